What follows belongs to an exercise in optimizing a design on an open flow for small area and a short achievable clock period; a production flow would make more cautious choices.
RTL that was checked went through simulation tests only; none was proved equivalent to the original.
The runs stand in the order in which they began. Some may have run side by side, so a run need not build on the results above it, and the first need not be the original design.
Some runs may be left out. An edit can pass the tests and still lose a function that they never use.
No functional check of the RTL was part of runs 2 to 7, 10 to 19, 23 to 34 and 36 to 41.

[design/flow/design.v]
module plastic_neuron (
    input wire clk,
    input wire rst,
    input wire [15:0] input_signal,       
    input wire [15:0] feedback_error,     
    input wire enable_learning,           
    output reg [31:0] output_signal       
);
    reg signed [15:0] weight;
    parameter LEARNING_RATE = 16'd10; 
    always @(posedge clk or posedge rst) begin
        if (rst) begin
            weight <= 16'd1000;  
            output_signal <= 0;
        end else begin
            output_signal <= $signed(input_signal) * $signed(weight);
            if (enable_learning) begin
                if (input_signal > 0 && feedback_error > 0) begin
                    weight <= weight + LEARNING_RATE;
                end else if (input_signal > 0 && feedback_error < 0) begin
                    weight <= weight - LEARNING_RATE;
                end
            end
        end
    end
endmodule
[design/flow/run.sh]
#!/bin/bash
# synth_recipe.tcl (not shown) runs the flow's synth.tcl, then flattens the netlist and writes it again
# the make line also repeats each setting of config.mk as NAME=value (left out here)
make -C /OpenROAD-flow-scripts/flow DESIGN_CONFIG=/design/flow/config.mk WORK_HOME=/design/flow/orfs CLKGATE_MAP_FILE= SYNTH_SCRIPT=/design/flow/synth_recipe.tcl finish
[design/flow/config.mk]
export PLATFORM = sky130hd
export DESIGN_NAME = plastic_neuron
export DESIGN_NICKNAME = plastic_neuron
export VERILOG_FILES = /design/flow/design.v
export SDC_FILE = /design/flow/constraint.sdc
export NUM_CORES = 4
export LEC_CHECK = 0
export CAP_MARGIN = 20
export CORE_MARGIN = 2
export CORE_UTILIZATION = 40
export SLEW_MARGIN = 20
[design/flow/constraint.sdc]
create_clock -name core_clock -period 7.0 [get_ports {clk}]
set_input_delay 1.4000 -clock core_clock [delete_from_list [all_inputs] [get_ports {clk}]]
set_output_delay 1.4000 -clock core_clock [all_outputs]
set_load 0.01 [all_outputs]
==> results of run 1 <==
## metal layers
layer  GRT usage  wire [µm]  part of all wire  vias to the layer above
li1            -          -                 -                     3573
met1      0.2354      10190              0.40                     4006
met2      0.3530      13970              0.55                      152
met3     0.01497        982             0.038                       23
met4     0.03336        367             0.014                        0
met5           0          0                 0                        -
## state kept, by name, indices dropped and copies added (netlist names)
register / flops
weight: 15
output_signal: 31
## area by class of cell
cell class	count	area (µm²)
clock buffer	5	125.1
clock inverter	3	25.02
fill	2482	13110
inverter	270	1015
multi-input combinational	751	8513
sequential	46	1159
tap	335	419.2
timing repair buffer	186	1619
## through the flow
| stage | TNS, ns | cell area, µm² |
|---|---|---|
| 6_report | 0 | 12870 |
| 4_1_cts | 0 | 12520 |
| 2_1_floorplan | 0 | 10580 |
| 5_1_grt | -0.04392 | 12870 |
| 3_3_place_gp | -4.453 | 12360 |
| 3_5_place_dp | -5.498 | 12360 |
## worst paths after layout
check / cells after the start / endpoint / slack, ns
max in group asynchronous: 2 / output_signal[4]$_DFF_PP0_ / 4.95
min in group asynchronous: 2 / output_signal[30]$_DFF_PP0_ / 1.54
worst max register to register: 20 / output_signal[30]$_DFF_PP0_ / 0.94
worst min-delay path: 2 / weight[15]$_DFFE_PP0P_ / 0.66
worst max-delay path: 21 / output_signal[30]$_DFF_PP0_ / 0.14
worst min register to register: 2 / weight[15]$_DFFE_PP0P_ / 0.66
## critical path, stage by stage
cell and delay (ns):
clkdlybuf4s50_1 0.42, buf_6 0.15, and2_1 0.17, fa_1 0.50
inv_1 0.06, fa_2 0.57, fa_1 0.43, fa_1 0.59
fa_1 0.43, fa_1 0.56, inv_2 0.06, ha_4 0.15
a211oi_1 0.21, o21ai_1 0.14, a211oi_2 0.28, o21ai_2 0.11
nand4_1 0.15, a41oi_2 0.16, buf_4 0.18, o2bb2ai_1 0.12
a31o_2 0.21
## cell usage in the layout (no fill, tap or decap), drive strengths merged, types with 9 or more instances in the layout
cell and n:
nand2 128, clkdlybuf4s50 54, nand3 11, fa 235, o21ai 15, xor2 10, buf 121, dfrtp 40
a21oi 17, inv 270, ha 86, xnor2 34, nor2 32, and2 107, nor4 9
## kinds of logic after synthesis
group           share of synthesized area
compound gates                    0.04788
xor+xnor                          0.03642
fa+ha+maj                          0.5462
buf+inv                            0.1117
flops                              0.1095
mux                              0.001064
other cells                     0.0003544
simple gates                       0.1468
## what timing repair did
action                     4_1_cts  5_1_grt
gates resized for setup         13       58
cloned                           0        3
pin swaps                        1       37
buffers inserted                 0        5
setup endpoints to repair       10       12
hold buffers                     0        0
==> flow_metrics.tcl, run 1 <==
set metrics [dict create \
    ant_nets 0 \
    num_rows 59 \
    worstHoldStart "weight[15]$_DFFE_PP0P_" \
    skew_ns 0.009183 \
    via_count 7754 \
    syn_avg_cell_area_um2 9.525 \
    layout_setup_ws_ns 0.1370 \
    io_buffers 65 \
    finalCritPeriodShare 0.9804 \
    setup_violations 0 \
    hp-class "reg -> reg" \
    worst_pin_slew_ns 0.8255 \
    cp_max_fo 7 \
    synth_area_leaders "fa_1 (44%), ha_1 (10%), inv_1 (9.6%), dfrtp_1 (9.5%), and2_1 (6.3%)" \
    cts_buffer_depth 2 \
    synth_largest_area_cell "fa_1" \
    cts-root-buf "clkbuf_16" \
    critical_path_class "in -> reg" \
    antenna_found_initial 0 \
    ys_types 47 \
    synth-edff-count 0 \
    drc 0 \
    dp_hpwl_um 21110 \
    synth-seq-cells 46 \
    ioPinCount 67 \
    grt_pass1_wl_um 41500 \
    die-area_mm2 0.02777 \
    yosys_warnings 1 \
    status "finished clean" \
    cts.clk_slew.worst_paths_ns 0.08 \
    core_area_mm2 0.02598 \
    clock.fmax_mhz 145.7 \
    place_ws_ns -0.5944 \
    synth_common_cells "inv_1 (270), fa_1 (235), nand2_1 (128)" \
    crit_path_end_kind "flip-flop" \
    drt-initial-drc-count 333 \
    wl_per_cell_um 15.98 \
    grt-ovfl-total 0 \
    placed_cells 1580 \
    layout_min_cycle_time_ns 6.863 \
    cts_tree "built" \
    layout-drive-gt1-share 0.1443 \
    grt_max_degree 47 \
    worstSetupStartpointType "input port" \
    place.gp.congestion 0.8533 \
    cts_made_buffers 5 \
    yosysMostFrequentCell "inv_1" \
    worstPathRequired_ns 7.19 \
    yosysSeqAreaShare 0.1095 \
    die_h_um 166.7 \
    hold_violations 0 \
    async_reset_ff_frac 1.000 \
    grt_pass1_vias 8336 \
    instances_no_fill 1596 \
    die_w_um 166.7 \
    syn_inst 1111 \
    whs_ns 0.6562 \
    syn-cell-area_mm2 0.01058 \
    clk-insertion-delay-late_ns 0.30 \
    routed_wl_um 25510 \
    cts_sinks 46 \
    viasPerCell 4.858 \
    slew_headroom 0.4496 \
    utilization 0.4955 \
    reg2reg_from "weight[11]$_DFFE_PP0P_" \
    arrival_ns 7.05 \
    ys.flop_type "dfrtp_1" \
    ctsHtreeMaxLevel 2 \
    drtPass1Iterations 5 \
    drv_cap 0 \
    rsz0062_at_grt "yes" \
    antenna_cells 0 \
    track_usage 0.1867 \
    start_util 0.4073 \
    syn_to_final_growth_pct 21.66 \
    synth_top_area_share 0.4445 \
    nets 1616 \
    finalMaxSlewViolations 0 \
    crit_start "input_signal[12]" \
]
Power of run 1 is not shown: default switching activity piles up to over one toggle a cycle in this logic, so the estimate is an artifact.
==> run 2: changes to the inputs <==
==> design/flow/design.v (replaced) <==
module plastic_neuron (
    input wire clk,
    input wire rst,
    input wire [15:0] input_signal,
    input wire [15:0] feedback_error,
    input wire enable_learning,
    output wire [31:0] output_signal
);
  reg [15:0] weight;
  wire learn = enable_learning & (|input_signal) & (|feedback_error);
  always @(posedge clk or posedge rst) begin
    if (rst) weight <= 16'd1000;
    else if (learn) weight <= weight + 16'd10;
  end
  wire pp1;
  wire pp2;
  wire pp3;
  wire pp4;
  wire pp5;
  wire pp6;
  wire pp7;
  wire pp8;
  wire pp9;
  wire pp10;
  wire pp11;
  wire pp12;
  wire pp13;
  wire pp14;
  wire pp15;
  wire pp16;
  wire pp17;
  wire pp18;
  wire pp19;
  wire pp20;
  wire pp21;
  wire pp22;
  wire pp23;
  wire pp24;
  wire pp25;
  wire pp26;
  wire pp27;
  wire pp28;
  wire pp29;
  wire pp30;
  wire pp31;
  wire pp32;
  wire pp33;
  wire pp34;
  wire pp35;
  wire pp36;
  wire pp37;
  wire pp38;
  wire pp39;
  wire pp40;
  wire pp41;
  wire pp42;
  wire pp43;
  wire pp44;
  wire pp45;
  wire pp46;
  wire pp47;
  wire pp48;
  wire pp49;
  wire pp50;
  wire pp51;
  wire pp52;
  wire pp53;
  wire pp54;
  wire pp55;
  wire pp56;
  wire pp57;
  wire pp58;
  wire pp59;
  wire pp60;
  wire pp61;
  wire pp62;
  wire pp63;
  wire pp64;
  wire pp65;
  wire pp66;
  wire pp67;
  wire pp68;
  wire pp69;
  wire pp70;
  wire pp71;
  wire pp72;
  wire pp73;
  wire pp74;
  wire pp75;
  wire pp76;
  wire pp77;
  wire pp78;
  wire pp79;
  wire pp80;
  wire pp81;
  wire pp82;
  wire pp83;
  wire pp84;
  wire pp85;
  wire pp86;
  wire pp87;
  wire pp88;
  wire pp89;
  wire pp90;
  wire pp91;
  wire pp92;
  wire pp93;
  wire pp94;
  wire pp95;
  wire pp96;
  wire pp97;
  wire pp98;
  wire pp99;
  wire pp100;
  wire pp101;
  wire pp102;
  wire pp103;
  wire pp104;
  wire pp105;
  wire pp106;
  wire pp107;
  wire pp108;
  wire pp109;
  wire pp110;
  wire pp111;
  wire pp112;
  wire pp113;
  wire pp114;
  wire pp115;
  wire pp116;
  wire pp117;
  wire pp118;
  wire pp119;
  wire pp120;
  wire pp121;
  wire pp122;
  wire pp123;
  wire pp124;
  wire pp125;
  wire pp126;
  wire pp127;
  wire pp128;
  wire pp129;
  wire pp130;
  wire pp131;
  wire pp132;
  wire pp133;
  wire pp134;
  wire pp135;
  wire pp136;
  wire nb137;
  wire nb138;
  wire nb139;
  wire nb140;
  wire nb141;
  wire nb142;
  wire nb143;
  wire nb144;
  wire s145;
  wire c146;
  wire s147;
  wire c148;
  wire s149;
  wire c150;
  wire s151;
  wire c152;
  wire s153;
  wire c154;
  wire s155;
  wire c156;
  wire s157;
  wire c158;
  wire s159;
  wire c160;
  wire s161;
  wire c162;
  wire s163;
  wire c164;
  wire s165;
  wire c166;
  wire s167;
  wire c168;
  wire s169;
  wire c170;
  wire s171;
  wire c172;
  wire s173;
  wire c174;
  wire s175;
  wire c176;
  wire s177;
  wire c178;
  wire s179;
  wire c180;
  wire s181;
  wire c182;
  wire s183;
  wire c184;
  wire s185;
  wire c186;
  wire s187;
  wire c188;
  wire s189;
  wire c190;
  wire s191;
  wire c192;
  wire s193;
  wire c194;
  wire s195;
  wire c196;
  wire s197;
  wire c198;
  wire s199;
  wire c200;
  wire s201;
  wire c202;
  wire s203;
  wire c204;
  wire s205;
  wire c206;
  wire s207;
  wire c208;
  wire s209;
  wire c210;
  wire s211;
  wire c212;
  wire s213;
  wire c214;
  wire s215;
  wire c216;
  wire s217;
  wire c218;
  wire s219;
  wire c220;
  wire s221;
  wire c222;
  wire s223;
  wire c224;
  wire s225;
  wire c226;
  wire s227;
  wire c228;
  wire s229;
  wire c230;
  wire s231;
  wire c232;
  wire s233;
  wire c234;
  wire s235;
  wire c236;
  wire s237;
  wire c238;
  wire s239;
  wire c240;
  wire s241;
  wire c242;
  wire s243;
  wire c244;
  wire s245;
  wire c246;
  wire s247;
  wire c248;
  wire s249;
  wire c250;
  wire s251;
  wire c252;
  wire s253;
  wire c254;
  wire s255;
  wire c256;
  wire s257;
  wire c258;
  wire s259;
  wire c260;
  wire s261;
  wire c262;
  wire s263;
  wire c264;
  wire s265;
  wire c266;
  wire s267;
  wire c268;
  wire s269;
  wire c270;
  wire s271;
  wire c272;
  wire s273;
  wire c274;
  wire s275;
  wire c276;
  wire s277;
  wire c278;
  wire s279;
  wire c280;
  wire s281;
  wire c282;
  wire s283;
  wire c284;
  wire s285;
  wire c286;
  wire s287;
  wire c288;
  wire s289;
  wire c290;
  wire s291;
  wire c292;
  wire s293;
  wire c294;
  wire s295;
  wire c296;
  wire s297;
  wire c298;
  wire s299;
  wire c300;
  wire s301;
  wire c302;
  wire s303;
  wire c304;
  wire s305;
  wire c306;
  wire s307;
  wire c308;
  wire s309;
  wire c310;
  wire s311;
  wire c312;
  wire s313;
  wire c314;
  wire s315;
  wire c316;
  wire s317;
  wire c318;
  wire s319;
  wire c320;
  wire s321;
  wire c322;
  wire s323;
  wire c324;
  wire s325;
  wire c326;
  wire s327;
  wire c328;
  wire s329;
  wire c330;
  wire s331;
  wire c332;
  wire s333;
  wire c334;
  wire s335;
  wire c336;
  wire s337;
  wire c338;
  wire s339;
  wire c340;
  wire s341;
  wire c342;
  wire s343;
  wire c344;
  wire s345;
  wire c346;
  wire s347;
  wire c348;
  wire s349;
  wire c350;
  wire s351;
  wire c352;
  wire s353;
  wire c354;
  wire s355;
  wire c356;
  wire s357;
  wire c358;
  wire s359;
  wire c360;
  wire s361;
  wire c362;
  wire s363;
  wire c364;
  wire s365;
  wire c366;
  wire s367;
  wire c368;
  wire s369;
  wire c370;
  wire s371;
  wire c372;
  wire s373;
  wire c374;
  wire s375;
  wire c376;
  wire s377;
  wire c378;
  wire s379;
  wire c380;
  wire s381;
  wire c382;
  wire one0 = weight[0] ^ 1'b0;
  wire two0 = (weight[1] & ~weight[0] & ~1'b0) | (~weight[1] & weight[0] & 1'b0);
  wire neg0 = weight[1];
  assign pp1 = ((input_signal[0] & one0) ^ neg0);
  assign pp2 = (((input_signal[1] & one0) | (input_signal[0] & two0)) ^ neg0);
  assign pp3 = (((input_signal[2] & one0) | (input_signal[1] & two0)) ^ neg0);
  assign pp4 = (((input_signal[3] & one0) | (input_signal[2] & two0)) ^ neg0);
  assign pp5 = (((input_signal[4] & one0) | (input_signal[3] & two0)) ^ neg0);
  assign pp6 = (((input_signal[5] & one0) | (input_signal[4] & two0)) ^ neg0);
  assign pp7 = (((input_signal[6] & one0) | (input_signal[5] & two0)) ^ neg0);
  assign pp8 = (((input_signal[7] & one0) | (input_signal[6] & two0)) ^ neg0);
  assign pp9 = (((input_signal[8] & one0) | (input_signal[7] & two0)) ^ neg0);
  assign pp10 = (((input_signal[9] & one0) | (input_signal[8] & two0)) ^ neg0);
  assign pp11 = (((input_signal[10] & one0) | (input_signal[9] & two0)) ^ neg0);
  assign pp12 = (((input_signal[11] & one0) | (input_signal[10] & two0)) ^ neg0);
  assign pp13 = (((input_signal[12] & one0) | (input_signal[11] & two0)) ^ neg0);
  assign pp14 = (((input_signal[13] & one0) | (input_signal[12] & two0)) ^ neg0);
  assign pp15 = (((input_signal[14] & one0) | (input_signal[13] & two0)) ^ neg0);
  assign pp16 = (((input_signal[15] & one0) | (input_signal[14] & two0)) ^ neg0);
  assign pp17 = ~((input_signal[15] & (one0 | two0)) ^ neg0);
  wire one1 = weight[2] ^ weight[1];
  wire two1 = (weight[3] & ~weight[2] & ~weight[1]) | (~weight[3] & weight[2] & weight[1]);
  wire neg1 = weight[3];
  assign pp18 = ((input_signal[0] & one1) ^ neg1);
  assign pp19 = (((input_signal[1] & one1) | (input_signal[0] & two1)) ^ neg1);
  assign pp20 = (((input_signal[2] & one1) | (input_signal[1] & two1)) ^ neg1);
  assign pp21 = (((input_signal[3] & one1) | (input_signal[2] & two1)) ^ neg1);
  assign pp22 = (((input_signal[4] & one1) | (input_signal[3] & two1)) ^ neg1);
  assign pp23 = (((input_signal[5] & one1) | (input_signal[4] & two1)) ^ neg1);
  assign pp24 = (((input_signal[6] & one1) | (input_signal[5] & two1)) ^ neg1);
  assign pp25 = (((input_signal[7] & one1) | (input_signal[6] & two1)) ^ neg1);
  assign pp26 = (((input_signal[8] & one1) | (input_signal[7] & two1)) ^ neg1);
  assign pp27 = (((input_signal[9] & one1) | (input_signal[8] & two1)) ^ neg1);
  assign pp28 = (((input_signal[10] & one1) | (input_signal[9] & two1)) ^ neg1);
  assign pp29 = (((input_signal[11] & one1) | (input_signal[10] & two1)) ^ neg1);
  assign pp30 = (((input_signal[12] & one1) | (input_signal[11] & two1)) ^ neg1);
  assign pp31 = (((input_signal[13] & one1) | (input_signal[12] & two1)) ^ neg1);
  assign pp32 = (((input_signal[14] & one1) | (input_signal[13] & two1)) ^ neg1);
  assign pp33 = (((input_signal[15] & one1) | (input_signal[14] & two1)) ^ neg1);
  assign pp34 = ~((input_signal[15] & (one1 | two1)) ^ neg1);
  wire one2 = weight[4] ^ weight[3];
  wire two2 = (weight[5] & ~weight[4] & ~weight[3]) | (~weight[5] & weight[4] & weight[3]);
  wire neg2 = weight[5];
  assign pp35 = ((input_signal[0] & one2) ^ neg2);
  assign pp36 = (((input_signal[1] & one2) | (input_signal[0] & two2)) ^ neg2);
  assign pp37 = (((input_signal[2] & one2) | (input_signal[1] & two2)) ^ neg2);
  assign pp38 = (((input_signal[3] & one2) | (input_signal[2] & two2)) ^ neg2);
  assign pp39 = (((input_signal[4] & one2) | (input_signal[3] & two2)) ^ neg2);
  assign pp40 = (((input_signal[5] & one2) | (input_signal[4] & two2)) ^ neg2);
  assign pp41 = (((input_signal[6] & one2) | (input_signal[5] & two2)) ^ neg2);
  assign pp42 = (((input_signal[7] & one2) | (input_signal[6] & two2)) ^ neg2);
  assign pp43 = (((input_signal[8] & one2) | (input_signal[7] & two2)) ^ neg2);
  assign pp44 = (((input_signal[9] & one2) | (input_signal[8] & two2)) ^ neg2);
  assign pp45 = (((input_signal[10] & one2) | (input_signal[9] & two2)) ^ neg2);
  assign pp46 = (((input_signal[11] & one2) | (input_signal[10] & two2)) ^ neg2);
  assign pp47 = (((input_signal[12] & one2) | (input_signal[11] & two2)) ^ neg2);
  assign pp48 = (((input_signal[13] & one2) | (input_signal[12] & two2)) ^ neg2);
  assign pp49 = (((input_signal[14] & one2) | (input_signal[13] & two2)) ^ neg2);
  assign pp50 = (((input_signal[15] & one2) | (input_signal[14] & two2)) ^ neg2);
  assign pp51 = ~((input_signal[15] & (one2 | two2)) ^ neg2);
  wire one3 = weight[6] ^ weight[5];
  wire two3 = (weight[7] & ~weight[6] & ~weight[5]) | (~weight[7] & weight[6] & weight[5]);
  wire neg3 = weight[7];
  assign pp52 = ((input_signal[0] & one3) ^ neg3);
  assign pp53 = (((input_signal[1] & one3) | (input_signal[0] & two3)) ^ neg3);
  assign pp54 = (((input_signal[2] & one3) | (input_signal[1] & two3)) ^ neg3);
  assign pp55 = (((input_signal[3] & one3) | (input_signal[2] & two3)) ^ neg3);
  assign pp56 = (((input_signal[4] & one3) | (input_signal[3] & two3)) ^ neg3);
  assign pp57 = (((input_signal[5] & one3) | (input_signal[4] & two3)) ^ neg3);
  assign pp58 = (((input_signal[6] & one3) | (input_signal[5] & two3)) ^ neg3);
  assign pp59 = (((input_signal[7] & one3) | (input_signal[6] & two3)) ^ neg3);
  assign pp60 = (((input_signal[8] & one3) | (input_signal[7] & two3)) ^ neg3);
  assign pp61 = (((input_signal[9] & one3) | (input_signal[8] & two3)) ^ neg3);
  assign pp62 = (((input_signal[10] & one3) | (input_signal[9] & two3)) ^ neg3);
  assign pp63 = (((input_signal[11] & one3) | (input_signal[10] & two3)) ^ neg3);
  assign pp64 = (((input_signal[12] & one3) | (input_signal[11] & two3)) ^ neg3);
  assign pp65 = (((input_signal[13] & one3) | (input_signal[12] & two3)) ^ neg3);
  assign pp66 = (((input_signal[14] & one3) | (input_signal[13] & two3)) ^ neg3);
  assign pp67 = (((input_signal[15] & one3) | (input_signal[14] & two3)) ^ neg3);
  assign pp68 = ~((input_signal[15] & (one3 | two3)) ^ neg3);
  wire one4 = weight[8] ^ weight[7];
  wire two4 = (weight[9] & ~weight[8] & ~weight[7]) | (~weight[9] & weight[8] & weight[7]);
  wire neg4 = weight[9];
  assign pp69 = ((input_signal[0] & one4) ^ neg4);
  assign pp70 = (((input_signal[1] & one4) | (input_signal[0] & two4)) ^ neg4);
  assign pp71 = (((input_signal[2] & one4) | (input_signal[1] & two4)) ^ neg4);
  assign pp72 = (((input_signal[3] & one4) | (input_signal[2] & two4)) ^ neg4);
  assign pp73 = (((input_signal[4] & one4) | (input_signal[3] & two4)) ^ neg4);
  assign pp74 = (((input_signal[5] & one4) | (input_signal[4] & two4)) ^ neg4);
  assign pp75 = (((input_signal[6] & one4) | (input_signal[5] & two4)) ^ neg4);
  assign pp76 = (((input_signal[7] & one4) | (input_signal[6] & two4)) ^ neg4);
  assign pp77 = (((input_signal[8] & one4) | (input_signal[7] & two4)) ^ neg4);
  assign pp78 = (((input_signal[9] & one4) | (input_signal[8] & two4)) ^ neg4);
  assign pp79 = (((input_signal[10] & one4) | (input_signal[9] & two4)) ^ neg4);
  assign pp80 = (((input_signal[11] & one4) | (input_signal[10] & two4)) ^ neg4);
  assign pp81 = (((input_signal[12] & one4) | (input_signal[11] & two4)) ^ neg4);
  assign pp82 = (((input_signal[13] & one4) | (input_signal[12] & two4)) ^ neg4);
  assign pp83 = (((input_signal[14] & one4) | (input_signal[13] & two4)) ^ neg4);
  assign pp84 = (((input_signal[15] & one4) | (input_signal[14] & two4)) ^ neg4);
  assign pp85 = ~((input_signal[15] & (one4 | two4)) ^ neg4);
  wire one5 = weight[10] ^ weight[9];
  wire two5 = (weight[11] & ~weight[10] & ~weight[9]) | (~weight[11] & weight[10] & weight[9]);
  wire neg5 = weight[11];
  assign pp86 = ((input_signal[0] & one5) ^ neg5);
  assign pp87 = (((input_signal[1] & one5) | (input_signal[0] & two5)) ^ neg5);
  assign pp88 = (((input_signal[2] & one5) | (input_signal[1] & two5)) ^ neg5);
  assign pp89 = (((input_signal[3] & one5) | (input_signal[2] & two5)) ^ neg5);
  assign pp90 = (((input_signal[4] & one5) | (input_signal[3] & two5)) ^ neg5);
  assign pp91 = (((input_signal[5] & one5) | (input_signal[4] & two5)) ^ neg5);
  assign pp92 = (((input_signal[6] & one5) | (input_signal[5] & two5)) ^ neg5);
  assign pp93 = (((input_signal[7] & one5) | (input_signal[6] & two5)) ^ neg5);
  assign pp94 = (((input_signal[8] & one5) | (input_signal[7] & two5)) ^ neg5);
  assign pp95 = (((input_signal[9] & one5) | (input_signal[8] & two5)) ^ neg5);
  assign pp96 = (((input_signal[10] & one5) | (input_signal[9] & two5)) ^ neg5);
  assign pp97 = (((input_signal[11] & one5) | (input_signal[10] & two5)) ^ neg5);
  assign pp98 = (((input_signal[12] & one5) | (input_signal[11] & two5)) ^ neg5);
  assign pp99 = (((input_signal[13] & one5) | (input_signal[12] & two5)) ^ neg5);
  assign pp100 = (((input_signal[14] & one5) | (input_signal[13] & two5)) ^ neg5);
  assign pp101 = (((input_signal[15] & one5) | (input_signal[14] & two5)) ^ neg5);
  assign pp102 = ~((input_signal[15] & (one5 | two5)) ^ neg5);
  wire one6 = weight[12] ^ weight[11];
  wire two6 = (weight[13] & ~weight[12] & ~weight[11]) | (~weight[13] & weight[12] & weight[11]);
  wire neg6 = weight[13];
  assign pp103 = ((input_signal[0] & one6) ^ neg6);
  assign pp104 = (((input_signal[1] & one6) | (input_signal[0] & two6)) ^ neg6);
  assign pp105 = (((input_signal[2] & one6) | (input_signal[1] & two6)) ^ neg6);
  assign pp106 = (((input_signal[3] & one6) | (input_signal[2] & two6)) ^ neg6);
  assign pp107 = (((input_signal[4] & one6) | (input_signal[3] & two6)) ^ neg6);
  assign pp108 = (((input_signal[5] & one6) | (input_signal[4] & two6)) ^ neg6);
  assign pp109 = (((input_signal[6] & one6) | (input_signal[5] & two6)) ^ neg6);
  assign pp110 = (((input_signal[7] & one6) | (input_signal[6] & two6)) ^ neg6);
  assign pp111 = (((input_signal[8] & one6) | (input_signal[7] & two6)) ^ neg6);
  assign pp112 = (((input_signal[9] & one6) | (input_signal[8] & two6)) ^ neg6);
  assign pp113 = (((input_signal[10] & one6) | (input_signal[9] & two6)) ^ neg6);
  assign pp114 = (((input_signal[11] & one6) | (input_signal[10] & two6)) ^ neg6);
  assign pp115 = (((input_signal[12] & one6) | (input_signal[11] & two6)) ^ neg6);
  assign pp116 = (((input_signal[13] & one6) | (input_signal[12] & two6)) ^ neg6);
  assign pp117 = (((input_signal[14] & one6) | (input_signal[13] & two6)) ^ neg6);
  assign pp118 = (((input_signal[15] & one6) | (input_signal[14] & two6)) ^ neg6);
  assign pp119 = ~((input_signal[15] & (one6 | two6)) ^ neg6);
  wire one7 = weight[14] ^ weight[13];
  wire two7 = (weight[15] & ~weight[14] & ~weight[13]) | (~weight[15] & weight[14] & weight[13]);
  wire neg7 = weight[15];
  assign pp120 = ((input_signal[0] & one7) ^ neg7);
  assign pp121 = (((input_signal[1] & one7) | (input_signal[0] & two7)) ^ neg7);
  assign pp122 = (((input_signal[2] & one7) | (input_signal[1] & two7)) ^ neg7);
  assign pp123 = (((input_signal[3] & one7) | (input_signal[2] & two7)) ^ neg7);
  assign pp124 = (((input_signal[4] & one7) | (input_signal[3] & two7)) ^ neg7);
  assign pp125 = (((input_signal[5] & one7) | (input_signal[4] & two7)) ^ neg7);
  assign pp126 = (((input_signal[6] & one7) | (input_signal[5] & two7)) ^ neg7);
  assign pp127 = (((input_signal[7] & one7) | (input_signal[6] & two7)) ^ neg7);
  assign pp128 = (((input_signal[8] & one7) | (input_signal[7] & two7)) ^ neg7);
  assign pp129 = (((input_signal[9] & one7) | (input_signal[8] & two7)) ^ neg7);
  assign pp130 = (((input_signal[10] & one7) | (input_signal[9] & two7)) ^ neg7);
  assign pp131 = (((input_signal[11] & one7) | (input_signal[10] & two7)) ^ neg7);
  assign pp132 = (((input_signal[12] & one7) | (input_signal[11] & two7)) ^ neg7);
  assign pp133 = (((input_signal[13] & one7) | (input_signal[12] & two7)) ^ neg7);
  assign pp134 = (((input_signal[14] & one7) | (input_signal[13] & two7)) ^ neg7);
  assign pp135 = (((input_signal[15] & one7) | (input_signal[14] & two7)) ^ neg7);
  assign pp136 = ~((input_signal[15] & (one7 | two7)) ^ neg7);
  assign nb137 = ~pp17;
  assign nb138 = ~pp33;
  assign nb139 = ~pp50;
  assign nb140 = ~pp67;
  assign nb141 = ~pp84;
  assign nb142 = ~pp101;
  assign nb143 = ~pp118;
  assign nb144 = ~pp135;
  assign s145 = neg5 ^ pp11;
  assign c146 = neg5 & pp11;
  assign s147 = pp12 ^ pp27;
  assign c148 = pp12 & pp27;
  assign s149 = neg6 ^ pp13 ^ pp28;
  assign c150 = (neg6 & pp13) | (neg6 & pp28) | (pp13 & pp28);
  assign s151 = pp43 ^ pp58;
  assign c152 = pp43 & pp58;
  assign s153 = pp14 ^ pp29 ^ pp44;
  assign c154 = (pp14 & pp29) | (pp14 & pp44) | (pp29 & pp44);
  assign s155 = pp59 ^ pp74;
  assign c156 = pp59 & pp74;
  assign s157 = neg7 ^ pp15 ^ pp30;
  assign c158 = (neg7 & pp15) | (neg7 & pp30) | (pp15 & pp30);
  assign s159 = pp45 ^ pp60 ^ pp75;
  assign c160 = (pp45 & pp60) | (pp45 & pp75) | (pp60 & pp75);
  assign s161 = pp90 ^ pp105;
  assign c162 = pp90 & pp105;
  assign s163 = pp16 ^ pp31 ^ pp46;
  assign c164 = (pp16 & pp31) | (pp16 & pp46) | (pp31 & pp46);
  assign s165 = pp61 ^ pp76 ^ pp91;
  assign c166 = (pp61 & pp76) | (pp61 & pp91) | (pp76 & pp91);
  assign s167 = pp106 ^ pp121;
  assign c168 = pp106 & pp121;
  assign s169 = pp32 ^ pp47 ^ pp62;
  assign c170 = (pp32 & pp47) | (pp32 & pp62) | (pp47 & pp62);
  assign s171 = pp77 ^ pp92 ^ pp107;
  assign c172 = (pp77 & pp92) | (pp77 & pp107) | (pp92 & pp107);
  assign s173 = pp122 ^ nb137;
  assign c174 = pp122 & nb137;
  assign s175 = pp48 ^ pp63 ^ pp78;
  assign c176 = (pp48 & pp63) | (pp48 & pp78) | (pp63 & pp78);
  assign s177 = pp93 ^ pp108 ^ pp123;
  assign c178 = (pp93 & pp108) | (pp93 & pp123) | (pp108 & pp123);
  assign s179 = pp17 ^ nb138;
  assign c180 = pp17 & nb138;
  assign s181 = pp34 ^ pp49 ^ pp64;
  assign c182 = (pp34 & pp49) | (pp34 & pp64) | (pp49 & pp64);
  assign s183 = pp79 ^ pp94 ^ pp109;
  assign c184 = (pp79 & pp94) | (pp79 & pp109) | (pp94 & pp109);
  assign s185 = pp124 ^ pp33;
  assign c186 = pp124 & pp33;
  assign s187 = pp65 ^ pp80 ^ pp95;
  assign c188 = (pp65 & pp80) | (pp65 & pp95) | (pp80 & pp95);
  assign s189 = pp110 ^ pp125;
  assign c190 = pp110 & pp125;
  assign s191 = pp51 ^ pp66 ^ pp81;
  assign c192 = (pp51 & pp66) | (pp51 & pp81) | (pp66 & pp81);
  assign s193 = pp96 ^ pp111;
  assign c194 = pp96 & pp111;
  assign s195 = pp82 ^ pp97;
  assign c196 = pp82 & pp97;
  assign s197 = pp68 ^ pp83;
  assign c198 = pp68 & pp83;
  assign s199 = neg3 ^ pp7;
  assign c200 = neg3 & pp7;
  assign s201 = pp8 ^ pp23;
  assign c202 = pp8 & pp23;
  assign s203 = neg4 ^ pp9 ^ pp24;
  assign c204 = (neg4 & pp9) | (neg4 & pp24) | (pp9 & pp24);
  assign s205 = pp39 ^ pp54;
  assign c206 = pp39 & pp54;
  assign s207 = pp10 ^ pp25 ^ pp40;
  assign c208 = (pp10 & pp25) | (pp10 & pp40) | (pp25 & pp40);
  assign s209 = pp55 ^ pp70;
  assign c210 = pp55 & pp70;
  assign s211 = pp26 ^ pp41 ^ pp56;
  assign c212 = (pp26 & pp41) | (pp26 & pp56) | (pp41 & pp56);
  assign s213 = pp71 ^ pp86 ^ s145;
  assign c214 = (pp71 & pp86) | (pp71 & s145) | (pp86 & s145);
  assign s215 = pp42 ^ pp57 ^ pp72;
  assign c216 = (pp42 & pp57) | (pp42 & pp72) | (pp57 & pp72);
  assign s217 = pp87 ^ c146 ^ s147;
  assign c218 = (pp87 & c146) | (pp87 & s147) | (c146 & s147);
  assign s219 = pp73 ^ pp88 ^ pp103;
  assign c220 = (pp73 & pp88) | (pp73 & pp103) | (pp88 & pp103);
  assign s221 = c148 ^ s151 ^ s149;
  assign c222 = (c148 & s151) | (c148 & s149) | (s151 & s149);
  assign s223 = pp89 ^ pp104 ^ c152;
  assign c224 = (pp89 & pp104) | (pp89 & c152) | (pp104 & c152);
  assign s225 = s155 ^ c150 ^ s153;
  assign c226 = (s155 & c150) | (s155 & s153) | (c150 & s153);
  assign s227 = pp120 ^ c156 ^ s161;
  assign c228 = (pp120 & c156) | (pp120 & s161) | (c156 & s161);
  assign s229 = c154 ^ s157 ^ s159;
  assign c230 = (c154 & s157) | (c154 & s159) | (s157 & s159);
  assign s231 = c162 ^ s167 ^ c158;
  assign c232 = (c162 & s167) | (c162 & c158) | (s167 & c158);
  assign s233 = c160 ^ s163 ^ s165;
  assign c234 = (c160 & s163) | (c160 & s165) | (s163 & s165);
  assign s235 = c168 ^ c164 ^ c166;
  assign c236 = (c168 & c164) | (c168 & c166) | (c164 & c166);
  assign s237 = s173 ^ s169 ^ s171;
  assign c238 = (s173 & s169) | (s173 & s171) | (s169 & s171);
  assign s239 = c174 ^ c170 ^ c172;
  assign c240 = (c174 & c170) | (c174 & c172) | (c170 & c172);
  assign s241 = s179 ^ s175 ^ s177;
  assign c242 = (s179 & s175) | (s179 & s177) | (s175 & s177);
  assign s243 = c180 ^ s185 ^ c176;
  assign c244 = (c180 & s185) | (c180 & c176) | (s185 & c176);
  assign s245 = c178 ^ s181 ^ s183;
  assign c246 = (c178 & s181) | (c178 & s183) | (s181 & s183);
  assign s247 = nb139 ^ c186 ^ s189;
  assign c248 = (nb139 & c186) | (nb139 & s189) | (c186 & s189);
  assign s249 = c182 ^ c184 ^ s187;
  assign c250 = (c182 & c184) | (c182 & s187) | (c184 & s187);
  assign s251 = pp126 ^ pp50 ^ c190;
  assign c252 = (pp126 & pp50) | (pp126 & c190) | (pp50 & c190);
  assign s253 = s193 ^ c188 ^ s191;
  assign c254 = (s193 & c188) | (s193 & s191) | (c188 & s191);
  assign s255 = pp112 ^ pp127 ^ nb140;
  assign c256 = (pp112 & pp127) | (pp112 & nb140) | (pp127 & nb140);
  assign s257 = c194 ^ s195 ^ c192;
  assign c258 = (c194 & s195) | (c194 & c192) | (s195 & c192);
  assign s259 = pp98 ^ pp113 ^ pp128;
  assign c260 = (pp98 & pp113) | (pp98 & pp128) | (pp113 & pp128);
  assign s261 = pp67 ^ c196 ^ s197;
  assign c262 = (pp67 & c196) | (pp67 & s197) | (c196 & s197);
  assign s263 = pp99 ^ pp114 ^ pp129;
  assign c264 = (pp99 & pp114) | (pp99 & pp129) | (pp114 & pp129);
  assign s265 = nb141 ^ c198;
  assign c266 = nb141 & c198;
  assign s267 = pp85 ^ pp100 ^ pp115;
  assign c268 = (pp85 & pp100) | (pp85 & pp115) | (pp100 & pp115);
  assign s269 = pp130 ^ pp84;
  assign c270 = pp130 & pp84;
  assign s271 = pp116 ^ pp131;
  assign c272 = pp116 & pp131;
  assign s273 = pp102 ^ pp117;
  assign c274 = pp102 & pp117;
  assign s275 = neg2 ^ pp5;
  assign c276 = neg2 & pp5;
  assign s277 = pp6 ^ pp21;
  assign c278 = pp6 & pp21;
  assign s279 = pp22 ^ pp37 ^ pp52;
  assign c280 = (pp22 & pp37) | (pp22 & pp52) | (pp37 & pp52);
  assign s281 = pp38 ^ pp53 ^ c200;
  assign c282 = (pp38 & pp53) | (pp38 & c200) | (pp53 & c200);
  assign s283 = pp69 ^ c202 ^ s205;
  assign c284 = (pp69 & c202) | (pp69 & s205) | (c202 & s205);
  assign s285 = c206 ^ s209 ^ c204;
  assign c286 = (c206 & s209) | (c206 & c204) | (s209 & c204);
  assign s287 = c210 ^ c208 ^ s211;
  assign c288 = (c210 & c208) | (c210 & s211) | (c208 & s211);
  assign s289 = c212 ^ s215 ^ c214;
  assign c290 = (c212 & s215) | (c212 & c214) | (s215 & c214);
  assign s291 = c216 ^ s219 ^ c218;
  assign c292 = (c216 & s219) | (c216 & c218) | (s219 & c218);
  assign s293 = c220 ^ s223 ^ c222;
  assign c294 = (c220 & s223) | (c220 & c222) | (s223 & c222);
  assign s295 = c224 ^ s227 ^ c226;
  assign c296 = (c224 & s227) | (c224 & c226) | (s227 & c226);
  assign s297 = c228 ^ c230 ^ s231;
  assign c298 = (c228 & c230) | (c228 & s231) | (c230 & s231);
  assign s299 = c232 ^ c234 ^ s235;
  assign c300 = (c232 & c234) | (c232 & s235) | (c234 & s235);
  assign s301 = c236 ^ c238 ^ s239;
  assign c302 = (c236 & c238) | (c236 & s239) | (c238 & s239);
  assign s303 = c240 ^ c242 ^ s243;
  assign c304 = (c240 & c242) | (c240 & s243) | (c242 & s243);
  assign s305 = c244 ^ s247 ^ c246;
  assign c306 = (c244 & s247) | (c244 & c246) | (s247 & c246);
  assign s307 = s251 ^ c248 ^ c250;
  assign c308 = (s251 & c248) | (s251 & c250) | (c248 & c250);
  assign s309 = s255 ^ c252 ^ c254;
  assign c310 = (s255 & c252) | (s255 & c254) | (c252 & c254);
  assign s311 = c256 ^ s259 ^ c258;
  assign c312 = (c256 & s259) | (c256 & c258) | (s259 & c258);
  assign s313 = c260 ^ s263 ^ s265;
  assign c314 = (c260 & s263) | (c260 & s265) | (s263 & s265);
  assign s315 = s269 ^ c264 ^ s267;
  assign c316 = (s269 & c264) | (s269 & s267) | (c264 & s267);
  assign s317 = nb142 ^ c270 ^ s271;
  assign c318 = (nb142 & c270) | (nb142 & s271) | (c270 & s271);
  assign s319 = pp132 ^ pp101 ^ c272;
  assign c320 = (pp132 & pp101) | (pp132 & c272) | (pp101 & c272);
  assign s321 = pp133 ^ nb143;
  assign c322 = pp133 & nb143;
  assign s323 = pp119 ^ pp134;
  assign c324 = pp119 & pp134;
  assign s325 = neg1 ^ pp3;
  assign c326 = neg1 & pp3;
  assign s327 = pp4 ^ pp19;
  assign c328 = pp4 & pp19;
  assign s329 = pp20 ^ pp35 ^ s275;
  assign c330 = (pp20 & pp35) | (pp20 & s275) | (pp35 & s275);
  assign s331 = pp36 ^ c276 ^ s277;
  assign c332 = (pp36 & c276) | (pp36 & s277) | (c276 & s277);
  assign s333 = c278 ^ s199 ^ s279;
  assign c334 = (c278 & s199) | (c278 & s279) | (s199 & s279);
  assign s335 = s201 ^ c280 ^ s281;
  assign c336 = (s201 & c280) | (s201 & s281) | (c280 & s281);
  assign s337 = s203 ^ c282 ^ s283;
  assign c338 = (s203 & c282) | (s203 & s283) | (c282 & s283);
  assign s339 = s207 ^ c284 ^ s285;
  assign c340 = (s207 & c284) | (s207 & s285) | (c284 & s285);
  assign s341 = c286 ^ s213 ^ s287;
  assign c342 = (c286 & s213) | (c286 & s287) | (s213 & s287);
  assign s343 = s217 ^ c288 ^ s289;
  assign c344 = (s217 & c288) | (s217 & s289) | (c288 & s289);
  assign s345 = s221 ^ c290 ^ s291;
  assign c346 = (s221 & c290) | (s221 & s291) | (c290 & s291);
  assign s347 = s225 ^ c292 ^ s293;
  assign c348 = (s225 & c292) | (s225 & s293) | (c292 & s293);
  assign s349 = s229 ^ c294 ^ s295;
  assign c350 = (s229 & c294) | (s229 & s295) | (c294 & s295);
  assign s351 = s233 ^ c296 ^ s297;
  assign c352 = (s233 & c296) | (s233 & s297) | (c296 & s297);
  assign s353 = s237 ^ c298 ^ s299;
  assign c354 = (s237 & c298) | (s237 & s299) | (c298 & s299);
  assign s355 = s241 ^ c300 ^ s301;
  assign c356 = (s241 & c300) | (s241 & s301) | (c300 & s301);
  assign s357 = s245 ^ c302 ^ s303;
  assign c358 = (s245 & c302) | (s245 & s303) | (c302 & s303);
  assign s359 = s249 ^ c304 ^ s305;
  assign c360 = (s249 & c304) | (s249 & s305) | (c304 & s305);
  assign s361 = s253 ^ c306 ^ s307;
  assign c362 = (s253 & c306) | (s253 & s307) | (c306 & s307);
  assign s363 = s257 ^ c308 ^ s309;
  assign c364 = (s257 & c308) | (s257 & s309) | (c308 & s309);
  assign s365 = s261 ^ s311 ^ c310;
  assign c366 = (s261 & s311) | (s261 & c310) | (s311 & c310);
  assign s367 = c262 ^ s313 ^ c312;
  assign c368 = (c262 & s313) | (c262 & c312) | (s313 & c312);
  assign s369 = c266 ^ s315 ^ c314;
  assign c370 = (c266 & s315) | (c266 & c314) | (s315 & c314);
  assign s371 = c268 ^ s317 ^ c316;
  assign c372 = (c268 & s317) | (c268 & c316) | (s317 & c316);
  assign s373 = s273 ^ s319 ^ c318;
  assign c374 = (s273 & s319) | (s273 & c318) | (s319 & c318);
  assign s375 = c274 ^ s321 ^ c320;
  assign c376 = (c274 & s321) | (c274 & c320) | (s321 & c320);
  assign s377 = pp118 ^ c322 ^ s323;
  assign c378 = (pp118 & c322) | (pp118 & s323) | (c322 & s323);
  assign s379 = nb144 ^ c324;
  assign c380 = nb144 & c324;
  assign s381 = pp136 ^ pp135;
  assign c382 = pp136 & pp135;
  wire [31:0] pa = {c382, c380, c378, c376, c374, c372, c370, c368, c366, c364, c362, c360, c358, c356, c354, c352, c350, c348, c346, c344, c342, c340, c338, c336, c334, c332, c330, c328, c326, s325, pp2, neg0};
  wire [31:0] pb = {1'b1, s381, s379, s377, s375, s373, s371, s369, s367, s365, s363, s361, s359, s357, s355, s353, s351, s349, s347, s345, s343, s341, s339, s337, s335, s333, s331, s329, s327, pp18, 1'b0, pp1};
  wire [31:0] prod = pa + pb;
  reg [31:0] prod_q;
  always @(posedge clk or posedge rst) begin
    if (rst) prod_q <= 32'd0;
    else prod_q <= prod;
  end
  assign output_signal = prod_q;
endmodule
==> run 2 against run 1 <==
Against the previous run: worst hold slack got worse by 0.12 ns; first-iteration DRC count increased by 20%; area after synthesis decreased by 27%; routed wire length decreased by 23%; critical path depth decreased by 5; critical endpoint is now prod_q[26]$_DFF_PP0_; still clean; via count decreased by 22%; flip-flop and latch count unchanged; critical path type unchanged.
==> flow_metrics.tcl, run 2 <==
set metrics [dict create \
    status "finished clean" \
    crit_path_end_kind "flip-flop" \
    grt_use_met2 0.3293 \
    syn-cell-area_mm2 0.007770 \
    start_util 0.4113 \
    routed_wl_um 19620 \
    drc 0 \
    setup_violations 0 \
    grt_max_degree 47 \
    cts_sinks 46 \
    finalCritPeriodShare 0.9013 \
    finalMaxSlewViolations 0 \
    cts.clk_slew.worst_paths_ns 0.07 \
    synthXorXnorAreaFrac 0.1758 \
    largest_reg_flops 31 \
    setup_tns_ns 0 \
    syn_to_final_growth_pct 14.32 \
    critical_path_class "in -> reg" \
    wl_per_cell_um 17.35 \
    ioPinCount 67 \
    synth_compound_gate_area_share 0.1734 \
    most-common-layout-cells "xnor2_1 (107), inv_1 (101), a22oi_1 (99)" \
    clk-insertion-delay-late_ns 0.31 \
    reg_top3 "prod_q: 31 flops, weight: 15 flops" \
    syn_avg_cell_area_um2 9.339 \
    synth_common_cells "xnor2_1 (107), inv_1 (102), a22oi_1 (99)" \
    dp_hpwl_um 15060 \
    die-area_mm2 0.02056 \
    yosys.area_share.simple 0.07713 \
    grt-ovfl-total 0 \
    synth_largest_area_cell "fa_1" \
    layout_commonest_cell "xnor2_1" \
    layout-drive-gt1-share 0.06774 \
    clock.fmax_mhz 158.5 \
    viasPerCell 5.363 \
    use_met1 0.2771 \
    worstPathRequired_ns 7.20 \
    cts_tree "built" \
    async_reset_ff_frac 1.000 \
    grt_pass1_wl_um 32240 \
    nets 1061 \
    globalRoute.busiestLayer "met2" \
    ant_nets 0 \
    place.gp.congestion 0.9000 \
    skew_ns 0.01170 \
    ctsHoldBuffers 0 \
    cts-root-buf "clkbuf_16" \
    ys_types 53 \
    synth_top_family_by_area "adder cells" \
    antenna_found_initial 0 \
    drtPass1Iterations 5 \
    hp-class "reg -> reg" \
    cts_buffer_depth 2 \
    yosys_warnings 1 \
    yosysMostFrequentCell "xnor2_1" \
    regToRegSetupSlack_ns 0.77 \
    drv_cap 0 \
    synth-edff-count 0 \
    cts_resized 0 \
    cp_max_fo 11 \
    cts_made_buffers 5 \
    rsz0062_at_grt "no" \
    arrival_ns 6.51 \
    antenna_cells 0 \
    use_met3 0.02732 \
    die_w_um 143.4 \
    die_h_um 143.4 \
    hold_violations 0 \
    syn_inst 832 \
    num_rows 50 \
    ys.flop_type "dfrtp_1" \
    synthMuxAreaShare 0.002738 \
    yosysSeqAreaShare 0.1491 \
    slew_headroom 0.3131 \
    ctsHtreeMaxLevel 2 \
    synth-seq-cells 46 \
    synth_top_area_share 0.2293 \
    track_usage 0.2027 \
    worstSetupStartpointType "input port" \
    drt-initial-drc-count 401 \
    io_buffers 65 \
    worst_pin_slew_ns 1.023 \
    cts_setup_buffers 0 \
    core_area_mm2 0.01889 \
    layout_min_cycle_time_ns 6.309 \
    via_count 6066 \
    synth_area_leaders "fa_1 (23%), dfrtp_1 (13%), xnor2_1 (12%), ha_1 (11%), a22oi_1 (9.6%)" \
    regMostFlops "prod_q" \
    grt_pass1_vias 6108 \
    synthAdderAreaFrac 0.3372 \
]
## run 2: cell type report
type                            count  area [µm²]
Fill cell                        1839       10010
Multi-Input combinational cell    614        5958
Sequential cell                    46        1159
Timing Repair Buffer               99       905.9
Inverter                          104       391.6
Tap cell                          260       325.3
Clock buffer                        6       128.9
Clock inverter                      2       13.76
## run 2: worst paths after layout
| check | startpoint | endpoint | cells after the start |
|---|---|---|---|
| min | weight[14]$_DFFE_PP0P_ | weight[14]$_DFFE_PP0P_ | 1 |
| max in group asynchronous | rst | weight[15]$_DFFE_PP0P_ | 2 |
| max | input_signal[8] | prod_q[26]$_DFF_PP0_ | 16 |
| min reg2reg | weight[14]$_DFFE_PP0P_ | weight[14]$_DFFE_PP0P_ | 1 |
| max reg2reg | weight[9]$_DFFE_PP1P_ | prod_q[26]$_DFF_PP0_ | 18 |
| min in group asynchronous | rst | prod_q[21]$_DFF_PP0_ | 2 |
## run 2: logic make-up (layout without fill, tap and decap cells)
group / Yosys count / in the layout
flops: 46 / 46
other cells: 1 / 1
mux: 2 / 2
fa+ha+maj: 156 / 156
simple gates: 116 / 116
xor+xnor: 156 / 156
compound gates: 183 / 183
buf+inv: 172 / 211
## run 2: per-layer routing
layer | vias to the layer above | share of wire
li1 | 2866 | -
met1 | 2944 | 0.45
met2 | 222 | 0.47
met3 | 34 | 0.055
met4 | 0 | 0.029
met5 | - | 0
## run 2: critical path: stages
cell             delay [ns]
clkdlybuf4s50_1        0.78
a22oi_1                0.20
xnor2_1                0.22
fa_1                   0.54
inv_1                  0.05
fa_1                   0.38
fa_1                   0.53
fa_1                   0.41
ha_1                   0.39
nand2_1                0.07
o21ai_0                0.42
o31a_1                 0.25
o41ai_4                0.14
o21ai_2                0.29
a31oi_1                0.18
o311ai_1               0.27
## run 2: per-stage QoR
step | cell area [µm²] | cells | util | setup WS, ns | hold WS [ns]
6_report | 8882 | 1131 | 0.4701 | 0.6911 | 0.5347
5_1_grt | 8882 | 1131 | 0.4701 | 0.4121 | 0.5621
4_1_cts | 8881 | 1131 | 0.4701 | 0.7332 | 0.5391
3_5_place_dp | 8738 | 1123 | 0.4625 | 0.3874 | 0.5252
3_3_place_gp | 8738 | 1123 | 0.4625 | 0.4800 | 0.5258
2_1_floorplan | 7770 | 832 | - | 1.091 | 0.4931
Power of run 2 is left out for the same reason.
==> run 3: changes to the inputs <==
--- a/design/flow/design.v
+++ b/design/flow/design.v
@@ -802,11 +802,18 @@
   assign c382 = pp136 & pp135;
   wire [31:0] pa = {c382, c380, c378, c376, c374, c372, c370, c368, c366, c364, c362, c360, c358, c356, c354, c352, c350, c348, c346, c344, c342, c340, c338, c336, c334, c332, c330, c328, c326, s325, pp2, neg0};
   wire [31:0] pb = {1'b1, s381, s379, s377, s375, s373, s371, s369, s367, s365, s363, s361, s359, s357, s355, s353, s351, s349, s347, s345, s343, s341, s339, s337, s335, s333, s331, s329, s327, pp18, 1'b0, pp1};
-  wire [31:0] prod = pa + pb;
-  reg [31:0] prod_q;
+  wire [6:0] lo_d = pa[5:0] + pb[5:0];
+  reg [6:0] lo_q;
+  reg [25:0] ha_q, hb_q;
   always @(posedge clk or posedge rst) begin
-    if (rst) prod_q <= 32'd0;
-    else prod_q <= prod;
+    if (rst) begin
+      ha_q <= 26'd0; hb_q <= 26'd0;
+      lo_q <= 7'd0;
+    end else begin
+      ha_q <= pa[31:6];
+      hb_q <= pb[31:6];
+      lo_q <= lo_d;
+    end
   end
-  assign output_signal = prod_q;
+  assign output_signal = {ha_q + hb_q + {25'd0, lo_q[6]}, lo_q[5:0]};
 endmodule
==> run 3 against run 2 <==
Against the previous run: critical path depth decreased by 4; final cell count increased by 4.7%; sequential share of layout area increased by 6.0 points; register-to-register slack improved by 1.7 ns; via count increased by 4.1%; clock skew decreased by 0.0042 ns; worst hold slack got worse by 0.020 ns; first-iteration DRC count unchanged.
==> flow_metrics.tcl, run 3 <==
set metrics [dict create \
    wl_per_cell_um 17.13 \
    worst_pin_slew_ns 0.9769 \
    drv_cap 0 \
    drc 0 \
    layout_commonest_cell "xnor2_1" \
    die_h_um 150.8 \
    skew_ns 0.007523 \
    slew_headroom 0.3487 \
    setup_tns_ns 0 \
    num_rows 53 \
    critical_path_class "reg -> out" \
    whs_ns 0.5148 \
    hold_violations 0 \
    grt_pass1_vias 6429 \
    ctsHoldBuffers 0 \
    synth_top_area_share 0.2114 \
    cts_tree "built" \
    dpl_cell_area_mm2 0.009363 \
    ys_types 51 \
    ctsHtreeMaxLevel 3 \
    synth_area_leaders "fa_1 (21%), dfrtp_1 (19%), xnor2_1 (12%), ha_1 (9.6%), a22oi_1 (8.7%)" \
    cp_max_fo 5 \
    cts_resized 0 \
    nets 1096 \
    start_util 0.4086 \
    yosys_warnings 1 \
    fin_area_mm2 0.009619 \
    via_count 6314 \
    syn_avg_cell_area_um2 9.617 \
    cts_sinks 73 \
    synth-seq-cells 73 \
    n_fill_cell 2064 \
    drt-initial-drc-count 401 \
    cts_setup_buffers 0 \
    dp_hpwl_um 15010 \
    grt-ovfl-total 0 \
    routed_wl_um 20280 \
    arrival_ns 3.67 \
    synth_largest_area_cell "fa_1" \
    grt_pass1_wl_um 33530 \
    yosysSeqAreaShare 0.2129 \
    worstSetupStartpointType "flip-flop" \
    grt_max_degree 74 \
    cts_made_buffers 9 \
    die-area_mm2 0.02273 \
    finalCritPeriodShare 0.7243 \
    syn-cell-area_mm2 0.008617 \
    antenna_cells 0 \
    hp-class "reg -> reg" \
    viasPerCell 5.333 \
    core_area_mm2 0.02109 \
    regToRegSetupSlack_ns 2.43 \
    syn_to_final_growth_pct 11.63 \
    rsz0062_at_grt "no" \
    most-common-layout-cells "xnor2_1 (116), inv_1 (115), a22oi_1 (100)" \
    multi_input_area_mm2 0.006012 \
    ant_nets 0 \
    cts_buffer_depth 2 \
    layout-drive-gt1-share 0.04730 \
    place.gp.congestion 0.8830 \
    syn_inst 896 \
    setup_violations 0 \
    ioPinCount 67 \
    die_w_um 150.8 \
    io_buffers 65 \
    finalMaxSlewViolations 0 \
    track_usage 0.1909 \
    synth-edff-count 0 \
    layout_min_cycle_time_ns 5.070 \
    cts-root-buf "clkbuf_16" \
    clock.fmax_mhz 197.2 \
    synth_common_cells "inv_1 (116), xnor2_1 (116), a22oi_1 (100)" \
    antenna_found_initial 0 \
    utilization 0.4562 \
    ys.flop_type "dfrtp_1" \
    worstPathRequired_ns 5.60 \
    crit_path_end_kind "primary output" \
    async_reset_ff_frac 1.000 \
    clk-insertion-delay-late_ns 0.35 \
    reg_top3 "ha_q: 26 flops, hb_q: 26 flops, weight: 15 flops" \
    drtPass1Iterations 6 \
    area.sequential_mm2 0.001834 \
    status "finished clean" \
    cts.clk_slew.worst_paths_ns 0.06 \
]
[run 3: changes by cell type after synthesis, sizes merged, moves of 5 or more]
cell	before	now
dfrtp	40	67
xor2	49	44
a21oi	18	27
xnor2	107	116
buf	11	19
nand2	28	33
inv	103	119
[run 3: logic make-up after synthesis]
logic type / share of synthesized area
adder cells (fa/ha/maj): 0.3072
XOR/XNOR: 0.1626
AO/OA/AOI/OAI: 0.1513
flip-flops: 0.2129
multiplexers: 0.001307
AND/OR/NAND/NOR: 0.07434
other: 0.0008715
buffers and inverters: 0.08944
[run 3: worst paths after layout]
path,to,cells after the start,start
worst min register to register,weight[6]$_DFFE_PP1P_,1,weight[6]$_DFFE_PP1P_
max in group asynchronous,hb_q[18]$_DFF_PP0_,3,rst
min in group asynchronous,hb_q[0]$_DFF_PP0_,3,rst
worst max-delay path,output_signal[30],12,lo_q[6]$_DFF_PP0_
worst max register to register,hb_q[12]$_DFF_PP0_,11,weight[13]$_DFFE_PP0P_
worst min-delay path,weight[6]$_DFFE_PP1P_,1,weight[6]$_DFFE_PP1P_
[run 3: stage by stage]
step	instances	setup WS, ns
2_1_floorplan	896	2.761
3_3_place_gp	1168	2.102
3_5_place_dp	1168	2.089
4_1_cts	1184	1.866
5_1_grt	1184	1.682
6_report	1184	1.930
[run 3: per-layer routing]
layer | GRT usage | part of all wire | wire, µm
met1 | 0.2669 | 0.46 | 9276
met2 | 0.3025 | 0.46 | 9346
met3 | 0.02741 | 0.057 | 1155
met4 | 0.07009 | 0.025 | 503
met5 | 0 | 0 | 0
[run 3: cell type report]
type	count	share of cell area
multi-input cells	626	0.6250
flip-flops and latches	73	0.1907
repair buffers	75	0.07544
inverters	119	0.04644
well taps	275	0.03577
clock buffers	12	0.02458
clock inverters	4	0.002081
[run 3: worst max-delay path, cell delays in order, from the launching register on]
cell and delay [ns]:
dfrtp_1 0.32, inv_1 0.05, fa_1 0.47, inv_1 0.09
fa_1 0.22, a21oi_1 0.11, nor3b_1 0.33, o211ai_1 0.22
o21ai_2 0.34, a41oi_1 0.27, o21ai_1 0.20, xor2_1 0.15
clkdlybuf4s50_1 0.55
Power of run 3 is left out for the same reason.
==> run 4: changes to the inputs <==
--- a/design/flow/config.mk
+++ b/design/flow/config.mk
@@ -5,7 +5,9 @@
 export SDC_FILE = /design/flow/constraint.sdc
 export NUM_CORES = 4
 export LEC_CHECK = 0
+export ABC_CLOCK_PERIOD_IN_PS = 2500
 export CAP_MARGIN = 20
 export CORE_MARGIN = 2
 export CORE_UTILIZATION = 40
+export SETUP_SLACK_MARGIN = 2.5
 export SLEW_MARGIN = 20
==> run 4 against run 3 <==
Against the previous run: worst setup slack better by 0.67 ns; utilization up 0.62 points; fmax up 15%; first-iteration DRC count down 12%; die area unchanged.
==> flow_metrics.tcl, run 4 <==
set metrics [dict create \
    cts_buffer_depth 2 \
    synth_common_cells "inv_1 (116), xnor2_1 (116), a22oi_1 (100)" \
    most-common-layout-cells "xnor2_1 (116), inv_1 (113), a22oi_1 (100)" \
    r2r_cells 11 \
    regToRegSetupSlack_ns 2.74 \
    reg2reg_from "weight[3]$_DFFE_PP1P_" \
    grt_pass1_vias 6471 \
    die-area_mm2 0.02273 \
    hp-class "reg -> reg" \
    drv_cap 0 \
    slowest_delay_ns 0.45 \
    skew_ns 0.007790 \
    reg_top3 "ha_q: 26 flops, hb_q: 26 flops, weight: 15 flops" \
    num_rows 53 \
    ctsHoldBuffers 0 \
    synth-seq-cells 73 \
    syn_inst 896 \
    synth-edff-count 0 \
    synth_area_leaders "fa_1 (21%), dfrtp_1 (19%), xnor2_1 (12%), ha_1 (9.6%), a22oi_1 (8.7%)" \
    start_util 0.4086 \
    ys_types 51 \
    slew_headroom 0.3851 \
    syn_avg_cell_area_um2 9.617 \
    arrival_ns 3.00 \
    slowest_stage "a221o_2" \
    cts_tree "built" \
    cts_sinks 73 \
    place.gp.congestion 0.8830 \
    ioPinCount 67 \
    cp_max_fo 3 \
    r2r-end "hb_q[9]$_DFF_PP0_" \
    nets 1105 \
    rsz0062_at_grt "yes" \
    whs_ns 0.5138 \
    viasPerCell 5.307 \
    grt_pass1_wl_um 33720 \
    die_h_um 150.8 \
    async_reset_ff_frac 1.000 \
    worst_pin_slew_ns 0.9223 \
    syn_to_final_growth_pct 13.14 \
    setup_tns_ns 0 \
    routed_wl_um 20590 \
    instances_no_fill 1193 \
    placed_cells 1168 \
    cts_made_buffers 9 \
    yosysSeqAreaShare 0.2129 \
    drc 0 \
    ys.flop_type "dfrtp_1" \
    core_area_mm2 0.02109 \
    ant_nets 0 \
    syn-cell-area_mm2 0.008617 \
    endpoint "output_signal[25]" \
    die_w_um 150.8 \
    critical_path_class "reg -> out" \
    worstSetupStartpointType "flip-flop" \
    synth_top_area_share 0.2114 \
    dp_hpwl_um 15010 \
    drtPass1Iterations 5 \
    layout_min_cycle_time_ns 4.401 \
    wl_per_cell_um 17.26 \
    status "finished clean" \
    clk-insertion-delay-late_ns 0.35 \
    grt-ovfl-total 0 \
    crit_path_end_kind "primary output" \
    layout_commonest_cell "xnor2_1" \
    cts.clk_slew.worst_paths_ns 0.05 \
    synth_largest_area_cell "fa_1" \
    finalCritPeriodShare 0.6287 \
    setup_violations 0 \
    ctsHtreeMaxLevel 3 \
    finalMaxSlewViolations 0 \
    crit_start "hb_q[1]$_DFF_PP0_" \
    grt_max_degree 74 \
    n_fill_cell 2060 \
    crit_chain "ha_1 -> nor2b_1 -> o31a_1 -> or2_1 -> a221o_2 -> buf_4 -> a31oi_4 -> o211ai_1 -> xor2_1 -> dlygate4sd2_1" \
    antenna_found_initial 0 \
    drt-initial-drc-count 354 \
    antenna_cells 0 \
    clock.fmax_mhz 227.2 \
    io_buffers 65 \
    track_usage 0.1919 \
    layout-drive-gt1-share 0.07407 \
    via_count 6331 \
    place_ws_ns 2.089 \
    worstPathRequired_ns 5.60 \
    hold_violations 0 \
    layout_setup_ws_ns 2.599 \
    cts-root-buf "clkbuf_16" \
    yosys_warnings 1 \
]
==> run 4: cell counts after synthesis <==
Identical to the previous run, type by type.
==> run 4: worst min-delay path by stage <==
stage | endpoint | start | cells past startpoint
finish | weight[6]$_DFFE_PP1P_ | weight[6]$_DFFE_PP1P_ | 1
global route | weight[6]$_DFFE_PP1P_ | weight[6]$_DFFE_PP1P_ | 1
CTS | weight[6]$_DFFE_PP1P_ | weight[6]$_DFFE_PP1P_ | 1
detailed placement | weight[6]$_DFFE_PP1P_ | weight[6]$_DFFE_PP1P_ | 1
global placement | weight[6]$_DFFE_PP1P_ | weight[6]$_DFFE_PP1P_ | 1
floorplan | weight[14]$_DFFE_PP0P_ | weight[14]$_DFFE_PP0P_ | 1
==> run 4: worst max-delay path: cells and delay by family, from the launching register on <==
family,cells,cell delay [ns]
xor gates and xnor gates,1,0.15
DFF,1,0.39
AOI/OAI and AO/OA,4,1.00
and+or+nand+nor,2,0.39
adders and majority gates,1,0.27
buffers and inverters,2,0.46
==> run 4: area by class of cell <==
cell class,instances,area [µm²],area share
Clock buffer,12,236.5,0.02426
Multi-Input combinational cell,626,6063,0.6219
Timing Repair Buffer,84,795.8,0.08162
Inverter,119,450.4,0.04620
Sequential cell,73,1839,0.1887
Tap cell,275,344.1,0.03529
Clock inverter,4,20.02,0.002053
==> run 4: cells by family after synthesis <==
| kind of cell | share of synthesized area |
|---|---|
| AO/OA/AOI/OAI | 0.1513 |
| AND/OR/NAND/NOR | 0.07434 |
| multiplexers | 0.001307 |
| flip-flops | 0.2129 |
| adder cells (fa/ha/maj) | 0.3072 |
| buffers and inverters | 0.08944 |
| other | 0.0008715 |
| XOR/XNOR | 0.1626 |
==> run 4: per-stage QoR <==
stage | util | instance area (µm²)
global placement | 0.4440 | 9363
finish | 0.4623 | 9749
CTS | 0.4598 | 9697
floorplan | - | 8617
detailed placement | 0.4440 | 9363
global route | 0.4623 | 9749
==> run 4: timing repair <==
item,in CTS,in global routing
setup buffers,6,3
setup endpoints to repair,20,25
pin swaps,6,7
resized for setup,26,34
==> run 4: layer usage <==
| metal | wire (µm) | track usage |
|---|---|---|
| met2 | 9532 | 0.3050 |
| met5 | 0 | 0 |
| met3 | 1050 | 0.02741 |
| met1 | 9498 | 0.2679 |
| met4 | 511 | 0.07009 |
Power of run 4 is left out for the same reason.
==> run 5: changes to the inputs <==
--- a/design/flow/config.mk
+++ b/design/flow/config.mk
@@ -5,7 +5,6 @@
 export SDC_FILE = /design/flow/constraint.sdc
 export NUM_CORES = 4
 export LEC_CHECK = 0
-export ABC_CLOCK_PERIOD_IN_PS = 2500
 export CAP_MARGIN = 20
 export CORE_MARGIN = 2
 export CORE_UTILIZATION = 40
==> run 5 against run 4 <==
Against the previous run: first-iteration DRC count stayed put; fmax stayed put; register-to-register slack hardly changed; final cell count stayed put; via count stayed put; sequential share of layout area stayed put; clock skew stayed put; area after synthesis stayed put; cell area stayed put; synthesized cell count stayed put; highest routed layer unchanged.
==> flow_metrics.tcl, run 5 <==
set metrics [dict create \
    synth_top_family_by_area "adder cells" \
    setup_violations 0 \
    wl_per_cell_um 17.26 \
    crit_start "hb_q[1]$_DFF_PP0_" \
    ys_types 51 \
    die_w_um 150.8 \
    holdPathStages 1 \
    cts_made_buffers 9 \
    syn_to_final_growth_pct 13.14 \
    start_util 0.4086 \
    setup_tns_ns 0 \
    r2r_cells 11 \
    slowest_delay_ns 0.45 \
    via_count 6331 \
    grt_max_degree 74 \
    num_rows 53 \
    synth-edff-count 0 \
    synth-seq-cells 73 \
    place.gp.congestion 0.8830 \
    antenna_cells 0 \
    finalCritPeriodShare 0.6287 \
    die-area_mm2 0.02273 \
    arrival_ns 3.00 \
    cts_sinks 73 \
    antenna_found_initial 0 \
    syn_inst 896 \
    ctsHoldBuffers 0 \
    core_area_mm2 0.02109 \
    cts_tree "built" \
    cp_max_fo 3 \
    clock.fmax_mhz 227.2 \
    synth_compound_gate_area_share 0.1513 \
    nets 1105 \
    yosys_warnings 1 \
    clk-insertion-delay-late_ns 0.35 \
    worstSetupStartpointType "flip-flop" \
    ys.flop_type "dfrtp_1" \
    cts_buffer_depth 2 \
    ioPinCount 67 \
    hp-class "reg -> reg" \
    cts.clk_slew.worst_paths_ns 0.05 \
    yosys.area_share.simple 0.07434 \
    slowest_stage "a221o_2" \
    crit_path_end_kind "primary output" \
    grt_pass1_wl_um 33720 \
    synth_top_area_share 0.2114 \
    cts-root-buf "clkbuf_16" \
    drt-initial-drc-count 354 \
    drv_cap 0 \
    grt-ovfl-total 0 \
    finalMaxSlewViolations 0 \
    drtPass1Iterations 5 \
    slew_headroom 0.3851 \
    layout_commonest_cell "xnor2_1" \
    worst_pin_slew_ns 0.9223 \
    io_buffers 65 \
    most-common-layout-cells "xnor2_1 (116), inv_1 (113), a22oi_1 (100)" \
    syn_avg_cell_area_um2 9.617 \
    worstHoldStart "weight[6]$_DFFE_PP1P_" \
    status "finished clean" \
    syn-cell-area_mm2 0.008617 \
    hold_violations 0 \
    grt_pass1_vias 6471 \
    drc 0 \
    synth_largest_area_cell "fa_1" \
    synthMuxAreaShare 0.001307 \
    viasPerCell 5.307 \
    reg_top3 "ha_q: 26 flops, hb_q: 26 flops, weight: 15 flops" \
    ctsHtreeMaxLevel 3 \
    yosysSeqAreaShare 0.2129 \
    n_fill_cell 2060 \
    skew_ns 0.007790 \
    worstPathRequired_ns 5.60 \
    layout_min_cycle_time_ns 4.401 \
    track_usage 0.1919 \
    synth_common_cells "inv_1 (116), xnor2_1 (116), a22oi_1 (100)" \
    synthXorXnorAreaFrac 0.1626 \
    critical_path_class "reg -> out" \
    die_h_um 150.8 \
    layout-drive-gt1-share 0.07407 \
    reg2reg_from "weight[3]$_DFFE_PP1P_" \
    ant_nets 0 \
    routed_wl_um 20590 \
    synth_area_leaders "fa_1 (21%), dfrtp_1 (19%), xnor2_1 (12%), ha_1 (9.6%), a22oi_1 (8.7%)" \
    dp_hpwl_um 15010 \
    synthAdderAreaFrac 0.3072 \
    async_reset_ff_frac 1.000 \
    crit_chain "ha_1 -> nor2b_1 -> o31a_1 -> or2_1 -> a221o_2 -> buf_4 -> a31oi_4 -> o211ai_1 -> xor2_1 -> dlygate4sd2_1" \
    rsz0062_at_grt "yes" \
    utilization 0.4623 \
]
==> run 5: cell counts after synthesis <==
Identical to the previous run, type by type.
==> run 5: repair_timing <==
item,in CTS,in global routing
endpoints found under the setup margin,20,25
resized for setup,26,34
pin swaps,6,7
gates cloned,0,0
buffers inserted,6,3
==> run 5: layer usage <==
metal | share of wire | global-route usage
met5 | 0 | 0
met4 | 0.025 | 0.07009
met3 | 0.051 | 0.02741
met2 | 0.46 | 0.3050
met1 | 0.46 | 0.2679
==> run 5: cells by family (layout without fill, tap and decap cells) <==
group	Yosys count	in the layout
xor+xnor	160	160
flops	73	73
simple gates	123	123
other cells	2	2
buf+inv	197	219
fa+ha+maj	157	157
compound gates	183	183
mux	1	1
==> run 5: worst max-delay path, delay by kind of cell (launching register included) <==
kind | cells | cell delay, ns
AOI/OAI and AO/OA | 4 | 1.00
buffers and inverters | 2 | 0.46
DFF | 1 | 0.39
and+or+nand+nor | 2 | 0.39
adders and majority gates | 1 | 0.27
xor gates and xnor gates | 1 | 0.15
==> run 5: final timing paths <==
| path | endpoint | slack, ns |
|---|---|---|
| min | weight[6]$_DFFE_PP1P_ | 0.51 |
| min in group asynchronous | hb_q[0]$_DFF_PP0_ | 1.67 |
| max in group asynchronous | weight[13]$_DFFE_PP0P_ | 4.70 |
| max | output_signal[25] | 2.60 |
| min reg2reg | weight[6]$_DFFE_PP1P_ | 0.51 |
| max reg2reg | hb_q[9]$_DFF_PP0_ | 2.74 |
==> run 5: final cells by class <==
cell class / count / area (µm²) / share of cell area
clock buffers: 12 / 236.5 / 0.02426
clock inverters: 4 / 20.02 / 0.002053
inverters: 119 / 450.4 / 0.04620
multi-input cells: 626 / 6063 / 0.6219
flip-flops and latches: 73 / 1839 / 0.1887
well taps: 275 / 344.1 / 0.03529
repair buffers: 84 / 795.8 / 0.08162
==> run 5: metrics by stage <==
step,cell area [µm²],worst slack (ns),hold WS [ns],std cells
2_1_floorplan,8617,2.761,0.4890,896
3_3_place_gp,9363,2.102,0.5034,1168
3_5_place_dp,9363,2.089,0.5074,1168
4_1_cts,9697,2.358,0.5174,1190
5_1_grt,9749,2.420,0.5361,1193
6_report,9749,2.599,0.5138,1193
Power of run 5 is left out for the same reason.
==> run 6: changes to the inputs <==
--- a/design/flow/config.mk
+++ b/design/flow/config.mk
@@ -8,5 +8,5 @@
 export CAP_MARGIN = 20
 export CORE_MARGIN = 2
 export CORE_UTILIZATION = 40
-export SETUP_SLACK_MARGIN = 2.5
+export SETUP_SLACK_MARGIN = 3.0
 export SLEW_MARGIN = 20
==> run 6 against run 5 <==
Against the previous run: flip-flop and latch count is the same; non-clock buffer count up 32; die area did not move; utilization up 2.0 points; register-to-register slack gained 0.43 ns; critical path type unchanged; critical endpoint is now output_signal[31].
==> flow_metrics.tcl, run 6 <==
set metrics [dict create \
    cts-root-buf "clkbuf_16" \
    io_buffers 65 \
    track_usage 0.1969 \
    wl_per_cell_um 17.14 \
    yosys.area_share.simple 0.07434 \
    async_reset_ff_frac 1.000 \
    slowest_stage "a221o_2" \
    crit_chain "ha_1 -> nor2b_1 -> o31a_1 -> or2_4 -> a221o_2 -> a31oi_4 -> buf_6 -> a31oi_1 -> xnor2_1 -> buf_2" \
    hp-class "reg -> reg" \
    syn_avg_cell_area_um2 9.617 \
    fin_area_mm2 0.01018 \
    layout_setup_ws_ns 2.695 \
    grt-ovfl-total 0 \
    die_h_um 150.8 \
    drt-initial-drc-count 607 \
    syn_inst 896 \
    num_rows 53 \
    worst_pin_slew_ns 0.9261 \
    routed_wl_um 21020 \
    cts_sinks 73 \
    drtPass1Iterations 5 \
    cp_max_fo 3 \
    drc 0 \
    setup_tns_ns 0 \
    ant_nets 0 \
    drv_cap 0 \
    synth_top_family_by_area "adder cells" \
    most-common-layout-cells "xnor2_1 (111), inv_1 (111), a22oi_1 (90)" \
    path_delay_family "compound AO/OA/AOI/OAI gates" \
    nets 1138 \
    dpl_cell_area_mm2 0.009403 \
    grt_max_degree 74 \
    slew_headroom 0.3826 \
    yosysSeqAreaShare 0.2129 \
    die-area_mm2 0.02273 \
    ioPinCount 67 \
    synthMuxAreaShare 0.001307 \
    synth_largest_area_cell "fa_1" \
    place_ws_ns 2.139 \
    viasPerCell 5.264 \
    rsz0062_at_grt "yes" \
    layout_min_cycle_time_ns 4.305 \
    critical_path_class "reg -> out" \
    place.gp.congestion 0.8801 \
    arrival_ns 2.90 \
    skew_ns 0.01223 \
    finalMaxSlewViolations 0 \
    grt_pass1_vias 6496 \
    yosys_warnings 1 \
    antenna_cells 0 \
    synthAdderAreaFrac 0.3072 \
    status "finished clean" \
    crit_path_end_kind "primary output" \
    critical_path_buf_inv_count 2 \
    antenna_found_initial 0 \
    cts_tree "built" \
    synth-seq-cells 73 \
    syn-cell-area_mm2 0.008617 \
    clock.fmax_mhz 232.3 \
    grt_pass1_wl_um 34850 \
    core_area_mm2 0.02109 \
    worstPathRequired_ns 5.60 \
    ys.flop_type "dfrtp_1" \
    ys_types 51 \
    layout-drive-gt1-share 0.1788 \
    synth_top_area_share 0.2114 \
    setup_violations 0 \
    ctsHoldBuffers 0 \
    die_w_um 150.8 \
    cts.clk_slew.worst_paths_ns 0.06 \
    cts_made_buffers 9 \
    synth_area_leaders "fa_1 (21%), dfrtp_1 (19%), xnor2_1 (12%), ha_1 (9.6%), a22oi_1 (8.7%)" \
    slowest_delay_ns 0.46 \
    finalCritPeriodShare 0.6150 \
    whs_ns 0.5259 \
    synth_compound_gate_area_share 0.1513 \
    synth-edff-count 0 \
    hold_violations 0 \
    clk-insertion-delay-late_ns 0.35 \
    ctsHtreeMaxLevel 3 \
    synth_common_cells "inv_1 (116), xnor2_1 (116), a22oi_1 (100)" \
    dp_hpwl_um 14980 \
    start_util 0.4086 \
    worstSetupStartpointType "flip-flop" \
    via_count 6454 \
    synthXorXnorAreaFrac 0.1626 \
    reg_top3 "ha_q: 26 flops, hb_q: 26 flops, weight: 15 flops" \
    syn_to_final_growth_pct 18.15 \
    cts_buffer_depth 2 \
]
==> run 6: changes by cell type in the layout (fill, tap and decap cells not counted), moves of 8 or more <==
cell	change
a22oi_2	+10
a22oi_1	-10
dlymetal6s2s_1	-13
dlygate4sd2_1	-8
buf_2	+24
buf_4	+23
==> run 6: timing repair <==
| item | CTS | global route |
|---|---|---|
| gates resized for setup | 143 | 57 |
| buffers inserted | 16 | 23 |
| endpoints found under the hold margin | 0 | 0 |
| endpoints found under the setup margin | 50 | 31 |
| gates cloned | 0 | 2 |
| pin swaps | 24 | 15 |
==> run 6: worst reg2reg max path: cells and delay by family, from the launching register on <==
kind	cells	cell delay, ns
buf+inv	4	0.51
compound gates	1	0.28
flops	1	0.64
xor+xnor	1	0.19
fa+ha+maj	5	2.08
==> run 6: kinds of logic after synthesis <==
kind of cell               Yosys count
AOI/OAI and AO/OA                  183
and+or+nand+nor                    123
xor gates and xnor gates           160
other                                2
adders and majority gates          157
muxes                                1
buffers and inverters              197
DFF                                 73
==> run 6: stage by stage <==
step | utilization | cells
floorplan | - | 896
global placement | 0.4459 | 1169
detailed placement | 0.4459 | 1169
CTS | 0.4678 | 1201
global route | 0.4828 | 1226
finish | 0.4828 | 1226
==> run 6: metal layers <==
| metal | vias to the layer above | global-route usage | wire length, µm |
|---|---|---|---|
| met3 | 23 | 0.04247 | 1588 |
| met2 | 228 | 0.3050 | 9688 |
| met1 | 3155 | 0.2779 | 9473 |
| li1 | 3048 | - | - |
| met5 | - | 0 | 0 |
| met4 | 0 | 0.05888 | 265 |
==> run 6: worst paths after layout <==
kind / slack (ns) / cells past startpoint / end / start
worst min-delay path: 0.53 / 1 / weight[6]$_DFFE_PP1P_ / weight[6]$_DFFE_PP1P_
worst max-delay path: 2.70 / 10 / output_signal[31] / ha_q[1]$_DFF_PP0_
min in group asynchronous: 1.66 / 3 / hb_q[0]$_DFF_PP0_ / rst
max in group asynchronous: 4.65 / 3 / weight[13]$_DFFE_PP0P_ / rst
worst max register to register: 3.17 / 11 / hb_q[11]$_DFF_PP0_ / weight[3]$_DFFE_PP1P_
worst min register to register: 0.53 / 1 / weight[6]$_DFFE_PP1P_ / weight[6]$_DFFE_PP1P_
==> run 6: layout make-up <==
type                       count  area [µm²]
inverter                     119       450.4
multi-input combinational    626        6275
fill                        2034       10910
timing repair inverter         1       7.507
sequential                    73        1857
timing repair buffer         116       979.7
tap                          275       344.1
clock buffer                  13       250.2
clock inverter                 3       17.52
Power of run 6 is left out for the same reason.
==> run 7: changes to the inputs <==
--- a/design/flow/config.mk
+++ b/design/flow/config.mk
@@ -8,5 +8,5 @@
 export CAP_MARGIN = 20
 export CORE_MARGIN = 2
 export CORE_UTILIZATION = 40
-export SETUP_SLACK_MARGIN = 3.0
+export SETUP_SLACK_MARGIN = 3.5
 export SLEW_MARGIN = 20
==> run 7 against run 6 <==
Against the previous run: highest routed layer unchanged; global-route usage is 1.1 points higher; worst setup slack worse by 0.12 ns; cell area is 9.1% higher; final cell count is 2.8% higher; utilization is 4.4 points higher.
==> flow_metrics.tcl, run 7 <==
set metrics [dict create \
    io_buffers 65 \
    layout-drive-gt1-share 0.3208 \
    path_delay_family "compound AO/OA/AOI/OAI gates" \
    ys.flop_type "dfrtp_1" \
    crit_start "ha_q[0]$_DFF_PP0_" \
    slowest_delay_ns 0.42 \
    setup_violations 0 \
    grt_max_degree 74 \
    setup_tns_ns 0 \
    die-area_mm2 0.02273 \
    most-common-layout-cells "inv_1 (97), xnor2_1 (96), dfrtp_1 (65)" \
    cts_buffer_depth 2 \
    synth-edff-count 0 \
    crit_chain "inv_2 -> fa_2 -> inv_2 -> fa_2 -> a21oi_2 -> nor3b_2 -> o211ai_1 -> buf_4 -> o21ai_4 -> a41oi_2 -> buf_4 -> o21ai_2 -> xor2_1 -> buf_2" \
    reg2reg_from "weight[3]$_DFFE_PP1P_" \
    worstHoldStart "weight[14]$_DFFE_PP0P_" \
    worstSetupStartpointType "flip-flop" \
    finalMaxSlewViolations 0 \
    critical_path_class "reg -> out" \
    antenna_cells 0 \
    nets 1172 \
    n_fill_cell 1908 \
    drc 0 \
    syn_avg_cell_area_um2 9.617 \
    drt-initial-drc-count 530 \
    regToRegSetupSlack_ns 3.39 \
    ys_types 51 \
    drv_cap 0 \
    synth_common_cells "inv_1 (116), xnor2_1 (116), a22oi_1 (100)" \
    grt_pass1_wl_um 36430 \
    cts_sinks 73 \
    syn_inst 896 \
    synth-seq-cells 73 \
    syn-cell-area_mm2 0.008617 \
    routed_wl_um 22540 \
    cts.clk_slew.worst_paths_ns 0.07 \
    clock.fmax_mhz 226.2 \
    ioPinCount 67 \
    yosysSeqAreaShare 0.2129 \
    status "finished clean" \
    core_area_mm2 0.02109 \
    via_count 6772 \
    utilization 0.5268 \
    synth_area_leaders "fa_1 (21%), dfrtp_1 (19%), xnor2_1 (12%), ha_1 (9.6%), a22oi_1 (8.7%)" \
    cp_max_fo 5 \
    place.gp.congestion 0.8331 \
    num_rows 53 \
    ant_nets 0 \
    worstPathRequired_ns 5.60 \
    finalCritPeriodShare 0.6316 \
    grt-ovfl-total 0 \
    grt_pass1_vias 6846 \
    dp_hpwl_um 15090 \
    track_usage 0.2077 \
    slowest_stage "fa_2" \
    ctsHoldBuffers 0 \
    die_h_um 150.8 \
    synth_largest_area_cell "fa_1" \
    synth_top_area_share 0.2114 \
    layout_commonest_cell "inv_1" \
    skew_ns 0.01351 \
    worst_pin_slew_ns 0.9213 \
    wl_per_cell_um 17.89 \
    hp-class "reg -> reg" \
    layout_min_cycle_time_ns 4.421 \
    ctsHtreeMaxLevel 3 \
    reg_top3 "ha_q: 26 flops, hb_q: 26 flops, weight: 15 flops" \
    viasPerCell 5.375 \
    syn_to_final_growth_pct 28.91 \
    slew_headroom 0.3858 \
    arrival_ns 3.02 \
    rsz0062_at_grt "yes" \
    die_w_um 150.8 \
    clk-insertion-delay-late_ns 0.35 \
    antenna_found_initial 0 \
    cts_made_buffers 9 \
    start_util 0.4086 \
    hold_violations 0 \
    async_reset_ff_frac 1.000 \
    yosys_warnings 1 \
    crit_path_end_kind "primary output" \
    drtPass1Iterations 5 \
    cts-root-buf "clkbuf_16" \
    cts_tree "built" \
    critical_path_buf_inv_count 5 \
]
run 7: cell counts after synthesis:
Identical to the previous run, type by type.
run 7: metrics by stage:
step	setup slack (ns)	area (µm²)	hold slack (ns)	instances
after global routing	2.446	11110	0.5595	1260
after detailed placement	2.108	9639	0.5118	1167
after global placement	2.137	9639	0.5049	1167
after floorplan	3.043	9209	0.4890	896
after CTS	2.540	10690	0.5298	1240
final	2.579	11110	0.5256	1260
run 7: area by class of cell:
type | instances | area (µm²) | area share
tap | 275 | 344.1 | 0.03098
inverter | 119 | 467.9 | 0.04213
clock buffer | 9 | 225.2 | 0.02027
sequential | 73 | 1854 | 0.1669
multi-input combinational | 626 | 6775 | 0.6099
timing repair buffer | 151 | 1364 | 0.1228
clock inverter | 7 | 77.57 | 0.006984
run 7: per-layer routing:
| metal | GRT usage | part of all wire |
|---|---|---|
| met4 | 0.07570 | 0.024 |
| met1 | 0.2875 | 0.44 |
| met5 | 0 | 0 |
| met3 | 0.03825 | 0.063 |
| met2 | 0.3266 | 0.47 |
run 7: timing repair:
| item | CTS | global route |
|---|---|---|
| pin swaps | 67 | 62 |
| setup endpoints to repair | 74 | 43 |
| resized for setup | 281 | 68 |
| gates cloned | 2 | 0 |
| setup buffers | 55 | 20 |
run 7: kinds of logic after synthesis:
group	share of synthesized area
and+or+nand+nor	0.07434
AOI/OAI and AO/OA	0.1513
DFF	0.2129
xor gates and xnor gates	0.1626
adders and majority gates	0.3072
other	0.0008715
muxes	0.001307
buffers and inverters	0.08944
run 7: final timing paths:
kind / to / depth (start not counted)
setup / recovery: output_signal[30] / 14
hold / removal: weight[14]$_DFFE_PP0P_ / 1
setup reg to reg: hb_q[10]$_DFF_PP0_ / 11
hold reg to reg: weight[14]$_DFFE_PP0P_ / 1
max in group asynchronous: weight[1]$_DFFE_PP0P_ / 3
min in group asynchronous: ha_q[4]$_DFF_PP0_ / 3
Power of run 7 is left out for the same reason.
--- run 8: outline of the changes from run 7 ---
design/flow/design.v: 819 -> 708 lines; modules unchanged: 0
  plastic_neuron: edited, 819 -> 700 lines, shown in part
  pn_fa: new, 4 lines
  pn_ha: new, 4 lines
==> module plastic_neuron as of run 8, first 119 of 700 lines <==
module plastic_neuron (
    input wire clk,
    input wire rst,
    input wire [15:0] input_signal,
    input wire [15:0] feedback_error,
    input wire enable_learning,
    output wire [31:0] output_signal
);
  reg [15:0] weight;
  wire learn = enable_learning & (|input_signal) & (|feedback_error);
  always @(posedge clk or posedge rst) begin
    if (rst) weight <= 16'd1000;
    else if (learn) weight <= weight + 16'd10;
  end
  wire pp1;
  wire pp2;
  wire pp3;
  wire pp4;
  wire pp5;
  wire pp6;
  wire pp7;
  wire pp8;
  wire pp9;
  wire pp10;
  wire pp11;
  wire pp12;
  wire pp13;
  wire pp14;
  wire pp15;
  wire pp16;
  wire pp17;
  wire pp18;
  wire pp19;
  wire pp20;
  wire pp21;
  wire pp22;
  wire pp23;
  wire pp24;
  wire pp25;
  wire pp26;
  wire pp27;
  wire pp28;
  wire pp29;
  wire pp30;
  wire pp31;
  wire pp32;
  wire pp33;
  wire pp34;
  wire pp35;
  wire pp36;
  wire pp37;
  wire pp38;
  wire pp39;
  wire pp40;
  wire pp41;
  wire pp42;
  wire pp43;
  wire pp44;
  wire pp45;
  wire pp46;
  wire pp47;
  wire pp48;
  wire pp49;
  wire pp50;
  wire pp51;
  wire pp52;
  wire pp53;
  wire pp54;
  wire pp55;
  wire pp56;
  wire pp57;
  wire pp58;
  wire pp59;
  wire pp60;
  wire pp61;
  wire pp62;
  wire pp63;
  wire pp64;
  wire pp65;
  wire pp66;
  wire pp67;
  wire pp68;
  wire pp69;
  wire pp70;
  wire pp71;
  wire pp72;
  wire pp73;
  wire pp74;
  wire pp75;
  wire pp76;
  wire pp77;
  wire pp78;
  wire pp79;
  wire pp80;
  wire pp81;
  wire pp82;
  wire pp83;
  wire pp84;
  wire pp85;
  wire pp86;
  wire pp87;
  wire pp88;
  wire pp89;
  wire pp90;
  wire pp91;
  wire pp92;
  wire pp93;
  wire pp94;
  wire pp95;
  wire pp96;
  wire pp97;
  wire pp98;
  wire pp99;
  wire pp100;
  wire pp101;
  wire pp102;
  wire pp103;
  wire pp104;
  wire pp105;
==> module pn_fa as of run 8 <==
module pn_fa (input wire a, input wire b, input wire c, output wire s, output wire co);
  assign s = a ^ b ^ c;
  assign co = (a & b) | (a & c) | (b & c);
endmodule
==> module pn_ha as of run 8 <==
module pn_ha (input wire a, input wire b, output wire s, output wire co);
  assign s = a ^ b;
  assign co = a & b;
endmodule
--- a/design/flow/config.mk
+++ b/design/flow/config.mk
@@ -8,5 +8,6 @@
 export CAP_MARGIN = 20
 export CORE_MARGIN = 2
 export CORE_UTILIZATION = 40
-export SETUP_SLACK_MARGIN = 3.5
+export SETUP_SLACK_MARGIN = 2.5
 export SLEW_MARGIN = 20
+export SYNTH_HIERARCHICAL = 1
==> run 8 against run 7 <==
Against the previous run: sequential share of layout area increased by 2.7 points; routed wire length decreased by 11%; flip-flop and latch count unchanged; final cell count decreased by 13%; highest routed layer unchanged; register-to-register slack got worse by 0.67 ns; worst hold slack improved by 0.0053 ns; global-route usage decreased by 1.7 points; worst setup slack improved by 0.030 ns.
==> flow_metrics.tcl, run 8 <==
set metrics [dict create \
    cp_max_fo 4 \
    cts_tree "built" \
    io_buffers 65 \
    start_util 0.4099 \
    via_count 6013 \
    maxUsedRoutingLayer "met4" \
    die_w_um 148.5 \
    grt_pass1_wl_um 33330 \
    synth-edff-count 0 \
    synth_largest_area_cell "fa_1" \
    slew_headroom 0.3974 \
    hp-class "reg -> reg" \
    syn-cell-area_mm2 0.008348 \
    ctsHtreeMaxLevel 3 \
    syn_inst 812 \
    ctsHoldBuffers 0 \
    drv_cap 0 \
    wl_met2_um 9170 \
    clock.fmax_mhz 227.8 \
    utilization 0.4665 \
    grt_pass1_vias 6301 \
    worstSetupStartpointType "flip-flop" \
    cts_made_buffers 9 \
    syn_to_final_growth_pct 13.80 \
    layout_commonest_cell "xnor2_1" \
    finalMaxSlewViolations 0 \
    cts_buffer_depth 2 \
    reg_top3 "ha_q: 26 flops, hb_q: 26 flops, weight: 15 flops" \
    n_fill_cell 1923 \
    most-common-layout-cells "xnor2_1 (133), a22oi_1 (98), fa_1 (90)" \
    arrival_ns 2.99 \
    layout-drive-gt1-share 0.07488 \
    wl_per_cell_um 18.22 \
    slowest_delay_ns 0.42 \
    drc 0 \
    rsz0062_at_grt "yes" \
    placed_cells 1077 \
    ys_types 55 \
    hold_violations 0 \
    fin_area_mm2 0.009500 \
    synth-seq-cells 73 \
    synth_top_area_share 0.2206 \
    path_delay_family "adder cells" \
    synth_area_leaders "fa_1 (22%), dfrtp_1 (20%), xnor2_1 (14%), ha_1 (9.7%), a22oi_1 (8.8%)" \
    ioPinCount 67 \
    regToRegSetupSlack_ns 2.72 \
    synth_common_cells "xnor2_1 (133), a22oi_1 (98), fa_1 (92)" \
    status "finished clean" \
    yosysMostFrequentCell "xnor2_1" \
    area.sequential_mm2 0.001839 \
    grt-ovfl-total 0 \
    die_h_um 148.5 \
    ys.flop_type "dfrtp_1" \
    critical_path_class "reg -> out" \
    worst_pin_slew_ns 0.9039 \
    slowest_stage "fa_2" \
    place.gp.congestion 0.8510 \
    instances_no_fill 1099 \
    setup_tns_ns 0 \
    worstPathRequired_ns 5.60 \
    wl_met1_um 9357 \
    drt-initial-drc-count 524 \
    critical_path_buf_inv_count 4 \
    yosys_warnings 7 \
    multi_input_area_mm2 0.006123 \
    nets 1015 \
    yosysSeqAreaShare 0.2197 \
    route.met3.wl_um 1294 \
    crit_path_end_kind "primary output" \
    skew_ns 0.009012 \
    track_usage 0.1911 \
    num_rows 52 \
    dpl_cell_area_mm2 0.009057 \
    viasPerCell 5.471 \
    finalCritPeriodShare 0.6272 \
    drtPass1Iterations 5 \
    cts-root-buf "clkbuf_16" \
    cts_sinks 73 \
    crit_chain "inv_1 -> fa_2 -> fa_2 -> nor2b_2 -> o2111ai_1 -> nand2_2 -> a31oi_4 -> o21ai_4 -> buf_4 -> buf_4 -> a41oi_1 -> xnor2_1 -> clkbuf_2" \
    ant_nets 0 \
    async_reset_ff_frac 1.000 \
    routed_wl_um 20020 \
    die-area_mm2 0.02204 \
    syn_avg_cell_area_um2 10.28 \
    clk-insertion-delay-late_ns 0.34 \
    layout_min_cycle_time_ns 4.391 \
    dp_hpwl_um 14460 \
    cts.clk_slew.worst_paths_ns 0.06 \
    antenna_found_initial 1 \
    core_area_mm2 0.02036 \
    setup_violations 0 \
    grt_max_degree 74 \
]
-- run 8: cell count changes after synthesis, sizes merged, moves of 4 or more --
cell,previous run,this run
inv,119,23
xor2,44,26
xnor2,116,133
nand3,12,6
nor2,19,25
o21a,3,8
a21o,6,10
buf,19,23
-- run 8: worst register-to-register path, cell delays in order, from the launching register on --
cell      delay (ns)
dfstp_4         0.82
clkinv_1        0.34
ha_1            0.40
clkinv_2        0.22
o21ai_0         0.29
xor2_1          0.25
fa_1            0.44
fa_1            0.42
fa_1            0.53
fa_1            0.43
-- run 8: logic make-up (layout without fill, tap and decap cells) --
group | after synthesis | after routing | share of synthesized area
mux | 2 | 2 | 0.002548
fa+ha+maj | 157 | 157 | 0.3180
simple gates | 120 | 120 | 0.07329
flops | 73 | 73 | 0.2197
xor+xnor | 159 | 159 | 0.1668
buf+inv | 105 | 121 | 0.05366
other cells | 2 | 3 | 0.0008996
compound gates | 194 | 194 | 0.1650
-- run 8: Yosys stat by module, one instance, submodules excluded --
module | copies in the design | cell area [µm²] | cells
pn_fa | 90 | 20.02 | 1
pn_ha | 29 | 12.51 | 1
plastic_neuron | 1 | 6183 | 693
-- run 8: what timing repair did --
action / 4_1_cts / 5_1_grt
resized for setup: 16 / 24
pin swaps: 3 / 7
endpoints found under the setup margin: 30 / 21
buffers inserted: 3 / 2
-- run 8: final cells by class --
cell class                 count  share of cell area
tap                          270             0.03556
clock inverter                 7            0.009746
clock buffer                   9             0.02371
antenna                        1           0.0002634
sequential                    73              0.1936
inverter                      25             0.01001
timing repair buffer          80             0.08258
multi-input combinational    634              0.6445
-- run 8: path summary, 6_finish.rpt --
kind                                   startpoint  cells after the start                endpoint
max                             lo_q[6]$_DFF_PP0_                     13       output_signal[30]
min                        weight[14]$_DFFE_PP0P_                      1  weight[14]$_DFFE_PP0P_
max reg2reg                 weight[3]$_DFFE_PP1P_                      9      hb_q[15]$_DFF_PP0_
min reg2reg                weight[14]$_DFFE_PP0P_                      1  weight[14]$_DFFE_PP0P_
max in group asynchronous                     rst                      3  weight[15]$_DFFE_PP0P_
min in group asynchronous                     rst                      3       hb_q[8]$_DFF_PP0_
-- run 8: metrics by stage --
step                setup WS, ns  hold WS, ns
detailed placement         2.170       0.5362
global route               2.412       0.5718
global placement           2.166       0.5282
finish                     2.609       0.5309
floorplan                  2.892       0.4928
CTS                        2.339       0.5442
-- run 8: layer usage --
| metal | GRT usage | vias up |
|---|---|---|
| li1 | - | 2811 |
| met1 | 0.2721 | 2976 |
| met2 | 0.2991 | 213 |
| met3 | 0.03804 | 13 |
| met4 | 0.05143 | 0 |
| met5 | 0 | - |
Power of run 8 is left out for the same reason.
==> run 9: changes to the inputs <==
--- a/design/flow/config.mk
+++ b/design/flow/config.mk
@@ -8,6 +8,6 @@
 export CAP_MARGIN = 20
 export CORE_MARGIN = 2
 export CORE_UTILIZATION = 40
-export SETUP_SLACK_MARGIN = 2.5
+export SETUP_SLACK_MARGIN = 3.0
 export SLEW_MARGIN = 20
 export SYNTH_HIERARCHICAL = 1
==> run 9 against run 8 <==
Against the previous run: still clean; synthesized cell count stayed put; final cell count is 0.73% higher; critical path depth is 1 lower; clock skew is 0.0060 ns higher; routed wire length is 5.3% higher; worst setup slack better by 0.17 ns; register-to-register slack better by 0.47 ns; utilization is 0.71 points higher; clock-buffer cell count is 2 higher; die area stayed put; cell area is 1.5% higher; critical endpoint is now output_signal[26].
==> flow_metrics.tcl, run 9 <==
set metrics [dict create \
    yosys_warnings 7 \
    crit_path_end_kind "primary output" \
    min_to "weight[14]$_DFFE_PP0P_" \
    finalCritPeriodShare 0.6025 \
    nets 1024 \
    synth-seq-cells 73 \
    worst_pin_slew_ns 0.9086 \
    worstHoldStart "weight[14]$_DFFE_PP0P_" \
    hold_violations 0 \
    reg2reg_from "weight[3]$_DFFE_PP1P_" \
    ctsHoldBuffers 0 \
    core_area_mm2 0.02036 \
    holdPathStages 1 \
    cts_tree "built" \
    cts.clk_slew.worst_paths_ns 0.06 \
    antenna_found_initial 0 \
    antenna_cells 0 \
    finalMaxSlewViolations 0 \
    synth_common_cells "xnor2_1 (133), a22oi_1 (98), fa_1 (92)" \
    most-common-layout-cells "xnor2_1 (131), a22oi_1 (98), fa_1 (90)" \
    async_reset_ff_frac 1.000 \
    syn-cell-area_mm2 0.008348 \
    grt-ovfl-total 0 \
    drtPass1Iterations 5 \
    synth_top_family_by_area "adder cells" \
    yosys.area_share.simple 0.07329 \
    layout_min_cycle_time_ns 4.218 \
    cts-root-buf "clkbuf_16" \
    cp_max_fo 4 \
    drc 0 \
    reg_top3 "ha_q: 26 flops, hb_q: 26 flops, weight: 15 flops" \
    ctsHtreeMaxLevel 3 \
    dp_hpwl_um 14580 \
    r2r_cells 9 \
    synth_area_leaders "fa_1 (22%), dfrtp_1 (20%), xnor2_1 (14%), ha_1 (9.7%), a22oi_1 (8.8%)" \
    synthXorXnorAreaFrac 0.1668 \
    yosysSeqAreaShare 0.2197 \
    io_buffers 65 \
    hp-class "reg -> reg" \
    cts_buffer_depth 2 \
    place.gp.congestion 0.8397 \
    n_fill_cell 1861 \
    via_count 6122 \
    layout-drive-gt1-share 0.1493 \
    ant_nets 0 \
    track_usage 0.1971 \
    status "finished clean" \
    num_rows 52 \
    ys_types 55 \
    regToRegSetupSlack_ns 3.19 \
    synthAdderAreaFrac 0.3180 \
    cts_made_buffers 9 \
    grt_max_degree 74 \
    worstSetupStartpointType "flip-flop" \
    clk-insertion-delay-late_ns 0.35 \
    r2r-end "hb_q[12]$_DFF_PP0_" \
    ys.flop_type "dfrtp_1" \
    setup_tns_ns 0 \
    critical_path_class "reg -> out" \
    grt_pass1_vias 6221 \
    die_w_um 148.5 \
    ioPinCount 67 \
    die-area_mm2 0.02204 \
    arrival_ns 2.82 \
    synth-edff-count 0 \
    rsz0062_at_grt "yes" \
    syn_to_final_growth_pct 15.54 \
    routed_wl_um 21080 \
    drv_cap 0 \
    synth_compound_gate_area_share 0.1650 \
    synthMuxAreaShare 0.002548 \
    wl_per_cell_um 19.05 \
    clock.fmax_mhz 237.1 \
    syn_avg_cell_area_um2 10.28 \
    layout_commonest_cell "xnor2_1" \
    viasPerCell 5.530 \
    drt-initial-drc-count 370 \
    yosysMostFrequentCell "xnor2_1" \
    grt_pass1_wl_um 34130 \
    syn_inst 812 \
    skew_ns 0.01505 \
    synth_largest_area_cell "fa_1" \
    synth_top_area_share 0.2206 \
    start_util 0.4099 \
    cts_sinks 73 \
    worstPathRequired_ns 5.60 \
    setup_violations 0 \
    slew_headroom 0.3943 \
    die_h_um 148.5 \
]
-- run 9: cell counts after synthesis --
Identical to the previous run, type by type.
-- run 9: how the worst max path moves through the flow --
stage / start / to / slack, ns / cells past startpoint
after floorplan: input_signal[13] / hb_q[12]$_DFF_PP0_ / 2.99 / 8
after global placement: input_signal[10] / hb_q[11]$_DFF_PP0_ / 2.16 / 7
after detailed placement: input_signal[12] / hb_q[9]$_DFF_PP0_ / 2.17 / 7
after CTS: hb_q[0]$_DFF_PP0_ / output_signal[26] / 2.64 / 12
after global routing: lo_q[6]$_DFF_PP0_ / output_signal[26] / 2.67 / 12
final: lo_q[6]$_DFF_PP0_ / output_signal[26] / 2.78 / 12
-- run 9: critical path, stage by stage (launching register included) --
cell	delay, ns
dfrtp_1	0.34
inv_2	0.04
fa_2	0.41
fa_2	0.39
nor2b_4	0.15
o2111ai_2	0.13
nand2_2	0.12
a31oi_4	0.14
o21ai_4	0.19
buf_6	0.13
a41oi_2	0.11
xnor2_2	0.17
buf_2	0.15
-- run 9: layout make-up --
type	instances	area (µm²)	share of cell area
multi-input combinational	634	6287	0.6518
sequential	73	1852	0.1920
timing repair buffer	89	772.0	0.08004
tap	270	337.8	0.03502
clock buffer	11	242.7	0.02517
inverter	25	97.59	0.01012
clock inverter	5	56.30	0.005837
-- run 9: stage by stage --
stage / area [µm²] / util / instances / hold WS, ns / worst slack, ns
after floorplan: 8362 / - / 812 / 0.4928 / 2.995
after global placement: 9072 / 0.4455 / 1079 / 0.5201 / 2.163
after detailed placement: 9072 / 0.4455 / 1079 / 0.5295 / 2.173
after CTS: 9509 / 0.4669 / 1103 / 0.5409 / 2.644
after global routing: 9646 / 0.4736 / 1107 / 0.5627 / 2.666
final: 9646 / 0.4736 / 1107 / 0.5371 / 2.782
-- run 9: metal layers --
| layer | part of all wire | vias up | GRT usage |
|---|---|---|---|
| li1 | - | 2825 | - |
| met1 | 0.46 | 3043 | 0.2781 |
| met2 | 0.46 | 228 | 0.3104 |
| met3 | 0.063 | 26 | 0.03804 |
| met4 | 0.014 | 0 | 0.05667 |
| met5 | 0 | - | 0 |
-- run 9: per-module statistics from Yosys (local to each module, per instance) --
| module | flops+latches | cells |
|---|---|---|
| plastic_neuron | 73 | 693 |
| pn_ha | 0 | 1 |
| pn_fa | 0 | 1 |
-- run 9: cell families (layout without fill, tap and decap cells) --
group	Yosys count	in the layout
xor+xnor	159	159
flops	73	73
compound gates	194	194
other cells	2	2
buf+inv	105	130
fa+ha+maj	157	157
mux	2	2
simple gates	120	120
-- run 9: repair_timing --
action | in CTS | in global routing
pin swaps | 22 | 19
setup endpoints to repair | 53 | 37
resized for setup | 132 | 39
setup buffers | 8 | 4
Power of run 9 is left out for the same reason.
==> run 10: changes to the inputs <==
--- a/design/flow/design.v
+++ b/design/flow/design.v
@@ -696,7 +696,8 @@
       lo_q <= lo_d;
     end
   end
-  assign output_signal = {ha_q + hb_q + {25'd0, lo_q[6]}, lo_q[5:0]};
+  wire [26:0] hi_sum = {ha_q, lo_q[6]} + {hb_q, lo_q[6]};
+  assign output_signal = {hi_sum[26:1], lo_q[5:0]};
 endmodule
 module pn_fa (input wire a, input wire b, input wire c, output wire s, output wire co);
   assign s = a ^ b ^ c;
==> run 10 against run 9 <==
Against the previous run: clock-buffer cell count down 2; non-clock buffer count up 9; area after synthesis is 0.75% higher; synthesized cell count rose by 2.3%; first-iteration DRC count decreased by 7.0%; largest cell class unchanged; flip-flop and latch count is the same; cell area grew 3.0%.
==> flow_metrics.tcl, run 10 <==
set metrics [dict create \
    viasPerCell 5.605 \
    reg2reg_from "weight[3]$_DFFE_PP1P_" \
    wl_per_cell_um 18.86 \
    core_area_mm2 0.02082 \
    rsz0062_at_grt "yes" \
    syn-cell-area_mm2 0.008411 \
    synth_top_area_share 0.2166 \
    use_met3 0.03089 \
    cts_tree "built" \
    die-area_mm2 0.02220 \
    r2r_cells 9 \
    clk-insertion-delay-late_ns 0.35 \
    finalMaxSlewViolations 0 \
    die_w_um 149.0 \
    syn_avg_cell_area_um2 10.12 \
    regToRegSetupSlack_ns 3.13 \
    worst_pin_slew_ns 0.8940 \
    status "finished clean" \
    layout-drive-gt1-share 0.1651 \
    yosysSeqAreaShare 0.2181 \
    critical_path_class "reg -> out" \
    ioPinCount 67 \
    antenna_cells 0 \
    cts_sinks 73 \
    num_rows 53 \
    cp_max_fo 3 \
    yosysMostFrequentCell "xnor2_1" \
    drt-initial-drc-count 344 \
    r2r-end "hb_q[15]$_DFF_PP0_" \
    finalCritPeriodShare 0.5833 \
    grt_pass1_wl_um 34890 \
    place.gp.congestion 0.8753 \
    yosys_warnings 7 \
    via_count 6395 \
    track_usage 0.2002 \
    reg_top3 "ha_q: 26 flops, hb_q: 26 flops, weight: 15 flops" \
    routed_wl_um 21520 \
    multi_input_area_mm2 0.006466 \
    syn_to_final_growth_pct 18.09 \
    min_to "weight[8]$_DFFE_PP1P_" \
    nets 1054 \
    grt_pass1_vias 6500 \
    holdPathStages 1 \
    grt-ovfl-total 0 \
    n_fill_cell 1942 \
    drc 0 \
    layout_commonest_cell "xnor2_1" \
    setup_violations 0 \
    globalRoute.busiestLayer "met2" \
    worstPathRequired_ns 5.60 \
    ctsHtreeMaxLevel 3 \
    dp_hpwl_um 15000 \
    synth_area_leaders "fa_1 (22%), dfrtp_1 (20%), xnor2_1 (14%), ha_1 (9.8%), a22oi_1 (8.7%)" \
    ys.flop_type "dfrtp_1" \
    synth-seq-cells 73 \
    most-common-layout-cells "xnor2_1 (130), a22oi_1 (97), fa_1 (89)" \
    worstHoldStart "weight[8]$_DFFE_PP1P_" \
    synth-edff-count 0 \
    io_buffers 65 \
    area.sequential_mm2 0.001849 \
    start_util 0.4039 \
    drtPass1Iterations 5 \
    die_h_um 149.0 \
    ys_types 55 \
    antenna_found_initial 0 \
    arrival_ns 2.68 \
    ant_nets 0 \
    syn_inst 831 \
    synth_common_cells "xnor2_1 (131), a22oi_1 (98), fa_1 (91)" \
    cts_buffer_depth 2 \
    worstSetupStartpointType "flip-flop" \
    crit_path_end_kind "primary output" \
    async_reset_ff_frac 1.000 \
    grt_max_degree 74 \
    cts_made_buffers 9 \
    cts-root-buf "clkbuf_16" \
    hold_violations 0 \
    use_met1 0.2723 \
    drv_cap 0 \
    slew_headroom 0.4040 \
    synth_largest_area_cell "fa_1" \
    skew_ns 0.01272 \
    hp-class "reg -> reg" \
    ctsHoldBuffers 0 \
    setup_tns_ns 0 \
    layout_min_cycle_time_ns 4.083 \
    cts.clk_slew.worst_paths_ns 0.07 \
    clock.fmax_mhz 244.9 \
    grt_use_met2 0.3267 \
]
-- run 10: changes by cell type after synthesis, moves of 3 or more --
| cell | before | now |
|---|---|---|
| a21o_1 | 10 | 1 |
| clkbuf_2 | 14 | 0 |
| buf_2 | 11 | 18 |
| nand3b_1 | 1 | 4 |
| a21oi_2 | 0 | 4 |
| o21bai_1 | 0 | 3 |
| nor2_1 | 25 | 31 |
| clkbuf_1 | 43 | 50 |
| buf_1 | 6 | 3 |
| o21ai_0 | 12 | 16 |
| o21ai_1 | 9 | 14 |
| nand2_1 | 35 | 39 |
-- run 10: logic make-up after synthesis --
kind of cell / count (synthesis) / synth area share
multiplexers: 1 / 0.001190
XOR/XNOR: 156 / 0.1625
buffers and inverters: 102 / 0.05132
AO/OA/AOI/OAI: 198 / 0.1663
adder cells (fa/ha/maj): 157 / 0.3148
flip-flops: 73 / 0.2181
other: 2 / 0.0008929
AND/OR/NAND/NOR: 142 / 0.08494
-- run 10: critical path: stages (launching register included) --
cell and delay, ns:
dfrtp_1 0.40, ha_4 0.27, a21oi_4 0.15, nand2b_1 0.10, o21a_1 0.21, a21o_1 0.20
buf_4 0.16, a2111oi_4 0.39, o21ai_1 0.15, xor2_1 0.15, clkbuf_2 0.15
-- run 10: worst max path at each step --
stage | endpoint | slack [ns] | cells after the start | startpoint
2_1_floorplan | hb_q[12]$_DFF_PP0_ | 3.00 | 8 | input_signal[4]
3_3_place_gp | hb_q[12]$_DFF_PP0_ | 2.17 | 7 | input_signal[11]
3_5_place_dp | hb_q[9]$_DFF_PP0_ | 2.16 | 7 | input_signal[12]
4_1_cts | output_signal[29] | 2.82 | 10 | ha_q[3]$_DFF_PP0_
5_1_grt | output_signal[21] | 2.79 | 12 | lo_q[6]$_DFF_PP0_
6_report | output_signal[29] | 2.92 | 10 | ha_q[3]$_DFF_PP0_
-- run 10: layout make-up --
cell class,instances,share of cell area
clock buffers,9,0.02268
inverters,24,0.009952
well taps,275,0.03464
clock inverters,6,0.009322
flip-flops and latches,73,0.1862
multi-input cells,656,0.6510
repair buffers,98,0.08617
-- run 10: routing by layer --
layer | routed length, µm | share of wire
met1 | 9390 | 0.44
met2 | 10120 | 0.47
met3 | 1460 | 0.068
met4 | 545 | 0.025
met5 | 0 | 0
-- run 10: stage by stage --
step	hold slack [ns]	setup slack (ns)	utilization	std cells	area [µm²]
finish	0.5172	2.917	0.4770	1141	9932
CTS	0.5181	2.817	0.4742	1134	9874
global route	0.5365	2.793	0.4770	1141	9932
floorplan	0.4894	2.998	-	831	8464
detailed placement	0.5027	2.159	0.4399	1105	9159
global placement	0.5026	2.171	0.4399	1105	9159
-- run 10: what timing repair did --
item                                    CTS  global route
endpoints found under the setup margin   49            30
buffers inserted                         14             7
pin swaps                                27            19
gates resized for setup                 138            38
-- run 10: per-module statistics from Yosys (local to each module, per instance) --
| module | cells inside | copies in the design | flops+latches |
|---|---|---|---|
| plastic_neuron | 712 | 1 | 73 |
| pn_ha | 1 | 29 | 0 |
| pn_fa | 1 | 90 | 0 |
Power of run 10 is left out for the same reason.
==> run 11: changes to the inputs <==
--- a/design/flow/config.mk
+++ b/design/flow/config.mk
@@ -8,6 +8,7 @@
 export CAP_MARGIN = 20
 export CORE_MARGIN = 2
 export CORE_UTILIZATION = 40
+export CTS_BUF_LIST = sky130_fd_sc_hd__clkbuf_4 sky130_fd_sc_hd__clkbuf_8
 export SETUP_SLACK_MARGIN = 3.0
 export SLEW_MARGIN = 20
 export SYNTH_HIERARCHICAL = 1
==> run 11 against run 10 <==
Against the previous run: cell area fell by 0.31%; register-to-register slack improved by 0.03 ns; clock-buffer cell count is the same; highest routed layer unchanged; largest cell class unchanged; first-iteration DRC count up 4.9%; area after synthesis stayed put; still clean on timing, DRC and antenna; die area unchanged; utilization down 0.15 points; final cell count rose by 0.26%; via count decreased by 0.30%; routed wire length is 0.17% higher; non-clock buffer count is 3 higher; fmax shrank 1.3%.
==> flow_metrics.tcl, run 11 <==
set metrics [dict create \
    status "finished clean" \
    cts.clk_slew.worst_paths_ns 0.09 \
    crit_path_end_kind "primary output" \
    ant_nets 0 \
    worstPathRequired_ns 5.60 \
    synth_top_family_by_area "adder cells" \
    setup_violations 0 \
    skew_ns 0.01543 \
    path_delay_family "simple AND/OR/NAND/NOR gates" \
    yosys.area_share.simple 0.08494 \
    crit_top_cell "buf_6" \
    cts_made_buffers 9 \
    yosysSeqAreaShare 0.2181 \
    grt_pass1_wl_um 35220 \
    setup_tns_ns 0 \
    crit_chain "inv_2 -> fa_2 -> nand2b_4 -> a21oi_4 -> buf_6 -> o211ai_1 -> nand2_2 -> buf_6 -> buf_6 -> nor4_4 -> nor3_2 -> xor2_1 -> buf_2" \
    grt_max_degree 74 \
    drt-initial-drc-count 361 \
    start_util 0.4039 \
    ctsHoldBuffers 0 \
    finalMaxSlewViolations 0 \
    hp-class "reg -> reg" \
    antenna_cells 0 \
    die-area_mm2 0.02220 \
    slew_headroom 0.4023 \
    layout_min_cycle_time_ns 4.135 \
    routed_wl_um 21560 \
    multi_input_area_mm2 0.006501 \
    synthAdderAreaFrac 0.3148 \
    syn_avg_cell_area_um2 10.12 \
    synth_top_area_share 0.2166 \
    synth_common_cells "xnor2_1 (131), a22oi_1 (98), fa_1 (91)" \
    yosysMostFrequentCell "xnor2_1" \
    core_area_mm2 0.02082 \
    synth-seq-cells 73 \
    io_buffers 65 \
    async_reset_ff_frac 1.000 \
    critical_path_buf_inv_count 5 \
    die_w_um 149.0 \
    synth_largest_area_cell "fa_1" \
    wl_per_cell_um 18.84 \
    cp_max_fo 3 \
    cts_tree "built" \
    dp_hpwl_um 15000 \
    ctsHtreeMaxLevel 3 \
    num_rows 53 \
    syn_to_final_growth_pct 17.72 \
    nets 1057 \
    grt-ovfl-total 0 \
    layout_commonest_cell "xnor2_1" \
    layout-drive-gt1-share 0.1749 \
    synth_area_leaders "fa_1 (22%), dfrtp_1 (20%), xnor2_1 (14%), ha_1 (9.8%), a22oi_1 (8.7%)" \
    drtPass1Iterations 5 \
    worstSetupStartpointType "flip-flop" \
    ys_types 55 \
    utilization 0.4755 \
    worst_pin_slew_ns 0.8966 \
    most-common-layout-cells "xnor2_1 (130), a22oi_1 (97), fa_1 (89)" \
    ioPinCount 67 \
    syn-cell-area_mm2 0.008411 \
    drc 0 \
    n_fill_cell 1958 \
    synth-edff-count 0 \
    slowest_stage "fa_2" \
    via_count 6376 \
    finalCritPeriodShare 0.5907 \
    synthXorXnorAreaFrac 0.1625 \
    place.gp.congestion 0.8753 \
    drv_cap 0 \
    reg_top3 "ha_q: 26 flops, hb_q: 26 flops, weight: 15 flops" \
    die_h_um 149.0 \
    synthMuxAreaShare 0.001190 \
    ys.flop_type "dfrtp_1" \
    viasPerCell 5.573 \
    synth_compound_gate_area_share 0.1663 \
    clk-insertion-delay-late_ns 0.37 \
    arrival_ns 2.73 \
    slowest_delay_ns 0.42 \
    hold_violations 0 \
    critical_path_class "reg -> out" \
    area.sequential_mm2 0.001849 \
    yosys_warnings 7 \
    cts_sinks 73 \
    grt_pass1_vias 6548 \
    track_usage 0.2016 \
    syn_inst 831 \
    cts_buffer_depth 2 \
    rsz0062_at_grt "yes" \
    clock.fmax_mhz 241.8 \
    cts-root-buf "clkbuf_8" \
    antenna_found_initial 0 \
]
-- run 11: changes by cell type in the layout (fill, tap and decap cells not counted), sizes merged --
cell           before  now
clkdlybuf4s18       2    0
clkdlybuf4s15      12   15
dlymetal6s2s        2    1
buf                42   46
dlygate4sd2         5    4
-- run 11: per-layer routing --
| layer | global-route usage | share of wire |
|---|---|---|
| met1 | 0.2758 | 0.44 |
| met2 | 0.3311 | 0.47 |
| met3 | 0.02966 | 0.065 |
| met4 | 0.06429 | 0.024 |
| met5 | 0 | 0 |
-- run 11: modules after synthesis, one instance, submodules excluded --
module / area, µm² / copies in the design / flops+latches
plastic_neuron: 6246 / 1 / 73
pn_ha: 12.51 / 29 / 0
pn_fa: 20.02 / 90 / 0
-- run 11: cells by family after synthesis --
group,Yosys count
other,2
muxes,1
DFF,73
buffers and inverters,102
adders and majority gates,157
AOI/OAI and AO/OA,198
and+or+nand+nor,142
xor gates and xnor gates,156
-- run 11: through the flow --
| stage | hold WS (ns) | worst slack (ns) | instance area [µm²] | cells |
|---|---|---|---|---|
| 6_report | 0.5208 | 2.865 | 9901 | 1144 |
| 5_1_grt | 0.5409 | 2.718 | 9901 | 1144 |
| 4_1_cts | 0.5221 | 2.863 | 9796 | 1137 |
| 3_5_place_dp | 0.5027 | 2.159 | 9159 | 1105 |
| 3_3_place_gp | 0.5026 | 2.171 | 9159 | 1105 |
| 2_1_floorplan | 0.4894 | 2.998 | 8464 | 831 |
-- run 11: worst register-to-register path, delay by kind of cell (launching register included) --
family / cells / cell delay (ns)
fa+ha+maj: 5 / 2.47
flops: 1 / 0.82
xor+xnor: 1 / 0.16
compound gates: 1 / 0.26
-- run 11: what timing repair did --
item                       CTS  global route
setup buffers               17             7
hold endpoints to repair     0             0
setup endpoints to repair   50            29
gates resized for setup    152            35
pin swaps                   34            19
-- run 11: final cells by class --
class / count / area share
Timing Repair Buffer: 101 / 0.08998
Inverter: 24 / 0.009984
Clock inverter: 6 / 0.009352
Tap cell: 275 / 0.03475
Clock buffer: 9 / 0.01251
Multi-Input combinational cell: 656 / 0.6566
Sequential cell: 73 / 0.1868
-- run 11: worst paths after layout --
| kind | slack (ns) | endpoint | from | cells past startpoint |
|---|---|---|---|---|
| worst max-delay path | 2.87 | output_signal[25] | ha_q[0]$_DFF_PP0_ | 13 |
| worst min-delay path | 0.52 | weight[8]$_DFFE_PP1P_ | weight[8]$_DFFE_PP1P_ | 1 |
| worst max register to register | 3.16 | hb_q[9]$_DFF_PP0_ | weight[1]$_DFFE_PP0P_ | 7 |
| worst min register to register | 0.52 | weight[8]$_DFFE_PP1P_ | weight[8]$_DFFE_PP1P_ | 1 |
| max in group asynchronous | 4.80 | ha_q[20]$_DFF_PP0_ | rst | 3 |
| min in group asynchronous | 1.62 | ha_q[4]$_DFF_PP0_ | rst | 3 |
Power of run 11 is left out for the same reason.
==> run 12: changes to the inputs <==
--- a/design/flow/config.mk
+++ b/design/flow/config.mk
@@ -7,8 +7,7 @@
 export LEC_CHECK = 0
 export CAP_MARGIN = 20
 export CORE_MARGIN = 2
-export CORE_UTILIZATION = 40
-export CTS_BUF_LIST = sky130_fd_sc_hd__clkbuf_4 sky130_fd_sc_hd__clkbuf_8
+export CORE_UTILIZATION = 65
 export SETUP_SLACK_MARGIN = 3.0
 export SLEW_MARGIN = 20
 export SYNTH_HIERARCHICAL = 1
==> run 12 against run 11 <==
Against the previous run: first-iteration DRC count is 96% higher; worst hold slack is essentially flat; final cell count decreased by 8.9%; worst setup slack lost 0.071 ns; non-clock buffer count did not move; fmax decreased by 1.7%; largest cell class unchanged; highest routed layer unchanged.
==> flow_metrics.tcl, run 12 <==
set metrics [dict create \
    hold_violations 0 \
    drt-initial-drc-count 706 \
    slew_headroom 0.3781 \
    synth-seq-cells 73 \
    setup_violations 0 \
    ys_types 55 \
    ctsHtreeMaxLevel 3 \
    arrival_ns 2.81 \
    clock.fmax_mhz 237.8 \
    reg_top3 "ha_q: 26 flops, hb_q: 26 flops, weight: 15 flops" \
    rsz0062_at_grt "yes" \
    cts.clk_slew.worst_paths_ns 0.06 \
    ant_nets 0 \
    via_count 6944 \
    finalMaxSlewViolations 0 \
    clk-insertion-delay-late_ns 0.34 \
    syn_avg_cell_area_um2 10.12 \
    track_usage 0.3463 \
    synth_common_cells "xnor2_1 (131), a22oi_1 (98), fa_1 (91)" \
    wl_per_cell_um 23.47 \
    layout-drive-gt1-share 0.1747 \
    grt_max_degree 74 \
    finalCritPeriodShare 0.6008 \
    drtPass1Iterations 5 \
    synth-edff-count 0 \
    worstSetupStartpointType "flip-flop" \
    hp-class "reg -> reg" \
    yosysMostFrequentCell "xnor2_1" \
    synth_top_area_share 0.2166 \
    ioPinCount 67 \
    grt_pass1_vias 7039 \
    cts_sinks 73 \
    dp_hpwl_um 15160 \
    cp_max_fo 7 \
    cts-root-buf "clkbuf_16" \
    n_fill_cell 848 \
    cts_made_buffers 9 \
    yosys_warnings 7 \
    place.gp.congestion 0.9297 \
    skew_ns 0.01062 \
    routed_wl_um 24460 \
    yosysSeqAreaShare 0.2181 \
    layout_commonest_cell "xnor2_1" \
    multi_input_area_mm2 0.006575 \
    die-area_mm2 0.01387 \
    cts_tree "built" \
    worst_pin_slew_ns 0.9328 \
    nets 1057 \
    synth_area_leaders "fa_1 (22%), dfrtp_1 (20%), xnor2_1 (14%), ha_1 (9.8%), a22oi_1 (8.7%)" \
    drv_cap 0 \
    die_w_um 117.8 \
    crit_path_end_kind "primary output" \
    io_buffers 65 \
    syn-cell-area_mm2 0.008411 \
    layout_min_cycle_time_ns 4.206 \
    antenna_found_initial 0 \
    synth_largest_area_cell "fa_1" \
    drc 0 \
    most-common-layout-cells "xnor2_1 (129), a22oi_1 (96), fa_1 (90)" \
    syn_to_final_growth_pct 17.84 \
    critical_path_class "reg -> out" \
    ys.flop_type "dfrtp_1" \
    core_area_mm2 0.01262 \
    utilization 0.7853 \
    num_rows 41 \
    viasPerCell 6.664 \
    grt-ovfl-total 0 \
    async_reset_ff_frac 1.000 \
    status "finished clean" \
    syn_inst 831 \
    cts_buffer_depth 2 \
    start_util 0.6665 \
    die_h_um 117.8 \
    antenna_cells 0 \
    grt_pass1_wl_um 37670 \
    setup_tns_ns 0 \
    area.sequential_mm2 0.001852 \
    worstPathRequired_ns 5.60 \
]
## run 12: path summary, 6_finish.rpt
| kind | depth (start not counted) | from | to | slack [ns] |
|---|---|---|---|---|
| min reg2reg | 1 | weight[8]$_DFFE_PP1P_ | weight[8]$_DFFE_PP1P_ | 0.52 |
| min | 1 | weight[8]$_DFFE_PP1P_ | weight[8]$_DFFE_PP1P_ | 0.52 |
| max reg2reg | 7 | weight[5]$_DFFE_PP1P_ | hb_q[15]$_DFF_PP0_ | 3.11 |
| max | 10 | ha_q[7]$_DFF_PP0_ | output_signal[25] | 2.79 |
| min in group asynchronous | 3 | rst | ha_q[6]$_DFF_PP0_ | 1.69 |
| max in group asynchronous | 3 | rst | ha_q[11]$_DFF_PP0_ | 4.66 |
## run 12: cells by family after synthesis
kind of cell,Yosys count,synth area share
AO/OA/AOI/OAI,198,0.1663
adder cells (fa/ha/maj),157,0.3148
XOR/XNOR,156,0.1625
AND/OR/NAND/NOR,142,0.08494
buffers and inverters,102,0.05132
flip-flops,73,0.2181
other,2,0.0008929
multiplexers,1,0.001190
## run 12: metrics by stage
step / setup WS [ns] / cells / cell area (µm²) / hold slack, ns
after global placement: 2.126 / 1000 / 9015 / 0.5006
after global routing: 2.744 / 1042 / 9911 / 0.5359
final: 2.794 / 1042 / 9911 / 0.5207
after detailed placement: 2.131 / 1000 / 9019 / 0.5124
after CTS: 2.937 / 1035 / 9784 / 0.5228
after floorplan: 2.998 / 831 / 8464 / 0.4894
## run 12: layout make-up
| cell class | count | area share |
|---|---|---|
| multi-input cells | 656 | 0.6634 |
| well taps | 172 | 0.02171 |
| clock inverters | 6 | 0.006817 |
| clock buffers | 10 | 0.02310 |
| flip-flops and latches | 73 | 0.1868 |
| repair buffers | 101 | 0.08863 |
| inverters | 24 | 0.009468 |
## run 12: what timing repair did
action / in CTS / in global routing
pin swaps: 29 / 19
buffers inserted: 19 / 7
cloned: 0 / 0
endpoints found under the setup margin: 49 / 36
hold buffers: 0 / 0
gates resized for setup: 135 / 57
## run 12: worst max-delay path, cell delays in order (launching register included)
cell and delay (ns):
dfrtp_1 0.41, ha_4 0.34, nand4_1 0.20, nor3_2 0.29, o211ai_1 0.20, nand2_1 0.17, buf_4 0.14, nor4_2 0.04
nor3_1 0.21, xor2_1 0.20, clkdlybuf4s15_2 0.24
## run 12: layer usage
metal	part of all wire	global-route usage
met1	0.41	0.4704
met2	0.48	0.5607
met3	0.074	0.05669
met4	0.033	0.1348
met5	0	0
## run 12: per-module statistics from Yosys (local to each module, per instance)
module / cell area, µm² / copies in the design / cells / flip-flops and latches
plastic_neuron: 6246 / 1 / 712 / 73
pn_fa: 20.02 / 90 / 1 / 0
pn_ha: 12.51 / 29 / 1 / 0
Power of run 12 is left out for the same reason.
## Run 13: large edit since run 12, in outline
design/flow/design.v: 709 -> 1398 lines; modules unchanged: 2
  plastic_neuron: edited, 701 -> 1369 lines, shown in part
  pn_inv: new, 3 lines
  pn_nand2: new, 3 lines
  pn_nor2: new, 3 lines
  pn_xor2: new, 3 lines
  pn_xnor2: new, 3 lines
  pn_aoi21: new, 3 lines
  pn_oai21: new, 3 lines
==> module plastic_neuron, changes in run 13, first 27 of 1006 lines <==
@@ -12,6 +12,30 @@
     if (rst) weight <= 16'd1000;
     else if (learn) weight <= weight + 16'd10;
   end
+  wire one0 = weight[0] ^ 1'b0;
+  wire two0 = (weight[1] & ~weight[0] & ~1'b0) | (~weight[1] & weight[0] & 1'b0);
+  wire neg0 = weight[1];
+  wire one1 = weight[2] ^ weight[1];
+  wire two1 = (weight[3] & ~weight[2] & ~weight[1]) | (~weight[3] & weight[2] & weight[1]);
+  wire neg1 = weight[3];
+  wire one2 = weight[4] ^ weight[3];
+  wire two2 = (weight[5] & ~weight[4] & ~weight[3]) | (~weight[5] & weight[4] & weight[3]);
+  wire neg2 = weight[5];
+  wire one3 = weight[6] ^ weight[5];
+  wire two3 = (weight[7] & ~weight[6] & ~weight[5]) | (~weight[7] & weight[6] & weight[5]);
+  wire neg3 = weight[7];
+  wire one4 = weight[8] ^ weight[7];
+  wire two4 = (weight[9] & ~weight[8] & ~weight[7]) | (~weight[9] & weight[8] & weight[7]);
+  wire neg4 = weight[9];
+  wire one5 = weight[10] ^ weight[9];
+  wire two5 = (weight[11] & ~weight[10] & ~weight[9]) | (~weight[11] & weight[10] & weight[9]);
+  wire neg5 = weight[11];
+  wire one6 = weight[12] ^ weight[11];
+  wire two6 = (weight[13] & ~weight[12] & ~weight[11]) | (~weight[13] & weight[12] & weight[11]);
+  wire neg6 = weight[13];
+  wire one7 = weight[14] ^ weight[13];
+  wire two7 = (weight[15] & ~weight[14] & ~weight[13]) | (~weight[15] & weight[14] & weight[13]);
==> module pn_inv as of run 13 <==
module pn_inv (input wire a, output wire y);
  assign y = ~a;
endmodule
==> module pn_nand2 as of run 13 <==
module pn_nand2 (input wire a, input wire b, output wire y);
  assign y = ~(a & b);
endmodule
==> module pn_nor2 as of run 13 <==
module pn_nor2 (input wire a, input wire b, output wire y);
  assign y = ~(a | b);
endmodule
==> module pn_xor2 as of run 13 <==
module pn_xor2 (input wire a, input wire b, output wire y);
  assign y = a ^ b;
endmodule
==> module pn_xnor2 as of run 13 <==
module pn_xnor2 (input wire a, input wire b, output wire y);
  assign y = ~(a ^ b);
endmodule
==> module pn_aoi21 as of run 13 <==
module pn_aoi21 (input wire g1, input wire t1, input wire g0, output wire y);
  assign y = ~(g1 | (t1 & g0));
endmodule
==> module pn_oai21 as of run 13 <==
module pn_oai21 (input wire g1, input wire t1, input wire g0, output wire y);
  assign y = ~(g1 & (t1 | g0));
endmodule
--- a/design/flow/config.mk
+++ b/design/flow/config.mk
@@ -7,7 +7,7 @@
 export LEC_CHECK = 0
 export CAP_MARGIN = 20
 export CORE_MARGIN = 2
-export CORE_UTILIZATION = 65
+export CORE_UTILIZATION = 40
 export SETUP_SLACK_MARGIN = 3.0
 export SLEW_MARGIN = 20
 export SYNTH_HIERARCHICAL = 1
==> run 13 against run 12 <==
Against the previous run: clock skew grew 0.0021 ns; global-route usage fell by 13 points; worst hold slack gained 0.0046 ns; cell area up 18%; clock-buffer cell count unchanged; critical path depth is 1 lower; sequential share of layout area grew 3.2 points; flip-flop and latch count grew 29; die area is 86% higher; non-clock buffer count is 7 higher; final cell count grew 30%; critical path type unchanged.
==> flow_metrics.tcl, run 13 <==
set metrics [dict create \
    grt-ovfl-total 0 \
    grt_max_degree 81 \
    die_h_um 160.8 \
    syn_avg_cell_area_um2 9.742 \
    status "finished clean" \
    syn-cell-area_mm2 0.009829 \
    ys_types 37 \
    worstPathRequired_ns 5.60 \
    crit_path_end_kind "primary output" \
    die_w_um 160.8 \
    start_util 0.4054 \
    clock.fmax_mhz 243.2 \
    setup_violations 0 \
    track_usage 0.2123 \
    n_fill_cell 2267 \
    viasPerCell 5.469 \
    slew_headroom 0.4519 \
    ys.flop_type "dfrtp_1" \
    routed_wl_um 27200 \
    syn_to_final_growth_pct 19.45 \
    synth-edff-count 0 \
    die-area_mm2 0.02584 \
    yosysSeqAreaShare 0.2604 \
    arrival_ns 2.71 \
    worst_pin_slew_ns 0.8209 \
    finalCritPeriodShare 0.5874 \
    cts_buffer_depth 2 \
    dp_hpwl_um 19440 \
    cts_made_buffers 9 \
    drc 0 \
    drv_cap 0 \
    finalMaxSlewViolations 0 \
    rsz0062_at_grt "yes" \
    setup_tns_ns 0 \
    layout_commonest_cell "xnor2_1" \
    layout-drive-gt1-share 0.2897 \
    yosys_warnings 7 \
    hp-class "reg -> reg" \
    clk-insertion-delay-late_ns 0.35 \
    wl_per_cell_um 20.06 \
    drtPass1Iterations 7 \
    most-common-layout-cells "xnor2_1 (126), a22oi_1 (98), dfrtp_1 (96)" \
    num_rows 57 \
    reg_top3 "cut_q: 87 flops, weight: 15 flops" \
    synth_top_area_share 0.2444 \
    synth_common_cells "xnor2_1 (128), a22oi_1 (98), dfrtp_1 (96)" \
    drt-initial-drc-count 525 \
    largest_reg_flops 87 \
    cts.clk_slew.worst_paths_ns 0.07 \
    grt_pass1_vias 7707 \
    synth_area_leaders "dfrtp_1 (24%), fa_1 (18%), xnor2_1 (11%), a22oi_1 (7.5%), xor2_1 (6.1%)" \
    place.gp.congestion 0.9312 \
    synth-seq-cells 102 \
    hold_violations 0 \
    synth_largest_area_cell "dfrtp_1" \
    grt_pass1_wl_um 42700 \
    worstSetupStartpointType "flip-flop" \
    core_area_mm2 0.02425 \
    syn_inst 1009 \
    cts-root-buf "clkbuf_16" \
    cts_tree "built" \
    io_buffers 65 \
    layout_min_cycle_time_ns 4.112 \
    yosysMostFrequentCell "xnor2_1" \
    cts_sinks 102 \
    via_count 7416 \
    critical_path_class "reg -> out" \
    nets 1189 \
    ioPinCount 67 \
    ctsHtreeMaxLevel 3 \
    antenna_cells 0 \
    skew_ns 0.01273 \
    regMostFlops "cut_q" \
    async_reset_ff_frac 1.000 \
    ant_nets 0 \
    cp_max_fo 3 \
    ctsHoldBuffers 0 \
    antenna_found_initial 0 \
]
[run 13: cell count changes after synthesis, sizes merged, moves of 7 or more]
cell / delta
buf: +31
nor2: +55
o21ai: +50
xor2: +43
ha: -29
clkbuf: -8
a21oi: +22
nand2: +49
o21a: -7
dfrtp: +29
[run 13: repair_timing]
| action | CTS | global route |
|---|---|---|
| endpoints found under the setup margin | 48 | 44 |
| gates resized for setup | 238 | 94 |
| buffers inserted | 19 | 13 |
| pin swaps | 40 | 37 |
[run 13: kinds of logic after synthesis]
kind of cell / Yosys count / share of synthesized area
xor+xnor: 196 / 0.1746
mux: 1 / 0.001146
simple gates: 222 / 0.09929
compound gates: 240 / 0.1693
other cells: 2 / 0.0007640
buf+inv: 119 / 0.06403
flops: 102 / 0.2604
fa+ha+maj: 127 / 0.2304
[run 13: final timing paths]
kind,end,slack (ns),from,depth (start not counted)
max,output_signal[10],2.89,cut_q[16]$_DFF_PP0_,9
min,weight[14]$_DFFE_PP0P_,0.53,weight[14]$_DFFE_PP0P_,1
max reg2reg,cut_q[41]$_DFF_PP0_,3.18,weight[7]$_DFFE_PP1P_,6
min reg2reg,weight[14]$_DFFE_PP0P_,0.53,weight[14]$_DFFE_PP0P_,1
max in group asynchronous,cut_q[71]$_DFF_PP0_,4.50,rst,4
min in group asynchronous,weight[2]$_DFFE_PP0P_,1.46,rst,2
[run 13: Yosys stat by module, one instance, submodules excluded, a selection]
module / cells / flops+latches
plastic_neuron: 553 / 102
pn_fa: 1 / 0
pn_xnor2: 1 / 0
pn_xor2: 1 / 0
pn_oai21: 1 / 0
pn_nand2: 1 / 0
pn_nor2: 1 / 0
[run 13: final cells by class]
type,count,area (µm²),area share
clock inverter,6,55.05,0.004689
clock buffer,10,229.0,0.01950
timing repair buffer,108,907.1,0.07726
tap,324,405.4,0.03453
multi-input combinational,788,7508,0.6395
sequential,102,2564,0.2183
inverter,18,72.57,0.006181
[run 13: metal layers]
layer  track usage  up-vias  part of all wire
li1              -     3395                 -
met1        0.2888     3691              0.45
met2        0.3452      263              0.47
met3       0.03409       67             0.053
met4       0.07549        0             0.033
met5             0        -                 0
[run 13: stage by stage]
stage	setup WS (ns)	utilization	instances	hold slack, ns	area [µm²]
4_1_cts	2.776	0.4704	1342	0.5268	11410
3_5_place_dp	2.557	0.4292	1307	0.5155	10410
5_1_grt	2.779	0.4842	1356	0.5365	11740
3_3_place_gp	2.587	0.4292	1307	0.5107	10410
2_1_floorplan	3.330	-	1009	0.3848	9833
6_report	2.888	0.4842	1356	0.5252	11740
[run 13: worst max-delay path, cell delays in order (launching register included)]
cell	delay [ns]
dfrtp_1	0.41
fa_2	0.55
nor2_4	0.23
nor2_4	0.09
a21oi_2	0.23
o21ai_2	0.11
a21oi_2	0.18
buf_4	0.14
xnor2_1	0.12
dlygate4sd2_1	0.29
Power of run 13 is left out for the same reason.
==> run 14: changes to the inputs <==
--- a/design/flow/design.v
+++ b/design/flow/design.v
@@ -756,7 +756,7 @@
   wire as718;
   wire as719;
   wire as720;
-  reg [87:0] cut_q;
+  reg [62:0] cut_q;
   assign pp1 = ((input_signal[0] & one0) ^ neg0);
   assign pp2 = (((input_signal[1] & one0) | (input_signal[0] & two0)) ^ neg0);
   assign pp3 = (((input_signal[2] & one0) | (input_signal[1] & two0)) ^ neg0);
@@ -991,126 +991,126 @@
   pn_fa u_s319 (.a(c272), .b(s273), .c(pp132), .s(s319), .co(c320));
   pn_ha u_s321 (.a(c274), .b(pp133), .s(s321), .co(c322));
   pn_ha u_s323 (.a(pp119), .b(pp134), .s(s323), .co(c324));
-  pn_ha u_s325 (.a(cut_q[0]), .b(cut_q[1]), .s(s325), .co(c326));
-  pn_ha u_s327 (.a(cut_q[2]), .b(cut_q[3]), .s(s327), .co(c328));
-  pn_fa u_s329 (.a(cut_q[4]), .b(cut_q[5]), .c(cut_q[6]), .s(s329), .co(c330));
-  pn_fa u_s331 (.a(cut_q[7]), .b(cut_q[8]), .c(cut_q[9]), .s(s331), .co(c332));
-  pn_fa u_s333 (.a(cut_q[10]), .b(cut_q[11]), .c(cut_q[12]), .s(s333), .co(c334));
-  pn_fa u_s335 (.a(cut_q[13]), .b(cut_q[14]), .c(cut_q[15]), .s(s335), .co(c336));
-  pn_fa u_s337 (.a(cut_q[16]), .b(cut_q[17]), .c(cut_q[18]), .s(s337), .co(c338));
-  pn_fa u_s339 (.a(cut_q[19]), .b(cut_q[20]), .c(cut_q[21]), .s(s339), .co(c340));
-  pn_fa u_s341 (.a(cut_q[22]), .b(cut_q[23]), .c(cut_q[24]), .s(s341), .co(c342));
-  pn_fa u_s343 (.a(cut_q[25]), .b(cut_q[26]), .c(cut_q[27]), .s(s343), .co(c344));
-  pn_fa u_s345 (.a(cut_q[28]), .b(cut_q[29]), .c(cut_q[30]), .s(s345), .co(c346));
-  pn_fa u_s347 (.a(cut_q[31]), .b(cut_q[32]), .c(cut_q[33]), .s(s347), .co(c348));
-  pn_fa u_s349 (.a(cut_q[34]), .b(cut_q[35]), .c(cut_q[36]), .s(s349), .co(c350));
-  pn_fa u_s351 (.a(cut_q[37]), .b(cut_q[38]), .c(cut_q[39]), .s(s351), .co(c352));
-  pn_fa u_s353 (.a(cut_q[40]), .b(cut_q[41]), .c(cut_q[42]), .s(s353), .co(c354));
-  pn_fa u_s355 (.a(cut_q[43]), .b(cut_q[44]), .c(cut_q[45]), .s(s355), .co(c356));
-  pn_fa u_s357 (.a(cut_q[46]), .b(cut_q[47]), .c(cut_q[48]), .s(s357), .co(c358));
-  pn_fa u_s359 (.a(cut_q[49]), .b(cut_q[50]), .c(cut_q[51]), .s(s359), .co(c360));
-  pn_fa u_s361 (.a(cut_q[52]), .b(cut_q[53]), .c(cut_q[54]), .s(s361), .co(c362));
-  pn_fa u_s363 (.a(cut_q[55]), .b(cut_q[56]), .c(cut_q[57]), .s(s363), .co(c364));
-  pn_fa u_s365 (.a(cut_q[58]), .b(cut_q[59]), .c(cut_q[60]), .s(s365), .co(c366));
-  pn_fa u_s367 (.a(cut_q[61]), .b(cut_q[62]), .c(cut_q[63]), .s(s367), .co(c368));
-  pn_fa u_s369 (.a(cut_q[64]), .b(cut_q[65]), .c(cut_q[66]), .s(s369), .co(c370));
-  pn_fa u_s371 (.a(cut_q[67]), .b(cut_q[68]), .c(cut_q[69]), .s(s371), .co(c372));
-  pn_fa u_s373 (.a(cut_q[70]), .b(cut_q[71]), .c(cut_q[72]), .s(s373), .co(c374));
-  pn_fa u_s375 (.a(cut_q[73]), .b(cut_q[74]), .c(cut_q[75]), .s(s375), .co(c376));
-  pn_fa u_s377 (.a(cut_q[76]), .b(cut_q[77]), .c(cut_q[78]), .s(s377), .co(c378));
-  pn_ha u_s379 (.a(cut_q[79]), .b(cut_q[80]), .s(s379), .co(c380));
-  pn_ha u_s381 (.a(cut_q[81]), .b(cut_q[82]), .s(s381), .co(c382));
+  pn_ha u_s325 (.a(pp3), .b(pp18), .s(s325), .co(c326));
+  pn_ha u_s327 (.a(pp4), .b(pp19), .s(s327), .co(c328));
+  pn_fa u_s329 (.a(s275), .b(pp35), .c(neg2), .s(s329), .co(c330));
+  pn_fa u_s331 (.a(c276), .b(s277), .c(pp36), .s(s331), .co(c332));
+  pn_fa u_s333 (.a(c278), .b(s279), .c(neg3), .s(s333), .co(c334));
+  pn_fa u_s335 (.a(c280), .b(s281), .c(pp53), .s(s335), .co(c336));
+  pn_fa u_s337 (.a(c282), .b(s283), .c(neg4), .s(s337), .co(c338));
+  pn_fa u_s339 (.a(c284), .b(s285), .c(s209), .s(s339), .co(c340));
+  pn_fa u_s341 (.a(c286), .b(s287), .c(s213), .s(s341), .co(c342));
+  pn_fa u_s343 (.a(c288), .b(s289), .c(s217), .s(s343), .co(c344));
+  pn_fa u_s345 (.a(c290), .b(s291), .c(s221), .s(s345), .co(c346));
+  pn_fa u_s347 (.a(c292), .b(s293), .c(s225), .s(s347), .co(c348));
+  pn_fa u_s349 (.a(c294), .b(s295), .c(s229), .s(s349), .co(c350));
+  pn_fa u_s351 (.a(c296), .b(s297), .c(s233), .s(s351), .co(c352));
+  pn_fa u_s353 (.a(c298), .b(s299), .c(s237), .s(s353), .co(c354));
+  pn_fa u_s355 (.a(c300), .b(s301), .c(s241), .s(s355), .co(c356));
+  pn_fa u_s357 (.a(c302), .b(s303), .c(s245), .s(s357), .co(c358));
+  pn_fa u_s359 (.a(c304), .b(s305), .c(s249), .s(s359), .co(c360));
+  pn_fa u_s361 (.a(c306), .b(s307), .c(s253), .s(s361), .co(c362));
+  pn_fa u_s363 (.a(c308), .b(s309), .c(s257), .s(s363), .co(c364));
+  pn_fa u_s365 (.a(c310), .b(s311), .c(s261), .s(s365), .co(c366));
+  pn_fa u_s367 (.a(c312), .b(s313), .c(s265), .s(s367), .co(c368));
+  pn_fa u_s369 (.a(c314), .b(s315), .c(s269), .s(s369), .co(c370));
+  pn_fa u_s371 (.a(c316), .b(s317), .c(nb142), .s(s371), .co(c372));
+  pn_fa u_s373 (.a(c318), .b(s319), .c(pp101), .s(s373), .co(c374));
+  pn_fa u_s375 (.a(c320), .b(s321), .c(nb143), .s(s375), .co(c376));
+  pn_fa u_s377 (.a(c322), .b(s323), .c(pp118), .s(s377), .co(c378));
+  pn_ha u_s379 (.a(c324), .b(nb144), .s(s379), .co(c380));
+  pn_ha u_s381 (.a(pp136), .b(pp135), .s(s381), .co(c382));
   assign losum383 = {pp1} + {neg0};
-  pn_xor2 u_ap384 (.a(cut_q[84]), .b(cut_q[85]), .y(ap384));
-  pn_xor2 u_ap385 (.a(s325), .b(cut_q[86]), .y(ap385));
-  pn_xor2 u_ap386 (.a(c326), .b(s327), .y(ap386));
-  pn_xor2 u_ap387 (.a(c328), .b(s329), .y(ap387));
-  pn_xor2 u_ap388 (.a(c330), .b(s331), .y(ap388));
-  pn_xor2 u_ap389 (.a(c332), .b(s333), .y(ap389));
-  pn_xor2 u_ap390 (.a(c334), .b(s335), .y(ap390));
-  pn_xor2 u_ap391 (.a(c336), .b(s337), .y(ap391));
-  pn_xor2 u_ap392 (.a(c338), .b(s339), .y(ap392));
-  pn_xor2 u_ap393 (.a(c340), .b(s341), .y(ap393));
-  pn_xor2 u_ap394 (.a(c342), .b(s343), .y(ap394));
-  pn_xor2 u_ap395 (.a(c344), .b(s345), .y(ap395));
-  pn_xor2 u_ap396 (.a(c346), .b(s347), .y(ap396));
-  pn_xor2 u_ap397 (.a(c348), .b(s349), .y(ap397));
-  pn_xor2 u_ap398 (.a(c350), .b(s351), .y(ap398));
-  pn_xor2 u_ap399 (.a(c352), .b(s353), .y(ap399));
-  pn_xor2 u_ap400 (.a(c354), .b(s355), .y(ap400));
-  pn_xor2 u_ap401 (.a(c356), .b(s357), .y(ap401));
-  pn_xor2 u_ap402 (.a(c358), .b(s359), .y(ap402));
-  pn_xor2 u_ap403 (.a(c360), .b(s361), .y(ap403));
-  pn_xor2 u_ap404 (.a(c362), .b(s363), .y(ap404));
-  pn_xor2 u_ap405 (.a(c364), .b(s365), .y(ap405));
-  pn_xor2 u_ap406 (.a(c366), .b(s367), .y(ap406));
-  pn_xor2 u_ap407 (.a(c368), .b(s369), .y(ap407));
-  pn_xor2 u_ap408 (.a(c370), .b(s371), .y(ap408));
-  pn_xor2 u_ap409 (.a(c372), .b(s373), .y(ap409));
-  pn_xor2 u_ap410 (.a(c374), .b(s375), .y(ap410));
-  pn_xor2 u_ap411 (.a(c376), .b(s377), .y(ap411));
-  pn_xor2 u_ap412 (.a(c378), .b(s379), .y(ap412));
-  pn_xor2 u_ap413 (.a(c380), .b(s381), .y(ap413));
-  pn_xor2 u_ap414 (.a(c382), .b(cut_q[87]), .y(ap414));
-  pn_nand2 u_ag415 (.a(cut_q[84]), .b(cut_q[85]), .y(ag415));
-  pn_nand2 u_ag416 (.a(s325), .b(cut_q[86]), .y(ag416));
-  pn_nand2 u_ag417 (.a(c326), .b(s327), .y(ag417));
-  pn_nand2 u_ag418 (.a(c328), .b(s329), .y(ag418));
-  pn_nand2 u_ag419 (.a(c330), .b(s331), .y(ag419));
-  pn_nand2 u_ag420 (.a(c332), .b(s333), .y(ag420));
-  pn_nand2 u_ag421 (.a(c334), .b(s335), .y(ag421));
-  pn_nand2 u_ag422 (.a(c336), .b(s337), .y(ag422));
-  pn_nand2 u_ag423 (.a(c338), .b(s339), .y(ag423));
-  pn_nand2 u_ag424 (.a(c340), .b(s341), .y(ag424));
-  pn_nand2 u_ag425 (.a(c342), .b(s343), .y(ag425));
-  pn_nand2 u_ag426 (.a(c344), .b(s345), .y(ag426));
-  pn_nand2 u_ag427 (.a(c346), .b(s347), .y(ag427));
-  pn_nand2 u_ag428 (.a(c348), .b(s349), .y(ag428));
-  pn_nand2 u_ag429 (.a(c350), .b(s351), .y(ag429));
-  pn_nand2 u_ag430 (.a(c352), .b(s353), .y(ag430));
-  pn_nand2 u_ag431 (.a(c354), .b(s355), .y(ag431));
-  pn_nand2 u_ag432 (.a(c356), .b(s357), .y(ag432));
-  pn_nand2 u_ag433 (.a(c358), .b(s359), .y(ag433));
-  pn_nand2 u_ag434 (.a(c360), .b(s361), .y(ag434));
-  pn_nand2 u_ag435 (.a(c362), .b(s363), .y(ag435));
-  pn_nand2 u_ag436 (.a(c364), .b(s365), .y(ag436));
-  pn_nand2 u_ag437 (.a(c366), .b(s367), .y(ag437));
-  pn_nand2 u_ag438 (.a(c368), .b(s369), .y(ag438));
-  pn_nand2 u_ag439 (.a(c370), .b(s371), .y(ag439));
-  pn_nand2 u_ag440 (.a(c372), .b(s373), .y(ag440));
-  pn_nand2 u_ag441 (.a(c374), .b(s375), .y(ag441));
-  pn_nand2 u_ag442 (.a(c376), .b(s377), .y(ag442));
-  pn_nand2 u_ag443 (.a(c378), .b(s379), .y(ag443));
-  pn_nand2 u_ag444 (.a(c380), .b(s381), .y(ag444));
-  pn_nor2 u_at445 (.a(s325), .b(cut_q[86]), .y(at445));
-  pn_nor2 u_at446 (.a(c326), .b(s327), .y(at446));
-  pn_nor2 u_at447 (.a(c328), .b(s329), .y(at447));
-  pn_nor2 u_at448 (.a(c330), .b(s331), .y(at448));
-  pn_nor2 u_at449 (.a(c332), .b(s333), .y(at449));
-  pn_nor2 u_at450 (.a(c334), .b(s335), .y(at450));
-  pn_nor2 u_at451 (.a(c336), .b(s337), .y(at451));
-  pn_nor2 u_at452 (.a(c338), .b(s339), .y(at452));
-  pn_nor2 u_at453 (.a(c340), .b(s341), .y(at453));
-  pn_nor2 u_at454 (.a(c342), .b(s343), .y(at454));
-  pn_nor2 u_at455 (.a(c344), .b(s345), .y(at455));
-  pn_nor2 u_at456 (.a(c346), .b(s347), .y(at456));
-  pn_nor2 u_at457 (.a(c348), .b(s349), .y(at457));
-  pn_nor2 u_at458 (.a(c350), .b(s351), .y(at458));
-  pn_nor2 u_at459 (.a(c352), .b(s353), .y(at459));
-  pn_nor2 u_at460 (.a(c354), .b(s355), .y(at460));
-  pn_nor2 u_at461 (.a(c356), .b(s357), .y(at461));
-  pn_nor2 u_at462 (.a(c358), .b(s359), .y(at462));
-  pn_nor2 u_at463 (.a(c360), .b(s361), .y(at463));
-  pn_nor2 u_at464 (.a(c362), .b(s363), .y(at464));
-  pn_nor2 u_at465 (.a(c364), .b(s365), .y(at465));
-  pn_nor2 u_at466 (.a(c366), .b(s367), .y(at466));
-  pn_nor2 u_at467 (.a(c368), .b(s369), .y(at467));
-  pn_nor2 u_at468 (.a(c370), .b(s371), .y(at468));
-  pn_nor2 u_at469 (.a(c372), .b(s373), .y(at469));
-  pn_nor2 u_at470 (.a(c374), .b(s375), .y(at470));
-  pn_nor2 u_at471 (.a(c376), .b(s377), .y(at471));
-  pn_nor2 u_at472 (.a(c378), .b(s379), .y(at472));
-  pn_nor2 u_at473 (.a(c380), .b(s381), .y(at473));
+  pn_xor2 u_ap384 (.a(cut_q[1]), .b(cut_q[32]), .y(ap384));
+  pn_xor2 u_ap385 (.a(cut_q[2]), .b(cut_q[33]), .y(ap385));
+  pn_xor2 u_ap386 (.a(cut_q[3]), .b(cut_q[34]), .y(ap386));
+  pn_xor2 u_ap387 (.a(cut_q[4]), .b(cut_q[35]), .y(ap387));
+  pn_xor2 u_ap388 (.a(cut_q[5]), .b(cut_q[36]), .y(ap388));
+  pn_xor2 u_ap389 (.a(cut_q[6]), .b(cut_q[37]), .y(ap389));
+  pn_xor2 u_ap390 (.a(cut_q[7]), .b(cut_q[38]), .y(ap390));
+  pn_xor2 u_ap391 (.a(cut_q[8]), .b(cut_q[39]), .y(ap391));
+  pn_xor2 u_ap392 (.a(cut_q[9]), .b(cut_q[40]), .y(ap392));
+  pn_xor2 u_ap393 (.a(cut_q[10]), .b(cut_q[41]), .y(ap393));
+  pn_xor2 u_ap394 (.a(cut_q[11]), .b(cut_q[42]), .y(ap394));
+  pn_xor2 u_ap395 (.a(cut_q[12]), .b(cut_q[43]), .y(ap395));
+  pn_xor2 u_ap396 (.a(cut_q[13]), .b(cut_q[44]), .y(ap396));
+  pn_xor2 u_ap397 (.a(cut_q[14]), .b(cut_q[45]), .y(ap397));
+  pn_xor2 u_ap398 (.a(cut_q[15]), .b(cut_q[46]), .y(ap398));
+  pn_xor2 u_ap399 (.a(cut_q[16]), .b(cut_q[47]), .y(ap399));
+  pn_xor2 u_ap400 (.a(cut_q[17]), .b(cut_q[48]), .y(ap400));
+  pn_xor2 u_ap401 (.a(cut_q[18]), .b(cut_q[49]), .y(ap401));
+  pn_xor2 u_ap402 (.a(cut_q[19]), .b(cut_q[50]), .y(ap402));
+  pn_xor2 u_ap403 (.a(cut_q[20]), .b(cut_q[51]), .y(ap403));
+  pn_xor2 u_ap404 (.a(cut_q[21]), .b(cut_q[52]), .y(ap404));
+  pn_xor2 u_ap405 (.a(cut_q[22]), .b(cut_q[53]), .y(ap405));
+  pn_xor2 u_ap406 (.a(cut_q[23]), .b(cut_q[54]), .y(ap406));
+  pn_xor2 u_ap407 (.a(cut_q[24]), .b(cut_q[55]), .y(ap407));
+  pn_xor2 u_ap408 (.a(cut_q[25]), .b(cut_q[56]), .y(ap408));
+  pn_xor2 u_ap409 (.a(cut_q[26]), .b(cut_q[57]), .y(ap409));
+  pn_xor2 u_ap410 (.a(cut_q[27]), .b(cut_q[58]), .y(ap410));
+  pn_xor2 u_ap411 (.a(cut_q[28]), .b(cut_q[59]), .y(ap411));
+  pn_xor2 u_ap412 (.a(cut_q[29]), .b(cut_q[60]), .y(ap412));
+  pn_xor2 u_ap413 (.a(cut_q[30]), .b(cut_q[61]), .y(ap413));
+  pn_xor2 u_ap414 (.a(cut_q[31]), .b(cut_q[62]), .y(ap414));
+  pn_nand2 u_ag415 (.a(cut_q[1]), .b(cut_q[32]), .y(ag415));
+  pn_nand2 u_ag416 (.a(cut_q[2]), .b(cut_q[33]), .y(ag416));
+  pn_nand2 u_ag417 (.a(cut_q[3]), .b(cut_q[34]), .y(ag417));
+  pn_nand2 u_ag418 (.a(cut_q[4]), .b(cut_q[35]), .y(ag418));
+  pn_nand2 u_ag419 (.a(cut_q[5]), .b(cut_q[36]), .y(ag419));
+  pn_nand2 u_ag420 (.a(cut_q[6]), .b(cut_q[37]), .y(ag420));
+  pn_nand2 u_ag421 (.a(cut_q[7]), .b(cut_q[38]), .y(ag421));
+  pn_nand2 u_ag422 (.a(cut_q[8]), .b(cut_q[39]), .y(ag422));
+  pn_nand2 u_ag423 (.a(cut_q[9]), .b(cut_q[40]), .y(ag423));
+  pn_nand2 u_ag424 (.a(cut_q[10]), .b(cut_q[41]), .y(ag424));
+  pn_nand2 u_ag425 (.a(cut_q[11]), .b(cut_q[42]), .y(ag425));
+  pn_nand2 u_ag426 (.a(cut_q[12]), .b(cut_q[43]), .y(ag426));
+  pn_nand2 u_ag427 (.a(cut_q[13]), .b(cut_q[44]), .y(ag427));
+  pn_nand2 u_ag428 (.a(cut_q[14]), .b(cut_q[45]), .y(ag428));
+  pn_nand2 u_ag429 (.a(cut_q[15]), .b(cut_q[46]), .y(ag429));
+  pn_nand2 u_ag430 (.a(cut_q[16]), .b(cut_q[47]), .y(ag430));
+  pn_nand2 u_ag431 (.a(cut_q[17]), .b(cut_q[48]), .y(ag431));
+  pn_nand2 u_ag432 (.a(cut_q[18]), .b(cut_q[49]), .y(ag432));
+  pn_nand2 u_ag433 (.a(cut_q[19]), .b(cut_q[50]), .y(ag433));
+  pn_nand2 u_ag434 (.a(cut_q[20]), .b(cut_q[51]), .y(ag434));
+  pn_nand2 u_ag435 (.a(cut_q[21]), .b(cut_q[52]), .y(ag435));
+  pn_nand2 u_ag436 (.a(cut_q[22]), .b(cut_q[53]), .y(ag436));
+  pn_nand2 u_ag437 (.a(cut_q[23]), .b(cut_q[54]), .y(ag437));
+  pn_nand2 u_ag438 (.a(cut_q[24]), .b(cut_q[55]), .y(ag438));
+  pn_nand2 u_ag439 (.a(cut_q[25]), .b(cut_q[56]), .y(ag439));
+  pn_nand2 u_ag440 (.a(cut_q[26]), .b(cut_q[57]), .y(ag440));
+  pn_nand2 u_ag441 (.a(cut_q[27]), .b(cut_q[58]), .y(ag441));
+  pn_nand2 u_ag442 (.a(cut_q[28]), .b(cut_q[59]), .y(ag442));
+  pn_nand2 u_ag443 (.a(cut_q[29]), .b(cut_q[60]), .y(ag443));
+  pn_nand2 u_ag444 (.a(cut_q[30]), .b(cut_q[61]), .y(ag444));
+  pn_nor2 u_at445 (.a(cut_q[2]), .b(cut_q[33]), .y(at445));
+  pn_nor2 u_at446 (.a(cut_q[3]), .b(cut_q[34]), .y(at446));
+  pn_nor2 u_at447 (.a(cut_q[4]), .b(cut_q[35]), .y(at447));
+  pn_nor2 u_at448 (.a(cut_q[5]), .b(cut_q[36]), .y(at448));
+  pn_nor2 u_at449 (.a(cut_q[6]), .b(cut_q[37]), .y(at449));
+  pn_nor2 u_at450 (.a(cut_q[7]), .b(cut_q[38]), .y(at450));
+  pn_nor2 u_at451 (.a(cut_q[8]), .b(cut_q[39]), .y(at451));
+  pn_nor2 u_at452 (.a(cut_q[9]), .b(cut_q[40]), .y(at452));
+  pn_nor2 u_at453 (.a(cut_q[10]), .b(cut_q[41]), .y(at453));
+  pn_nor2 u_at454 (.a(cut_q[11]), .b(cut_q[42]), .y(at454));
+  pn_nor2 u_at455 (.a(cut_q[12]), .b(cut_q[43]), .y(at455));
+  pn_nor2 u_at456 (.a(cut_q[13]), .b(cut_q[44]), .y(at456));
+  pn_nor2 u_at457 (.a(cut_q[14]), .b(cut_q[45]), .y(at457));
+  pn_nor2 u_at458 (.a(cut_q[15]), .b(cut_q[46]), .y(at458));
+  pn_nor2 u_at459 (.a(cut_q[16]), .b(cut_q[47]), .y(at459));
+  pn_nor2 u_at460 (.a(cut_q[17]), .b(cut_q[48]), .y(at460));
+  pn_nor2 u_at461 (.a(cut_q[18]), .b(cut_q[49]), .y(at461));
+  pn_nor2 u_at462 (.a(cut_q[19]), .b(cut_q[50]), .y(at462));
+  pn_nor2 u_at463 (.a(cut_q[20]), .b(cut_q[51]), .y(at463));
+  pn_nor2 u_at464 (.a(cut_q[21]), .b(cut_q[52]), .y(at464));
+  pn_nor2 u_at465 (.a(cut_q[22]), .b(cut_q[53]), .y(at465));
+  pn_nor2 u_at466 (.a(cut_q[23]), .b(cut_q[54]), .y(at466));
+  pn_nor2 u_at467 (.a(cut_q[24]), .b(cut_q[55]), .y(at467));
+  pn_nor2 u_at468 (.a(cut_q[25]), .b(cut_q[56]), .y(at468));
+  pn_nor2 u_at469 (.a(cut_q[26]), .b(cut_q[57]), .y(at469));
+  pn_nor2 u_at470 (.a(cut_q[27]), .b(cut_q[58]), .y(at470));
+  pn_nor2 u_at471 (.a(cut_q[28]), .b(cut_q[59]), .y(at471));
+  pn_nor2 u_at472 (.a(cut_q[29]), .b(cut_q[60]), .y(at472));
+  pn_nor2 u_at473 (.a(cut_q[30]), .b(cut_q[61]), .y(at473));
   pn_oai21 u_pg474 (.g1(ag416), .t1(at445), .g0(ag415), .y(pg474));
   pn_oai21 u_pg475 (.g1(ag417), .t1(at446), .g0(ag416), .y(pg475));
   pn_nor2 u_pt476 (.a(at446), .b(at445), .y(pt476));
@@ -1360,12 +1360,12 @@
   pn_xor2 u_as720 (.a(ap414), .b(pg690), .y(as720));
   always @(posedge clk or posedge rst) begin
     if (rst) begin
-      cut_q <= 88'd0;
+      cut_q <= 63'd0;
     end else begin
-      cut_q <= {1'b1, neg1, losum383[1], pp2, losum383[0], pp135, pp136, nb144, c324, pp118, s323, c322, nb143, s321, c320, pp101, s319, c318, nb142, s317, c316, s269, s315, c314, s265, s313, c312, s261, s311, c310, s257, s309, c308, s253, s307, c306, s249, s305, c304, s245, s303, c302, s241, s301, c300, s237, s299, c298, s233, s297, c296, s229, s295, c294, s225, s293, c292, s221, s291, c290, s217, s289, c288, s213, s287, c286, s209, s285, c284, neg4, s283, c282, pp53, s281, c280, neg3, s279, c278, pp36, s277, c276, neg2, pp35, s275, pp19, pp4, pp18, pp3};
+      cut_q <= {1'b1, s381, s379, s377, s375, s373, s371, s369, s367, s365, s363, s361, s359, s357, s355, s353, s351, s349, s347, s345, s343, s341, s339, s337, s335, s333, s331, s329, s327, neg1, losum383[1], c382, c380, c378, c376, c374, c372, c370, c368, c366, c364, c362, c360, c358, c356, c354, c352, c350, c348, c346, c344, c342, c340, c338, c336, c334, c332, c330, c328, c326, s325, pp2, losum383[0]};
     end
   end
-  assign output_signal = {{as720, as719, as718, as717, as716, as715, as714, as713, as712, as711, as710, as709, as708, as707, as706, as705, as704, as703, as702, as701, as700, as699, as698, as697, as696, as695, as694, as693, as692, as691, ap384}, {cut_q[83]}};
+  assign output_signal = {{as720, as719, as718, as717, as716, as715, as714, as713, as712, as711, as710, as709, as708, as707, as706, as705, as704, as703, as702, as701, as700, as699, as698, as697, as696, as695, as694, as693, as692, as691, ap384}, {cut_q[0]}};
 endmodule
 module pn_inv (input wire a, output wire y);
   assign y = ~a;
==> run 14 against run 13 <==
Against the previous run: non-clock buffer count down 13; synthesized cell count down 2.5%; utilization down 1.8 points; first-iteration DRC count down 0.19%; fmax up 4.5%; area after synthesis down 6.4%; highest routed layer unchanged; critical path depth down 2; worst hold slack worse by 0.0060 ns; register-to-register slack worse by 0.09 ns; critical path type is now in -> reg; sequential share of layout area down 3.3 points; flip-flop and latch count down 25; final cell count down 5.7%.
==> flow_metrics.tcl, run 14 <==
set metrics [dict create \
    layout-drive-gt1-share 0.2082 \
    reg_top3 "cut_q: 62 flops, weight: 15 flops" \
    die_h_um 155.7 \
    antenna_cells 0 \
    syn_inst 984 \
    grt_pass1_wl_um 39420 \
    yosysSeqAreaShare 0.2102 \
    setup_tns_ns 0 \
    place.gp.congestion 0.9379 \
    yosysMostFrequentCell "xnor2_1" \
    ys_types 37 \
    cts_made_buffers 9 \
    grt_max_degree 78 \
    drtPass1Iterations 6 \
    start_util 0.4065 \
    synth-seq-cells 77 \
    clock.fmax_mhz 254.1 \
    worst_pin_slew_ns 0.9658 \
    grt-ovfl-total 0 \
    grt_pass1_vias 7302 \
    regMostFlops "cut_q" \
    core_area_mm2 0.02264 \
    cts_sinks 77 \
    syn_avg_cell_area_um2 9.353 \
    setup_violations 0 \
    critical_path_class "in -> reg" \
    synth-edff-count 0 \
    cts_buffer_depth 2 \
    die_w_um 155.7 \
    most-common-layout-cells "xnor2_1 (127), a22oi_1 (87), nand2_1 (85)" \
    clk-insertion-delay-late_ns 0.35 \
    worstPathRequired_ns 7.21 \
    cts-root-buf "clkbuf_16" \
    fin_area_mm2 0.01055 \
    rsz0062_at_grt "yes" \
    layout_commonest_cell "xnor2_1" \
    via_count 7101 \
    whs_ns 0.5193 \
    layout_min_cycle_time_ns 3.936 \
    wl_per_cell_um 19.67 \
    viasPerCell 5.552 \
    largest_reg_flops 62 \
    cts.clk_slew.worst_paths_ns 0.06 \
    skew_ns 0.007481 \
    finalCritPeriodShare 0.5623 \
    drt-initial-drc-count 524 \
    num_rows 55 \
    synth_common_cells "xnor2_1 (128), a22oi_1 (98), fa_1 (90)" \
    synth_top_area_share 0.1958 \
    track_usage 0.2093 \
    ant_nets 0 \
    finalMaxSlewViolations 0 \
    nets 1151 \
    arrival_ns 4.15 \
    async_reset_ff_frac 1.000 \
    cp_max_fo 16 \
    synth_area_leaders "fa_1 (20%), dfrtp_1 (19%), xnor2_1 (12%), a22oi_1 (8.0%), xor2_1 (6.5%)" \
    io_buffers 65 \
    ioPinCount 67 \
    hold_violations 0 \
    die-area_mm2 0.02424 \
    ys.flop_type "dfrtp_1" \
    crit_path_end_kind "flip-flop" \
    ctsHtreeMaxLevel 3 \
    drv_cap 0 \
    yosys_warnings 7 \
    antenna_found_initial 0 \
    ctsHoldBuffers 0 \
    status "finished clean" \
    hp-class "reg -> reg" \
    dp_hpwl_um 18770 \
    dpl_cell_area_mm2 0.009806 \
    cts_tree "built" \
    routed_wl_um 25150 \
    syn-cell-area_mm2 0.009204 \
    synth_largest_area_cell "fa_1" \
    syn_to_final_growth_pct 14.67 \
    slew_headroom 0.3561 \
    drc 0 \
    worstSetupStartpointType "input port" \
]
-- run 14: cell count changes after synthesis --
cell / change
dfrtp_1: -25
-- run 14: stage by stage --
stage	std cells	setup WS, ns	util
finish	1279	3.064	0.4662
global route	1279	2.931	0.4662
CTS	1263	2.990	0.4543
detailed placement	1242	2.065	0.4331
global placement	1242	2.082	0.4331
floorplan	984	2.963	-
-- run 14: final cells by class --
| type | instances | area (µm²) |
|---|---|---|
| Clock inverter | 6 | 92.59 |
| Inverter | 18 | 73.82 |
| Sequential cell | 77 | 1952 |
| Timing Repair Buffer | 95 | 847.1 |
| Multi-Input combinational cell | 788 | 6993 |
| Fill cell | 2140 | 12090 |
| Clock buffer | 10 | 239.0 |
| Tap cell | 285 | 356.6 |
-- run 14: Yosys stat by module, one instance, submodules excluded --
module,cell area (µm²),cells
pn_oai21,5.005,1
pn_nand2,3.754,1
pn_inv,3.754,1
pn_ha,12.51,1
pn_fa,20.02,1
plastic_neuron,5132,528
pn_xnor2,8.758,1
pn_aoi21,8.758,1
pn_xor2,8.758,1
pn_nor2,3.754,1
-- run 14: critical path, stage by stage --
cell             delay [ns]
clkdlybuf4s18_2        0.38
a22oi_1                0.32
xnor2_1                0.13
fa_1                   0.45
fa_1                   0.55
fa_1                   0.45
fa_1                   0.47
-- run 14: path summary, 6_finish.rpt --
check	slack, ns	endpoint	startpoint	depth (start not counted)
setup / recovery	3.06	cut_q[50]$_DFF_PP0_	input_signal[8]	7
hold / removal	0.52	weight[14]$_DFFE_PP0P_	weight[14]$_DFFE_PP0P_	1
setup reg to reg	3.09	cut_q[52]$_DFF_PP0_	weight[3]$_DFFE_PP1P_	9
hold reg to reg	0.52	weight[14]$_DFFE_PP0P_	weight[14]$_DFFE_PP0P_	1
max in group asynchronous	4.64	weight[11]$_DFFE_PP0P_	rst	3
min in group asynchronous	1.64	cut_q[31]$_DFF_PP0_	rst	3
-- run 14: repair_timing --
action,CTS,global route
buffers inserted,5,16
gates resized for setup,70,82
pin swaps,2,6
endpoints found under the setup margin,49,36
-- run 14: cell families after synthesis --
logic type | count (synthesis) | share of synthesized area
compound gates | 240 | 0.1808
simple gates | 222 | 0.1060
xor+xnor | 196 | 0.1865
fa+ha+maj | 127 | 0.2461
buf+inv | 119 | 0.06838
flops | 77 | 0.2102
other cells | 2 | 0.0008160
mux | 1 | 0.001223
-- run 14: metal layers --
| layer | track usage | wire length, µm | vias up |
|---|---|---|---|
| met5 | 0 | 0 | - |
| met4 | 0.06815 | 671 | 0 |
| met3 | 0.04528 | 1742 | 55 |
| met2 | 0.3378 | 11650 | 276 |
| met1 | 0.2810 | 11090 | 3474 |
| li1 | - | - | 3296 |
Power of run 14 is left out for the same reason.
==> run 15: changes to the inputs <==
==> design/flow/flow/run.sh (new file) <==
#!/bin/bash
# Layout flow: the standard flow (standard.sh), with the standard
# synthesis unchanged, and the I/O port buffers made from the plain buffer
# family (buf_N) instead of the delay-buffer cells buffer_ports picks on its
# own, so that repair_timing can size them. Each step's output goes to its
# own log in this folder.
set -euo pipefail
bash standard.sh synth > synth.log 2>&1
bash standard.sh BUFFER_PORTS_ARGS="-buffer_cell sky130_fd_sc_hd__buf_4" finish > layout.log 2>&1
==> design/flow/standard.sh (new file) <==
#!/bin/bash
# synth_recipe.tcl (not shown) runs the flow's synth.tcl, then flattens the netlist and writes it again
# the make line also repeats each setting of config.mk as NAME=value (left out here)
make -C /OpenROAD-flow-scripts/flow DESIGN_CONFIG=/design/flow/config.mk WORK_HOME=/design/flow/orfs CLKGATE_MAP_FILE= SYNTH_SCRIPT=/design/flow/synth_recipe.tcl "${@:-finish}"
removed: design/flow/run.sh
==> run 15 against run 14 <==
Against the previous run: still clean; cell area down 4.4%; via count down 0.18%; register-to-register slack better by 0.05 ns; utilization down 2.1 points; die area unchanged; global-route usage about the same; worst setup slack better by 0.079 ns; final cell count down 1.0%; clock-buffer cell count down 1; critical path type is now reg -> reg.
==> flow_metrics.tcl, run 15 <==
set metrics [dict create \
    status "finished clean" \
    r2r_cells 7 \
    crit_chain "ha_2 -> a22oi_1 -> xnor2_1 -> fa_1 -> fa_1 -> fa_1 -> fa_1" \
    worstSetupStartpointType "flip-flop" \
    worstSetupPathDepth 7 \
    antenna_cells 0 \
    ctsHtreeMaxLevel 3 \
    drv_cap 0 \
    cts-root-buf "clkbuf_16" \
    layout-drive-gt1-share 0.1906 \
    grt-ovfl-total 0 \
    cts_buffer_depth 2 \
    endpoint "cut_q[47]$_DFF_PP0_" \
    yosysSeqAreaShare 0.2102 \
    antenna_found_initial 0 \
    rsz0062_at_grt "yes" \
    start_util 0.4065 \
    regToRegSetupSlack_ns 3.14 \
    clock.fmax_mhz 259.3 \
    regMostFlops "cut_q" \
    ys_types 37 \
    ioPinCount 67 \
    dp_hpwl_um 18760 \
    async_reset_ff_frac 1.000 \
    via_count 7088 \
    crit_start "weight[5]$_DFFE_PP1P_" \
    ctsHoldBuffers 0 \
    finalCritPeriodShare 0.5510 \
    worstPathRequired_ns 7.21 \
    finalMaxSlewViolations 0 \
    slew_headroom 0.5215 \
    grt_pass1_vias 7062 \
    drtPass1Iterations 5 \
    cts_tree "built" \
    path_delay_family "adder cells" \
    cp_max_fo 25 \
    die_h_um 155.7 \
    n_fill_cell 2156 \
    ys.flop_type "dfrtp_1" \
    syn_to_final_growth_pct 9.598 \
    place.gp.congestion 0.9176 \
    drt-initial-drc-count 532 \
    cts_made_buffers 9 \
    crit_path_end_kind "flip-flop" \
    ant_nets 0 \
    r2r-end "cut_q[47]$_DFF_PP0_" \
    core_area_mm2 0.02264 \
    most-common-layout-cells "xnor2_1 (127), nand2_1 (87), nor2_1 (87), a22oi_1 (87), fa_1 (84)" \
    yosys_warnings 7 \
    synth-seq-cells 77 \
    grt_pass1_wl_um 39080 \
    layout_min_cycle_time_ns 3.857 \
    cts_sinks 77 \
    synth_area_leaders "fa_1 (20%), dfrtp_1 (19%), xnor2_1 (12%), a22oi_1 (8.0%), xor2_1 (6.5%)" \
    crit_top_cell "fa_1" \
    drc 0 \
    syn-cell-area_mm2 0.009204 \
    critical_path_class "reg -> reg" \
    multi_input_area_mm2 0.006746 \
    syn_avg_cell_area_um2 9.353 \
    area.sequential_mm2 0.001951 \
    routed_wl_um 24920 \
    synth_top_area_share 0.1958 \
    largest_reg_flops 62 \
    setup_tns_ns 0 \
    layout_commonest_cell "xnor2_1" \
    yosysMostFrequentCell "xnor2_1" \
    skew_ns 0.01427 \
    wl_per_cell_um 19.69 \
    viasPerCell 5.599 \
    hp-class "reg -> reg" \
    syn_inst 984 \
    synth-edff-count 0 \
    nets 1138 \
    arrival_ns 4.06 \
    cts.clk_slew.worst_paths_ns 0.07 \
    synth_largest_area_cell "fa_1" \
    setup_violations 0 \
    synth_common_cells "xnor2_1 (128), a22oi_1 (98), fa_1 (90)" \
    num_rows 55 \
    die-area_mm2 0.02424 \
    io_buffers 65 \
    hold_violations 0 \
    reg2reg_from "weight[5]$_DFFE_PP1P_" \
    critical_path_buf_inv_count 0 \
    reg_top3 "cut_q: 62 flops, weight: 15 flops" \
    worst_pin_slew_ns 0.7177 \
    die_w_um 155.7 \
    slowest_stage "dfstp_4" \
    clk-insertion-delay-late_ns 0.35 \
    slowest_delay_ns 0.86 \
    track_usage 0.2088 \
    grt_max_degree 56 \
]
run 15: routing by layer:
metal  wire length (µm)  track usage  share of wire  vias to the layer above
met5                  0            0              0                        -
met4                648      0.07121          0.026                        0
met3               1450      0.03333          0.058                       44
met2              11690       0.3420           0.47                      257
met1              11140       0.2826           0.45                     3521
li1                   -            -              -                     3266
run 15: cell families after synthesis:
| family | Yosys count | synth area share |
|---|---|---|
| adders and majority gates | 127 | 0.2461 |
| DFF | 77 | 0.2102 |
| and+or+nand+nor | 222 | 0.1060 |
| buffers and inverters | 119 | 0.06838 |
| xor gates and xnor gates | 196 | 0.1865 |
| muxes | 1 | 0.001223 |
| AOI/OAI and AO/OA | 240 | 0.1808 |
| other | 2 | 0.0008160 |
run 15: per-stage QoR:
| step | hold WS (ns) | instances | area (µm²) | utilization | setup WS (ns) |
|---|---|---|---|---|---|
| after floorplan | 0.3848 | 984 | 9330 | - | 2.963 |
| after global placement | 0.5114 | 1243 | 9644 | 0.4260 | 2.478 |
| after detailed placement | 0.5121 | 1243 | 9644 | 0.4260 | 2.374 |
| after CTS | 0.5259 | 1260 | 10010 | 0.4421 | 3.058 |
| after global routing | 0.5349 | 1266 | 10090 | 0.4455 | 2.998 |
| final | 0.5266 | 1266 | 10090 | 0.4455 | 3.143 |
run 15: modules after synthesis (local to each module, per instance):
module          area (µm²)  cells
plastic_neuron        5132    528
pn_fa                20.02      1
pn_ha                12.51      1
pn_aoi21             8.758      1
pn_xnor2             8.758      1
pn_xor2              8.758      1
pn_oai21             5.005      1
pn_inv               3.754      1
pn_nand2             3.754      1
pn_nor2              3.754      1
run 15: worst min-delay path by stage:
stage | start | endpoint | depth (start not counted)
floorplan | weight[1]$_DFFE_PP0P_ | cut_q[32]$_DFF_PP0_ | 0
global placement | weight[8]$_DFFE_PP1P_ | weight[8]$_DFFE_PP1P_ | 1
detailed placement | weight[8]$_DFFE_PP1P_ | weight[8]$_DFFE_PP1P_ | 1
CTS | weight[8]$_DFFE_PP1P_ | weight[8]$_DFFE_PP1P_ | 1
global route | weight[8]$_DFFE_PP1P_ | weight[8]$_DFFE_PP1P_ | 1
finish | weight[8]$_DFFE_PP1P_ | weight[8]$_DFFE_PP1P_ | 1
run 15: cell type report:
| cell class | count | area share |
|---|---|---|
| sequential | 77 | 0.1934 |
| inverter | 18 | 0.007318 |
| clock buffer | 9 | 0.02233 |
| timing repair buffer | 82 | 0.06413 |
| tap | 285 | 0.03535 |
| clock inverter | 7 | 0.008683 |
| multi-input combinational | 788 | 0.6688 |
run 15: repair_timing:
item                                    CTS  global route
endpoints found under the setup margin   34            13
pin swaps                                 0             1
setup buffers                             1             6
gates resized for setup                  12             3
Power of run 15 is left out for the same reason.
==> run 16: changes to the inputs <==
==> design/flow/design.v: back to that of run 13 <==
==> run 16 against run 15 <==
Against the previous run: clock skew up 0.0019 ns; flip-flop and latch count up 25; final cell count up 5.8%; fmax down 4.7%; clock-buffer cell count unchanged; highest routed layer unchanged.
==> flow_metrics.tcl, run 16 <==
set metrics [dict create \
    setup_tns_ns 0 \
    die_h_um 160.8 \
    worstPathRequired_ns 5.60 \
    syn_avg_cell_area_um2 9.742 \
    hp-class "reg -> reg" \
    reg_top3 "cut_q: 87 flops, weight: 15 flops" \
    crit_start "cut_q[14]$_DFF_PP0_" \
    finalMaxSlewViolations 0 \
    viasPerCell 5.457 \
    regMostFlops "cut_q" \
    ys_types 37 \
    utilization 0.4671 \
    drc 0 \
    synth_common_cells "xnor2_1 (128), a22oi_1 (98), dfrtp_1 (96)" \
    syn-cell-area_mm2 0.009829 \
    grt_max_degree 63 \
    regToRegSetupSlack_ns 3.12 \
    crit_path_end_kind "primary output" \
    skew_ns 0.01614 \
    layout_min_cycle_time_ns 4.049 \
    place_ws_ns 2.949 \
    synth_top_area_share 0.2444 \
    crit_chain "fa_2 -> nor2_4 -> o21ai_2 -> a21oi_2 -> o21ai_2 -> buf_4 -> a21oi_2 -> o21ai_1 -> xor2_1 -> buf_4" \
    worst_pin_slew_ns 0.9423 \
    die_w_um 160.8 \
    critical_path_class "reg -> out" \
    cts_buffer_depth 2 \
    endpoint "output_signal[18]" \
    ys.flop_type "dfrtp_1" \
    slowest_stage "fa_2" \
    clock.fmax_mhz 247.0 \
    layout-drive-gt1-share 0.3110 \
    hold_violations 0 \
    yosysMostFrequentCell "xnor2_1" \
    finalCritPeriodShare 0.5784 \
    synth-seq-cells 102 \
    rsz0062_at_grt "yes" \
    start_util 0.4054 \
    cts-root-buf "clkbuf_16" \
    track_usage 0.2082 \
    layout_setup_ws_ns 2.951 \
    antenna_found_initial 0 \
    ctsHtreeMaxLevel 3 \
    reg2reg_from "weight[5]$_DFFE_PP1P_" \
    arrival_ns 2.65 \
    ioPinCount 67 \
    slew_headroom 0.3705 \
    r2r_cells 6 \
    nets 1174 \
    ant_nets 0 \
    holdPathStages 1 \
    dp_hpwl_um 19420 \
    routed_wl_um 26570 \
    r2r-end "cut_q[53]$_DFF_PP0_" \
    yosysSeqAreaShare 0.2604 \
    grt_pass1_vias 7652 \
    cts_made_buffers 9 \
    most-common-layout-cells "xnor2_1 (128), a22oi_1 (98), dfrtp_1 (96)" \
    grt_pass1_wl_um 41970 \
    status "finished clean" \
    cts_sinks 102 \
    num_rows 57 \
    io_buffers 65 \
    slowest_delay_ns 0.52 \
    async_reset_ff_frac 1.000 \
    ctsHoldBuffers 0 \
    die-area_mm2 0.02584 \
    cts.clk_slew.worst_paths_ns 0.08 \
    grt-ovfl-total 0 \
    yosys_warnings 7 \
    wl_per_cell_um 19.83 \
    synth_area_leaders "dfrtp_1 (24%), fa_1 (18%), xnor2_1 (11%), a22oi_1 (7.5%), xor2_1 (6.1%)" \
    via_count 7313 \
    clk-insertion-delay-late_ns 0.36 \
    layout_commonest_cell "xnor2_1" \
    synth_largest_area_cell "dfrtp_1" \
    cts_tree "built" \
    cp_max_fo 3 \
    drtPass1Iterations 5 \
    syn_to_final_growth_pct 15.24 \
    synth-edff-count 0 \
    setup_violations 0 \
    core_area_mm2 0.02425 \
    antenna_cells 0 \
    worstSetupStartpointType "flip-flop" \
    drv_cap 0 \
    syn_inst 1009 \
    place.gp.congestion 0.8638 \
    largest_reg_flops 87 \
    drt-initial-drc-count 505 \
]
==> run 16: how the worst min path moves through the flow <==
stage / from / endpoint / slack, ns
floorplan: weight[1]$_DFFE_PP0P_ / cut_q[85]$_DFF_PP0_ / 0.38
global placement: weight[8]$_DFFE_PP1P_ / weight[8]$_DFFE_PP1P_ / 0.51
detailed placement: weight[8]$_DFFE_PP1P_ / weight[8]$_DFFE_PP1P_ / 0.51
CTS: weight[8]$_DFFE_PP1P_ / weight[8]$_DFFE_PP1P_ / 0.53
global route: weight[8]$_DFFE_PP1P_ / weight[8]$_DFFE_PP1P_ / 0.55
finish: weight[8]$_DFFE_PP1P_ / weight[8]$_DFFE_PP1P_ / 0.53
==> run 16: final cells by class <==
type | count | area (µm²)
fill | 2251 | 12920
multi-input combinational | 788 | 7307
sequential | 102 | 2564
timing repair buffer | 93 | 698.2
tap | 324 | 405.4
clock buffer | 9 | 225.2
inverter | 18 | 75.07
clock inverter | 6 | 52.55
==> run 16: Yosys stat by module, one instance, submodules excluded, a selection <==
| module | flops+latches | area [µm²] |
|---|---|---|
| plastic_neuron | 102 | 5758 |
| pn_fa | 0 | 20.02 |
| pn_ha | 0 | 12.51 |
| pn_xnor2 | 0 | 8.758 |
| pn_xor2 | 0 | 8.758 |
| pn_aoi21 | 0 | 8.758 |
| pn_oai21 | 0 | 5.005 |
| pn_nor2 | 0 | 3.754 |
| pn_nand2 | 0 | 3.754 |
==> run 16: per-layer routing <==
| metal | part of all wire | wire [µm] | GRT usage |
|---|---|---|---|
| met5 | 0 | 0 | 0 |
| met4 | 0.025 | 674 | 0.07792 |
| met3 | 0.065 | 1739 | 0.03435 |
| met2 | 0.47 | 12480 | 0.3325 |
| met1 | 0.44 | 11680 | 0.2860 |
==> run 16: through the flow <==
step	cell area, µm²	hold slack (ns)	std cells
final	11330	0.5264	1340
after global routing	11330	0.5470	1340
after CTS	10920	0.5261	1332
after detailed placement	10250	0.5097	1308
after global placement	10250	0.5107	1308
after floorplan	9833	0.3848	1009
==> run 16: kinds of logic after synthesis <==
family | share of synthesized area
flip-flops | 0.2604
multiplexers | 0.001146
buffers and inverters | 0.06403
AND/OR/NAND/NOR | 0.09929
XOR/XNOR | 0.1746
other | 0.0007640
adder cells (fa/ha/maj) | 0.2304
AO/OA/AOI/OAI | 0.1693
==> run 16: critical path, delay by kind of cell (launching register included) <==
kind,cells,cell delay [ns]
adder cells (fa/ha/maj),1,0.52
XOR/XNOR,1,0.26
AND/OR/NAND/NOR,1,0.20
AO/OA/AOI/OAI,5,0.60
buffers and inverters,2,0.31
flip-flops,1,0.41
==> run 16: timing repair <==
item,in CTS,in global routing
pin swaps,16,25
endpoints found under the setup margin,22,28
setup buffers,9,8
gates resized for setup,102,92
hold endpoints to repair,0,0
Power of run 16 is left out for the same reason.
==> run 17: changes to the inputs <==
==> design/flow/design.v: back to that of run 14 <==
--- a/design/flow/config.mk
+++ b/design/flow/config.mk
@@ -8,6 +8,6 @@
 export CAP_MARGIN = 20
 export CORE_MARGIN = 2
 export CORE_UTILIZATION = 40
-export SETUP_SLACK_MARGIN = 3.0
+export SETUP_SLACK_MARGIN = 3.3
 export SLEW_MARGIN = 20
 export SYNTH_HIERARCHICAL = 1
==> run 17 against run 16 <==
Against the previous run: still clean on timing, DRC and antenna; cell area down 6.5%; final cell count down 4.0%; worst setup slack better by 0.38 ns; first-iteration DRC count down 3.6%; fmax up 11%; via count down 2.6%; worst hold slack better by 0.027 ns; sequential share of layout area down 4.2 points; non-clock buffer count up 8; routed wire length down 3.2%; critical path type is now in -> reg; highest routed layer unchanged.
==> flow_metrics.tcl, run 17 <==
set metrics [dict create \
    status "finished clean" \
    yosysSeqAreaShare 0.2102 \
    syn-cell-area_mm2 0.009204 \
    ys_types 37 \
    regMostFlops "cut_q" \
    ctsHoldBuffers 0 \
    drc 0 \
    drtPass1Iterations 6 \
    slowest_delay_ns 0.62 \
    finalMaxSlewViolations 0 \
    finalCritPeriodShare 0.5234 \
    layout_min_cycle_time_ns 3.664 \
    rsz0062_at_grt "yes" \
    worstSetupStartpointType "input port" \
    reg2reg_from "weight[3]$_DFFE_PP1P_" \
    synth_common_cells "xnor2_1 (128), a22oi_1 (98), fa_1 (90)" \
    synth_top_area_share 0.1958 \
    syn_inst 984 \
    cts_buffer_depth 2 \
    wl_per_cell_um 20.00 \
    grt-ovfl-total 0 \
    clk-insertion-delay-late_ns 0.37 \
    clock.fmax_mhz 272.9 \
    ioPinCount 67 \
    worstPathRequired_ns 7.23 \
    reg_top3 "cut_q: 62 flops, weight: 15 flops" \
    grt_pass1_vias 7424 \
    core_area_mm2 0.02264 \
    ys.flop_type "dfrtp_1" \
    cts-root-buf "clkbuf_16" \
    fin_area_mm2 0.01059 \
    synth-edff-count 0 \
    skew_ns 0.01572 \
    instances_no_fill 1286 \
    most-common-layout-cells "xnor2_1 (119), nand2_1 (86), buf_4 (82)" \
    worst_pin_slew_ns 0.7165 \
    dpl_cell_area_mm2 0.009732 \
    largest_reg_flops 62 \
    layout-drive-gt1-share 0.2677 \
    die_w_um 155.7 \
    syn_avg_cell_area_um2 9.353 \
    place.gp.congestion 0.9081 \
    crit_path_end_kind "flip-flop" \
    viasPerCell 5.537 \
    nets 1158 \
    layout_commonest_cell "xnor2_1" \
    die-area_mm2 0.02424 \
    yosys_warnings 7 \
    cts.clk_slew.worst_paths_ns 0.07 \
    io_buffers 65 \
    syn_to_final_growth_pct 15.08 \
    cp_max_fo 16 \
    via_count 7121 \
    antenna_cells 0 \
    slew_headroom 0.5223 \
    grt_pass1_wl_um 40570 \
    crit_start "input_signal[5]" \
    placed_cells 1243 \
    hold_violations 0 \
    ctsHtreeMaxLevel 3 \
    crit_top_cell "fa_1" \
    cts_tree "built" \
    cts_made_buffers 9 \
    synth-seq-cells 77 \
    cts_sinks 77 \
    setup_tns_ns 0 \
    hp-class "reg -> reg" \
    drt-initial-drc-count 487 \
    start_util 0.4065 \
    routed_wl_um 25730 \
    slowest_stage "fa_1" \
    yosysMostFrequentCell "xnor2_1" \
    die_h_um 155.7 \
    worstHoldStart "weight[12]$_DFFE_PP0P_" \
    critical_path_buf_inv_count 1 \
    track_usage 0.2180 \
    num_rows 55 \
    ant_nets 0 \
    synth_largest_area_cell "fa_1" \
    critical_path_class "in -> reg" \
    path_delay_family "adder cells" \
    drv_cap 0 \
    arrival_ns 3.89 \
    setup_violations 0 \
    antenna_found_initial 0 \
    async_reset_ff_frac 1.000 \
    grt_max_degree 78 \
    dp_hpwl_um 18250 \
    crit_chain "buf_4 -> a22oi_1 -> xnor2_1 -> fa_1 -> fa_1 -> fa_1 -> fa_2" \
    synth_area_leaders "fa_1 (20%), dfrtp_1 (19%), xnor2_1 (12%), a22oi_1 (8.0%), xor2_1 (6.5%)" \
]
run 17: path summary, 6_finish.rpt:
kind                                          end  cells past startpoint  slack, ns
setup / recovery              cut_q[50]$_DFF_PP0_                      7       3.34
hold / removal             weight[12]$_DFFE_PP0P_                      1       0.55
setup reg to reg              cut_q[50]$_DFF_PP0_                     10       3.38
hold reg to reg            weight[12]$_DFFE_PP0P_                      1       0.55
max in group asynchronous   weight[1]$_DFFE_PP0P_                      3       5.24
min in group asynchronous     cut_q[31]$_DFF_PP0_                      3       1.21
run 17: cell type report:
type | instances | area [µm²]
Fill cell | 2096 | 12050
Sequential cell | 77 | 1951
Timing Repair Buffer | 101 | 858.3
Clock buffer | 10 | 229.0
Timing Repair inverter | 1 | 5.005
Clock inverter | 6 | 47.55
Multi-Input combinational cell | 788 | 7071
Tap cell | 285 | 356.6
Inverter | 18 | 73.82
run 17: repair_timing:
action                                  4_1_cts  5_1_grt
resized for setup                            34       40
endpoints found under the setup margin       47       26
setup buffers                                18        8
gates cloned                                  0        1
pin swaps                                     3        6
run 17: logic make-up after synthesis:
kind of cell,synth area share
adders and majority gates,0.2461
DFF,0.2102
muxes,0.001223
other,0.0008160
AOI/OAI and AO/OA,0.1808
and+or+nand+nor,0.1060
xor gates and xnor gates,0.1865
buffers and inverters,0.06838
run 17: modules after synthesis (local to each module, per instance), excerpt:
module / cell area, µm² / cells inside / times used
pn_fa: 20.02 / 1 / 90
pn_nand2: 3.754 / 1 / 70
pn_ha: 12.51 / 1 / 29
plastic_neuron: 5132 / 528 / 1
pn_inv: 3.754 / 1 / 8
pn_aoi21: 8.758 / 1 / 50
pn_xnor2: 8.758 / 1 / 11
run 17: per-stage QoR:
step | util | hold slack, ns | setup WS [ns]
floorplan | - | 0.3848 | 3.015
global placement | 0.4298 | 0.5191 | 2.424
detailed placement | 0.4298 | 0.5213 | 2.349
CTS | 0.4565 | 0.5409 | 3.311
global route | 0.4678 | 0.5640 | 3.264
finish | 0.4678 | 0.5533 | 3.336
run 17: layer usage:
layer | wire [µm] | share of wire | up-vias | global-route usage
li1 | - | - | 3318 | -
met1 | 11370 | 0.44 | 3442 | 0.2907
met2 | 11720 | 0.46 | 311 | 0.3506
met3 | 1840 | 0.072 | 50 | 0.03556
met4 | 794 | 0.031 | 0 | 0.09699
met5 | 0 | 0 | - | 0
Power of run 17 is left out for the same reason.
## Run 18: large edit since run 17, in outline
design/flow/design.v: 1398 -> 1244 lines; modules unchanged: 9
  plastic_neuron: edited, 1369 -> 1209 lines, shown in part
  pn_nand3: new, 3 lines
  pn_xor2e: new, 3 lines
==> module plastic_neuron, changes in run 18, first 119 of 762 lines <==
@@ -538,224 +538,144 @@
   wire pt500;
   wire pg501;
   wire pt502;
-  wire pg503;
-  wire pt504;
+  wire iv503;
+  wire pg504;
   wire pg505;
-  wire pt506;
-  wire pg507;
-  wire pt508;
-  wire pg509;
-  wire pt510;
-  wire pg511;
-  wire pt512;
-  wire pg513;
-  wire pt514;
-  wire pg515;
-  wire pt516;
-  wire pg517;
-  wire pt518;
-  wire pg519;
-  wire pt520;
-  wire pg521;
-  wire pt522;
-  wire pg523;
-  wire pt524;
-  wire pg525;
-  wire pt526;
-  wire pg527;
-  wire pt528;
-  wire pg529;
-  wire pt530;
+  wire iv506;
+  wire iv507;
+  wire pg508;
+  wire pt509;
+  wire pg510;
+  wire pt511;
+  wire iv512;
+  wire iv513;
+  wire pg514;
+  wire pt515;
+  wire pg516;
+  wire pt517;
+  wire iv518;
+  wire iv519;
+  wire pg520;
+  wire pt521;
+  wire pg522;
+  wire pt523;
+  wire iv524;
+  wire iv525;
+  wire pg526;
+  wire pt527;
+  wire pg528;
+  wire pt529;
+  wire iv530;
   wire iv531;
   wire pg532;
-  wire pg533;
+  wire pt533;
   wire pg534;
   wire pt535;
-  wire pg536;
-  wire pt537;
+  wire iv536;
+  wire iv537;
   wire pg538;
   wire pt539;
   wire pg540;
   wire pt541;
   wire pg542;
-  wire pt543;
+  wire iv543;
   wire pg544;
-  wire pt545;
+  wire pg545;
   wire pg546;
-  wire pt547;
-  wire pg548;
-  wire pt549;
-  wire pg550;
-  wire pt551;
-  wire pg552;
-  wire pt553;
-  wire pg554;
-  wire pt555;
-  wire pg556;
-  wire pt557;
-  wire pg558;
-  wire pt559;
-  wire pg560;
-  wire pt561;
-  wire pg562;
-  wire pt563;
-  wire pg564;
-  wire pt565;
-  wire pg566;
-  wire pt567;
-  wire pg568;
-  wire pt569;
-  wire pg570;
-  wire pt571;
-  wire pg572;
-  wire pt573;
+  wire pg547;
+  wire pt548;
+  wire iv549;
+  wire iv550;
+  wire pg551;
+  wire pt552;
+  wire pg553;
+  wire pt554;
+  wire pg555;
+  wire pt556;
+  wire pg557;
+  wire pt558;
==> module pn_nand3 as of run 18 <==
module pn_nand3 (input wire a, input wire b, input wire c, output wire y);
  assign y = ~(a & b & c);
endmodule
==> module pn_xor2e as of run 18 <==
module pn_xor2e (input wire a, input wire b, input wire e, output wire y);
  assign y = (a ^ b) & e;
endmodule
--- a/design/flow/config.mk
+++ b/design/flow/config.mk
@@ -8,6 +8,6 @@
 export CAP_MARGIN = 20
 export CORE_MARGIN = 2
 export CORE_UTILIZATION = 40
-export SETUP_SLACK_MARGIN = 3.3
+export SETUP_SLACK_MARGIN = 3.0
 export SLEW_MARGIN = 20
 export SYNTH_HIERARCHICAL = 1
==> run 18 against run 17 <==
Against the previous run: still clean; clock-buffer cell count grew 2; sequential share of layout area grew 1.7 points; cell area shrank 8.7%; critical path type is now reg -> reg; critical endpoint is now cut_q[46]$_DFF_PP0_; largest cell class unchanged.
==> flow_metrics.tcl, run 18 <==
set metrics [dict create \
    die_h_um 152.0 \
    ctsHtreeMaxLevel 3 \
    worstPathRequired_ns 7.22 \
    yosys_warnings 7 \
    syn_avg_cell_area_um2 9.691 \
    antenna_found_initial 0 \
    dpl_cell_area_mm2 0.009191 \
    most-common-layout-cells "xnor2_1 (131), a22oi_1 (87), fa_1 (84)" \
    drv_cap 0 \
    dp_hpwl_um 14290 \
    ys.flop_type "dfrtp_1" \
    cts-root-buf "clkbuf_16" \
    multi_input_area_mm2 0.006280 \
    start_util 0.4039 \
    hold_violations 0 \
    setup_violations 0 \
    regMostFlops "cut_q" \
    slowest_delay_ns 0.84 \
    clk-insertion-delay-late_ns 0.35 \
    drtPass1Iterations 6 \
    slew_headroom 0.5298 \
    grt_pass1_wl_um 32390 \
    cts_sinks 77 \
    via_count 6163 \
    cts_made_buffers 9 \
    finalMaxSlewViolations 0 \
    grt_pass1_vias 6399 \
    setup_tns_ns 0 \
    nets 1060 \
    antenna_cells 0 \
    core_area_mm2 0.02169 \
    io_buffers 65 \
    cts_tree "built" \
    syn_inst 904 \
    synth_common_cells "xnor2_1 (132), a22oi_1 (98), fa_1 (90)" \
    die-area_mm2 0.02310 \
    layout_commonest_cell "xnor2_1" \
    wl_met1_um 8851 \
    syn-cell-area_mm2 0.008761 \
    skew_ns 0.01372 \
    wl_met2_um 9401 \
    layout-drive-gt1-share 0.1860 \
    ant_nets 0 \
    cp_max_fo 25 \
    cts_buffer_depth 2 \
    crit_chain "ha_2 -> a22oi_1 -> xnor2_1 -> fa_1 -> fa_1 -> fa_1 -> fa_1" \
    rsz0062_at_grt "no" \
    fin_area_mm2 0.009673 \
    worstSetupStartpointType "flip-flop" \
    die_w_um 152.0 \
    finalCritPeriodShare 0.5435 \
    num_rows 54 \
    ioPinCount 67 \
    worst_pin_slew_ns 0.7053 \
    grt_max_degree 78 \
    synth_top_area_share 0.2057 \
    cts.clk_slew.worst_paths_ns 0.06 \
    drt-initial-drc-count 470 \
    reg_top3 "cut_q: 62 flops, weight: 15 flops" \
    synth_area_leaders "fa_1 (21%), dfrtp_1 (20%), xnor2_1 (13%), a22oi_1 (8.4%), xor2_1 (6.4%)" \
    yosysSeqAreaShare 0.2208 \
    status "finished clean" \
    clock.fmax_mhz 262.9 \
    syn_to_final_growth_pct 10.41 \
    largest_reg_flops 62 \
    viasPerCell 5.210 \
    grt-ovfl-total 0 \
    area.sequential_mm2 0.001949 \
    track_usage 0.1708 \
    synth_largest_area_cell "fa_1" \
    layout_min_cycle_time_ns 3.804 \
    slowest_stage "dfstp_4" \
    wl_per_cell_um 16.33 \
    n_fill_cell 2083 \
    crit_path_end_kind "flip-flop" \
    place.gp.congestion 0.7975 \
    yosysMostFrequentCell "xnor2_1" \
    critical_path_class "reg -> reg" \
    hp-class "reg -> reg" \
    synth-seq-cells 77 \
    routed_wl_um 19310 \
    synth-edff-count 0 \
    ctsHoldBuffers 0 \
    async_reset_ff_frac 1.000 \
    ys_types 37 \
    maxUsedRoutingLayer "met4" \
    drc 0 \
    arrival_ns 4.02 \
    route.met3.wl_um 887 \
    crit_top_cell "fa_1" \
]
run 18: cell types whose count changed after synthesis:
| cell | previous run | this run |
|---|---|---|
| a21oi_2 | 50 | 28 |
| inv_1 | 17 | 33 |
| nand2_1 | 87 | 61 |
| nor2_1 | 87 | 65 |
| o21ai_1 | 75 | 49 |
| xnor2_1 | 128 | 132 |
| xor2_1 | 68 | 64 |
run 18: layer usage:
| layer | global-route usage | vias to the layer above |
|---|---|---|
| li1 | - | 2963 |
| met5 | 0 | - |
| met1 | 0.2319 | 3034 |
| met2 | 0.2851 | 156 |
| met3 | 0.03309 | 10 |
| met4 | 0.03694 | 0 |
run 18: metrics by stage:
step | utilization | instances | hold WS (ns) | worst slack [ns]
detailed placement | 0.4238 | 1158 | 0.5147 | 2.367
global route | 0.4460 | 1183 | 0.5492 | 3.001
global placement | 0.4238 | 1158 | 0.5136 | 2.548
CTS | 0.4421 | 1177 | 0.5247 | 3.011
finish | 0.4460 | 1183 | 0.5259 | 3.196
floorplan | - | 904 | 0.3848 | 2.963
run 18: timing repair:
| item | in CTS | in global routing |
|---|---|---|
| endpoints found under the setup margin | 52 | 33 |
| resized for setup | 14 | 8 |
| buffers inserted | 3 | 6 |
| pin swaps | 1 | 1 |
| hold endpoints to repair | 0 | 0 |
run 18: worst paths after layout:
path                                  startpoint                endpoint  slack (ns)  depth (start not counted)
setup / recovery           weight[9]$_DFFE_PP1P_     cut_q[46]$_DFF_PP0_        3.20                          7
hold / removal             weight[8]$_DFFE_PP1P_   weight[8]$_DFFE_PP1P_        0.53                          1
setup reg to reg           weight[9]$_DFFE_PP1P_     cut_q[46]$_DFF_PP0_        3.20                          7
hold reg to reg            weight[8]$_DFFE_PP1P_   weight[8]$_DFFE_PP1P_        0.53                          1
max in group asynchronous                    rst  weight[13]$_DFFE_PP0P_        5.27                          3
min in group asynchronous                    rst     cut_q[54]$_DFF_PP0_        1.24                          3
run 18: layout make-up:
type / instances / area share
clock buffers: 12 / 0.02445
clock inverters: 4 / 0.007632
inverters: 34 / 0.01423
multi-input cells: 692 / 0.6492
flip-flops and latches: 77 / 0.2015
well taps: 280 / 0.03622
repair buffers: 84 / 0.06674
run 18: modules after synthesis, one instance, submodules excluded, excerpt:
| module | flops+latches | cells |
|---|---|---|
| pn_nand2 | 0 | 1 |
| pn_inv | 0 | 1 |
| pn_ha | 0 | 1 |
| pn_xnor2 | 0 | 1 |
| pn_oai21 | 0 | 1 |
| pn_xor2 | 0 | 1 |
run 18: critical path, delay by kind of cell (launching register included):
kind / cells / cell delay, ns
compound gates: 1 / 0.25
flops: 1 / 0.84
xor+xnor: 1 / 0.17
fa+ha+maj: 5 / 2.39
run 18: logic make-up after synthesis:
logic type	count (synthesis)	share of synthesized area
adder cells (fa/ha/maj)	127	0.2585
AND/OR/NAND/NOR	174	0.09083
AO/OA/AOI/OAI	192	0.1531
flip-flops	77	0.2208
other	2	0.0008572
XOR/XNOR	196	0.1959
buffers and inverters	135	0.07869
multiplexers	1	0.001285
Power of run 18 is left out for the same reason.
--- run 19: outline of the changes from run 18 ---
design/flow/design.v: 1244 -> 1228 lines; modules unchanged: 11
  plastic_neuron: edited, 1209 -> 1193 lines, shown in part
==> module plastic_neuron, changes in run 19, first 119 of 475 lines <==
@@ -538,114 +538,114 @@
   wire pt500;
   wire pg501;
   wire pt502;
-  wire iv503;
+  wire pg503;
   wire pg504;
-  wire pg505;
-  wire iv506;
-  wire iv507;
+  wire pt505;
+  wire pg506;
+  wire pt507;
   wire pg508;
   wire pt509;
   wire pg510;
   wire pt511;
-  wire iv512;
-  wire iv513;
+  wire pg512;
+  wire pt513;
   wire pg514;
   wire pt515;
   wire pg516;
   wire pt517;
-  wire iv518;
-  wire iv519;
+  wire pg518;
+  wire pt519;
   wire pg520;
   wire pt521;
   wire pg522;
   wire pt523;
-  wire iv524;
-  wire iv525;
+  wire pg524;
+  wire pt525;
   wire pg526;
   wire pt527;
   wire pg528;
   wire pt529;
   wire iv530;
-  wire iv531;
+  wire pg531;
   wire pg532;
-  wire pt533;
-  wire pg534;
-  wire pt535;
-  wire iv536;
-  wire iv537;
-  wire pg538;
-  wire pt539;
-  wire pg540;
-  wire pt541;
-  wire pg542;
-  wire iv543;
-  wire pg544;
+  wire pg533;
+  wire pt534;
+  wire pg535;
+  wire pt536;
+  wire pg537;
+  wire pt538;
+  wire pg539;
+  wire pt540;
+  wire pg541;
+  wire pt542;
+  wire pg543;
+  wire pt544;
   wire pg545;
-  wire pg546;
+  wire pt546;
   wire pg547;
   wire pt548;
-  wire iv549;
-  wire iv550;
+  wire pg549;
+  wire pt550;
   wire pg551;
   wire pt552;
   wire pg553;
   wire pt554;
   wire pg555;
-  wire pt556;
+  wire iv556;
   wire pg557;
-  wire pt558;
-  wire iv559;
-  wire iv560;
-  wire pg561;
-  wire pt562;
-  wire pg563;
-  wire pt564;
-  wire pg565;
-  wire pt566;
-  wire pg567;
-  wire pt568;
-  wire iv569;
-  wire iv570;
-  wire pg571;
-  wire pt572;
-  wire iv573;
+  wire pg558;
+  wire pg559;
+  wire pg560;
+  wire pt561;
+  wire pg562;
+  wire pt563;
+  wire pg564;
+  wire pt565;
+  wire pg566;
+  wire pt567;
+  wire pg568;
+  wire pt569;
+  wire pg570;
+  wire pt571;
+  wire pg572;
+  wire pt573;
   wire pg574;
==> run 19 against run 18 <==
Against the previous run: global-route usage is 2.6 points higher; die area shrank 0.42%; clock-buffer cell count shrank 1; utilization decreased by 0.063 points; critical endpoint is now output_signal[24]; register-to-register slack got worse by 0.07 ns; worst setup slack worse by 0.091 ns; critical path depth up 3; first-iteration DRC count decreased by 21%; synthesized cell count is 0.88% lower; clock skew up 0.0017 ns; via count up 0.67%.
==> flow_metrics.tcl, run 19 <==
set metrics [dict create \
    crit_start "cut_q[1]$_DFF_PP0_" \
    layout_min_cycle_time_ns 3.895 \
    nets 1048 \
    reg2reg_from "weight[9]$_DFFE_PP1P_" \
    clk-insertion-delay-late_ns 0.36 \
    synth_area_leaders "fa_1 (21%), dfrtp_1 (20%), xnor2_1 (12%), a22oi_1 (8.4%), xor2_1 (7.3%)" \
    finalCritPeriodShare 0.5564 \
    synth_compound_gate_area_share 0.1542 \
    via_count 6204 \
    area.sequential_mm2 0.001951 \
    wl_met1_um 9814 \
    route.met3.wl_um 1150 \
    utilization 0.4454 \
    arrival_ns 2.49 \
    layout_commonest_cell "xnor2_1" \
    drc 0 \
    worst_pin_slew_ns 0.6642 \
    syn_to_final_growth_pct 10.38 \
    wl_met2_um 10530 \
    ctsHtreeMaxLevel 3 \
    worstSetupStartpointType "flip-flop" \
    critical_path_class "reg -> out" \
    cts-root-buf "clkbuf_16" \
    die_w_um 151.7 \
    synthXorXnorAreaFrac 0.1968 \
    io_buffers 65 \
    cts_made_buffers 9 \
    track_usage 0.1968 \
    syn_avg_cell_area_um2 9.736 \
    status "finished clean" \
    largest_reg_flops 62 \
    rsz0062_at_grt "yes" \
    viasPerCell 5.298 \
    cp_max_fo 4 \
    worstHoldStart "weight[8]$_DFFE_PP1P_" \
    yosysSeqAreaShare 0.2217 \
    clock.fmax_mhz 256.7 \
    grt_pass1_wl_um 34280 \
    worstPathRequired_ns 5.60 \
    hold_violations 0 \
    cts.clk_slew.worst_paths_ns 0.07 \
    synth_top_area_share 0.2065 \
    wl_per_cell_um 18.73 \
    drv_cap 0 \
    antenna_found_initial 0 \
    synth_common_cells "xnor2_1 (123), a22oi_1 (98), fa_1 (90)" \
    grt-ovfl-total 0 \
    skew_ns 0.01544 \
    grt_max_degree 54 \
    cts_buffer_depth 2 \
    regToRegSetupSlack_ns 3.13 \
    finalMaxSlewViolations 0 \
    regMostFlops "cut_q" \
    syn_inst 896 \
    multi_input_area_mm2 0.006287 \
    most-common-layout-cells "xnor2_1 (122), a22oi_1 (87), fa_1 (84)" \
    instances_no_fill 1171 \
    die-area_mm2 0.02301 \
    ys_types 37 \
    dp_hpwl_um 16110 \
    ctsHoldBuffers 0 \
    placed_cells 1151 \
    synth-seq-cells 77 \
    start_util 0.4035 \
    synth_top_family_by_area "adder cells" \
    setup_tns_ns 0 \
    routed_wl_um 21930 \
    ioPinCount 67 \
    maxUsedRoutingLayer "met4" \
    layout-drive-gt1-share 0.1852 \
    grt_pass1_vias 6202 \
    slew_headroom 0.5572 \
    n_fill_cell 2091 \
    drtPass1Iterations 5 \
    cts_sinks 77 \
    cts_tree "built" \
    crit_path_end_kind "primary output" \
    num_rows 54 \
    ys.flop_type "dfrtp_1" \
    yosysMostFrequentCell "xnor2_1" \
    whs_ns 0.5266 \
    synth-edff-count 0 \
    async_reset_ff_frac 1.000 \
    hp-class "reg -> reg" \
    core_area_mm2 0.02162 \
    antenna_cells 0 \
    yosys.area_share.simple 0.09251 \
    synthMuxAreaShare 0.001291 \
    ant_nets 0 \
    synth_largest_area_cell "fa_1" \
    setup_violations 0 \
    drt-initial-drc-count 369 \
    place.gp.congestion 0.8619 \
    synthAdderAreaFrac 0.2596 \
    die_h_um 151.7 \
    reg_top3 "cut_q: 62 flops, weight: 15 flops" \
    syn-cell-area_mm2 0.008723 \
    yosys_warnings 7 \
]
==> run 19: per-module statistics from Yosys, one instance, submodules excluded <==
module          area (µm²)  cells  copies in the design
plastic_neuron        5132    528                     1
pn_fa                20.02      1                    90
pn_ha                12.51      1                    29
pn_aoi21             8.758      1                    25
pn_xnor2             8.758      1                     6
pn_xor2              8.758      1                    55
pn_oai21             5.005      1                    49
pn_inv               3.754      1                    10
pn_nand2             3.754      1                    50
pn_nor2              3.754      1                    54
==> run 19: routing by layer <==
layer | GRT usage | up-vias
li1 | - | 2945
met1 | 0.2722 | 3040
met2 | 0.3216 | 188
met3 | 0.02844 | 31
met4 | 0.05833 | 0
met5 | 0 | -
==> run 19: worst paths after layout <==
check / to / cells after the start
max in group asynchronous: cut_q[56]$_DFF_PP0_ / 3
worst min register to register: weight[8]$_DFFE_PP1P_ / 1
min in group asynchronous: cut_q[35]$_DFF_PP0_ / 2
worst max-delay path: output_signal[24] / 10
worst max register to register: cut_q[50]$_DFF_PP0_ / 7
worst min-delay path: weight[8]$_DFFE_PP1P_ / 1
==> run 19: repair_timing <==
item	4_1_cts	5_1_grt
resized for setup	14	8
buffers inserted	1	3
pin swaps	0	1
setup endpoints to repair	40	20
==> run 19: kinds of logic after synthesis <==
kind of cell               after synthesis
xor gates and xnor gates               196
AOI/OAI and AO/OA                      195
and+or+nand+nor                        177
adders and majority gates              127
buffers and inverters                  121
DFF                                     77
other                                    2
muxes                                    1
==> run 19: cell type report <==
type / count / area share
multi-input combinational: 698 / 0.6529
sequential: 77 / 0.2026
timing repair buffer: 80 / 0.06354
tap: 280 / 0.03638
clock buffer: 11 / 0.02521
clock inverter: 5 / 0.01117
inverter: 20 / 0.008186
==> run 19: critical path: stages, from the launching register on <==
cell,delay (ns)
dfrtp_1,0.36
nand2_1,0.12
o21ai_4,0.23
inv_1,0.16
o21ai_2,0.28
inv_1,0.15
o21ai_2,0.24
inv_1,0.07
o21ai_1,0.18
xor2_1,0.20
buf_4,0.15
==> run 19: stage by stage <==
stage / instance area (µm²) / setup WS (ns)
global route: 9629 / 2.985
CTS: 9572 / 3.019
finish: 9629 / 3.105
global placement: 9161 / 2.500
detailed placement: 9161 / 2.430
floorplan: 8850 / 2.963
Power of run 19 is left out for the same reason.
==> run 20: changes to the inputs <==
--- a/design/flow/design.v
+++ b/design/flow/design.v
@@ -552,122 +552,74 @@
   wire pg514;
   wire pt515;
   wire pg516;
-  wire pt517;
-  wire pg518;
-  wire pt519;
-  wire pg520;
-  wire pt521;
-  wire pg522;
-  wire pt523;
-  wire pg524;
-  wire pt525;
+  wire pg517;
+  wire pt518;
+  wire pg519;
+  wire pt520;
+  wire pg521;
+  wire iv522;
+  wire pg523;
+  wire iv524;
+  wire pg525;
   wire pg526;
-  wire pt527;
-  wire pg528;
-  wire pt529;
-  wire iv530;
+  wire pg527;
+  wire iv528;
+  wire pg529;
+  wire pg530;
   wire pg531;
   wire pg532;
   wire pg533;
-  wire pt534;
+  wire iv534;
   wire pg535;
-  wire pt536;
-  wire pg537;
-  wire pt538;
+  wire pg536;
+  wire iv537;
+  wire pg538;
   wire pg539;
-  wire pt540;
+  wire pg540;
   wire pg541;
-  wire pt542;
-  wire pg543;
-  wire pt544;
+  wire pg542;
+  wire iv543;
+  wire pg544;
   wire pg545;
-  wire pt546;
+  wire pg546;
   wire pg547;
-  wire pt548;
+  wire iv548;
   wire pg549;
-  wire pt550;
+  wire pg550;
   wire pg551;
-  wire pt552;
-  wire pg553;
-  wire pt554;
-  wire pg555;
-  wire iv556;
-  wire pg557;
-  wire pg558;
-  wire pg559;
-  wire pg560;
-  wire pt561;
-  wire pg562;
-  wire pt563;
-  wire pg564;
-  wire pt565;
-  wire pg566;
-  wire pt567;
-  wire pg568;
-  wire pt569;
-  wire pg570;
-  wire pt571;
-  wire pg572;
-  wire pt573;
-  wire pg574;
-  wire pg575;
-  wire iv576;
-  wire pg577;
-  wire iv578;
-  wire pg579;
-  wire pg580;
-  wire pg581;
-  wire pg582;
-  wire pg583;
-  wire pg584;
-  wire pg585;
-  wire pg586;
-  wire pg587;
-  wire pg588;
-  wire pg589;
-  wire pg590;
-  wire iv591;
-  wire pg592;
-  wire iv593;
-  wire pg594;
-  wire iv595;
-  wire pg596;
-  wire iv597;
-  wire pg598;
-  wire iv599;
-  wire pg600;
-  wire iv601;
-  wire pg602;
-  wire as603;
-  wire as604;
-  wire as605;
-  wire as606;
-  wire as607;
-  wire as608;
-  wire as609;
-  wire as610;
-  wire as611;
-  wire as612;
-  wire as613;
-  wire as614;
-  wire as615;
-  wire as616;
-  wire as617;
-  wire as618;
-  wire as619;
-  wire as620;
-  wire as621;
-  wire as622;
-  wire as623;
-  wire as624;
-  wire as625;
-  wire as626;
-  wire as627;
-  wire as628;
-  wire as629;
-  wire as630;
-  wire as631;
-  wire as632;
+  wire pg552;
+  wire iv553;
+  wire pg554;
+  wire as555;
+  wire as556;
+  wire as557;
+  wire as558;
+  wire as559;
+  wire as560;
+  wire as561;
+  wire as562;
+  wire as563;
+  wire as564;
+  wire as565;
+  wire as566;
+  wire as567;
+  wire as568;
+  wire as569;
+  wire as570;
+  wire as571;
+  wire as572;
+  wire as573;
+  wire as574;
+  wire as575;
+  wire as576;
+  wire as577;
+  wire as578;
+  wire as579;
+  wire as580;
+  wire as581;
+  wire as582;
+  wire as583;
+  wire as584;
   reg [62:0] cut_q;
   assign pp1 = ((input_signal[0] & one0) ^ neg0);
   assign pp2 = (((input_signal[1] & one0) | (input_signal[0] & two0)) ^ neg0);
@@ -1053,135 +1005,87 @@
   pn_oai21 u_pg501 (.g1(ag444), .t1(at473), .g0(ag443), .y(pg501));
   pn_nor2 u_pt502 (.a(at473), .b(at472), .y(pt502));
   pn_aoi21 u_pg503 (.g1(pg475), .t1(pt476), .g0(pg474), .y(pg503));
-  pn_aoi21 u_pg504 (.g1(pg477), .t1(pt478), .g0(pg475), .y(pg504));
-  pn_nand2 u_pt505 (.a(pt478), .b(pt476), .y(pt505));
-  pn_aoi21 u_pg506 (.g1(pg479), .t1(pt480), .g0(pg477), .y(pg506));
-  pn_nand2 u_pt507 (.a(pt480), .b(pt478), .y(pt507));
-  pn_aoi21 u_pg508 (.g1(pg481), .t1(pt482), .g0(pg479), .y(pg508));
-  pn_nand2 u_pt509 (.a(pt482), .b(pt480), .y(pt509));
-  pn_aoi21 u_pg510 (.g1(pg483), .t1(pt484), .g0(pg481), .y(pg510));
-  pn_nand2 u_pt511 (.a(pt484), .b(pt482), .y(pt511));
-  pn_aoi21 u_pg512 (.g1(pg485), .t1(pt486), .g0(pg483), .y(pg512));
-  pn_nand2 u_pt513 (.a(pt486), .b(pt484), .y(pt513));
-  pn_aoi21 u_pg514 (.g1(pg487), .t1(pt488), .g0(pg485), .y(pg514));
-  pn_nand2 u_pt515 (.a(pt488), .b(pt486), .y(pt515));
-  pn_aoi21 u_pg516 (.g1(pg489), .t1(pt490), .g0(pg487), .y(pg516));
-  pn_nand2 u_pt517 (.a(pt490), .b(pt488), .y(pt517));
-  pn_aoi21 u_pg518 (.g1(pg491), .t1(pt492), .g0(pg489), .y(pg518));
-  pn_nand2 u_pt519 (.a(pt492), .b(pt490), .y(pt519));
-  pn_aoi21 u_pg520 (.g1(pg493), .t1(pt494), .g0(pg491), .y(pg520));
-  pn_nand2 u_pt521 (.a(pt494), .b(pt492), .y(pt521));
-  pn_aoi21 u_pg522 (.g1(pg495), .t1(pt496), .g0(pg493), .y(pg522));
-  pn_nand2 u_pt523 (.a(pt496), .b(pt494), .y(pt523));
-  pn_aoi21 u_pg524 (.g1(pg497), .t1(pt498), .g0(pg495), .y(pg524));
-  pn_nand2 u_pt525 (.a(pt498), .b(pt496), .y(pt525));
-  pn_aoi21 u_pg526 (.g1(pg499), .t1(pt500), .g0(pg497), .y(pg526));
-  pn_nand2 u_pt527 (.a(pt500), .b(pt498), .y(pt527));
-  pn_aoi21 u_pg528 (.g1(pg501), .t1(pt502), .g0(pg499), .y(pg528));
-  pn_nand2 u_pt529 (.a(pt502), .b(pt500), .y(pt529));
-  pn_inv u_iv530 (.a(pg474), .y(iv530));
-  pn_oai21 u_pg531 (.g1(pg504), .t1(pt505), .g0(iv530), .y(pg531));
-  pn_oai21 u_pg532 (.g1(pg506), .t1(pt507), .g0(pg503), .y(pg532));
-  pn_oai21 u_pg533 (.g1(pg508), .t1(pt509), .g0(pg504), .y(pg533));
-  pn_nor2 u_pt534 (.a(pt509), .b(pt505), .y(pt534));
-  pn_oai21 u_pg535 (.g1(pg510), .t1(pt511), .g0(pg506), .y(pg535));
-  pn_nor2 u_pt536 (.a(pt511), .b(pt507), .y(pt536));
-  pn_oai21 u_pg537 (.g1(pg512), .t1(pt513), .g0(pg508), .y(pg537));
-  pn_nor2 u_pt538 (.a(pt513), .b(pt509), .y(pt538));
-  pn_oai21 u_pg539 (.g1(pg514), .t1(pt515), .g0(pg510), .y(pg539));
-  pn_nor2 u_pt540 (.a(pt515), .b(pt511), .y(pt540));
-  pn_oai21 u_pg541 (.g1(pg516), .t1(pt517), .g0(pg512), .y(pg541));
-  pn_nor2 u_pt542 (.a(pt517), .b(pt513), .y(pt542));
-  pn_oai21 u_pg543 (.g1(pg518), .t1(pt519), .g0(pg514), .y(pg543));
-  pn_nor2 u_pt544 (.a(pt519), .b(pt515), .y(pt544));
-  pn_oai21 u_pg545 (.g1(pg520), .t1(pt521), .g0(pg516), .y(pg545));
-  pn_nor2 u_pt546 (.a(pt521), .b(pt517), .y(pt546));
-  pn_oai21 u_pg547 (.g1(pg522), .t1(pt523), .g0(pg518), .y(pg547));
-  pn_nor2 u_pt548 (.a(pt523), .b(pt519), .y(pt548));
-  pn_oai21 u_pg549 (.g1(pg524), .t1(pt525), .g0(pg520), .y(pg549));
-  pn_nor2 u_pt550 (.a(pt525), .b(pt521), .y(pt550));
-  pn_oai21 u_pg551 (.g1(pg526), .t1(pt527), .g0(pg522), .y(pg551));
-  pn_nor2 u_pt552 (.a(pt527), .b(pt523), .y(pt552));
-  pn_oai21 u_pg553 (.g1(pg528), .t1(pt529), .g0(pg524), .y(pg553));
-  pn_nor2 u_pt554 (.a(pt529), .b(pt525), .y(pt554));
-  pn_aoi21 u_pg555 (.g1(pg533), .t1(pt534), .g0(pg474), .y(pg555));
-  pn_inv u_iv556 (.a(pg503), .y(iv556));
-  pn_aoi21 u_pg557 (.g1(pg535), .t1(pt536), .g0(iv556), .y(pg557));
-  pn_aoi21 u_pg558 (.g1(pg537), .t1(pt538), .g0(pg531), .y(pg558));
-  pn_aoi21 u_pg559 (.g1(pg539), .t1(pt540), .g0(pg532), .y(pg559));
-  pn_aoi21 u_pg560 (.g1(pg541), .t1(pt542), .g0(pg533), .y(pg560));
-  pn_nand2 u_pt561 (.a(pt542), .b(pt534), .y(pt561));
-  pn_aoi21 u_pg562 (.g1(pg543), .t1(pt544), .g0(pg535), .y(pg562));
-  pn_nand2 u_pt563 (.a(pt544), .b(pt536), .y(pt563));
-  pn_aoi21 u_pg564 (.g1(pg545), .t1(pt546), .g0(pg537), .y(pg564));
-  pn_nand2 u_pt565 (.a(pt546), .b(pt538), .y(pt565));
-  pn_aoi21 u_pg566 (.g1(pg547), .t1(pt548), .g0(pg539), .y(pg566));
-  pn_nand2 u_pt567 (.a(pt548), .b(pt540), .y(pt567));
-  pn_aoi21 u_pg568 (.g1(pg549), .t1(pt550), .g0(pg541), .y(pg568));
-  pn_nand2 u_pt569 (.a(pt550), .b(pt542), .y(pt569));
-  pn_aoi21 u_pg570 (.g1(pg551), .t1(pt552), .g0(pg543), .y(pg570));
-  pn_nand2 u_pt571 (.a(pt552), .b(pt544), .y(pt571));
-  pn_aoi21 u_pg572 (.g1(pg553), .t1(pt554), .g0(pg545), .y(pg572));
-  pn_nand2 u_pt573 (.a(pt554), .b(pt546), .y(pt573));
-  pn_oai21 u_pg574 (.g1(pg560), .t1(pt561), .g0(iv530), .y(pg574));
-  pn_oai21 u_pg575 (.g1(pg562), .t1(pt563), .g0(pg503), .y(pg575));
-  pn_inv u_iv576 (.a(pg531), .y(iv576));
-  pn_oai21 u_pg577 (.g1(pg564), .t1(pt565), .g0(iv576), .y(pg577));
-  pn_inv u_iv578 (.a(pg532), .y(iv578));
-  pn_oai21 u_pg579 (.g1(pg566), .t1(pt567), .g0(iv578), .y(pg579));
-  pn_oai21 u_pg580 (.g1(pg568), .t1(pt569), .g0(pg555), .y(pg580));
-  pn_oai21 u_pg581 (.g1(pg570), .t1(pt571), .g0(pg557), .y(pg581));
-  pn_oai21 u_pg582 (.g1(pg572), .t1(pt573), .g0(pg558), .y(pg582));
-  pn_oai21 u_pg583 (.g1(ag417), .t1(at446), .g0(iv530), .y(pg583));
-  pn_oai21 u_pg584 (.g1(ag419), .t1(at448), .g0(pg503), .y(pg584));
-  pn_oai21 u_pg585 (.g1(ag421), .t1(at450), .g0(iv576), .y(pg585));
-  pn_oai21 u_pg586 (.g1(ag423), .t1(at452), .g0(iv578), .y(pg586));
-  pn_oai21 u_pg587 (.g1(ag425), .t1(at454), .g0(pg555), .y(pg587));
-  pn_oai21 u_pg588 (.g1(ag427), .t1(at456), .g0(pg557), .y(pg588));
-  pn_oai21 u_pg589 (.g1(ag429), .t1(at458), .g0(pg558), .y(pg589));
-  pn_oai21 u_pg590 (.g1(ag431), .t1(at460), .g0(pg559), .y(pg590));
-  pn_inv u_iv591 (.a(pg574), .y(iv591));
-  pn_oai21 u_pg592 (.g1(ag433), .t1(at462), .g0(iv591), .y(pg592));
-  pn_inv u_iv593 (.a(pg575), .y(iv593));
-  pn_oai21 u_pg594 (.g1(ag435), .t1(at464), .g0(iv593), .y(pg594));
-  pn_inv u_iv595 (.a(pg577), .y(iv595));
-  pn_oai21 u_pg596 (.g1(ag437), .t1(at466), .g0(iv595), .y(pg596));
-  pn_inv u_iv597 (.a(pg579), .y(iv597));
-  pn_oai21 u_pg598 (.g1(ag439), .t1(at468), .g0(iv597), .y(pg598));
-  pn_inv u_iv599 (.a(pg580), .y(iv599));
-  pn_oai21 u_pg600 (.g1(ag441), .t1(at470), .g0(iv599), .y(pg600));
-  pn_inv u_iv601 (.a(pg581), .y(iv601));
-  pn_oai21 u_pg602 (.g1(ag443), .t1(at472), .g0(iv601), .y(pg602));
-  pn_xnor2 u_as603 (.a(ap385), .b(ag415), .y(as603));
-  pn_xor2 u_as604 (.a(ap386), .b(pg474), .y(as604));
-  pn_xor2 u_as605 (.a(ap387), .b(pg583), .y(as605));
-  pn_xnor2 u_as606 (.a(ap388), .b(pg503), .y(as606));
-  pn_xor2 u_as607 (.a(ap389), .b(pg584), .y(as607));
-  pn_xor2 u_as608 (.a(ap390), .b(pg531), .y(as608));
-  pn_xor2 u_as609 (.a(ap391), .b(pg585), .y(as609));
-  pn_xor2 u_as610 (.a(ap392), .b(pg532), .y(as610));
-  pn_xor2 u_as611 (.a(ap393), .b(pg586), .y(as611));
-  pn_xnor2 u_as612 (.a(ap394), .b(pg555), .y(as612));
-  pn_xor2 u_as613 (.a(ap395), .b(pg587), .y(as613));
-  pn_xnor2 u_as614 (.a(ap396), .b(pg557), .y(as614));
-  pn_xor2 u_as615 (.a(ap397), .b(pg588), .y(as615));
-  pn_xnor2 u_as616 (.a(ap398), .b(pg558), .y(as616));
-  pn_xor2 u_as617 (.a(ap399), .b(pg589), .y(as617));
-  pn_xnor2 u_as618 (.a(ap400), .b(pg559), .y(as618));
-  pn_xor2 u_as619 (.a(ap401), .b(pg590), .y(as619));
-  pn_xor2 u_as620 (.a(ap402), .b(pg574), .y(as620));
-  pn_xor2 u_as621 (.a(ap403), .b(pg592), .y(as621));
-  pn_xor2 u_as622 (.a(ap404), .b(pg575), .y(as622));
-  pn_xor2 u_as623 (.a(ap405), .b(pg594), .y(as623));
-  pn_xor2 u_as624 (.a(ap406), .b(pg577), .y(as624));
-  pn_xor2 u_as625 (.a(ap407), .b(pg596), .y(as625));
-  pn_xor2 u_as626 (.a(ap408), .b(pg579), .y(as626));
-  pn_xor2 u_as627 (.a(ap409), .b(pg598), .y(as627));
-  pn_xor2 u_as628 (.a(ap410), .b(pg580), .y(as628));
-  pn_xor2 u_as629 (.a(ap411), .b(pg600), .y(as629));
-  pn_xor2 u_as630 (.a(ap412), .b(pg581), .y(as630));
-  pn_xor2 u_as631 (.a(ap413), .b(pg602), .y(as631));
-  pn_xor2 u_as632 (.a(ap414), .b(pg582), .y(as632));
+  pn_aoi21 u_pg504 (.g1(pg479), .t1(pt480), .g0(pg477), .y(pg504));
+  pn_nand2 u_pt505 (.a(pt480), .b(pt478), .y(pt505));
+  pn_aoi21 u_pg506 (.g1(pg483), .t1(pt484), .g0(pg481), .y(pg506));
+  pn_nand2 u_pt507 (.a(pt484), .b(pt482), .y(pt507));
+  pn_aoi21 u_pg508 (.g1(pg487), .t1(pt488), .g0(pg485), .y(pg508));
+  pn_nand2 u_pt509 (.a(pt488), .b(pt486), .y(pt509));
+  pn_aoi21 u_pg510 (.g1(pg491), .t1(pt492), .g0(pg489), .y(pg510));
+  pn_nand2 u_pt511 (.a(pt492), .b(pt490), .y(pt511));
+  pn_aoi21 u_pg512 (.g1(pg495), .t1(pt496), .g0(pg493), .y(pg512));
+  pn_nand2 u_pt513 (.a(pt496), .b(pt494), .y(pt513));
+  pn_aoi21 u_pg514 (.g1(pg499), .t1(pt500), .g0(pg497), .y(pg514));
+  pn_nand2 u_pt515 (.a(pt500), .b(pt498), .y(pt515));
+  pn_oai21 u_pg516 (.g1(pg504), .t1(pt505), .g0(pg503), .y(pg516));
+  pn_oai21 u_pg517 (.g1(pg508), .t1(pt509), .g0(pg506), .y(pg517));
+  pn_nor2 u_pt518 (.a(pt509), .b(pt507), .y(pt518));
+  pn_oai21 u_pg519 (.g1(pg512), .t1(pt513), .g0(pg510), .y(pg519));
+  pn_nor2 u_pt520 (.a(pt513), .b(pt511), .y(pt520));
+  pn_aoi21 u_pg521 (.g1(pg517), .t1(pt518), .g0(pg516), .y(pg521));
+  pn_inv u_iv522 (.a(pg521), .y(iv522));
+  pn_aoi21 u_pg523 (.g1(pg519), .t1(pt520), .g0(iv522), .y(pg523));
+  pn_inv u_iv524 (.a(pg516), .y(iv524));
+  pn_oai21 u_pg525 (.g1(pg506), .t1(pt507), .g0(iv524), .y(pg525));
+  pn_oai21 u_pg526 (.g1(pg510), .t1(pt511), .g0(pg521), .y(pg526));
+  pn_oai21 u_pg527 (.g1(pg514), .t1(pt515), .g0(pg523), .y(pg527));
+  pn_inv u_iv528 (.a(pg503), .y(iv528));
+  pn_aoi21 u_pg529 (.g1(pg477), .t1(pt478), .g0(iv528), .y(pg529));
+  pn_aoi21 u_pg530 (.g1(pg481), .t1(pt482), .g0(pg516), .y(pg530));
+  pn_aoi21 u_pg531 (.g1(pg485), .t1(pt486), .g0(pg525), .y(pg531));
+  pn_aoi21 u_pg532 (.g1(pg489), .t1(pt490), .g0(iv522), .y(pg532));
+  pn_aoi21 u_pg533 (.g1(pg493), .t1(pt494), .g0(pg526), .y(pg533));
+  pn_inv u_iv534 (.a(pg523), .y(iv534));
+  pn_aoi21 u_pg535 (.g1(pg497), .t1(pt498), .g0(iv534), .y(pg535));
+  pn_aoi21 u_pg536 (.g1(pg501), .t1(pt502), .g0(pg527), .y(pg536));
+  pn_inv u_iv537 (.a(pg474), .y(iv537));
+  pn_oai21 u_pg538 (.g1(ag417), .t1(at446), .g0(iv537), .y(pg538));
+  pn_oai21 u_pg539 (.g1(ag419), .t1(at448), .g0(pg503), .y(pg539));
+  pn_oai21 u_pg540 (.g1(ag421), .t1(at450), .g0(pg529), .y(pg540));
+  pn_oai21 u_pg541 (.g1(ag423), .t1(at452), .g0(iv524), .y(pg541));
+  pn_oai21 u_pg542 (.g1(ag425), .t1(at454), .g0(pg530), .y(pg542));
+  pn_inv u_iv543 (.a(pg525), .y(iv543));
+  pn_oai21 u_pg544 (.g1(ag427), .t1(at456), .g0(iv543), .y(pg544));
+  pn_oai21 u_pg545 (.g1(ag429), .t1(at458), .g0(pg531), .y(pg545));
+  pn_oai21 u_pg546 (.g1(ag431), .t1(at460), .g0(pg521), .y(pg546));
+  pn_oai21 u_pg547 (.g1(ag433), .t1(at462), .g0(pg532), .y(pg547));
+  pn_inv u_iv548 (.a(pg526), .y(iv548));
+  pn_oai21 u_pg549 (.g1(ag435), .t1(at464), .g0(iv548), .y(pg549));
+  pn_oai21 u_pg550 (.g1(ag437), .t1(at466), .g0(pg533), .y(pg550));
+  pn_oai21 u_pg551 (.g1(ag439), .t1(at468), .g0(pg523), .y(pg551));
+  pn_oai21 u_pg552 (.g1(ag441), .t1(at470), .g0(pg535), .y(pg552));
+  pn_inv u_iv553 (.a(pg527), .y(iv553));
+  pn_oai21 u_pg554 (.g1(ag443), .t1(at472), .g0(iv553), .y(pg554));
+  pn_xnor2 u_as555 (.a(ap385), .b(ag415), .y(as555));
+  pn_xor2 u_as556 (.a(ap386), .b(pg474), .y(as556));
+  pn_xor2 u_as557 (.a(ap387), .b(pg538), .y(as557));
+  pn_xnor2 u_as558 (.a(ap388), .b(pg503), .y(as558));
+  pn_xor2 u_as559 (.a(ap389), .b(pg539), .y(as559));
+  pn_xnor2 u_as560 (.a(ap390), .b(pg529), .y(as560));
+  pn_xor2 u_as561 (.a(ap391), .b(pg540), .y(as561));
+  pn_xor2 u_as562 (.a(ap392), .b(pg516), .y(as562));
+  pn_xor2 u_as563 (.a(ap393), .b(pg541), .y(as563));
+  pn_xnor2 u_as564 (.a(ap394), .b(pg530), .y(as564));
+  pn_xor2 u_as565 (.a(ap395), .b(pg542), .y(as565));
+  pn_xor2 u_as566 (.a(ap396), .b(pg525), .y(as566));
+  pn_xor2 u_as567 (.a(ap397), .b(pg544), .y(as567));
+  pn_xnor2 u_as568 (.a(ap398), .b(pg531), .y(as568));
+  pn_xor2 u_as569 (.a(ap399), .b(pg545), .y(as569));
+  pn_xnor2 u_as570 (.a(ap400), .b(pg521), .y(as570));
+  pn_xor2 u_as571 (.a(ap401), .b(pg546), .y(as571));
+  pn_xnor2 u_as572 (.a(ap402), .b(pg532), .y(as572));
+  pn_xor2 u_as573 (.a(ap403), .b(pg547), .y(as573));
+  pn_xor2 u_as574 (.a(ap404), .b(pg526), .y(as574));
+  pn_xor2 u_as575 (.a(ap405), .b(pg549), .y(as575));
+  pn_xnor2 u_as576 (.a(ap406), .b(pg533), .y(as576));
+  pn_xor2 u_as577 (.a(ap407), .b(pg550), .y(as577));
+  pn_xnor2 u_as578 (.a(ap408), .b(pg523), .y(as578));
+  pn_xor2 u_as579 (.a(ap409), .b(pg551), .y(as579));
+  pn_xnor2 u_as580 (.a(ap410), .b(pg535), .y(as580));
+  pn_xor2 u_as581 (.a(ap411), .b(pg552), .y(as581));
+  pn_xor2 u_as582 (.a(ap412), .b(pg527), .y(as582));
+  pn_xor2 u_as583 (.a(ap413), .b(pg554), .y(as583));
+  pn_xnor2 u_as584 (.a(ap414), .b(pg536), .y(as584));
   always @(posedge clk or posedge rst) begin
     if (rst) begin
       cut_q <= 63'd0;
@@ -1189,7 +1093,7 @@
       cut_q <= {1'b1, s381, s379, s377, s375, s373, s371, s369, s367, s365, s363, s361, s359, s357, s355, s353, s351, s349, s347, s345, s343, s341, s339, s337, s335, s333, s331, s329, s327, neg1, losum383[1], c382, c380, c378, c376, c374, c372, c370, c368, c366, c364, c362, c360, c358, c356, c354, c352, c350, c348, c346, c344, c342, c340, c338, c336, c334, c332, c330, c328, c326, s325, pp2, losum383[0]};
     end
   end
-  assign output_signal = {{as632, as631, as630, as629, as628, as627, as626, as625, as624, as623, as622, as621, as620, as619, as618, as617, as616, as615, as614, as613, as612, as611, as610, as609, as608, as607, as606, as605, as604, as603, ap384}, {cut_q[0]}};
+  assign output_signal = {{as584, as583, as582, as581, as580, as579, as578, as577, as576, as575, as574, as573, as572, as571, as570, as569, as568, as567, as566, as565, as564, as563, as562, as561, as560, as559, as558, as557, as556, as555, ap384}, {cut_q[0]}};
 endmodule
 module pn_inv (input wire a, output wire y);
   assign y = ~a;
==> run 20 against run 19 <==
Against the previous run: still clean; sequential share of layout area rose by 0.33 points; via count fell by 5.1%; worst setup slack improved by 0.078 ns; flip-flop and latch count did not move; clock skew fell by 0.0058 ns; first-iteration DRC count rose by 7.6%; fmax rose by 2.0%; clock-buffer cell count did not move; utilization rose by 0.83 points; global-route usage fell by 1.8 points; final cell count fell by 3.8%; die area fell by 2.7%; critical endpoint is now cut_q[49]$_DFF_PP0_.
==> flow_metrics.tcl, run 20 <==
set metrics [dict create \
    drtPass1Iterations 5 \
    layout-drive-gt1-share 0.2031 \
    drt-initial-drc-count 397 \
    drc 0 \
    slowest_delay_ns 0.78 \
    hold_violations 0 \
    finalCritPeriodShare 0.5453 \
    grt_pass1_wl_um 31180 \
    antenna_cells 0 \
    hp-class "reg -> reg" \
    cts_buffer_depth 2 \
    cts-root-buf "clkbuf_16" \
    viasPerCell 5.222 \
    cts.clk_slew.worst_paths_ns 0.06 \
    syn_avg_cell_area_um2 10.00 \
    yosys_warnings 7 \
    clock.fmax_mhz 262.0 \
    rsz0062_at_grt "yes" \
    syn_to_final_growth_pct 11.74 \
    start_util 0.4060 \
    largest_reg_flops 62 \
    setup_tns_ns 0 \
    synth_common_cells "xnor2_1 (128), a22oi_1 (98), fa_1 (90)" \
    synth_area_leaders "fa_1 (21%), dfrtp_1 (21%), xnor2_1 (13%), a22oi_1 (8.7%), xor2_1 (7.0%)" \
    io_buffers 65 \
    critical_path_buf_inv_count 1 \
    slew_headroom 0.3576 \
    crit_path_end_kind "flip-flop" \
    die-area_mm2 0.02238 \
    die_h_um 149.6 \
    track_usage 0.1784 \
    grt_max_degree 78 \
    ioPinCount 67 \
    crit_chain "buf_4 -> ha_1 -> a22oi_1 -> xnor2_1 -> fa_1 -> fa_1 -> fa_1 -> fa_1" \
    crit_top_cell "fa_1" \
    syn_inst 848 \
    antenna_found_initial 0 \
    slowest_stage "ha_1" \
    die_w_um 149.6 \
    syn-cell-area_mm2 0.008481 \
    num_rows 53 \
    clk-insertion-delay-late_ns 0.36 \
    cts_made_buffers 9 \
    grt-ovfl-total 0 \
    cp_max_fo 25 \
    reg_top3 "cut_q: 62 flops, weight: 15 flops" \
    nets 1010 \
    synth-edff-count 0 \
    ctsHtreeMaxLevel 3 \
    critical_path_class "reg -> reg" \
    synth_largest_area_cell "fa_1" \
    routed_wl_um 18590 \
    synth_top_area_share 0.2125 \
    cts_sinks 77 \
    skew_ns 0.009592 \
    setup_violations 0 \
    ys_types 37 \
    status "finished clean" \
    cts_tree "built" \
    layout_commonest_cell "xnor2_1" \
    regMostFlops "cut_q" \
    synth-seq-cells 77 \
    finalMaxSlewViolations 0 \
    core_area_mm2 0.02089 \
    async_reset_ff_frac 1.000 \
    worstPathRequired_ns 7.23 \
    via_count 5885 \
    worstSetupStartpointType "flip-flop" \
    yosysSeqAreaShare 0.2281 \
    ys.flop_type "dfrtp_1" \
    drv_cap 0 \
    worst_pin_slew_ns 0.9636 \
    ant_nets 0 \
    layout_min_cycle_time_ns 3.817 \
    most-common-layout-cells "xnor2_1 (127), buf_4 (88), a22oi_1 (87)" \
    wl_per_cell_um 16.49 \
    ctsHoldBuffers 0 \
    yosysMostFrequentCell "xnor2_1" \
    place.gp.congestion 0.7859 \
    dp_hpwl_um 13500 \
    arrival_ns 4.04 \
    path_delay_family "adder cells" \
    grt_pass1_vias 6058 \
]
run 20: cell types whose count changed in the layout (fill, tap and decap cells not counted), moves of 5 or more:
cell	before	now
nor2_1	59	46
buf_4	78	88
a21oi_2	25	13
xnor2_1	122	127
o21ai_1	49	32
nand2_1	67	53
xor2_1	73	68
run 20: path summary, 6_finish.rpt:
kind,startpoint,endpoint,slack (ns),cells after the start
max in group asynchronous,rst,weight[1]$_DFFE_PP0P_,4.97,3
worst max-delay path,weight[11]$_DFFE_PP0P_,cut_q[49]$_DFF_PP0_,3.18,8
worst min register to register,weight[14]$_DFFE_PP0P_,weight[14]$_DFFE_PP0P_,0.52,1
worst min-delay path,weight[14]$_DFFE_PP0P_,weight[14]$_DFFE_PP0P_,0.52,1
worst max register to register,weight[11]$_DFFE_PP0P_,cut_q[49]$_DFF_PP0_,3.18,8
min in group asynchronous,rst,cut_q[19]$_DFF_PP0_,1.34,3
run 20: logic make-up after synthesis:
kind of cell	Yosys count	synth area share
AO/OA/AOI/OAI	172	0.1410
other	2	0.0008855
XOR/XNOR	196	0.2024
AND/OR/NAND/NOR	154	0.08498
buffers and inverters	119	0.07421
multiplexers	1	0.001328
adder cells (fa/ha/maj)	127	0.2670
flip-flops	77	0.2281
run 20: final cells by class:
cell class / count / area [µm²]
fillers: 1970 / 11410
multi-input cells: 652 / 6108
flip-flops and latches: 77 / 1951
repair buffers: 90 / 686.9
well taps: 275 / 344.1
clock buffers: 11 / 242.7
clock inverters: 4 / 72.57
inverters: 18 / 71.32
run 20: worst register-to-register path, delay by kind of cell, from the launching register on:
kind,cells,cell delay [ns]
flops,1,0.36
fa+ha+maj,5,2.64
xor+xnor,1,0.20
buf+inv,1,0.26
compound gates,1,0.24
run 20: what timing repair did:
action	in CTS	in global routing
buffers inserted	9	6
pin swaps	5	9
resized for setup	18	17
endpoints found under the setup margin	45	26
hold endpoints to repair	0	0
run 20: Yosys stat by module (local to each module, per instance):
module	cells inside	times used	cell area (µm²)
pn_nand2	1	36	3.754
pn_xor2	1	50	8.758
plastic_neuron	528	1	5132
pn_ha	1	29	12.51
pn_inv	1	8	3.754
pn_oai21	1	35	5.005
pn_xnor2	1	11	8.758
pn_aoi21	1	16	8.758
pn_nor2	1	45	3.754
pn_fa	1	90	20.02
run 20: through the flow:
stage          instance area (µm²)  utilization  hold WS, ns  setup slack (ns)  instances
2_1_floorplan                 8607            -       0.3848             2.963        848
3_3_place_gp                  8905       0.4263       0.5085             2.555       1097
3_5_place_dp                  8905       0.4263       0.5152             2.448       1097
4_1_cts                       9364       0.4483       0.5248             3.003       1121
5_1_grt                       9477       0.4537       0.5589             2.977       1127
6_report                      9477       0.4537       0.5248             3.183       1127
run 20: per-layer routing:
layer	global-route usage	vias up	share of wire
met4	0.05571	0	0.015
met1	0.2384	2935	0.45
met3	0.03567	17	0.050
li1	-	2798	-
met2	0.2924	135	0.49
met5	0	-	0
Power of run 20 is left out for the same reason.
==> run 21: changes to the inputs <==
--- a/design/flow/flow/run.sh
+++ b/design/flow/flow/run.sh
@@ -6,4 +6,4 @@
 # own log in this folder.
 set -euo pipefail
 bash standard.sh synth > synth.log 2>&1
-bash standard.sh BUFFER_PORTS_ARGS="-buffer_cell sky130_fd_sc_hd__buf_4" finish > layout.log 2>&1
+bash standard.sh BUFFER_PORTS_ARGS="-buffer_cell sky130_fd_sc_hd__buf_2" finish > layout.log 2>&1
==> run 21 against run 20 <==
Against the previous run: die area did not move; critical path type is now reg -> out; register-to-register slack barely moved; utilization fell by 0.92 points; largest cell class unchanged; clock skew fell by 0.0031 ns; synthesized cell count did not move; highest routed layer unchanged; critical path depth rose by 4; routed wire length fell by 2.5%; clock-buffer cell count rose by 1; via count rose by 0.46%; area after synthesis did not move.
==> flow_metrics.tcl, run 21 <==
set metrics [dict create \
    worstPathRequired_ns 5.60 \
    via_count 5912 \
    finalCritPeriodShare 0.5539 \
    synth_common_cells "xnor2_1 (128), a22oi_1 (98), fa_1 (90)" \
    crit_chain "nor2_1 -> o21ai_2 -> a21oi_2 -> o21ai_4 -> a21oi_4 -> inv_2 -> a21oi_4 -> inv_1 -> a21oi_2 -> o21ai_1 -> xor2_1 -> buf_2" \
    drt-initial-drc-count 401 \
    synth_top_area_share 0.2125 \
    setup_tns_ns 0 \
    cts_tree "built" \
    die_h_um 149.6 \
    layout-drive-gt1-share 0.1930 \
    ctsHtreeMaxLevel 3 \
    most-common-layout-cells "xnor2_1 (127), a22oi_1 (87), fa_1 (84)" \
    grt_pass1_wl_um 30570 \
    place_ws_ns 2.384 \
    critical_path_class "reg -> out" \
    holdPathStages 1 \
    io_buffers 65 \
    wl_per_cell_um 16.03 \
    ys_types 37 \
    yosysSeqAreaShare 0.2281 \
    arrival_ns 2.48 \
    slowest_delay_ns 0.40 \
    synth_area_leaders "fa_1 (21%), dfrtp_1 (21%), xnor2_1 (13%), a22oi_1 (8.7%), xor2_1 (7.0%)" \
    die-area_mm2 0.02238 \
    routed_wl_um 18130 \
    grt_pass1_vias 6018 \
    regMostFlops "cut_q" \
    syn_to_final_growth_pct 9.472 \
    place.gp.congestion 0.7886 \
    ioPinCount 67 \
    syn_inst 848 \
    dp_hpwl_um 13390 \
    instances_no_fill 1131 \
    antenna_found_initial 1 \
    slew_headroom 0.3560 \
    grt_max_degree 78 \
    slowest_stage "dfrtp_1" \
    ys.flop_type "dfrtp_1" \
    cts.clk_slew.worst_paths_ns 0.06 \
    cts-root-buf "clkbuf_16" \
    placed_cells 1097 \
    reg2reg_from "weight[5]$_DFFE_PP1P_" \
    crit_path_end_kind "primary output" \
    status "finished clean" \
    clock.fmax_mhz 257.9 \
    die_w_um 149.6 \
    r2r_cells 9 \
    worstSetupStartpointType "flip-flop" \
    worst_pin_slew_ns 0.9660 \
    yosysMostFrequentCell "xnor2_1" \
    hold_violations 0 \
    finalMaxSlewViolations 0 \
    cp_max_fo 4 \
    clk-insertion-delay-late_ns 0.35 \
    min_to "weight[14]$_DFFE_PP0P_" \
    setup_violations 0 \
    num_rows 53 \
    ant_nets 0 \
    synth_largest_area_cell "fa_1" \
    reg_top3 "cut_q: 62 flops, weight: 15 flops" \
    drc 0 \
    drtPass1Iterations 6 \
    cts_buffer_depth 2 \
    yosys_warnings 7 \
    layout_min_cycle_time_ns 3.878 \
    synth-seq-cells 77 \
    layout_setup_ws_ns 3.123 \
    ctsHoldBuffers 0 \
    layout_commonest_cell "xnor2_1" \
    start_util 0.4060 \
    core_area_mm2 0.02089 \
    async_reset_ff_frac 1.000 \
    regToRegSetupSlack_ns 3.18 \
    worstHoldStart "weight[14]$_DFFE_PP0P_" \
    syn-cell-area_mm2 0.008481 \
    hp-class "reg -> reg" \
    skew_ns 0.006481 \
    cts_sinks 77 \
    r2r-end "cut_q[49]$_DFF_PP0_" \
    synth-edff-count 0 \
    nets 1012 \
    viasPerCell 5.227 \
    largest_reg_flops 62 \
    cts_made_buffers 9 \
    drv_cap 0 \
    syn_avg_cell_area_um2 10.00 \
    grt-ovfl-total 0 \
    rsz0062_at_grt "yes" \
    track_usage 0.1729 \
]
-- run 21: logic make-up (layout without fill, tap and decap cells) --
| family | count (synthesis) | in the layout | synth area share |
|---|---|---|---|
| AO/OA/AOI/OAI | 172 | 172 | 0.1410 |
| multiplexers | 1 | 1 | 0.001328 |
| flip-flops | 77 | 77 | 0.2281 |
| XOR/XNOR | 196 | 196 | 0.2024 |
| other | 2 | 3 | 0.0008855 |
| adder cells (fa/ha/maj) | 127 | 127 | 0.2670 |
| buffers and inverters | 119 | 126 | 0.07421 |
| AND/OR/NAND/NOR | 154 | 154 | 0.08498 |
-- run 21: per-layer routing --
| metal | part of all wire | up-vias | wire (µm) | track usage |
|---|---|---|---|---|
| met1 | 0.45 | 2949 | 8149 | 0.2266 |
| met2 | 0.49 | 137 | 8834 | 0.2904 |
| met3 | 0.047 | 20 | 856 | 0.03811 |
| met5 | 0 | - | 0 | 0 |
| met4 | 0.016 | 0 | 292 | 0.04524 |
| li1 | - | 2806 | - | - |
-- run 21: repair_timing --
action                                  in CTS  in global routing
pin swaps                                    6                  6
gates resized for setup                     20                  4
buffers inserted                             6                 11
endpoints found under the setup margin      46                 15
-- run 21: worst max-delay path, delay by kind of cell (launching register included) --
kind            cells  cell delay, ns
compound gates      7            1.11
flops               1            0.40
xor+xnor            1            0.16
buf+inv             3            0.30
simple gates        1            0.14
-- run 21: per-stage QoR --
stage                     cell area [µm²]  hold slack [ns]  utilization
after floorplan                      8607           0.3848            -
after global placement               8742           0.5098       0.4185
after detailed placement             8742           0.5142       0.4185
after CTS                            9180           0.5263       0.4395
after global routing                 9281           0.5490       0.4443
final                                9284           0.5205       0.4444
-- run 21: area by class of cell --
| cell class | instances | area [µm²] |
|---|---|---|
| clock inverter | 4 | 72.57 |
| multi-input combinational | 652 | 6068 |
| inverter | 18 | 73.82 |
| fill | 1958 | 11600 |
| sequential | 77 | 1951 |
| tap | 275 | 344.1 |
| antenna | 1 | 2.502 |
| timing repair buffer | 92 | 535.5 |
| clock buffer | 12 | 236.5 |
-- run 21: modules after synthesis (local to each module, per instance), a selection --
| module | cells inside | times used | cell area [µm²] | flip-flops and latches |
|---|---|---|---|---|
| plastic_neuron | 528 | 1 | 5132 | 77 |
| pn_aoi21 | 1 | 16 | 8.758 | 0 |
| pn_xor2 | 1 | 50 | 8.758 | 0 |
| pn_xnor2 | 1 | 11 | 8.758 | 0 |
| pn_oai21 | 1 | 35 | 5.005 | 0 |
| pn_inv | 1 | 8 | 3.754 | 0 |
| pn_nor2 | 1 | 45 | 3.754 | 0 |
| pn_nand2 | 1 | 36 | 3.754 | 0 |
-- run 21: how the worst max path moves through the flow --
stage / start / end / slack (ns) / depth (start not counted)
floorplan: input_signal[9] / cut_q[44]$_DFF_PP0_ / 2.96 / 8
global placement: weight[5]$_DFFE_PP1P_ / cut_q[51]$_DFF_PP0_ / 2.55 / 8
detailed placement: weight[5]$_DFFE_PP1P_ / cut_q[52]$_DFF_PP0_ / 2.38 / 8
CTS: cut_q[2]$_DFF_PP0_ / output_signal[28] / 3.01 / 12
global route: cut_q[2]$_DFF_PP0_ / output_signal[28] / 2.97 / 12
finish: cut_q[2]$_DFF_PP0_ / output_signal[28] / 3.12 / 12
Power of run 21 is left out for the same reason.
==> run 22: changes to the inputs <==
--- a/design/flow/flow/run.sh
+++ b/design/flow/flow/run.sh
@@ -6,4 +6,4 @@
 # own log in this folder.
 set -euo pipefail
 bash standard.sh synth > synth.log 2>&1
-bash standard.sh BUFFER_PORTS_ARGS="-buffer_cell sky130_fd_sc_hd__buf_2" finish > layout.log 2>&1
+bash standard.sh BUFFER_PORTS_ARGS="-buffer_cell sky130_fd_sc_hd__buf_1" finish > layout.log 2>&1
==> run 22 against run 21 <==
Against the previous run: critical path type is now in -> reg; critical endpoint is now cut_q[46]$_DFF_PP0_; cell area down 0.20%; critical path depth decreased by 5; highest routed layer unchanged; utilization is 0.090 points lower; worst hold slack improved by 0.015 ns; flip-flop and latch count did not move; via count increased by 0.58%; first-iteration DRC count fell by 21%.
==> flow_metrics.tcl, run 22 <==
set metrics [dict create \
    cts.clk_slew.worst_paths_ns 0.06 \
    cp_max_fo 16 \
    layout_commonest_cell "xnor2_1" \
    cts_sinks 77 \
    async_reset_ff_frac 1.000 \
    slowest_stage "fa_1" \
    place.gp.congestion 0.7989 \
    hp-class "reg -> reg" \
    die-area_mm2 0.02238 \
    syn_inst 848 \
    yosys_warnings 7 \
    die_h_um 149.6 \
    synth-seq-cells 77 \
    synth_largest_area_cell "fa_1" \
    whs_ns 0.5351 \
    drtPass1Iterations 5 \
    arrival_ns 4.12 \
    yosysMostFrequentCell "xnor2_1" \
    cts_made_buffers 9 \
    ys_types 37 \
    setup_violations 0 \
    viasPerCell 5.276 \
    synth-edff-count 0 \
    ioPinCount 67 \
    antenna_found_initial 0 \
    drv_cap 0 \
    regMostFlops "cut_q" \
    utilization 0.4435 \
    cts_tree "built" \
    drt-initial-drc-count 315 \
    io_buffers 65 \
    grt_max_degree 78 \
    core_area_mm2 0.02089 \
    grt_pass1_wl_um 30700 \
    via_count 5946 \
    start_util 0.4060 \
    grt-ovfl-total 0 \
    rsz0062_at_grt "yes" \
    cts-root-buf "clkbuf_16" \
    synth_area_leaders "fa_1 (21%), dfrtp_1 (21%), xnor2_1 (13%), a22oi_1 (8.7%), xor2_1 (7.0%)" \
    slew_headroom 0.4013 \
    worst_pin_slew_ns 0.8980 \
    regToRegSetupSlack_ns 3.18 \
    synth_top_area_share 0.2125 \
    critical_path_class "in -> reg" \
    grt_pass1_vias 5891 \
    crit_chain "clkdlybuf4s15_2 -> a22oi_1 -> xnor2_1 -> fa_1 -> fa_1 -> fa_1 -> fa_1" \
    n_fill_cell 1990 \
    layout_min_cycle_time_ns 3.904 \
    worstSetupStartpointType "input port" \
    finalMaxSlewViolations 0 \
    finalCritPeriodShare 0.5577 \
    slowest_delay_ns 0.54 \
    yosysSeqAreaShare 0.2281 \
    synth_common_cells "xnor2_1 (128), a22oi_1 (98), fa_1 (90)" \
    ant_nets 0 \
    num_rows 53 \
    syn-cell-area_mm2 0.008481 \
    hold_violations 0 \
    crit_path_end_kind "flip-flop" \
    routed_wl_um 18630 \
    track_usage 0.1750 \
    syn_to_final_growth_pct 9.251 \
    largest_reg_flops 62 \
    nets 1009 \
    place_ws_ns 2.337 \
    layout_setup_ws_ns 3.096 \
    drc 0 \
    antenna_cells 0 \
    most-common-layout-cells "xnor2_1 (127), a22oi_1 (87), fa_1 (84)" \
    ctsHtreeMaxLevel 3 \
    die_w_um 149.6 \
    wl_per_cell_um 16.53 \
    crit_top_cell "fa_1" \
    reg_top3 "cut_q: 62 flops, weight: 15 flops" \
    syn_avg_cell_area_um2 10.00 \
    layout-drive-gt1-share 0.1432 \
    setup_tns_ns 0 \
    ys.flop_type "dfrtp_1" \
    clk-insertion-delay-late_ns 0.35 \
    worstPathRequired_ns 7.22 \
    clock.fmax_mhz 256.2 \
    cts_buffer_depth 2 \
    dp_hpwl_um 13370 \
    skew_ns 0.009283 \
    status "finished clean" \
]
## run 22: cell counts after synthesis
Identical to the previous run, type by type.
## run 22: area by class of cell
cell class / count / area, µm² / share of cell area
clock buffers: 13 / 270.3 / 0.02917
repair buffers: 89 / 479.2 / 0.05172
flip-flops and latches: 77 / 1951 / 0.2105
multi-input cells: 652 / 6107 / 0.6591
inverters: 18 / 71.32 / 0.007697
well taps: 275 / 344.1 / 0.03714
clock inverters: 3 / 42.54 / 0.004591
## run 22: modules after synthesis (local to each module, per instance), excerpt
module / times used / flip-flops and latches / area, µm² / cells
pn_ha: 29 / 0 / 12.51 / 1
pn_oai21: 35 / 0 / 5.005 / 1
pn_nand2: 36 / 0 / 3.754 / 1
pn_xnor2: 11 / 0 / 8.758 / 1
pn_fa: 90 / 0 / 20.02 / 1
pn_inv: 8 / 0 / 3.754 / 1
pn_aoi21: 16 / 0 / 8.758 / 1
pn_xor2: 50 / 0 / 8.758 / 1
## run 22: cells by family after synthesis
group                    share of synthesized area
AO/OA/AOI/OAI                               0.1410
XOR/XNOR                                    0.2024
adder cells (fa/ha/maj)                     0.2670
buffers and inverters                      0.07421
flip-flops                                  0.2281
multiplexers                              0.001328
other                                    0.0008855
AND/OR/NAND/NOR                            0.08498
## run 22: final timing paths
path,from,to,cells after the start
max in group asynchronous,rst,weight[1]$_DFFE_PP0P_,3
worst max register to register,weight[7]$_DFFE_PP1P_,cut_q[49]$_DFF_PP0_,9
worst min-delay path,weight[14]$_DFFE_PP0P_,weight[14]$_DFFE_PP0P_,1
worst max-delay path,input_signal[6],cut_q[46]$_DFF_PP0_,7
min in group asynchronous,rst,cut_q[53]$_DFF_PP0_,3
worst min register to register,weight[14]$_DFFE_PP0P_,weight[14]$_DFFE_PP0P_,1
## run 22: critical path, delay by kind of cell
family / cells / cell delay, ns
AOI/OAI and AO/OA: 1 / 0.29
xor gates and xnor gates: 1 / 0.16
adders and majority gates: 4 / 1.88
buffers and inverters: 1 / 0.37
## run 22: per-layer routing
metal  up-vias  GRT usage  wire length [µm]
li1       2802          -                 -
met1      2977     0.2429              8632
met2       145     0.2782              8784
met3        22    0.02896               892
met4         0    0.06000               319
met5         -          0                 0
## run 22: stage by stage
step                cell area [µm²]  cells
detailed placement             8676   1099
global route                   9265   1127
global placement               8676   1099
finish                         9265   1127
CTS                            9179   1122
floorplan                      8607    848
## run 22: timing repair
action                     in CTS  in global routing
setup buffers                   7                  5
hold buffers                    0                  0
hold endpoints to repair        0                  0
pin swaps                       6                  7
resized for setup              40                 30
setup endpoints to repair      47                 32
gates cloned                    0                  0
Power of run 22 is left out for the same reason.
==> run 23: changes to the inputs <==
--- a/design/flow/design.v
+++ b/design/flow/design.v
@@ -765,15 +765,15 @@
   assign nb142 = ~pp101;
   assign nb143 = ~pp118;
   assign nb144 = ~pp135;
-  pn_ha u_s145 (.a(pp11), .b(pp26), .s(s145), .co(c146));
+  pn_ha u_s145 (.a(neg5), .b(pp11), .s(s145), .co(c146));
   pn_ha u_s147 (.a(pp12), .b(pp27), .s(s147), .co(c148));
-  pn_fa u_s149 (.a(pp13), .b(pp28), .c(pp43), .s(s149), .co(c150));
-  pn_ha u_s151 (.a(pp58), .b(pp73), .s(s151), .co(c152));
+  pn_fa u_s149 (.a(neg6), .b(pp13), .c(pp28), .s(s149), .co(c150));
+  pn_ha u_s151 (.a(pp43), .b(pp58), .s(s151), .co(c152));
   pn_fa u_s153 (.a(pp14), .b(pp29), .c(pp44), .s(s153), .co(c154));
   pn_ha u_s155 (.a(pp59), .b(pp74), .s(s155), .co(c156));
-  pn_fa u_s157 (.a(pp15), .b(pp30), .c(pp45), .s(s157), .co(c158));
-  pn_fa u_s159 (.a(pp60), .b(pp75), .c(pp90), .s(s159), .co(c160));
-  pn_ha u_s161 (.a(pp105), .b(pp120), .s(s161), .co(c162));
+  pn_fa u_s157 (.a(neg7), .b(pp15), .c(pp30), .s(s157), .co(c158));
+  pn_fa u_s159 (.a(pp45), .b(pp60), .c(pp75), .s(s159), .co(c160));
+  pn_ha u_s161 (.a(pp90), .b(pp105), .s(s161), .co(c162));
   pn_fa u_s163 (.a(pp16), .b(pp31), .c(pp46), .s(s163), .co(c164));
   pn_fa u_s165 (.a(pp61), .b(pp76), .c(pp91), .s(s165), .co(c166));
   pn_ha u_s167 (.a(pp106), .b(pp121), .s(s167), .co(c168));
@@ -792,99 +792,99 @@
   pn_ha u_s193 (.a(pp96), .b(pp111), .s(s193), .co(c194));
   pn_ha u_s195 (.a(pp82), .b(pp97), .s(s195), .co(c196));
   pn_ha u_s197 (.a(pp68), .b(pp83), .s(s197), .co(c198));
-  pn_ha u_s199 (.a(pp7), .b(pp22), .s(s199), .co(c200));
+  pn_ha u_s199 (.a(neg3), .b(pp7), .s(s199), .co(c200));
   pn_ha u_s201 (.a(pp8), .b(pp23), .s(s201), .co(c202));
-  pn_fa u_s203 (.a(pp9), .b(pp24), .c(pp39), .s(s203), .co(c204));
-  pn_ha u_s205 (.a(pp54), .b(pp69), .s(s205), .co(c206));
+  pn_fa u_s203 (.a(neg4), .b(pp9), .c(pp24), .s(s203), .co(c204));
+  pn_ha u_s205 (.a(pp39), .b(pp54), .s(s205), .co(c206));
   pn_fa u_s207 (.a(pp10), .b(pp25), .c(pp40), .s(s207), .co(c208));
   pn_ha u_s209 (.a(pp55), .b(pp70), .s(s209), .co(c210));
-  pn_fa u_s211 (.a(s145), .b(pp41), .c(pp56), .s(s211), .co(c212));
-  pn_fa u_s213 (.a(pp71), .b(pp86), .c(neg5), .s(s213), .co(c214));
-  pn_fa u_s215 (.a(c146), .b(s147), .c(pp42), .s(s215), .co(c216));
-  pn_fa u_s217 (.a(pp57), .b(pp72), .c(pp87), .s(s217), .co(c218));
-  pn_fa u_s219 (.a(c148), .b(s149), .c(s151), .s(s219), .co(c220));
-  pn_fa u_s221 (.a(pp88), .b(pp103), .c(neg6), .s(s221), .co(c222));
-  pn_fa u_s223 (.a(c150), .b(c152), .c(s153), .s(s223), .co(c224));
-  pn_fa u_s225 (.a(s155), .b(pp89), .c(pp104), .s(s225), .co(c226));
-  pn_fa u_s227 (.a(c154), .b(c156), .c(s157), .s(s227), .co(c228));
-  pn_fa u_s229 (.a(s159), .b(s161), .c(neg7), .s(s229), .co(c230));
-  pn_fa u_s231 (.a(c158), .b(c160), .c(c162), .s(s231), .co(c232));
-  pn_fa u_s233 (.a(s163), .b(s165), .c(s167), .s(s233), .co(c234));
-  pn_fa u_s235 (.a(c164), .b(c166), .c(c168), .s(s235), .co(c236));
-  pn_fa u_s237 (.a(s169), .b(s171), .c(s173), .s(s237), .co(c238));
-  pn_fa u_s239 (.a(c170), .b(c172), .c(c174), .s(s239), .co(c240));
-  pn_fa u_s241 (.a(s175), .b(s177), .c(s179), .s(s241), .co(c242));
-  pn_fa u_s243 (.a(c176), .b(c178), .c(c180), .s(s243), .co(c244));
-  pn_fa u_s245 (.a(s181), .b(s183), .c(s185), .s(s245), .co(c246));
-  pn_fa u_s247 (.a(c182), .b(c184), .c(c186), .s(s247), .co(c248));
-  pn_fa u_s249 (.a(s187), .b(s189), .c(nb139), .s(s249), .co(c250));
-  pn_fa u_s251 (.a(c188), .b(c190), .c(s191), .s(s251), .co(c252));
-  pn_fa u_s253 (.a(s193), .b(pp126), .c(pp50), .s(s253), .co(c254));
-  pn_fa u_s255 (.a(c192), .b(c194), .c(s195), .s(s255), .co(c256));
-  pn_fa u_s257 (.a(pp112), .b(pp127), .c(nb140), .s(s257), .co(c258));
-  pn_fa u_s259 (.a(c196), .b(s197), .c(pp98), .s(s259), .co(c260));
-  pn_fa u_s261 (.a(pp113), .b(pp128), .c(pp67), .s(s261), .co(c262));
-  pn_fa u_s263 (.a(c198), .b(pp99), .c(pp114), .s(s263), .co(c264));
-  pn_ha u_s265 (.a(pp129), .b(nb141), .s(s265), .co(c266));
+  pn_fa u_s211 (.a(pp26), .b(pp41), .c(pp56), .s(s211), .co(c212));
+  pn_fa u_s213 (.a(pp71), .b(pp86), .c(s145), .s(s213), .co(c214));
+  pn_fa u_s215 (.a(pp42), .b(pp57), .c(pp72), .s(s215), .co(c216));
+  pn_fa u_s217 (.a(pp87), .b(c146), .c(s147), .s(s217), .co(c218));
+  pn_fa u_s219 (.a(pp73), .b(pp88), .c(pp103), .s(s219), .co(c220));
+  pn_fa u_s221 (.a(c148), .b(s151), .c(s149), .s(s221), .co(c222));
+  pn_fa u_s223 (.a(pp89), .b(pp104), .c(c152), .s(s223), .co(c224));
+  pn_fa u_s225 (.a(s155), .b(c150), .c(s153), .s(s225), .co(c226));
+  pn_fa u_s227 (.a(pp120), .b(c156), .c(s161), .s(s227), .co(c228));
+  pn_fa u_s229 (.a(c154), .b(s157), .c(s159), .s(s229), .co(c230));
+  pn_fa u_s231 (.a(c162), .b(s167), .c(c158), .s(s231), .co(c232));
+  pn_fa u_s233 (.a(c160), .b(s163), .c(s165), .s(s233), .co(c234));
+  pn_fa u_s235 (.a(c168), .b(s173), .c(c164), .s(s235), .co(c236));
+  pn_fa u_s237 (.a(c166), .b(s169), .c(s171), .s(s237), .co(c238));
+  pn_fa u_s239 (.a(c174), .b(s179), .c(c170), .s(s239), .co(c240));
+  pn_fa u_s241 (.a(c172), .b(s175), .c(s177), .s(s241), .co(c242));
+  pn_fa u_s243 (.a(c180), .b(s185), .c(c176), .s(s243), .co(c244));
+  pn_fa u_s245 (.a(c178), .b(s181), .c(s183), .s(s245), .co(c246));
+  pn_fa u_s247 (.a(nb139), .b(c186), .c(s189), .s(s247), .co(c248));
+  pn_fa u_s249 (.a(c182), .b(c184), .c(s187), .s(s249), .co(c250));
+  pn_fa u_s251 (.a(pp126), .b(pp50), .c(c190), .s(s251), .co(c252));
+  pn_fa u_s253 (.a(s193), .b(c188), .c(s191), .s(s253), .co(c254));
+  pn_fa u_s255 (.a(pp112), .b(pp127), .c(nb140), .s(s255), .co(c256));
+  pn_fa u_s257 (.a(c194), .b(s195), .c(c192), .s(s257), .co(c258));
+  pn_fa u_s259 (.a(pp98), .b(pp113), .c(pp128), .s(s259), .co(c260));
+  pn_fa u_s261 (.a(pp67), .b(c196), .c(s197), .s(s261), .co(c262));
+  pn_fa u_s263 (.a(pp99), .b(pp114), .c(pp129), .s(s263), .co(c264));
+  pn_ha u_s265 (.a(nb141), .b(c198), .s(s265), .co(c266));
   pn_fa u_s267 (.a(pp85), .b(pp100), .c(pp115), .s(s267), .co(c268));
   pn_ha u_s269 (.a(pp130), .b(pp84), .s(s269), .co(c270));
   pn_ha u_s271 (.a(pp116), .b(pp131), .s(s271), .co(c272));
   pn_ha u_s273 (.a(pp102), .b(pp117), .s(s273), .co(c274));
-  pn_ha u_s275 (.a(pp5), .b(pp20), .s(s275), .co(c276));
+  pn_ha u_s275 (.a(neg2), .b(pp5), .s(s275), .co(c276));
   pn_ha u_s277 (.a(pp6), .b(pp21), .s(s277), .co(c278));
-  pn_fa u_s279 (.a(s199), .b(pp37), .c(pp52), .s(s279), .co(c280));
-  pn_fa u_s281 (.a(c200), .b(s201), .c(pp38), .s(s281), .co(c282));
-  pn_fa u_s283 (.a(c202), .b(s203), .c(s205), .s(s283), .co(c284));
-  pn_fa u_s285 (.a(c204), .b(c206), .c(s207), .s(s285), .co(c286));
-  pn_fa u_s287 (.a(c208), .b(c210), .c(s211), .s(s287), .co(c288));
-  pn_fa u_s289 (.a(c212), .b(c214), .c(s215), .s(s289), .co(c290));
-  pn_fa u_s291 (.a(c216), .b(c218), .c(s219), .s(s291), .co(c292));
-  pn_fa u_s293 (.a(c220), .b(c222), .c(s223), .s(s293), .co(c294));
-  pn_fa u_s295 (.a(c224), .b(c226), .c(s227), .s(s295), .co(c296));
+  pn_fa u_s279 (.a(pp22), .b(pp37), .c(pp52), .s(s279), .co(c280));
+  pn_fa u_s281 (.a(pp38), .b(pp53), .c(c200), .s(s281), .co(c282));
+  pn_fa u_s283 (.a(pp69), .b(c202), .c(s205), .s(s283), .co(c284));
+  pn_fa u_s285 (.a(c206), .b(s209), .c(c204), .s(s285), .co(c286));
+  pn_fa u_s287 (.a(c210), .b(c208), .c(s211), .s(s287), .co(c288));
+  pn_fa u_s289 (.a(c212), .b(s215), .c(c214), .s(s289), .co(c290));
+  pn_fa u_s291 (.a(c216), .b(s219), .c(c218), .s(s291), .co(c292));
+  pn_fa u_s293 (.a(c220), .b(s223), .c(c222), .s(s293), .co(c294));
+  pn_fa u_s295 (.a(c224), .b(s227), .c(c226), .s(s295), .co(c296));
   pn_fa u_s297 (.a(c228), .b(c230), .c(s231), .s(s297), .co(c298));
   pn_fa u_s299 (.a(c232), .b(c234), .c(s235), .s(s299), .co(c300));
   pn_fa u_s301 (.a(c236), .b(c238), .c(s239), .s(s301), .co(c302));
   pn_fa u_s303 (.a(c240), .b(c242), .c(s243), .s(s303), .co(c304));
-  pn_fa u_s305 (.a(c244), .b(c246), .c(s247), .s(s305), .co(c306));
-  pn_fa u_s307 (.a(c248), .b(c250), .c(s251), .s(s307), .co(c308));
-  pn_fa u_s309 (.a(c252), .b(c254), .c(s255), .s(s309), .co(c310));
-  pn_fa u_s311 (.a(c256), .b(c258), .c(s259), .s(s311), .co(c312));
-  pn_fa u_s313 (.a(c260), .b(c262), .c(s263), .s(s313), .co(c314));
-  pn_fa u_s315 (.a(c264), .b(c266), .c(s267), .s(s315), .co(c316));
-  pn_fa u_s317 (.a(c268), .b(c270), .c(s271), .s(s317), .co(c318));
-  pn_fa u_s319 (.a(c272), .b(s273), .c(pp132), .s(s319), .co(c320));
-  pn_ha u_s321 (.a(c274), .b(pp133), .s(s321), .co(c322));
+  pn_fa u_s305 (.a(c244), .b(s247), .c(c246), .s(s305), .co(c306));
+  pn_fa u_s307 (.a(s251), .b(c248), .c(c250), .s(s307), .co(c308));
+  pn_fa u_s309 (.a(s255), .b(c252), .c(c254), .s(s309), .co(c310));
+  pn_fa u_s311 (.a(c256), .b(s259), .c(c258), .s(s311), .co(c312));
+  pn_fa u_s313 (.a(c260), .b(s263), .c(s265), .s(s313), .co(c314));
+  pn_fa u_s315 (.a(s269), .b(c264), .c(c266), .s(s315), .co(c316));
+  pn_fa u_s317 (.a(nb142), .b(c270), .c(s271), .s(s317), .co(c318));
+  pn_fa u_s319 (.a(pp132), .b(pp101), .c(c272), .s(s319), .co(c320));
+  pn_ha u_s321 (.a(pp133), .b(nb143), .s(s321), .co(c322));
   pn_ha u_s323 (.a(pp119), .b(pp134), .s(s323), .co(c324));
-  pn_ha u_s325 (.a(pp3), .b(pp18), .s(s325), .co(c326));
+  pn_ha u_s325 (.a(neg1), .b(pp3), .s(s325), .co(c326));
   pn_ha u_s327 (.a(pp4), .b(pp19), .s(s327), .co(c328));
-  pn_fa u_s329 (.a(s275), .b(pp35), .c(neg2), .s(s329), .co(c330));
-  pn_fa u_s331 (.a(c276), .b(s277), .c(pp36), .s(s331), .co(c332));
-  pn_fa u_s333 (.a(c278), .b(s279), .c(neg3), .s(s333), .co(c334));
-  pn_fa u_s335 (.a(c280), .b(s281), .c(pp53), .s(s335), .co(c336));
-  pn_fa u_s337 (.a(c282), .b(s283), .c(neg4), .s(s337), .co(c338));
-  pn_fa u_s339 (.a(c284), .b(s285), .c(s209), .s(s339), .co(c340));
-  pn_fa u_s341 (.a(c286), .b(s287), .c(s213), .s(s341), .co(c342));
-  pn_fa u_s343 (.a(c288), .b(s289), .c(s217), .s(s343), .co(c344));
-  pn_fa u_s345 (.a(c290), .b(s291), .c(s221), .s(s345), .co(c346));
-  pn_fa u_s347 (.a(c292), .b(s293), .c(s225), .s(s347), .co(c348));
-  pn_fa u_s349 (.a(c294), .b(s295), .c(s229), .s(s349), .co(c350));
-  pn_fa u_s351 (.a(c296), .b(s297), .c(s233), .s(s351), .co(c352));
-  pn_fa u_s353 (.a(c298), .b(s299), .c(s237), .s(s353), .co(c354));
-  pn_fa u_s355 (.a(c300), .b(s301), .c(s241), .s(s355), .co(c356));
-  pn_fa u_s357 (.a(c302), .b(s303), .c(s245), .s(s357), .co(c358));
-  pn_fa u_s359 (.a(c304), .b(s305), .c(s249), .s(s359), .co(c360));
-  pn_fa u_s361 (.a(c306), .b(s307), .c(s253), .s(s361), .co(c362));
-  pn_fa u_s363 (.a(c308), .b(s309), .c(s257), .s(s363), .co(c364));
-  pn_fa u_s365 (.a(c310), .b(s311), .c(s261), .s(s365), .co(c366));
-  pn_fa u_s367 (.a(c312), .b(s313), .c(s265), .s(s367), .co(c368));
-  pn_fa u_s369 (.a(c314), .b(s315), .c(s269), .s(s369), .co(c370));
-  pn_fa u_s371 (.a(c316), .b(s317), .c(nb142), .s(s371), .co(c372));
-  pn_fa u_s373 (.a(c318), .b(s319), .c(pp101), .s(s373), .co(c374));
-  pn_fa u_s375 (.a(c320), .b(s321), .c(nb143), .s(s375), .co(c376));
-  pn_fa u_s377 (.a(c322), .b(s323), .c(pp118), .s(s377), .co(c378));
-  pn_ha u_s379 (.a(c324), .b(nb144), .s(s379), .co(c380));
+  pn_fa u_s329 (.a(pp20), .b(pp35), .c(s275), .s(s329), .co(c330));
+  pn_fa u_s331 (.a(pp36), .b(c276), .c(s277), .s(s331), .co(c332));
+  pn_fa u_s333 (.a(c278), .b(s199), .c(s279), .s(s333), .co(c334));
+  pn_fa u_s335 (.a(s201), .b(c280), .c(s281), .s(s335), .co(c336));
+  pn_fa u_s337 (.a(s203), .b(c282), .c(s283), .s(s337), .co(c338));
+  pn_fa u_s339 (.a(s207), .b(c284), .c(s285), .s(s339), .co(c340));
+  pn_fa u_s341 (.a(c286), .b(s213), .c(s287), .s(s341), .co(c342));
+  pn_fa u_s343 (.a(s217), .b(c288), .c(s289), .s(s343), .co(c344));
+  pn_fa u_s345 (.a(s221), .b(c290), .c(s291), .s(s345), .co(c346));
+  pn_fa u_s347 (.a(s225), .b(c292), .c(s293), .s(s347), .co(c348));
+  pn_fa u_s349 (.a(s229), .b(c294), .c(s295), .s(s349), .co(c350));
+  pn_fa u_s351 (.a(s233), .b(c296), .c(s297), .s(s351), .co(c352));
+  pn_fa u_s353 (.a(s237), .b(c298), .c(s299), .s(s353), .co(c354));
+  pn_fa u_s355 (.a(s241), .b(c300), .c(s301), .s(s355), .co(c356));
+  pn_fa u_s357 (.a(s245), .b(c302), .c(s303), .s(s357), .co(c358));
+  pn_fa u_s359 (.a(s249), .b(c304), .c(s305), .s(s359), .co(c360));
+  pn_fa u_s361 (.a(s253), .b(c306), .c(s307), .s(s361), .co(c362));
+  pn_fa u_s363 (.a(s257), .b(c308), .c(s309), .s(s363), .co(c364));
+  pn_fa u_s365 (.a(s261), .b(c310), .c(s311), .s(s365), .co(c366));
+  pn_fa u_s367 (.a(c262), .b(s313), .c(c312), .s(s367), .co(c368));
+  pn_fa u_s369 (.a(s267), .b(s315), .c(c314), .s(s369), .co(c370));
+  pn_fa u_s371 (.a(c268), .b(s317), .c(c316), .s(s371), .co(c372));
+  pn_fa u_s373 (.a(s273), .b(s319), .c(c318), .s(s373), .co(c374));
+  pn_fa u_s375 (.a(c274), .b(s321), .c(c320), .s(s375), .co(c376));
+  pn_fa u_s377 (.a(pp118), .b(c322), .c(s323), .s(s377), .co(c378));
+  pn_ha u_s379 (.a(nb144), .b(c324), .s(s379), .co(c380));
   pn_ha u_s381 (.a(pp136), .b(pp135), .s(s381), .co(c382));
-  assign losum383 = {pp1} + {neg0};
+  assign losum383 = {neg0} + {pp1};
   pn_xor2 u_ap384 (.a(cut_q[1]), .b(cut_q[32]), .y(ap384));
   pn_xor2 u_ap385 (.a(cut_q[2]), .b(cut_q[33]), .y(ap385));
   pn_xor2 u_ap386 (.a(cut_q[3]), .b(cut_q[34]), .y(ap386));
@@ -1090,7 +1090,7 @@
     if (rst) begin
       cut_q <= 63'd0;
     end else begin
-      cut_q <= {1'b1, s381, s379, s377, s375, s373, s371, s369, s367, s365, s363, s361, s359, s357, s355, s353, s351, s349, s347, s345, s343, s341, s339, s337, s335, s333, s331, s329, s327, neg1, losum383[1], c382, c380, c378, c376, c374, c372, c370, c368, c366, c364, c362, c360, c358, c356, c354, c352, c350, c348, c346, c344, c342, c340, c338, c336, c334, c332, c330, c328, c326, s325, pp2, losum383[0]};
+      cut_q <= {1'b1, s381, s379, s377, s375, s373, s371, s369, s367, s365, s363, s361, s359, s357, s355, s353, s351, s349, s347, s345, s343, s341, s339, s337, s335, s333, s331, s329, s327, pp18, losum383[1], c382, c380, c378, c376, c374, c372, c370, c368, c366, c364, c362, c360, c358, c356, c354, c352, c350, c348, c346, c344, c342, c340, c338, c336, c334, c332, c330, c328, c326, s325, pp2, losum383[0]};
     end
   end
   assign output_signal = {{as584, as583, as582, as581, as580, as579, as578, as577, as576, as575, as574, as573, as572, as571, as570, as569, as568, as567, as566, as565, as564, as563, as562, as561, as560, as559, as558, as557, as556, as555, ap384}, {cut_q[0]}};
--- a/design/flow/flow/run.sh
+++ b/design/flow/flow/run.sh
@@ -6,4 +6,4 @@
 # own log in this folder.
 set -euo pipefail
 bash standard.sh synth > synth.log 2>&1
-bash standard.sh BUFFER_PORTS_ARGS="-buffer_cell sky130_fd_sc_hd__buf_1" finish > layout.log 2>&1
+bash standard.sh BUFFER_PORTS_ARGS="-buffer_cell sky130_fd_sc_hd__buf_2" finish > layout.log 2>&1
==> run 23 against run 22 <==
Against the previous run: still clean; cell area shrank 0.46%; die area is the same; via count is essentially flat; routed wire length grew 5.8%; fmax grew 1.2%; utilization shrank 0.20 points; worst hold slack lost 0.0062 ns; non-clock buffer count shrank 6; flip-flop and latch count is the same; critical path depth is the same; register-to-register slack is essentially flat; global-route usage grew 1.0 points; critical endpoint is now cut_q[47]$_DFF_PP0_.
==> flow_metrics.tcl, run 23 <==
set metrics [dict create \
    synth_common_cells "xnor2_1 (128), a22oi_1 (98), fa_1 (90)" \
    slowest_stage "fa_1" \
    ctsHtreeMaxLevel 3 \
    hold_violations 0 \
    reg_top3 "cut_q: 62 flops, weight: 15 flops" \
    cts-root-buf "clkbuf_16" \
    clock.fmax_mhz 259.2 \
    worstSetupStartpointType "input port" \
    syn_inst 848 \
    hp-class "reg -> reg" \
    wl_per_cell_um 17.58 \
    finalMaxSlewViolations 0 \
    finalCritPeriodShare 0.5512 \
    synthAdderAreaFrac 0.2670 \
    yosysSeqAreaShare 0.2281 \
    grt_pass1_wl_um 32310 \
    layout_min_cycle_time_ns 3.858 \
    layout-drive-gt1-share 0.1820 \
    most-common-layout-cells "xnor2_1 (128), a22oi_1 (97), fa_1 (90)" \
    via_count 5943 \
    largest_reg_flops 62 \
    cts_tree "built" \
    cts_made_buffers 9 \
    cts_sinks 77 \
    synth-seq-cells 77 \
    place_ws_ns 2.569 \
    ys_types 37 \
    layout_commonest_cell "xnor2_1" \
    status "finished clean" \
    synth-edff-count 0 \
    core_area_mm2 0.02089 \
    die-area_mm2 0.02238 \
    synth_compound_gate_area_share 0.1410 \
    critical_path_class "in -> reg" \
    start_util 0.4060 \
    cp_max_fo 16 \
    slew_headroom 0.5221 \
    nets 1003 \
    synth_top_family_by_area "adder cells" \
    ctsHoldBuffers 0 \
    syn_avg_cell_area_um2 10.00 \
    yosys.area_share.simple 0.08498 \
    critical_path_buf_inv_count 1 \
    grt_max_degree 78 \
    ioPinCount 67 \
    synth_top_area_share 0.2125 \
    cts_buffer_depth 2 \
    drtPass1Iterations 5 \
    synthXorXnorAreaFrac 0.2024 \
    fin_area_mm2 0.009223 \
    yosysMostFrequentCell "xnor2_1" \
    worstPathRequired_ns 7.21 \
    slowest_delay_ns 0.53 \
    clk-insertion-delay-late_ns 0.35 \
    utilization 0.4415 \
    synth_largest_area_cell "fa_1" \
    die_w_um 149.6 \
    rsz0062_at_grt "yes" \
    setup_violations 0 \
    worst_pin_slew_ns 0.7167 \
    dp_hpwl_um 13380 \
    layout_setup_ws_ns 3.142 \
    drt-initial-drc-count 426 \
    drv_cap 0 \
    regMostFlops "cut_q" \
    routed_wl_um 19710 \
    crit_path_end_kind "flip-flop" \
    viasPerCell 5.302 \
    die_h_um 149.6 \
    yosys_warnings 7 \
    place.gp.congestion 0.8792 \
    antenna_cells 0 \
    cts.clk_slew.worst_paths_ns 0.06 \
    num_rows 53 \
    crit_top_cell "fa_1" \
    track_usage 0.1851 \
    path_delay_family "adder cells" \
    syn-cell-area_mm2 0.008481 \
    antenna_found_initial 0 \
    syn_to_final_growth_pct 8.749 \
    dpl_cell_area_mm2 0.008656 \
    io_buffers 65 \
    grt-ovfl-total 0 \
    arrival_ns 4.07 \
    setup_tns_ns 0 \
    ys.flop_type "dfrtp_1" \
    grt_pass1_vias 6183 \
    async_reset_ff_frac 1.000 \
    crit_chain "buf_2 -> a22oi_1 -> xnor2_1 -> fa_1 -> fa_1 -> fa_1 -> fa_1" \
    ant_nets 0 \
    skew_ns 0.008397 \
    synth_area_leaders "fa_1 (21%), dfrtp_1 (21%), xnor2_1 (13%), a22oi_1 (8.7%), xor2_1 (7.0%)" \
    synthMuxAreaShare 0.001328 \
    drc 0 \
]
## run 23: cell types whose count changed in the layout (fill, tap and decap cells not counted), sizes merged
cell           change
clkdlybuf4s15      -2
buf                -3
bufinv             +1
clkbuf             -4
inv                +2
## run 23: final timing paths
path	start	cells after the start	end	slack, ns
min in group asynchronous	rst	3	cut_q[60]$_DFF_PP0_	1.22
worst min-delay path	weight[8]$_DFFE_PP1P_	1	weight[8]$_DFFE_PP1P_	0.53
max in group asynchronous	rst	3	weight[1]$_DFFE_PP0P_	5.28
worst max register to register	weight[3]$_DFFE_PP1P_	8	cut_q[50]$_DFF_PP0_	3.17
worst min register to register	weight[8]$_DFFE_PP1P_	1	weight[8]$_DFFE_PP1P_	0.53
worst max-delay path	input_signal[13]	7	cut_q[47]$_DFF_PP0_	3.14
## run 23: cell families after synthesis
kind of cell	after synthesis
AO/OA/AOI/OAI	172
XOR/XNOR	196
adder cells (fa/ha/maj)	127
buffers and inverters	119
flip-flops	77
multiplexers	1
other	2
AND/OR/NAND/NOR	154
## run 23: Yosys stat by module (local to each module, per instance), a selection
module / cells / times used / flip-flops and latches
pn_xnor2: 1 / 11 / 0
pn_fa: 1 / 90 / 0
pn_inv: 1 / 8 / 0
pn_ha: 1 / 29 / 0
pn_nor2: 1 / 45 / 0
pn_nand2: 1 / 36 / 0
## run 23: stage by stage
stage / std cells / hold WS, ns
after floorplan: 848 / 0.3848
after detailed placement: 1094 / 0.5168
after global routing: 1121 / 0.5410
after CTS: 1116 / 0.5272
final: 1121 / 0.5289
after global placement: 1094 / 0.5094
## run 23: cell type report
cell class                      instances  area, µm²
Fill cell                            1984      11670
Multi-Input combinational cell        652       6046
Sequential cell                        77       1953
Timing Repair Buffer                   83      475.5
Tap cell                              275      344.1
Clock buffer                           10      239.0
Clock inverter                          6      93.84
Inverter                               18      71.32
## run 23: per-layer routing
metal	vias to the layer above	share of wire	track usage
li1	2784	-	-
met1	2961	0.44	0.2484
met2	172	0.49	0.3103
met3	26	0.049	0.02957
met4	0	0.019	0.05238
met5	-	0	0
## run 23: what timing repair did
item	4_1_cts	5_1_grt
resized for setup	17	19
buffers inserted	6	5
endpoints found under the setup margin	38	24
pin swaps	6	6
Power of run 23 is left out for the same reason.
==> run 24: changes to the inputs <==
--- a/design/flow/config.mk
+++ b/design/flow/config.mk
@@ -8,6 +8,7 @@
 export CAP_MARGIN = 20
 export CORE_MARGIN = 2
 export CORE_UTILIZATION = 40
+export GPL_TIMING_DRIVEN = 1
 export SETUP_SLACK_MARGIN = 3.0
 export SLEW_MARGIN = 20
 export SYNTH_HIERARCHICAL = 1
==> run 24 against run 23 <==
Against the previous run: critical path depth is the same; cell area is the same; flip-flop and latch count is the same; die area is the same; still clean; critical path type unchanged; first-iteration DRC count is the same.
==> flow_metrics.tcl, run 24 <==
set metrics [dict create \
    status "finished clean" \
    finalCritPeriodShare 0.5512 \
    setup_tns_ns 0 \
    critical_path_class "in -> reg" \
    async_reset_ff_frac 1.000 \
    ys_types 37 \
    nets 1003 \
    drc 0 \
    worst_pin_slew_ns 0.7167 \
    place.gp.congestion 0.8792 \
    largest_reg_flops 62 \
    cts_sinks 77 \
    synth-seq-cells 77 \
    crit_start "input_signal[13]" \
    track_usage 0.1851 \
    yosysMostFrequentCell "xnor2_1" \
    critical_path_buf_inv_count 1 \
    start_util 0.4060 \
    hold_violations 0 \
    drt-initial-drc-count 426 \
    cts_made_buffers 9 \
    drtPass1Iterations 5 \
    layout-drive-gt1-share 0.1820 \
    rsz0062_at_grt "yes" \
    holdPathStages 1 \
    synth-edff-count 0 \
    dp_hpwl_um 13380 \
    worstPathRequired_ns 7.21 \
    yosysSeqAreaShare 0.2281 \
    crit_top_cell "fa_1" \
    layout_setup_ws_ns 3.142 \
    die_h_um 149.6 \
    reg_top3 "cut_q: 62 flops, weight: 15 flops" \
    regToRegSetupSlack_ns 3.17 \
    finalMaxSlewViolations 0 \
    core_area_mm2 0.02089 \
    clock.fmax_mhz 259.2 \
    ctsHtreeMaxLevel 3 \
    yosys_warnings 7 \
    drv_cap 0 \
    layout_commonest_cell "xnor2_1" \
    grt-ovfl-total 0 \
    synth_largest_area_cell "fa_1" \
    synth_area_leaders "fa_1 (21%), dfrtp_1 (21%), xnor2_1 (13%), a22oi_1 (8.7%), xor2_1 (7.0%)" \
    grt_pass1_wl_um 32310 \
    clk-insertion-delay-late_ns 0.35 \
    cts_buffer_depth 2 \
    n_fill_cell 1984 \
    io_buffers 65 \
    synth_top_area_share 0.2125 \
    crit_chain "buf_2 -> a22oi_1 -> xnor2_1 -> fa_1 -> fa_1 -> fa_1 -> fa_1" \
    setup_violations 0 \
    regMostFlops "cut_q" \
    die-area_mm2 0.02238 \
    syn-cell-area_mm2 0.008481 \
    syn_inst 848 \
    worstHoldStart "weight[8]$_DFFE_PP1P_" \
    arrival_ns 4.07 \
    via_count 5943 \
    ioPinCount 67 \
    wl_per_cell_um 17.58 \
    r2r_cells 8 \
    syn_to_final_growth_pct 8.749 \
    slowest_stage "fa_1" \
    reg2reg_from "weight[3]$_DFFE_PP1P_" \
    ys.flop_type "dfrtp_1" \
    min_to "weight[8]$_DFFE_PP1P_" \
    grt_max_degree 78 \
    slew_headroom 0.5221 \
    skew_ns 0.008397 \
    worstSetupStartpointType "input port" \
    cts-root-buf "clkbuf_16" \
    viasPerCell 5.302 \
    crit_path_end_kind "flip-flop" \
    antenna_cells 0 \
    cts_tree "built" \
    path_delay_family "adder cells" \
    syn_avg_cell_area_um2 10.00 \
    layout_min_cycle_time_ns 3.858 \
    synth_common_cells "xnor2_1 (128), a22oi_1 (98), fa_1 (90)" \
    hp-class "reg -> reg" \
    r2r-end "cut_q[50]$_DFF_PP0_" \
    antenna_found_initial 0 \
    die_w_um 149.6 \
    ant_nets 0 \
    place_ws_ns 2.569 \
    most-common-layout-cells "xnor2_1 (128), a22oi_1 (97), fa_1 (90)" \
    grt_pass1_vias 6183 \
    routed_wl_um 19710 \
    cp_max_fo 16 \
    ctsHoldBuffers 0 \
    num_rows 53 \
    whs_ns 0.5289 \
    cts.clk_slew.worst_paths_ns 0.06 \
    slowest_delay_ns 0.53 \
]
## run 24: stage by stage
stage                     instances  utilization  instance area (µm²)
after floorplan                 848            -                 8499
after global placement         1094       0.4140                 8647
after detailed placement       1094       0.4144                 8656
after CTS                      1116       0.4355                 9096
after global routing           1121       0.4415                 9223
final                          1121       0.4415                 9223
## run 24: cell families after synthesis
kind of cell,share of synthesized area
buffers and inverters,0.07421
XOR/XNOR,0.2024
other,0.0008855
flip-flops,0.2281
AND/OR/NAND/NOR,0.08498
multiplexers,0.001328
AO/OA/AOI/OAI,0.1410
adder cells (fa/ha/maj),0.2670
## run 24: area by class of cell
class	count	area, µm²	share of cell area
well taps	275	344.1	0.03731
clock inverters	6	93.84	0.01018
clock buffers	10	239.0	0.02591
multi-input cells	652	6046	0.6555
repair buffers	83	475.5	0.05155
inverters	18	71.32	0.007733
flip-flops and latches	77	1953	0.2118
## run 24: how the worst max path moves through the flow
stage                                     end  slack, ns  cells after the start
after detailed placement  cut_q[50]$_DFF_PP0_       2.57                      8
after floorplan           cut_q[49]$_DFF_PP0_       3.00                      8
final                     cut_q[47]$_DFF_PP0_       3.14                      7
after global placement    cut_q[49]$_DFF_PP0_       2.55                      7
after global routing        output_signal[28]       2.98                     12
after CTS                   output_signal[28]       3.01                     12
## run 24: modules after synthesis (local to each module, per instance), a selection
| module | flops+latches | copies in the design | area, µm² |
|---|---|---|---|
| plastic_neuron | 77 | 1 | 5132 |
| pn_aoi21 | 0 | 16 | 8.758 |
| pn_inv | 0 | 8 | 3.754 |
| pn_nand2 | 0 | 36 | 3.754 |
| pn_nor2 | 0 | 45 | 3.754 |
| pn_oai21 | 0 | 35 | 5.005 |
| pn_xnor2 | 0 | 11 | 8.758 |
| pn_xor2 | 0 | 50 | 8.758 |
## run 24: timing repair
item,CTS,global route
pin swaps,6,6
setup buffers,6,5
endpoints found under the setup margin,38,24
resized for setup,17,19
## run 24: layer usage
layer | vias to the layer above | share of wire | global-route usage
li1 | 2784 | - | -
met3 | 26 | 0.049 | 0.02957
met4 | 0 | 0.019 | 0.05238
met1 | 2961 | 0.44 | 0.2484
met2 | 172 | 0.49 | 0.3103
met5 | - | 0 | 0
Power of run 24 is left out for the same reason.
==> run 25: changes to the inputs <==
--- a/design/flow/config.mk
+++ b/design/flow/config.mk
@@ -8,7 +8,7 @@
 export CAP_MARGIN = 20
 export CORE_MARGIN = 2
 export CORE_UTILIZATION = 40
-export GPL_TIMING_DRIVEN = 1
+export PLACE_DENSITY = 0.75
 export SETUP_SLACK_MARGIN = 3.0
 export SLEW_MARGIN = 20
 export SYNTH_HIERARCHICAL = 1
==> run 25 against run 24 <==
Against the previous run: still clean; routed wire length shrank 3.6%; clock-buffer cell count increased by 1; largest cell class unchanged; via count grew 3.0%; flip-flop and latch count unchanged; worst setup slack worse by 0.0021 ns; critical endpoint is now cut_q[46]$_DFF_PP0_.
==> flow_metrics.tcl, run 25 <==
set metrics [dict create \
    status "finished clean" \
    drt-initial-drc-count 497 \
    grt_pass1_wl_um 31380 \
    ctsHtreeMaxLevel 3 \
    syn-cell-area_mm2 0.008481 \
    syn_inst 848 \
    place.gp.congestion 0.9126 \
    die-area_mm2 0.02238 \
    layout_setup_ws_ns 3.140 \
    most-common-layout-cells "xnor2_1 (128), a22oi_1 (97), fa_1 (90)" \
    area.sequential_mm2 0.001952 \
    antenna_cells 0 \
    yosysMostFrequentCell "xnor2_1" \
    nets 1007 \
    clk-insertion-delay-late_ns 0.35 \
    n_fill_cell 1990 \
    critical_path_class "in -> reg" \
    track_usage 0.1784 \
    regMostFlops "cut_q" \
    multi_input_area_mm2 0.006017 \
    finalCritPeriodShare 0.5515 \
    finalMaxSlewViolations 0 \
    cts.clk_slew.worst_paths_ns 0.06 \
    ctsHoldBuffers 0 \
    cts_made_buffers 9 \
    cts_tree "built" \
    largest_reg_flops 62 \
    synth_top_area_share 0.2125 \
    num_rows 53 \
    ant_nets 0 \
    wl_per_cell_um 16.88 \
    antenna_found_initial 0 \
    synth_largest_area_cell "fa_1" \
    rsz0062_at_grt "yes" \
    synth-seq-cells 77 \
    reg_top3 "cut_q: 62 flops, weight: 15 flops" \
    io_buffers 65 \
    clock.fmax_mhz 259.0 \
    drv_cap 0 \
    worstPathRequired_ns 7.22 \
    layout_min_cycle_time_ns 3.860 \
    core_area_mm2 0.02089 \
    arrival_ns 4.08 \
    layout-drive-gt1-share 0.1776 \
    die_h_um 149.6 \
    hold_violations 0 \
    synth_area_leaders "fa_1 (21%), dfrtp_1 (21%), xnor2_1 (13%), a22oi_1 (8.7%), xor2_1 (7.0%)" \
    drtPass1Iterations 6 \
    crit_path_end_kind "flip-flop" \
    syn_to_final_growth_pct 8.498 \
    worstSetupStartpointType "input port" \
    dp_hpwl_um 13370 \
    syn_avg_cell_area_um2 10.00 \
    viasPerCell 5.439 \
    setup_tns_ns 0 \
    regToRegSetupSlack_ns 3.18 \
    cts_sinks 77 \
    grt_pass1_vias 6363 \
    cp_max_fo 16 \
    place_ws_ns 2.568 \
    worst_pin_slew_ns 0.9575 \
    yosys_warnings 7 \
    slew_headroom 0.3617 \
    ys_types 37 \
    cts_buffer_depth 2 \
    cts-root-buf "clkbuf_16" \
    routed_wl_um 18990 \
    grt-ovfl-total 0 \
    drc 0 \
    skew_ns 0.008636 \
    synth-edff-count 0 \
    yosysSeqAreaShare 0.2281 \
    layout_commonest_cell "xnor2_1" \
    ys.flop_type "dfrtp_1" \
    grt_max_degree 78 \
    hp-class "reg -> reg" \
    ioPinCount 67 \
    start_util 0.4060 \
    setup_violations 0 \
    synth_common_cells "xnor2_1 (128), a22oi_1 (98), fa_1 (90)" \
    via_count 6119 \
    die_w_um 149.6 \
    async_reset_ff_frac 1.000 \
]
## run 25: area by class of cell
type                       instances  area share
tap                              275     0.03739
multi-input combinational        652      0.6539
clock buffer                      11     0.02638
clock inverter                     5    0.006527
inverter                          18    0.007479
timing repair buffer              87     0.05616
sequential                        77      0.2121
## run 25: worst paths after layout
kind | startpoint | end | cells after the start
hold reg to reg | weight[8]$_DFFE_PP1P_ | weight[8]$_DFFE_PP1P_ | 1
max in group asynchronous | rst | weight[11]$_DFFE_PP0P_ | 3
setup reg to reg | weight[11]$_DFFE_PP0P_ | cut_q[48]$_DFF_PP0_ | 9
setup / recovery | input_signal[12] | cut_q[46]$_DFF_PP0_ | 7
min in group asynchronous | rst | cut_q[62]$_DFF_PP0_ | 3
hold / removal | weight[8]$_DFFE_PP1P_ | weight[8]$_DFFE_PP1P_ | 1
## run 25: critical path, stage by stage
cell,delay [ns]
buf_2,0.32
a22oi_1,0.17
xnor2_1,0.28
fa_1,0.52
fa_1,0.43
fa_1,0.53
fa_1,0.41
## run 25: stage by stage
stage               cell area (µm²)  std cells    util  hold slack, ns
global route                   9201       1125  0.4405          0.5524
detailed placement             8655       1095  0.4143          0.5161
global placement               8653       1095  0.4143          0.5081
CTS                            9066       1115  0.4340          0.5244
finish                         9201       1125  0.4405          0.5303
floorplan                      8499        848       -          0.3848
## run 25: modules after synthesis, one instance, submodules excluded
module / times used / cell area [µm²]
pn_xor2: 50 / 8.758
pn_xnor2: 11 / 8.758
pn_nand2: 36 / 3.754
pn_inv: 8 / 3.754
plastic_neuron: 1 / 5132
pn_oai21: 35 / 5.005
pn_nor2: 45 / 3.754
pn_ha: 29 / 12.51
pn_aoi21: 16 / 8.758
pn_fa: 90 / 20.02
## run 25: layer usage
layer  part of all wire  vias to the layer above  track usage
li1                   -                     2793            -
met1               0.41                     3028       0.2283
met2               0.48                      253       0.2936
met3              0.087                       45      0.04573
met4              0.027                        0      0.06238
met5                  0                        -            0
## run 25: logic make-up (layout without fill, tap and decap cells)
group / after synthesis / count (layout) / share of synthesized area
buffers and inverters: 119 / 121 / 0.07421
other: 2 / 2 / 0.0008855
XOR/XNOR: 196 / 196 / 0.2024
AO/OA/AOI/OAI: 172 / 172 / 0.1410
adder cells (fa/ha/maj): 127 / 127 / 0.2670
AND/OR/NAND/NOR: 154 / 154 / 0.08498
multiplexers: 1 / 1 / 0.001328
flip-flops: 77 / 77 / 0.2281
## run 25: what timing repair did
item	in CTS	in global routing
gates resized for setup	18	11
pin swaps	6	5
setup endpoints to repair	38	24
buffers inserted	4	10
Power of run 25 is left out for the same reason.
==> run 26: changes to the inputs <==
==> design/flow/flow/run.sh (replaced) <==
#!/bin/bash
# Layout flow: the standard flow (standard.sh) with the standard
# synthesis unchanged; the I/O port buffers are plain buf_2 cells (sizeable
# by repair_timing) instead of the delay buffers buffer_ports picks, and an
# area-recovery pass runs after global routing. Each step logs to its own
# file in this folder.
set -euo pipefail
bash standard.sh synth > synth.log 2>&1
bash standard.sh BUFFER_PORTS_ARGS="-buffer_cell sky130_fd_sc_hd__buf_2" \
  POST_GLOBAL_ROUTE_TCL="$PWD/flow/post_grt.tcl" finish > layout.log 2>&1
==> design/flow/flow/post_grt.tcl (new file) <==
# Area recovery after global routing, keeping the setup margin the flow
# repaired to.
report_tns
report_wns
repair_timing -recover_power 100 -setup_margin 3.0 -verbose
report_tns
report_wns
--- a/design/flow/config.mk
+++ b/design/flow/config.mk
@@ -8,7 +8,6 @@
 export CAP_MARGIN = 20
 export CORE_MARGIN = 2
 export CORE_UTILIZATION = 40
-export PLACE_DENSITY = 0.75
 export SETUP_SLACK_MARGIN = 3.0
 export SLEW_MARGIN = 20
 export SYNTH_HIERARCHICAL = 1
==> run 26 against run 25 <==
Against the previous run: via count down 3.4%; die area is the same; worst hold slack got worse by 0.0026 ns; utilization fell by 0.58 points; fmax is 23% lower; now fails the layout checks on max-capacitance violations, max-slew violations; largest cell class unchanged; critical path depth unchanged; synthesized cell count did not move; global-route usage up 0.67 points; register-to-register slack got worse by 1.2 ns; highest routed layer unchanged; flip-flop and latch count unchanged.
==> flow_metrics.tcl, run 26 <==
set metrics [dict create \
    status "finished with violations" \
    so.violations "max-capacitance violations, max-slew violations" \
    arrival_ns 5.26 \
    synth_largest_area_cell "fa_1" \
    yosysSeqAreaShare 0.2281 \
    slew_headroom -0.2700 \
    synth_area_leaders "fa_1 (21%), dfrtp_1 (21%), xnor2_1 (13%), a22oi_1 (8.7%), xor2_1 (7.0%)" \
    finalCritPeriodShare 0.7192 \
    num_rows 53 \
    ctsHtreeMaxLevel 3 \
    place_ws_ns 2.569 \
    finalMaxSlewViolations 17 \
    grt-ovfl-total 0 \
    wl_per_cell_um 17.57 \
    grt_pass1_vias 6183 \
    cts_setup_buffers 6 \
    nets 1003 \
    ant_nets 0 \
    worst_pin_slew_ns 1.885 \
    cts-root-buf "clkbuf_16" \
    cts.clk_slew.worst_paths_ns 0.06 \
    cts_buffer_depth 2 \
    n_fill_cell 2009 \
    instances_no_fill 1121 \
    layout_min_cycle_time_ns 5.035 \
    ys.flop_type "dfrtp_1" \
    synth-edff-count 0 \
    dp_hpwl_um 13380 \
    syn-cell-area_mm2 0.008481 \
    setup_violations 0 \
    drtPass1Iterations 5 \
    regMostFlops "cut_q" \
    die_h_um 149.6 \
    drt-initial-drc-count 450 \
    crit_path_end_kind "flip-flop" \
    viasPerCell 5.271 \
    multi_input_area_mm2 0.005928 \
    clk-insertion-delay-late_ns 0.35 \
    io_buffers 65 \
    die_w_um 149.6 \
    yosys_warnings 7 \
    hold_violations 0 \
    critical_path_class "reg -> reg" \
    syn_to_final_growth_pct 7.067 \
    drv_cap 1 \
    grt_pass1_wl_um 32310 \
    drc 0 \
    worstPathRequired_ns 7.23 \
    via_count 5909 \
    layout_setup_ws_ns 1.965 \
    ys_types 37 \
    core_area_mm2 0.02089 \
    syn_avg_cell_area_um2 10.00 \
    cp_max_fo 26 \
    grt_max_degree 78 \
    synth_top_area_share 0.2125 \
    synth_common_cells "xnor2_1 (128), a22oi_1 (98), fa_1 (90)" \
    place.gp.congestion 0.8792 \
    area.sequential_mm2 0.001951 \
    skew_ns 0.007687 \
    layout-drive-gt1-share 0.1454 \
    cts_resized 17 \
    cts_made_buffers 9 \
    worstSetupStartpointType "flip-flop" \
    clock.fmax_mhz 198.6 \
    antenna_cells 0 \
    largest_reg_flops 62 \
    most-common-layout-cells "xnor2_1 (128), a22oi_1 (97), fa_1 (90)" \
    start_util 0.4060 \
    layout_commonest_cell "xnor2_1" \
    hp-class "reg -> reg" \
    placed_cells 1094 \
    reg_top3 "cut_q: 62 flops, weight: 15 flops" \
    ioPinCount 67 \
    track_usage 0.1851 \
    synth-seq-cells 77 \
    cts_sinks 77 \
    setup_tns_ns 0 \
    yosysMostFrequentCell "xnor2_1" \
    cts_tree "built" \
    async_reset_ff_frac 1.000 \
    syn_inst 848 \
    antenna_found_initial 0 \
    die-area_mm2 0.02238 \
    ctsHoldBuffers 0 \
    routed_wl_um 19700 \
]
[run 26: cell counts after synthesis]
Identical to the previous run, type by type.
[run 26: cell families after synthesis]
group           Yosys count  share of synthesized area
compound gates          172                     0.1410
xor+xnor                196                     0.2024
fa+ha+maj               127                     0.2670
buf+inv                 119                    0.07421
flops                    77                     0.2281
mux                       1                   0.001328
other cells               2                  0.0008855
simple gates            154                    0.08498
[run 26: modules after synthesis, one instance, submodules excluded, excerpt]
module / flops+latches / area [µm²] / copies in the design
plastic_neuron: 77 / 5132 / 1
pn_aoi21: 0 / 8.758 / 16
pn_ha: 0 / 12.51 / 29
pn_nand2: 0 / 3.754 / 36
pn_oai21: 0 / 5.005 / 35
pn_xnor2: 0 / 8.758 / 11
[run 26: layout make-up]
class                           instances  area share
Multi-Input combinational cell        652      0.6529
Sequential cell                        77      0.2148
Timing Repair Buffer                   83     0.04988
Tap cell                              275     0.03789
Clock buffer                           10     0.02632
Clock inverter                          6     0.01033
Inverter                               18    0.007854
[run 26: path summary, 6_finish.rpt]
path                       slack (ns)                     end                    from  cells past startpoint
max                              1.97     cut_q[49]$_DFF_PP0_  weight[13]$_DFFE_PP0P_                      7
min                              0.53   weight[8]$_DFFE_PP1P_   weight[8]$_DFFE_PP1P_                      1
max reg2reg                      1.97     cut_q[49]$_DFF_PP0_  weight[13]$_DFFE_PP0P_                      7
min reg2reg                      0.53   weight[8]$_DFFE_PP1P_   weight[8]$_DFFE_PP1P_                      1
max in group asynchronous        5.25  weight[11]$_DFFE_PP0P_                     rst                      3
min in group asynchronous        1.26     cut_q[60]$_DFF_PP0_                     rst                      3
[run 26: layer usage]
metal,vias up,part of all wire,track usage
met5,-,0,0
met4,0,0.016,0.05238
met3,22,0.047,0.02957
met2,157,0.49,0.3103
met1,2951,0.44,0.2484
li1,2779,-,-
[run 26: stage by stage]
step                cell area, µm²  hold WS, ns  utilization
finish                        9080       0.5277       0.4347
global placement              8647       0.5094       0.4140
CTS                           9096       0.5272       0.4355
detailed placement            8656       0.5168       0.4144
floorplan                     8499       0.3848            -
[run 26: worst max-delay path, stage by stage, from the launching register on]
cell and delay, ns:
dfrtp_1 0.87, o21ai_0 1.67, a22oi_1 0.23, xnor2_1 0.30
fa_1 0.50, fa_1 0.41, fa_1 0.53, fa_1 0.41
Power of run 26 is left out for the same reason.
==> run 27: changes to the inputs <==
==> design/flow/flow/run.sh (replaced) <==
#!/bin/bash
# Layout flow: the standard flow (standard.sh), with the standard
# synthesis unchanged, and the I/O port buffers made from the plain buffer
# family (buf_N) instead of the delay-buffer cells buffer_ports picks on its
# own, so that repair_timing can size them. Each step's output goes to its
# own log in this folder.
set -euo pipefail
bash standard.sh synth > synth.log 2>&1
bash standard.sh BUFFER_PORTS_ARGS="-buffer_cell sky130_fd_sc_hd__buf_2" finish > layout.log 2>&1
--- a/design/flow/config.mk
+++ b/design/flow/config.mk
@@ -8,6 +8,6 @@
 export CAP_MARGIN = 20
 export CORE_MARGIN = 2
 export CORE_UTILIZATION = 40
-export SETUP_SLACK_MARGIN = 3.0
+export SETUP_SLACK_MARGIN = 2.6
 export SLEW_MARGIN = 20
 export SYNTH_HIERARCHICAL = 1
removed: design/flow/flow/post_grt.tcl
==> run 27 against run 26 <==
Against the previous run: the run now finishes clean; register-to-register slack improved by 0.82 ns; synthesized cell count stayed put; clock skew about the same; worst hold slack better by 0.0052 ns; sequential share of layout area is 0.098 points higher; non-clock buffer count fell by 10; utilization decreased by 0.42 points; critical path depth stayed put; largest cell class unchanged; highest routed layer unchanged.
==> flow_metrics.tcl, run 27 <==
set metrics [dict create \
    dp_hpwl_um 13560 \
    finalMaxSlewViolations 0 \
    grt_max_degree 78 \
    clock.fmax_mhz 237.1 \
    area.sequential_mm2 0.001941 \
    skew_ns 0.007609 \
    arrival_ns 4.45 \
    grt_pass1_wl_um 31800 \
    ys_types 37 \
    slew_headroom 0.4685 \
    antenna_found_initial 0 \
    wl_per_cell_um 17.44 \
    syn_avg_cell_area_um2 10.00 \
    drtPass1Iterations 6 \
    crit_top_cell "fa_1" \
    ys.flop_type "dfrtp_1" \
    num_rows 53 \
    layout_min_cycle_time_ns 4.218 \
    start_util 0.4060 \
    path_delay_family "adder cells" \
    synth_common_cells "xnor2_1 (128), a22oi_1 (98), fa_1 (90)" \
    regMostFlops "cut_q" \
    drv_cap 0 \
    multi_input_area_mm2 0.005951 \
    synth-seq-cells 77 \
    rsz0062_at_grt "no" \
    drt-initial-drc-count 446 \
    cts-root-buf "clkbuf_16" \
    use_met3 0.03018 \
    antenna_cells 0 \
    globalRoute.busiestLayer "met2" \
    critical_path_class "reg -> reg" \
    largest_reg_flops 62 \
    slowest_delay_ns 1.02 \
    track_usage 0.1825 \
    viasPerCell 5.338 \
    utilization 0.4305 \
    clk-insertion-delay-late_ns 0.36 \
    cts_buffer_depth 2 \
    synth_largest_area_cell "fa_1" \
    syn_to_final_growth_pct 6.034 \
    grt_pass1_vias 6116 \
    io_buffers 65 \
    ctsHtreeMaxLevel 3 \
    yosysMostFrequentCell "xnor2_1" \
    async_reset_ff_frac 1.000 \
    placed_cells 1095 \
    synth-edff-count 0 \
    instances_no_fill 1111 \
    cts_made_buffers 9 \
    n_fill_cell 2018 \
    syn-cell-area_mm2 0.008481 \
    syn_inst 848 \
    setup_tns_ns 0 \
    worst_pin_slew_ns 0.7973 \
    die-area_mm2 0.02238 \
    synth_area_leaders "fa_1 (21%), dfrtp_1 (21%), xnor2_1 (13%), a22oi_1 (8.7%), xor2_1 (7.0%)" \
    cts_sinks 77 \
    reg_top3 "cut_q: 62 flops, weight: 15 flops" \
    via_count 5931 \
    layout_commonest_cell "xnor2_1" \
    crit_path_end_kind "flip-flop" \
    ioPinCount 67 \
    layout-drive-gt1-share 0.1471 \
    nets 993 \
    cp_max_fo 25 \
    most-common-layout-cells "xnor2_1 (128), a22oi_1 (98), fa_1 (90)" \
    hp-class "reg -> reg" \
    use_met1 0.2438 \
    place.gp.congestion 0.8622 \
    grt_use_met2 0.3067 \
    yosys_warnings 7 \
    worstSetupStartpointType "flip-flop" \
    die_w_um 149.6 \
    grt-ovfl-total 0 \
    critical_path_buf_inv_count 0 \
    whs_ns 0.5329 \
    die_h_um 149.6 \
    slowest_stage "dfstp_2" \
    routed_wl_um 19380 \
    worstPathRequired_ns 7.23 \
    status "finished clean" \
    finalCritPeriodShare 0.6026 \
    core_area_mm2 0.02089 \
    setup_violations 0 \
    cts.clk_slew.worst_paths_ns 0.06 \
    cts_tree "built" \
    ant_nets 0 \
    drc 0 \
    synth_top_area_share 0.2125 \
    crit_chain "ha_1 -> a22oi_1 -> xnor2_1 -> fa_1 -> fa_1 -> fa_1 -> fa_1" \
    hold_violations 0 \
    yosysSeqAreaShare 0.2281 \
]
==> run 27: final cells by class <==
cell class                 count  share of cell area
sequential                    77              0.2158
timing repair buffer          73             0.04369
tap                          275             0.03826
clock buffer                  10             0.02658
inverter                      18            0.008070
clock inverter                 6            0.005844
multi-input combinational    652              0.6618
==> run 27: kinds of logic after synthesis <==
kind of cell | share of synthesized area
other cells | 0.0008855
mux | 0.001328
flops | 0.2281
xor+xnor | 0.2024
buf+inv | 0.07421
fa+ha+maj | 0.2670
compound gates | 0.1410
simple gates | 0.08498
==> run 27: layer usage <==
layer,part of all wire,wire length (µm)
met5,0,0
met4,0.017,327
met3,0.055,1069
met2,0.49,9582
met1,0.43,8395
==> run 27: stage by stage <==
stage	area, µm²	worst slack, ns
2_1_floorplan	8481	2.906
3_3_place_gp	8642	2.578
3_5_place_dp	8655	2.529
4_1_cts	8961	2.588
5_1_grt	8992	2.599
6_report	8992	2.782
==> run 27: what timing repair did <==
| action | 4_1_cts | 5_1_grt |
|---|---|---|
| setup buffers | 0 | 0 |
| pin swaps | 0 | 0 |
| endpoints found under the setup margin | 8 | 23 |
| cloned | 0 | 0 |
| gates resized for setup | 3 | 5 |
| hold buffers | 0 | 0 |
==> run 27: worst reg2reg max path, cell delays in order (launching register included) <==
cell     delay [ns]
dfstp_2        1.02
ha_1           0.76
a22oi_1        0.22
xnor2_1        0.20
fa_1           0.50
fa_1           0.46
fa_1           0.53
fa_1           0.40
==> run 27: path summary, 6_finish.rpt <==
kind | startpoint | cells past startpoint | to | slack, ns
worst min-delay path | weight[8]$_DFFE_PP1P_ | 1 | weight[8]$_DFFE_PP1P_ | 0.53
worst min register to register | weight[8]$_DFFE_PP1P_ | 1 | weight[8]$_DFFE_PP1P_ | 0.53
worst max-delay path | weight[7]$_DFFE_PP1P_ | 7 | cut_q[49]$_DFF_PP0_ | 2.78
worst max register to register | weight[7]$_DFFE_PP1P_ | 7 | cut_q[49]$_DFF_PP0_ | 2.78
min in group asynchronous | rst | 3 | cut_q[30]$_DFF_PP0_ | 1.22
max in group asynchronous | rst | 3 | weight[13]$_DFFE_PP0P_ | 5.29
==> run 27: modules after synthesis, one instance, submodules excluded, a selection <==
module          flops+latches  times used
pn_nand2                    0          36
pn_fa                       0          90
pn_aoi21                    0          16
pn_oai21                    0          35
pn_inv                      0           8
plastic_neuron             77           1
pn_xor2                     0          50
pn_nor2                     0          45
pn_ha                       0          29
Power of run 27 is left out for the same reason.
==> run 28: changes to the inputs <==
--- a/design/flow/config.mk
+++ b/design/flow/config.mk
@@ -8,6 +8,8 @@
 export CAP_MARGIN = 20
 export CORE_MARGIN = 2
 export CORE_UTILIZATION = 40
-export SETUP_SLACK_MARGIN = 2.6
+export CTS_CLUSTER_DIAMETER = 200
+export CTS_CLUSTER_SIZE = 30
+export SETUP_SLACK_MARGIN = 3.0
 export SLEW_MARGIN = 20
 export SYNTH_HIERARCHICAL = 1
==> run 28 against run 27 <==
Against the previous run: cell area is 2.6% higher; flip-flop and latch count stayed put; via count is 0.20% higher; global-route usage is 0.25 points higher; area after synthesis stayed put; worst hold slack worse by 0.0040 ns; largest cell class unchanged; utilization is 1.1 points higher; die area stayed put; register-to-register slack better by 0.39 ns; clock-buffer cell count stayed put; sequential share of layout area is 0.40 points lower; still clean.
==> flow_metrics.tcl, run 28 <==
set metrics [dict create \
    nets 1003 \
    arrival_ns 4.07 \
    regMostFlops "cut_q" \
    grt_pass1_vias 6183 \
    multi_input_area_mm2 0.006046 \
    synth-seq-cells 77 \
    cts_tree "built" \
    layout_min_cycle_time_ns 3.858 \
    ant_nets 0 \
    cts.clk_slew.worst_paths_ns 0.06 \
    n_fill_cell 1984 \
    synth_largest_area_cell "fa_1" \
    layout_commonest_cell "xnor2_1" \
    setup_violations 0 \
    slowest_delay_ns 0.53 \
    largest_reg_flops 62 \
    area.sequential_mm2 0.001953 \
    place.gp.congestion 0.8792 \
    drtPass1Iterations 5 \
    ys.flop_type "dfrtp_1" \
    whs_ns 0.5289 \
    yosys_warnings 7 \
    hp-class "reg -> reg" \
    critical_path_buf_inv_count 1 \
    viasPerCell 5.302 \
    num_rows 53 \
    cp_max_fo 16 \
    via_count 5943 \
    syn_avg_cell_area_um2 10.00 \
    async_reset_ff_frac 1.000 \
    rsz0062_at_grt "yes" \
    crit_top_cell "fa_1" \
    die_h_um 149.6 \
    worstSetupPathDepth 7 \
    ys_types 37 \
    die_w_um 149.6 \
    finalCritPeriodShare 0.5512 \
    ctsHoldBuffers 0 \
    skew_ns 0.008397 \
    yosysSeqAreaShare 0.2281 \
    layout-drive-gt1-share 0.1820 \
    cts_buffer_depth 2 \
    routed_wl_um 19710 \
    reg_top3 "cut_q: 62 flops, weight: 15 flops" \
    antenna_found_initial 0 \
    wl_per_cell_um 17.58 \
    status "finished clean" \
    drt-initial-drc-count 426 \
    dp_hpwl_um 13380 \
    worstPathRequired_ns 7.21 \
    die-area_mm2 0.02238 \
    r2r_cells 8 \
    yosysMostFrequentCell "xnor2_1" \
    place_ws_ns 2.569 \
    cts_made_buffers 9 \
    start_util 0.4060 \
    synth-edff-count 0 \
    crit_path_end_kind "flip-flop" \
    io_buffers 65 \
    slew_headroom 0.5221 \
    grt_pass1_wl_um 32310 \
    syn_to_final_growth_pct 8.749 \
    ioPinCount 67 \
    worstSetupStartpointType "input port" \
    slowest_stage "fa_1" \
    critical_path_class "in -> reg" \
    synth_common_cells "xnor2_1 (128), a22oi_1 (98), fa_1 (90)" \
    path_delay_family "adder cells" \
    antenna_cells 0 \
    clk-insertion-delay-late_ns 0.35 \
    cts-root-buf "clkbuf_16" \
    drv_cap 0 \
    layout_setup_ws_ns 3.142 \
    track_usage 0.1851 \
    synth_area_leaders "fa_1 (21%), dfrtp_1 (21%), xnor2_1 (13%), a22oi_1 (8.7%), xor2_1 (7.0%)" \
    clock.fmax_mhz 259.2 \
    cts_sinks 77 \
    grt_max_degree 78 \
    finalMaxSlewViolations 0 \
    grt-ovfl-total 0 \
    setup_tns_ns 0 \
    crit_chain "buf_2 -> a22oi_1 -> xnor2_1 -> fa_1 -> fa_1 -> fa_1 -> fa_1" \
    placed_cells 1094 \
    syn-cell-area_mm2 0.008481 \
    drc 0 \
    syn_inst 848 \
    instances_no_fill 1121 \
    worst_pin_slew_ns 0.7167 \
    most-common-layout-cells "xnor2_1 (128), a22oi_1 (97), fa_1 (90)" \
    core_area_mm2 0.02089 \
    holdPathStages 1 \
    ctsHtreeMaxLevel 3 \
    hold_violations 0 \
    synth_top_area_share 0.2125 \
]
## run 28: cell counts after synthesis
No cell type changed its count.
## run 28: stage by stage
stage / instance area, µm² / utilization
3_3_place_gp: 8647 / 0.4140
4_1_cts: 9096 / 0.4355
2_1_floorplan: 8499 / -
5_1_grt: 9223 / 0.4415
6_report: 9223 / 0.4415
3_5_place_dp: 8656 / 0.4144
## run 28: final cells by class
cell class              count  area share
multi-input cells         652      0.6555
inverters                  18    0.007733
flip-flops and latches     77      0.2118
well taps                 275     0.03731
clock buffers              10     0.02591
repair buffers             83     0.05155
clock inverters             6     0.01018
## run 28: worst reg2reg max path: stages, from the launching register on
cell and delay (ns):
dfstp_4 0.73, nand2b_1 0.09, o22ai_2 0.51, o21ai_0 0.21
xnor2_1 0.29, fa_1 0.48, fa_1 0.47, fa_1 0.52
fa_1 0.41
## run 28: kinds of logic (layout without fill, tap and decap cells)
| logic type | Yosys count | after routing | synth area share |
|---|---|---|---|
| AO/OA/AOI/OAI | 172 | 172 | 0.1410 |
| XOR/XNOR | 196 | 196 | 0.2024 |
| adder cells (fa/ha/maj) | 127 | 127 | 0.2670 |
| buffers and inverters | 119 | 117 | 0.07421 |
| flip-flops | 77 | 77 | 0.2281 |
| multiplexers | 1 | 1 | 0.001328 |
| other | 2 | 2 | 0.0008855 |
| AND/OR/NAND/NOR | 154 | 154 | 0.08498 |
## run 28: final timing paths
| path | end | from | slack [ns] |
|---|---|---|---|
| min in group asynchronous | cut_q[60]$_DFF_PP0_ | rst | 1.22 |
| setup reg to reg | cut_q[50]$_DFF_PP0_ | weight[3]$_DFFE_PP1P_ | 3.17 |
| setup / recovery | cut_q[47]$_DFF_PP0_ | input_signal[13] | 3.14 |
| hold reg to reg | weight[8]$_DFFE_PP1P_ | weight[8]$_DFFE_PP1P_ | 0.53 |
| max in group asynchronous | weight[1]$_DFFE_PP0P_ | rst | 5.28 |
| hold / removal | weight[8]$_DFFE_PP1P_ | weight[8]$_DFFE_PP1P_ | 0.53 |
## run 28: per-module statistics from Yosys, one instance, submodules excluded
module          flip-flops and latches  area [µm²]
plastic_neuron                      77        5132
pn_aoi21                             0       8.758
pn_fa                                0       20.02
pn_ha                                0       12.51
pn_inv                               0       3.754
pn_nand2                             0       3.754
pn_nor2                              0       3.754
pn_oai21                             0       5.005
pn_xnor2                             0       8.758
pn_xor2                              0       8.758
## run 28: timing repair
item                                   CTS  global route
pin swaps                                6             6
buffers inserted                         6             5
endpoints found under the hold margin    0             0
setup endpoints to repair               38            24
resized for setup                       17            19
## run 28: routing by layer
| layer | vias to the layer above | track usage | wire, µm |
|---|---|---|---|
| li1 | 2784 | - | - |
| met1 | 2961 | 0.2484 | 8732 |
| met2 | 172 | 0.3103 | 9616 |
| met3 | 26 | 0.02957 | 971 |
| met4 | 0 | 0.05238 | 384 |
| met5 | - | 0 | 0 |
Power of run 28 is left out for the same reason.
==> run 29: changes to the inputs <==
--- a/design/flow/config.mk
+++ b/design/flow/config.mk
@@ -8,8 +8,6 @@
 export CAP_MARGIN = 20
 export CORE_MARGIN = 2
 export CORE_UTILIZATION = 40
-export CTS_CLUSTER_DIAMETER = 200
-export CTS_CLUSTER_SIZE = 30
-export SETUP_SLACK_MARGIN = 3.0
+export SETUP_SLACK_MARGIN = 3.4
 export SLEW_MARGIN = 20
 export SYNTH_HIERARCHICAL = 1
==> run 29 against run 28 <==
Against the previous run: clock-buffer cell count stayed put; register-to-register slack gained 0.24 ns; worst hold slack improved by 0.026 ns; worst setup slack improved by 0.057 ns; non-clock buffer count rose by 34; routed wire length up 2.5%; critical path depth increased by 5; die area unchanged.
==> flow_metrics.tcl, run 29 <==
set metrics [dict create \
    status "finished clean" \
    synth_top_area_share 0.2125 \
    layout_commonest_cell "xnor2_1" \
    io_buffers 65 \
    drtPass1Iterations 5 \
    num_rows 53 \
    grt_max_degree 78 \
    synth_common_cells "xnor2_1 (128), a22oi_1 (98), fa_1 (90)" \
    clk-insertion-delay-late_ns 0.36 \
    start_util 0.4060 \
    regMostFlops "cut_q" \
    via_count 6144 \
    ctsHtreeMaxLevel 3 \
    die-area_mm2 0.02238 \
    dpl_cell_area_mm2 0.008846 \
    synthXorXnorAreaFrac 0.2024 \
    ioPinCount 67 \
    synthAdderAreaFrac 0.2670 \
    crit_start "cut_q[3]$_DFF_PP0_" \
    cts_buffer_depth 2 \
    reg_top3 "cut_q: 62 flops, weight: 15 flops" \
    ant_nets 0 \
    cts_tree "built" \
    clock.fmax_mhz 263.1 \
    cts-root-buf "clkbuf_16" \
    grt-ovfl-total 0 \
    routed_wl_um 20190 \
    antenna_cells 0 \
    layout-drive-gt1-share 0.3121 \
    fin_area_mm2 0.01012 \
    ys.flop_type "dfrtp_1" \
    finalMaxSlewViolations 0 \
    wl_per_cell_um 17.47 \
    cts_sinks 77 \
    syn_to_final_growth_pct 19.33 \
    yosysSeqAreaShare 0.2281 \
    setup_tns_ns 0 \
    cts_made_buffers 9 \
    finalCritPeriodShare 0.5431 \
    yosysMostFrequentCell "xnor2_1" \
    core_area_mm2 0.02089 \
    drc 0 \
    yosys_warnings 7 \
    min_to "weight[8]$_DFFE_PP1P_" \
    hold_violations 0 \
    most-common-layout-cells "xnor2_1 (111), fa_1 (69), dfrtp_1 (69)" \
    synth_compound_gate_area_share 0.1410 \
    syn_avg_cell_area_um2 10.00 \
    ctsHoldBuffers 0 \
    cp_max_fo 3 \
    worst_pin_slew_ns 0.6928 \
    worstPathRequired_ns 5.60 \
    hp-class "reg -> reg" \
    die_h_um 149.6 \
    track_usage 0.1875 \
    cts.clk_slew.worst_paths_ns 0.07 \
    layout_min_cycle_time_ns 3.802 \
    syn_inst 848 \
    r2r_cells 10 \
    instances_no_fill 1156 \
    synth_top_family_by_area "adder cells" \
    die_w_um 149.6 \
    rsz0062_at_grt "yes" \
    worstSetupStartpointType "flip-flop" \
    nets 1038 \
    r2r-end "cut_q[48]$_DFF_PP0_" \
    holdPathStages 1 \
    arrival_ns 2.40 \
    placed_cells 1096 \
    yosys.area_share.simple 0.08498 \
    setup_violations 0 \
    drv_cap 0 \
    grt_pass1_vias 6277 \
    syn-cell-area_mm2 0.008481 \
    slew_headroom 0.5381 \
    ys_types 37 \
    dp_hpwl_um 13490 \
    synth-edff-count 0 \
    synth_area_leaders "fa_1 (21%), dfrtp_1 (21%), xnor2_1 (13%), a22oi_1 (8.7%), xor2_1 (7.0%)" \
    synthMuxAreaShare 0.001328 \
    regToRegSetupSlack_ns 3.41 \
    worstHoldStart "weight[8]$_DFFE_PP1P_" \
    reg2reg_from "weight[3]$_DFFE_PP1P_" \
    critical_path_class "reg -> out" \
    drt-initial-drc-count 361 \
    grt_pass1_wl_um 32630 \
    crit_path_end_kind "primary output" \
    skew_ns 0.01087 \
    largest_reg_flops 62 \
    synth_largest_area_cell "fa_1" \
    synth-seq-cells 77 \
    antenna_found_initial 0 \
    async_reset_ff_frac 1.000 \
    place.gp.congestion 0.8342 \
    viasPerCell 5.315 \
]
## run 29: cell counts after synthesis
Identical to the previous run, type by type.
## run 29: per-layer routing
metal | share of wire | GRT usage
met5 | 0 | 0
met4 | 0.021 | 0.06048
met3 | 0.050 | 0.03659
met2 | 0.50 | 0.3122
met1 | 0.43 | 0.2465
## run 29: worst max-delay path by stage
stage / endpoint / slack (ns)
final: output_signal[27] / 3.20
after CTS: output_signal[27] / 3.11
after global routing: output_signal[27] / 3.07
after floorplan: cut_q[46]$_DFF_PP0_ / 3.09
after global placement: cut_q[52]$_DFF_PP0_ / 2.51
after detailed placement: cut_q[52]$_DFF_PP0_ / 2.48
## run 29: modules after synthesis, one instance, submodules excluded
module / cell area, µm² / times used / flops+latches / cells
plastic_neuron: 5132 / 1 / 77 / 528
pn_fa: 20.02 / 90 / 0 / 1
pn_ha: 12.51 / 29 / 0 / 1
pn_aoi21: 8.758 / 16 / 0 / 1
pn_xnor2: 8.758 / 11 / 0 / 1
pn_xor2: 8.758 / 50 / 0 / 1
pn_oai21: 5.005 / 35 / 0 / 1
pn_inv: 3.754 / 8 / 0 / 1
pn_nand2: 3.754 / 36 / 0 / 1
pn_nor2: 3.754 / 45 / 0 / 1
## run 29: area by class of cell
| type | count | area (µm²) |
|---|---|---|
| clock buffers | 10 | 239.0 |
| clock inverters | 6 | 51.30 |
| fillers | 1916 | 10770 |
| inverters | 18 | 80.08 |
| multi-input cells | 652 | 6551 |
| flip-flops and latches | 77 | 1957 |
| well taps | 275 | 344.1 |
| repair buffers | 117 | 892.1 |
| repair inverters | 1 | 5.005 |
## run 29: timing repair
item | in CTS | in global routing
buffers inserted | 20 | 23
pin swaps | 25 | 35
gates resized for setup | 71 | 64
cloned | 0 | 1
endpoints found under the setup margin | 57 | 36
## run 29: logic make-up (layout without fill, tap and decap cells)
family | after synthesis | in the layout
AND/OR/NAND/NOR | 154 | 154
buffers and inverters | 119 | 152
multiplexers | 1 | 1
flip-flops | 77 | 77
other | 2 | 2
AO/OA/AOI/OAI | 172 | 172
adder cells (fa/ha/maj) | 127 | 127
XOR/XNOR | 196 | 196
## run 29: per-stage QoR
step	util	hold WS, ns	setup slack (ns)
2_1_floorplan	-	0.3848	3.094
3_3_place_gp	0.4233	0.5164	2.511
3_5_place_dp	0.4235	0.5220	2.481
4_1_cts	0.4604	0.5367	3.106
5_1_grt	0.4845	0.5695	3.073
6_report	0.4845	0.5547	3.198
## run 29: worst max-delay path, cell delays in order (launching register included)
cell	delay, ns
dfrtp_1	0.41
nor2_2	0.15
nor2_2	0.07
a21oi_4	0.19
o21ai_4	0.10
a21oi_4	0.21
inv_2	0.08
a21oi_4	0.24
inv_2	0.07
a21oi_4	0.14
buf_4	0.13
xnor2_2	0.10
buf_2	0.15
Power of run 29 is left out for the same reason.
==> run 30: changes to the inputs <==
==> design/flow/config.mk (replaced) <==
export PLATFORM = sky130hd
export DESIGN_NAME = plastic_neuron
export DESIGN_NICKNAME = plastic_neuron
export VERILOG_FILES = /design/flow/design.v
export SDC_FILE = /design/flow/constraint.sdc
export NUM_CORES = 4
export LEC_CHECK = 0
export CAP_MARGIN = 5
export CORE_MARGIN = 2
export CORE_UTILIZATION = 40
export SETUP_SLACK_MARGIN = 3.0
export SLEW_MARGIN = 5
export SYNTH_HIERARCHICAL = 1
==> run 30 against run 29 <==
Against the previous run: routed wire length decreased by 2.6%; critical path type unchanged; non-clock buffer count decreased by 35; final cell count decreased by 3.1%; clock skew increased by 0.0018 ns; largest cell class unchanged; critical endpoint is now output_signal[28]; fmax decreased by 1.4%; via count decreased by 2.5%; critical path depth unchanged; flip-flop and latch count unchanged; synthesized cell count unchanged.
==> flow_metrics.tcl, run 30 <==
set metrics [dict create \
    place.gp.congestion 0.8792 \
    drv_cap 0 \
    track_usage 0.1839 \
    synth_area_leaders "fa_1 (21%), dfrtp_1 (21%), xnor2_1 (13%), a22oi_1 (8.7%), xor2_1 (7.0%)" \
    io_buffers 65 \
    drc 0 \
    layout_commonest_cell "xnor2_1" \
    synth-edff-count 0 \
    setup_tns_ns 0 \
    cts_buffer_depth 2 \
    arrival_ns 2.46 \
    cts.clk_slew.worst_paths_ns 0.06 \
    via_count 5988 \
    slew_headroom 0.3527 \
    ioPinCount 67 \
    hp-class "reg -> reg" \
    hold_violations 0 \
    grt_max_degree 78 \
    setup_violations 0 \
    dpl_cell_area_mm2 0.008647 \
    async_reset_ff_frac 1.000 \
    antenna_cells 0 \
    slowest_stage "dfrtp_1" \
    grt-ovfl-total 0 \
    reg_top3 "cut_q: 62 flops, weight: 15 flops" \
    worstSetupStartpointType "flip-flop" \
    num_rows 53 \
    cts-root-buf "clkbuf_16" \
    crit_chain "nor2_2 -> o21ai_4 -> a21oi_4 -> o21ai_4 -> a21oi_4 -> inv_2 -> a21oi_4 -> inv_1 -> a21oi_2 -> o21ai_1 -> xor2_1 -> buf_2" \
    yosys_warnings 7 \
    ant_nets 0 \
    area.sequential_mm2 0.001953 \
    core_area_mm2 0.02089 \
    die_w_um 149.6 \
    die-area_mm2 0.02238 \
    synth-seq-cells 77 \
    drtPass1Iterations 5 \
    ys_types 37 \
    layout_min_cycle_time_ns 3.855 \
    wl_per_cell_um 17.55 \
    clk-insertion-delay-late_ns 0.36 \
    skew_ns 0.01266 \
    synth_common_cells "xnor2_1 (128), a22oi_1 (98), fa_1 (90)" \
    n_fill_cell 2015 \
    start_util 0.4060 \
    nets 1002 \
    synth_top_area_share 0.2125 \
    multi_input_area_mm2 0.006041 \
    syn_inst 848 \
    syn_to_final_growth_pct 8.262 \
    cp_max_fo 3 \
    crit_path_end_kind "primary output" \
    yosysSeqAreaShare 0.2281 \
    worstPathRequired_ns 5.60 \
    grt_pass1_vias 6115 \
    synth_largest_area_cell "fa_1" \
    rsz0062_at_grt "yes" \
    drt-initial-drc-count 502 \
    die_h_um 149.6 \
    ctsHtreeMaxLevel 3 \
    finalCritPeriodShare 0.5507 \
    slowest_delay_ns 0.41 \
    viasPerCell 5.346 \
    grt_pass1_wl_um 31970 \
    instances_no_fill 1120 \
    clock.fmax_mhz 259.4 \
    crit_top_cell "a21oi_4" \
    placed_cells 1094 \
    status "finished clean" \
    worst_pin_slew_ns 0.9709 \
    antenna_found_initial 0 \
    yosysMostFrequentCell "xnor2_1" \
    cts_made_buffers 9 \
    finalMaxSlewViolations 0 \
    cts_tree "built" \
    syn-cell-area_mm2 0.008481 \
    critical_path_class "reg -> out" \
    fin_area_mm2 0.009181 \
    regMostFlops "cut_q" \
    routed_wl_um 19660 \
    largest_reg_flops 62 \
    most-common-layout-cells "xnor2_1 (128), a22oi_1 (97), fa_1 (90)" \
    syn_avg_cell_area_um2 10.00 \
    dp_hpwl_um 13400 \
    ys.flop_type "dfrtp_1" \
    layout-drive-gt1-share 0.1811 \
    cts_sinks 77 \
]
[run 30: per-module statistics from Yosys (local to each module, per instance)]
module,times used,area [µm²],cells inside,flops+latches
pn_nor2,45,3.754,1,0
pn_oai21,35,5.005,1,0
pn_inv,8,3.754,1,0
pn_xnor2,11,8.758,1,0
pn_nand2,36,3.754,1,0
pn_xor2,50,8.758,1,0
pn_fa,90,20.02,1,0
plastic_neuron,1,5132,528,77
pn_aoi21,16,8.758,1,0
pn_ha,29,12.51,1,0
[run 30: critical path, delay by kind of cell (launching register included)]
kind / cells / cell delay [ns]
xor+xnor: 1 / 0.16
simple gates: 1 / 0.17
buf+inv: 3 / 0.30
flops: 1 / 0.41
compound gates: 7 / 1.05
[run 30: final cells by class]
| class | instances | share of cell area |
|---|---|---|
| Tap cell | 275 | 0.03748 |
| Inverter | 18 | 0.007768 |
| Timing Repair Buffer | 82 | 0.05056 |
| Sequential cell | 77 | 0.2127 |
| Clock inverter | 6 | 0.007495 |
| Clock buffer | 10 | 0.02603 |
| Multi-Input combinational cell | 652 | 0.6579 |
[run 30: kinds of logic (layout without fill, tap and decap cells)]
family,after synthesis,after routing,share of synthesized area
other,2,2,0.0008855
xor gates and xnor gates,196,196,0.2024
buffers and inverters,119,116,0.07421
AOI/OAI and AO/OA,172,172,0.1410
muxes,1,1,0.001328
DFF,77,77,0.2281
and+or+nand+nor,154,154,0.08498
adders and majority gates,127,127,0.2670
[run 30: through the flow]
step,setup WS (ns),util,hold WS [ns]
floorplan,3.003,-,0.3848
global placement,2.551,0.4140,0.5094
detailed placement,2.540,0.4140,0.5171
CTS,3.003,0.4341,0.5268
global route,2.974,0.4395,0.5390
finish,3.145,0.4395,0.5264
[run 30: final timing paths]
path	start	end	slack, ns	cells past startpoint
max	cut_q[33]$_DFF_PP0_	output_signal[28]	3.14	12
min	weight[8]$_DFFE_PP1P_	weight[8]$_DFFE_PP1P_	0.53	1
max reg2reg	weight[3]$_DFFE_PP1P_	cut_q[50]$_DFF_PP0_	3.16	8
min reg2reg	weight[8]$_DFFE_PP1P_	weight[8]$_DFFE_PP1P_	0.53	1
max in group asynchronous	rst	weight[1]$_DFFE_PP0P_	4.98	3
min in group asynchronous	rst	cut_q[60]$_DFF_PP0_	1.34	3
[run 30: layer usage]
| layer | track usage | up-vias | share of wire |
|---|---|---|---|
| met5 | 0 | - | 0 |
| met4 | 0.06048 | 0 | 0.022 |
| met3 | 0.02744 | 29 | 0.061 |
| met2 | 0.3023 | 199 | 0.49 |
| met1 | 0.2499 | 2983 | 0.43 |
| li1 | - | 2777 | - |
[run 30: what timing repair did]
item / in CTS / in global routing
setup buffers: 5 / 5
pin swaps: 5 / 6
setup endpoints to repair: 39 / 25
resized for setup: 20 / 18
hold buffers: 0 / 0
Power of run 30 is left out for the same reason.
==> run 31: changes to the inputs <==
==> design/flow/flow/run.sh (replaced) <==
#!/bin/bash
# Layout flow: the standard flow (standard.sh) with the standard
# synthesis unchanged, and two changes to how the layout is made:
#  - the I/O port buffers are plain buf_2 cells (which repair_timing can
#    size) instead of the delay buffers buffer_ports picks on its own;
#  - clock tree synthesis builds from clkbuf_8 cells and adds no dummy loads.
# Each step logs to its own file in this folder.
set -euo pipefail
bash standard.sh synth > synth.log 2>&1
bash standard.sh BUFFER_PORTS_ARGS="-buffer_cell sky130_fd_sc_hd__buf_2" \
  CTS_ARGS="-sink_clustering_enable -repair_clock_nets -dont_use_dummy_load -buf_list sky130_fd_sc_hd__clkbuf_8" \
  finish > layout.log 2>&1
--- a/design/flow/config.mk
+++ b/design/flow/config.mk
@@ -5,9 +5,9 @@
 export SDC_FILE = /design/flow/constraint.sdc
 export NUM_CORES = 4
 export LEC_CHECK = 0
-export CAP_MARGIN = 5
+export CAP_MARGIN = 20
 export CORE_MARGIN = 2
 export CORE_UTILIZATION = 40
 export SETUP_SLACK_MARGIN = 3.0
-export SLEW_MARGIN = 5
+export SLEW_MARGIN = 20
 export SYNTH_HIERARCHICAL = 1
==> run 31 against run 30 <==
Against the previous run: fmax shrank 0.24%; via count shrank 0.47%; final cell count is the same; worst setup slack lost 0.0093 ns; area after synthesis is the same.
==> flow_metrics.tcl, run 31 <==
set metrics [dict create \
    drv_cap 0 \
    finalCritPeriodShare 0.5520 \
    synth-edff-count 0 \
    ant_nets 0 \
    synthXorXnorAreaFrac 0.2024 \
    finalMaxSlewViolations 0 \
    routed_wl_um 19570 \
    dpl_cell_area_mm2 0.008656 \
    core_area_mm2 0.02089 \
    yosysSeqAreaShare 0.2281 \
    setup_violations 0 \
    cp_max_fo 4 \
    io_buffers 65 \
    reg_top3 "cut_q: 62 flops, weight: 15 flops" \
    regMostFlops "cut_q" \
    synth_top_area_share 0.2125 \
    die-area_mm2 0.02238 \
    nets 1009 \
    worstPathRequired_ns 5.60 \
    most-common-layout-cells "xnor2_1 (128), a22oi_1 (97), fa_1 (90)" \
    route.met3.wl_um 1108 \
    layout-drive-gt1-share 0.1870 \
    die_w_um 149.6 \
    synth_top_family_by_area "adder cells" \
    dp_hpwl_um 13380 \
    synth_compound_gate_area_share 0.1410 \
    drt-initial-drc-count 427 \
    layout_min_cycle_time_ns 3.864 \
    antenna_found_initial 0 \
    skew_ns 0.01694 \
    clock.fmax_mhz 258.8 \
    syn-cell-area_mm2 0.008481 \
    grt_max_degree 78 \
    wl_met1_um 8415 \
    async_reset_ff_frac 1.000 \
    place.gp.congestion 0.8792 \
    ctsHtreeMaxLevel 3 \
    maxUsedRoutingLayer "met4" \
    worst_pin_slew_ns 0.7336 \
    die_h_um 149.6 \
    cts_tree "built" \
    syn_avg_cell_area_um2 10.00 \
    worstSetupStartpointType "flip-flop" \
    wl_per_cell_um 17.47 \
    cts_sinks 77 \
    cts_made_buffers 9 \
    n_fill_cell 2007 \
    hp-class "reg -> reg" \
    syn_inst 848 \
    ctsHoldBuffers 0 \
    ys.flop_type "dfrtp_1" \
    synth_largest_area_cell "fa_1" \
    track_usage 0.1841 \
    critical_path_class "reg -> out" \
    synth_area_leaders "fa_1 (21%), dfrtp_1 (21%), xnor2_1 (13%), a22oi_1 (8.7%), xor2_1 (7.0%)" \
    drtPass1Iterations 5 \
    wl_met2_um 9650 \
    ys_types 37 \
    crit_path_end_kind "primary output" \
    drc 0 \
    start_util 0.4060 \
    grt-ovfl-total 0 \
    via_count 5960 \
    arrival_ns 2.46 \
    grt_pass1_wl_um 32140 \
    clk-insertion-delay-late_ns 0.37 \
    fin_area_mm2 0.009074 \
    antenna_cells 0 \
    yosys_warnings 7 \
    cts-root-buf "clkbuf_8" \
    largest_reg_flops 62 \
    layout_commonest_cell "xnor2_1" \
    synth_common_cells "xnor2_1 (128), a22oi_1 (98), fa_1 (90)" \
    rsz0062_at_grt "yes" \
    cts_buffer_depth 2 \
    synth-seq-cells 77 \
    status "finished clean" \
    synthAdderAreaFrac 0.2670 \
    hold_violations 0 \
    ioPinCount 67 \
    grt_pass1_vias 6182 \
    yosys.area_share.simple 0.08498 \
    viasPerCell 5.321 \
    syn_to_final_growth_pct 6.993 \
    cts.clk_slew.worst_paths_ns 0.08 \
    num_rows 53 \
    slew_headroom 0.5109 \
    synthMuxAreaShare 0.001328 \
    yosysMostFrequentCell "xnor2_1" \
    setup_tns_ns 0 \
]
## run 31: cell type report
type	instances	area, µm²	share of cell area
tap	275	344.1	0.03792
timing repair buffer	89	520.5	0.05736
multi-input combinational	652	6061	0.6680
clock buffer	9	123.9	0.01365
sequential	77	1953	0.2153
inverter	18	71.32	0.007860
## run 31: Yosys stat by module (local to each module, per instance)
module	cell area (µm²)	flops+latches	cells inside
pn_aoi21	8.758	0	1
plastic_neuron	5132	77	528
pn_ha	12.51	0	1
pn_xnor2	8.758	0	1
pn_nor2	3.754	0	1
pn_xor2	8.758	0	1
pn_inv	3.754	0	1
pn_oai21	5.005	0	1
pn_nand2	3.754	0	1
pn_fa	20.02	0	1
## run 31: worst paths after layout
| check | end | slack [ns] | from | depth (start not counted) |
|---|---|---|---|---|
| max reg2reg | cut_q[50]$_DFF_PP0_ | 3.17 | weight[3]$_DFFE_PP1P_ | 8 |
| min | weight[8]$_DFFE_PP1P_ | 0.53 | weight[8]$_DFFE_PP1P_ | 1 |
| max | output_signal[28] | 3.14 | cut_q[4]$_DFF_PP0_ | 12 |
| min in group asynchronous | cut_q[60]$_DFF_PP0_ | 1.21 | rst | 3 |
| max in group asynchronous | weight[11]$_DFFE_PP0P_ | 5.29 | rst | 3 |
| min reg2reg | weight[8]$_DFFE_PP1P_ | 0.53 | weight[8]$_DFFE_PP1P_ | 1 |
## run 31: routing by layer
metal  vias up  GRT usage
met5         -          0
met4         0    0.05714
met3        25    0.02988
met2       183     0.3062
met1      2964     0.2469
li1       2788          -
## run 31: worst max-delay path, cell delays in order (launching register included)
cell and delay [ns]:
dfrtp_1 0.41, nor2_2 0.14, o21ai_1 0.10, a21oi_4 0.18, o21ai_4 0.10, a21oi_4 0.22
inv_2 0.08, a21oi_4 0.25, inv_2 0.07, a21oi_4 0.14, o21ai_2 0.07, xor2_1 0.16
buf_2 0.15
## run 31: repair_timing
item,4_1_cts,5_1_grt
resized for setup,20,21
setup endpoints to repair,39,24
setup buffers,8,9
pin swaps,8,11
## run 31: stage by stage
step	util	hold slack, ns	std cells	setup WS, ns
6_report	0.4344	0.5287	1120	3.136
5_1_grt	0.4344	0.5414	1120	2.973
4_1_cts	0.4266	0.5274	1111	2.998
3_5_place_dp	0.4144	0.5168	1094	2.569
3_3_place_gp	0.4140	0.5094	1094	2.551
2_1_floorplan	-	0.3848	848	3.003
## run 31: logic make-up (layout without fill, tap and decap cells)
kind of cell             Yosys count  count (layout)
multiplexers                       1               1
other                              2               2
AND/OR/NAND/NOR                  154             154
adder cells (fa/ha/maj)          127             127
AO/OA/AOI/OAI                    172             172
flip-flops                        77              77
buffers and inverters            119             116
XOR/XNOR                         196             196
Power of run 31 is left out for the same reason.
==> run 32: changes to the inputs <==
==> design/flow/flow/run.sh (replaced) <==
#!/bin/bash
# Layout flow: the standard flow (standard.sh), with the standard
# synthesis unchanged, and the I/O port buffers made from the plain buffer
# family (buf_N) instead of the delay-buffer cells buffer_ports picks on its
# own, so that repair_timing can size them. Each step's output goes to its
# own log in this folder.
set -euo pipefail
bash standard.sh synth > synth.log 2>&1
bash standard.sh BUFFER_PORTS_ARGS="-buffer_cell sky130_fd_sc_hd__buf_2" finish > layout.log 2>&1
==> design/flow/config.mk (replaced) <==
export PLATFORM = sky130hd
export DESIGN_NAME = plastic_neuron
export DESIGN_NICKNAME = plastic_neuron
export VERILOG_FILES = /design/flow/design.v
export SDC_FILE = /design/flow/constraint.sdc
export NUM_CORES = 4
export LEC_CHECK = 0
export CAP_MARGIN = 5
export CORE_MARGIN = 2
export CORE_UTILIZATION = 40
export SETUP_SLACK_MARGIN = 3.1
export SLEW_MARGIN = 5
export SYNTH_HIERARCHICAL = 1
==> run 32 against run 31 <==
Against the previous run: highest routed layer unchanged; cell area is 3.1% higher; non-clock buffer count is 2 lower; flip-flop and latch count stayed put; routed wire length is 3.1% higher; first-iteration DRC count is 4.9% lower; synthesized cell count stayed put; worst hold slack better by 0.0027 ns; critical path depth stayed put; still clean on timing, DRC and antenna; clock skew is 0.013 ns lower; final cell count is 0.45% higher; utilization is 1.3 points higher; die area stayed put; critical path type unchanged.
==> flow_metrics.tcl, run 32 <==
set metrics [dict create \
    status "finished clean" \
    slew_headroom 0.3386 \
    path_delay_family "compound AO/OA/AOI/OAI gates" \
    critical_path_buf_inv_count 3 \
    yosys_warnings 7 \
    regMostFlops "cut_q" \
    setup_violations 0 \
    yosys.area_share.simple 0.08498 \
    synth-seq-cells 77 \
    grt-ovfl-total 0 \
    via_count 6054 \
    drv_cap 0 \
    clk-insertion-delay-late_ns 0.35 \
    cp_max_fo 3 \
    synthAdderAreaFrac 0.2670 \
    syn_inst 848 \
    yosysMostFrequentCell "xnor2_1" \
    ctsHtreeMaxLevel 3 \
    cts_sinks 77 \
    synth_area_leaders "fa_1 (21%), dfrtp_1 (21%), xnor2_1 (13%), a22oi_1 (8.7%), xor2_1 (7.0%)" \
    grt_pass1_vias 6034 \
    start_util 0.4060 \
    dp_hpwl_um 14670 \
    syn-cell-area_mm2 0.008481 \
    synth-edff-count 0 \
    hp-class "reg -> reg" \
    crit_chain "nor2_2 -> o21ai_2 -> a21oi_2 -> o21ai_4 -> a21oi_4 -> inv_4 -> a21oi_4 -> inv_2 -> a21oi_2 -> o21ai_1 -> xor2_1 -> buf_2" \
    ys_types 37 \
    skew_ns 0.004336 \
    ctsHoldBuffers 0 \
    finalMaxSlewViolations 0 \
    synth_largest_area_cell "fa_1" \
    ioPinCount 67 \
    io_buffers 65 \
    slowest_stage "dfrtp_1" \
    async_reset_ff_frac 1.000 \
    num_rows 53 \
    hold_violations 0 \
    drt-initial-drc-count 406 \
    syn_avg_cell_area_um2 10.00 \
    wl_per_cell_um 17.93 \
    whs_ns 0.5314 \
    place_ws_ns 2.481 \
    arrival_ns 2.43 \
    cts.clk_slew.worst_paths_ns 0.06 \
    track_usage 0.1897 \
    drtPass1Iterations 5 \
    antenna_found_initial 1 \
    synth_common_cells "xnor2_1 (128), a22oi_1 (98), fa_1 (90)" \
    synth_compound_gate_area_share 0.1410 \
    setup_tns_ns 0 \
    synthMuxAreaShare 0.001328 \
    worst_pin_slew_ns 0.9921 \
    ys.flop_type "dfrtp_1" \
    largest_reg_flops 62 \
    cts-root-buf "clkbuf_16" \
    drc 0 \
    layout_commonest_cell "xnor2_1" \
    die-area_mm2 0.02238 \
    n_fill_cell 2013 \
    grt_pass1_wl_um 32680 \
    most-common-layout-cells "xnor2_1 (126), fa_1 (82), a22oi_1 (78)" \
    worstSetupStartpointType "flip-flop" \
    core_area_mm2 0.02089 \
    layout_setup_ws_ns 3.170 \
    ant_nets 0 \
    syn_to_final_growth_pct 10.28 \
    layout-drive-gt1-share 0.2179 \
    rsz0062_at_grt "yes" \
    nets 1007 \
    critical_path_class "reg -> out" \
    finalCritPeriodShare 0.5472 \
    reg_top3 "cut_q: 62 flops, weight: 15 flops" \
    synth_top_area_share 0.2125 \
    place.gp.congestion 0.8367 \
    die_w_um 149.6 \
    synthXorXnorAreaFrac 0.2024 \
    routed_wl_um 20170 \
    layout_min_cycle_time_ns 3.830 \
    die_h_um 149.6 \
    slowest_delay_ns 0.41 \
    cts_made_buffers 9 \
    worstPathRequired_ns 5.60 \
    viasPerCell 5.381 \
    cts_buffer_depth 2 \
    grt_max_degree 78 \
    yosysSeqAreaShare 0.2281 \
    clock.fmax_mhz 261.1 \
    cts_tree "built" \
    synth_top_family_by_area "adder cells" \
    crit_path_end_kind "primary output" \
]
==> run 32: timing repair <==
action / CTS / global route
setup endpoints to repair: 50 / 28
hold endpoints to repair: 0 / 0
setup buffers: 7 / 7
pin swaps: 8 / 13
resized for setup: 23 / 19
==> run 32: cells by family (layout without fill, tap and decap cells) <==
kind of cell / count (synthesis) / count (layout)
simple gates: 154 / 154
flops: 77 / 77
buf+inv: 119 / 120
fa+ha+maj: 127 / 127
xor+xnor: 196 / 196
compound gates: 172 / 172
other cells: 2 / 3
mux: 1 / 1
==> run 32: worst reg2reg max path, cell delays in order (launching register included) <==
cell	delay [ns]
dfstp_4	0.84
nand3b_1	0.15
o21ai_2	0.16
buf_4	0.27
a22oi_2	0.08
xnor2_1	0.28
fa_1	0.46
fa_2	0.38
fa_1	0.54
fa_1	0.41
==> run 32: final cells by class <==
class                      instances  area [µm²]  area share
antenna                            1       2.502   0.0002676
sequential                        77        1952      0.2087
inverter                          18       73.82    0.007893
clock inverter                     5       61.31    0.006555
timing repair buffer              87       514.2     0.05498
clock buffer                      10       239.0     0.02555
tap                              275       344.1     0.03679
multi-input combinational        652        6166      0.6593
==> run 32: path summary, 6_finish.rpt <==
path	start	endpoint	slack [ns]	depth (start not counted)
max	cut_q[33]$_DFF_PP0_	output_signal[28]	3.17	12
min	weight[14]$_DFFE_PP0P_	weight[14]$_DFFE_PP0P_	0.53	1
max reg2reg	weight[5]$_DFFE_PP1P_	cut_q[47]$_DFF_PP0_	3.28	9
min reg2reg	weight[14]$_DFFE_PP0P_	weight[14]$_DFFE_PP0P_	0.53	1
max in group asynchronous	rst	weight[11]$_DFFE_PP0P_	4.94	3
min in group asynchronous	rst	cut_q[1]$_DFF_PP0_	1.37	3
==> run 32: routing by layer <==
layer / up-vias / track usage / part of all wire / wire length (µm)
met2: 221 / 0.3257 / 0.50 / 10050
met3: 28 / 0.03384 / 0.062 / 1249
met5: - / 0 / 0 / 0
met1: 3012 / 0.2441 / 0.42 / 8450
li1: 2793 / - / - / -
met4: 0 / 0.05762 / 0.021 / 419
==> run 32: modules after synthesis (local to each module, per instance) <==
module,times used,area (µm²),flops+latches
plastic_neuron,1,5132,77
pn_fa,90,20.02,0
pn_ha,29,12.51,0
pn_aoi21,16,8.758,0
pn_xnor2,11,8.758,0
pn_xor2,50,8.758,0
pn_oai21,35,5.005,0
pn_inv,8,3.754,0
pn_nand2,36,3.754,0
pn_nor2,45,3.754,0
==> run 32: per-stage QoR <==
step	instance area, µm²	instances	util
5_1_grt	9353	1125	0.4477
2_1_floorplan	8717	848	-
6_report	9353	1125	0.4477
4_1_cts	9213	1117	0.4410
3_5_place_dp	8770	1095	0.4198
3_3_place_gp	8770	1095	0.4198
Power of run 32 is left out for the same reason.
==> run 33: changes to the inputs <==
==> design/flow/flow/run.sh (replaced) <==
#!/bin/bash
# Layout flow: the standard flow (standard.sh) with the standard
# synthesis unchanged, and two changes to how the layout is made:
#  - the I/O port buffers are plain buf_2 cells (which repair_timing can
#    size) instead of the delay buffers buffer_ports picks on its own;
#  - clock tree synthesis builds from clkbuf_8 cells and adds no dummy loads.
# Each step logs to its own file in this folder.
set -euo pipefail
bash standard.sh synth > synth.log 2>&1
bash standard.sh BUFFER_PORTS_ARGS="-buffer_cell sky130_fd_sc_hd__buf_2" \
  CTS_ARGS="-sink_clustering_enable -repair_clock_nets -dont_use_dummy_load -buf_list sky130_fd_sc_hd__clkbuf_8" \
  finish > layout.log 2>&1
--- a/design/flow/config.mk
+++ b/design/flow/config.mk
@@ -8,6 +8,6 @@
 export CAP_MARGIN = 5
 export CORE_MARGIN = 2
 export CORE_UTILIZATION = 40
-export SETUP_SLACK_MARGIN = 3.1
+export SETUP_SLACK_MARGIN = 3.0
 export SLEW_MARGIN = 5
 export SYNTH_HIERARCHICAL = 1
==> run 33 against run 32 <==
Against the previous run: still clean; worst setup slack worse by 0.026 ns; die area stayed put; final cell count is 0.62% lower; fmax is 0.67% lower; utilization is 1.4 points lower; non-clock buffer count stayed put; via count is 1.1% lower; routed wire length is 2.8% lower; first-iteration DRC count is 32% higher; critical endpoint is now output_signal[20].
==> flow_metrics.tcl, run 33 <==
set metrics [dict create \
    yosys_warnings 7 \
    syn_inst 848 \
    crit_chain "nor2_2 -> o21ai_4 -> a21oi_4 -> o21ai_4 -> a21oi_4 -> inv_2 -> buf_4 -> buf_4 -> a21oi_2 -> o21ai_1 -> xor2_1 -> buf_2" \
    worstSetupStartpointType "flip-flop" \
    die-area_mm2 0.02238 \
    drv_cap 0 \
    num_rows 53 \
    wl_per_cell_um 17.54 \
    worst_pin_slew_ns 0.9716 \
    crit_path_end_kind "primary output" \
    ctsHtreeMaxLevel 3 \
    clk-insertion-delay-late_ns 0.38 \
    cts.clk_slew.worst_paths_ns 0.08 \
    yosysMostFrequentCell "xnor2_1" \
    clock.fmax_mhz 259.3 \
    regMostFlops "cut_q" \
    start_util 0.4060 \
    routed_wl_um 19610 \
    synth_common_cells "xnor2_1 (128), a22oi_1 (98), fa_1 (90)" \
    drt-initial-drc-count 534 \
    layout_min_cycle_time_ns 3.856 \
    skew_ns 0.02393 \
    status "finished clean" \
    dp_hpwl_um 13400 \
    cts_tree "built" \
    rsz0062_at_grt "yes" \
    ys_types 37 \
    min_to "weight[8]$_DFFE_PP1P_" \
    via_count 5989 \
    ctsHoldBuffers 0 \
    nets 1007 \
    track_usage 0.1829 \
    ys.flop_type "dfrtp_1" \
    r2r-end "cut_q[50]$_DFF_PP0_" \
    synth_largest_area_cell "fa_1" \
    grt_max_degree 78 \
    syn_to_final_growth_pct 6.919 \
    cts_buffer_depth 2 \
    die_w_um 149.6 \
    antenna_cells 0 \
    synth-seq-cells 77 \
    antenna_found_initial 0 \
    slew_headroom 0.3522 \
    io_buffers 65 \
    regToRegSetupSlack_ns 3.18 \
    viasPerCell 5.357 \
    layout-drive-gt1-share 0.1839 \
    place.gp.congestion 0.8792 \
    worstPathRequired_ns 5.60 \
    finalMaxSlewViolations 0 \
    synth_top_area_share 0.2125 \
    reg2reg_from "weight[3]$_DFFE_PP1P_" \
    synth_area_leaders "fa_1 (21%), dfrtp_1 (21%), xnor2_1 (13%), a22oi_1 (8.7%), xor2_1 (7.0%)" \
    hp-class "reg -> reg" \
    syn_avg_cell_area_um2 10.00 \
    grt_pass1_vias 6116 \
    reg_top3 "cut_q: 62 flops, weight: 15 flops" \
    ioPinCount 67 \
    cts_sinks 77 \
    cp_max_fo 3 \
    largest_reg_flops 62 \
    slowest_stage "dfrtp_1" \
    cts_made_buffers 9 \
    synth-edff-count 0 \
    yosysSeqAreaShare 0.2281 \
    most-common-layout-cells "xnor2_1 (128), a22oi_1 (97), fa_1 (90)" \
    worstHoldStart "weight[8]$_DFFE_PP1P_" \
    multi_input_area_mm2 0.006070 \
    grt_pass1_wl_um 31880 \
    critical_path_class "reg -> out" \
    area.sequential_mm2 0.001953 \
    drc 0 \
    drtPass1Iterations 6 \
    hold_violations 0 \
    setup_violations 0 \
    ant_nets 0 \
    die_h_um 149.6 \
    async_reset_ff_frac 1.000 \
    layout_commonest_cell "xnor2_1" \
    holdPathStages 1 \
    finalCritPeriodShare 0.5509 \
    arrival_ns 2.46 \
    cts-root-buf "clkbuf_8" \
    slowest_delay_ns 0.41 \
    r2r_cells 8 \
    setup_tns_ns 0 \
    grt-ovfl-total 0 \
    n_fill_cell 2041 \
    syn-cell-area_mm2 0.008481 \
    core_area_mm2 0.02089 \
]
## run 33: kinds of logic (layout without fill, tap and decap cells)
family | after synthesis | after routing | synth area share
AO/OA/AOI/OAI | 172 | 172 | 0.1410
XOR/XNOR | 196 | 196 | 0.2024
adder cells (fa/ha/maj) | 127 | 127 | 0.2670
buffers and inverters | 119 | 114 | 0.07421
flip-flops | 77 | 77 | 0.2281
multiplexers | 1 | 1 | 0.001328
other | 2 | 2 | 0.0008855
AND/OR/NAND/NOR | 154 | 154 | 0.08498
## run 33: per-module statistics from Yosys (local to each module, per instance), a selection
module | cells | flip-flops and latches | area (µm²) | times used
pn_xnor2 | 1 | 0 | 8.758 | 11
pn_ha | 1 | 0 | 12.51 | 29
pn_oai21 | 1 | 0 | 5.005 | 35
pn_nor2 | 1 | 0 | 3.754 | 45
pn_nand2 | 1 | 0 | 3.754 | 36
plastic_neuron | 528 | 77 | 5132 | 1
## run 33: per-layer routing
metal  track usage  part of all wire  vias to the layer above
met4       0.04905             0.018                        0
met3       0.03018             0.066                       23
met2        0.3037              0.49                      202
met5             0                 0                        -
met1        0.2485              0.43                     2985
li1              -                 -                     2779
## run 33: area by class of cell
cell class	count	share of cell area
clock buffers	9	0.01366
well taps	275	0.03795
repair buffers	87	0.05575
flip-flops and latches	77	0.2154
multi-input cells	652	0.6694
inverters	18	0.007865
## run 33: how the worst max path moves through the flow
| stage | from | to | slack [ns] | cells past startpoint |
|---|---|---|---|---|
| floorplan | input_signal[2] | cut_q[49]$_DFF_PP0_ | 3.00 | 8 |
| detailed placement | weight[13]$_DFFE_PP0P_ | cut_q[49]$_DFF_PP0_ | 2.54 | 7 |
| finish | cut_q[2]$_DFF_PP0_ | output_signal[20] | 3.14 | 12 |
| CTS | cut_q[2]$_DFF_PP0_ | output_signal[28] | 3.01 | 12 |
| global placement | weight[13]$_DFFE_PP0P_ | cut_q[49]$_DFF_PP0_ | 2.55 | 7 |
| global route | cut_q[3]$_DFF_PP0_ | output_signal[24] | 2.99 | 11 |
## run 33: worst max-delay path, delay by kind of cell, from the launching register on
| family | cells | cell delay (ns) |
|---|---|---|
| AO/OA/AOI/OAI | 6 | 0.86 |
| XOR/XNOR | 1 | 0.16 |
| buffers and inverters | 4 | 0.47 |
| flip-flops | 1 | 0.41 |
| AND/OR/NAND/NOR | 1 | 0.17 |
## run 33: repair_timing
item,in CTS,in global routing
endpoints found under the hold margin,0,0
buffers inserted,7,8
pin swaps,8,9
endpoints found under the setup margin,40,28
gates resized for setup,21,25
## run 33: stage by stage
step | cell area, µm² | util | hold WS, ns | setup slack (ns) | cells
after floorplan | 8499 | - | 0.3848 | 3.003 | 848
after global placement | 8647 | 0.4140 | 0.5094 | 2.551 | 1094
after detailed placement | 8647 | 0.4140 | 0.5171 | 2.540 | 1094
after CTS | 8902 | 0.4262 | 0.5265 | 3.006 | 1110
after global routing | 9067 | 0.4341 | 0.5390 | 2.987 | 1118
final | 9067 | 0.4341 | 0.5241 | 3.144 | 1118
Power of run 33 is left out for the same reason.
==> run 34: changes to the inputs <==
--- a/design/flow/config.mk
+++ b/design/flow/config.mk
@@ -8,6 +8,6 @@
 export CAP_MARGIN = 5
 export CORE_MARGIN = 2
 export CORE_UTILIZATION = 40
-export SETUP_SLACK_MARGIN = 3.0
+export SETUP_SLACK_MARGIN = 2.9
 export SLEW_MARGIN = 5
 export SYNTH_HIERARCHICAL = 1
==> run 34 against run 33 <==
Against the previous run: still clean on timing, DRC and antenna; clock-buffer cell count did not move; worst hold slack improved by 0.0083 ns; non-clock buffer count decreased by 8; routed wire length down 2.1%; global-route usage fell by 0.084 points.
==> flow_metrics.tcl, run 34 <==
set metrics [dict create \
    ys_types 37 \
    worstPathRequired_ns 7.24 \
    num_rows 53 \
    ant_nets 0 \
    setup_tns_ns 0 \
    layout_commonest_cell "xnor2_1" \
    dp_hpwl_um 13490 \
    ys.flop_type "dfrtp_1" \
    wl_per_cell_um 17.30 \
    grt_pass1_wl_um 31640 \
    grt-ovfl-total 0 \
    syn_to_final_growth_pct 5.429 \
    die-area_mm2 0.02238 \
    yosysMostFrequentCell "xnor2_1" \
    grt_max_degree 78 \
    yosys_warnings 7 \
    ioPinCount 67 \
    syn_inst 848 \
    setup_violations 0 \
    die_h_um 149.6 \
    arrival_ns 4.19 \
    antenna_cells 0 \
    yosysSeqAreaShare 0.2281 \
    synth-seq-cells 77 \
    routed_wl_um 19200 \
    worstSetupStartpointType "flip-flop" \
    synth_area_leaders "fa_1 (21%), dfrtp_1 (21%), xnor2_1 (13%), a22oi_1 (8.7%), xor2_1 (7.0%)" \
    core_area_mm2 0.02089 \
    synth_largest_area_cell "fa_1" \
    largest_reg_flops 62 \
    track_usage 0.1820 \
    slew_headroom 0.3506 \
    clk-insertion-delay-late_ns 0.38 \
    rsz0062_at_grt "yes" \
    skew_ns 0.02493 \
    cts_buffer_depth 2 \
    io_buffers 65 \
    die_w_um 149.6 \
    drt-initial-drc-count 398 \
    cts_sinks 77 \
    synth_top_area_share 0.2125 \
    viasPerCell 5.325 \
    critical_path_class "reg -> reg" \
    hp-class "reg -> reg" \
    synth_common_cells "xnor2_1 (128), a22oi_1 (98), fa_1 (90)" \
    start_util 0.4060 \
    drtPass1Iterations 6 \
    ctsHtreeMaxLevel 3 \
    via_count 5911 \
    clock.fmax_mhz 253.1 \
    layout_min_cycle_time_ns 3.951 \
    cts_tree "built" \
    synth-edff-count 0 \
    cts.clk_slew.worst_paths_ns 0.06 \
    regMostFlops "cut_q" \
    antenna_found_initial 0 \
    syn-cell-area_mm2 0.008481 \
    worst_pin_slew_ns 0.9741 \
    drv_cap 0 \
    drc 0 \
    finalCritPeriodShare 0.5645 \
    status "finished clean" \
    reg_top3 "cut_q: 62 flops, weight: 15 flops" \
    finalMaxSlewViolations 0 \
    nets 999 \
    place.gp.congestion 0.8622 \
    async_reset_ff_frac 1.000 \
    cts-root-buf "clkbuf_8" \
    layout-drive-gt1-share 0.1593 \
    cts_made_buffers 9 \
    cp_max_fo 25 \
    grt_pass1_vias 6091 \
    ctsHoldBuffers 0 \
    hold_violations 0 \
    most-common-layout-cells "xnor2_1 (128), a22oi_1 (98), fa_1 (90)" \
    syn_avg_cell_area_um2 10.00 \
    crit_path_end_kind "flip-flop" \
]
-- run 34: changes by cell type in the layout (fill, tap and decap cells not counted), sizes merged --
cell | previous run | this run
inv | 17 | 16
buf | 87 | 79
clkinv | 1 | 2
-- run 34: cell families (layout without fill, tap and decap cells) --
family / after synthesis / count (layout) / share of synthesized area
xor+xnor: 196 / 196 / 0.2024
simple gates: 154 / 154 / 0.08498
buf+inv: 119 / 106 / 0.07421
compound gates: 172 / 172 / 0.1410
fa+ha+maj: 127 / 127 / 0.2670
mux: 1 / 1 / 0.001328
flops: 77 / 77 / 0.2281
other cells: 2 / 2 / 0.0008855
-- run 34: final cells by class --
type / instances / area, µm²
Fill cell: 2018 / 11950
Multi-Input combinational cell: 652 / 6016
Sequential cell: 77 / 1953
Timing Repair Buffer: 79 / 434.2
Tap cell: 275 / 344.1
Clock buffer: 9 / 123.9
Inverter: 18 / 70.07
-- run 34: worst paths after layout --
kind / cells past startpoint / endpoint / slack [ns] / startpoint
setup / recovery: 7 / cut_q[47]$_DFF_PP0_ / 3.05 / weight[9]$_DFFE_PP1P_
hold / removal: 1 / weight[8]$_DFFE_PP1P_ / 0.53 / weight[8]$_DFFE_PP1P_
setup reg to reg: 7 / cut_q[47]$_DFF_PP0_ / 3.05 / weight[9]$_DFFE_PP1P_
hold reg to reg: 1 / weight[8]$_DFFE_PP1P_ / 0.53 / weight[8]$_DFFE_PP1P_
max in group asynchronous: 3 / weight[11]$_DFFE_PP0P_ / 5.01 / rst
min in group asynchronous: 3 / weight[10]$_DFFE_PP0P_ / 1.31 / rst
-- run 34: worst max-delay path, stage by stage (launching register included) --
cell and delay (ns):
dfstp_4 0.88, ha_1 0.57, a22oi_1 0.20, xnor2_1 0.29
fa_1 0.50, fa_1 0.41, fa_1 0.54, fa_1 0.41
-- run 34: stage by stage --
step / setup WS, ns / instances / util / hold WS (ns) / instance area, µm²
global route: 2.895 / 1110 / 0.4280 / 0.5585 / 8941
detailed placement: 2.541 / 1094 / 0.4137 / 0.5243 / 8642
finish: 3.049 / 1110 / 0.4280 / 0.5325 / 8941
CTS: 2.920 / 1106 / 0.4250 / 0.5355 / 8879
floorplan: 2.906 / 848 / - / 0.3848 / 8481
global placement: 2.578 / 1094 / 0.4137 / 0.5147 / 8642
-- run 34: what timing repair did --
action / CTS / global route
pin swaps: 3 / 5
resized for setup: 20 / 9
buffers inserted: 3 / 4
endpoints found under the setup margin: 36 / 19
endpoints found under the hold margin: 0 / 0
-- run 34: modules after synthesis (local to each module, per instance) --
module          cells inside  cell area [µm²]
pn_nand2                   1            3.754
pn_aoi21                   1            8.758
pn_oai21                   1            5.005
pn_xnor2                   1            8.758
pn_inv                     1            3.754
pn_ha                      1            12.51
pn_nor2                    1            3.754
pn_fa                      1            20.02
plastic_neuron           528             5132
pn_xor2                    1            8.758
-- run 34: layer usage --
layer  part of all wire  up-vias  wire (µm)  global-route usage
li1                   -     2761          -                   -
met1               0.44     2955       8412              0.2449
met2               0.49      170       9354              0.3053
met3              0.055       25       1058             0.02744
met4              0.020        0        378             0.05238
met5                  0        -          0                   0
Power of run 34 is left out for the same reason.
==> run 35: changes to the inputs <==
--- a/design/flow/design.v
+++ b/design/flow/design.v
@@ -1104,12 +1104,6 @@
 module pn_nor2 (input wire a, input wire b, output wire y);
   assign y = ~(a | b);
 endmodule
-module pn_nand3 (input wire a, input wire b, input wire c, output wire y);
-  assign y = ~(a & b & c);
-endmodule
-module pn_xor2e (input wire a, input wire b, input wire e, output wire y);
-  assign y = (a ^ b) & e;
-endmodule
 module pn_xor2 (input wire a, input wire b, output wire y);
   assign y = a ^ b;
 endmodule
--- a/design/flow/config.mk
+++ b/design/flow/config.mk
@@ -8,6 +8,6 @@
 export CAP_MARGIN = 5
 export CORE_MARGIN = 2
 export CORE_UTILIZATION = 40
-export SETUP_SLACK_MARGIN = 2.9
+export SETUP_SLACK_MARGIN = 3.0
 export SLEW_MARGIN = 5
 export SYNTH_HIERARCHICAL = 1
==> run 35 against run 34 <==
Against the previous run: still clean on timing, DRC and antenna; first-iteration DRC count increased by 34%; flip-flop and latch count unchanged; clock-buffer cell count unchanged; critical endpoint is now output_signal[20]; largest cell class unchanged; highest routed layer unchanged.
==> flow_metrics.tcl, run 35 <==
set metrics [dict create \
    arrival_ns 2.46 \
    syn_avg_cell_area_um2 10.00 \
    worstSetupStartpointType "flip-flop" \
    use_met3 0.03018 \
    place.gp.congestion 0.8792 \
    ys.flop_type "dfrtp_1" \
    layout_min_cycle_time_ns 3.856 \
    skew_ns 0.02393 \
    synth_common_cells "xnor2_1 (128), a22oi_1 (98), fa_1 (90)" \
    io_buffers 65 \
    most-common-layout-cells "xnor2_1 (128), a22oi_1 (97), fa_1 (90)" \
    track_usage 0.1829 \
    cts_tree "built" \
    grt_use_met2 0.3037 \
    largest_reg_flops 62 \
    cts_made_buffers 9 \
    grt-ovfl-total 0 \
    slew_headroom 0.3522 \
    die-area_mm2 0.02238 \
    syn_inst 848 \
    critical_path_class "reg -> out" \
    core_area_mm2 0.02089 \
    via_count 5989 \
    synth_area_leaders "fa_1 (21%), dfrtp_1 (21%), xnor2_1 (13%), a22oi_1 (8.7%), xor2_1 (7.0%)" \
    antenna_found_initial 0 \
    worstPathRequired_ns 5.60 \
    die_h_um 149.6 \
    use_met1 0.2485 \
    syn_to_final_growth_pct 6.919 \
    clk-insertion-delay-late_ns 0.38 \
    cp_max_fo 3 \
    finalCritPeriodShare 0.5509 \
    setup_tns_ns 0 \
    place_ws_ns 2.540 \
    synth_top_area_share 0.2125 \
    hold_violations 0 \
    grt_max_degree 78 \
    dp_hpwl_um 13400 \
    regMostFlops "cut_q" \
    yosysSeqAreaShare 0.2281 \
    rsz0062_at_grt "yes" \
    finalMaxSlewViolations 0 \
    wl_per_cell_um 17.54 \
    syn-cell-area_mm2 0.008481 \
    cts_sinks 77 \
    hp-class "reg -> reg" \
    whs_ns 0.5241 \
    synth-edff-count 0 \
    ant_nets 0 \
    num_rows 53 \
    start_util 0.4060 \
    routed_wl_um 19610 \
    status "finished clean" \
    die_w_um 149.6 \
    layout_commonest_cell "xnor2_1" \
    yosys_warnings 7 \
    viasPerCell 5.357 \
    drt-initial-drc-count 534 \
    layout-drive-gt1-share 0.1839 \
    setup_violations 0 \
    drv_cap 0 \
    ctsHtreeMaxLevel 3 \
    ioPinCount 67 \
    layout_setup_ws_ns 3.144 \
    async_reset_ff_frac 1.000 \
    antenna_cells 0 \
    clock.fmax_mhz 259.3 \
    crit_path_end_kind "primary output" \
    drc 0 \
    cts-root-buf "clkbuf_8" \
    synth_largest_area_cell "fa_1" \
    drtPass1Iterations 6 \
    synth-seq-cells 77 \
    cts.clk_slew.worst_paths_ns 0.08 \
    globalRoute.busiestLayer "met2" \
    reg_top3 "cut_q: 62 flops, weight: 15 flops" \
    yosysMostFrequentCell "xnor2_1" \
    cts_buffer_depth 2 \
    nets 1007 \
    grt_pass1_wl_um 31880 \
    ys_types 37 \
    grt_pass1_vias 6116 \
    worst_pin_slew_ns 0.9716 \
]
[run 35: cell types whose count changed in the layout (fill, tap and decap cells not counted), sizes merged]
cell    change
buf         +8
clkinv      -1
inv         +1
[run 35: area by class of cell]
| type | count | area (µm²) |
|---|---|---|
| inverter | 18 | 71.32 |
| fill | 2041 | 11820 |
| timing repair buffer | 87 | 505.5 |
| sequential | 77 | 1953 |
| tap | 275 | 344.1 |
| clock buffer | 9 | 123.9 |
| multi-input combinational | 652 | 6070 |
[run 35: stage by stage]
stage,util,area [µm²],cells
floorplan,-,8499,848
detailed placement,0.4140,8647,1094
CTS,0.4262,8902,1110
global route,0.4341,9067,1118
global placement,0.4140,8647,1094
finish,0.4341,9067,1118
[run 35: Yosys stat by module, one instance, submodules excluded]
module / flip-flops and latches / copies in the design / cells inside / cell area [µm²]
pn_ha: 0 / 29 / 1 / 12.51
pn_nor2: 0 / 45 / 1 / 3.754
pn_aoi21: 0 / 16 / 1 / 8.758
pn_nand2: 0 / 36 / 1 / 3.754
pn_fa: 0 / 90 / 1 / 20.02
pn_xnor2: 0 / 11 / 1 / 8.758
plastic_neuron: 77 / 1 / 528 / 5132
pn_oai21: 0 / 35 / 1 / 5.005
pn_xor2: 0 / 50 / 1 / 8.758
pn_inv: 0 / 8 / 1 / 3.754
[run 35: timing repair]
item,in CTS,in global routing
gates resized for setup,21,25
pin swaps,8,9
buffers inserted,7,8
cloned,0,0
setup endpoints to repair,40,28
hold buffers,0,0
[run 35: kinds of logic (layout without fill, tap and decap cells)]
family / after synthesis / after routing / share of synthesized area
xor+xnor: 196 / 196 / 0.2024
other cells: 2 / 2 / 0.0008855
buf+inv: 119 / 114 / 0.07421
simple gates: 154 / 154 / 0.08498
mux: 1 / 1 / 0.001328
compound gates: 172 / 172 / 0.1410
flops: 77 / 77 / 0.2281
fa+ha+maj: 127 / 127 / 0.2670
[run 35: worst max-delay path: stages, from the launching register on]
cell and delay (ns):
dfrtp_1 0.41, nor2_2 0.17, o21ai_4 0.10, a21oi_4 0.19, o21ai_4 0.09, a21oi_4 0.22, inv_2 0.08, buf_4 0.13
buf_4 0.12, a21oi_2 0.15, o21ai_1 0.11, xor2_1 0.16, buf_2 0.14
[run 35: layer usage]
| layer | routed length [µm] | vias to the layer above |
|---|---|---|
| li1 | - | 2779 |
| met1 | 8395 | 2985 |
| met2 | 9568 | 202 |
| met3 | 1299 | 23 |
| met4 | 350 | 0 |
| met5 | 0 | - |
[run 35: worst paths after layout]
path                       slack, ns  cells after the start                endpoint                   from
max                             3.14                     12       output_signal[20]     cut_q[2]$_DFF_PP0_
min                             0.52                      1   weight[8]$_DFFE_PP1P_  weight[8]$_DFFE_PP1P_
max reg2reg                     3.18                      8     cut_q[50]$_DFF_PP0_  weight[3]$_DFFE_PP1P_
min reg2reg                     0.52                      1   weight[8]$_DFFE_PP1P_  weight[8]$_DFFE_PP1P_
max in group asynchronous       4.99                      3  weight[11]$_DFFE_PP0P_                    rst
min in group asynchronous       1.32                      3     cut_q[59]$_DFF_PP0_                    rst
Power of run 35 is left out for the same reason.
==> run 36: changes to the inputs <==
--- a/design/flow/design.v
+++ b/design/flow/design.v
@@ -620,7 +620,7 @@
   wire as582;
   wire as583;
   wire as584;
-  reg [62:0] cut_q;
+  reg [61:0] cut_q;
   assign pp1 = ((input_signal[0] & one0) ^ neg0);
   assign pp2 = (((input_signal[1] & one0) | (input_signal[0] & two0)) ^ neg0);
   assign pp3 = (((input_signal[2] & one0) | (input_signal[1] & two0)) ^ neg0);
@@ -885,96 +885,96 @@
   pn_ha u_s379 (.a(nb144), .b(c324), .s(s379), .co(c380));
   pn_ha u_s381 (.a(pp136), .b(pp135), .s(s381), .co(c382));
   assign losum383 = {neg0} + {pp1};
-  pn_xor2 u_ap384 (.a(cut_q[1]), .b(cut_q[32]), .y(ap384));
-  pn_xor2 u_ap385 (.a(cut_q[2]), .b(cut_q[33]), .y(ap385));
-  pn_xor2 u_ap386 (.a(cut_q[3]), .b(cut_q[34]), .y(ap386));
-  pn_xor2 u_ap387 (.a(cut_q[4]), .b(cut_q[35]), .y(ap387));
-  pn_xor2 u_ap388 (.a(cut_q[5]), .b(cut_q[36]), .y(ap388));
-  pn_xor2 u_ap389 (.a(cut_q[6]), .b(cut_q[37]), .y(ap389));
-  pn_xor2 u_ap390 (.a(cut_q[7]), .b(cut_q[38]), .y(ap390));
-  pn_xor2 u_ap391 (.a(cut_q[8]), .b(cut_q[39]), .y(ap391));
-  pn_xor2 u_ap392 (.a(cut_q[9]), .b(cut_q[40]), .y(ap392));
-  pn_xor2 u_ap393 (.a(cut_q[10]), .b(cut_q[41]), .y(ap393));
-  pn_xor2 u_ap394 (.a(cut_q[11]), .b(cut_q[42]), .y(ap394));
-  pn_xor2 u_ap395 (.a(cut_q[12]), .b(cut_q[43]), .y(ap395));
-  pn_xor2 u_ap396 (.a(cut_q[13]), .b(cut_q[44]), .y(ap396));
-  pn_xor2 u_ap397 (.a(cut_q[14]), .b(cut_q[45]), .y(ap397));
-  pn_xor2 u_ap398 (.a(cut_q[15]), .b(cut_q[46]), .y(ap398));
-  pn_xor2 u_ap399 (.a(cut_q[16]), .b(cut_q[47]), .y(ap399));
-  pn_xor2 u_ap400 (.a(cut_q[17]), .b(cut_q[48]), .y(ap400));
-  pn_xor2 u_ap401 (.a(cut_q[18]), .b(cut_q[49]), .y(ap401));
-  pn_xor2 u_ap402 (.a(cut_q[19]), .b(cut_q[50]), .y(ap402));
-  pn_xor2 u_ap403 (.a(cut_q[20]), .b(cut_q[51]), .y(ap403));
-  pn_xor2 u_ap404 (.a(cut_q[21]), .b(cut_q[52]), .y(ap404));
-  pn_xor2 u_ap405 (.a(cut_q[22]), .b(cut_q[53]), .y(ap405));
-  pn_xor2 u_ap406 (.a(cut_q[23]), .b(cut_q[54]), .y(ap406));
-  pn_xor2 u_ap407 (.a(cut_q[24]), .b(cut_q[55]), .y(ap407));
-  pn_xor2 u_ap408 (.a(cut_q[25]), .b(cut_q[56]), .y(ap408));
-  pn_xor2 u_ap409 (.a(cut_q[26]), .b(cut_q[57]), .y(ap409));
-  pn_xor2 u_ap410 (.a(cut_q[27]), .b(cut_q[58]), .y(ap410));
-  pn_xor2 u_ap411 (.a(cut_q[28]), .b(cut_q[59]), .y(ap411));
-  pn_xor2 u_ap412 (.a(cut_q[29]), .b(cut_q[60]), .y(ap412));
-  pn_xor2 u_ap413 (.a(cut_q[30]), .b(cut_q[61]), .y(ap413));
-  pn_xor2 u_ap414 (.a(cut_q[31]), .b(cut_q[62]), .y(ap414));
-  pn_nand2 u_ag415 (.a(cut_q[1]), .b(cut_q[32]), .y(ag415));
-  pn_nand2 u_ag416 (.a(cut_q[2]), .b(cut_q[33]), .y(ag416));
-  pn_nand2 u_ag417 (.a(cut_q[3]), .b(cut_q[34]), .y(ag417));
-  pn_nand2 u_ag418 (.a(cut_q[4]), .b(cut_q[35]), .y(ag418));
-  pn_nand2 u_ag419 (.a(cut_q[5]), .b(cut_q[36]), .y(ag419));
-  pn_nand2 u_ag420 (.a(cut_q[6]), .b(cut_q[37]), .y(ag420));
-  pn_nand2 u_ag421 (.a(cut_q[7]), .b(cut_q[38]), .y(ag421));
-  pn_nand2 u_ag422 (.a(cut_q[8]), .b(cut_q[39]), .y(ag422));
-  pn_nand2 u_ag423 (.a(cut_q[9]), .b(cut_q[40]), .y(ag423));
-  pn_nand2 u_ag424 (.a(cut_q[10]), .b(cut_q[41]), .y(ag424));
-  pn_nand2 u_ag425 (.a(cut_q[11]), .b(cut_q[42]), .y(ag425));
-  pn_nand2 u_ag426 (.a(cut_q[12]), .b(cut_q[43]), .y(ag426));
-  pn_nand2 u_ag427 (.a(cut_q[13]), .b(cut_q[44]), .y(ag427));
-  pn_nand2 u_ag428 (.a(cut_q[14]), .b(cut_q[45]), .y(ag428));
-  pn_nand2 u_ag429 (.a(cut_q[15]), .b(cut_q[46]), .y(ag429));
-  pn_nand2 u_ag430 (.a(cut_q[16]), .b(cut_q[47]), .y(ag430));
-  pn_nand2 u_ag431 (.a(cut_q[17]), .b(cut_q[48]), .y(ag431));
-  pn_nand2 u_ag432 (.a(cut_q[18]), .b(cut_q[49]), .y(ag432));
-  pn_nand2 u_ag433 (.a(cut_q[19]), .b(cut_q[50]), .y(ag433));
-  pn_nand2 u_ag434 (.a(cut_q[20]), .b(cut_q[51]), .y(ag434));
-  pn_nand2 u_ag435 (.a(cut_q[21]), .b(cut_q[52]), .y(ag435));
-  pn_nand2 u_ag436 (.a(cut_q[22]), .b(cut_q[53]), .y(ag436));
-  pn_nand2 u_ag437 (.a(cut_q[23]), .b(cut_q[54]), .y(ag437));
-  pn_nand2 u_ag438 (.a(cut_q[24]), .b(cut_q[55]), .y(ag438));
-  pn_nand2 u_ag439 (.a(cut_q[25]), .b(cut_q[56]), .y(ag439));
-  pn_nand2 u_ag440 (.a(cut_q[26]), .b(cut_q[57]), .y(ag440));
-  pn_nand2 u_ag441 (.a(cut_q[27]), .b(cut_q[58]), .y(ag441));
-  pn_nand2 u_ag442 (.a(cut_q[28]), .b(cut_q[59]), .y(ag442));
-  pn_nand2 u_ag443 (.a(cut_q[29]), .b(cut_q[60]), .y(ag443));
-  pn_nand2 u_ag444 (.a(cut_q[30]), .b(cut_q[61]), .y(ag444));
-  pn_nor2 u_at445 (.a(cut_q[2]), .b(cut_q[33]), .y(at445));
-  pn_nor2 u_at446 (.a(cut_q[3]), .b(cut_q[34]), .y(at446));
-  pn_nor2 u_at447 (.a(cut_q[4]), .b(cut_q[35]), .y(at447));
-  pn_nor2 u_at448 (.a(cut_q[5]), .b(cut_q[36]), .y(at448));
-  pn_nor2 u_at449 (.a(cut_q[6]), .b(cut_q[37]), .y(at449));
-  pn_nor2 u_at450 (.a(cut_q[7]), .b(cut_q[38]), .y(at450));
-  pn_nor2 u_at451 (.a(cut_q[8]), .b(cut_q[39]), .y(at451));
-  pn_nor2 u_at452 (.a(cut_q[9]), .b(cut_q[40]), .y(at452));
-  pn_nor2 u_at453 (.a(cut_q[10]), .b(cut_q[41]), .y(at453));
-  pn_nor2 u_at454 (.a(cut_q[11]), .b(cut_q[42]), .y(at454));
-  pn_nor2 u_at455 (.a(cut_q[12]), .b(cut_q[43]), .y(at455));
-  pn_nor2 u_at456 (.a(cut_q[13]), .b(cut_q[44]), .y(at456));
-  pn_nor2 u_at457 (.a(cut_q[14]), .b(cut_q[45]), .y(at457));
-  pn_nor2 u_at458 (.a(cut_q[15]), .b(cut_q[46]), .y(at458));
-  pn_nor2 u_at459 (.a(cut_q[16]), .b(cut_q[47]), .y(at459));
-  pn_nor2 u_at460 (.a(cut_q[17]), .b(cut_q[48]), .y(at460));
-  pn_nor2 u_at461 (.a(cut_q[18]), .b(cut_q[49]), .y(at461));
-  pn_nor2 u_at462 (.a(cut_q[19]), .b(cut_q[50]), .y(at462));
-  pn_nor2 u_at463 (.a(cut_q[20]), .b(cut_q[51]), .y(at463));
-  pn_nor2 u_at464 (.a(cut_q[21]), .b(cut_q[52]), .y(at464));
-  pn_nor2 u_at465 (.a(cut_q[22]), .b(cut_q[53]), .y(at465));
-  pn_nor2 u_at466 (.a(cut_q[23]), .b(cut_q[54]), .y(at466));
-  pn_nor2 u_at467 (.a(cut_q[24]), .b(cut_q[55]), .y(at467));
-  pn_nor2 u_at468 (.a(cut_q[25]), .b(cut_q[56]), .y(at468));
-  pn_nor2 u_at469 (.a(cut_q[26]), .b(cut_q[57]), .y(at469));
-  pn_nor2 u_at470 (.a(cut_q[27]), .b(cut_q[58]), .y(at470));
-  pn_nor2 u_at471 (.a(cut_q[28]), .b(cut_q[59]), .y(at471));
-  pn_nor2 u_at472 (.a(cut_q[29]), .b(cut_q[60]), .y(at472));
-  pn_nor2 u_at473 (.a(cut_q[30]), .b(cut_q[61]), .y(at473));
+  pn_xork u_ap384 (.a(cut_q[0]), .b(cut_q[31]), .k(z), .y(ap384));
+  pn_xork u_ap385 (.a(cut_q[1]), .b(cut_q[32]), .k(z), .y(ap385));
+  pn_xork u_ap386 (.a(cut_q[2]), .b(cut_q[33]), .k(z), .y(ap386));
+  pn_xork u_ap387 (.a(cut_q[3]), .b(cut_q[34]), .k(z), .y(ap387));
+  pn_xork u_ap388 (.a(cut_q[4]), .b(cut_q[35]), .k(z), .y(ap388));
+  pn_xork u_ap389 (.a(cut_q[5]), .b(cut_q[36]), .k(z), .y(ap389));
+  pn_xork u_ap390 (.a(cut_q[6]), .b(cut_q[37]), .k(z), .y(ap390));
+  pn_xork u_ap391 (.a(cut_q[7]), .b(cut_q[38]), .k(z), .y(ap391));
+  pn_xork u_ap392 (.a(cut_q[8]), .b(cut_q[39]), .k(z), .y(ap392));
+  pn_xork u_ap393 (.a(cut_q[9]), .b(cut_q[40]), .k(z), .y(ap393));
+  pn_xork u_ap394 (.a(cut_q[10]), .b(cut_q[41]), .k(z), .y(ap394));
+  pn_xork u_ap395 (.a(cut_q[11]), .b(cut_q[42]), .k(z), .y(ap395));
+  pn_xork u_ap396 (.a(cut_q[12]), .b(cut_q[43]), .k(z), .y(ap396));
+  pn_xork u_ap397 (.a(cut_q[13]), .b(cut_q[44]), .k(z), .y(ap397));
+  pn_xork u_ap398 (.a(cut_q[14]), .b(cut_q[45]), .k(z), .y(ap398));
+  pn_xork u_ap399 (.a(cut_q[15]), .b(cut_q[46]), .k(z), .y(ap399));
+  pn_xork u_ap400 (.a(cut_q[16]), .b(cut_q[47]), .k(z), .y(ap400));
+  pn_xork u_ap401 (.a(cut_q[17]), .b(cut_q[48]), .k(z), .y(ap401));
+  pn_xork u_ap402 (.a(cut_q[18]), .b(cut_q[49]), .k(z), .y(ap402));
+  pn_xork u_ap403 (.a(cut_q[19]), .b(cut_q[50]), .k(z), .y(ap403));
+  pn_xork u_ap404 (.a(cut_q[20]), .b(cut_q[51]), .k(z), .y(ap404));
+  pn_xork u_ap405 (.a(cut_q[21]), .b(cut_q[52]), .k(z), .y(ap405));
+  pn_xork u_ap406 (.a(cut_q[22]), .b(cut_q[53]), .k(z), .y(ap406));
+  pn_xork u_ap407 (.a(cut_q[23]), .b(cut_q[54]), .k(z), .y(ap407));
+  pn_xork u_ap408 (.a(cut_q[24]), .b(cut_q[55]), .k(z), .y(ap408));
+  pn_xork u_ap409 (.a(cut_q[25]), .b(cut_q[56]), .k(z), .y(ap409));
+  pn_xork u_ap410 (.a(cut_q[26]), .b(cut_q[57]), .k(z), .y(ap410));
+  pn_xork u_ap411 (.a(cut_q[27]), .b(cut_q[58]), .k(z), .y(ap411));
+  pn_xork u_ap412 (.a(cut_q[28]), .b(cut_q[59]), .k(z), .y(ap412));
+  pn_xork u_ap413 (.a(cut_q[29]), .b(cut_q[60]), .k(z), .y(ap413));
+  pn_xork u_ap414 (.a(cut_q[30]), .b(cut_q[61]), .k(z), .y(ap414));
+  pn_nand3 u_ag415 (.a(cut_q[0]), .b(cut_q[31]), .c(en), .y(ag415));
+  pn_nand3 u_ag416 (.a(cut_q[1]), .b(cut_q[32]), .c(en), .y(ag416));
+  pn_nand3 u_ag417 (.a(cut_q[2]), .b(cut_q[33]), .c(en), .y(ag417));
+  pn_nand3 u_ag418 (.a(cut_q[3]), .b(cut_q[34]), .c(en), .y(ag418));
+  pn_nand3 u_ag419 (.a(cut_q[4]), .b(cut_q[35]), .c(en), .y(ag419));
+  pn_nand3 u_ag420 (.a(cut_q[5]), .b(cut_q[36]), .c(en), .y(ag420));
+  pn_nand3 u_ag421 (.a(cut_q[6]), .b(cut_q[37]), .c(en), .y(ag421));
+  pn_nand3 u_ag422 (.a(cut_q[7]), .b(cut_q[38]), .c(en), .y(ag422));
+  pn_nand3 u_ag423 (.a(cut_q[8]), .b(cut_q[39]), .c(en), .y(ag423));
+  pn_nand3 u_ag424 (.a(cut_q[9]), .b(cut_q[40]), .c(en), .y(ag424));
+  pn_nand3 u_ag425 (.a(cut_q[10]), .b(cut_q[41]), .c(en), .y(ag425));
+  pn_nand3 u_ag426 (.a(cut_q[11]), .b(cut_q[42]), .c(en), .y(ag426));
+  pn_nand3 u_ag427 (.a(cut_q[12]), .b(cut_q[43]), .c(en), .y(ag427));
+  pn_nand3 u_ag428 (.a(cut_q[13]), .b(cut_q[44]), .c(en), .y(ag428));
+  pn_nand3 u_ag429 (.a(cut_q[14]), .b(cut_q[45]), .c(en), .y(ag429));
+  pn_nand3 u_ag430 (.a(cut_q[15]), .b(cut_q[46]), .c(en), .y(ag430));
+  pn_nand3 u_ag431 (.a(cut_q[16]), .b(cut_q[47]), .c(en), .y(ag431));
+  pn_nand3 u_ag432 (.a(cut_q[17]), .b(cut_q[48]), .c(en), .y(ag432));
+  pn_nand3 u_ag433 (.a(cut_q[18]), .b(cut_q[49]), .c(en), .y(ag433));
+  pn_nand3 u_ag434 (.a(cut_q[19]), .b(cut_q[50]), .c(en), .y(ag434));
+  pn_nand3 u_ag435 (.a(cut_q[20]), .b(cut_q[51]), .c(en), .y(ag435));
+  pn_nand3 u_ag436 (.a(cut_q[21]), .b(cut_q[52]), .c(en), .y(ag436));
+  pn_nand3 u_ag437 (.a(cut_q[22]), .b(cut_q[53]), .c(en), .y(ag437));
+  pn_nand3 u_ag438 (.a(cut_q[23]), .b(cut_q[54]), .c(en), .y(ag438));
+  pn_nand3 u_ag439 (.a(cut_q[24]), .b(cut_q[55]), .c(en), .y(ag439));
+  pn_nand3 u_ag440 (.a(cut_q[25]), .b(cut_q[56]), .c(en), .y(ag440));
+  pn_nand3 u_ag441 (.a(cut_q[26]), .b(cut_q[57]), .c(en), .y(ag441));
+  pn_nand3 u_ag442 (.a(cut_q[27]), .b(cut_q[58]), .c(en), .y(ag442));
+  pn_nand3 u_ag443 (.a(cut_q[28]), .b(cut_q[59]), .c(en), .y(ag443));
+  pn_nand3 u_ag444 (.a(cut_q[29]), .b(cut_q[60]), .c(en), .y(ag444));
+  pn_nor2 u_at445 (.a(cut_q[1]), .b(cut_q[32]), .y(at445));
+  pn_nor2 u_at446 (.a(cut_q[2]), .b(cut_q[33]), .y(at446));
+  pn_nor2 u_at447 (.a(cut_q[3]), .b(cut_q[34]), .y(at447));
+  pn_nor2 u_at448 (.a(cut_q[4]), .b(cut_q[35]), .y(at448));
+  pn_nor2 u_at449 (.a(cut_q[5]), .b(cut_q[36]), .y(at449));
+  pn_nor2 u_at450 (.a(cut_q[6]), .b(cut_q[37]), .y(at450));
+  pn_nor2 u_at451 (.a(cut_q[7]), .b(cut_q[38]), .y(at451));
+  pn_nor2 u_at452 (.a(cut_q[8]), .b(cut_q[39]), .y(at452));
+  pn_nor2 u_at453 (.a(cut_q[9]), .b(cut_q[40]), .y(at453));
+  pn_nor2 u_at454 (.a(cut_q[10]), .b(cut_q[41]), .y(at454));
+  pn_nor2 u_at455 (.a(cut_q[11]), .b(cut_q[42]), .y(at455));
+  pn_nor2 u_at456 (.a(cut_q[12]), .b(cut_q[43]), .y(at456));
+  pn_nor2 u_at457 (.a(cut_q[13]), .b(cut_q[44]), .y(at457));
+  pn_nor2 u_at458 (.a(cut_q[14]), .b(cut_q[45]), .y(at458));
+  pn_nor2 u_at459 (.a(cut_q[15]), .b(cut_q[46]), .y(at459));
+  pn_nor2 u_at460 (.a(cut_q[16]), .b(cut_q[47]), .y(at460));
+  pn_nor2 u_at461 (.a(cut_q[17]), .b(cut_q[48]), .y(at461));
+  pn_nor2 u_at462 (.a(cut_q[18]), .b(cut_q[49]), .y(at462));
+  pn_nor2 u_at463 (.a(cut_q[19]), .b(cut_q[50]), .y(at463));
+  pn_nor2 u_at464 (.a(cut_q[20]), .b(cut_q[51]), .y(at464));
+  pn_nor2 u_at465 (.a(cut_q[21]), .b(cut_q[52]), .y(at465));
+  pn_nor2 u_at466 (.a(cut_q[22]), .b(cut_q[53]), .y(at466));
+  pn_nor2 u_at467 (.a(cut_q[23]), .b(cut_q[54]), .y(at467));
+  pn_nor2 u_at468 (.a(cut_q[24]), .b(cut_q[55]), .y(at468));
+  pn_nor2 u_at469 (.a(cut_q[25]), .b(cut_q[56]), .y(at469));
+  pn_nor2 u_at470 (.a(cut_q[26]), .b(cut_q[57]), .y(at470));
+  pn_nor2 u_at471 (.a(cut_q[27]), .b(cut_q[58]), .y(at471));
+  pn_nor2 u_at472 (.a(cut_q[28]), .b(cut_q[59]), .y(at472));
+  pn_nor2 u_at473 (.a(cut_q[29]), .b(cut_q[60]), .y(at473));
   pn_oai21 u_pg474 (.g1(ag416), .t1(at445), .g0(ag415), .y(pg474));
   pn_oai21 u_pg475 (.g1(ag418), .t1(at447), .g0(ag417), .y(pg475));
   pn_nor2 u_pt476 (.a(at447), .b(at446), .y(pt476));
@@ -1086,14 +1086,22 @@
   pn_xor2 u_as582 (.a(ap412), .b(pg527), .y(as582));
   pn_xor2 u_as583 (.a(ap413), .b(pg554), .y(as583));
   pn_xnor2 u_as584 (.a(ap414), .b(pg536), .y(as584));
+  reg [0:0] lo_q;
+  reg z;
+  wire en = ~z;
+  always @(posedge clk) begin
+    cut_q <= {1'b1, s381, s379, s377, s375, s373, s371, s369, s367, s365, s363, s361, s359, s357, s355, s353, s351, s349, s347, s345, s343, s341, s339, s337, s335, s333, s331, s329, s327, pp18, losum383[1], c382, c380, c378, c376, c374, c372, c370, c368, c366, c364, c362, c360, c358, c356, c354, c352, c350, c348, c346, c344, c342, c340, c338, c336, c334, c332, c330, c328, c326, s325, pp2};
+  end
   always @(posedge clk or posedge rst) begin
     if (rst) begin
-      cut_q <= 63'd0;
+      lo_q <= 1'd0;
+      z <= 1'b1;
     end else begin
-      cut_q <= {1'b1, s381, s379, s377, s375, s373, s371, s369, s367, s365, s363, s361, s359, s357, s355, s353, s351, s349, s347, s345, s343, s341, s339, s337, s335, s333, s331, s329, s327, pp18, losum383[1], c382, c380, c378, c376, c374, c372, c370, c368, c366, c364, c362, c360, c358, c356, c354, c352, c350, c348, c346, c344, c342, c340, c338, c336, c334, c332, c330, c328, c326, s325, pp2, losum383[0]};
+      lo_q <= {losum383[0]};
+      z <= 1'b0;
     end
   end
-  assign output_signal = {{as584, as583, as582, as581, as580, as579, as578, as577, as576, as575, as574, as573, as572, as571, as570, as569, as568, as567, as566, as565, as564, as563, as562, as561, as560, as559, as558, as557, as556, as555, ap384}, {cut_q[0]}};
+  assign output_signal = {{as584, as583, as582, as581, as580, as579, as578, as577, as576, as575, as574, as573, as572, as571, as570, as569, as568, as567, as566, as565, as564, as563, as562, as561, as560, as559, as558, as557, as556, as555, ap384}, {lo_q[0]}};
 endmodule
 module pn_inv (input wire a, output wire y);
   assign y = ~a;
@@ -1104,6 +1112,12 @@
 module pn_nor2 (input wire a, input wire b, output wire y);
   assign y = ~(a | b);
 endmodule
+module pn_nand3 (input wire a, input wire b, input wire c, output wire y);
+  assign y = ~(a & b & c);
+endmodule
+module pn_xork (input wire a, input wire b, input wire k, output wire y);
+  assign y = ~(~(a ^ b) | k);
+endmodule
 module pn_xor2 (input wire a, input wire b, output wire y);
   assign y = a ^ b;
 endmodule
==> run 36 against run 35 <==
Against the previous run: die area up 0.22%; critical path type unchanged; cell area up 2.2%; worst setup slack worse by 0.52 ns; highest routed layer is now met5.
==> flow_metrics.tcl, run 36 <==
set metrics [dict create \
    status "finished clean" \
    synthXorXnorAreaFrac 0.2080 \
    ctsHtreeMaxLevel 3 \
    finalMaxSlewViolations 0 \
    synth_area_leaders "fa_1 (21%), xnor2_1 (16%), dfxtp_1 (14%), a22oi_1 (8.7%), ha_1 (5.4%)" \
    syn_inst 888 \
    ioPinCount 67 \
    ys.flop_type "dfxtp_1" \
    drt-initial-drc-count 413 \
    setup_tns_ns 0 \
    clk-insertion-delay-late_ns 0.38 \
    reg_top3 "cut_q: 61 flops, weight: 15 flops, z: 1 flops" \
    antenna_cells 0 \
    layout_commonest_cell "xnor2_1" \
    layout_min_cycle_time_ns 4.375 \
    cts.clk_slew.worst_paths_ns 0.08 \
    track_usage 0.1870 \
    async_reset_ff_frac 0.2078 \
    cts_made_buffers 9 \
    start_util 0.4056 \
    worstPathRequired_ns 5.60 \
    via_count 6304 \
    hp-class "reg -> reg" \
    cts-root-buf "clkbuf_8" \
    placed_cells 1128 \
    core_area_mm2 0.02096 \
    yosysMostFrequentCell "xnor2_1" \
    synth_top_area_share 0.2120 \
    grt-ovfl-total 0 \
    clock.fmax_mhz 228.6 \
    worstSetupStartpointType "flip-flop" \
    grt_pass1_vias 6275 \
    yosys.area_share.simple 0.1116 \
    synth-edff-count 0 \
    layout_setup_ws_ns 2.625 \
    grt_pass1_wl_um 32860 \
    num_rows 53 \
    worst_pin_slew_ns 0.7599 \
    largest_reg_flops 61 \
    routed_wl_um 20200 \
    cts_tree "built" \
    syn_avg_cell_area_um2 9.571 \
    synth-seq-cells 77 \
    critical_path_class "reg -> out" \
    nets 1056 \
    most-common-layout-cells "xnor2_1 (156), a22oi_1 (97), fa_1 (90)" \
    drtPass1Iterations 5 \
    synth_top_family_by_area "adder cells" \
    regMostFlops "cut_q" \
    crit_start "z$_DFF_PP1_" \
    synthMuxAreaShare 0.001767 \
    rsz0062_at_grt "yes" \
    ctsHoldBuffers 0 \
    drv_cap 0 \
    antenna_found_initial 1 \
    viasPerCell 5.402 \
    ys_types 43 \
    wl_per_cell_um 17.31 \
    layout-drive-gt1-share 0.2085 \
    yosysSeqAreaShare 0.1918 \
    hold_violations 0 \
    die-area_mm2 0.02243 \
    cts_sinks 77 \
    place.gp.congestion 0.7937 \
    ant_nets 0 \
    dp_hpwl_um 13840 \
    die_w_um 149.8 \
    yosys_warnings 7 \
    synth_largest_area_cell "fa_1" \
    synthAdderAreaFrac 0.2665 \
    reg2reg_from "weight[3]$_DFFE_PP1P_" \
    slew_headroom 0.4933 \
    finalCritPeriodShare 0.6250 \
    instances_no_fill 1167 \
    setup_violations 0 \
    io_buffers 65 \
    die_h_um 149.8 \
    place_ws_ns 2.090 \
    grt_max_degree 32 \
    synth_compound_gate_area_share 0.1440 \
    drc 0 \
    crit_path_end_kind "primary output" \
    cp_max_fo 8 \
    syn_to_final_growth_pct 9.053 \
    synth_common_cells "xnor2_1 (157), a22oi_1 (98), fa_1 (90)" \
    cts_buffer_depth 2 \
    syn-cell-area_mm2 0.008499 \
    skew_ns 0.01880 \
    worstHoldStart "weight[14]$_DFFE_PP0P_" \
    arrival_ns 2.97 \
]
[run 36: worst max-delay path, cell delays in order, from the launching register on]
cell and delay [ns]:
dfstp_4 0.63, clkinvlp_4 0.21, buf_8 0.22, nand3_4 0.09, o21ai_4 0.07, a21oi_2 0.18
o21ai_2 0.09, a21oi_4 0.18, inv_2 0.08, a21oi_4 0.24, buf_4 0.16, buf_6 0.09
buf_4 0.10, xnor2_1 0.10, buf_2 0.14
[run 36: per-stage QoR]
| step | hold slack (ns) | instance area, µm² | utilization |
|---|---|---|---|
| after floorplan | 0.3901 | 8553 | - |
| after global placement | 0.5133 | 8643 | 0.4125 |
| after detailed placement | 0.5274 | 8643 | 0.4125 |
| after CTS | 0.5383 | 9049 | 0.4318 |
| after global routing | 0.5535 | 9269 | 0.4423 |
| final | 0.5337 | 9269 | 0.4423 |
[run 36: final timing paths]
path | to | slack, ns | cells past startpoint
max in group asynchronous | weight[11]$_DFFE_PP0P_ | 5.46 | 2
worst min-delay path | weight[14]$_DFFE_PP0P_ | 0.53 | 1
worst max register to register | cut_q[49]$_DFF_P_ | 3.14 | 8
worst max-delay path | output_signal[25] | 2.63 | 14
min in group asynchronous | weight[1]$_DFFE_PP0P_ | 1.09 | 2
worst min register to register | weight[14]$_DFFE_PP0P_ | 0.53 | 1
[run 36: cells by family after synthesis]
logic type      count (synthesis)
xor+xnor                      201
other cells                     2
flops                          77
simple gates                  189
compound gates                172
mux                             1
fa+ha+maj                     127
buf+inv                       119
[run 36: area by class of cell]
cell class | instances | area, µm²
Tap cell | 275 | 344.1
Timing Repair Buffer | 98 | 629.4
Fill cell | 2013 | 11690
Timing Repair inverter | 1 | 7.507
Sequential cell | 77 | 1652
Clock buffer | 9 | 123.9
Inverter | 14 | 58.81
Multi-Input combinational cell | 693 | 6454
[run 36: layer usage]
metal  track usage  vias to the layer above  share of wire
li1              -                     2945              -
met1        0.2527                     3126           0.45
met2        0.2984                      194           0.46
met3       0.02805                       37          0.060
met4       0.08160                        2          0.027
met5             0                        -        0.00064
[run 36: Yosys stat by module, one instance, submodules excluded, a selection]
module,copies in the design,cells,flip-flops and latches,area (µm²)
pn_xor2,19,1,0,8.758
pn_aoi21,16,1,0,8.758
pn_xork,31,2,0,12.51
pn_nand2,6,1,0,3.754
pn_ha,29,1,0,12.51
pn_oai21,35,1,0,5.005
plastic_neuron,1,537,77,4997
pn_xnor2,11,1,0,8.758
[run 36: what timing repair did]
action,CTS,global route
pin swaps,12,13
buffers inserted,11,18
gates cloned,1,0
setup endpoints to repair,51,28
gates resized for setup,41,11
Power of run 36 is left out for the same reason.
==> run 37: changes to the inputs <==
==> design/flow/design.v: back to that of run 23 <==
--- a/design/flow/config.mk
+++ b/design/flow/config.mk
@@ -7,7 +7,7 @@
 export LEC_CHECK = 0
 export CAP_MARGIN = 5
 export CORE_MARGIN = 2
-export CORE_UTILIZATION = 40
+export CORE_UTILIZATION = 50
 export SETUP_SLACK_MARGIN = 3.0
 export SLEW_MARGIN = 5
 export SYNTH_HIERARCHICAL = 1
==> run 37 against run 36 <==
Against the previous run: clock-buffer cell count unchanged; first-iteration DRC count increased by 5.8%; cell area fell by 1.9%; synthesized cell count shrank 4.5%; final cell count decreased by 8.4%; register-to-register slack worse by 0.04 ns; die area decreased by 20%; critical path depth shrank 7; sequential share of layout area rose by 3.7 points; flip-flop and latch count did not move.
==> flow_metrics.tcl, run 37 <==
set metrics [dict create \
    status "finished clean" \
    grt_max_degree 78 \
    syn_avg_cell_area_um2 10.00 \
    die-area_mm2 0.01802 \
    r2r-end "cut_q[49]$_DFF_PP0_" \
    cts-root-buf "clkbuf_8" \
    cts_tree "built" \
    synth-seq-cells 77 \
    syn_inst 848 \
    reg_top3 "cut_q: 62 flops, weight: 15 flops" \
    r2r_cells 7 \
    worstSetupStartpointType "input port" \
    core_area_mm2 0.01658 \
    yosysMostFrequentCell "xnor2_1" \
    worst_pin_slew_ns 0.9890 \
    finalMaxSlewViolations 0 \
    layout_commonest_cell "xnor2_1" \
    ys_types 37 \
    grt-ovfl-total 0 \
    worstPathRequired_ns 7.24 \
    start_util 0.5114 \
    routed_wl_um 20360 \
    hold_violations 0 \
    skew_ns 0.02531 \
    dp_hpwl_um 14250 \
    die_h_um 134.2 \
    largest_reg_flops 62 \
    place.gp.congestion 0.8527 \
    reg2reg_from "weight[9]$_DFFE_PP1P_" \
    syn-cell-area_mm2 0.008481 \
    drc 0 \
    nets 1013 \
    drtPass1Iterations 5 \
    synth_common_cells "xnor2_1 (128), a22oi_1 (98), fa_1 (90)" \
    rsz0062_at_grt "yes" \
    arrival_ns 4.17 \
    drv_cap 0 \
    synth_top_area_share 0.2125 \
    wl_per_cell_um 19.05 \
    die_w_um 134.2 \
    synth-edff-count 0 \
    hp-class "reg -> reg" \
    layout-drive-gt1-share 0.1932 \
    slew_headroom 0.3407 \
    cts.clk_slew.worst_paths_ns 0.06 \
    crit_path_end_kind "flip-flop" \
    drt-initial-drc-count 437 \
    via_count 6107 \
    regMostFlops "cut_q" \
    cp_max_fo 16 \
    syn_to_final_growth_pct 7.200 \
    finalCritPeriodShare 0.5611 \
    synth_area_leaders "fa_1 (21%), dfrtp_1 (21%), xnor2_1 (13%), a22oi_1 (8.7%), xor2_1 (7.0%)" \
    layout_min_cycle_time_ns 3.927 \
    cts_buffer_depth 2 \
    io_buffers 65 \
    viasPerCell 5.713 \
    ant_nets 0 \
    ctsHtreeMaxLevel 3 \
    grt_pass1_vias 6352 \
    setup_violations 0 \
    holdPathStages 1 \
    ys.flop_type "dfrtp_1" \
    cts_made_buffers 9 \
    worstHoldStart "weight[14]$_DFFE_PP0P_" \
    clk-insertion-delay-late_ns 0.38 \
    grt_pass1_wl_um 33420 \
    async_reset_ff_frac 1.000 \
    critical_path_class "in -> reg" \
    track_usage 0.2386 \
    cts_sinks 77 \
    num_rows 47 \
    min_to "weight[14]$_DFFE_PP0P_" \
    most-common-layout-cells "xnor2_1 (127), a22oi_1 (97), fa_1 (90)" \
    clock.fmax_mhz 254.6 \
    yosys_warnings 7 \
    yosysSeqAreaShare 0.2281 \
    ctsHoldBuffers 0 \
    synth_largest_area_cell "fa_1" \
    ioPinCount 67 \
    regToRegSetupSlack_ns 3.10 \
    setup_tns_ns 0 \
    antenna_cells 0 \
    antenna_found_initial 0 \
]
-- run 37: metrics by stage --
stage	cells	setup slack (ns)	util	hold slack, ns	instance area [µm²]
CTS	1058	2.999	0.5389	0.5230	8937
detailed placement	1038	2.286	0.5172	0.5132	8577
finish	1069	3.073	0.5482	0.5362	9091
global route	1069	2.938	0.5482	0.5475	9091
floorplan	848	3.003	-	0.3848	8499
global placement	1038	2.396	0.5172	0.5107	8577
-- run 37: worst max path at each step --
stage / from / to / slack, ns / cells past startpoint
6_report: input_signal[15] / cut_q[50]$_DFF_PP0_ / 3.07 / 7
3_5_place_dp: weight[3]$_DFFE_PP1P_ / cut_q[50]$_DFF_PP0_ / 2.29 / 8
4_1_cts: cut_q[2]$_DFF_PP0_ / output_signal[28] / 3.00 / 12
5_1_grt: cut_q[34]$_DFF_PP0_ / output_signal[28] / 2.94 / 12
2_1_floorplan: input_signal[2] / cut_q[49]$_DFF_PP0_ / 3.00 / 8
3_3_place_gp: weight[3]$_DFFE_PP1P_ / cut_q[50]$_DFF_PP0_ / 2.40 / 8
-- run 37: final cells by class --
cell class | count | area [µm²]
Clock buffer | 9 | 123.9
Inverter | 18 | 70.07
Sequential cell | 77 | 1952
Multi-Input combinational cell | 652 | 6106
Timing Repair Buffer | 93 | 564.3
Fill cell | 1502 | 7492
Tap cell | 220 | 275.3
-- run 37: per-layer routing --
layer	GRT usage	up-vias	wire [µm]
met5	0.02500	-	56
met4	0.07018	2	269
met3	0.03212	17	1132
met2	0.3875	191	9662
met1	0.3337	3103	9243
li1	-	2794	-
-- run 37: kinds of logic after synthesis --
group,count (synthesis),share of synthesized area
flops,77,0.2281
buf+inv,119,0.07421
fa+ha+maj,127,0.2670
xor+xnor,196,0.2024
compound gates,172,0.1410
simple gates,154,0.08498
other cells,2,0.0008855
mux,1,0.001328
-- run 37: Yosys stat by module (local to each module, per instance) --
| module | copies in the design | area, µm² | cells inside |
|---|---|---|---|
| pn_ha | 29 | 12.51 | 1 |
| pn_aoi21 | 16 | 8.758 | 1 |
| pn_nand2 | 36 | 3.754 | 1 |
| pn_xor2 | 50 | 8.758 | 1 |
| pn_fa | 90 | 20.02 | 1 |
| pn_inv | 8 | 3.754 | 1 |
| pn_xnor2 | 11 | 8.758 | 1 |
| pn_nor2 | 45 | 3.754 | 1 |
| plastic_neuron | 1 | 5132 | 528 |
| pn_oai21 | 35 | 5.005 | 1 |
-- run 37: timing repair --
action,in CTS,in global routing
setup endpoints to repair,46,22
endpoints found under the hold margin,0,0
pin swaps,12,13
buffers inserted,11,11
gates resized for setup,36,13
-- run 37: critical path: stages --
cell and delay [ns]:
buf_2 0.29, o21ai_0 0.21, xnor2_1 0.42, fa_1 0.50
fa_1 0.42, fa_1 0.52, fa_1 0.41
Power of run 37 is left out for the same reason.
==> run 38: too many edits to list; what changed since run 37 <==
design/flow/design.v: 1132 -> 1238 lines; modules unchanged: 9
  plastic_neuron: edited, 1097 -> 1209 lines, shown in part
  removed: pn_nand3, pn_xor2e
==> module plastic_neuron, changes in run 38, first 119 of 440 lines <==
@@ -538,88 +538,144 @@
   wire pt500;
   wire pg501;
   wire pt502;
-  wire pg503;
+  wire iv503;
   wire pg504;
-  wire pt505;
-  wire pg506;
-  wire pt507;
+  wire pg505;
+  wire iv506;
+  wire iv507;
   wire pg508;
   wire pt509;
   wire pg510;
   wire pt511;
-  wire pg512;
-  wire pt513;
+  wire iv512;
+  wire iv513;
   wire pg514;
   wire pt515;
   wire pg516;
-  wire pg517;
-  wire pt518;
-  wire pg519;
-  wire pt520;
-  wire pg521;
-  wire iv522;
-  wire pg523;
+  wire pt517;
+  wire iv518;
+  wire iv519;
+  wire pg520;
+  wire pt521;
+  wire pg522;
+  wire pt523;
   wire iv524;
-  wire pg525;
+  wire iv525;
   wire pg526;
-  wire pg527;
-  wire iv528;
-  wire pg529;
-  wire pg530;
-  wire pg531;
+  wire pt527;
+  wire pg528;
+  wire pt529;
+  wire iv530;
+  wire iv531;
   wire pg532;
-  wire pg533;
-  wire iv534;
-  wire pg535;
-  wire pg536;
+  wire pt533;
+  wire pg534;
+  wire pt535;
+  wire iv536;
   wire iv537;
   wire pg538;
-  wire pg539;
+  wire pt539;
   wire pg540;
-  wire pg541;
+  wire pt541;
   wire pg542;
   wire iv543;
   wire pg544;
   wire pg545;
   wire pg546;
   wire pg547;
-  wire iv548;
-  wire pg549;
-  wire pg550;
+  wire pt548;
+  wire iv549;
+  wire iv550;
   wire pg551;
-  wire pg552;
-  wire iv553;
-  wire pg554;
-  wire as555;
-  wire as556;
-  wire as557;
-  wire as558;
-  wire as559;
-  wire as560;
-  wire as561;
-  wire as562;
-  wire as563;
-  wire as564;
-  wire as565;
-  wire as566;
-  wire as567;
-  wire as568;
-  wire as569;
-  wire as570;
-  wire as571;
-  wire as572;
-  wire as573;
-  wire as574;
-  wire as575;
-  wire as576;
-  wire as577;
-  wire as578;
-  wire as579;
-  wire as580;
-  wire as581;
-  wire as582;
-  wire as583;
-  wire as584;
+  wire pt552;
+  wire pg553;
+  wire pt554;
+  wire pg555;
+  wire pt556;
--- a/design/flow/config.mk
+++ b/design/flow/config.mk
@@ -7,7 +7,7 @@
 export LEC_CHECK = 0
 export CAP_MARGIN = 5
 export CORE_MARGIN = 2
-export CORE_UTILIZATION = 50
+export CORE_UTILIZATION = 40
 export SETUP_SLACK_MARGIN = 3.0
 export SLEW_MARGIN = 5
 export SYNTH_HIERARCHICAL = 1
==> run 38 against run 37 <==
Against the previous run: clock skew rose by 0.0090 ns; die area is 28% higher; flip-flop and latch count is the same; first-iteration DRC count up 0.69%; routed wire length fell by 2.4%; sequential share of layout area fell by 0.42 points; largest cell class unchanged; critical endpoint is now cut_q[48]$_DFF_PP0_; cell area grew 2.0%; via count up 1.7%; critical path depth up 2; fmax grew 1.5%; final cell count up 9.8%.
==> flow_metrics.tcl, run 38 <==
set metrics [dict create \
    antenna_cells 0 \
    cp_max_fo 17 \
    drc 0 \
    drtPass1Iterations 5 \
    cts.clk_slew.worst_paths_ns 0.09 \
    reg_top3 "cut_q: 62 flops, weight: 15 flops" \
    most-common-layout-cells "xnor2_1 (130), a22oi_1 (97), fa_1 (90)" \
    yosys.area_share.simple 0.09083 \
    ys.flop_type "dfrtp_1" \
    reg2reg_from "weight[3]$_DFFE_PP1P_" \
    die_w_um 152.0 \
    layout_commonest_cell "xnor2_1" \
    crit_start "weight[3]$_DFFE_PP1P_" \
    rsz0062_at_grt "no" \
    synth-seq-cells 77 \
    nets 1058 \
    ant_nets 0 \
    cts_tree "built" \
    syn-cell-area_mm2 0.008761 \
    place_ws_ns 2.509 \
    endpoint "cut_q[48]$_DFF_PP0_" \
    routed_wl_um 19880 \
    worstPathRequired_ns 7.22 \
    synthXorXnorAreaFrac 0.1959 \
    finalCritPeriodShare 0.5528 \
    viasPerCell 5.290 \
    finalMaxSlewViolations 0 \
    via_count 6210 \
    syn_to_final_growth_pct 5.855 \
    place.gp.congestion 0.7999 \
    start_util 0.4039 \
    regMostFlops "cut_q" \
    arrival_ns 4.09 \
    cts_made_buffers 9 \
    synth_area_leaders "fa_1 (21%), dfrtp_1 (20%), xnor2_1 (13%), a22oi_1 (8.4%), xor2_1 (6.4%)" \
    utilization 0.4276 \
    yosysMostFrequentCell "xnor2_1" \
    hp-class "reg -> reg" \
    synth_common_cells "xnor2_1 (132), a22oi_1 (98), fa_1 (90)" \
    grt-ovfl-total 0 \
    setup_violations 0 \
    hold_violations 0 \
    fin_area_mm2 0.009274 \
    clk-insertion-delay-late_ns 0.38 \
    layout-drive-gt1-share 0.1723 \
    synth_top_family_by_area "adder cells" \
    ioPinCount 67 \
    r2r_cells 9 \
    drv_cap 0 \
    status "finished clean" \
    synth_top_area_share 0.2057 \
    grt_pass1_wl_um 33740 \
    worstSetupStartpointType "flip-flop" \
    synth_compound_gate_area_share 0.1531 \
    crit_path_end_kind "flip-flop" \
    yosys_warnings 7 \
    ys_types 37 \
    ctsHtreeMaxLevel 3 \
    antenna_found_initial 0 \
    layout_setup_ws_ns 3.130 \
    synthAdderAreaFrac 0.2585 \
    cts-root-buf "clkbuf_8" \
    wl_per_cell_um 16.93 \
    n_fill_cell 2072 \
    grt_max_degree 78 \
    critical_path_class "reg -> reg" \
    async_reset_ff_frac 1.000 \
    cts_sinks 77 \
    synth-edff-count 0 \
    setup_tns_ns 0 \
    num_rows 54 \
    ctsHoldBuffers 0 \
    die-area_mm2 0.02310 \
    yosysSeqAreaShare 0.2208 \
    dpl_cell_area_mm2 0.008934 \
    slew_headroom 0.3536 \
    regToRegSetupSlack_ns 3.13 \
    largest_reg_flops 62 \
    skew_ns 0.03436 \
    dp_hpwl_um 14530 \
    clock.fmax_mhz 258.4 \
    io_buffers 65 \
    syn_inst 904 \
    r2r-end "cut_q[48]$_DFF_PP0_" \
    cts_buffer_depth 2 \
    worst_pin_slew_ns 0.9696 \
    synth_largest_area_cell "fa_1" \
    drt-initial-drc-count 440 \
    track_usage 0.1795 \
    synthMuxAreaShare 0.001285 \
    core_area_mm2 0.02169 \
    grt_pass1_vias 6497 \
    layout_min_cycle_time_ns 3.870 \
    syn_avg_cell_area_um2 9.691 \
    die_h_um 152.0 \
]
==> run 38: cell types whose count changed in the layout (fill, tap and decap cells not counted), moves of 3 or more <==
cell     previous run  this run
xnor2_1           127       130
inv_2               4         0
inv_1              13        31
o21ai_4             7         3
nor2_1             47        60
o21ai_1            29        44
a21oi_2            13        25
xor2_1             68        64
buf_4              25        15
nand2_1            52        61
==> run 38: worst min path at each step <==
stage / startpoint / end / slack, ns / cells past startpoint
detailed placement: weight[8]$_DFFE_PP1P_ / weight[8]$_DFFE_PP1P_ / 0.51 / 1
global route: weight[8]$_DFFE_PP1P_ / weight[8]$_DFFE_PP1P_ / 0.56 / 1
floorplan: weight[1]$_DFFE_PP0P_ / cut_q[32]$_DFF_PP0_ / 0.38 / 0
global placement: weight[8]$_DFFE_PP1P_ / weight[8]$_DFFE_PP1P_ / 0.51 / 1
finish: weight[8]$_DFFE_PP1P_ / weight[8]$_DFFE_PP1P_ / 0.53 / 1
CTS: weight[8]$_DFFE_PP1P_ / weight[8]$_DFFE_PP1P_ / 0.53 / 1
==> run 38: cell families after synthesis <==
logic type                 Yosys count
xor gates and xnor gates           196
buffers and inverters              135
DFF                                 77
and+or+nand+nor                    174
adders and majority gates          127
other                                2
muxes                                1
AOI/OAI and AO/OA                  192
==> run 38: layout make-up <==
cell class	instances	area (µm²)	area share
Clock buffer	9	123.9	0.01336
Inverter	34	133.9	0.01444
Multi-Input combinational cell	692	6254	0.6743
Sequential cell	77	1952	0.2105
Tap cell	280	350.3	0.03778
Timing Repair Buffer	82	460.4	0.04965
==> run 38: repair_timing <==
item	CTS	global route
setup endpoints to repair	42	28
pin swaps	2	3
resized for setup	16	18
setup buffers	5	5
==> run 38: critical path: stages (launching register included) <==
cell	delay, ns
dfstp_4	0.74
inv_1	0.12
ha_1	0.30
clkinv_2	0.21
a22oi_1	0.27
xnor2_1	0.16
fa_1	0.49
fa_1	0.44
fa_1	0.54
fa_1	0.42
==> run 38: metrics by stage <==
step | std cells | hold slack [ns]
3_5_place_dp | 1155 | 0.5135
2_1_floorplan | 904 | 0.3848
4_1_cts | 1169 | 0.5285
3_3_place_gp | 1155 | 0.5093
5_1_grt | 1174 | 0.5637
6_report | 1174 | 0.5271
==> run 38: routing by layer <==
layer / part of all wire / routed length [µm] / global-route usage
met1: 0.45 / 8946 / 0.2396
met2: 0.49 / 9741 / 0.3050
met3: 0.044 / 866 / 0.02710
met4: 0.016 / 323 / 0.04940
met5: 0 / 0 / 0
==> run 38: per-module statistics from Yosys, one instance, submodules excluded <==
module	copies in the design	flip-flops and latches	cells	area, µm²
plastic_neuron	1	77	528	5132
pn_aoi21	28	0	1	8.758
pn_fa	90	0	1	20.02
pn_ha	29	0	1	12.51
pn_inv	24	0	1	3.754
pn_nand2	44	0	1	3.754
pn_nor2	57	0	1	3.754
pn_oai21	43	0	1	5.005
pn_xnor2	15	0	1	8.758
pn_xor2	46	0	1	8.758
Power of run 38 is left out for the same reason.
==> run 39: changes to the inputs <==
==> design/flow/design.v: back to that of run 23 <==
--- a/design/flow/config.mk
+++ b/design/flow/config.mk
@@ -7,7 +7,7 @@
 export LEC_CHECK = 0
 export CAP_MARGIN = 5
 export CORE_MARGIN = 2
-export CORE_UTILIZATION = 40
+export CORE_UTILIZATION = 35
 export SETUP_SLACK_MARGIN = 3.0
 export SLEW_MARGIN = 5
 export SYNTH_HIERARCHICAL = 1
==> run 39 against run 38 <==
Against the previous run: still clean on timing, DRC and antenna; area after synthesis shrank 3.2%; clock skew shrank 0.0087 ns; fmax shrank 0.50%; non-clock buffer count grew 4; critical path type unchanged.
==> flow_metrics.tcl, run 39 <==
set metrics [dict create \
    start_util 0.3592 \
    nets 1006 \
    synth_top_area_share 0.2125 \
    cts_tree "built" \
    syn_inst 848 \
    worst_pin_slew_ns 0.9813 \
    setup_violations 0 \
    status "finished clean" \
    setup_tns_ns 0 \
    most-common-layout-cells "xnor2_1 (128), a22oi_1 (97), fa_1 (90)" \
    clock.fmax_mhz 257.1 \
    cp_max_fo 26 \
    io_buffers 65 \
    routed_wl_um 19160 \
    ctsHoldBuffers 0 \
    layout_min_cycle_time_ns 3.890 \
    viasPerCell 5.057 \
    crit_top_cell "fa_1" \
    yosys_warnings 7 \
    grt_pass1_wl_um 31400 \
    ioPinCount 67 \
    synth_area_leaders "fa_1 (21%), dfrtp_1 (21%), xnor2_1 (13%), a22oi_1 (8.7%), xor2_1 (7.0%)" \
    grt_pass1_vias 5921 \
    hp-class "reg -> reg" \
    synth_largest_area_cell "fa_1" \
    yosysMostFrequentCell "xnor2_1" \
    path_delay_family "adder cells" \
    ys.flop_type "dfrtp_1" \
    largest_reg_flops 62 \
    via_count 5871 \
    drc 0 \
    dp_hpwl_um 13580 \
    syn_avg_cell_area_um2 10.00 \
    synth_common_cells "xnor2_1 (128), a22oi_1 (98), fa_1 (90)" \
    critical_path_class "reg -> reg" \
    critical_path_buf_inv_count 0 \
    slowest_delay_ns 0.78 \
    wl_per_cell_um 16.50 \
    crit_chain "ha_1 -> a22oi_1 -> xnor2_1 -> fa_1 -> fa_1 -> fa_1 -> fa_1" \
    ant_nets 0 \
    synth-edff-count 0 \
    syn_to_final_growth_pct 7.067 \
    cts-root-buf "clkbuf_8" \
    drt-initial-drc-count 353 \
    finalCritPeriodShare 0.5556 \
    antenna_found_initial 0 \
    hold_violations 0 \
    rsz0062_at_grt "yes" \
    cts_sinks 77 \
    grt_max_degree 78 \
    cts_made_buffers 9 \
    layout-drive-gt1-share 0.1758 \
    arrival_ns 4.13 \
    layout_commonest_cell "xnor2_1" \
    antenna_cells 0 \
    syn-cell-area_mm2 0.008481 \
    worstPathRequired_ns 7.24 \
    async_reset_ff_frac 1.000 \
    worstSetupStartpointType "flip-flop" \
    reg_top3 "cut_q: 62 flops, weight: 15 flops" \
    cts.clk_slew.worst_paths_ns 0.07 \
    drtPass1Iterations 5 \
    slew_headroom 0.3458 \
    core_area_mm2 0.02361 \
    ctsHtreeMaxLevel 3 \
    num_rows 56 \
    grt-ovfl-total 0 \
    crit_path_end_kind "flip-flop" \
    cts_buffer_depth 2 \
    place.gp.congestion 0.8396 \
    track_usage 0.1533 \
    finalMaxSlewViolations 0 \
    skew_ns 0.02566 \
    die_h_um 159.7 \
    yosysSeqAreaShare 0.2281 \
    ys_types 37 \
    die-area_mm2 0.02549 \
    clk-insertion-delay-late_ns 0.37 \
    synth-seq-cells 77 \
    regMostFlops "cut_q" \
    die_w_um 159.7 \
    slowest_stage "ha_1" \
    drv_cap 0 \
]
[run 39: changes by cell type after synthesis]
| cell | change |
|---|---|
| xnor2_1 | -4 |
| a21oi_2 | -12 |
| inv_1 | -16 |
| nor2_1 | -12 |
| nand2_1 | -8 |
| xor2_1 | +4 |
| o21ai_1 | -8 |
[run 39: final cells by class]
cell class              count  area [µm²]
clock buffers               9       123.9
multi-input cells         652        6041
fillers                  2381       14530
inverters                  18       70.07
well taps                 319       399.1
repair buffers             86       494.2
flip-flops and latches     77        1952
[run 39: final timing paths]
check                                       start                      to  slack (ns)  cells past startpoint
max                        weight[13]$_DFFE_PP0P_     cut_q[49]$_DFF_PP0_        3.11                      7
min                         weight[8]$_DFFE_PP1P_   weight[8]$_DFFE_PP1P_        0.53                      1
max reg2reg                weight[13]$_DFFE_PP0P_     cut_q[49]$_DFF_PP0_        3.11                      7
min reg2reg                 weight[8]$_DFFE_PP1P_   weight[8]$_DFFE_PP1P_        0.53                      1
max in group asynchronous                     rst  weight[11]$_DFFE_PP0P_        5.00                      3
min in group asynchronous                     rst     cut_q[62]$_DFF_PP0_        1.33                      3
[run 39: metal layers]
layer,wire [µm],vias to the layer above,GRT usage
met5,0,-,0
met4,203,0,0.03347
met3,964,16,0.02390
met2,9194,152,0.2554
met1,8798,2922,0.2111
li1,-,2781,-
[run 39: through the flow]
| stage | hold WS (ns) | util | instance area [µm²] | cells | setup slack, ns |
|---|---|---|---|---|---|
| 6_report | 0.5330 | 0.3845 | 9080 | 1161 | 3.111 |
| 5_1_grt | 0.5414 | 0.3845 | 9080 | 1161 | 2.935 |
| 4_1_cts | 0.5348 | 0.3802 | 8977 | 1156 | 3.011 |
| 3_5_place_dp | 0.5145 | 0.3689 | 8710 | 1139 | 2.561 |
| 3_3_place_gp | 0.5110 | 0.3689 | 8710 | 1139 | 2.563 |
| 2_1_floorplan | 0.3848 | - | 8499 | 848 | 3.003 |
[run 39: worst reg2reg max path: cells and delay by family, from the launching register on]
kind	cells	cell delay (ns)
xor gates and xnor gates	1	0.25
AOI/OAI and AO/OA	1	0.20
adders and majority gates	5	2.63
DFF	1	0.68
[run 39: logic make-up after synthesis]
family / after synthesis / synth area share
AOI/OAI and AO/OA: 172 / 0.1410
xor gates and xnor gates: 196 / 0.2024
adders and majority gates: 127 / 0.2670
buffers and inverters: 119 / 0.07421
DFF: 77 / 0.2281
muxes: 1 / 0.001328
other: 2 / 0.0008855
and+or+nand+nor: 154 / 0.08498
[run 39: Yosys stat by module (local to each module, per instance), excerpt]
| module | cells inside | flops+latches |
|---|---|---|
| pn_aoi21 | 1 | 0 |
| pn_nor2 | 1 | 0 |
| pn_ha | 1 | 0 |
| pn_xor2 | 1 | 0 |
| pn_fa | 1 | 0 |
| pn_oai21 | 1 | 0 |
| pn_inv | 1 | 0 |
| plastic_neuron | 528 | 77 |
[run 39: repair_timing]
item | 4_1_cts | 5_1_grt
endpoints found under the setup margin | 40 | 26
pin swaps | 7 | 9
resized for setup | 22 | 15
setup buffers | 8 | 5
Power of run 39 is left out for the same reason.
==> run 40: changes to the inputs <==
--- a/design/flow/config.mk
+++ b/design/flow/config.mk
@@ -7,7 +7,8 @@
 export LEC_CHECK = 0
 export CAP_MARGIN = 5
 export CORE_MARGIN = 2
-export CORE_UTILIZATION = 35
+export CORE_UTILIZATION = 40
 export SETUP_SLACK_MARGIN = 3.0
 export SLEW_MARGIN = 5
 export SYNTH_HIERARCHICAL = 1
+export TNS_END_PERCENT = 10
==> run 40 against run 39 <==
Against the previous run: area after synthesis is the same; die area down 12%; synthesized cell count stayed put; worst setup slack better by 0.037 ns; sequential share of layout area is essentially flat; via count grew 2.8%; cell area shrank 0.19%; global-route usage increased by 3.2 points; clock skew decreased by 0.0026 ns; final cell count is 3.2% lower; register-to-register slack gained 0.07 ns; critical path type is now reg -> out; critical path depth is 5 higher.
==> flow_metrics.tcl, run 40 <==
set metrics [dict create \
    status "finished clean" \
    ys.flop_type "dfrtp_1" \
    slew_headroom 0.3481 \
    rsz0062_at_grt "yes" \
    hold_violations 0 \
    viasPerCell 5.367 \
    synth-edff-count 0 \
    regToRegSetupSlack_ns 3.18 \
    antenna_cells 0 \
    cts.clk_slew.worst_paths_ns 0.09 \
    worstSetupPathDepth 12 \
    cp_max_fo 4 \
    wl_per_cell_um 17.34 \
    io_buffers 65 \
    r2r_cells 9 \
    layout_commonest_cell "xnor2_1" \
    place_ws_ns 2.562 \
    crit_path_end_kind "primary output" \
    utilization 0.4338 \
    grt_pass1_vias 6249 \
    path_delay_family "compound AO/OA/AOI/OAI gates" \
    drv_cap 0 \
    syn_avg_cell_area_um2 10.00 \
    die_h_um 149.6 \
    n_fill_cell 2012 \
    cts_made_buffers 9 \
    worst_pin_slew_ns 0.9779 \
    endpoint "output_signal[28]" \
    antenna_found_initial 0 \
    cts_buffer_depth 2 \
    skew_ns 0.02306 \
    synth_top_area_share 0.2125 \
    worstSetupStartpointType "flip-flop" \
    finalCritPeriodShare 0.5503 \
    layout_setup_ws_ns 3.148 \
    slowest_stage "dfrtp_1" \
    drc 0 \
    finalMaxSlewViolations 0 \
    syn-cell-area_mm2 0.008481 \
    cts-root-buf "clkbuf_8" \
    synth_largest_area_cell "fa_1" \
    critical_path_class "reg -> out" \
    yosysMostFrequentCell "xnor2_1" \
    setup_tns_ns 0 \
    synth_area_leaders "fa_1 (21%), dfrtp_1 (21%), xnor2_1 (13%), a22oi_1 (8.7%), xor2_1 (7.0%)" \
    synth_common_cells "xnor2_1 (128), a22oi_1 (98), fa_1 (90)" \
    clock.fmax_mhz 259.6 \
    crit_chain "nor2_2 -> o21ai_2 -> a21oi_2 -> o21ai_4 -> a21oi_4 -> inv_2 -> a21oi_4 -> inv_2 -> a21oi_2 -> o21ai_1 -> xor2_1 -> buf_2" \
    drt-initial-drc-count 491 \
    hp-class "reg -> reg" \
    start_util 0.4060 \
    grt_pass1_wl_um 32500 \
    r2r-end "cut_q[50]$_DFF_PP0_" \
    track_usage 0.1857 \
    place.gp.congestion 0.8453 \
    critical_path_buf_inv_count 3 \
    area.sequential_mm2 0.001949 \
    multi_input_area_mm2 0.006035 \
    crit_start "cut_q[37]$_DFF_PP0_" \
    worstPathRequired_ns 5.60 \
    dp_hpwl_um 13560 \
    layout_min_cycle_time_ns 3.852 \
    largest_reg_flops 62 \
    drtPass1Iterations 8 \
    syn_to_final_growth_pct 6.860 \
    nets 1013 \
    yosysSeqAreaShare 0.2281 \
    die-area_mm2 0.02238 \
    reg2reg_from "weight[1]$_DFFE_PP0P_" \
    syn_inst 848 \
    routed_wl_um 19490 \
    reg_top3 "cut_q: 62 flops, weight: 15 flops" \
    regMostFlops "cut_q" \
    ctsHtreeMaxLevel 3 \
    via_count 6033 \
    cts_sinks 77 \
    cts_tree "built" \
    layout-drive-gt1-share 0.1790 \
    ioPinCount 67 \
    slowest_delay_ns 0.41 \
    async_reset_ff_frac 1.000 \
    yosys_warnings 7 \
    die_w_um 149.6 \
    synth-seq-cells 77 \
    core_area_mm2 0.02089 \
    setup_violations 0 \
    grt_max_degree 78 \
    clk-insertion-delay-late_ns 0.38 \
    ys_types 37 \
    ant_nets 0 \
    grt-ovfl-total 0 \
    arrival_ns 2.45 \
    most-common-layout-cells "xnor2_1 (128), a22oi_1 (98), fa_1 (90)" \
    num_rows 53 \
]
-- run 40: repair_timing --
item | 4_1_cts | 5_1_grt
gates resized for setup | 23 | 12
pin swaps | 9 | 9
setup buffers | 13 | 5
endpoints found under the setup margin | 39 | 25
hold buffers | 0 | 0
-- run 40: cell families after synthesis --
family	synth area share
flops	0.2281
fa+ha+maj	0.2670
xor+xnor	0.2024
other cells	0.0008855
compound gates	0.1410
mux	0.001328
buf+inv	0.07421
simple gates	0.08498
-- run 40: routing by layer --
metal,track usage,vias up,part of all wire
met4,0.04381,0,0.014
met3,0.03110,23,0.060
met2,0.3154,197,0.50
met1,0.2485,3023,0.43
met5,0,-,0
li1,-,2790,-
-- run 40: layout make-up --
| cell class | count | share of cell area |
|---|---|---|
| multi-input combinational | 652 | 0.6659 |
| sequential | 77 | 0.2151 |
| timing repair buffer | 93 | 0.05951 |
| tap | 275 | 0.03797 |
| clock buffer | 9 | 0.01367 |
| inverter | 18 | 0.007870 |
-- run 40: worst min path at each step --
stage	start	depth (start not counted)	slack, ns	end
6_report	weight[8]$_DFFE_PP1P_	1	0.53	weight[8]$_DFFE_PP1P_
5_1_grt	weight[8]$_DFFE_PP1P_	1	0.55	weight[8]$_DFFE_PP1P_
4_1_cts	weight[8]$_DFFE_PP1P_	1	0.53	weight[8]$_DFFE_PP1P_
3_5_place_dp	weight[8]$_DFFE_PP1P_	1	0.52	weight[8]$_DFFE_PP1P_
3_3_place_gp	weight[8]$_DFFE_PP1P_	1	0.51	weight[8]$_DFFE_PP1P_
2_1_floorplan	weight[1]$_DFFE_PP0P_	0	0.38	cut_q[32]$_DFF_PP0_
-- run 40: metrics by stage --
stage	instance area (µm²)	hold slack [ns]	cells
2_1_floorplan	8494	0.3848	848
3_3_place_gp	8665	0.5102	1097
3_5_place_dp	8665	0.5169	1097
4_1_cts	8976	0.5279	1119
5_1_grt	9062	0.5502	1124
6_report	9062	0.5286	1124
-- run 40: Yosys stat by module, one instance, submodules excluded --
module          times used  flops+latches  cells inside  cell area [µm²]
pn_ha                   29              0             1            12.51
pn_aoi21                16              0             1            8.758
pn_fa                   90              0             1            20.02
pn_inv                   8              0             1            3.754
plastic_neuron           1             77           528             5132
pn_nor2                 45              0             1            3.754
pn_nand2                36              0             1            3.754
pn_xor2                 50              0             1            8.758
pn_xnor2                11              0             1            8.758
pn_oai21                35              0             1            5.005
Power of run 40 is left out for the same reason.
==> run 41: changes to the inputs <==
--- a/design/flow/config.mk
+++ b/design/flow/config.mk
@@ -11,4 +11,4 @@
 export SETUP_SLACK_MARGIN = 3.0
 export SLEW_MARGIN = 5
 export SYNTH_HIERARCHICAL = 1
-export TNS_END_PERCENT = 10
+export TNS_END_PERCENT = 50
==> run 41 against run 40 <==
Against the previous run: clock skew is essentially flat; area after synthesis is the same; global-route usage decreased by 0.28 points; register-to-register slack about the same; largest cell class unchanged.
==> flow_metrics.tcl, run 41 <==
set metrics [dict create \
    num_rows 53 \
    status "finished clean" \
    setup_tns_ns 0 \
    ctsHtreeMaxLevel 3 \
    yosysSeqAreaShare 0.2281 \
    wl_met2_um 9538 \
    antenna_found_initial 0 \
    io_buffers 65 \
    worstPathRequired_ns 5.60 \
    skew_ns 0.02354 \
    clk-insertion-delay-late_ns 0.37 \
    synth-seq-cells 77 \
    cts_buffer_depth 2 \
    worst_pin_slew_ns 0.9705 \
    layout_min_cycle_time_ns 3.856 \
    cts_made_buffers 9 \
    finalMaxSlewViolations 0 \
    start_util 0.4060 \
    syn-cell-area_mm2 0.008481 \
    rsz0062_at_grt "yes" \
    layout-drive-gt1-share 0.1839 \
    drtPass1Iterations 5 \
    via_count 5992 \
    yosysMostFrequentCell "xnor2_1" \
    ys_types 37 \
    grt_pass1_vias 6116 \
    place.gp.congestion 0.8792 \
    synth_common_cells "xnor2_1 (128), a22oi_1 (98), fa_1 (90)" \
    crit_path_end_kind "primary output" \
    route.met3.wl_um 1096 \
    drt-initial-drc-count 534 \
    synth-edff-count 0 \
    async_reset_ff_frac 1.000 \
    ys.flop_type "dfrtp_1" \
    cp_max_fo 3 \
    drv_cap 0 \
    synth_largest_area_cell "fa_1" \
    cts.clk_slew.worst_paths_ns 0.08 \
    regMostFlops "cut_q" \
    layout_commonest_cell "xnor2_1" \
    most-common-layout-cells "xnor2_1 (128), a22oi_1 (97), fa_1 (90)" \
    die_h_um 149.6 \
    hp-class "reg -> reg" \
    hold_violations 0 \
    ctsHoldBuffers 0 \
    antenna_cells 0 \
    dp_hpwl_um 13400 \
    routed_wl_um 19610 \
    die_w_um 149.6 \
    syn_inst 848 \
    die-area_mm2 0.02238 \
    critical_path_class "reg -> out" \
    grt_pass1_wl_um 31880 \
    nets 1007 \
    synth_area_leaders "fa_1 (21%), dfrtp_1 (21%), xnor2_1 (13%), a22oi_1 (8.7%), xor2_1 (7.0%)" \
    cts_tree "built" \
    setup_violations 0 \
    arrival_ns 2.46 \
    core_area_mm2 0.02089 \
    slew_headroom 0.3530 \
    synth_top_area_share 0.2125 \
    syn_to_final_growth_pct 6.875 \
    wl_per_cell_um 17.54 \
    ioPinCount 67 \
    syn_avg_cell_area_um2 10.00 \
    track_usage 0.1829 \
    ant_nets 0 \
    finalCritPeriodShare 0.5508 \
    drc 0 \
    viasPerCell 5.360 \
    clock.fmax_mhz 259.4 \
    cts-root-buf "clkbuf_8" \
    cts_sinks 77 \
    worstSetupStartpointType "flip-flop" \
    yosys_warnings 7 \
    largest_reg_flops 62 \
    maxUsedRoutingLayer "met4" \
    grt-ovfl-total 0 \
    reg_top3 "cut_q: 62 flops, weight: 15 flops" \
    wl_met1_um 8585 \
    grt_max_degree 78 \
]
==> run 41: cell counts after synthesis <==
Identical to the previous run, type by type.
==> run 41: area by class of cell <==
type                       instances  area [µm²]
clock buffer                       9       123.9
sequential                        77        1953
multi-input combinational        652        6070
fill                            2042       11830
inverter                          18       71.32
tap                              275       344.1
timing repair buffer              87       501.7
==> run 41: cells by family after synthesis <==
| family | synth area share |
|---|---|
| and+or+nand+nor | 0.08498 |
| other | 0.0008855 |
| DFF | 0.2281 |
| buffers and inverters | 0.07421 |
| muxes | 0.001328 |
| xor gates and xnor gates | 0.2024 |
| adders and majority gates | 0.2670 |
| AOI/OAI and AO/OA | 0.1410 |
==> run 41: path summary, 6_finish.rpt <==
check | from | endpoint | slack (ns) | cells past startpoint
setup / recovery | cut_q[2]$_DFF_PP0_ | output_signal[20] | 3.14 | 12
hold / removal | weight[8]$_DFFE_PP1P_ | weight[8]$_DFFE_PP1P_ | 0.52 | 1
setup reg to reg | weight[3]$_DFFE_PP1P_ | cut_q[50]$_DFF_PP0_ | 3.18 | 8
hold reg to reg | weight[8]$_DFFE_PP1P_ | weight[8]$_DFFE_PP1P_ | 0.52 | 1
max in group asynchronous | rst | weight[11]$_DFFE_PP0P_ | 4.99 | 3
min in group asynchronous | rst | cut_q[59]$_DFF_PP0_ | 1.32 | 3
==> run 41: critical path: stages, from the launching register on <==
cell and delay, ns:
dfrtp_1 0.41, nor2_2 0.17, o21ai_4 0.10, a21oi_4 0.19, o21ai_4 0.09, a21oi_4 0.22
inv_2 0.08, buf_4 0.13, buf_4 0.12, a21oi_2 0.15, o21ai_1 0.11, xor2_1 0.16
buf_2 0.14
==> run 41: routing by layer <==
layer	up-vias	GRT usage
li1	2778	-
met3	25	0.03018
met1	2998	0.2485
met4	0	0.04905
met5	-	0
met2	191	0.3037
==> run 41: stage by stage <==
stage / util / cells / hold WS, ns / worst slack, ns / cell area, µm²
2_1_floorplan: - / 848 / 0.3848 / 3.003 / 8499
3_3_place_gp: 0.4140 / 1094 / 0.5094 / 2.551 / 8647
3_5_place_dp: 0.4140 / 1094 / 0.5171 / 2.540 / 8647
4_1_cts: 0.4262 / 1110 / 0.5265 / 3.006 / 8902
5_1_grt: 0.4339 / 1118 / 0.5390 / 2.985 / 9064
6_report: 0.4339 / 1118 / 0.5239 / 3.144 / 9064
==> run 41: timing repair <==
action / 4_1_cts / 5_1_grt
hold endpoints to repair: 0 / 0
gates resized for setup: 21 / 24
pin swaps: 8 / 9
endpoints found under the setup margin: 40 / 28
setup buffers: 7 / 8
gates cloned: 0 / 0
==> run 41: modules after synthesis (local to each module, per instance) <==
module,flip-flops and latches,cells
pn_fa,0,1
pn_aoi21,0,1
pn_ha,0,1
pn_xnor2,0,1
pn_nand2,0,1
plastic_neuron,77,528
pn_xor2,0,1
pn_nor2,0,1
pn_inv,0,1
pn_oai21,0,1
Power of run 41 is left out for the same reason.

-- static timing again, ports no longer ideal --
The results above use ideal ports. As a check the final layouts listed here were re-extracted and re-timed, cells and wires unchanged.
Step 1: set_driving_cell puts a clkbuf_16 on clk and a buf_2 on each other input, an assumption about the parent block.
Step 2 also shifts input and output timing later by t, the mid clock arrival at the registers, as if the neighbouring blocks saw the same clock.
Three values: ideal ports, drivers, drivers and shift; two values: the first two.
run | t (ns) | slack for setup (ns) | hold WS [ns] | latest minus earliest clock arrival (ns) | worst slew at a driven data input, ns
run 1 | 0.338 | 0.137 / 0.152 / -0.185 | 0.656 / 0.656 / 0.656 | 0.010 / 0.009 | 0.05
run 2 | 0.352 | 0.691 / 0.693 / 0.341 | 0.535 / 0.535 / 0.535 | 0.012 / 0.012 | 0.05
run 3 | 0.388 | 1.930 / 1.887 / 2.059 | 0.515 / 0.515 / 0.515 | 0.008 / 0.008 | 0.03
run 4 | 0.388 | 2.599 / 2.556 / 2.259 | 0.514 / 0.514 / 0.514 | 0.008 / 0.008 | 0.03
run 5 | 0.388 | 2.599 / 2.556 / 2.259 | 0.514 / 0.514 / 0.514 | 0.008 / 0.008 | 0.03
run 6 | 0.389 | 2.695 / 2.648 / 2.720 | 0.526 / 0.526 / 0.526 | 0.013 / 0.014 | 0.04
run 7 | 0.387 | 2.579 / 2.538 / 2.925 | 0.526 / 0.526 / 0.526 | 0.014 / 0.015 | 0.06
run 8 | 0.375 | 2.609 / 2.569 / 2.267 | 0.531 / 0.531 / 0.531 | 0.009 / 0.010 | 0.05
run 9 | 0.382 | 2.782 / 2.743 / 2.716 | 0.537 / 0.537 / 0.537 | 0.015 / 0.015 | 0.04
run 10 | 0.385 | 2.917 / 2.875 / 2.701 | 0.517 / 0.517 / 0.517 | 0.013 / 0.013 | 0.04
run 11 | 0.400 | 2.865 / 2.829 / 2.698 | 0.521 / 0.521 / 0.521 | 0.016 / 0.016 | 0.04
run 12 | 0.381 | 2.794 / 2.752 / 2.688 | 0.521 / 0.521 / 0.521 | 0.011 / 0.011 | 0.04
run 13 | 0.393 | 2.888 / 2.843 / 2.662 | 0.525 / 0.525 / 0.525 | 0.013 / 0.012 | 0.03
run 14 | 0.389 | 3.064 / 3.033 / 2.693 | 0.519 / 0.519 / 0.519 | 0.009 / 0.009 | 0.03
run 15 | 0.383 | 3.143 / 3.143 / 2.798 | 0.527 / 0.527 / 0.527 | 0.014 / 0.014 | 0.04
run 16 | 0.390 | 2.951 / 2.909 / 3.117 | 0.526 / 0.526 / 0.526 | 0.016 / 0.016 | 0.04
run 17 | 0.399 | 3.336 / 3.333 / 2.934 | 0.553 / 0.553 / 0.553 | 0.016 / 0.016 | 0.06
run 18 | 0.388 | 3.196 / 3.193 / 2.876 | 0.526 / 0.526 / 0.526 | 0.013 / 0.014 | 0.04
run 19 | 0.394 | 3.105 / 3.059 / 2.748 | 0.527 / 0.527 / 0.527 | 0.015 / 0.015 | 0.03
run 20 | 0.394 | 3.183 / 3.149 / 2.918 | 0.525 / 0.525 / 0.525 | 0.009 / 0.009 | 0.05
run 21 | 0.389 | 3.122 / 3.079 / 2.777 | 0.520 / 0.520 / 0.520 | 0.006 / 0.007 | 0.05
run 22 | 0.390 | 3.096 / 3.078 / 2.731 | 0.535 / 0.535 / 0.535 | 0.010 / 0.009 | 0.04
run 23 | 0.389 | 3.142 / 3.108 / 2.765 | 0.529 / 0.529 / 0.529 | 0.009 / 0.009 | 0.05
run 24 | 0.389 | 3.142 / 3.108 / 2.765 | 0.529 / 0.529 / 0.529 | 0.009 / 0.009 | 0.05
run 25 | 0.390 | 3.140 / 3.102 / 2.772 | 0.530 / 0.530 / 0.530 | 0.009 / 0.009 | 0.04
run 26 | 0.389 | 1.965 / 1.966 / 1.966 | 0.528 / 0.528 / 0.528 | 0.009 / 0.008 | 0.05
run 27 | 0.395 | 2.782 / 2.743 / 2.756 | 0.533 / 0.533 / 0.533 | 0.008 / 0.007 | 0.05
run 28 | 0.389 | 3.142 / 3.108 / 2.765 | 0.529 / 0.529 / 0.529 | 0.009 / 0.009 | 0.05
run 29 | 0.394 | 3.198 / 3.155 / 3.027 | 0.555 / 0.555 / 0.555 | 0.011 / 0.011 | 0.06
run 30 | 0.397 | 3.145 / 3.099 / 2.800 | 0.526 / 0.526 / 0.526 | 0.014 / 0.013 | 0.05
run 31 | 0.400 | 3.136 / 3.097 / 2.748 | 0.529 / 0.529 / 0.529 | 0.021 / 0.021 | 0.05
run 32 | 0.385 | 3.170 / 3.129 / 2.828 | 0.531 / 0.531 / 0.531 | 0.005 / 0.005 | 0.05
run 33 | 0.402 | 3.144 / 3.106 / 2.803 | 0.524 / 0.524 / 0.524 | 0.024 / 0.024 | 0.05
run 34 | 0.402 | 3.049 / 3.012 / 2.766 | 0.532 / 0.532 / 0.532 | 0.033 / 0.033 | 0.05
run 35 | 0.402 | 3.144 / 3.106 / 2.803 | 0.524 / 0.524 / 0.524 | 0.024 / 0.024 | 0.05
run 36 | 0.411 | 2.625 / 2.585 / 2.797 | 0.534 / 0.534 / 0.534 | 0.024 / 0.025 | 0.06
run 37 | 0.412 | 3.073 / 3.069 / 2.671 | 0.536 / 0.536 / 0.536 | 0.034 / 0.033 | 0.03
run 38 | 0.397 | 3.130 / 3.130 / 2.808 | 0.527 / 0.527 / 0.527 | 0.035 / 0.034 | 0.04
run 39 | 0.398 | 3.110 / 3.110 / 2.735 | 0.533 / 0.533 / 0.533 | 0.026 / 0.027 | 0.07
run 40 | 0.399 | 3.148 / 3.110 / 2.769 | 0.529 / 0.529 / 0.529 | 0.032 / 0.032 | 0.06
run 41 | 0.401 | 3.144 / 3.106 / 2.805 | 0.524 / 0.524 / 0.524 | 0.024 / 0.024 | 0.05
With both steps, setup timing fails in run 1, where it was met with ideal ports.
